This is an optimization exercise on Yosys and OpenROAD, whose aim is small area, not a production implementation. Where RTL was checked, it was by simulation tests only, not by an equivalence proof against the original. Order is by start time. A run may have started before the one above it ended, and the first run may already hold edits. Some runs may be left out. An edit can pass the tests and still lose a function that they never use. Function not checked in runs 1, 2, 4, 5 and 7: the RTL went through the layout flow alone.

[design/flow/run.sh]
#!/bin/bash
# synth_recipe.tcl (not shown) runs the flow's synth.tcl, then flattens the netlist and writes it again
# the make line also repeats each setting of config.mk as NAME=value (left out here)
make -C /OpenROAD-flow-scripts/flow DESIGN_CONFIG=/design/flow/config.mk WORK_HOME=/design/flow/orfs CLKGATE_MAP_FILE= SYNTH_SCRIPT=/design/flow/synth_recipe.tcl finish
[design/flow/config.mk]
export PLATFORM = sky130hd
export DESIGN_NAME = CORDIC_Rotation_top
export DESIGN_NICKNAME = CORDIC_Rotation_top
export VERILOG_FILES = /design/flow/design.v
export SDC_FILE = /design/flow/constraint.sdc
export NUM_CORES = 4
export LEC_CHECK = 0
export CAP_MARGIN = 20
export CORE_MARGIN = 2
export CORE_UTILIZATION = 40
export PLACE_DENSITY = 0.6
export SLEW_MARGIN = 20
[design/flow/constraint.sdc]
create_clock -name core_clock -period 10.0 [get_ports {clk}]
set_input_delay 2.0000 -clock core_clock [delete_from_list [all_inputs] [get_ports {clk}]]
set_output_delay 2.0000 -clock core_clock [all_outputs]
set_load 0.01 [all_outputs]
[design/flow/design.v]
module quad_chk #(
        parameter DATA_WIDTH = 16,
        parameter ANGLE_WIDTH = 16,
        parameter CORDIC_STAGES = 16
    ) (
    	input clk,
    	input nreset,
    	input signed [DATA_WIDTH-1:0] x_in,
        input signed [DATA_WIDTH-1:0] y_in,
        input signed [ANGLE_WIDTH-1:0] angle_in,
        input [CORDIC_STAGES-1:0] micro_rot_in,
        input enable,
        input angle_microRot_n,
        input [1:0] quad_in,
        output reg signed [DATA_WIDTH-1:0] x_out,
        output reg signed [DATA_WIDTH-1:0] y_out,  
        output reg signed [ANGLE_WIDTH-1:0] angle_out,
        output [CORDIC_STAGES-1:0] micro_rot_out    
    );
	wire [1:0] quad;
	assign quad = angle_microRot_n ? angle_in[ANGLE_WIDTH-1:ANGLE_WIDTH-2] : {quad_in[1],quad_in[1]^quad_in[0]};	
    reg [CORDIC_STAGES-2:0] quad_r;
    always @(posedge clk or negedge nreset) begin
        if (~nreset)
            quad_r <= {CORDIC_STAGES-1{1'b0}};
        else
            quad_r <= {quad_r[CORDIC_STAGES-3:0],enable && quad[0]};
    end
    assign micro_rot_out = {quad_r,quad[0]} ^ micro_rot_in;
	always @* begin
	    case ({enable,quad})
	        3'b100:									 
			    begin
			        x_out = x_in;
					y_out = y_in;
					angle_out = angle_in;
				end
			3'b101: 
			    begin						 
				    x_out = ~x_in + 1'b1;	 
					y_out = ~y_in + 1'b1;
				    angle_out = {1'b1,angle_in[ANGLE_WIDTH-2:0]};
				end
			3'b110:
			    begin						 
				    x_out = ~x_in + 1'b1;	 
					y_out = ~y_in + 1'b1;
				    angle_out = {1'b0,angle_in[ANGLE_WIDTH-2:0]};
				end
			3'b111: 
			    begin						 
				    x_out = x_in;
					y_out = y_in;
					angle_out = angle_in;
				end
			default: 
			    begin
				    x_out = x_in;
					y_out = y_in;
					angle_out = angle_in;
				end
		endcase
	end	
endmodule
module ip_upscale #(
        parameter DATA_WIDTH = 16,
        parameter CORDIC_WIDTH = 22
    ) (
	    input [DATA_WIDTH-1:0] x_in,
        input [DATA_WIDTH-1:0] y_in,
        output [CORDIC_WIDTH-1:0] x_out,
        output [CORDIC_WIDTH-1:0] y_out
    );
    assign x_out = {x_in,{CORDIC_WIDTH-DATA_WIDTH{1'b0}}};
    assign y_out = {y_in,{CORDIC_WIDTH-DATA_WIDTH{1'b0}}};
endmodule
module micro_rot_gen #(
        parameter ANGLE_WIDTH = 16,
        parameter CORDIC_STAGES = 16
    ) (
        input clk,
        input nreset,
        input enable_in,
        input angle_microRot_n,
        input signed [ANGLE_WIDTH-1:0] angle_in,     
        input [CORDIC_STAGES-1:0] micro_rot_in,   
        output [CORDIC_STAGES-1:0] micro_rot_out
    );
    reg [ANGLE_WIDTH-1:0] atan [CORDIC_STAGES-1:0];
    always @(posedge clk) begin
        atan[0] <= 16'h2000;
        atan[1] <= 16'h12E4;
        atan[2] <= 16'h09FB;
        atan[3] <= 16'h0511;
        atan[4] <= 16'h028B;
        atan[5] <= 16'h0145;
        atan[6] <= 16'h00A2;
        atan[7] <= 16'h0051;
        atan[8] <= 16'h0028;
        atan[9] <= 16'h0014;
        atan[10] <= 16'h000A;
        atan[11] <= 16'h0005;
        atan[12] <= 16'h0002;
        atan[13] <= 16'h0001;
        atan[14] <= 16'h0000;
        atan[15] <= 16'h0000;
    end
    reg [CORDIC_STAGES-2:0] angle_microRot_n_r;
    always @(posedge clk or negedge nreset) begin
        if (~nreset)
            angle_microRot_n_r <= {CORDIC_STAGES-1{1'b0}};
        else
            angle_microRot_n_r <= {angle_microRot_n_r[CORDIC_STAGES-3:0],enable_in && angle_microRot_n};
    end
    reg signed [ANGLE_WIDTH-1:0] angle_diff [CORDIC_STAGES-2:0];
    always @(posedge clk or negedge nreset) begin
        if (~nreset)
            angle_diff[0] <= {ANGLE_WIDTH{1'b0}};
        else begin
            if (enable_in && angle_microRot_n) begin
                if (angle_in[ANGLE_WIDTH-1])
                    angle_diff[0] <= angle_in + atan[0]; 
                else
                    angle_diff[0] <= angle_in - atan[0];
            end
            else if (~enable_in && angle_microRot_n_r[0])
                angle_diff[0] <= {ANGLE_WIDTH{1'b0}};
        end 
    end
    genvar i;        
    generate
        for (i=1;i<CORDIC_STAGES-1;i=i+1) begin:genblk_CRM_angle_diff
            always @(posedge clk or negedge nreset) begin
                if (~nreset)
                    angle_diff[i] <= {ANGLE_WIDTH{1'b0}};
                else if (angle_microRot_n_r[i-1]) begin
                    if (angle_diff[i-1][ANGLE_WIDTH-1])
                        angle_diff[i] <= angle_diff[i-1] + atan[i];
                    else
                        angle_diff[i] <= angle_diff[i-1] - atan[i];
                end
            end
        end
    endgenerate 
    wire [CORDIC_STAGES-1:0] micro_rot;
    assign micro_rot[0] = angle_in[ANGLE_WIDTH-1];
    generate  
        for (i=1;i<CORDIC_STAGES;i=i+1) begin:genblk_microRot_angle_direct
            assign micro_rot[i] = angle_diff[i-1][ANGLE_WIDTH-1];
        end
    endgenerate
    assign micro_rot_out[0] = angle_microRot_n ? micro_rot[0] : micro_rot_in[0];
    generate  
        for (i=1;i<CORDIC_STAGES;i=i+1) begin:genblk_microRot_out  
            assign micro_rot_out[i] = angle_microRot_n_r[i-1] ? micro_rot[i] : micro_rot_in[i];
        end
    endgenerate
endmodule
module rot_block_first_stage #(
        parameter CORDIC_WIDTH = 22
    ) (
        input clk,
        input nreset,
        input enable,    
        input signed [CORDIC_WIDTH-1:0] x_in,
        input signed [CORDIC_WIDTH-1:0] y_in,
        input microRot_dir_in,
        output reg signed [CORDIC_WIDTH-1:0] x_out,
        output reg signed [CORDIC_WIDTH-1:0] y_out,    
        output reg enable_next,
        output reg rot_active
    );
    always @(posedge clk or negedge nreset) begin
        if (~nreset) begin
            x_out <= {CORDIC_WIDTH{1'b0}};
            y_out <= {CORDIC_WIDTH{1'b0}};
            enable_next <= 1'b0;
            rot_active <= 1'b0;
        end
        else begin
            if (!enable) begin
                x_out <= {CORDIC_WIDTH{1'b0}};
                y_out <= {CORDIC_WIDTH{1'b0}};
                enable_next <= 1'b0;
                rot_active <= 1'b0;
            end
            else begin
                enable_next <= 1'b1;
                rot_active <= 1'b1;
                if (~microRot_dir_in) begin
                    x_out <= x_in + y_in;       
                    y_out <= y_in - x_in;
                end
                else begin
                    x_out <= x_in - y_in;
                    y_out <= y_in + x_in;
                end
            end
        end
    end 
endmodule
module rot_block #(
        parameter CORDIC_WIDTH = 22,
        parameter MICRO_ROT_STAGE = 1
    ) (
        input clk,
        input nreset,
        input enable,    
        input signed [CORDIC_WIDTH-1:0] x_in,
        input signed [CORDIC_WIDTH-1:0] y_in,
        input microRot_dir_in,
        output reg signed [CORDIC_WIDTH-1:0] x_out,
        output reg signed [CORDIC_WIDTH-1:0] y_out,    
        output reg enable_next
    );
    always @(posedge clk or negedge nreset) begin
        if (~nreset) begin
            x_out <= {CORDIC_WIDTH{1'b0}};
            y_out <= {CORDIC_WIDTH{1'b0}};
            enable_next <= 1'b0;
        end
        else begin
            if (!enable) begin
                x_out <= {CORDIC_WIDTH{1'b0}};
                y_out <= {CORDIC_WIDTH{1'b0}};
                enable_next <= 1'b0;
            end
            else begin
                enable_next <= 1'b1;
                if (~microRot_dir_in) begin     
                    x_out <= x_in + {{MICRO_ROT_STAGE{y_in[CORDIC_WIDTH-1]}},y_in[CORDIC_WIDTH-1:MICRO_ROT_STAGE]};       
                    y_out <= y_in - {{MICRO_ROT_STAGE{x_in[CORDIC_WIDTH-1]}},x_in[CORDIC_WIDTH-1:MICRO_ROT_STAGE]};
                end
                else begin                           
                    x_out <= x_in - {{MICRO_ROT_STAGE{y_in[CORDIC_WIDTH-1]}},y_in[CORDIC_WIDTH-1:MICRO_ROT_STAGE]};
                    y_out <= y_in + {{MICRO_ROT_STAGE{x_in[CORDIC_WIDTH-1]}},x_in[CORDIC_WIDTH-1:MICRO_ROT_STAGE]};
                end
            end
        end
    end 
endmodule
module rot_block_last_stage #(
        parameter CORDIC_WIDTH = 22,
        parameter MICRO_ROT_STAGE = 15
    ) (
        input clk,
        input nreset,
        input enable,    
        input signed [CORDIC_WIDTH-1:0] x_in,
        input signed [CORDIC_WIDTH-1:0] y_in,
        input microRot_dir_in,
        output reg signed [CORDIC_WIDTH-1:0] x_out,
        output reg signed [CORDIC_WIDTH-1:0] y_out,
        output reg op_valid
    );
    always @(posedge clk or negedge nreset) begin
        if (~nreset) begin
            x_out <= {CORDIC_WIDTH{1'b0}};
            y_out <= {CORDIC_WIDTH{1'b0}};
            op_valid <= 1'b0;
        end
        else begin
            if (!enable) begin
                x_out <= {CORDIC_WIDTH{1'b0}};
                y_out <= {CORDIC_WIDTH{1'b0}};
                op_valid <= 1'b0;
            end
            else begin
                op_valid <= 1'b1;
                if (~microRot_dir_in) begin
                    x_out <= x_in + {{MICRO_ROT_STAGE{y_in[CORDIC_WIDTH-1]}},y_in[CORDIC_WIDTH-1:MICRO_ROT_STAGE]};       
                    y_out <= y_in - {{MICRO_ROT_STAGE{x_in[CORDIC_WIDTH-1]}},x_in[CORDIC_WIDTH-1:MICRO_ROT_STAGE]};
                end
                else begin
                    x_out <= x_in - {{MICRO_ROT_STAGE{y_in[CORDIC_WIDTH-1]}},y_in[CORDIC_WIDTH-1:MICRO_ROT_STAGE]};
                    y_out <= y_in + {{MICRO_ROT_STAGE{x_in[CORDIC_WIDTH-1]}},x_in[CORDIC_WIDTH-1:MICRO_ROT_STAGE]};
                end
            end
        end
    end 
endmodule
module output_scale #(
        parameter CORDIC_WIDTH = 22
    ) (
	    input signed [CORDIC_WIDTH-1:0] x_in,
        input signed [CORDIC_WIDTH-1:0] y_in,
        input en,
        output reg signed [CORDIC_WIDTH-1:0] x_out,
        output reg signed [CORDIC_WIDTH-1:0] y_out    
    );
	always @* begin 
	   if (en) begin
	       x_out = {x_in[CORDIC_WIDTH-1],x_in[CORDIC_WIDTH-1:1]} + {{4{x_in[CORDIC_WIDTH-1]}},x_in[CORDIC_WIDTH-1:4]} +
						{{5{x_in[CORDIC_WIDTH-1]}},x_in[CORDIC_WIDTH-1:5]} + {{7{x_in[CORDIC_WIDTH-1]}},x_in[CORDIC_WIDTH-1:7]} +
						{{8{x_in[CORDIC_WIDTH-1]}},x_in[CORDIC_WIDTH-1:8]} + {{10{x_in[CORDIC_WIDTH-1]}},x_in[CORDIC_WIDTH-1:10]} +
						{{11{x_in[CORDIC_WIDTH-1]}},x_in[CORDIC_WIDTH-1:11]} + {{12{x_in[CORDIC_WIDTH-1]}},x_in[CORDIC_WIDTH-1:12]} +
						{{14{x_in[CORDIC_WIDTH-1]}},x_in[CORDIC_WIDTH-1:14]};
	       y_out = {y_in[CORDIC_WIDTH-1],y_in[CORDIC_WIDTH-1:1]} + {{4{y_in[CORDIC_WIDTH-1]}},y_in[CORDIC_WIDTH-1:4]} +
                        {{5{y_in[CORDIC_WIDTH-1]}},y_in[CORDIC_WIDTH-1:5]} + {{7{y_in[CORDIC_WIDTH-1]}},y_in[CORDIC_WIDTH-1:7]} +
                        {{8{y_in[CORDIC_WIDTH-1]}},y_in[CORDIC_WIDTH-1:8]} + {{10{y_in[CORDIC_WIDTH-1]}},y_in[CORDIC_WIDTH-1:10]} +
                        {{11{y_in[CORDIC_WIDTH-1]}},y_in[CORDIC_WIDTH-1:11]} + {{12{y_in[CORDIC_WIDTH-1]}},y_in[CORDIC_WIDTH-1:12]} +
                        {{14{y_in[CORDIC_WIDTH-1]}},y_in[CORDIC_WIDTH-1:14]};
       end
	   else begin
	       x_out = {CORDIC_WIDTH{1'b0}};
	       y_out = {CORDIC_WIDTH{1'b0}};
       end
   end
endmodule
module op_downscale #(
        parameter CORDIC_WIDTH = 22,
        parameter DATA_WIDTH = 16
   ) (
	    input clk,
	    input nreset,
	    input [CORDIC_WIDTH-1:0] x_in,
        input [CORDIC_WIDTH-1:0] y_in,
        input enable,
        output [DATA_WIDTH-1:0] x_out,
        output [DATA_WIDTH-1:0] y_out,
        output op_vld
    );
	reg signed [DATA_WIDTH-1:0] x_downscaled;
    reg signed [DATA_WIDTH-1:0] y_downscaled;
    reg enable_r;
    always @(posedge clk or negedge nreset) begin
        if (~nreset) begin
            x_downscaled <= {DATA_WIDTH{1'b0}};
            y_downscaled <= {DATA_WIDTH{1'b0}};
            enable_r <= 1'b0;
        end
        else begin
            if (enable) begin   
                x_downscaled <= x_in [CORDIC_WIDTH-1:CORDIC_WIDTH-DATA_WIDTH];
                y_downscaled <= y_in [CORDIC_WIDTH-1:CORDIC_WIDTH-DATA_WIDTH];
                enable_r <= 1'b1;
            end
            else
                enable_r <= 1'b0;
        end
    end
    assign x_out = x_downscaled;
    assign y_out = y_downscaled;
    assign op_vld = enable_r;
endmodule
module CORDIC_Rotation_top #(
        parameter DATA_WIDTH = 16,
        parameter CORDIC_WIDTH = 22,
        parameter ANGLE_WIDTH = 16,
        parameter CORDIC_STAGES = 16
    ) (
        input clk,
        input nreset,
        input enable_in,
        input angle_microRot_n,                      
        input signed [DATA_WIDTH-1:0] x_in,
        input signed [DATA_WIDTH-1:0] y_in,
        input signed [ANGLE_WIDTH-1:0] angle_in,     
        input [CORDIC_STAGES-1:0] microRot_dir_in,   
        input microRot_vld,                          
        input [1:0] quad_in,                         
        output signed [DATA_WIDTH-1:0] x_out,
        output signed [DATA_WIDTH-1:0] y_out,
        output output_valid_o,
        output rot_active_o
    );
	wire signed [DATA_WIDTH-1:0] x_quadChk_out;	
    wire signed [DATA_WIDTH-1:0] y_quadChk_out;
	wire [CORDIC_STAGES-1:0] micro_rot_quadChk_out;
	wire signed [ANGLE_WIDTH-1:0] angle;
	wire signed [CORDIC_WIDTH-1:0] x_upscaled;
	wire signed [CORDIC_WIDTH-1:0] y_upscaled;	
	wire upscaled_opvld;
    wire [CORDIC_STAGES-1:0] microRot_dir;
    wire [CORDIC_STAGES-1:0] enable;
    wire [CORDIC_STAGES*CORDIC_WIDTH-1:0] rot_stage_xin;
    wire [CORDIC_STAGES*CORDIC_WIDTH-1:0] rot_stage_yin;            
    wire signed [CORDIC_WIDTH-1:0] rot_lastStage_xout;
    wire signed [CORDIC_WIDTH-1:0] rot_lastStage_yout;
	wire rot_LastStage_opvld;
	wire signed [CORDIC_WIDTH-1:0] x_scaled_out;
	wire signed [CORDIC_WIDTH-1:0] y_scaled_out;	
	wire signed [DATA_WIDTH-1:0] x_downscale;
    wire signed [DATA_WIDTH-1:0] y_downscale;
    reg downscale_vld;
    reg downscale_vld_real;
  always @(posedge clk or negedge nreset) begin
        if (~nreset)
           downscale_vld_real  <= 1'b0;
        else
            downscale_vld_real <= downscale_vld;
    end
	quad_chk #(
	    .DATA_WIDTH (DATA_WIDTH),
	    .ANGLE_WIDTH (ANGLE_WIDTH),
	    .CORDIC_STAGES (CORDIC_STAGES)
	) Quad( 
        .clk(clk),
        .nreset(nreset),
		.x_in (x_in),
		.y_in (y_in),
		.angle_in (angle_in),
		.micro_rot_in (microRot_dir_in),
		.enable (enable_in),
		.angle_microRot_n (angle_microRot_n),
		.quad_in (quad_in),
		.x_out (x_quadChk_out),
		.y_out (y_quadChk_out),
		.angle_out (angle),
		.micro_rot_out (micro_rot_quadChk_out)
	);
	ip_upscale #(
        .DATA_WIDTH (DATA_WIDTH),
        .CORDIC_WIDTH (CORDIC_WIDTH)
    ) ip_up(
        .x_in (x_quadChk_out),
        .y_in (y_quadChk_out),
        .x_out (x_upscaled),
        .y_out (y_upscaled)
    );
    micro_rot_gen #(
        .ANGLE_WIDTH (ANGLE_WIDTH),
        .CORDIC_STAGES (CORDIC_STAGES)
    ) microRot_Gen(
        .clk (clk),
        .nreset (nreset),
        .enable_in (enable_in),
        .angle_microRot_n (angle_microRot_n),
        .micro_rot_in (micro_rot_quadChk_out),
        .angle_in (angle),
        .micro_rot_out (microRot_dir)
    );
    assign rot_stage_xin[CORDIC_WIDTH-1:0] = x_upscaled;
    assign rot_stage_yin[CORDIC_WIDTH-1:0] = y_upscaled;
    assign enable[0] = enable_in;   
	rot_block_first_stage #(
	    .CORDIC_WIDTH (CORDIC_WIDTH)
	) Rot_Stage_0 (
	    .clk (clk),
	    .nreset (nreset),
	    .enable (enable[0]),
	    .x_in (rot_stage_xin[CORDIC_WIDTH-1:0]),
	    .y_in (rot_stage_yin[CORDIC_WIDTH-1:0]),
        .microRot_dir_in (microRot_dir[0]),
        .x_out (rot_stage_xin[CORDIC_WIDTH*2-1:CORDIC_WIDTH]),
        .y_out (rot_stage_yin[CORDIC_WIDTH*2-1:CORDIC_WIDTH]),    
        .enable_next (enable[1]),
        .rot_active (rot_active_o)
	);    	
	genvar i;
	generate
        for (i=1;i<CORDIC_STAGES-1;i=i+1) begin: Rot_Stage
	        rot_block #(
	            .CORDIC_WIDTH (CORDIC_WIDTH),
	            .MICRO_ROT_STAGE (i)
	        ) MicroRot_Stage (
        	    .clk (clk),
                .nreset (nreset),
                .enable (enable[i]),
                .x_in (rot_stage_xin[CORDIC_WIDTH*(i+1)-1:CORDIC_WIDTH*i]),
                .y_in (rot_stage_yin[CORDIC_WIDTH*(i+1)-1:CORDIC_WIDTH*i]),
                .microRot_dir_in (microRot_dir[i]),
                .x_out (rot_stage_xin[CORDIC_WIDTH*(i+2)-1:CORDIC_WIDTH*(i+1)]),
                .y_out (rot_stage_yin[CORDIC_WIDTH*(i+2)-1:CORDIC_WIDTH*(i+1)]),    
                .enable_next (enable[i+1])
            );	            
	    end
	endgenerate
	rot_block_last_stage #(
	    .CORDIC_WIDTH (CORDIC_WIDTH)
	) Rot_Stage_Last (
	    .clk (clk),
	    .nreset (nreset),
	    .enable (enable[CORDIC_STAGES-1]),
	    .x_in (rot_stage_xin[CORDIC_WIDTH*(CORDIC_STAGES)-1:CORDIC_WIDTH*(CORDIC_STAGES-1)]),
	    .y_in (rot_stage_yin[CORDIC_WIDTH*(CORDIC_STAGES)-1:CORDIC_WIDTH*(CORDIC_STAGES-1)]),
        .microRot_dir_in (microRot_dir[CORDIC_STAGES-1]),
        .x_out (rot_lastStage_xout),
        .y_out (rot_lastStage_yout),    
        .op_valid (rot_LastStage_opvld)
	);    		
	output_scale #(
	    .CORDIC_WIDTH (CORDIC_WIDTH)
	) scaling (
		.x_in (rot_lastStage_xout),
		.y_in (rot_lastStage_yout),
		.en (rot_LastStage_opvld),
		.x_out (x_scaled_out),
		.y_out (y_scaled_out)
    );
	op_downscale #(
	    .DATA_WIDTH (DATA_WIDTH),
        .CORDIC_WIDTH (CORDIC_WIDTH)
    ) op_down(
        .clk (clk),
        .nreset (nreset),
        .enable (rot_LastStage_opvld),
		.x_in (x_scaled_out),
		.y_in (y_scaled_out),
		.x_out (x_downscale),
		.y_out (y_downscale),
      .op_vld (downscale_vld)
    );
	assign x_out = x_downscale;
	assign y_out = y_downscale;
    assign output_valid_o = downscale_vld_real;
endmodule
==> results.cfg, run 1 <==
[drt]
first_pass_iters = 6
route.detailed.wl_per_inst_um = 16.9
drt_wl_total_um = 203000
post_drt_via_cell_ratio = 5.38
drt_iter0_markers = 4045
drc_errors = 0
antenna_left = 0
via_count = 64409

[global_route]
grt_pass1_wl_um = 334000
grtUsageTotal_pct = 19.2
antenna_found_initial = 5
grt_pass1_vias = 63831
grt_max_degree = 170
overflow = 0

[place]
dpl_worst_slack_ns = 2.79
place_congestion = 0.894
port_buffers = 103
placed_area_um2 = 85700
dp_cells = 11748
post-dp-hpwl_um = 161000

[layout]
multi_input_area_um2 = 54500
final_nets = 10405
fin_area_um2 = 89700
syn_to_final_growth_pct = 9.80
nFillCells = 19564
instances_no_fill = 11967
final_common_cell = dfrtp_1
regArea_um2 = 24000
drive_gt1_share_pct = 5.62
most-common-layout-cells = dfrtp_1, ha_1, nor2_1

[setup_path]
path_class = in -> reg
worstPathRequired_ns = 10.59
startpoint_type = primary input
critical_path_arrival_ns = 7.04
crit_fanout = 32
end_kind = flip-flop

[clock_tree]
post_cts_resized = 0
clk_pin_slew_ns = 0.06
cts_sinks = 960
holdBufCountCts = 0
htreeDepth = 3
clockBufferDepth = 3
cts_setup_buffers = 0
cts_buffers = 115
cts_tree = built
clockRootBuffer = clkbuf_16
clk_latency_ns = 0.78

[yosys]
synth_cell_types = 91
ys_ff_latch = 960
yosysTopAreaCellShare_pct = 29.4
async_reset_ff_share_pct = 100
seq_area_frac_synth_pct = 29.4
synth_edf_count = 0
synth_largest_area_cell = dfrtp_1
synthCells = 9132
yosys-top-cells-area = dfrtp_1, ha_1, xnor2_1, fa_1, a21oi_1
synth_area_um2 = 81700
postSynthAreaPerCell_um2 = 8.95
synth_nets = 10343
yosys_warnings = 23
ys.flop_type = dfrtp_1

[timing]
finalSetupViolations = 0
hold_violations = 0
fmax_mhz = 155
drv_slew = 0
rsz0062_at_grt = false
setup_ws_ns = 3.55
tns_ns = 0
fin_worst_skew_ns = 0.0501
max-slew-margin-rel_pct = 29.4
period_needed_ns = 6.45
finalCritPeriodShare_pct = 64.5
worst_pin_slew_ns = 1.03

[floorplan]
start_util_pct = 40.3
core_um2 = 203000
die_w_um = 456
fp.dieArea_um2 = 208000
num_rows = 165
dieHeight_um = 456
io_pins = 105

[job]
maxCapViolCount = 0

[worst_hold_path]
min_path_type = reg -> reg

[run_status]
outcome = finished clean
[stage by stage]
step	util, %	hold slack [ns]
detailed placement	42.3	0.337
finish	44.3	0.350
global placement	42.3	0.332
CTS	44.3	0.350
global route	44.3	0.350
floorplan	-	0.331
[Yosys cell counts (all sizes together) (19+ instances only)]
cell / n
dfrtp: 960
ha: 947
nor2: 780
a21oi: 731
inv: 658
xnor2: 594
nand2: 525
o21ai: 486
xor2: 397
nor3: 287
and2: 255
a21o: 235
fa: 193
mux2: 189
nor2b: 189
clkbuf: 176
nand3: 125
nand2b: 114
o31ai: 105
or3: 100
o21a: 95
o21bai: 80
and3: 78
a31oi: 75
a211oi: 67
nor3b: 64
o41ai: 55
mux2i: 52
nor4: 51
a21boi: 44
nand4: 40
o211ai: 40
or2: 35
buf: 27
and3b: 23
a211o: 20
or4: 19
[per-layer routing]
layer	GRT usage [%]	wire length (µm)	vias to the layer above	part of all wire, %
met5	0	13	-	0.0064
met4	5.35	5070	2	2.5
li1	-	-	32101	-
met3	1.90	7390	237	3.6
met1	26.3	95900	31010	47
met2	32.2	94400	1059	47
[final timing paths]
check	startpoint	to	slack, ns	depth (start not counted)
max	enable_in	Rot_Stage_0.x_out[20]	3.55	16
min	op_down.enable_r	downscale_vld_real	0.35	0
max reg2reg	Rot_Stage_Last.x_out[15]	op_down.x_downscaled[15]	4.01	19
min reg2reg	op_down.enable_r	downscale_vld_real	0.35	0
max in group asynchronous	nreset	Rot_Stage[3].MicroRot_Stage.x_out[21]	6.68	3
min in group asynchronous	nreset	Rot_Stage[9].MicroRot_Stage.y_out[14]	1.26	1
[cell type report]
| type | instances | share of cell area, % |
|---|---|---|
| Clock inverter | 57 | 0.703 |
| Timing Repair Buffer | 148 | 1.63 |
| Inverter | 661 | 2.77 |
| Clock buffer | 158 | 3.69 |
| Antenna cell | 3 | 0.00837 |
| Multi-Input combinational cell | 7308 | 60.7 |
| Tap cell | 2672 | 3.73 |
| Sequential cell | 960 | 26.8 |
[flip-flops by register name (all words and copies together), names as in the netlist, 14 cells and up]
signal,flops
op_down.y_downscaled,16
Rot_Stage_0.x_out,16
microRot_Gen.angle_microRot_n_r,15
Rot_Stage.MicroRot_Stage.y_out,297
Rot_Stage_Last.y_out,21
op_down.x_downscaled,16
Quad.quad_r,15
Rot_Stage_Last.x_out,21
Rot_Stage.MicroRot_Stage.x_out,300
microRot_Gen.angle_diff,210
Rot_Stage.MicroRot_Stage.enable_next,14
Rot_Stage_0.y_out,15
[cell families after synthesis]
group	share of synthesized area (%)
AO/OA/AOI/OAI	16.8
XOR/XNOR	10.6
adder cells (fa/ha/maj)	19.2
buffers and inverters	3.98
flip-flops	29.4
multiplexers	3.24
AND/OR/NAND/NOR	16.8
[critical path, cell delays in order]
cell,delay [ns]
clkdlybuf4s50_1,0.66
inv_1,0.48
nor2_1,0.88
mux2i_1,0.60
inv_1,0.20
fa_1,0.48
o21bai_1,0.15
a21oi_1,0.13
o21ai_0,0.25
a21boi_0,0.13
o21a_1,0.24
or3_1,0.32
a21oi_1,0.16
nor3_1,0.09
nor3_1,0.18
nor3_1,0.07
Power of run 1 is not shown: default switching activity piles up to over one toggle a cycle in this logic, so the estimate is an artifact.
==> inputs of run 2 (changes only) <==
==> design/flow/design.v (replaced) <==
module quad_chk (
        input  [15:0] x_in,
        input  [15:0] y_in,
        input         neg,
        output [15:0] x_out,
        output [15:0] y_out
    );
    assign x_out = neg ? (~x_in + 16'd1) : x_in;
    assign y_out = neg ? (~y_in + 16'd1) : y_in;
endmodule
module ip_upscale #(parameter W = 22) (
        input  [W-1:0] a,
        input  [W-1:0] b,
        input          ci,
        output [W-1:0] s
    );
    wire [W:0] c;
    assign c[0] = ci;
    genvar j;
    generate
        for (j = 0; j < W; j = j + 1) begin : bitj
            assign s[j]   = a[j] ^ b[j] ^ c[j];
            assign c[j+1] = (a[j] & b[j]) | (c[j] & (a[j] ^ b[j]));
        end
    endgenerate
endmodule
module micro_rot_gen (
        input         clk,
        input  [13:0] r0,
        input  [15:1] am,
        input  [15:1] qp,
        input  [15:1] dir_in,
        output [15:1] dirs
    );
    localparam [4*14-1:0] WR = {4'd4,4'd4,4'd4,4'd5,4'd6,4'd7,4'd8,4'd9,4'd10,4'd11,4'd12,4'd13,4'd14,4'd14};
    localparam [16*14-1:0] AT = {16'h0001,16'h0002,16'h0005,16'h000A,16'h0014,16'h0028,16'h0051,
                                 16'h00A2,16'h0145,16'h028B,16'h0511,16'h09FB,16'h12E4,16'h2000};
    wire [15:1] asign;
    reg [13:0] rr0;
    always @(posedge clk) rr0 <= r0;
    wire [14*14-1:0] rv;
    assign rv[13:0] = rr0;
    assign asign[1] = rr0[13];
    genvar i;
    generate
        for (i = 1; i < 14; i = i + 1) begin : res
            localparam WI = WR[4*(i-1) +: 4];
            localparam WO = WR[4*i +: 4];
            wire [WO-1:0] rn;
            rot_block_last_stage #(.WI(WI), .WO(WO), .ATAN(AT[16*i +: 16])) st (
                .r_in(rv[14*(i-1) +: WI]), .r_out(rn)
            );
            reg [WO-1:0] rr;
            always @(posedge clk) rr <= rn;
            assign rv[14*i +: 14] = {{(14-WO){1'b0}}, rr};
            assign asign[i+1] = rr[WO-1];
        end
    endgenerate
    reg s14;
    always @(posedge clk) s14 <= asign[14];
    assign asign[15] = s14;
    assign dirs = (am & asign) | (~am & (dir_in ^ qp));
endmodule
module rot_block_first_stage (
        input  [15:0] x_in,
        input  [15:0] y_in,
        input         dir,
        output [15:0] x_out,
        output [15:0] y_out
    );
    ip_upscale #(.W(16)) ax (.a(x_in), .b(y_in ^ {16{dir}}),  .ci(dir),  .s(x_out));
    ip_upscale #(.W(16)) ay (.a(y_in), .b(x_in ^ {16{~dir}}), .ci(~dir), .s(y_out));
endmodule
module rot_block #(
        parameter W  = 22,
        parameter SH = 1,
        parameter LO = 0
    ) (
        input  [W-1:0] x_in,
        input  [W-1:0] y_in,
        input          dir,
        output [W-1:0] x_out,
        output [W-1:0] y_out
    );
    wire [W-1:0] ysh = {{SH{y_in[W-1]}}, y_in[W-1:SH]};
    wire [W-1:0] xsh = {{SH{x_in[W-1]}}, x_in[W-1:SH]};
    wire [W-1:LO] xa, ya;
    ip_upscale #(.W(W-LO)) ax (.a(x_in[W-1:LO]), .b(ysh[W-1:LO] ^ {(W-LO){dir}}),  .ci(dir),  .s(xa));
    ip_upscale #(.W(W-LO)) ay (.a(y_in[W-1:LO]), .b(xsh[W-1:LO] ^ {(W-LO){~dir}}), .ci(~dir), .s(ya));
    generate
        if (LO > 0) begin : pad
            assign x_out = {xa, {LO{1'b0}}};
            assign y_out = {ya, {LO{1'b0}}};
        end else begin : nopad
            assign x_out = xa;
            assign y_out = ya;
        end
    endgenerate
endmodule
module rot_block_last_stage #(
        parameter WI = 14,
        parameter WO = 14,
        parameter [15:0] ATAN = 16'h0
    ) (
        input  [WI-1:0] r_in,
        output [WO-1:0] r_out
    );
    wire [WO-1:0] ri = r_in[WO-1:0];
    wire [WO-1:0] at = ATAN[WO-1:0];
    assign r_out = r_in[WI-1] ? ri + at : ri - at;
endmodule
module output_scale (
        input  [21:0] x_in,
        input  [21:0] y_in,
        output [15:0] x_out,
        output [15:0] y_out
    );
    function [21:0] scl(input [21:0] a);
        scl = {{1{a[21]}},  a[21:1]}  + {{4{a[21]}},  a[21:4]}  + {{5{a[21]}},  a[21:5]}  +
              {{7{a[21]}},  a[21:7]}  + {{8{a[21]}},  a[21:8]}  + {{10{a[21]}}, a[21:10]} +
              {{11{a[21]}}, a[21:11]} + {{12{a[21]}}, a[21:12]} + {{14{a[21]}}, a[21:14]};
    endfunction
    wire [21:0] xs = scl(x_in);
    wire [21:0] ys = scl(y_in);
    assign x_out = xs[21:6];
    assign y_out = ys[21:6];
endmodule
module op_downscale (
        input             clk,
        input             nreset,
        input             en,
        input      [15:0] x_in,
        input      [15:0] y_in,
        output reg [15:0] x_out,
        output reg [15:0] y_out
    );
    always @(posedge clk or negedge nreset) begin
        if (~nreset) begin
            x_out <= 16'd0;
            y_out <= 16'd0;
        end else if (en) begin
            x_out <= x_in;
            y_out <= y_in;
        end
    end
endmodule
module CORDIC_Rotation_top #(
        parameter DATA_WIDTH = 16,
        parameter CORDIC_WIDTH = 22,
        parameter ANGLE_WIDTH = 16,
        parameter CORDIC_STAGES = 16
    ) (
        input clk,
        input nreset,
        input enable_in,
        input angle_microRot_n,
        input signed [DATA_WIDTH-1:0] x_in,
        input signed [DATA_WIDTH-1:0] y_in,
        input signed [ANGLE_WIDTH-1:0] angle_in,
        input [CORDIC_STAGES-1:0] microRot_dir_in,
        input microRot_vld,
        input [1:0] quad_in,
        output signed [DATA_WIDTH-1:0] x_out,
        output signed [DATA_WIDTH-1:0] y_out,
        output output_valid_o,
        output rot_active_o
    );
    localparam W = 22;
    wire [1:0] quad = angle_microRot_n ? angle_in[15:14] : {quad_in[1], quad_in[1] ^ quad_in[0]};
    wire       neg  = quad[1] ^ quad[0];
    wire       dir0 = angle_microRot_n ? angle_in[14] : (microRot_dir_in[0] ^ quad[0]);
    wire [15:0] xq, yq;
    quad_chk qc (.x_in(x_in), .y_in(y_in), .neg(neg), .x_out(xq), .y_out(yq));
    wire [15:0] x1, y1;
    rot_block_first_stage s0 (.x_in(xq), .y_in(yq), .dir(dir0), .x_out(x1), .y_out(y1));
    wire [13:0] r0 = {~angle_in[13], angle_in[12:0]};
    reg [16:1] v;
    reg        v17, v18;
    always @(posedge clk or negedge nreset) begin
        if (~nreset) begin
            v   <= 16'd0;
            v17 <= 1'b0;
            v18 <= 1'b0;
        end else begin
            v   <= {v[15:1], enable_in};
            v17 <= v[16];
            v18 <= v17;
        end
    end
    assign rot_active_o   = v[1];
    assign output_valid_o = v18;
    reg [15:1] am, qp;
    always @(posedge clk) begin
        am <= {am[14:1], angle_microRot_n};
        qp <= {qp[14:1], quad[0]};
    end
    wire [W*17-1:0] xs, ys;
    wire [15:0] dirs;
    assign dirs[0] = dir0;
    micro_rot_gen mrg (
        .clk(clk), .r0(r0), .am(am), .qp(qp), .dir_in(microRot_dir_in[15:1]), .dirs(dirs[15:1])
    );
    reg [15:0] x1r, y1r;
    always @(posedge clk) begin
        x1r <= ~x1;
        y1r <= ~y1;
    end
    assign xs[W*1 +: W] = {~x1r, 6'd0};
    assign ys[W*1 +: W] = {~y1r, 6'd0};
    genvar k;
    generate
        for (k = 1; k < 16; k = k + 1) begin : stg
            localparam LI = (k == 1) ? 6 : (k == 2) ? 5 : (k == 3) ? 3 : 0;    
            localparam LO = (LI > k) ? LI - k : 0;                                
            wire [W-1:0] xi = xs[W*k +: W];
            wire [W-1:0] yi = ys[W*k +: W];
            wire [W-1:0] xn, yn;
            rot_block #(.W(W), .SH(k), .LO(LO)) rb (
                .x_in(xi), .y_in(yi), .dir(dirs[k]), .x_out(xn), .y_out(yn)
            );
            reg [W-1:LO] xr, yr;
            always @(posedge clk) begin
                xr <= ~xn[W-1:LO];
                yr <= ~yn[W-1:LO];
            end
            if (LO > 0) begin : pad
                assign xs[W*(k+1) +: W] = {~xr, {LO{1'b0}}};
                assign ys[W*(k+1) +: W] = {~yr, {LO{1'b0}}};
            end else begin : nopad
                assign xs[W*(k+1) +: W] = ~xr;
                assign ys[W*(k+1) +: W] = ~yr;
            end
        end
    endgenerate
    wire [15:0] xo, yo;
    output_scale sc (.x_in(xs[W*16 +: W]), .y_in(ys[W*16 +: W]), .x_out(xo), .y_out(yo));
    op_downscale od (.clk(clk), .nreset(nreset), .en(v[16]), .x_in(xo), .y_in(yo), .x_out(x_out), .y_out(y_out));
endmodule
==> results.cfg, run 2 <==
[floorplan]
dieHeight_um = 340
num_rows = 123
core_um2 = 112000
start_util_pct = 40.3
die_w_um = 340
fp.dieArea_um2 = 116000
io_pins = 105

[setup_path]
critical_path_arrival_ns = 10.61
worstPathRequired_ns = 10.54
startpoint_type = primary input
crit_fanout = 4
end_kind = flip-flop
path_class = in -> reg
reg2reg_depth = 28
r2r-end = stg[14].xr[21]
r2r-start = qp[14]
slowest_delay_ns = 0.43
crit_top_cell = fa_2
r2r_slack_ns = 1.02
slowest_stage = fa_2

[yosys]
synth_common_cells = dfxtp_1, fa_1, xnor2_1
synthCells = 3312
ys.flop_type = dfxtp_1
postSynthAreaPerCell_um2 = 13.6
async_reset_ff_share_pct = 5.75
synth_area_um2 = 45200
synth_nets = 4319
synth_cell_types = 69
synth_most_common_cell = dfxtp_1
synth.area.mux_share_pct = 1.22
synth-adder-area-share_pct = 38.7
yosys.area_share.simple_pct = 2.10
yosys-top-cells-area = dfxtp_1, fa_1, xnor2_1, ha_1, xor2_1
yosysTopAreaCellShare_pct = 36.3
synth-xor-area-share_pct = 12.0
seq_area_frac_synth_pct = 39.1
synth_largest_area_cell = dfxtp_1
synth-compound-area-share_pct = 3.46
synth_top_family_by_area = adder cells
yosys_warnings = 4
synth_edf_count = 0
ys_ff_latch = 869

[layout]
final_nets = 4573
top_regs = stg.yr x321, stg.xr x318, mrg.res.rr x104
antenna_cells = 0
regArea_um2 = 17600
largest_reg_flops = 321
regMostFlops = stg.yr
drive_gt1_share_pct = 26.0
multi_input_area_um2 = 28000
instances_no_fill = 5142
syn_to_final_growth_pct = 19.5
nFillCells = 9802
final_common_cell = dfxtp_1
most-common-layout-cells = dfxtp_1, fa_2, xnor2_1

[timing]
drv_slew = 0
hold_violations = 0
worst_pin_slew_ns = 0.879
finalSetupViolations = 1
finalCritPeriodShare_pct = 101
setup_ws_ns = -0.0631
fin_worst_skew_ns = 0.0379
rsz0062_at_grt = true
hold_ws_ns = 0.325
period_needed_ns = 10.06
fmax_mhz = 99.4
max-slew-margin-rel_pct = 41.0

[worst_hold_path]
holdCritStartpoint = mrg.res[5].rr[0]
min_path_type = reg -> reg
worstHoldEndpoint = mrg.res[6].rr[0]
hold_path_depth = 0

[clock_tree]
clockRootBuffer = clkbuf_16
clk_pin_slew_ns = 0.06
cts_buffers = 95
cts_tree = built
holdBufCountCts = 0
htreeDepth = 3
clockBufferDepth = 3
cts_sinks = 869
clk_latency_ns = 0.68

[place]
port_buffers = 103
place_congestion = 0.823
dp_cells = 4924
post-dp-hpwl_um = 63200

[drt]
post_drt_via_cell_ratio = 4.36
drc_errors = 0
drt_wl_total_um = 76600
antenna_left = 0
drt_iter0_markers = 577
via_count = 22434
first_pass_iters = 6
route.detailed.wl_per_inst_um = 14.9

[global_route]
antenna_found_initial = 0
overflow = 0
grt_pass1_vias = 25637
grtUsageTotal_pct = 14.0
grt_max_degree = 51
grt_pass1_wl_um = 128000

[job]
maxCapViolCount = 0

[run_status]
outcome = complete, but fails checks
so_faults = negative setup slack
-- run 2: cells by family after synthesis --
| group | count (synthesis) |
|---|---|
| muxes | 51 |
| adders and majority gates | 936 |
| buffers and inverters | 412 |
| AOI/OAI and AO/OA | 237 |
| DFF | 869 |
| xor gates and xnor gates | 621 |
| and+or+nand+nor | 186 |
-- run 2: through the flow --
step	util, %	TNS [ns]	cell area, µm²	setup WS [ns]
6_report	48.1	-0.0631	54000	-0.0631
5_1_grt	48.1	-2.99	54000	-0.304
4_1_cts	47.7	-1.30	53500	-0.363
3_5_place_dp	44.4	-95.56	49800	-1.79
3_3_place_gp	44.4	-90.91	49800	-1.73
2_1_floorplan	-	-15.81	46800	-0.869
-- run 2: worst max-delay path by stage --
stage,from,to,slack [ns]
3_3_place_gp,microRot_dir_in[15],stg[15].xr[21],-1.73
6_report,microRot_dir_in[14],stg[14].xr[21],-0.06
5_1_grt,microRot_dir_in[14],stg[14].xr[21],-0.30
3_5_place_dp,microRot_dir_in[15],stg[15].yr[21],-1.79
2_1_floorplan,microRot_dir_in[15],stg[15].xr[21],-0.87
4_1_cts,microRot_dir_in[10],stg[10].xr[21],-0.36
-- run 2: final cells by class --
| type | instances | share of cell area, % |
|---|---|---|
| timing repair buffer | 207 | 3.75 |
| clock buffer | 140 | 5.09 |
| clock inverter | 33 | 0.718 |
| multi-input combinational | 2031 | 51.8 |
| inverter | 362 | 2.52 |
| tap | 1500 | 3.48 |
| sequential | 869 | 32.7 |
-- run 2: critical path, delay by kind of cell --
| family | cells | cell delay (ns) |
|---|---|---|
| AOI/OAI and AO/OA | 1 | 0.29 |
| and+or+nand+nor | 1 | 0.07 |
| adders and majority gates | 20 | 7.50 |
| xor gates and xnor gates | 3 | 0.36 |
| buffers and inverters | 4 | 0.36 |
-- run 2: what timing repair did --
item	CTS	global route
gates resized for setup	135	101
endpoints found under the setup margin	67	57
buffers inserted	23	27
gates cloned	0	1
pin swaps	142	89
-- run 2: routing by layer --
metal	wire length [µm]	vias up	GRT usage, %	part of all wire [%]
met5	0	-	0	0
met4	2770	0	5.31	3.6
met3	2440	147	2.36	3.2
met2	45100	231	28.4	59
met1	26400	11235	13.8	34
li1	-	10821	-	-
Power of run 2 is left out for the same reason.
==> inputs of run 3 (changes only) <==
--- a/design/flow/design.v
+++ b/design/flow/design.v
@@ -28,7 +28,6 @@
         input         clk,
         input  [13:0] r0,
         input  [15:1] am,
-        input  [15:1] qp,
         input  [15:1] dir_in,
         output [15:1] dirs
     );
@@ -51,7 +50,7 @@
                 .r_in(rv[14*(i-1) +: WI]), .r_out(rn)
             );
             reg [WO-1:0] rr;
-            always @(posedge clk) rr <= rn;
+            always @(posedge clk) rr <= {am[i] ? rn[WO-1] : rv[14*(i-1)+WI-1], rn[WO-2:0]};
             assign rv[14*i +: 14] = {{(14-WO){1'b0}}, rr};
             assign asign[i+1] = rr[WO-1];
         end
@@ -59,7 +58,7 @@
     reg s14;
     always @(posedge clk) s14 <= asign[14];
     assign asign[15] = s14;
-    assign dirs = (am & asign) | (~am & (dir_in ^ qp));
+    assign dirs = asign ^ (~am & dir_in);
 endmodule
 module rot_block_first_stage (
         input  [15:0] x_in,
@@ -173,7 +172,7 @@
     quad_chk qc (.x_in(x_in), .y_in(y_in), .neg(neg), .x_out(xq), .y_out(yq));
     wire [15:0] x1, y1;
     rot_block_first_stage s0 (.x_in(xq), .y_in(yq), .dir(dir0), .x_out(x1), .y_out(y1));
-    wire [13:0] r0 = {~angle_in[13], angle_in[12:0]};
+    wire [13:0] r0 = {angle_microRot_n ? ~angle_in[13] : quad[0], angle_in[12:0]};
     reg [16:1] v;
     reg        v17, v18;
     always @(posedge clk or negedge nreset) begin
@@ -189,16 +188,13 @@
     end
     assign rot_active_o   = v[1];
     assign output_valid_o = v18;
-    reg [15:1] am, qp;
-    always @(posedge clk) begin
-        am <= {am[14:1], angle_microRot_n};
-        qp <= {qp[14:1], quad[0]};
-    end
+    reg [15:1] am;
+    always @(posedge clk) am <= {am[14:1], angle_microRot_n};
     wire [W*17-1:0] xs, ys;
     wire [15:0] dirs;
     assign dirs[0] = dir0;
     micro_rot_gen mrg (
-        .clk(clk), .r0(r0), .am(am), .qp(qp), .dir_in(microRot_dir_in[15:1]), .dirs(dirs[15:1])
+        .clk(clk), .r0(r0), .am(am), .dir_in(microRot_dir_in[15:1]), .dirs(dirs[15:1])
     );
     reg [15:0] x1r, y1r;
     always @(posedge clk) begin
--- a/design/flow/config.mk
+++ b/design/flow/config.mk
@@ -7,6 +7,8 @@
 export LEC_CHECK = 0
 export CAP_MARGIN = 20
 export CORE_MARGIN = 2
-export CORE_UTILIZATION = 40
-export PLACE_DENSITY = 0.6
+export CORE_UTILIZATION = 60
+export CTS_BUF_LIST = sky130_fd_sc_hd__clkbuf_8
+export CTS_CLUSTER_SIZE = 30
+export PLACE_DENSITY = 0.75
 export SLEW_MARGIN = 20
==> results.cfg, run 3 <==
[setup_path]
path_class = in -> reg
r2r-start = am[5]
startpoint_type = primary input
end_kind = flip-flop
crit_fanout = 5
r2r-end = stg[5].xr[21]
r2r_slack_ns = 1.11
worstPathRequired_ns = 10.65
crit_start = microRot_dir_in[11]
critical_path_arrival_ns = 10.56
reg2reg_depth = 27
cp-endpoint = stg[11].yr[21]

[floorplan]
start_util_pct = 60.5
io_pins = 105
core_um2 = 74300
dieHeight_um = 278
die_w_um = 278
fp.dieArea_um2 = 77100
num_rows = 100

[drt]
drc_errors = 0
first_pass_iters = 4
antenna_left = 0
post_drt_via_cell_ratio = 4.98
via_count = 23395
route.detailed.wl_per_inst_um = 16.8
drt_iter0_markers = 749
drt_wl_total_um = 79100

[place]
port_buffers = 103
dp_cells = 4408
place_congestion = 0.849
dpl_worst_slack_ns = -1.03
placed_area_um2 = 49200
post-dp-hpwl_um = 63400

[layout]
final_nets = 4632
most-common-layout-cells = dfxtp_1, fa_2, inv_1
top_regs = stg.yr x321, stg.xr x318, mrg.res.rr x104
regMostFlops = stg.yr
final_common_cell = dfxtp_1
regArea_um2 = 17300
syn_to_final_growth_pct = 17.3
drive_gt1_share_pct = 25.4
multi_input_area_um2 = 28000
nFillCells = 4882
fin_util_pct = 70.9
fin_area_um2 = 52700
largest_reg_flops = 321
instances_no_fill = 4698

[yosys]
synth_largest_area_cell = dfxtp_1
synth_area_um2 = 44900
seq_area_frac_synth_pct = 38.6
synth_nets = 4335
synth_edf_count = 0
synth_cell_types = 63
ys.flop_type = dfxtp_1
postSynthAreaPerCell_um2 = 13.5
async_reset_ff_share_pct = 5.85
synth_most_common_cell = dfxtp_1
yosys_warnings = 4
yosys-top-cells-area = dfxtp_1, fa_1, xnor2_1, xor2_1, ha_1
yosysTopAreaCellShare_pct = 35.8
synth_common_cells = dfxtp_1, fa_1, inv_1
ys_ff_latch = 854
synthCells = 3328

[global_route]
grt_pass1_wl_um = 133000
grt_max_degree = 51
antenna_found_initial = 1
grtUsageTotal_pct = 21.9
overflow = 0
grt_pass1_vias = 27482

[timing]
hold_violations = 0
finalSetupViolations = 0
fmax_mhz = 101
fin_worst_skew_ns = 0.0307
rsz0062_at_grt = true
setup_ws_ns = 0.0926
worst_pin_slew_ns = 1.02
period_needed_ns = 9.91
max-slew-margin-rel_pct = 31.5
drv_slew = 0
finalCritPeriodShare_pct = 99.1

[clock_tree]
clockRootBuffer = clkbuf_8
cts_tree = built
clk_latency_ns = 0.79
clockBufferDepth = 3
clk_pin_slew_ns = 0.06
htreeDepth = 4
cts_sinks = 854
cts_buffers = 143
holdBufCountCts = 0

[job]
maxCapViolCount = 0

[run_status]
outcome = finished clean

[worst_hold_path]
min_path_type = reg -> reg
==> run 3: what timing repair did <==
action	in CTS	in global routing
endpoints found under the setup margin	36	45
pin swaps	151	125
resized for setup	59	58
hold endpoints to repair	0	0
setup buffers	26	16
==> run 3: cell type report <==
class | count | area share [%]
multi-input combinational | 2059 | 53.0
clock inverter | 73 | 0.906
clock buffer | 175 | 4.57
tap | 969 | 2.30
antenna | 1 | 0.00475
sequential | 854 | 32.9
timing repair buffer | 198 | 3.65
inverter | 369 | 2.63
==> run 3: through the flow <==
stage          hold WS (ns)  TNS [ns]
6_report              0.321         0
5_1_grt               0.326    -0.386
4_1_cts               0.324    -0.308
3_5_place_dp          0.312    -67.83
3_3_place_gp          0.315    -59.68
2_1_floorplan         0.310     -9.31
==> run 3: how the worst min path moves through the flow <==
stage                     startpoint           endpoint  cells past startpoint
floorplan           mrg.res[9].rr[0]  mrg.res[10].rr[0]                      0
global placement    mrg.res[8].rr[0]   mrg.res[9].rr[0]                      0
detailed placement  mrg.res[8].rr[0]   mrg.res[9].rr[0]                      0
CTS                 mrg.res[9].rr[0]  mrg.res[10].rr[0]                      0
global route        mrg.res[8].rr[1]   mrg.res[9].rr[1]                      0
finish              mrg.res[9].rr[0]  mrg.res[10].rr[0]                      0
==> run 3: metal layers <==
metal,up-vias,wire (µm),share of wire [%],GRT usage [%]
met5,-,0,0,0
met4,0,2640,3.3,8.69
met3,174,2500,3.2,4.02
met2,322,44400,56,41.5
met1,11953,29600,37,24.1
li1,10946,-,-,-
==> run 3: logic make-up after synthesis <==
group / count (synthesis) / share of synthesized area (%)
and+or+nand+nor: 230 / 2.61
buffers and inverters: 415 / 3.47
adders and majority gates: 936 / 38.9
muxes: 36 / 0.891
AOI/OAI and AO/OA: 247 / 3.56
xor gates and xnor gates: 610 / 12.0
DFF: 854 / 38.6
==> run 3: worst max-delay path: stages <==
cell and delay (ns):
dlygate4sd2_1 0.23, nor2b_4 0.13, xnor2_4 0.40, xor2_1 0.17, fa_2 0.37, fa_2 0.38
fa_2 0.37, fa_2 0.37, fa_2 0.37, fa_2 0.38, fa_2 0.38, fa_2 0.37
fa_2 0.39, fa_2 0.41, fa_2 0.38, fa_2 0.38, fa_2 0.38, fa_2 0.38
fa_2 0.38, fa_2 0.37, fa_2 0.37, fa_2 0.37, inv_2 0.07, fa_2 0.19
inv_2 0.04, fa_2 0.35, xor2_1 0.17
Power of run 3 is left out for the same reason.
==> inputs of run 4 (changes only) <==
--- a/design/flow/design.v
+++ b/design/flow/design.v
@@ -114,15 +114,466 @@
         output [15:0] x_out,
         output [15:0] y_out
     );
-    function [21:0] scl(input [21:0] a);
-        scl = {{1{a[21]}},  a[21:1]}  + {{4{a[21]}},  a[21:4]}  + {{5{a[21]}},  a[21:5]}  +
-              {{7{a[21]}},  a[21:7]}  + {{8{a[21]}},  a[21:8]}  + {{10{a[21]}}, a[21:10]} +
-              {{11{a[21]}}, a[21:11]} + {{12{a[21]}}, a[21:12]} + {{14{a[21]}}, a[21:14]};
-    endfunction
-    wire [21:0] xs = scl(x_in);
-    wire [21:0] ys = scl(y_in);
-    assign x_out = xs[21:6];
-    assign y_out = ys[21:6];
+    wire x_w2 = x_in[1] ^ x_in[4] ^ x_in[5];
+    wire x_w1 = (x_in[1] & x_in[4]) | (x_in[5] & (x_in[1] ^ x_in[4]));
+    wire x_w4 = x_in[7] ^ x_in[8] ^ x_in[10];
+    wire x_w3 = (x_in[7] & x_in[8]) | (x_in[10] & (x_in[7] ^ x_in[8]));
+    wire x_w6 = x_in[11] ^ x_in[12] ^ x_in[14];
+    wire x_w5 = (x_in[11] & x_in[12]) | (x_in[14] & (x_in[11] ^ x_in[12]));
+    wire x_w7 = (x_w2 & x_w4) | (x_w6 & (x_w2 ^ x_w4));
+    wire x_w9 = x_in[2] ^ x_in[5] ^ x_in[6];
+    wire x_w8 = (x_in[2] & x_in[5]) | (x_in[6] & (x_in[2] ^ x_in[5]));
+    wire x_w11 = x_in[8] ^ x_in[9] ^ x_in[11];
+    wire x_w10 = (x_in[8] & x_in[9]) | (x_in[11] & (x_in[8] ^ x_in[9]));
+    wire x_w13 = x_in[12] ^ x_in[13] ^ x_in[15];
+    wire x_w12 = (x_in[12] & x_in[13]) | (x_in[15] & (x_in[12] ^ x_in[13]));
+    wire x_w15 = x_w1 ^ x_w3 ^ x_w5;
+    wire x_w14 = (x_w1 & x_w3) | (x_w5 & (x_w1 ^ x_w3));
+    wire x_w17 = x_w7 ^ x_w9 ^ x_w11;
+    wire x_w16 = (x_w7 & x_w9) | (x_w11 & (x_w7 ^ x_w9));
+    wire x_w18 = (x_w13 & x_w15) | (x_w17 & (x_w13 ^ x_w15));
+    wire x_w20 = x_in[3] ^ x_in[6] ^ x_in[7];
+    wire x_w19 = (x_in[3] & x_in[6]) | (x_in[7] & (x_in[3] ^ x_in[6]));
+    wire x_w22 = x_in[9] ^ x_in[10] ^ x_in[12];
+    wire x_w21 = (x_in[9] & x_in[10]) | (x_in[12] & (x_in[9] ^ x_in[10]));
+    wire x_w24 = x_in[13] ^ x_in[14] ^ x_in[16];
+    wire x_w23 = (x_in[13] & x_in[14]) | (x_in[16] & (x_in[13] ^ x_in[14]));
+    wire x_w26 = x_w8 ^ x_w10 ^ x_w12;
+    wire x_w25 = (x_w8 & x_w10) | (x_w12 & (x_w8 ^ x_w10));
+    wire x_w28 = x_w14 ^ x_w16 ^ x_w18;
+    wire x_w27 = (x_w14 & x_w16) | (x_w18 & (x_w14 ^ x_w16));
+    wire x_w30 = x_w20 ^ x_w22 ^ x_w24;
+    wire x_w29 = (x_w20 & x_w22) | (x_w24 & (x_w20 ^ x_w22));
+    wire x_w31 = (x_w26 & x_w28) | (x_w30 & (x_w26 ^ x_w28));
+    wire x_w33 = x_in[4] ^ x_in[7] ^ x_in[8];
+    wire x_w32 = (x_in[4] & x_in[7]) | (x_in[8] & (x_in[4] ^ x_in[7]));
+    wire x_w35 = x_in[10] ^ x_in[11] ^ x_in[13];
+    wire x_w34 = (x_in[10] & x_in[11]) | (x_in[13] & (x_in[10] ^ x_in[11]));
+    wire x_w37 = x_in[14] ^ x_in[15] ^ x_in[17];
+    wire x_w36 = (x_in[14] & x_in[15]) | (x_in[17] & (x_in[14] ^ x_in[15]));
+    wire x_w39 = x_w19 ^ x_w21 ^ x_w23;
+    wire x_w38 = (x_w19 & x_w21) | (x_w23 & (x_w19 ^ x_w21));
+    wire x_w41 = x_w25 ^ x_w27 ^ x_w29;
+    wire x_w40 = (x_w25 & x_w27) | (x_w29 & (x_w25 ^ x_w27));
+    wire x_w43 = x_w31 ^ x_w33 ^ x_w35;
+    wire x_w42 = (x_w31 & x_w33) | (x_w35 & (x_w31 ^ x_w33));
+    wire x_w45 = x_w37 ^ x_w39 ^ x_w41;
+    wire x_w44 = (x_w37 & x_w39) | (x_w41 & (x_w37 ^ x_w39));
+    wire x_w46 = x_w43 & x_w45;
+    wire x_w48 = x_in[5] ^ x_in[8] ^ x_in[9];
+    wire x_w47 = (x_in[5] & x_in[8]) | (x_in[9] & (x_in[5] ^ x_in[8]));
+    wire x_w50 = x_in[11] ^ x_in[12] ^ x_in[14];
+    wire x_w49 = (x_in[11] & x_in[12]) | (x_in[14] & (x_in[11] ^ x_in[12]));
+    wire x_w52 = x_in[15] ^ x_in[16] ^ x_in[18];
+    wire x_w51 = (x_in[15] & x_in[16]) | (x_in[18] & (x_in[15] ^ x_in[16]));
+    wire x_w54 = x_w32 ^ x_w34 ^ x_w36;
+    wire x_w53 = (x_w32 & x_w34) | (x_w36 & (x_w32 ^ x_w34));
+    wire x_w56 = x_w38 ^ x_w40 ^ x_w42;
+    wire x_w55 = (x_w38 & x_w40) | (x_w42 & (x_w38 ^ x_w40));
+    wire x_w58 = x_w44 ^ x_w46 ^ x_w48;
+    wire x_w57 = (x_w44 & x_w46) | (x_w48 & (x_w44 ^ x_w46));
+    wire x_w60 = x_w50 ^ x_w52 ^ x_w54;
+    wire x_w59 = (x_w50 & x_w52) | (x_w54 & (x_w50 ^ x_w52));
+    wire x_w61 = (x_w56 & x_w58) | (x_w60 & (x_w56 ^ x_w58));
+    wire x_w63 = x_in[6] ^ x_in[9] ^ x_in[10];
+    wire x_w62 = (x_in[6] & x_in[9]) | (x_in[10] & (x_in[6] ^ x_in[9]));
+    wire x_w65 = x_in[12] ^ x_in[13] ^ x_in[15];
+    wire x_w64 = (x_in[12] & x_in[13]) | (x_in[15] & (x_in[12] ^ x_in[13]));
+    wire x_w67 = x_in[16] ^ x_in[17] ^ x_in[19];
+    wire x_w66 = (x_in[16] & x_in[17]) | (x_in[19] & (x_in[16] ^ x_in[17]));
+    wire x_w69 = x_w47 ^ x_w49 ^ x_w51;
+    wire x_w68 = (x_w47 & x_w49) | (x_w51 & (x_w47 ^ x_w49));
+    wire x_w71 = x_w53 ^ x_w55 ^ x_w57;
+    wire x_w70 = (x_w53 & x_w55) | (x_w57 & (x_w53 ^ x_w55));
+    wire x_w73 = x_w59 ^ x_w61 ^ x_w63;
+    wire x_w72 = (x_w59 & x_w61) | (x_w63 & (x_w59 ^ x_w61));
+    wire x_w75 = x_w65 ^ x_w67 ^ x_w69;
+    wire x_w74 = (x_w65 & x_w67) | (x_w69 & (x_w65 ^ x_w67));
+    wire x_w76 = (x_w71 & x_w73) | (x_w75 & (x_w71 ^ x_w73));
+    wire x_w78 = x_in[7] ^ x_in[10] ^ x_in[11];
+    wire x_w77 = (x_in[7] & x_in[10]) | (x_in[11] & (x_in[7] ^ x_in[10]));
+    wire x_w80 = x_in[13] ^ x_in[14] ^ x_in[16];
+    wire x_w79 = (x_in[13] & x_in[14]) | (x_in[16] & (x_in[13] ^ x_in[14]));
+    wire x_w82 = x_in[17] ^ x_in[18] ^ x_in[20];
+    wire x_w81 = (x_in[17] & x_in[18]) | (x_in[20] & (x_in[17] ^ x_in[18]));
+    wire x_w84 = x_w62 ^ x_w64 ^ x_w66;
+    wire x_w83 = (x_w62 & x_w64) | (x_w66 & (x_w62 ^ x_w64));
+    wire x_w86 = x_w68 ^ x_w70 ^ x_w72;
+    wire x_w85 = (x_w68 & x_w70) | (x_w72 & (x_w68 ^ x_w70));
+    wire x_w88 = x_w74 ^ x_w76 ^ x_w78;
+    wire x_w87 = (x_w74 & x_w76) | (x_w78 & (x_w74 ^ x_w76));
+    wire x_w90 = x_w80 ^ x_w82 ^ x_w84;
+    wire x_w89 = (x_w80 & x_w82) | (x_w84 & (x_w80 ^ x_w82));
+    wire x_w92 = x_w86 ^ x_w88 ^ x_w90;
+    wire x_w91 = (x_w86 & x_w88) | (x_w90 & (x_w86 ^ x_w88));
+    wire x_w93 = ~(x_in[8] ^ x_in[11]);
+    wire x_w94 = x_in[8] | x_in[11];
+    wire x_w96 = x_in[12] ^ x_in[14] ^ x_in[15];
+    wire x_w95 = (x_in[12] & x_in[14]) | (x_in[15] & (x_in[12] ^ x_in[14]));
+    wire x_w98 = x_in[17] ^ x_in[18] ^ x_in[19];
+    wire x_w97 = (x_in[17] & x_in[18]) | (x_in[19] & (x_in[17] ^ x_in[18]));
+    wire x_w100 = ~x_in[21] ^ x_w77 ^ x_w79;
+    wire x_w99 = (~x_in[21] & x_w77) | (x_w79 & (~x_in[21] ^ x_w77));
+    wire x_w102 = x_w81 ^ x_w83 ^ x_w85;
+    wire x_w101 = (x_w81 & x_w83) | (x_w85 & (x_w81 ^ x_w83));
+    wire x_w104 = x_w87 ^ x_w89 ^ x_w91;
+    wire x_w103 = (x_w87 & x_w89) | (x_w91 & (x_w87 ^ x_w89));
+    wire x_w106 = x_w93 ^ x_w96 ^ x_w98;
+    wire x_w105 = (x_w93 & x_w96) | (x_w98 & (x_w93 ^ x_w96));
+    wire x_w108 = x_w100 ^ x_w102 ^ x_w104;
+    wire x_w107 = (x_w100 & x_w102) | (x_w104 & (x_w100 ^ x_w102));
+    wire x_w110 = x_w106 ^ x_w108;
+    wire x_w109 = x_w106 & x_w108;
+    wire x_w111 = ~(x_in[9] ^ x_in[12]);
+    wire x_w112 = x_in[9] | x_in[12];
+    wire x_w114 = x_in[13] ^ x_in[15] ^ x_in[16];
+    wire x_w113 = (x_in[13] & x_in[15]) | (x_in[16] & (x_in[13] ^ x_in[15]));
+    wire x_w116 = x_in[18] ^ x_in[19] ^ x_in[20];
+    wire x_w115 = (x_in[18] & x_in[19]) | (x_in[20] & (x_in[18] ^ x_in[19]));
+    wire x_w118 = x_w94 ^ x_w95 ^ x_w97;
+    wire x_w117 = (x_w94 & x_w95) | (x_w97 & (x_w94 ^ x_w95));
+    wire x_w120 = x_w99 ^ x_w101 ^ x_w103;
+    wire x_w119 = (x_w99 & x_w101) | (x_w103 & (x_w99 ^ x_w101));
+    wire x_w122 = x_w105 ^ x_w107 ^ x_w109;
+    wire x_w121 = (x_w105 & x_w107) | (x_w109 & (x_w105 ^ x_w107));
+    wire x_w124 = x_w111 ^ x_w114 ^ x_w116;
+    wire x_w123 = (x_w111 & x_w114) | (x_w116 & (x_w111 ^ x_w114));
+    wire x_w126 = x_w118 ^ x_w120 ^ x_w122;
+    wire x_w125 = (x_w118 & x_w120) | (x_w122 & (x_w118 ^ x_w120));
+    wire x_w128 = x_w124 ^ x_w126;
+    wire x_w127 = x_w124 & x_w126;
+    wire x_w130 = x_in[10] ^ x_in[13] ^ x_in[14];
+    wire x_w129 = (x_in[10] & x_in[13]) | (x_in[14] & (x_in[10] ^ x_in[13]));
+    wire x_w132 = x_in[16] ^ x_in[17] ^ x_in[19];
+    wire x_w131 = (x_in[16] & x_in[17]) | (x_in[19] & (x_in[16] ^ x_in[17]));
+    wire x_w134 = x_in[20] ^ ~x_in[21] ^ x_w112;
+    wire x_w133 = (x_in[20] & ~x_in[21]) | (x_w112 & (x_in[20] ^ ~x_in[21]));
+    wire x_w136 = x_w113 ^ x_w115 ^ x_w117;
+    wire x_w135 = (x_w113 & x_w115) | (x_w117 & (x_w113 ^ x_w115));
+    wire x_w138 = x_w119 ^ x_w121 ^ x_w123;
+    wire x_w137 = (x_w119 & x_w121) | (x_w123 & (x_w119 ^ x_w121));
+    wire x_w140 = x_w125 ^ x_w127 ^ x_w130;
+    wire x_w139 = (x_w125 & x_w127) | (x_w130 & (x_w125 ^ x_w127));
+    wire x_w142 = x_w132 ^ x_w134 ^ x_w136;
+    wire x_w141 = (x_w132 & x_w134) | (x_w136 & (x_w132 ^ x_w134));
+    wire x_w144 = x_w138 ^ x_w140 ^ x_w142;
+    wire x_w143 = (x_w138 & x_w140) | (x_w142 & (x_w138 ^ x_w140));
+    wire x_w146 = x_in[11] ^ x_in[14] ^ x_in[15];
+    wire x_w145 = (x_in[11] & x_in[14]) | (x_in[15] & (x_in[11] ^ x_in[14]));
+    wire x_w148 = x_in[17] ^ x_in[18] ^ x_in[20];
+    wire x_w147 = (x_in[17] & x_in[18]) | (x_in[20] & (x_in[17] ^ x_in[18]));
+    wire x_w150 = ~x_in[21] ^ x_w129 ^ x_w131;
+    wire x_w149 = (~x_in[21] & x_w129) | (x_w131 & (~x_in[21] ^ x_w129));
+    wire x_w152 = x_w133 ^ x_w135 ^ x_w137;
+    wire x_w151 = (x_w133 & x_w135) | (x_w137 & (x_w133 ^ x_w135));
+    wire x_w154 = x_w139 ^ x_w141 ^ x_w143;
+    wire x_w153 = (x_w139 & x_w141) | (x_w143 & (x_w139 ^ x_w141));
+    wire x_w156 = x_w146 ^ x_w148 ^ x_w150;
+    wire x_w155 = (x_w146 & x_w148) | (x_w150 & (x_w146 ^ x_w148));
+    wire x_w158 = x_w152 ^ x_w154 ^ x_w156;
+    wire x_w157 = (x_w152 & x_w154) | (x_w156 & (x_w152 ^ x_w154));
+    wire x_w160 = x_in[12] ^ x_in[15] ^ x_in[16];
+    wire x_w159 = (x_in[12] & x_in[15]) | (x_in[16] & (x_in[12] ^ x_in[15]));
+    wire x_w162 = x_in[18] ^ x_in[19] ^ ~x_in[21];
+    wire x_w161 = (x_in[18] & x_in[19]) | (~x_in[21] & (x_in[18] ^ x_in[19]));
+    wire x_w164 = x_w145 ^ x_w147 ^ x_w149;
+    wire x_w163 = (x_w145 & x_w147) | (x_w149 & (x_w145 ^ x_w147));
+    wire x_w166 = x_w151 ^ x_w153 ^ x_w155;
+    wire x_w165 = (x_w151 & x_w153) | (x_w155 & (x_w151 ^ x_w153));
+    wire x_w168 = x_w157 ^ x_w160 ^ x_w162;
+    wire x_w167 = (x_w157 & x_w160) | (x_w162 & (x_w157 ^ x_w160));
+    wire x_w170 = x_w164 ^ x_w166 ^ x_w168;
+    wire x_w169 = (x_w164 & x_w166) | (x_w168 & (x_w164 ^ x_w166));
+    wire x_w171 = ~(x_in[13] ^ x_in[16]);
+    wire x_w172 = x_in[13] | x_in[16];
+    wire x_w174 = x_in[17] ^ x_in[19] ^ x_in[20];
+    wire x_w173 = (x_in[17] & x_in[19]) | (x_in[20] & (x_in[17] ^ x_in[19]));
+    wire x_w176 = x_w159 ^ x_w161 ^ x_w163;
+    wire x_w175 = (x_w159 & x_w161) | (x_w163 & (x_w159 ^ x_w161));
+    wire x_w178 = x_w165 ^ x_w167 ^ x_w169;
+    wire x_w177 = (x_w165 & x_w167) | (x_w169 & (x_w165 ^ x_w167));
+    wire x_w180 = x_w171 ^ x_w174 ^ x_w176;
+    wire x_w179 = (x_w171 & x_w174) | (x_w176 & (x_w171 ^ x_w174));
+    wire x_w182 = x_w178 ^ x_w180;
+    wire x_w181 = x_w178 & x_w180;
+    wire x_w184 = x_in[14] ^ x_in[17] ^ x_in[18];
+    wire x_w183 = (x_in[14] & x_in[17]) | (x_in[18] & (x_in[14] ^ x_in[17]));
+    wire x_w186 = x_in[20] ^ ~x_in[21] ^ x_w172;
+    wire x_w185 = (x_in[20] & ~x_in[21]) | (x_w172 & (x_in[20] ^ ~x_in[21]));
+    wire x_w188 = x_w173 ^ x_w175 ^ x_w177;
+    wire x_w187 = (x_w173 & x_w175) | (x_w177 & (x_w173 ^ x_w175));
+    wire x_w190 = x_w179 ^ x_w181 ^ x_w184;
+    wire x_w189 = (x_w179 & x_w181) | (x_w184 & (x_w179 ^ x_w181));
+    wire x_w192 = x_w186 ^ x_w188 ^ x_w190;
+    wire x_w191 = (x_w186 & x_w188) | (x_w190 & (x_w186 ^ x_w188));
+    wire x_w194 = x_in[15] ^ x_in[18] ^ x_in[19];
+    wire x_w193 = (x_in[15] & x_in[18]) | (x_in[19] & (x_in[15] ^ x_in[18]));
+    wire x_w196 = ~x_in[21] ^ x_w183 ^ x_w185;
+    wire x_w195 = (~x_in[21] & x_w183) | (x_w185 & (~x_in[21] ^ x_w183));
+    wire x_w198 = x_w187 ^ x_w189 ^ x_w191;
+    wire x_w197 = (x_w187 & x_w189) | (x_w191 & (x_w187 ^ x_w189));
+    wire x_w200 = x_w194 ^ x_w196 ^ x_w198;
+    wire x_w199 = (x_w194 & x_w196) | (x_w198 & (x_w194 ^ x_w196));
+    wire x_w201 = ~(x_in[16] ^ x_in[19]);
+    wire x_w202 = x_in[16] | x_in[19];
+    wire x_w204 = x_in[20] ^ x_w193 ^ x_w195;
+    wire x_w203 = (x_in[20] & x_w193) | (x_w195 & (x_in[20] ^ x_w193));
+    wire x_w206 = x_w197 ^ x_w199 ^ x_w201;
+    wire x_w205 = (x_w197 & x_w199) | (x_w201 & (x_w197 ^ x_w199));
+    wire x_w208 = x_w204 ^ x_w206;
+    wire x_w207 = x_w204 & x_w206;
+    wire x_w210 = x_in[17] ^ x_in[20] ^ ~x_in[21];
+    wire x_w209 = (x_in[17] & x_in[20]) | (~x_in[21] & (x_in[17] ^ x_in[20]));
+    wire x_w212 = x_w202 ^ x_w203 ^ x_w205;
+    wire x_w211 = (x_w202 & x_w203) | (x_w205 & (x_w202 ^ x_w203));
+    wire x_w214 = x_w207 ^ x_w210 ^ x_w212;
+    wire x_w213 = (x_w207 & x_w210) | (x_w212 & (x_w207 ^ x_w210));
+    wire x_w216 = x_in[18] ^ ~x_in[21] ^ x_w209;
+    wire x_w215 = (x_in[18] & ~x_in[21]) | (x_w209 & (x_in[18] ^ ~x_in[21]));
+    wire x_w218 = x_w211 ^ x_w213 ^ x_w216;
+    wire x_w217 = (x_w211 & x_w213) | (x_w216 & (x_w211 ^ x_w213));
+    wire x_w219 = ~(x_in[19] ^ x_w215);
+    wire x_w220 = x_in[19] | x_w215;
+    wire x_w222 = x_w217 ^ x_w219;
+    wire x_w221 = x_w217 & x_w219;
+    wire x_w223 = ~(x_in[20] ^ x_w220);
+    wire x_w224 = x_in[20] | x_w220;
+    wire x_w226 = x_w221 ^ x_w223;
+    wire x_w225 = x_w221 & x_w223;
+    wire x_w228 = ~x_in[21] ^ x_w224 ^ x_w225;
+    wire x_w227 = (~x_in[21] & x_w224) | (x_w225 & (~x_in[21] ^ x_w224));
+    wire x_w229 = ~x_w227;
+    wire y_w231 = y_in[1] ^ y_in[4] ^ y_in[5];
+    wire y_w230 = (y_in[1] & y_in[4]) | (y_in[5] & (y_in[1] ^ y_in[4]));
+    wire y_w233 = y_in[7] ^ y_in[8] ^ y_in[10];
+    wire y_w232 = (y_in[7] & y_in[8]) | (y_in[10] & (y_in[7] ^ y_in[8]));
+    wire y_w235 = y_in[11] ^ y_in[12] ^ y_in[14];
+    wire y_w234 = (y_in[11] & y_in[12]) | (y_in[14] & (y_in[11] ^ y_in[12]));
+    wire y_w236 = (y_w231 & y_w233) | (y_w235 & (y_w231 ^ y_w233));
+    wire y_w238 = y_in[2] ^ y_in[5] ^ y_in[6];
+    wire y_w237 = (y_in[2] & y_in[5]) | (y_in[6] & (y_in[2] ^ y_in[5]));
+    wire y_w240 = y_in[8] ^ y_in[9] ^ y_in[11];
+    wire y_w239 = (y_in[8] & y_in[9]) | (y_in[11] & (y_in[8] ^ y_in[9]));
+    wire y_w242 = y_in[12] ^ y_in[13] ^ y_in[15];
+    wire y_w241 = (y_in[12] & y_in[13]) | (y_in[15] & (y_in[12] ^ y_in[13]));
+    wire y_w244 = y_w230 ^ y_w232 ^ y_w234;
+    wire y_w243 = (y_w230 & y_w232) | (y_w234 & (y_w230 ^ y_w232));
+    wire y_w246 = y_w236 ^ y_w238 ^ y_w240;
+    wire y_w245 = (y_w236 & y_w238) | (y_w240 & (y_w236 ^ y_w238));
+    wire y_w247 = (y_w242 & y_w244) | (y_w246 & (y_w242 ^ y_w244));
+    wire y_w249 = y_in[3] ^ y_in[6] ^ y_in[7];
+    wire y_w248 = (y_in[3] & y_in[6]) | (y_in[7] & (y_in[3] ^ y_in[6]));
+    wire y_w251 = y_in[9] ^ y_in[10] ^ y_in[12];
+    wire y_w250 = (y_in[9] & y_in[10]) | (y_in[12] & (y_in[9] ^ y_in[10]));
+    wire y_w253 = y_in[13] ^ y_in[14] ^ y_in[16];
+    wire y_w252 = (y_in[13] & y_in[14]) | (y_in[16] & (y_in[13] ^ y_in[14]));
+    wire y_w255 = y_w237 ^ y_w239 ^ y_w241;
+    wire y_w254 = (y_w237 & y_w239) | (y_w241 & (y_w237 ^ y_w239));
+    wire y_w257 = y_w243 ^ y_w245 ^ y_w247;
+    wire y_w256 = (y_w243 & y_w245) | (y_w247 & (y_w243 ^ y_w245));
+    wire y_w259 = y_w249 ^ y_w251 ^ y_w253;
+    wire y_w258 = (y_w249 & y_w251) | (y_w253 & (y_w249 ^ y_w251));
+    wire y_w260 = (y_w255 & y_w257) | (y_w259 & (y_w255 ^ y_w257));
+    wire y_w262 = y_in[4] ^ y_in[7] ^ y_in[8];
+    wire y_w261 = (y_in[4] & y_in[7]) | (y_in[8] & (y_in[4] ^ y_in[7]));
+    wire y_w264 = y_in[10] ^ y_in[11] ^ y_in[13];
+    wire y_w263 = (y_in[10] & y_in[11]) | (y_in[13] & (y_in[10] ^ y_in[11]));
+    wire y_w266 = y_in[14] ^ y_in[15] ^ y_in[17];
+    wire y_w265 = (y_in[14] & y_in[15]) | (y_in[17] & (y_in[14] ^ y_in[15]));
+    wire y_w268 = y_w248 ^ y_w250 ^ y_w252;
+    wire y_w267 = (y_w248 & y_w250) | (y_w252 & (y_w248 ^ y_w250));
+    wire y_w270 = y_w254 ^ y_w256 ^ y_w258;
+    wire y_w269 = (y_w254 & y_w256) | (y_w258 & (y_w254 ^ y_w256));
+    wire y_w272 = y_w260 ^ y_w262 ^ y_w264;
+    wire y_w271 = (y_w260 & y_w262) | (y_w264 & (y_w260 ^ y_w262));
+    wire y_w274 = y_w266 ^ y_w268 ^ y_w270;
+    wire y_w273 = (y_w266 & y_w268) | (y_w270 & (y_w266 ^ y_w268));
+    wire y_w275 = y_w272 & y_w274;
+    wire y_w277 = y_in[5] ^ y_in[8] ^ y_in[9];
+    wire y_w276 = (y_in[5] & y_in[8]) | (y_in[9] & (y_in[5] ^ y_in[8]));
+    wire y_w279 = y_in[11] ^ y_in[12] ^ y_in[14];
+    wire y_w278 = (y_in[11] & y_in[12]) | (y_in[14] & (y_in[11] ^ y_in[12]));
+    wire y_w281 = y_in[15] ^ y_in[16] ^ y_in[18];
+    wire y_w280 = (y_in[15] & y_in[16]) | (y_in[18] & (y_in[15] ^ y_in[16]));
+    wire y_w283 = y_w261 ^ y_w263 ^ y_w265;
+    wire y_w282 = (y_w261 & y_w263) | (y_w265 & (y_w261 ^ y_w263));
+    wire y_w285 = y_w267 ^ y_w269 ^ y_w271;
+    wire y_w284 = (y_w267 & y_w269) | (y_w271 & (y_w267 ^ y_w269));
+    wire y_w287 = y_w273 ^ y_w275 ^ y_w277;
+    wire y_w286 = (y_w273 & y_w275) | (y_w277 & (y_w273 ^ y_w275));
+    wire y_w289 = y_w279 ^ y_w281 ^ y_w283;
+    wire y_w288 = (y_w279 & y_w281) | (y_w283 & (y_w279 ^ y_w281));
+    wire y_w290 = (y_w285 & y_w287) | (y_w289 & (y_w285 ^ y_w287));
+    wire y_w292 = y_in[6] ^ y_in[9] ^ y_in[10];
+    wire y_w291 = (y_in[6] & y_in[9]) | (y_in[10] & (y_in[6] ^ y_in[9]));
+    wire y_w294 = y_in[12] ^ y_in[13] ^ y_in[15];
+    wire y_w293 = (y_in[12] & y_in[13]) | (y_in[15] & (y_in[12] ^ y_in[13]));
+    wire y_w296 = y_in[16] ^ y_in[17] ^ y_in[19];
+    wire y_w295 = (y_in[16] & y_in[17]) | (y_in[19] & (y_in[16] ^ y_in[17]));
+    wire y_w298 = y_w276 ^ y_w278 ^ y_w280;
+    wire y_w297 = (y_w276 & y_w278) | (y_w280 & (y_w276 ^ y_w278));
+    wire y_w300 = y_w282 ^ y_w284 ^ y_w286;
+    wire y_w299 = (y_w282 & y_w284) | (y_w286 & (y_w282 ^ y_w284));
+    wire y_w302 = y_w288 ^ y_w290 ^ y_w292;
+    wire y_w301 = (y_w288 & y_w290) | (y_w292 & (y_w288 ^ y_w290));
+    wire y_w304 = y_w294 ^ y_w296 ^ y_w298;
+    wire y_w303 = (y_w294 & y_w296) | (y_w298 & (y_w294 ^ y_w296));
+    wire y_w305 = (y_w300 & y_w302) | (y_w304 & (y_w300 ^ y_w302));
+    wire y_w307 = y_in[7] ^ y_in[10] ^ y_in[11];
+    wire y_w306 = (y_in[7] & y_in[10]) | (y_in[11] & (y_in[7] ^ y_in[10]));
+    wire y_w309 = y_in[13] ^ y_in[14] ^ y_in[16];
+    wire y_w308 = (y_in[13] & y_in[14]) | (y_in[16] & (y_in[13] ^ y_in[14]));
+    wire y_w311 = y_in[17] ^ y_in[18] ^ y_in[20];
+    wire y_w310 = (y_in[17] & y_in[18]) | (y_in[20] & (y_in[17] ^ y_in[18]));
+    wire y_w313 = y_w291 ^ y_w293 ^ y_w295;
+    wire y_w312 = (y_w291 & y_w293) | (y_w295 & (y_w291 ^ y_w293));
+    wire y_w315 = y_w297 ^ y_w299 ^ y_w301;
+    wire y_w314 = (y_w297 & y_w299) | (y_w301 & (y_w297 ^ y_w299));
+    wire y_w317 = y_w303 ^ y_w305 ^ y_w307;
+    wire y_w316 = (y_w303 & y_w305) | (y_w307 & (y_w303 ^ y_w305));
+    wire y_w319 = y_w309 ^ y_w311 ^ y_w313;
+    wire y_w318 = (y_w309 & y_w311) | (y_w313 & (y_w309 ^ y_w311));
+    wire y_w321 = y_w315 ^ y_w317 ^ y_w319;
+    wire y_w320 = (y_w315 & y_w317) | (y_w319 & (y_w315 ^ y_w317));
+    wire y_w322 = ~(y_in[8] ^ y_in[11]);
+    wire y_w323 = y_in[8] | y_in[11];
+    wire y_w325 = y_in[12] ^ y_in[14] ^ y_in[15];
+    wire y_w324 = (y_in[12] & y_in[14]) | (y_in[15] & (y_in[12] ^ y_in[14]));
+    wire y_w327 = y_in[17] ^ y_in[18] ^ y_in[19];
+    wire y_w326 = (y_in[17] & y_in[18]) | (y_in[19] & (y_in[17] ^ y_in[18]));
+    wire y_w329 = ~y_in[21] ^ y_w306 ^ y_w308;
+    wire y_w328 = (~y_in[21] & y_w306) | (y_w308 & (~y_in[21] ^ y_w306));
+    wire y_w331 = y_w310 ^ y_w312 ^ y_w314;
+    wire y_w330 = (y_w310 & y_w312) | (y_w314 & (y_w310 ^ y_w312));
+    wire y_w333 = y_w316 ^ y_w318 ^ y_w320;
+    wire y_w332 = (y_w316 & y_w318) | (y_w320 & (y_w316 ^ y_w318));
+    wire y_w335 = y_w322 ^ y_w325 ^ y_w327;
+    wire y_w334 = (y_w322 & y_w325) | (y_w327 & (y_w322 ^ y_w325));
+    wire y_w337 = y_w329 ^ y_w331 ^ y_w333;
+    wire y_w336 = (y_w329 & y_w331) | (y_w333 & (y_w329 ^ y_w331));
+    wire y_w339 = y_w335 ^ y_w337;
+    wire y_w338 = y_w335 & y_w337;
+    wire y_w340 = ~(y_in[9] ^ y_in[12]);
+    wire y_w341 = y_in[9] | y_in[12];
+    wire y_w343 = y_in[13] ^ y_in[15] ^ y_in[16];
+    wire y_w342 = (y_in[13] & y_in[15]) | (y_in[16] & (y_in[13] ^ y_in[15]));
+    wire y_w345 = y_in[18] ^ y_in[19] ^ y_in[20];
+    wire y_w344 = (y_in[18] & y_in[19]) | (y_in[20] & (y_in[18] ^ y_in[19]));
+    wire y_w347 = y_w323 ^ y_w324 ^ y_w326;
+    wire y_w346 = (y_w323 & y_w324) | (y_w326 & (y_w323 ^ y_w324));
+    wire y_w349 = y_w328 ^ y_w330 ^ y_w332;
+    wire y_w348 = (y_w328 & y_w330) | (y_w332 & (y_w328 ^ y_w330));
+    wire y_w351 = y_w334 ^ y_w336 ^ y_w338;
+    wire y_w350 = (y_w334 & y_w336) | (y_w338 & (y_w334 ^ y_w336));
+    wire y_w353 = y_w340 ^ y_w343 ^ y_w345;
+    wire y_w352 = (y_w340 & y_w343) | (y_w345 & (y_w340 ^ y_w343));
+    wire y_w355 = y_w347 ^ y_w349 ^ y_w351;
+    wire y_w354 = (y_w347 & y_w349) | (y_w351 & (y_w347 ^ y_w349));
+    wire y_w357 = y_w353 ^ y_w355;
+    wire y_w356 = y_w353 & y_w355;
+    wire y_w359 = y_in[10] ^ y_in[13] ^ y_in[14];
+    wire y_w358 = (y_in[10] & y_in[13]) | (y_in[14] & (y_in[10] ^ y_in[13]));
+    wire y_w361 = y_in[16] ^ y_in[17] ^ y_in[19];
+    wire y_w360 = (y_in[16] & y_in[17]) | (y_in[19] & (y_in[16] ^ y_in[17]));
+    wire y_w363 = y_in[20] ^ ~y_in[21] ^ y_w341;
+    wire y_w362 = (y_in[20] & ~y_in[21]) | (y_w341 & (y_in[20] ^ ~y_in[21]));
+    wire y_w365 = y_w342 ^ y_w344 ^ y_w346;
+    wire y_w364 = (y_w342 & y_w344) | (y_w346 & (y_w342 ^ y_w344));
+    wire y_w367 = y_w348 ^ y_w350 ^ y_w352;
+    wire y_w366 = (y_w348 & y_w350) | (y_w352 & (y_w348 ^ y_w350));
+    wire y_w369 = y_w354 ^ y_w356 ^ y_w359;
+    wire y_w368 = (y_w354 & y_w356) | (y_w359 & (y_w354 ^ y_w356));
+    wire y_w371 = y_w361 ^ y_w363 ^ y_w365;
+    wire y_w370 = (y_w361 & y_w363) | (y_w365 & (y_w361 ^ y_w363));
+    wire y_w373 = y_w367 ^ y_w369 ^ y_w371;
+    wire y_w372 = (y_w367 & y_w369) | (y_w371 & (y_w367 ^ y_w369));
+    wire y_w375 = y_in[11] ^ y_in[14] ^ y_in[15];
+    wire y_w374 = (y_in[11] & y_in[14]) | (y_in[15] & (y_in[11] ^ y_in[14]));
+    wire y_w377 = y_in[17] ^ y_in[18] ^ y_in[20];
+    wire y_w376 = (y_in[17] & y_in[18]) | (y_in[20] & (y_in[17] ^ y_in[18]));
+    wire y_w379 = ~y_in[21] ^ y_w358 ^ y_w360;
+    wire y_w378 = (~y_in[21] & y_w358) | (y_w360 & (~y_in[21] ^ y_w358));
+    wire y_w381 = y_w362 ^ y_w364 ^ y_w366;
+    wire y_w380 = (y_w362 & y_w364) | (y_w366 & (y_w362 ^ y_w364));
+    wire y_w383 = y_w368 ^ y_w370 ^ y_w372;
+    wire y_w382 = (y_w368 & y_w370) | (y_w372 & (y_w368 ^ y_w370));
+    wire y_w385 = y_w375 ^ y_w377 ^ y_w379;
+    wire y_w384 = (y_w375 & y_w377) | (y_w379 & (y_w375 ^ y_w377));
+    wire y_w387 = y_w381 ^ y_w383 ^ y_w385;
+    wire y_w386 = (y_w381 & y_w383) | (y_w385 & (y_w381 ^ y_w383));
+    wire y_w389 = y_in[12] ^ y_in[15] ^ y_in[16];
+    wire y_w388 = (y_in[12] & y_in[15]) | (y_in[16] & (y_in[12] ^ y_in[15]));
+    wire y_w391 = y_in[18] ^ y_in[19] ^ ~y_in[21];
+    wire y_w390 = (y_in[18] & y_in[19]) | (~y_in[21] & (y_in[18] ^ y_in[19]));
+    wire y_w393 = y_w374 ^ y_w376 ^ y_w378;
+    wire y_w392 = (y_w374 & y_w376) | (y_w378 & (y_w374 ^ y_w376));
+    wire y_w395 = y_w380 ^ y_w382 ^ y_w384;
+    wire y_w394 = (y_w380 & y_w382) | (y_w384 & (y_w380 ^ y_w382));
+    wire y_w397 = y_w386 ^ y_w389 ^ y_w391;
+    wire y_w396 = (y_w386 & y_w389) | (y_w391 & (y_w386 ^ y_w389));
+    wire y_w399 = y_w393 ^ y_w395 ^ y_w397;
+    wire y_w398 = (y_w393 & y_w395) | (y_w397 & (y_w393 ^ y_w395));
+    wire y_w400 = ~(y_in[13] ^ y_in[16]);
+    wire y_w401 = y_in[13] | y_in[16];
+    wire y_w403 = y_in[17] ^ y_in[19] ^ y_in[20];
+    wire y_w402 = (y_in[17] & y_in[19]) | (y_in[20] & (y_in[17] ^ y_in[19]));
+    wire y_w405 = y_w388 ^ y_w390 ^ y_w392;
+    wire y_w404 = (y_w388 & y_w390) | (y_w392 & (y_w388 ^ y_w390));
+    wire y_w407 = y_w394 ^ y_w396 ^ y_w398;
+    wire y_w406 = (y_w394 & y_w396) | (y_w398 & (y_w394 ^ y_w396));
+    wire y_w409 = y_w400 ^ y_w403 ^ y_w405;
+    wire y_w408 = (y_w400 & y_w403) | (y_w405 & (y_w400 ^ y_w403));
+    wire y_w411 = y_w407 ^ y_w409;
+    wire y_w410 = y_w407 & y_w409;
+    wire y_w413 = y_in[14] ^ y_in[17] ^ y_in[18];
+    wire y_w412 = (y_in[14] & y_in[17]) | (y_in[18] & (y_in[14] ^ y_in[17]));
+    wire y_w415 = y_in[20] ^ ~y_in[21] ^ y_w401;
+    wire y_w414 = (y_in[20] & ~y_in[21]) | (y_w401 & (y_in[20] ^ ~y_in[21]));
+    wire y_w417 = y_w402 ^ y_w404 ^ y_w406;
+    wire y_w416 = (y_w402 & y_w404) | (y_w406 & (y_w402 ^ y_w404));
+    wire y_w419 = y_w408 ^ y_w410 ^ y_w413;
+    wire y_w418 = (y_w408 & y_w410) | (y_w413 & (y_w408 ^ y_w410));
+    wire y_w421 = y_w415 ^ y_w417 ^ y_w419;
+    wire y_w420 = (y_w415 & y_w417) | (y_w419 & (y_w415 ^ y_w417));
+    wire y_w423 = y_in[15] ^ y_in[18] ^ y_in[19];
+    wire y_w422 = (y_in[15] & y_in[18]) | (y_in[19] & (y_in[15] ^ y_in[18]));
+    wire y_w425 = ~y_in[21] ^ y_w412 ^ y_w414;
+    wire y_w424 = (~y_in[21] & y_w412) | (y_w414 & (~y_in[21] ^ y_w412));
+    wire y_w427 = y_w416 ^ y_w418 ^ y_w420;
+    wire y_w426 = (y_w416 & y_w418) | (y_w420 & (y_w416 ^ y_w418));
+    wire y_w429 = y_w423 ^ y_w425 ^ y_w427;
+    wire y_w428 = (y_w423 & y_w425) | (y_w427 & (y_w423 ^ y_w425));
+    wire y_w430 = ~(y_in[16] ^ y_in[19]);
+    wire y_w431 = y_in[16] | y_in[19];
+    wire y_w433 = y_in[20] ^ y_w422 ^ y_w424;
+    wire y_w432 = (y_in[20] & y_w422) | (y_w424 & (y_in[20] ^ y_w422));
+    wire y_w435 = y_w426 ^ y_w428 ^ y_w430;
+    wire y_w434 = (y_w426 & y_w428) | (y_w430 & (y_w426 ^ y_w428));
+    wire y_w437 = y_w433 ^ y_w435;
+    wire y_w436 = y_w433 & y_w435;
+    wire y_w439 = y_in[17] ^ y_in[20] ^ ~y_in[21];
+    wire y_w438 = (y_in[17] & y_in[20]) | (~y_in[21] & (y_in[17] ^ y_in[20]));
+    wire y_w441 = y_w431 ^ y_w432 ^ y_w434;
+    wire y_w440 = (y_w431 & y_w432) | (y_w434 & (y_w431 ^ y_w432));
+    wire y_w443 = y_w436 ^ y_w439 ^ y_w441;
+    wire y_w442 = (y_w436 & y_w439) | (y_w441 & (y_w436 ^ y_w439));
+    wire y_w445 = y_in[18] ^ ~y_in[21] ^ y_w438;
+    wire y_w444 = (y_in[18] & ~y_in[21]) | (y_w438 & (y_in[18] ^ ~y_in[21]));
+    wire y_w447 = y_w440 ^ y_w442 ^ y_w445;
+    wire y_w446 = (y_w440 & y_w442) | (y_w445 & (y_w440 ^ y_w442));
+    wire y_w448 = ~(y_in[19] ^ y_w444);
+    wire y_w449 = y_in[19] | y_w444;
+    wire y_w451 = y_w446 ^ y_w448;
+    wire y_w450 = y_w446 & y_w448;
+    wire y_w452 = ~(y_in[20] ^ y_w449);
+    wire y_w453 = y_in[20] | y_w449;
+    wire y_w455 = y_w450 ^ y_w452;
+    wire y_w454 = y_w450 & y_w452;
+    wire y_w457 = ~y_in[21] ^ y_w453 ^ y_w454;
+    wire y_w456 = (~y_in[21] & y_w453) | (y_w454 & (~y_in[21] ^ y_w453));
+    wire y_w458 = ~y_w456;
+    assign x_out = {x_w229, x_w228, x_w226, x_w222, x_w218, x_w214, x_w208, x_w200, x_w192, x_w182, x_w170, x_w158, x_w144, x_w128, x_w110, x_w92};
+    assign y_out = {y_w458, y_w457, y_w455, y_w451, y_w447, y_w443, y_w437, y_w429, y_w421, y_w411, y_w399, y_w387, y_w373, y_w357, y_w339, y_w321};
 endmodule
 module op_downscale (
         input             clk,
--- a/design/flow/config.mk
+++ b/design/flow/config.mk
@@ -9,6 +9,7 @@
 export CORE_MARGIN = 2
 export CORE_UTILIZATION = 60
 export CTS_BUF_LIST = sky130_fd_sc_hd__clkbuf_8
-export CTS_CLUSTER_SIZE = 30
+export CTS_CLUSTER_DIAMETER = 80
+export CTS_CLUSTER_SIZE = 20
 export PLACE_DENSITY = 0.75
 export SLEW_MARGIN = 20
==> results.cfg, run 4 <==
[run_status]
outcome = complete, but fails checks
so_faults = negative setup slack

[place]
place_congestion = 0.884
post-dp-hpwl_um = 67600
port_buffers = 103

[drt]
via_count = 21816
first_pass_iters = 24
antenna_left = 0
drt_wl_total_um = 78400
drt_iter0_markers = 716
drc_errors = 0
route.detailed.wl_per_inst_um = 17.6
post_drt_via_cell_ratio = 4.89

[clock_tree]
htreeDepth = 2
cts_tree = built
cts_sinks = 854
clk_pin_slew_ns = 0.11
clockBufferDepth = 3
cts_buffers = 52
holdBufCountCts = 0
clockRootBuffer = clkbuf_8
clk_latency_ns = 0.70

[yosys]
yosysTopAreaCellShare_pct = 36.3
synth_nets = 4223
ys.flop_type = dfxtp_1
synth_cell_types = 51
synthCells = 3228
yosys-top-cells-area = fa_1, dfxtp_1, xnor2_1, xor2_1, inv_1
ys_ff_latch = 854
synth_common_cells = fa_1, dfxtp_1, inv_1
yosys_warnings = 3
synth_edf_count = 0
synth_area_um2 = 44400
seq_area_frac_synth_pct = 39.1
synth_most_common_cell = fa_1
async_reset_ff_share_pct = 5.85
postSynthAreaPerCell_um2 = 13.8
synth_largest_area_cell = fa_1

[worst_hold_path]
min_path_type = reg -> reg
holdCritStartpoint = mrg.res[9].rr[0]

[setup_path]
reg2reg_depth = 59
path_class = reg -> reg
r2r-end = od.x_out[14]
crit_start = stg[15].xr[1]
startpoint_type = flip-flop
slowest_stage = fa_1
crit_top_cell = fa_1
crit_fanout = 1
r2r-start = stg[15].xr[1]
end_kind = flip-flop
r2r_slack_ns = -5.86
slowest_delay_ns = 0.54
critical_path_arrival_ns = 16.49
worstPathRequired_ns = 10.63
cp-endpoint = od.x_out[14]

[global_route]
overflow = 0
grt_max_degree = 37
grtUsageTotal_pct = 21.5
antenna_found_initial = 3
grt_pass1_vias = 25409
grt_pass1_wl_um = 129000

[floorplan]
num_rows = 99
dieHeight_um = 276
fp.dieArea_um2 = 76200
io_pins = 105
start_util_pct = 60.8
core_um2 = 73100
die_w_um = 276

[timing]
drv_slew = 0
hold_violations = 0
fmax_mhz = 63.1
hold_ws_ns = 0.324
finalCritPeriodShare_pct = 159
fin_worst_skew_ns = 0.0286
setup_ws_ns = -5.86
max-slew-margin-rel_pct = 26.3
period_needed_ns = 15.86
rsz0062_at_grt = true
worst_pin_slew_ns = 1.09
finalSetupViolations = 24

[job]
maxCapViolCount = 0

[layout]
drive_gt1_share_pct = 22.6
syn_to_final_growth_pct = 13.0
top_regs = stg.yr x321, stg.xr x318, mrg.res.rr x104
regMostFlops = stg.yr
final_nets = 4478
largest_reg_flops = 321
final_common_cell = dfxtp_1
most-common-layout-cells = dfxtp_1, fa_2, inv_1
run 4: cell count changes after synthesis, moves of 7 or more:
cell      previous run  this run
inv_1              367       419
ha_1               168       118
fa_1               768       806
a21oi_1             95        65
xor2_1             268       240
o21bai_1            21         3
mux2i_1              7        18
o21ai_0             33        22
nand3_1             16         6
nor2_1              71        62
mux2_2              28        36
o31ai_1             11         4
run 4: worst min-delay path by stage:
stage | endpoint | slack [ns] | cells after the start
final | mrg.res[10].rr[0] | 0.32 | 0
after global placement | mrg.res[1].rr[1] | 0.31 | 0
after CTS | mrg.res[10].rr[0] | 0.32 | 0
after global routing | mrg.res[10].rr[0] | 0.33 | 0
after detailed placement | mrg.res[9].rr[0] | 0.31 | 0
after floorplan | mrg.res[10].rr[0] | 0.31 | 0
run 4: cell type report:
type	instances	area, µm²
fillers	5104	22900
well taps	959	1200
inverters	420	1590
diodes	2	5.00
clock inverters	13	193
clock buffers	54	743
flip-flops and latches	854	17400
repair buffers	246	2160
multi-input cells	1909	26900
run 4: what timing repair did:
action                                  4_1_cts  5_1_grt
setup buffers                                 6       12
pin swaps                                    80       63
gates resized for setup                      37       61
endpoints found under the setup margin       43       64
run 4: logic make-up (layout without fill, tap and decap cells):
family	after synthesis	count (layout)	share of synthesized area, %
flip-flops	854	854	39.1
buffers and inverters	465	733	3.95
adder cells (fa/ha/maj)	924	924	39.7
AO/OA/AOI/OAI	169	169	2.42
multiplexers	54	54	1.32
other	0	2	0
AND/OR/NAND/NOR	174	174	1.88
XOR/XNOR	588	588	11.7
run 4: worst max-delay path: cells and delay by family, from the launching register on:
kind | cells | cell delay (ns)
compound gates | 5 | 0.71
buf+inv | 15 | 0.77
simple gates | 1 | 0.07
mux | 1 | 0.15
flops | 1 | 0.34
fa+ha+maj | 37 | 13.76
run 4: per-layer routing:
layer / global-route usage (%) / routed length [µm]
met3: 3.00 / 2660
met4: 4.97 / 1900
met5: 0 / 13
met2: 41.5 / 43500
met1: 25.1 / 30300
run 4: through the flow:
stage	worst slack (ns)	cell area [µm²]	instances	util, %	setup TNS, ns
global route	-6.36	50200	4457	68.7	-105.84
detailed placement	-6.03	48800	4370	66.8	-148.02
CTS	-5.95	49900	4443	68.3	-96.43
finish	-5.86	50200	4457	68.7	-94.08
floorplan	-5.47	45900	3228	-	-89.39
global placement	-5.74	48800	4370	66.8	-133.92
Power of run 4 is left out for the same reason.
==> inputs of run 5 (changes only) <==
--- a/design/flow/config.mk
+++ b/design/flow/config.mk
@@ -8,8 +8,8 @@
 export CAP_MARGIN = 20
 export CORE_MARGIN = 2
 export CORE_UTILIZATION = 60
-export CTS_BUF_LIST = sky130_fd_sc_hd__clkbuf_8
-export CTS_CLUSTER_DIAMETER = 80
-export CTS_CLUSTER_SIZE = 20
+export CTS_BUF_LIST = sky130_fd_sc_hd__clkbuf_16
+export CTS_CLUSTER_DIAMETER = 100
+export CTS_CLUSTER_SIZE = 35
 export PLACE_DENSITY = 0.75
 export SLEW_MARGIN = 20
==> results.cfg, run 5 <==
[run_status]
outcome = complete, but fails checks
so_faults = negative setup slack

[global_route]
grt_pass1_wl_um = 131000
grt_max_degree = 37
grtUsageTotal_pct = 21.8
grt_pass1_vias = 25692
overflow = 0
antenna_found_initial = 2

[timing]
period_needed_ns = 15.89
fin_worst_skew_ns = 0.0339
max-slew-margin-rel_pct = 27.3
hold_ws_ns = 0.341
setup_ws_ns = -5.89
worst_pin_slew_ns = 1.07
rsz0062_at_grt = true
finalCritPeriodShare_pct = 159
finalSetupViolations = 24
fmax_mhz = 63.0
hold_violations = 0
drv_slew = 0

[clock_tree]
clk_latency_ns = 0.60
clockRootBuffer = clkbuf_16
holdBufCountCts = 0
cts_sinks = 854
cts_buffers = 35
clockBufferDepth = 3
clk_pin_slew_ns = 0.12
cts_tree = built
htreeDepth = 2

[place]
dp_cells = 4370
post-dp-hpwl_um = 67600
port_buffers = 103
placed_area_um2 = 48800
place_congestion = 0.884

[drt]
post_drt_via_cell_ratio = 4.92
antenna_left = 0
drt_wl_total_um = 79900
drc_errors = 0
route.detailed.wl_per_inst_um = 17.9
via_count = 21928
drt_iter0_markers = 813
first_pass_iters = 24

[yosys]
async_reset_ff_share_pct = 5.85
synth_most_common_cell = fa_1
synth-adder-area-share_pct = 39.7
synth_area_um2 = 44400
seq_area_frac_synth_pct = 39.1
postSynthAreaPerCell_um2 = 13.8
synth_top_family_by_area = adder cells
synth-xor-area-share_pct = 11.7
synth-compound-area-share_pct = 2.42
yosys.area_share.simple_pct = 1.88
ys_ff_latch = 854
synth_nets = 4223
yosys-top-cells-area = fa_1, dfxtp_1, xnor2_1, xor2_1, inv_1
yosysTopAreaCellShare_pct = 36.3
ys.flop_type = dfxtp_1
synth_cell_types = 51
synth_largest_area_cell = fa_1
synth_common_cells = fa_1, dfxtp_1, inv_1
yosys_warnings = 3
synth.area.mux_share_pct = 1.32
synth_edf_count = 0
synthCells = 3228

[setup_path]
r2r_slack_ns = -5.89
r2r-start = stg[15].xr[1]
end_kind = flip-flop
startpoint_type = flip-flop
reg2reg_depth = 59
crit_top_cell = fa_1
path_buf_inv = 15
critical_path_arrival_ns = 16.38
slowest_delay_ns = 0.54
r2r-end = od.x_out[14]
crit_fanout = 1
path_class = reg -> reg
worstPathRequired_ns = 10.50
crit_family = adder cells
slowest_stage = fa_1

[floorplan]
core_um2 = 73100
fp.dieArea_um2 = 76200
io_pins = 105
dieHeight_um = 276
start_util_pct = 60.8
die_w_um = 276
num_rows = 99

[layout]
drive_gt1_share_pct = 24.0
top_regs = stg.yr x321, stg.xr x318, mrg.res.rr x104
instances_no_fill = 4456
fin_area_um2 = 50800
most-common-layout-cells = dfxtp_1, fa_2, inv_1
largest_reg_flops = 321
final_common_cell = dfxtp_1
regMostFlops = stg.yr
final_nets = 4472
syn_to_final_growth_pct = 14.3

[worst_hold_path]
min_path_type = reg -> reg
worstHoldEndpoint = mrg.res[9].rr[0]
holdCritStartpoint = mrg.res[8].rr[0]
hold_path_depth = 0

[job]
maxCapViolCount = 0
==> run 5: worst max-delay path by stage <==
stage	endpoint	cells past startpoint	startpoint	slack, ns
floorplan	od.y_out[14]	59	stg[15].yr[7]	-5.47
global route	od.x_out[14]	59	stg[15].xr[10]	-6.40
global placement	od.y_out[14]	59	stg[15].yr[1]	-5.74
finish	od.x_out[14]	59	stg[15].xr[1]	-5.89
CTS	od.x_out[14]	59	stg[15].xr[1]	-5.98
detailed placement	od.y_out[14]	59	stg[15].yr[7]	-6.03
==> run 5: per-layer routing <==
| layer | global-route usage (%) | share of wire [%] | vias to the layer above |
|---|---|---|---|
| li1 | - | - | 10238 |
| met1 | 25.5 | 39 | 11315 |
| met2 | 42.1 | 56 | 264 |
| met3 | 2.50 | 2.8 | 109 |
| met4 | 5.77 | 2.8 | 2 |
| met5 | 0 | 0.016 | - |
==> run 5: area by class of cell <==
class | instances | area [µm²]
multi-input cells | 1910 | 27100
flip-flops and latches | 854 | 17400
clock inverters | 19 | 230
repair buffers | 256 | 2320
fillers | 4963 | 22300
well taps | 959 | 1200
inverters | 420 | 1590
diodes | 1 | 2.50
clock buffers | 37 | 926
==> run 5: kinds of logic after synthesis <==
family / after synthesis
adder cells (fa/ha/maj): 924
flip-flops: 854
XOR/XNOR: 588
buffers and inverters: 465
AND/OR/NAND/NOR: 174
AO/OA/AOI/OAI: 169
multiplexers: 54
==> run 5: worst reg2reg max path: cells and delay by family (launching register included) <==
family / cells / cell delay [ns]
simple gates: 1 / 0.06
flops: 1 / 0.34
fa+ha+maj: 37 / 13.76
mux: 1 / 0.15
buf+inv: 15 / 0.77
compound gates: 5 / 0.70
==> run 5: metrics by stage <==
stage / util, % / setup slack, ns / TNS [ns]
floorplan: - / -5.47 / -89.39
global placement: 66.8 / -5.74 / -133.92
detailed placement: 66.8 / -6.03 / -148.02
CTS: 68.8 / -5.98 / -97.32
global route: 69.5 / -6.40 / -106.03
finish: 69.5 / -5.89 / -94.21
==> run 5: timing repair <==
action,CTS,global route
cloned,0,1
setup endpoints to repair,61,76
resized for setup,71,91
pin swaps,79,96
setup buffers,13,18
hold endpoints to repair,0,0
Power of run 5 is left out for the same reason.
==> inputs of run 6 (changes only) <==
==> design/flow/design.v (replaced) <==
module quad_chk (
        input  [15:0] x_in,
        input  [15:0] y_in,
        input         neg,
        output [15:0] x_out,
        output [15:0] y_out
    );
    assign x_out = neg ? (~x_in + 16'd1) : x_in;
    assign y_out = neg ? (~y_in + 16'd1) : y_in;
endmodule
module ip_upscale #(parameter W = 22) (
        input  [W-1:0] a,
        input  [W-1:0] b,
        input          ci,
        output [W-1:0] s
    );
    wire [W:0] c;
    assign c[0] = ci;
    genvar j;
    generate
        for (j = 0; j < W; j = j + 1) begin : bitj
            assign s[j]   = a[j] ^ b[j] ^ c[j];
            assign c[j+1] = (a[j] & b[j]) | (c[j] & (a[j] ^ b[j]));
        end
    endgenerate
endmodule
module micro_rot_gen (
        input         clk,
        input  [13:0] r0,
        input  [15:1] am,
        input  [15:1] dir_in,
        output [15:1] dirs
    );
    localparam [4*14-1:0] WR = {4'd4,4'd4,4'd4,4'd5,4'd6,4'd7,4'd8,4'd9,4'd10,4'd11,4'd12,4'd13,4'd14,4'd14};
    localparam [16*14-1:0] AT = {16'h0001,16'h0002,16'h0005,16'h000A,16'h0014,16'h0028,16'h0051,
                                 16'h00A2,16'h0145,16'h028B,16'h0511,16'h09FB,16'h12E4,16'h2000};
    wire [15:1] asign;
    reg [13:0] rr0;
    always @(posedge clk) rr0 <= r0;
    wire [14*14-1:0] rv;
    assign rv[13:0] = rr0;
    assign asign[1] = rr0[13];
    genvar i;
    generate
        for (i = 1; i < 14; i = i + 1) begin : res
            localparam WI = WR[4*(i-1) +: 4];
            localparam WO = WR[4*i +: 4];
            wire [WO-1:0] rn;
            rot_block_last_stage #(.WI(WI), .WO(WO), .ATAN(AT[16*i +: 16])) st (
                .r_in(rv[14*(i-1) +: WI]), .r_out(rn)
            );
            reg [WO-1:0] rr;
            always @(posedge clk) rr <= {am[i] ? rn[WO-1] : rv[14*(i-1)+WI-1], rn[WO-2:0]};
            assign rv[14*i +: 14] = {{(14-WO){1'b0}}, rr};
            assign asign[i+1] = rr[WO-1];
        end
    endgenerate
    reg s14;
    always @(posedge clk) s14 <= asign[14];
    assign asign[15] = s14;
    assign dirs = asign ^ (~am & dir_in);
endmodule
module rot_block_first_stage (
        input  [15:0] x_in,
        input  [15:0] y_in,
        input         dir,
        output [15:0] x_out,
        output [15:0] y_out
    );
    ip_upscale #(.W(16)) ax (.a(x_in), .b(y_in ^ {16{dir}}),  .ci(dir),  .s(x_out));
    ip_upscale #(.W(16)) ay (.a(y_in), .b(x_in ^ {16{~dir}}), .ci(~dir), .s(y_out));
endmodule
module rot_block #(
        parameter W  = 22,
        parameter SH = 1,
        parameter LO = 0
    ) (
        input  [W-1:0] x_in,
        input  [W-1:0] y_in,
        input          dir,
        output [W-1:0] x_out,
        output [W-1:0] y_out
    );
    wire [W-1:0] ysh = {{SH{y_in[W-1]}}, y_in[W-1:SH]};
    wire [W-1:0] xsh = {{SH{x_in[W-1]}}, x_in[W-1:SH]};
    wire [W-1:LO] xa, ya;
    ip_upscale #(.W(W-LO)) ax (.a(x_in[W-1:LO]), .b(ysh[W-1:LO] ^ {(W-LO){dir}}),  .ci(dir),  .s(xa));
    ip_upscale #(.W(W-LO)) ay (.a(y_in[W-1:LO]), .b(xsh[W-1:LO] ^ {(W-LO){~dir}}), .ci(~dir), .s(ya));
    generate
        if (LO > 0) begin : pad
            assign x_out = {xa, {LO{1'b0}}};
            assign y_out = {ya, {LO{1'b0}}};
        end else begin : nopad
            assign x_out = xa;
            assign y_out = ya;
        end
    endgenerate
endmodule
module rot_block_last_stage #(
        parameter WI = 14,
        parameter WO = 14,
        parameter [15:0] ATAN = 16'h0
    ) (
        input  [WI-1:0] r_in,
        output [WO-1:0] r_out
    );
    wire [WO-1:0] ri = r_in[WO-1:0];
    wire [WO-1:0] at = ATAN[WO-1:0];
    assign r_out = r_in[WI-1] ? ri + at : ri - at;
endmodule
module output_scale (
        input  [21:0] x_in,
        input  [21:0] y_in,
        output [15:0] x_out,
        output [15:0] y_out
    );
    localparam SPLIT = 16;
    wire xw_1 = x_in[8] ^ x_in[11];
    wire xw_2 = x_in[8] & x_in[11];
    wire xw_3 = x_in[9] ^ x_in[12];
    wire xw_4 = x_in[9] & x_in[12];
    wire xw_5 = x_in[1] ^ x_in[4] ^ x_in[5];
    wire xw_6 = (x_in[1] & x_in[4]) | (x_in[5] & (x_in[1] ^ x_in[4]));
    wire xw_7 = x_in[7] ^ x_in[8];
    wire xw_8 = x_in[7] & x_in[8];
    wire xw_9 = x_in[2] ^ x_in[5] ^ x_in[6];
    wire xw_10 = (x_in[2] & x_in[5]) | (x_in[6] & (x_in[2] ^ x_in[5]));
    wire xw_11 = x_in[8] ^ x_in[9] ^ x_in[11];
    wire xw_12 = (x_in[8] & x_in[9]) | (x_in[11] & (x_in[8] ^ x_in[9]));
    wire xw_13 = x_in[12] ^ x_in[13];
    wire xw_14 = x_in[12] & x_in[13];
    wire xw_15 = x_in[3] ^ x_in[6] ^ x_in[7];
    wire xw_16 = (x_in[3] & x_in[6]) | (x_in[7] & (x_in[3] ^ x_in[6]));
    wire xw_17 = x_in[9] ^ x_in[10] ^ x_in[12];
    wire xw_18 = (x_in[9] & x_in[10]) | (x_in[12] & (x_in[9] ^ x_in[10]));
    wire xw_19 = x_in[13] ^ x_in[14] ^ x_in[16];
    wire xw_20 = (x_in[13] & x_in[14]) | (x_in[16] & (x_in[13] ^ x_in[14]));
    wire xw_21 = x_in[4] ^ x_in[7] ^ x_in[8];
    wire xw_22 = (x_in[4] & x_in[7]) | (x_in[8] & (x_in[4] ^ x_in[7]));
    wire xw_23 = x_in[10] ^ x_in[11] ^ x_in[13];
    wire xw_24 = (x_in[10] & x_in[11]) | (x_in[13] & (x_in[10] ^ x_in[11]));
    wire xw_25 = x_in[14] ^ x_in[15] ^ x_in[17];
    wire xw_26 = (x_in[14] & x_in[15]) | (x_in[17] & (x_in[14] ^ x_in[15]));
    wire xw_27 = x_in[5] ^ x_in[8] ^ x_in[9];
    wire xw_28 = (x_in[5] & x_in[8]) | (x_in[9] & (x_in[5] ^ x_in[8]));
    wire xw_29 = x_in[11] ^ x_in[12] ^ x_in[14];
    wire xw_30 = (x_in[11] & x_in[12]) | (x_in[14] & (x_in[11] ^ x_in[12]));
    wire xw_31 = x_in[15] ^ x_in[16] ^ x_in[18];
    wire xw_32 = (x_in[15] & x_in[16]) | (x_in[18] & (x_in[15] ^ x_in[16]));
    wire xw_33 = x_in[6] ^ x_in[9] ^ x_in[10];
    wire xw_34 = (x_in[6] & x_in[9]) | (x_in[10] & (x_in[6] ^ x_in[9]));
    wire xw_35 = x_in[12] ^ x_in[13] ^ x_in[15];
    wire xw_36 = (x_in[12] & x_in[13]) | (x_in[15] & (x_in[12] ^ x_in[13]));
    wire xw_37 = x_in[16] ^ x_in[17] ^ x_in[19];
    wire xw_38 = (x_in[16] & x_in[17]) | (x_in[19] & (x_in[16] ^ x_in[17]));
    wire xw_39 = x_in[7] ^ x_in[10] ^ x_in[11];
    wire xw_40 = (x_in[7] & x_in[10]) | (x_in[11] & (x_in[7] ^ x_in[10]));
    wire xw_41 = x_in[13] ^ x_in[14] ^ x_in[16];
    wire xw_42 = (x_in[13] & x_in[14]) | (x_in[16] & (x_in[13] ^ x_in[14]));
    wire xw_43 = x_in[17] ^ x_in[18] ^ x_in[20];
    wire xw_44 = (x_in[17] & x_in[18]) | (x_in[20] & (x_in[17] ^ x_in[18]));
    wire xw_45 = x_in[12] ^ x_in[14] ^ x_in[15];
    wire xw_46 = (x_in[12] & x_in[14]) | (x_in[15] & (x_in[12] ^ x_in[14]));
    wire xw_47 = x_in[17] ^ x_in[18] ^ x_in[19];
    wire xw_48 = (x_in[17] & x_in[18]) | (x_in[19] & (x_in[17] ^ x_in[18]));
    wire xw_49 = ~x_in[21] ^ 1'b1 ^ xw_1;
    wire xw_50 = (~x_in[21] & 1'b1) | (xw_1 & (~x_in[21] ^ 1'b1));
    wire xw_51 = x_in[13] ^ x_in[15] ^ x_in[16];
    wire xw_52 = (x_in[13] & x_in[15]) | (x_in[16] & (x_in[13] ^ x_in[15]));
    wire xw_53 = x_in[18] ^ x_in[19] ^ x_in[20];
    wire xw_54 = (x_in[18] & x_in[19]) | (x_in[20] & (x_in[18] ^ x_in[19]));
    wire xw_55 = 1'b1 ^ xw_3 ^ xw_2;
    wire xw_56 = (1'b1 & xw_3) | (xw_2 & (1'b1 ^ xw_3));
    wire xw_57 = x_in[10] ^ x_in[13] ^ x_in[14];
    wire xw_58 = (x_in[10] & x_in[13]) | (x_in[14] & (x_in[10] ^ x_in[13]));
    wire xw_59 = x_in[16] ^ x_in[17] ^ x_in[19];
    wire xw_60 = (x_in[16] & x_in[17]) | (x_in[19] & (x_in[16] ^ x_in[17]));
    wire xw_61 = x_in[20] ^ ~x_in[21] ^ xw_4;
    wire xw_62 = (x_in[20] & ~x_in[21]) | (xw_4 & (x_in[20] ^ ~x_in[21]));
    wire xw_63 = x_in[11] ^ x_in[14] ^ x_in[15];
    wire xw_64 = (x_in[11] & x_in[14]) | (x_in[15] & (x_in[11] ^ x_in[14]));
    wire xw_65 = x_in[17] ^ x_in[18] ^ x_in[20];
    wire xw_66 = (x_in[17] & x_in[18]) | (x_in[20] & (x_in[17] ^ x_in[18]));
    wire xw_67 = x_in[12] ^ x_in[15] ^ x_in[16];
    wire xw_68 = (x_in[12] & x_in[15]) | (x_in[16] & (x_in[12] ^ x_in[15]));
    wire xw_69 = x_in[13] ^ x_in[16];
    wire xw_70 = x_in[13] & x_in[16];
    wire xw_71 = x_in[10] ^ x_in[11] ^ x_in[12];
    wire xw_72 = (x_in[10] & x_in[11]) | (x_in[12] & (x_in[10] ^ x_in[11]));
    wire xw_73 = x_in[15] ^ xw_9 ^ xw_11;
    wire xw_74 = (x_in[15] & xw_9) | (xw_11 & (x_in[15] ^ xw_9));
    wire xw_75 = xw_13 ^ xw_6;
    wire xw_76 = xw_13 & xw_6;
    wire xw_77 = xw_15 ^ xw_17 ^ xw_19;
    wire xw_78 = (xw_15 & xw_17) | (xw_19 & (xw_15 ^ xw_17));
    wire xw_79 = xw_10 ^ xw_12 ^ xw_14;
    wire xw_80 = (xw_10 & xw_12) | (xw_14 & (xw_10 ^ xw_12));
    wire xw_81 = xw_21 ^ xw_23 ^ xw_25;
    wire xw_82 = (xw_21 & xw_23) | (xw_25 & (xw_21 ^ xw_23));
    wire xw_83 = xw_16 ^ xw_18 ^ xw_20;
    wire xw_84 = (xw_16 & xw_18) | (xw_20 & (xw_16 ^ xw_18));
    wire xw_85 = xw_27 ^ xw_29 ^ xw_31;
    wire xw_86 = (xw_27 & xw_29) | (xw_31 & (xw_27 ^ xw_29));
    wire xw_87 = xw_22 ^ xw_24 ^ xw_26;
    wire xw_88 = (xw_22 & xw_24) | (xw_26 & (xw_22 ^ xw_24));
    wire xw_89 = xw_33 ^ xw_35 ^ xw_37;
    wire xw_90 = (xw_33 & xw_35) | (xw_37 & (xw_33 ^ xw_35));
    wire xw_91 = xw_28 ^ xw_30 ^ xw_32;
    wire xw_92 = (xw_28 & xw_30) | (xw_32 & (xw_28 ^ xw_30));
    wire xw_93 = xw_39 ^ xw_41 ^ xw_43;
    wire xw_94 = (xw_39 & xw_41) | (xw_43 & (xw_39 ^ xw_41));
    wire xw_95 = xw_34 ^ xw_36 ^ xw_38;
    wire xw_96 = (xw_34 & xw_36) | (xw_38 & (xw_34 ^ xw_36));
    wire xw_97 = xw_45 ^ xw_47 ^ xw_49;
    wire xw_98 = (xw_45 & xw_47) | (xw_49 & (xw_45 ^ xw_47));
    wire xw_99 = xw_40 ^ xw_42 ^ xw_44;
    wire xw_100 = (xw_40 & xw_42) | (xw_44 & (xw_40 ^ xw_42));
    wire xw_101 = xw_51 ^ xw_53 ^ xw_55;
    wire xw_102 = (xw_51 & xw_53) | (xw_55 & (xw_51 ^ xw_53));
    wire xw_103 = xw_46 ^ xw_48 ^ xw_50;
    wire xw_104 = (xw_46 & xw_48) | (xw_50 & (xw_46 ^ xw_48));
    wire xw_105 = xw_57 ^ xw_59 ^ xw_61;
    wire xw_106 = (xw_57 & xw_59) | (xw_61 & (xw_57 ^ xw_59));
    wire xw_107 = xw_52 ^ xw_54 ^ xw_56;
    wire xw_108 = (xw_52 & xw_54) | (xw_56 & (xw_52 ^ xw_54));
    wire xw_109 = ~x_in[21] ^ xw_63 ^ xw_65;
    wire xw_110 = (~x_in[21] & xw_63) | (xw_65 & (~x_in[21] ^ xw_63));
    wire xw_111 = xw_58 ^ xw_60 ^ xw_62;
    wire xw_112 = (xw_58 & xw_60) | (xw_62 & (xw_58 ^ xw_60));
    wire xw_113 = x_in[18] ^ x_in[19] ^ ~x_in[21];
    wire xw_114 = (x_in[18] & x_in[19]) | (~x_in[21] & (x_in[18] ^ x_in[19]));
    wire xw_115 = xw_67 ^ xw_64 ^ xw_66;
    wire xw_116 = (xw_67 & xw_64) | (xw_66 & (xw_67 ^ xw_64));
    wire xw_117 = x_in[17] ^ x_in[19] ^ x_in[20];
    wire xw_118 = (x_in[17] & x_in[19]) | (x_in[20] & (x_in[17] ^ x_in[19]));
    wire xw_119 = 1'b1 ^ xw_69 ^ xw_68;
    wire xw_120 = (1'b1 & xw_69) | (xw_68 & (1'b1 ^ xw_69));
    wire xw_121 = x_in[14] ^ x_in[17] ^ x_in[18];
    wire xw_122 = (x_in[14] & x_in[17]) | (x_in[18] & (x_in[14] ^ x_in[17]));
    wire xw_123 = x_in[20] ^ ~x_in[21] ^ xw_70;
    wire xw_124 = (x_in[20] & ~x_in[21]) | (xw_70 & (x_in[20] ^ ~x_in[21]));
    wire xw_125 = x_in[15] ^ x_in[18] ^ x_in[19];
    wire xw_126 = (x_in[15] & x_in[18]) | (x_in[19] & (x_in[15] ^ x_in[18]));
    wire xw_127 = x_in[16] ^ x_in[19];
    wire xw_128 = x_in[16] & x_in[19];
    wire xw_129 = x_in[14] ^ xw_5;
    wire xw_130 = x_in[14] & xw_5;
    wire xw_131 = xw_8 ^ xw_73 ^ xw_75;
    wire xw_132 = (xw_8 & xw_73) | (xw_75 & (xw_8 ^ xw_73));
    wire xw_133 = xw_77 ^ xw_79 ^ xw_74;
    wire xw_134 = (xw_77 & xw_79) | (xw_74 & (xw_77 ^ xw_79));
    wire xw_135 = xw_81 ^ xw_83 ^ xw_78;
    wire xw_136 = (xw_81 & xw_83) | (xw_78 & (xw_81 ^ xw_83));
    wire xw_137 = xw_85 ^ xw_87 ^ xw_82;
    wire xw_138 = (xw_85 & xw_87) | (xw_82 & (xw_85 ^ xw_87));
    wire xw_139 = xw_89 ^ xw_91 ^ xw_86;
    wire xw_140 = (xw_89 & xw_91) | (xw_86 & (xw_89 ^ xw_91));
    wire xw_141 = xw_93 ^ xw_95 ^ xw_90;
    wire xw_142 = (xw_93 & xw_95) | (xw_90 & (xw_93 ^ xw_95));
    wire xw_143 = xw_97 ^ xw_99 ^ xw_94;
    wire xw_144 = (xw_97 & xw_99) | (xw_94 & (xw_97 ^ xw_99));
    wire xw_145 = xw_101 ^ xw_103 ^ xw_98;
    wire xw_146 = (xw_101 & xw_103) | (xw_98 & (xw_101 ^ xw_103));
    wire xw_147 = xw_105 ^ xw_107 ^ xw_102;
    wire xw_148 = (xw_105 & xw_107) | (xw_102 & (xw_105 ^ xw_107));
    wire xw_149 = xw_109 ^ xw_111 ^ xw_106;
    wire xw_150 = (xw_109 & xw_111) | (xw_106 & (xw_109 ^ xw_111));
    wire xw_151 = xw_113 ^ xw_115 ^ xw_110;
    wire xw_152 = (xw_113 & xw_115) | (xw_110 & (xw_113 ^ xw_115));
    wire xw_153 = xw_117 ^ xw_119 ^ xw_114;
    wire xw_154 = (xw_117 & xw_119) | (xw_114 & (xw_117 ^ xw_119));
    wire xw_155 = xw_121 ^ xw_123 ^ xw_118;
    wire xw_156 = (xw_121 & xw_123) | (xw_118 & (xw_121 ^ xw_123));
    wire xw_157 = ~x_in[21] ^ xw_125 ^ xw_122;
    wire xw_158 = (~x_in[21] & xw_125) | (xw_122 & (~x_in[21] ^ xw_125));
    wire xw_159 = x_in[20] ^ 1'b1 ^ xw_127;
    wire xw_160 = (x_in[20] & 1'b1) | (xw_127 & (x_in[20] ^ 1'b1));
    wire xw_161 = x_in[17] ^ x_in[20] ^ ~x_in[21];
    wire xw_162 = (x_in[17] & x_in[20]) | (~x_in[21] & (x_in[17] ^ x_in[20]));
    wire xw_163 = xw_7 ^ xw_71;
    wire xw_164 = xw_7 & xw_71;
    wire xw_165 = xw_72 ^ xw_131 ^ xw_130;
    wire xw_166 = (xw_72 & xw_131) | (xw_130 & (xw_72 ^ xw_131));
    wire xw_167 = xw_76 ^ xw_133 ^ xw_132;
    wire xw_168 = (xw_76 & xw_133) | (xw_132 & (xw_76 ^ xw_133));
    wire xw_169 = xw_80 ^ xw_135 ^ xw_134;
    wire xw_170 = (xw_80 & xw_135) | (xw_134 & (xw_80 ^ xw_135));
    wire xw_171 = xw_84 ^ xw_137 ^ xw_136;
    wire xw_172 = (xw_84 & xw_137) | (xw_136 & (xw_84 ^ xw_137));
    wire xw_173 = xw_88 ^ xw_139 ^ xw_138;
    wire xw_174 = (xw_88 & xw_139) | (xw_138 & (xw_88 ^ xw_139));
    wire xw_175 = xw_92 ^ xw_141 ^ xw_140;
    wire xw_176 = (xw_92 & xw_141) | (xw_140 & (xw_92 ^ xw_141));
    wire xw_177 = xw_96 ^ xw_143 ^ xw_142;
    wire xw_178 = (xw_96 & xw_143) | (xw_142 & (xw_96 ^ xw_143));
    wire xw_179 = xw_100 ^ xw_145 ^ xw_144;
    wire xw_180 = (xw_100 & xw_145) | (xw_144 & (xw_100 ^ xw_145));
    wire xw_181 = xw_104 ^ xw_147 ^ xw_146;
    wire xw_182 = (xw_104 & xw_147) | (xw_146 & (xw_104 ^ xw_147));
    wire xw_183 = xw_108 ^ xw_149 ^ xw_148;
    wire xw_184 = (xw_108 & xw_149) | (xw_148 & (xw_108 ^ xw_149));
    wire xw_185 = xw_112 ^ xw_151 ^ xw_150;
    wire xw_186 = (xw_112 & xw_151) | (xw_150 & (xw_112 ^ xw_151));
    wire xw_187 = xw_116 ^ xw_153 ^ xw_152;
    wire xw_188 = (xw_116 & xw_153) | (xw_152 & (xw_116 ^ xw_153));
    wire xw_189 = xw_120 ^ xw_155 ^ xw_154;
    wire xw_190 = (xw_120 & xw_155) | (xw_154 & (xw_120 ^ xw_155));
    wire xw_191 = xw_124 ^ xw_157 ^ xw_156;
    wire xw_192 = (xw_124 & xw_157) | (xw_156 & (xw_124 ^ xw_157));
    wire xw_193 = xw_126 ^ xw_159 ^ xw_158;
    wire xw_194 = (xw_126 & xw_159) | (xw_158 & (xw_126 ^ xw_159));
    wire xw_195 = xw_128 ^ xw_161 ^ xw_160;
    wire xw_196 = (xw_128 & xw_161) | (xw_160 & (xw_128 ^ xw_161));
    wire xw_197 = x_in[18] ^ ~x_in[21] ^ xw_162;
    wire xw_198 = (x_in[18] & ~x_in[21]) | (xw_162 & (x_in[18] ^ ~x_in[21]));
    wire xw_199 = x_in[19] ^ 1'b1;
    wire xw_200 = x_in[19] & 1'b1;
    wire xw_201 = x_in[20] ^ 1'b1;
    wire xw_202 = x_in[20] & 1'b1;
    wire yw_1 = y_in[8] ^ y_in[11];
    wire yw_2 = y_in[8] & y_in[11];
    wire yw_3 = y_in[9] ^ y_in[12];
    wire yw_4 = y_in[9] & y_in[12];
    wire yw_5 = y_in[1] ^ y_in[4] ^ y_in[5];
    wire yw_6 = (y_in[1] & y_in[4]) | (y_in[5] & (y_in[1] ^ y_in[4]));
    wire yw_7 = y_in[7] ^ y_in[8];
    wire yw_8 = y_in[7] & y_in[8];
    wire yw_9 = y_in[2] ^ y_in[5] ^ y_in[6];
    wire yw_10 = (y_in[2] & y_in[5]) | (y_in[6] & (y_in[2] ^ y_in[5]));
    wire yw_11 = y_in[8] ^ y_in[9] ^ y_in[11];
    wire yw_12 = (y_in[8] & y_in[9]) | (y_in[11] & (y_in[8] ^ y_in[9]));
    wire yw_13 = y_in[12] ^ y_in[13];
    wire yw_14 = y_in[12] & y_in[13];
    wire yw_15 = y_in[3] ^ y_in[6] ^ y_in[7];
    wire yw_16 = (y_in[3] & y_in[6]) | (y_in[7] & (y_in[3] ^ y_in[6]));
    wire yw_17 = y_in[9] ^ y_in[10] ^ y_in[12];
    wire yw_18 = (y_in[9] & y_in[10]) | (y_in[12] & (y_in[9] ^ y_in[10]));
    wire yw_19 = y_in[13] ^ y_in[14] ^ y_in[16];
    wire yw_20 = (y_in[13] & y_in[14]) | (y_in[16] & (y_in[13] ^ y_in[14]));
    wire yw_21 = y_in[4] ^ y_in[7] ^ y_in[8];
    wire yw_22 = (y_in[4] & y_in[7]) | (y_in[8] & (y_in[4] ^ y_in[7]));
    wire yw_23 = y_in[10] ^ y_in[11] ^ y_in[13];
    wire yw_24 = (y_in[10] & y_in[11]) | (y_in[13] & (y_in[10] ^ y_in[11]));
    wire yw_25 = y_in[14] ^ y_in[15] ^ y_in[17];
    wire yw_26 = (y_in[14] & y_in[15]) | (y_in[17] & (y_in[14] ^ y_in[15]));
    wire yw_27 = y_in[5] ^ y_in[8] ^ y_in[9];
    wire yw_28 = (y_in[5] & y_in[8]) | (y_in[9] & (y_in[5] ^ y_in[8]));
    wire yw_29 = y_in[11] ^ y_in[12] ^ y_in[14];
    wire yw_30 = (y_in[11] & y_in[12]) | (y_in[14] & (y_in[11] ^ y_in[12]));
    wire yw_31 = y_in[15] ^ y_in[16] ^ y_in[18];
    wire yw_32 = (y_in[15] & y_in[16]) | (y_in[18] & (y_in[15] ^ y_in[16]));
    wire yw_33 = y_in[6] ^ y_in[9] ^ y_in[10];
    wire yw_34 = (y_in[6] & y_in[9]) | (y_in[10] & (y_in[6] ^ y_in[9]));
    wire yw_35 = y_in[12] ^ y_in[13] ^ y_in[15];
    wire yw_36 = (y_in[12] & y_in[13]) | (y_in[15] & (y_in[12] ^ y_in[13]));
    wire yw_37 = y_in[16] ^ y_in[17] ^ y_in[19];
    wire yw_38 = (y_in[16] & y_in[17]) | (y_in[19] & (y_in[16] ^ y_in[17]));
    wire yw_39 = y_in[7] ^ y_in[10] ^ y_in[11];
    wire yw_40 = (y_in[7] & y_in[10]) | (y_in[11] & (y_in[7] ^ y_in[10]));
    wire yw_41 = y_in[13] ^ y_in[14] ^ y_in[16];
    wire yw_42 = (y_in[13] & y_in[14]) | (y_in[16] & (y_in[13] ^ y_in[14]));
    wire yw_43 = y_in[17] ^ y_in[18] ^ y_in[20];
    wire yw_44 = (y_in[17] & y_in[18]) | (y_in[20] & (y_in[17] ^ y_in[18]));
    wire yw_45 = y_in[12] ^ y_in[14] ^ y_in[15];
    wire yw_46 = (y_in[12] & y_in[14]) | (y_in[15] & (y_in[12] ^ y_in[14]));
    wire yw_47 = y_in[17] ^ y_in[18] ^ y_in[19];
    wire yw_48 = (y_in[17] & y_in[18]) | (y_in[19] & (y_in[17] ^ y_in[18]));
    wire yw_49 = ~y_in[21] ^ 1'b1 ^ yw_1;
    wire yw_50 = (~y_in[21] & 1'b1) | (yw_1 & (~y_in[21] ^ 1'b1));
    wire yw_51 = y_in[13] ^ y_in[15] ^ y_in[16];
    wire yw_52 = (y_in[13] & y_in[15]) | (y_in[16] & (y_in[13] ^ y_in[15]));
    wire yw_53 = y_in[18] ^ y_in[19] ^ y_in[20];
    wire yw_54 = (y_in[18] & y_in[19]) | (y_in[20] & (y_in[18] ^ y_in[19]));
    wire yw_55 = 1'b1 ^ yw_3 ^ yw_2;
    wire yw_56 = (1'b1 & yw_3) | (yw_2 & (1'b1 ^ yw_3));
    wire yw_57 = y_in[10] ^ y_in[13] ^ y_in[14];
    wire yw_58 = (y_in[10] & y_in[13]) | (y_in[14] & (y_in[10] ^ y_in[13]));
    wire yw_59 = y_in[16] ^ y_in[17] ^ y_in[19];
    wire yw_60 = (y_in[16] & y_in[17]) | (y_in[19] & (y_in[16] ^ y_in[17]));
    wire yw_61 = y_in[20] ^ ~y_in[21] ^ yw_4;
    wire yw_62 = (y_in[20] & ~y_in[21]) | (yw_4 & (y_in[20] ^ ~y_in[21]));
    wire yw_63 = y_in[11] ^ y_in[14] ^ y_in[15];
    wire yw_64 = (y_in[11] & y_in[14]) | (y_in[15] & (y_in[11] ^ y_in[14]));
    wire yw_65 = y_in[17] ^ y_in[18] ^ y_in[20];
    wire yw_66 = (y_in[17] & y_in[18]) | (y_in[20] & (y_in[17] ^ y_in[18]));
    wire yw_67 = y_in[12] ^ y_in[15] ^ y_in[16];
    wire yw_68 = (y_in[12] & y_in[15]) | (y_in[16] & (y_in[12] ^ y_in[15]));
    wire yw_69 = y_in[13] ^ y_in[16];
    wire yw_70 = y_in[13] & y_in[16];
    wire yw_71 = y_in[10] ^ y_in[11] ^ y_in[12];
    wire yw_72 = (y_in[10] & y_in[11]) | (y_in[12] & (y_in[10] ^ y_in[11]));
    wire yw_73 = y_in[15] ^ yw_9 ^ yw_11;
    wire yw_74 = (y_in[15] & yw_9) | (yw_11 & (y_in[15] ^ yw_9));
    wire yw_75 = yw_13 ^ yw_6;
    wire yw_76 = yw_13 & yw_6;
    wire yw_77 = yw_15 ^ yw_17 ^ yw_19;
    wire yw_78 = (yw_15 & yw_17) | (yw_19 & (yw_15 ^ yw_17));
    wire yw_79 = yw_10 ^ yw_12 ^ yw_14;
    wire yw_80 = (yw_10 & yw_12) | (yw_14 & (yw_10 ^ yw_12));
    wire yw_81 = yw_21 ^ yw_23 ^ yw_25;
    wire yw_82 = (yw_21 & yw_23) | (yw_25 & (yw_21 ^ yw_23));
    wire yw_83 = yw_16 ^ yw_18 ^ yw_20;
    wire yw_84 = (yw_16 & yw_18) | (yw_20 & (yw_16 ^ yw_18));
    wire yw_85 = yw_27 ^ yw_29 ^ yw_31;
    wire yw_86 = (yw_27 & yw_29) | (yw_31 & (yw_27 ^ yw_29));
    wire yw_87 = yw_22 ^ yw_24 ^ yw_26;
    wire yw_88 = (yw_22 & yw_24) | (yw_26 & (yw_22 ^ yw_24));
    wire yw_89 = yw_33 ^ yw_35 ^ yw_37;
    wire yw_90 = (yw_33 & yw_35) | (yw_37 & (yw_33 ^ yw_35));
    wire yw_91 = yw_28 ^ yw_30 ^ yw_32;
    wire yw_92 = (yw_28 & yw_30) | (yw_32 & (yw_28 ^ yw_30));
    wire yw_93 = yw_39 ^ yw_41 ^ yw_43;
    wire yw_94 = (yw_39 & yw_41) | (yw_43 & (yw_39 ^ yw_41));
    wire yw_95 = yw_34 ^ yw_36 ^ yw_38;
    wire yw_96 = (yw_34 & yw_36) | (yw_38 & (yw_34 ^ yw_36));
    wire yw_97 = yw_45 ^ yw_47 ^ yw_49;
    wire yw_98 = (yw_45 & yw_47) | (yw_49 & (yw_45 ^ yw_47));
    wire yw_99 = yw_40 ^ yw_42 ^ yw_44;
    wire yw_100 = (yw_40 & yw_42) | (yw_44 & (yw_40 ^ yw_42));
    wire yw_101 = yw_51 ^ yw_53 ^ yw_55;
    wire yw_102 = (yw_51 & yw_53) | (yw_55 & (yw_51 ^ yw_53));
    wire yw_103 = yw_46 ^ yw_48 ^ yw_50;
    wire yw_104 = (yw_46 & yw_48) | (yw_50 & (yw_46 ^ yw_48));
    wire yw_105 = yw_57 ^ yw_59 ^ yw_61;
    wire yw_106 = (yw_57 & yw_59) | (yw_61 & (yw_57 ^ yw_59));
    wire yw_107 = yw_52 ^ yw_54 ^ yw_56;
    wire yw_108 = (yw_52 & yw_54) | (yw_56 & (yw_52 ^ yw_54));
    wire yw_109 = ~y_in[21] ^ yw_63 ^ yw_65;
    wire yw_110 = (~y_in[21] & yw_63) | (yw_65 & (~y_in[21] ^ yw_63));
    wire yw_111 = yw_58 ^ yw_60 ^ yw_62;
    wire yw_112 = (yw_58 & yw_60) | (yw_62 & (yw_58 ^ yw_60));
    wire yw_113 = y_in[18] ^ y_in[19] ^ ~y_in[21];
    wire yw_114 = (y_in[18] & y_in[19]) | (~y_in[21] & (y_in[18] ^ y_in[19]));
    wire yw_115 = yw_67 ^ yw_64 ^ yw_66;
    wire yw_116 = (yw_67 & yw_64) | (yw_66 & (yw_67 ^ yw_64));
    wire yw_117 = y_in[17] ^ y_in[19] ^ y_in[20];
    wire yw_118 = (y_in[17] & y_in[19]) | (y_in[20] & (y_in[17] ^ y_in[19]));
    wire yw_119 = 1'b1 ^ yw_69 ^ yw_68;
    wire yw_120 = (1'b1 & yw_69) | (yw_68 & (1'b1 ^ yw_69));
    wire yw_121 = y_in[14] ^ y_in[17] ^ y_in[18];
    wire yw_122 = (y_in[14] & y_in[17]) | (y_in[18] & (y_in[14] ^ y_in[17]));
    wire yw_123 = y_in[20] ^ ~y_in[21] ^ yw_70;
    wire yw_124 = (y_in[20] & ~y_in[21]) | (yw_70 & (y_in[20] ^ ~y_in[21]));
    wire yw_125 = y_in[15] ^ y_in[18] ^ y_in[19];
    wire yw_126 = (y_in[15] & y_in[18]) | (y_in[19] & (y_in[15] ^ y_in[18]));
    wire yw_127 = y_in[16] ^ y_in[19];
    wire yw_128 = y_in[16] & y_in[19];
    wire yw_129 = y_in[14] ^ yw_5;
    wire yw_130 = y_in[14] & yw_5;
    wire yw_131 = yw_8 ^ yw_73 ^ yw_75;
    wire yw_132 = (yw_8 & yw_73) | (yw_75 & (yw_8 ^ yw_73));
    wire yw_133 = yw_77 ^ yw_79 ^ yw_74;
    wire yw_134 = (yw_77 & yw_79) | (yw_74 & (yw_77 ^ yw_79));
    wire yw_135 = yw_81 ^ yw_83 ^ yw_78;
    wire yw_136 = (yw_81 & yw_83) | (yw_78 & (yw_81 ^ yw_83));
    wire yw_137 = yw_85 ^ yw_87 ^ yw_82;
    wire yw_138 = (yw_85 & yw_87) | (yw_82 & (yw_85 ^ yw_87));
    wire yw_139 = yw_89 ^ yw_91 ^ yw_86;
    wire yw_140 = (yw_89 & yw_91) | (yw_86 & (yw_89 ^ yw_91));
    wire yw_141 = yw_93 ^ yw_95 ^ yw_90;
    wire yw_142 = (yw_93 & yw_95) | (yw_90 & (yw_93 ^ yw_95));
    wire yw_143 = yw_97 ^ yw_99 ^ yw_94;
    wire yw_144 = (yw_97 & yw_99) | (yw_94 & (yw_97 ^ yw_99));
    wire yw_145 = yw_101 ^ yw_103 ^ yw_98;
    wire yw_146 = (yw_101 & yw_103) | (yw_98 & (yw_101 ^ yw_103));
    wire yw_147 = yw_105 ^ yw_107 ^ yw_102;
    wire yw_148 = (yw_105 & yw_107) | (yw_102 & (yw_105 ^ yw_107));
    wire yw_149 = yw_109 ^ yw_111 ^ yw_106;
    wire yw_150 = (yw_109 & yw_111) | (yw_106 & (yw_109 ^ yw_111));
    wire yw_151 = yw_113 ^ yw_115 ^ yw_110;
    wire yw_152 = (yw_113 & yw_115) | (yw_110 & (yw_113 ^ yw_115));
    wire yw_153 = yw_117 ^ yw_119 ^ yw_114;
    wire yw_154 = (yw_117 & yw_119) | (yw_114 & (yw_117 ^ yw_119));
    wire yw_155 = yw_121 ^ yw_123 ^ yw_118;
    wire yw_156 = (yw_121 & yw_123) | (yw_118 & (yw_121 ^ yw_123));
    wire yw_157 = ~y_in[21] ^ yw_125 ^ yw_122;
    wire yw_158 = (~y_in[21] & yw_125) | (yw_122 & (~y_in[21] ^ yw_125));
    wire yw_159 = y_in[20] ^ 1'b1 ^ yw_127;
    wire yw_160 = (y_in[20] & 1'b1) | (yw_127 & (y_in[20] ^ 1'b1));
    wire yw_161 = y_in[17] ^ y_in[20] ^ ~y_in[21];
    wire yw_162 = (y_in[17] & y_in[20]) | (~y_in[21] & (y_in[17] ^ y_in[20]));
    wire yw_163 = yw_7 ^ yw_71;
    wire yw_164 = yw_7 & yw_71;
    wire yw_165 = yw_72 ^ yw_131 ^ yw_130;
    wire yw_166 = (yw_72 & yw_131) | (yw_130 & (yw_72 ^ yw_131));
    wire yw_167 = yw_76 ^ yw_133 ^ yw_132;
    wire yw_168 = (yw_76 & yw_133) | (yw_132 & (yw_76 ^ yw_133));
    wire yw_169 = yw_80 ^ yw_135 ^ yw_134;
    wire yw_170 = (yw_80 & yw_135) | (yw_134 & (yw_80 ^ yw_135));
    wire yw_171 = yw_84 ^ yw_137 ^ yw_136;
    wire yw_172 = (yw_84 & yw_137) | (yw_136 & (yw_84 ^ yw_137));
    wire yw_173 = yw_88 ^ yw_139 ^ yw_138;
    wire yw_174 = (yw_88 & yw_139) | (yw_138 & (yw_88 ^ yw_139));
    wire yw_175 = yw_92 ^ yw_141 ^ yw_140;
    wire yw_176 = (yw_92 & yw_141) | (yw_140 & (yw_92 ^ yw_141));
    wire yw_177 = yw_96 ^ yw_143 ^ yw_142;
    wire yw_178 = (yw_96 & yw_143) | (yw_142 & (yw_96 ^ yw_143));
    wire yw_179 = yw_100 ^ yw_145 ^ yw_144;
    wire yw_180 = (yw_100 & yw_145) | (yw_144 & (yw_100 ^ yw_145));
    wire yw_181 = yw_104 ^ yw_147 ^ yw_146;
    wire yw_182 = (yw_104 & yw_147) | (yw_146 & (yw_104 ^ yw_147));
    wire yw_183 = yw_108 ^ yw_149 ^ yw_148;
    wire yw_184 = (yw_108 & yw_149) | (yw_148 & (yw_108 ^ yw_149));
    wire yw_185 = yw_112 ^ yw_151 ^ yw_150;
    wire yw_186 = (yw_112 & yw_151) | (yw_150 & (yw_112 ^ yw_151));
    wire yw_187 = yw_116 ^ yw_153 ^ yw_152;
    wire yw_188 = (yw_116 & yw_153) | (yw_152 & (yw_116 ^ yw_153));
    wire yw_189 = yw_120 ^ yw_155 ^ yw_154;
    wire yw_190 = (yw_120 & yw_155) | (yw_154 & (yw_120 ^ yw_155));
    wire yw_191 = yw_124 ^ yw_157 ^ yw_156;
    wire yw_192 = (yw_124 & yw_157) | (yw_156 & (yw_124 ^ yw_157));
    wire yw_193 = yw_126 ^ yw_159 ^ yw_158;
    wire yw_194 = (yw_126 & yw_159) | (yw_158 & (yw_126 ^ yw_159));
    wire yw_195 = yw_128 ^ yw_161 ^ yw_160;
    wire yw_196 = (yw_128 & yw_161) | (yw_160 & (yw_128 ^ yw_161));
    wire yw_197 = y_in[18] ^ ~y_in[21] ^ yw_162;
    wire yw_198 = (y_in[18] & ~y_in[21]) | (yw_162 & (y_in[18] ^ ~y_in[21]));
    wire yw_199 = y_in[19] ^ 1'b1;
    wire yw_200 = y_in[19] & 1'b1;
    wire yw_201 = y_in[20] ^ 1'b1;
    wire yw_202 = y_in[20] & 1'b1;
    wire [21:0] x_r0 = {1'b1, ~x_in[21], xw_201, xw_199, xw_197, xw_195, xw_193, xw_191, xw_189, xw_187, xw_185, xw_183, xw_181, xw_179, xw_177, xw_175, xw_173, xw_171, xw_169, xw_167, xw_165, xw_129};
    wire [21:0] x_r1 = {1'b0, xw_202, xw_200, xw_198, xw_196, xw_194, xw_192, xw_190, xw_188, xw_186, xw_184, xw_182, xw_180, xw_178, xw_176, xw_174, xw_172, xw_170, xw_168, xw_166, xw_164, xw_163};
    wire [22:0] x_c; assign x_c[0] = 1'b0; wire [21:0] x_sum;
    genvar x_j; generate for (x_j = 0; x_j < SPLIT; x_j = x_j + 1) begin : x_cpa
        assign x_sum[x_j] = x_r0[x_j] ^ x_r1[x_j] ^ x_c[x_j];
        assign x_c[x_j+1] = (x_r0[x_j] & x_r1[x_j]) | (x_c[x_j] & (x_r0[x_j] ^ x_r1[x_j]));
    end endgenerate
    assign x_sum[21:SPLIT] = x_r0[21:SPLIT] + x_r1[21:SPLIT] + x_c[SPLIT];
    wire [21:0] y_r0 = {1'b1, ~y_in[21], yw_201, yw_199, yw_197, yw_195, yw_193, yw_191, yw_189, yw_187, yw_185, yw_183, yw_181, yw_179, yw_177, yw_175, yw_173, yw_171, yw_169, yw_167, yw_165, yw_129};
    wire [21:0] y_r1 = {1'b0, yw_202, yw_200, yw_198, yw_196, yw_194, yw_192, yw_190, yw_188, yw_186, yw_184, yw_182, yw_180, yw_178, yw_176, yw_174, yw_172, yw_170, yw_168, yw_166, yw_164, yw_163};
    wire [22:0] y_c; assign y_c[0] = 1'b0; wire [21:0] y_sum;
    genvar y_j; generate for (y_j = 0; y_j < SPLIT; y_j = y_j + 1) begin : y_cpa
        assign y_sum[y_j] = y_r0[y_j] ^ y_r1[y_j] ^ y_c[y_j];
        assign y_c[y_j+1] = (y_r0[y_j] & y_r1[y_j]) | (y_c[y_j] & (y_r0[y_j] ^ y_r1[y_j]));
    end endgenerate
    assign y_sum[21:SPLIT] = y_r0[21:SPLIT] + y_r1[21:SPLIT] + y_c[SPLIT];
    assign x_out = x_sum[21:6];
    assign y_out = y_sum[21:6];
endmodule
module op_downscale (
        input             clk,
        input             nreset,
        input             en,
        input      [15:0] x_in,
        input      [15:0] y_in,
        output reg [15:0] x_out,
        output reg [15:0] y_out
    );
    always @(posedge clk or negedge nreset) begin
        if (~nreset) begin
            x_out <= 16'd0;
            y_out <= 16'd0;
        end else if (en) begin
            x_out <= x_in;
            y_out <= y_in;
        end
    end
endmodule
module CORDIC_Rotation_top #(
        parameter DATA_WIDTH = 16,
        parameter CORDIC_WIDTH = 22,
        parameter ANGLE_WIDTH = 16,
        parameter CORDIC_STAGES = 16
    ) (
        input clk,
        input nreset,
        input enable_in,
        input angle_microRot_n,
        input signed [DATA_WIDTH-1:0] x_in,
        input signed [DATA_WIDTH-1:0] y_in,
        input signed [ANGLE_WIDTH-1:0] angle_in,
        input [CORDIC_STAGES-1:0] microRot_dir_in,
        input microRot_vld,
        input [1:0] quad_in,
        output signed [DATA_WIDTH-1:0] x_out,
        output signed [DATA_WIDTH-1:0] y_out,
        output output_valid_o,
        output rot_active_o
    );
    localparam W = 22;
    wire [1:0] quad = angle_microRot_n ? angle_in[15:14] : {quad_in[1], quad_in[1] ^ quad_in[0]};
    wire       neg  = quad[1] ^ quad[0];
    wire       dir0 = angle_microRot_n ? angle_in[14] : (microRot_dir_in[0] ^ quad[0]);
    wire [15:0] xq, yq;
    quad_chk qc (.x_in(x_in), .y_in(y_in), .neg(neg), .x_out(xq), .y_out(yq));
    wire [15:0] x1, y1;
    rot_block_first_stage s0 (.x_in(xq), .y_in(yq), .dir(dir0), .x_out(x1), .y_out(y1));
    wire [13:0] r0 = {angle_microRot_n ? ~angle_in[13] : quad[0], angle_in[12:0]};
    reg [16:1] v;
    reg        v17, v18;
    always @(posedge clk or negedge nreset) begin
        if (~nreset) begin
            v   <= 16'd0;
            v17 <= 1'b0;
            v18 <= 1'b0;
        end else begin
            v   <= {v[15:1], enable_in};
            v17 <= v[16];
            v18 <= v17;
        end
    end
    assign rot_active_o   = v[1];
    assign output_valid_o = v18;
    reg [15:1] am;
    always @(posedge clk) am <= {am[14:1], angle_microRot_n};
    wire [W*17-1:0] xs, ys;
    wire [15:0] dirs;
    assign dirs[0] = dir0;
    micro_rot_gen mrg (
        .clk(clk), .r0(r0), .am(am), .dir_in(microRot_dir_in[15:1]), .dirs(dirs[15:1])
    );
    reg [15:0] x1r, y1r;
    always @(posedge clk) begin
        x1r <= ~x1;
        y1r <= ~y1;
    end
    assign xs[W*1 +: W] = {~x1r, 6'd0};
    assign ys[W*1 +: W] = {~y1r, 6'd0};
    genvar k;
    generate
        for (k = 1; k < 16; k = k + 1) begin : stg
            localparam LI = (k == 1) ? 6 : (k == 2) ? 5 : (k == 3) ? 3 : 0;    
            localparam LO = (LI > k) ? LI - k : 0;                                
            wire [W-1:0] xi = xs[W*k +: W];
            wire [W-1:0] yi = ys[W*k +: W];
            wire [W-1:0] xn, yn;
            rot_block #(.W(W), .SH(k), .LO(LO)) rb (
                .x_in(xi), .y_in(yi), .dir(dirs[k]), .x_out(xn), .y_out(yn)
            );
            reg [W-1:LO] xr, yr;
            always @(posedge clk) begin
                xr <= ~xn[W-1:LO];
                yr <= ~yn[W-1:LO];
            end
            if (LO > 0) begin : pad
                assign xs[W*(k+1) +: W] = {~xr, {LO{1'b0}}};
                assign ys[W*(k+1) +: W] = {~yr, {LO{1'b0}}};
            end else begin : nopad
                assign xs[W*(k+1) +: W] = ~xr;
                assign ys[W*(k+1) +: W] = ~yr;
            end
        end
    endgenerate
    wire [15:0] xo, yo;
    output_scale sc (.x_in(xs[W*16 +: W]), .y_in(ys[W*16 +: W]), .x_out(xo), .y_out(yo));
    op_downscale od (.clk(clk), .nreset(nreset), .en(v[16]), .x_in(xo), .y_in(yo), .x_out(x_out), .y_out(y_out));
endmodule
--- a/design/flow/config.mk
+++ b/design/flow/config.mk
@@ -8,8 +8,8 @@
 export CAP_MARGIN = 20
 export CORE_MARGIN = 2
 export CORE_UTILIZATION = 60
-export CTS_BUF_LIST = sky130_fd_sc_hd__clkbuf_16
-export CTS_CLUSTER_DIAMETER = 100
-export CTS_CLUSTER_SIZE = 35
+export CTS_BUF_LIST = sky130_fd_sc_hd__clkbuf_8
+export CTS_CLUSTER_DIAMETER = 70
+export CTS_CLUSTER_SIZE = 16
 export PLACE_DENSITY = 0.75
 export SLEW_MARGIN = 20
==> results.cfg, run 6 <==
[run_status]
outcome = finished clean

[clock_tree]
clockBufferDepth = 3
cts_tree = built
clk_pin_slew_ns = 0.10
cts_buffers = 67
cts_sinks = 854
holdBufCountCts = 0
clk_latency_ns = 0.69
clockRootBuffer = clkbuf_8
htreeDepth = 3

[place]
port_buffers = 103
dpl_worst_slack_ns = -1.26
place_congestion = 0.883
post-dp-hpwl_um = 65000

[setup_path]
slowest_delay_ns = 0.41
startpoint_type = primary input
crit_fanout = 3
critical_path_arrival_ns = 10.43
path_buf_inv = 3
path_class = in -> reg
worstPathRequired_ns = 10.55
crit_top_cell = fa_2
crit_family = adder cells
end_kind = flip-flop
slowest_stage = clkdlybuf4s50_1

[layout]
syn_to_final_growth_pct = 12.6
most-common-layout-cells = dfxtp_1, fa_2, inv_1
top_regs = stg.yr x321, stg.xr x318, mrg.res.rr x104
final_common_cell = dfxtp_1
nFillCells = 5045
regMostFlops = stg.yr
final_nets = 4460
largest_reg_flops = 321
drive_gt1_share_pct = 20.5

[yosys]
synth_most_common_cell = fa_1
postSynthAreaPerCell_um2 = 13.9
synth-xor-area-share_pct = 11.9
synth_edf_count = 0
synth_area_um2 = 44600
synth_nets = 4225
ys_ff_latch = 854
yosysTopAreaCellShare_pct = 36.3
yosys.area_share.simple_pct = 1.44
synth-adder-area-share_pct = 39.8
synth-compound-area-share_pct = 2.92
synth_top_family_by_area = adder cells
synth.area.mux_share_pct = 1.19
synth_cell_types = 53
yosys-top-cells-area = fa_1, dfxtp_1, xnor2_1, xor2_1, ha_1
yosys_warnings = 3
ys.flop_type = dfxtp_1
async_reset_ff_share_pct = 5.85
synth_largest_area_cell = fa_1
seq_area_frac_synth_pct = 38.9
synthCells = 3218
synth_common_cells = fa_1, dfxtp_1, inv_1

[drt]
drt_wl_total_um = 77600
antenna_left = 0
via_count = 21852
first_pass_iters = 4
drc_errors = 0
route.detailed.wl_per_inst_um = 17.5
drt_iter0_markers = 583
post_drt_via_cell_ratio = 4.93

[floorplan]
start_util_pct = 60.8
io_pins = 105
num_rows = 99
die_w_um = 277
dieHeight_um = 277
fp.dieArea_um2 = 76600
core_um2 = 73300

[timing]
rsz0062_at_grt = true
finalSetupViolations = 0
finalCritPeriodShare_pct = 98.8
hold_violations = 0
drv_slew = 0
fmax_mhz = 101
setup_ws_ns = 0.118
max-slew-margin-rel_pct = 38.4
period_needed_ns = 9.88
worst_pin_slew_ns = 0.921
fin_worst_skew_ns = 0.0330

[global_route]
grtUsageTotal_pct = 21.4
grt_pass1_wl_um = 129000
grt_pass1_vias = 25753
grt_max_degree = 51
overflow = 0
antenna_found_initial = 2

[worst_hold_path]
min_path_type = reg -> reg

[job]
maxCapViolCount = 0
## run 6: cell types whose count changed in the layout (fill, tap and decap cells not counted), sizes merged, moves of 7 or more
cell | previous run | this run
buf | 155 | 106
clkbuf | 38 | 71
xor2 | 240 | 266
xnor2 | 349 | 328
nor2 | 62 | 44
nor3 | 23 | 8
a21oi | 66 | 80
ha | 118 | 128
mux2i | 18 | 8
clkinv | 10 | 1
inv | 427 | 418
o21ai | 22 | 30
o21bai | 3 | 10
## run 6: layout make-up
cell class	instances	area (µm²)	share of cell area (%)
clock inverter	19	148	0.294
timing repair buffer	210	2010	4.01
antenna	1	2.50	0.00498
sequential	854	17400	34.5
inverter	406	1530	3.04
clock buffer	70	963	1.92
tap	959	1200	2.39
multi-input combinational	1914	27000	53.8
## run 6: worst register-to-register path, delay by kind of cell, from the launching register on
family / cells / cell delay, ns
adder cells (fa/ha/maj): 17 / 7.39
AO/OA/AOI/OAI: 6 / 1.01
flip-flops: 1 / 0.38
buffers and inverters: 5 / 0.35
multiplexers: 1 / 0.27
XOR/XNOR: 1 / 0.08
## run 6: cells by family after synthesis
group,count (synthesis)
flops,854
simple gates,131
buf+inv,450
fa+ha+maj,936
compound gates,203
mux,48
xor+xnor,596
## run 6: final timing paths
path | from | to | slack [ns] | depth (start not counted)
worst max register to register | stg[15].yr[11] | od.y_out[14] | 0.41 | 30
worst min-delay path | mrg.res[9].rr[0] | mrg.res[10].rr[0] | 0.33 | 0
worst min register to register | mrg.res[9].rr[0] | mrg.res[10].rr[0] | 0.33 | 0
worst max-delay path | microRot_dir_in[14] | stg[14].yr[21] | 0.12 | 27
max in group asynchronous | nreset | v[2] | 8.07 | 2
min in group asynchronous | nreset | od.y_out[13] | 1.42 | 2
## run 6: through the flow
step | instance area (µm²) | utilization (%) | hold slack (ns) | std cells | TNS (ns)
after floorplan | 45700 | - | 0.310 | 3218 | -2.34
after detailed placement | 48200 | 65.8 | 0.312 | 4306 | -54.84
after global placement | 48200 | 65.8 | 0.314 | 4306 | -46.76
after global routing | 50200 | 68.5 | 0.330 | 4433 | -0.189
after CTS | 49700 | 67.8 | 0.333 | 4406 | -0.0729
final | 50200 | 68.5 | 0.330 | 4433 | 0
## run 6: repair_timing
item                       in CTS  in global routing
gates cloned                    2                  0
resized for setup              54                117
pin swaps                      16                 61
setup endpoints to repair      26                 48
setup buffers                   9                 27
## run 6: metal layers
layer,wire length [µm],part of all wire (%),track usage (%),vias up
li1,-,-,-,10216
met1,28100,36,23.2,11232
met2,44900,58,43.1,272
met3,2110,2.7,2.56,130
met4,2450,3.2,6.26,2
met5,13,0.017,0,-
Power of run 6 is left out for the same reason.
==> inputs of run 7 (changes only) <==
==> design/flow/design.v (replaced) <==
module quad_chk (
        input  [15:0] x_in,
        input  [15:0] y_in,
        input         neg,
        output [15:0] x_out,
        output [15:0] y_out
    );
    assign x_out = neg ? (~x_in + 16'd1) : x_in;
    assign y_out = neg ? (~y_in + 16'd1) : y_in;
endmodule
module fa_cell (
        input  a,
        input  b,
        input  c,
        output s,
        output co
    );
    assign s  = a ^ b ^ c;
    assign co = (a & b) | (c & (a ^ b));
endmodule
module micro_rot_gen (
        input  [15:1] asign,
        input  [15:1] am,
        input  [15:1] dir_in,
        output [15:1] dirs
    );
    assign dirs = asign ^ (~am & dir_in);
endmodule
module rot_block_first_stage (
        input  [15:0] x_in,
        input  [15:0] y_in,
        input         dir,
        output [15:0] x_out,
        output [15:0] y_out
    );
    wire [15:0] bx = y_in ^ {16{dir}};
    wire [15:0] by = x_in ^ {16{~dir}};
    wire [16:0] cx, cy;
    assign x_out[0] = x_in[0] ^ y_in[0];
    assign y_out[0] = y_in[0] ^ x_in[0];
    assign cx[1] = dir ? (x_in[0] | ~y_in[0]) : (x_in[0] & y_in[0]);
    assign cy[1] = dir ? (y_in[0] & x_in[0]) : (y_in[0] | ~x_in[0]);
    genvar j;
    generate
        for (j = 1; j < 16; j = j + 1) begin : bitj
            fa_cell fx (.a(x_in[j]), .b(bx[j]), .c(cx[j]), .s(x_out[j]), .co(cx[j+1]));
            fa_cell fy (.a(y_in[j]), .b(by[j]), .c(cy[j]), .s(y_out[j]), .co(cy[j+1]));
        end
    endgenerate
endmodule
module rot_block #(
        parameter W  = 22,
        parameter SH = 1,
        parameter LI = 0,
        parameter LO = 0
    ) (
        input  [W-1:LI] x_in,
        input  [W-1:LI] y_in,
        input           dir,
        output [W-1:LO] x_out,
        output [W-1:LO] y_out
    );
    localparam M = W - 1 - SH;
    localparam R = SH + 1;
    localparam L = (R >= 3) ? (R + 1) / 2 : 0;
    wire [W-1:0] xf, yf;
    generate
        if (LI > 0) begin : zx
            assign xf = {x_in, {LI{1'b0}}};
            assign yf = {y_in, {LI{1'b0}}};
        end else begin : nz
            assign xf = x_in;
            assign yf = y_in;
        end
    endgenerate
    wire [2*W-1:0] av = {yf, xf};
    wire [2*W-1:0] tv = {{{SH{xf[W-1]}}, xf[W-1:SH]}, {{SH{yf[W-1]}}, yf[W-1:SH]}};
    wire [1:0]     dv = {~dir, dir};
    wire [2*W-1:0]  sv;
    assign x_out = sv[W-1+0*W -: W-LO] ;
    assign y_out = sv[W-1+1*W -: W-LO] ;
    genvar n, j;
    generate
        for (n = 0; n < 2; n = n + 1) begin : lane
            wire [W-1:0] a = av[n*W +: W];
            wire [W-1:0] t = tv[n*W +: W];
            wire         d = dv[n];
            wire [W-1:0] b = t ^ {W{d}};
            wire [W:0]   c;
            wire [W-1:0] s;
            assign s[LO]   = a[LO] ^ t[LO];
            assign c[LO+1] = d ? (a[LO] | ~t[LO]) : (a[LO] & t[LO]);
            for (j = LO + 1; j < W; j = j + 1) begin : bitj
                wire cj;
                if (L > 0 && j == M + L) begin : skip
                    wire e = b[M];
                    assign cj = (c[M] & ((&a[M+L-1:M]) | e)) | (e & (|a[M+L-1:M]));
                end else begin : rip
                    assign cj = c[j];
                end
                if (j < LI) begin : half
                    ha_cell h (.a(b[j]), .b(cj), .s(s[j]), .co(c[j+1]));
                end else begin : full
                    fa_cell f (.a(a[j]), .b(b[j]), .c(cj), .s(s[j]), .co(c[j+1]));
                end
            end
            assign sv[n*W+LO +: W-LO] = s[W-1:LO];
            if (LO > 0) begin : low
                assign s[LO-1:0] = {LO{1'b0}};
                assign sv[n*W +: LO] = {LO{1'b0}};
            end
        end
    endgenerate
endmodule
module rot_block_last_stage #(
        parameter WI = 14,
        parameter WO = 14,
        parameter [15:0] ATAN = 16'h0
    ) (
        input  [WI-1:0] r_in,
        output [WO-1:0] r_out
    );
    wire [WO-1:0] ri = r_in[WO-1:0];
    wire [WO-1:0] at = ATAN[WO-1:0];
    assign r_out = r_in[WI-1] ? ri + at : ri - at;
endmodule
module output_scale (
        input  [21:1] x_in,
        input  [21:1] y_in,
        output [15:0] x_out,
        output [15:0] y_out
    );
    wire xw_n21 = ~x_in[21];
    wire xw1 = ~x_in[8];
    wire xw2 = x_in[8];
    wire xw3 = ~x_in[9];
    wire xw4 = x_in[9];
    wire xw5, xw6;
    fa_cell u_xw5 (.a(x_in[1]), .b(x_in[4]), .c(x_in[5]), .s(xw5), .co(xw6));
    wire xw7, xw8;
    ha_cell u_xw7 (.a(x_in[7]), .b(x_in[8]), .s(xw7), .co(xw8));
    wire xw9, xw10;
    fa_cell u_xw9 (.a(x_in[2]), .b(x_in[5]), .c(x_in[6]), .s(xw9), .co(xw10));
    wire xw11, xw12;
    fa_cell u_xw11 (.a(x_in[8]), .b(x_in[9]), .c(x_in[11]), .s(xw11), .co(xw12));
    wire xw13, xw14;
    ha_cell u_xw13 (.a(x_in[12]), .b(x_in[13]), .s(xw13), .co(xw14));
    wire xw15, xw16;
    fa_cell u_xw15 (.a(x_in[3]), .b(x_in[6]), .c(x_in[7]), .s(xw15), .co(xw16));
    wire xw17, xw18;
    fa_cell u_xw17 (.a(x_in[9]), .b(x_in[10]), .c(x_in[12]), .s(xw17), .co(xw18));
    wire xw19, xw20;
    fa_cell u_xw19 (.a(x_in[13]), .b(x_in[14]), .c(x_in[16]), .s(xw19), .co(xw20));
    wire xw21, xw22;
    fa_cell u_xw21 (.a(x_in[4]), .b(x_in[7]), .c(x_in[8]), .s(xw21), .co(xw22));
    wire xw23, xw24;
    fa_cell u_xw23 (.a(x_in[10]), .b(x_in[11]), .c(x_in[13]), .s(xw23), .co(xw24));
    wire xw25, xw26;
    fa_cell u_xw25 (.a(x_in[14]), .b(x_in[15]), .c(x_in[17]), .s(xw25), .co(xw26));
    wire xw27, xw28;
    fa_cell u_xw27 (.a(x_in[5]), .b(x_in[8]), .c(x_in[9]), .s(xw27), .co(xw28));
    wire xw29, xw30;
    fa_cell u_xw29 (.a(x_in[11]), .b(x_in[12]), .c(x_in[14]), .s(xw29), .co(xw30));
    wire xw31, xw32;
    fa_cell u_xw31 (.a(x_in[15]), .b(x_in[16]), .c(x_in[18]), .s(xw31), .co(xw32));
    wire xw33, xw34;
    fa_cell u_xw33 (.a(x_in[6]), .b(x_in[9]), .c(x_in[10]), .s(xw33), .co(xw34));
    wire xw35, xw36;
    fa_cell u_xw35 (.a(x_in[12]), .b(x_in[13]), .c(x_in[15]), .s(xw35), .co(xw36));
    wire xw37, xw38;
    fa_cell u_xw37 (.a(x_in[16]), .b(x_in[17]), .c(x_in[19]), .s(xw37), .co(xw38));
    wire xw39, xw40;
    fa_cell u_xw39 (.a(x_in[7]), .b(x_in[10]), .c(x_in[11]), .s(xw39), .co(xw40));
    wire xw41, xw42;
    fa_cell u_xw41 (.a(x_in[13]), .b(x_in[14]), .c(x_in[16]), .s(xw41), .co(xw42));
    wire xw43, xw44;
    fa_cell u_xw43 (.a(x_in[17]), .b(x_in[18]), .c(x_in[20]), .s(xw43), .co(xw44));
    wire xw45, xw46;
    fa_cell u_xw45 (.a(x_in[11]), .b(x_in[12]), .c(x_in[14]), .s(xw45), .co(xw46));
    wire xw47, xw48;
    fa_cell u_xw47 (.a(x_in[15]), .b(x_in[17]), .c(x_in[18]), .s(xw47), .co(xw48));
    wire xw49, xw50;
    fa_cell u_xw49 (.a(x_in[19]), .b(xw_n21), .c(xw1), .s(xw49), .co(xw50));
    wire xw51, xw52;
    fa_cell u_xw51 (.a(x_in[12]), .b(x_in[13]), .c(x_in[15]), .s(xw51), .co(xw52));
    wire xw53, xw54;
    fa_cell u_xw53 (.a(x_in[16]), .b(x_in[18]), .c(x_in[19]), .s(xw53), .co(xw54));
    wire xw55, xw56;
    fa_cell u_xw55 (.a(x_in[20]), .b(xw3), .c(xw2), .s(xw55), .co(xw56));
    wire xw57, xw58;
    fa_cell u_xw57 (.a(x_in[10]), .b(x_in[13]), .c(x_in[14]), .s(xw57), .co(xw58));
    wire xw59, xw60;
    fa_cell u_xw59 (.a(x_in[16]), .b(x_in[17]), .c(x_in[19]), .s(xw59), .co(xw60));
    wire xw61, xw62;
    fa_cell u_xw61 (.a(x_in[20]), .b(xw_n21), .c(xw4), .s(xw61), .co(xw62));
    wire xw63, xw64;
    fa_cell u_xw63 (.a(x_in[11]), .b(x_in[14]), .c(x_in[15]), .s(xw63), .co(xw64));
    wire xw65, xw66;
    fa_cell u_xw65 (.a(x_in[17]), .b(x_in[18]), .c(x_in[20]), .s(xw65), .co(xw66));
    wire xw67, xw68;
    fa_cell u_xw67 (.a(x_in[12]), .b(x_in[15]), .c(x_in[16]), .s(xw67), .co(xw68));
    wire xw69 = ~x_in[13];
    wire xw70 = x_in[13];
    wire xw71, xw72;
    fa_cell u_xw71 (.a(x_in[10]), .b(x_in[11]), .c(x_in[12]), .s(xw71), .co(xw72));
    wire xw73, xw74;
    fa_cell u_xw73 (.a(x_in[15]), .b(xw9), .c(xw11), .s(xw73), .co(xw74));
    wire xw75, xw76;
    ha_cell u_xw75 (.a(xw13), .b(xw6), .s(xw75), .co(xw76));
    wire xw77, xw78;
    fa_cell u_xw77 (.a(xw15), .b(xw17), .c(xw19), .s(xw77), .co(xw78));
    wire xw79, xw80;
    fa_cell u_xw79 (.a(xw10), .b(xw12), .c(xw14), .s(xw79), .co(xw80));
    wire xw81, xw82;
    fa_cell u_xw81 (.a(xw21), .b(xw23), .c(xw25), .s(xw81), .co(xw82));
    wire xw83, xw84;
    fa_cell u_xw83 (.a(xw16), .b(xw18), .c(xw20), .s(xw83), .co(xw84));
    wire xw85, xw86;
    fa_cell u_xw85 (.a(xw27), .b(xw29), .c(xw31), .s(xw85), .co(xw86));
    wire xw87, xw88;
    fa_cell u_xw87 (.a(xw22), .b(xw24), .c(xw26), .s(xw87), .co(xw88));
    wire xw89, xw90;
    fa_cell u_xw89 (.a(xw33), .b(xw35), .c(xw37), .s(xw89), .co(xw90));
    wire xw91, xw92;
    fa_cell u_xw91 (.a(xw28), .b(xw30), .c(xw32), .s(xw91), .co(xw92));
    wire xw93, xw94;
    fa_cell u_xw93 (.a(xw39), .b(xw41), .c(xw43), .s(xw93), .co(xw94));
    wire xw95, xw96;
    fa_cell u_xw95 (.a(xw34), .b(xw36), .c(xw38), .s(xw95), .co(xw96));
    wire xw97, xw98;
    fa_cell u_xw97 (.a(xw45), .b(xw47), .c(xw49), .s(xw97), .co(xw98));
    wire xw99, xw100;
    fa_cell u_xw99 (.a(xw40), .b(xw42), .c(xw44), .s(xw99), .co(xw100));
    wire xw101, xw102;
    fa_cell u_xw101 (.a(xw51), .b(xw53), .c(xw55), .s(xw101), .co(xw102));
    wire xw103, xw104;
    fa_cell u_xw103 (.a(xw46), .b(xw48), .c(xw50), .s(xw103), .co(xw104));
    wire xw105, xw106;
    fa_cell u_xw105 (.a(xw57), .b(xw59), .c(xw61), .s(xw105), .co(xw106));
    wire xw107, xw108;
    fa_cell u_xw107 (.a(xw52), .b(xw54), .c(xw56), .s(xw107), .co(xw108));
    wire xw109, xw110;
    fa_cell u_xw109 (.a(xw_n21), .b(xw63), .c(xw65), .s(xw109), .co(xw110));
    wire xw111, xw112;
    fa_cell u_xw111 (.a(xw58), .b(xw60), .c(xw62), .s(xw111), .co(xw112));
    wire xw113, xw114;
    fa_cell u_xw113 (.a(x_in[18]), .b(x_in[19]), .c(xw_n21), .s(xw113), .co(xw114));
    wire xw115, xw116;
    fa_cell u_xw115 (.a(xw67), .b(xw64), .c(xw66), .s(xw115), .co(xw116));
    wire xw117, xw118;
    fa_cell u_xw117 (.a(x_in[16]), .b(x_in[17]), .c(x_in[19]), .s(xw117), .co(xw118));
    wire xw119, xw120;
    fa_cell u_xw119 (.a(x_in[20]), .b(xw69), .c(xw68), .s(xw119), .co(xw120));
    wire xw121, xw122;
    fa_cell u_xw121 (.a(x_in[14]), .b(x_in[17]), .c(x_in[18]), .s(xw121), .co(xw122));
    wire xw123, xw124;
    fa_cell u_xw123 (.a(x_in[20]), .b(xw_n21), .c(xw70), .s(xw123), .co(xw124));
    wire xw125, xw126;
    fa_cell u_xw125 (.a(x_in[15]), .b(x_in[18]), .c(x_in[19]), .s(xw125), .co(xw126));
    wire xw127 = ~x_in[16];
    wire xw128 = x_in[16];
    wire xw129, xw130;
    ha_cell u_xw129 (.a(x_in[14]), .b(xw5), .s(xw129), .co(xw130));
    wire xw131, xw132;
    fa_cell u_xw131 (.a(xw8), .b(xw73), .c(xw75), .s(xw131), .co(xw132));
    wire xw133, xw134;
    fa_cell u_xw133 (.a(xw77), .b(xw79), .c(xw74), .s(xw133), .co(xw134));
    wire xw135, xw136;
    fa_cell u_xw135 (.a(xw81), .b(xw83), .c(xw78), .s(xw135), .co(xw136));
    wire xw137, xw138;
    fa_cell u_xw137 (.a(xw85), .b(xw87), .c(xw82), .s(xw137), .co(xw138));
    wire xw139, xw140;
    fa_cell u_xw139 (.a(xw89), .b(xw91), .c(xw86), .s(xw139), .co(xw140));
    wire xw141, xw142;
    fa_cell u_xw141 (.a(xw93), .b(xw95), .c(xw90), .s(xw141), .co(xw142));
    wire xw143, xw144;
    fa_cell u_xw143 (.a(xw97), .b(xw99), .c(xw94), .s(xw143), .co(xw144));
    wire xw145, xw146;
    fa_cell u_xw145 (.a(xw101), .b(xw103), .c(xw98), .s(xw145), .co(xw146));
    wire xw147, xw148;
    fa_cell u_xw147 (.a(xw105), .b(xw107), .c(xw102), .s(xw147), .co(xw148));
    wire xw149, xw150;
    fa_cell u_xw149 (.a(xw109), .b(xw111), .c(xw106), .s(xw149), .co(xw150));
    wire xw151, xw152;
    fa_cell u_xw151 (.a(xw113), .b(xw115), .c(xw110), .s(xw151), .co(xw152));
    wire xw153, xw154;
    fa_cell u_xw153 (.a(xw117), .b(xw119), .c(xw114), .s(xw153), .co(xw154));
    wire xw155, xw156;
    fa_cell u_xw155 (.a(xw121), .b(xw123), .c(xw118), .s(xw155), .co(xw156));
    wire xw157, xw158;
    fa_cell u_xw157 (.a(xw_n21), .b(xw125), .c(xw122), .s(xw157), .co(xw158));
    wire xw159, xw160;
    fa_cell u_xw159 (.a(x_in[19]), .b(x_in[20]), .c(xw127), .s(xw159), .co(xw160));
    wire xw161, xw162;
    fa_cell u_xw161 (.a(x_in[17]), .b(x_in[20]), .c(xw_n21), .s(xw161), .co(xw162));
    wire xw163, xw164;
    ha_cell u_xw163 (.a(xw7), .b(xw71), .s(xw163), .co(xw164));
    wire xw165, xw166;
    fa_cell u_xw165 (.a(xw72), .b(xw131), .c(xw130), .s(xw165), .co(xw166));
    wire xw167, xw168;
    fa_cell u_xw167 (.a(xw76), .b(xw133), .c(xw132), .s(xw167), .co(xw168));
    wire xw169, xw170;
    fa_cell u_xw169 (.a(xw80), .b(xw135), .c(xw134), .s(xw169), .co(xw170));
    wire xw171, xw172;
    fa_cell u_xw171 (.a(xw84), .b(xw137), .c(xw136), .s(xw171), .co(xw172));
    wire xw173, xw174;
    fa_cell u_xw173 (.a(xw88), .b(xw139), .c(xw138), .s(xw173), .co(xw174));
    wire xw175, xw176;
    fa_cell u_xw175 (.a(xw92), .b(xw141), .c(xw140), .s(xw175), .co(xw176));
    wire xw177, xw178;
    fa_cell u_xw177 (.a(xw96), .b(xw143), .c(xw142), .s(xw177), .co(xw178));
    wire xw179, xw180;
    fa_cell u_xw179 (.a(xw100), .b(xw145), .c(xw144), .s(xw179), .co(xw180));
    wire xw181, xw182;
    fa_cell u_xw181 (.a(xw104), .b(xw147), .c(xw146), .s(xw181), .co(xw182));
    wire xw183, xw184;
    fa_cell u_xw183 (.a(xw108), .b(xw149), .c(xw148), .s(xw183), .co(xw184));
    wire xw185, xw186;
    fa_cell u_xw185 (.a(xw112), .b(xw151), .c(xw150), .s(xw185), .co(xw186));
    wire xw187, xw188;
    fa_cell u_xw187 (.a(xw116), .b(xw153), .c(xw152), .s(xw187), .co(xw188));
    wire xw189, xw190;
    fa_cell u_xw189 (.a(xw120), .b(xw155), .c(xw154), .s(xw189), .co(xw190));
    wire xw191, xw192;
    fa_cell u_xw191 (.a(xw124), .b(xw157), .c(xw156), .s(xw191), .co(xw192));
    wire xw193, xw194;
    fa_cell u_xw193 (.a(xw126), .b(xw159), .c(xw158), .s(xw193), .co(xw194));
    wire xw195, xw196;
    fa_cell u_xw195 (.a(xw128), .b(xw161), .c(xw160), .s(xw195), .co(xw196));
    wire xw197, xw198;
    fa_cell u_xw197 (.a(x_in[18]), .b(xw_n21), .c(xw162), .s(xw197), .co(xw198));
    wire xw199 = ~x_in[19];
    wire xw200 = x_in[19];
    wire xw201 = ~x_in[20];
    wire xw202 = x_in[20];
    wire xw203 = xw129 & xw163;
    wire xw204 = (xw165 & xw164) | (xw203 & (xw165 ^ xw164));
    wire xw205 = (xw167 & xw166) | (xw204 & (xw167 ^ xw166));
    wire xw206 = (xw169 & xw168) | (xw205 & (xw169 ^ xw168));
    wire xw207 = (xw171 & xw170) | (xw206 & (xw171 ^ xw170));
    wire xw208 = (xw173 & xw172) | (xw207 & (xw173 ^ xw172));
    wire xw209, xw210;
    fa_cell u_xw209 (.a(xw175), .b(xw174), .c(xw208), .s(xw209), .co(xw210));
    wire xw211, xw212;
    fa_cell u_xw211 (.a(xw177), .b(xw176), .c(xw210), .s(xw211), .co(xw212));
    wire xw213, xw214;
    fa_cell u_xw213 (.a(xw179), .b(xw178), .c(xw212), .s(xw213), .co(xw214));
    wire xw215, xw216;
    fa_cell u_xw215 (.a(xw181), .b(xw180), .c(xw214), .s(xw215), .co(xw216));
    wire xw217, xw218;
    fa_cell u_xw217 (.a(xw183), .b(xw182), .c(xw216), .s(xw217), .co(xw218));
    wire xw219, xw220;
    fa_cell u_xw219 (.a(xw185), .b(xw184), .c(xw218), .s(xw219), .co(xw220));
    wire xw221, xw222;
    fa_cell u_xw221 (.a(xw187), .b(xw186), .c(xw220), .s(xw221), .co(xw222));
    wire xw223, xw224;
    fa_cell u_xw223 (.a(xw189), .b(xw188), .c(xw222), .s(xw223), .co(xw224));
    wire xw225, xw226;
    fa_cell u_xw225 (.a(xw191), .b(xw190), .c(xw224), .s(xw225), .co(xw226));
    wire xw227, xw228;
    fa_cell u_xw227 (.a(xw193), .b(xw192), .c(xw226), .s(xw227), .co(xw228));
    wire [5:0] xwhi = {1'b1, xw_n21, xw201, xw199, xw197, xw195} + {1'b0, xw202, xw200, xw198, xw196, xw194} + xw228;
    wire yw_n21 = ~y_in[21];
    wire yw1 = ~y_in[8];
    wire yw2 = y_in[8];
    wire yw3 = ~y_in[9];
    wire yw4 = y_in[9];
    wire yw5, yw6;
    fa_cell u_yw5 (.a(y_in[1]), .b(y_in[4]), .c(y_in[5]), .s(yw5), .co(yw6));
    wire yw7, yw8;
    ha_cell u_yw7 (.a(y_in[7]), .b(y_in[8]), .s(yw7), .co(yw8));
    wire yw9, yw10;
    fa_cell u_yw9 (.a(y_in[2]), .b(y_in[5]), .c(y_in[6]), .s(yw9), .co(yw10));
    wire yw11, yw12;
    fa_cell u_yw11 (.a(y_in[8]), .b(y_in[9]), .c(y_in[11]), .s(yw11), .co(yw12));
    wire yw13, yw14;
    ha_cell u_yw13 (.a(y_in[12]), .b(y_in[13]), .s(yw13), .co(yw14));
    wire yw15, yw16;
    fa_cell u_yw15 (.a(y_in[3]), .b(y_in[6]), .c(y_in[7]), .s(yw15), .co(yw16));
    wire yw17, yw18;
    fa_cell u_yw17 (.a(y_in[9]), .b(y_in[10]), .c(y_in[12]), .s(yw17), .co(yw18));
    wire yw19, yw20;
    fa_cell u_yw19 (.a(y_in[13]), .b(y_in[14]), .c(y_in[16]), .s(yw19), .co(yw20));
    wire yw21, yw22;
    fa_cell u_yw21 (.a(y_in[4]), .b(y_in[7]), .c(y_in[8]), .s(yw21), .co(yw22));
    wire yw23, yw24;
    fa_cell u_yw23 (.a(y_in[10]), .b(y_in[11]), .c(y_in[13]), .s(yw23), .co(yw24));
    wire yw25, yw26;
    fa_cell u_yw25 (.a(y_in[14]), .b(y_in[15]), .c(y_in[17]), .s(yw25), .co(yw26));
    wire yw27, yw28;
    fa_cell u_yw27 (.a(y_in[5]), .b(y_in[8]), .c(y_in[9]), .s(yw27), .co(yw28));
    wire yw29, yw30;
    fa_cell u_yw29 (.a(y_in[11]), .b(y_in[12]), .c(y_in[14]), .s(yw29), .co(yw30));
    wire yw31, yw32;
    fa_cell u_yw31 (.a(y_in[15]), .b(y_in[16]), .c(y_in[18]), .s(yw31), .co(yw32));
    wire yw33, yw34;
    fa_cell u_yw33 (.a(y_in[6]), .b(y_in[9]), .c(y_in[10]), .s(yw33), .co(yw34));
    wire yw35, yw36;
    fa_cell u_yw35 (.a(y_in[12]), .b(y_in[13]), .c(y_in[15]), .s(yw35), .co(yw36));
    wire yw37, yw38;
    fa_cell u_yw37 (.a(y_in[16]), .b(y_in[17]), .c(y_in[19]), .s(yw37), .co(yw38));
    wire yw39, yw40;
    fa_cell u_yw39 (.a(y_in[7]), .b(y_in[10]), .c(y_in[11]), .s(yw39), .co(yw40));
    wire yw41, yw42;
    fa_cell u_yw41 (.a(y_in[13]), .b(y_in[14]), .c(y_in[16]), .s(yw41), .co(yw42));
    wire yw43, yw44;
    fa_cell u_yw43 (.a(y_in[17]), .b(y_in[18]), .c(y_in[20]), .s(yw43), .co(yw44));
    wire yw45, yw46;
    fa_cell u_yw45 (.a(y_in[11]), .b(y_in[12]), .c(y_in[14]), .s(yw45), .co(yw46));
    wire yw47, yw48;
    fa_cell u_yw47 (.a(y_in[15]), .b(y_in[17]), .c(y_in[18]), .s(yw47), .co(yw48));
    wire yw49, yw50;
    fa_cell u_yw49 (.a(y_in[19]), .b(yw_n21), .c(yw1), .s(yw49), .co(yw50));
    wire yw51, yw52;
    fa_cell u_yw51 (.a(y_in[12]), .b(y_in[13]), .c(y_in[15]), .s(yw51), .co(yw52));
    wire yw53, yw54;
    fa_cell u_yw53 (.a(y_in[16]), .b(y_in[18]), .c(y_in[19]), .s(yw53), .co(yw54));
    wire yw55, yw56;
    fa_cell u_yw55 (.a(y_in[20]), .b(yw3), .c(yw2), .s(yw55), .co(yw56));
    wire yw57, yw58;
    fa_cell u_yw57 (.a(y_in[10]), .b(y_in[13]), .c(y_in[14]), .s(yw57), .co(yw58));
    wire yw59, yw60;
    fa_cell u_yw59 (.a(y_in[16]), .b(y_in[17]), .c(y_in[19]), .s(yw59), .co(yw60));
    wire yw61, yw62;
    fa_cell u_yw61 (.a(y_in[20]), .b(yw_n21), .c(yw4), .s(yw61), .co(yw62));
    wire yw63, yw64;
    fa_cell u_yw63 (.a(y_in[11]), .b(y_in[14]), .c(y_in[15]), .s(yw63), .co(yw64));
    wire yw65, yw66;
    fa_cell u_yw65 (.a(y_in[17]), .b(y_in[18]), .c(y_in[20]), .s(yw65), .co(yw66));
    wire yw67, yw68;
    fa_cell u_yw67 (.a(y_in[12]), .b(y_in[15]), .c(y_in[16]), .s(yw67), .co(yw68));
    wire yw69 = ~y_in[13];
    wire yw70 = y_in[13];
    wire yw71, yw72;
    fa_cell u_yw71 (.a(y_in[10]), .b(y_in[11]), .c(y_in[12]), .s(yw71), .co(yw72));
    wire yw73, yw74;
    fa_cell u_yw73 (.a(y_in[15]), .b(yw9), .c(yw11), .s(yw73), .co(yw74));
    wire yw75, yw76;
    ha_cell u_yw75 (.a(yw13), .b(yw6), .s(yw75), .co(yw76));
    wire yw77, yw78;
    fa_cell u_yw77 (.a(yw15), .b(yw17), .c(yw19), .s(yw77), .co(yw78));
    wire yw79, yw80;
    fa_cell u_yw79 (.a(yw10), .b(yw12), .c(yw14), .s(yw79), .co(yw80));
    wire yw81, yw82;
    fa_cell u_yw81 (.a(yw21), .b(yw23), .c(yw25), .s(yw81), .co(yw82));
    wire yw83, yw84;
    fa_cell u_yw83 (.a(yw16), .b(yw18), .c(yw20), .s(yw83), .co(yw84));
    wire yw85, yw86;
    fa_cell u_yw85 (.a(yw27), .b(yw29), .c(yw31), .s(yw85), .co(yw86));
    wire yw87, yw88;
    fa_cell u_yw87 (.a(yw22), .b(yw24), .c(yw26), .s(yw87), .co(yw88));
    wire yw89, yw90;
    fa_cell u_yw89 (.a(yw33), .b(yw35), .c(yw37), .s(yw89), .co(yw90));
    wire yw91, yw92;
    fa_cell u_yw91 (.a(yw28), .b(yw30), .c(yw32), .s(yw91), .co(yw92));
    wire yw93, yw94;
    fa_cell u_yw93 (.a(yw39), .b(yw41), .c(yw43), .s(yw93), .co(yw94));
    wire yw95, yw96;
    fa_cell u_yw95 (.a(yw34), .b(yw36), .c(yw38), .s(yw95), .co(yw96));
    wire yw97, yw98;
    fa_cell u_yw97 (.a(yw45), .b(yw47), .c(yw49), .s(yw97), .co(yw98));
    wire yw99, yw100;
    fa_cell u_yw99 (.a(yw40), .b(yw42), .c(yw44), .s(yw99), .co(yw100));
    wire yw101, yw102;
    fa_cell u_yw101 (.a(yw51), .b(yw53), .c(yw55), .s(yw101), .co(yw102));
    wire yw103, yw104;
    fa_cell u_yw103 (.a(yw46), .b(yw48), .c(yw50), .s(yw103), .co(yw104));
    wire yw105, yw106;
    fa_cell u_yw105 (.a(yw57), .b(yw59), .c(yw61), .s(yw105), .co(yw106));
    wire yw107, yw108;
    fa_cell u_yw107 (.a(yw52), .b(yw54), .c(yw56), .s(yw107), .co(yw108));
    wire yw109, yw110;
    fa_cell u_yw109 (.a(yw_n21), .b(yw63), .c(yw65), .s(yw109), .co(yw110));
    wire yw111, yw112;
    fa_cell u_yw111 (.a(yw58), .b(yw60), .c(yw62), .s(yw111), .co(yw112));
    wire yw113, yw114;
    fa_cell u_yw113 (.a(y_in[18]), .b(y_in[19]), .c(yw_n21), .s(yw113), .co(yw114));
    wire yw115, yw116;
    fa_cell u_yw115 (.a(yw67), .b(yw64), .c(yw66), .s(yw115), .co(yw116));
    wire yw117, yw118;
    fa_cell u_yw117 (.a(y_in[16]), .b(y_in[17]), .c(y_in[19]), .s(yw117), .co(yw118));
    wire yw119, yw120;
    fa_cell u_yw119 (.a(y_in[20]), .b(yw69), .c(yw68), .s(yw119), .co(yw120));
    wire yw121, yw122;
    fa_cell u_yw121 (.a(y_in[14]), .b(y_in[17]), .c(y_in[18]), .s(yw121), .co(yw122));
    wire yw123, yw124;
    fa_cell u_yw123 (.a(y_in[20]), .b(yw_n21), .c(yw70), .s(yw123), .co(yw124));
    wire yw125, yw126;
    fa_cell u_yw125 (.a(y_in[15]), .b(y_in[18]), .c(y_in[19]), .s(yw125), .co(yw126));
    wire yw127 = ~y_in[16];
    wire yw128 = y_in[16];
    wire yw129, yw130;
    ha_cell u_yw129 (.a(y_in[14]), .b(yw5), .s(yw129), .co(yw130));
    wire yw131, yw132;
    fa_cell u_yw131 (.a(yw8), .b(yw73), .c(yw75), .s(yw131), .co(yw132));
    wire yw133, yw134;
    fa_cell u_yw133 (.a(yw77), .b(yw79), .c(yw74), .s(yw133), .co(yw134));
    wire yw135, yw136;
    fa_cell u_yw135 (.a(yw81), .b(yw83), .c(yw78), .s(yw135), .co(yw136));
    wire yw137, yw138;
    fa_cell u_yw137 (.a(yw85), .b(yw87), .c(yw82), .s(yw137), .co(yw138));
    wire yw139, yw140;
    fa_cell u_yw139 (.a(yw89), .b(yw91), .c(yw86), .s(yw139), .co(yw140));
    wire yw141, yw142;
    fa_cell u_yw141 (.a(yw93), .b(yw95), .c(yw90), .s(yw141), .co(yw142));
    wire yw143, yw144;
    fa_cell u_yw143 (.a(yw97), .b(yw99), .c(yw94), .s(yw143), .co(yw144));
    wire yw145, yw146;
    fa_cell u_yw145 (.a(yw101), .b(yw103), .c(yw98), .s(yw145), .co(yw146));
    wire yw147, yw148;
    fa_cell u_yw147 (.a(yw105), .b(yw107), .c(yw102), .s(yw147), .co(yw148));
    wire yw149, yw150;
    fa_cell u_yw149 (.a(yw109), .b(yw111), .c(yw106), .s(yw149), .co(yw150));
    wire yw151, yw152;
    fa_cell u_yw151 (.a(yw113), .b(yw115), .c(yw110), .s(yw151), .co(yw152));
    wire yw153, yw154;
    fa_cell u_yw153 (.a(yw117), .b(yw119), .c(yw114), .s(yw153), .co(yw154));
    wire yw155, yw156;
    fa_cell u_yw155 (.a(yw121), .b(yw123), .c(yw118), .s(yw155), .co(yw156));
    wire yw157, yw158;
    fa_cell u_yw157 (.a(yw_n21), .b(yw125), .c(yw122), .s(yw157), .co(yw158));
    wire yw159, yw160;
    fa_cell u_yw159 (.a(y_in[19]), .b(y_in[20]), .c(yw127), .s(yw159), .co(yw160));
    wire yw161, yw162;
    fa_cell u_yw161 (.a(y_in[17]), .b(y_in[20]), .c(yw_n21), .s(yw161), .co(yw162));
    wire yw163, yw164;
    ha_cell u_yw163 (.a(yw7), .b(yw71), .s(yw163), .co(yw164));
    wire yw165, yw166;
    fa_cell u_yw165 (.a(yw72), .b(yw131), .c(yw130), .s(yw165), .co(yw166));
    wire yw167, yw168;
    fa_cell u_yw167 (.a(yw76), .b(yw133), .c(yw132), .s(yw167), .co(yw168));
    wire yw169, yw170;
    fa_cell u_yw169 (.a(yw80), .b(yw135), .c(yw134), .s(yw169), .co(yw170));
    wire yw171, yw172;
    fa_cell u_yw171 (.a(yw84), .b(yw137), .c(yw136), .s(yw171), .co(yw172));
    wire yw173, yw174;
    fa_cell u_yw173 (.a(yw88), .b(yw139), .c(yw138), .s(yw173), .co(yw174));
    wire yw175, yw176;
    fa_cell u_yw175 (.a(yw92), .b(yw141), .c(yw140), .s(yw175), .co(yw176));
    wire yw177, yw178;
    fa_cell u_yw177 (.a(yw96), .b(yw143), .c(yw142), .s(yw177), .co(yw178));
    wire yw179, yw180;
    fa_cell u_yw179 (.a(yw100), .b(yw145), .c(yw144), .s(yw179), .co(yw180));
    wire yw181, yw182;
    fa_cell u_yw181 (.a(yw104), .b(yw147), .c(yw146), .s(yw181), .co(yw182));
    wire yw183, yw184;
    fa_cell u_yw183 (.a(yw108), .b(yw149), .c(yw148), .s(yw183), .co(yw184));
    wire yw185, yw186;
    fa_cell u_yw185 (.a(yw112), .b(yw151), .c(yw150), .s(yw185), .co(yw186));
    wire yw187, yw188;
    fa_cell u_yw187 (.a(yw116), .b(yw153), .c(yw152), .s(yw187), .co(yw188));
    wire yw189, yw190;
    fa_cell u_yw189 (.a(yw120), .b(yw155), .c(yw154), .s(yw189), .co(yw190));
    wire yw191, yw192;
    fa_cell u_yw191 (.a(yw124), .b(yw157), .c(yw156), .s(yw191), .co(yw192));
    wire yw193, yw194;
    fa_cell u_yw193 (.a(yw126), .b(yw159), .c(yw158), .s(yw193), .co(yw194));
    wire yw195, yw196;
    fa_cell u_yw195 (.a(yw128), .b(yw161), .c(yw160), .s(yw195), .co(yw196));
    wire yw197, yw198;
    fa_cell u_yw197 (.a(y_in[18]), .b(yw_n21), .c(yw162), .s(yw197), .co(yw198));
    wire yw199 = ~y_in[19];
    wire yw200 = y_in[19];
    wire yw201 = ~y_in[20];
    wire yw202 = y_in[20];
    wire yw203 = yw129 & yw163;
    wire yw204 = (yw165 & yw164) | (yw203 & (yw165 ^ yw164));
    wire yw205 = (yw167 & yw166) | (yw204 & (yw167 ^ yw166));
    wire yw206 = (yw169 & yw168) | (yw205 & (yw169 ^ yw168));
    wire yw207 = (yw171 & yw170) | (yw206 & (yw171 ^ yw170));
    wire yw208 = (yw173 & yw172) | (yw207 & (yw173 ^ yw172));
    wire yw209, yw210;
    fa_cell u_yw209 (.a(yw175), .b(yw174), .c(yw208), .s(yw209), .co(yw210));
    wire yw211, yw212;
    fa_cell u_yw211 (.a(yw177), .b(yw176), .c(yw210), .s(yw211), .co(yw212));
    wire yw213, yw214;
    fa_cell u_yw213 (.a(yw179), .b(yw178), .c(yw212), .s(yw213), .co(yw214));
    wire yw215, yw216;
    fa_cell u_yw215 (.a(yw181), .b(yw180), .c(yw214), .s(yw215), .co(yw216));
    wire yw217, yw218;
    fa_cell u_yw217 (.a(yw183), .b(yw182), .c(yw216), .s(yw217), .co(yw218));
    wire yw219, yw220;
    fa_cell u_yw219 (.a(yw185), .b(yw184), .c(yw218), .s(yw219), .co(yw220));
    wire yw221, yw222;
    fa_cell u_yw221 (.a(yw187), .b(yw186), .c(yw220), .s(yw221), .co(yw222));
    wire yw223, yw224;
    fa_cell u_yw223 (.a(yw189), .b(yw188), .c(yw222), .s(yw223), .co(yw224));
    wire yw225, yw226;
    fa_cell u_yw225 (.a(yw191), .b(yw190), .c(yw224), .s(yw225), .co(yw226));
    wire yw227, yw228;
    fa_cell u_yw227 (.a(yw193), .b(yw192), .c(yw226), .s(yw227), .co(yw228));
    wire [5:0] ywhi = {1'b1, yw_n21, yw201, yw199, yw197, yw195} + {1'b0, yw202, yw200, yw198, yw196, yw194} + yw228;
    assign x_out = {xwhi[5], xwhi[4], xwhi[3], xwhi[2], xwhi[1], xwhi[0], xw227, xw225, xw223, xw221, xw219, xw217, xw215, xw213, xw211, xw209};
    assign y_out = {ywhi[5], ywhi[4], ywhi[3], ywhi[2], ywhi[1], ywhi[0], yw227, yw225, yw223, yw221, yw219, yw217, yw215, yw213, yw211, yw209};
endmodule
module ha_cell (
        input  a,
        input  b,
        output s,
        output co
    );
    assign s  = a ^ b;
    assign co = a & b;
endmodule
module CORDIC_Rotation_top #(
        parameter DATA_WIDTH = 16,
        parameter CORDIC_WIDTH = 22,
        parameter ANGLE_WIDTH = 16,
        parameter CORDIC_STAGES = 16
    ) (
        input clk,
        input nreset,
        input enable_in,
        input angle_microRot_n,
        input signed [DATA_WIDTH-1:0] x_in,
        input signed [DATA_WIDTH-1:0] y_in,
        input signed [ANGLE_WIDTH-1:0] angle_in,
        input [CORDIC_STAGES-1:0] microRot_dir_in,
        input microRot_vld,
        input [1:0] quad_in,
        output signed [DATA_WIDTH-1:0] x_out,
        output signed [DATA_WIDTH-1:0] y_out,
        output output_valid_o,
        output rot_active_o
    );
    localparam W = 22;
    wire [1:0] quad = angle_microRot_n ? angle_in[15:14] : {quad_in[1], quad_in[1] ^ quad_in[0]};
    wire       neg  = quad[1] ^ quad[0];
    wire       dir0 = angle_microRot_n ? angle_in[14] : (microRot_dir_in[0] ^ quad[0]);
    wire [15:0] xq, yq;
    quad_chk qc (.x_in(x_in), .y_in(y_in), .neg(neg), .x_out(xq), .y_out(yq));
    wire [15:0] x1, y1;
    rot_block_first_stage s0 (.x_in(xq), .y_in(yq), .dir(dir0), .x_out(x1), .y_out(y1));
    wire [13:0] r0 = {angle_microRot_n ? ~angle_in[13] : quad[0], angle_in[12:0]};
    reg [16:1] v;
    reg        v17, v18;
    always @(posedge clk or negedge nreset) begin
        if (~nreset) begin
            v   <= 16'd0;
            v17 <= 1'b0;
            v18 <= 1'b0;
        end else begin
            v   <= {v[15:1], enable_in};
            v17 <= v[16];
            v18 <= v17;
        end
    end
    assign rot_active_o   = v[1];
    assign output_valid_o = v18;
    reg [15:1] am;
    always @(posedge clk) am <= {am[14:1], angle_microRot_n};
    localparam [4*14-1:0] WR = {4'd4,4'd4,4'd4,4'd5,4'd6,4'd7,4'd8,4'd9,4'd10,4'd11,4'd12,4'd13,4'd14,4'd14};
    localparam [16*14-1:0] AT = {16'h0001,16'h0002,16'h0005,16'h000A,16'h0014,16'h0028,16'h0051,
                                 16'h00A2,16'h0145,16'h028B,16'h0511,16'h09FB,16'h12E4,16'h2000};
    wire [15:1] asign;
    reg  [13:0] rr0;
    always @(posedge clk) rr0 <= r0;
    wire [14*14-1:0] rv;
    assign rv[13:0] = rr0;
    assign asign[1] = rr0[13];
    genvar i;
    generate
        for (i = 1; i < 14; i = i + 1) begin : res
            localparam WI = WR[4*(i-1) +: 4];
            localparam WO = WR[4*i +: 4];
            wire [WO-1:0] rn;
            rot_block_last_stage #(.WI(WI), .WO(WO), .ATAN(AT[16*i +: 16])) st (
                .r_in(rv[14*(i-1) +: WI]), .r_out(rn)
            );
            reg [WO-1:0] rr;
            always @(posedge clk) rr <= {am[i] ? rn[WO-1] : rv[14*(i-1)+WI-1], rn[WO-2:0]};
            assign rv[14*i +: 14] = {{(14-WO){1'b0}}, rr};
            assign asign[i+1] = rr[WO-1];
        end
    endgenerate
    reg s14;
    always @(posedge clk) s14 <= asign[14];
    assign asign[15] = s14;
    wire [15:0] dirs;
    assign dirs[0] = dir0;
    micro_rot_gen mrg (.asign(asign), .am(am), .dir_in(microRot_dir_in[15:1]), .dirs(dirs[15:1]));
    wire [W*17-1:0] xs, ys;
    reg [15:0] x1r, y1r;
    always @(posedge clk) begin
        x1r <= x1;
        y1r <= y1;
    end
    assign xs[W*1 +: W] = {x1r, 6'd0};
    assign ys[W*1 +: W] = {y1r, 6'd0};
    genvar k;
    generate
        for (k = 1; k < 16; k = k + 1) begin : stg
            localparam LI = (k == 1) ? 6 : (k == 2) ? 5 : (k == 3) ? 3 : 0;
            localparam LO = (LI > k) ? LI - k : 0;
            wire [W-1:LO] xn, yn;
            rot_block #(.W(W), .SH(k), .LI(LI), .LO(LO)) rb (
                .x_in(xs[W*k+LI +: W-LI]), .y_in(ys[W*k+LI +: W-LI]), .dir(dirs[k]),
                .x_out(xn), .y_out(yn)
            );
            reg [W-1:LO] xr, yr;
            always @(posedge clk) begin
                xr <= xn;
                yr <= yn;
            end
            if (LO > 0) begin : pad
                assign xs[W*(k+1) +: W] = {xr, {LO{1'b0}}};
                assign ys[W*(k+1) +: W] = {yr, {LO{1'b0}}};
            end else begin : nopad
                assign xs[W*(k+1) +: W] = xr;
                assign ys[W*(k+1) +: W] = yr;
            end
        end
    endgenerate
    wire [15:0] xo, yo;
    output_scale sc (.x_in(xs[W*16+1 +: W-1]), .y_in(ys[W*16+1 +: W-1]), .x_out(xo), .y_out(yo));
    reg [15:0] xor_q, yor_q;
    always @(posedge clk or negedge nreset) begin
        if (~nreset) begin
            xor_q <= 16'd0;
            yor_q <= 16'd0;
        end else if (v[16]) begin
            xor_q <= xo;
            yor_q <= yo;
        end
    end
    assign x_out = xor_q;
    assign y_out = yor_q;
endmodule
--- a/design/flow/config.mk
+++ b/design/flow/config.mk
@@ -13,3 +13,4 @@
 export CTS_CLUSTER_SIZE = 16
 export PLACE_DENSITY = 0.75
 export SLEW_MARGIN = 20
+export SYNTH_HIERARCHICAL = 1
==> results.cfg, run 7 <==
[global_route]
grt_pass1_wl_um = 130000
overflow = 0
grt_max_degree = 51
antenna_found_initial = 0
grtUsageTotal_pct = 20.7
grt_pass1_vias = 25773

[clock_tree]
htreeDepth = 3
clk_latency_ns = 0.68
holdBufCountCts = 0
cts_sinks = 858
cts_tree = built
post_cts_resized = 0
cts_buffers = 67
clockBufferDepth = 3
cts_setup_buffers = 0
clockRootBuffer = clkbuf_8
clk_pin_slew_ns = 0.10

[setup_path]
end_kind = flip-flop
r2r_slack_ns = 1.02
crit_fanout = 6
reg2reg_depth = 26
path_class = in -> reg
startpoint_type = primary input
critical_path_arrival_ns = 10.27
worstPathRequired_ns = 10.55

[layout]
top_regs = stg.xr x321, stg.yr x321, res.rr x104
final_common_cell = fa_1
antenna_cells = 0
regArea_um2 = 17400
nFillCells = 5436
instances_no_fill = 4290
multi_input_area_um2 = 27800
drive_gt1_share_pct = 9.39
syn_to_final_growth_pct = 6.60
most-common-layout-cells = fa_1, dfxtp_1, xnor2_1
final_nets = 4271

[timing]
period_needed_ns = 9.72
hold_violations = 0
worst_pin_slew_ns = 1.02
finalCritPeriodShare_pct = 97.2
drv_slew = 0
fin_worst_skew_ns = 0.0324
max-slew-margin-rel_pct = 32.1
finalSetupViolations = 0
setup_ws_ns = 0.275
rsz0062_at_grt = false
fmax_mhz = 103

[drt]
drc_errors = 0
first_pass_iters = 4
post_drt_via_cell_ratio = 5.13
drt_iter0_markers = 896
antenna_left = 0
route.detailed.wl_per_inst_um = 17.7
via_count = 21994
drt_wl_total_um = 75900

[yosys]
synth_nets = 4145
synthCells = 3114
yosys_warnings = 7
synth_area_um2 = 46300
postSynthAreaPerCell_um2 = 14.9

[floorplan]
start_util_pct = 60.7
fp.dieArea_um2 = 79400
dieHeight_um = 282
num_rows = 101
core_um2 = 76200
io_pins = 105
die_w_um = 282

[place]
dpl_worst_slack_ns = -0.755
port_buffers = 103
dp_cells = 4201
post-dp-hpwl_um = 63600
place_congestion = 0.872

[run_status]
outcome = finished clean

[job]
maxCapViolCount = 0

[worst_hold_path]
hold_path_depth = 0
min_path_type = reg -> reg
-- run 7: cell count changes in the layout (fill, tap and decap cells not counted), moves of 23 or more --
cell,before,now
fa_1,398,848
nand2_1,28,52
mux2_4,5,30
o21ai_1,0,26
xnor2_1,309,281
a21oi_1,75,52
inv_1,403,87
fa_2,410,6
nand4_1,3,29
buf_4,85,49
-- run 7: worst paths after layout --
check / start / end
setup reg to reg: stg[15].yr[15] / yor_q[14]
max in group asynchronous: nreset / v[16]
hold / removal: rr0[0] / res[1].rr[0]
setup / recovery: microRot_dir_in[7] / stg[7].yr[21]
hold reg to reg: rr0[0] / res[1].rr[0]
min in group asynchronous: nreset / yor_q[11]
-- run 7: area by class of cell --
class | instances | area share, %
multi-input combinational | 2075 | 56.2
sequential | 858 | 35.3
timing repair buffer | 154 | 2.90
tap | 1030 | 2.61
clock buffer | 69 | 1.92
inverter | 84 | 0.639
clock inverter | 20 | 0.355
-- run 7: layer usage --
metal	vias up	part of all wire (%)	routed length (µm)	global-route usage, %
met5	-	0	0	0
met4	0	2.0	1530	5.36
met3	98	2.2	1670	2.41
met2	235	57	43500	39.8
met1	11535	39	29200	24.5
li1	10126	-	-	-
-- run 7: critical path: stages --
cell	delay [ns]
clkdlybuf4s50_1	0.54
nand2b_4	0.09
xnor2_4	0.32
o21ai_0	0.19
fa_1	0.42
fa_1	0.40
fa_1	0.39
fa_1	0.40
fa_1	0.40
fa_1	0.40
fa_1	0.40
fa_1	0.39
fa_1	0.39
fa_1	0.39
fa_1	0.39
fa_1	0.39
fa_1	0.42
nand4_1	0.13
nand2_1	0.07
o2bb2ai_1	0.15
fa_1	0.39
fa_1	0.38
fa_1	0.39
fa_1	0.43
-- run 7: stage by stage --
stage | cell area (µm²) | hold WS (ns) | utilization [%] | TNS, ns
2_1_floorplan | 46300 | 0.331 | - | -0.000952
5_1_grt | 49300 | 0.337 | 64.8 | 0
3_5_place_dp | 48200 | 0.315 | 63.2 | -14.11
4_1_cts | 49300 | 0.332 | 64.7 | 0
6_report | 49300 | 0.329 | 64.8 | 0
3_3_place_gp | 48200 | 0.313 | 63.2 | -8.35
Power of run 7 is left out for the same reason.
==> inputs of run 8 (changes only) <==
==> design/flow/design.v (replaced) <==
module quad_chk (
        input  [15:0] x_in,
        input  [15:0] y_in,
        input         neg,
        output [15:0] x_out,
        output [15:0] y_out
    );
    assign x_out = neg ? (~x_in + 16'd1) : x_in;
    assign y_out = neg ? (~y_in + 16'd1) : y_in;
endmodule
module ip_upscale #(parameter W = 22) (
        input  [W-1:0] a,
        input  [W-1:0] b,
        input          ci,
        output [W-1:0] s
    );
    wire [W:0] c;
    assign c[0] = ci;
    genvar j;
    generate
        for (j = 0; j < W; j = j + 1) begin : bitj
            assign s[j]   = a[j] ^ b[j] ^ c[j];
            assign c[j+1] = (a[j] & b[j]) | (c[j] & (a[j] ^ b[j]));
        end
    endgenerate
endmodule
module addsub_sh #(
        parameter W = 22,
        parameter M = 21,
        parameter L = 0
    ) (
        input  [W-1:0] a,
        input  [W-1:0] t,
        input          d,
        output [W-1:0] s
    );
    wire [W-1:0] b = t ^ {W{d}};
    wire [W:0] c;
    assign s[0] = a[0] ^ t[0];
    assign c[1] = d ? (a[0] | ~t[0]) : (a[0] & t[0]);
    genvar j;
    generate
        for (j = 1; j < W; j = j + 1) begin : bitj
            wire cj;
            if (L > 0 && j == M + L) begin : skip
                wire e = b[M];
                assign cj = (c[M] & ((&a[M+L-1:M]) | e)) | (e & (|a[M+L-1:M]));
            end else begin : rip
                assign cj = c[j];
            end
            assign s[j]   = a[j] ^ b[j] ^ cj;
            assign c[j+1] = (a[j] & b[j]) | (cj & (a[j] ^ b[j]));
        end
    endgenerate
endmodule
module micro_rot_gen (
        input         clk,
        input  [13:0] r0,
        input  [15:1] am,
        input  [15:1] dir_in,
        output [15:1] dirs
    );
    localparam [4*14-1:0] WR = {4'd4,4'd4,4'd4,4'd5,4'd6,4'd7,4'd8,4'd9,4'd10,4'd11,4'd12,4'd13,4'd14,4'd14};
    localparam [16*14-1:0] AT = {16'h0001,16'h0002,16'h0005,16'h000A,16'h0014,16'h0028,16'h0051,
                                 16'h00A2,16'h0145,16'h028B,16'h0511,16'h09FB,16'h12E4,16'h2000};
    wire [15:1] asign;
    reg [13:0] rr0;
    always @(posedge clk) rr0 <= r0;
    wire [14*14-1:0] rv;
    assign rv[13:0] = rr0;
    assign asign[1] = rr0[13];
    genvar i;
    generate
        for (i = 1; i < 14; i = i + 1) begin : res
            localparam WI = WR[4*(i-1) +: 4];
            localparam WO = WR[4*i +: 4];
            wire [WO-1:0] rn;
            rot_block_last_stage #(.WI(WI), .WO(WO), .ATAN(AT[16*i +: 16])) st (
                .r_in(rv[14*(i-1) +: WI]), .r_out(rn)
            );
            reg [WO-1:0] rr;
            always @(posedge clk) rr <= {am[i] ? rn[WO-1] : rv[14*(i-1)+WI-1], rn[WO-2:0]};
            assign rv[14*i +: 14] = {{(14-WO){1'b0}}, rr};
            assign asign[i+1] = rr[WO-1];
        end
    endgenerate
    reg s14;
    always @(posedge clk) s14 <= asign[14];
    assign asign[15] = s14;
    assign dirs = asign ^ (~am & dir_in);
endmodule
module rot_block_first_stage (
        input  [15:0] x_in,
        input  [15:0] y_in,
        input         dir,
        output [15:0] x_out,
        output [15:0] y_out
    );
    ip_upscale #(.W(16)) ax (.a(x_in), .b(y_in ^ {16{dir}}),  .ci(dir),  .s(x_out));
    ip_upscale #(.W(16)) ay (.a(y_in), .b(x_in ^ {16{~dir}}), .ci(~dir), .s(y_out));
endmodule
module rot_block #(
        parameter W  = 22,
        parameter SH = 1,
        parameter LO = 0
    ) (
        input  [W-1:0] x_in,
        input  [W-1:0] y_in,
        input          dir,
        output [W-1:0] x_out,
        output [W-1:0] y_out
    );
    wire [W-1:0] ysh = {{SH{y_in[W-1]}}, y_in[W-1:SH]};
    wire [W-1:0] xsh = {{SH{x_in[W-1]}}, x_in[W-1:SH]};
    localparam M = W - 1 - SH - LO;              
    localparam R = SH + 1;                       
    localparam L = (R >= 3) ? (R + 1) / 2 : 0;   
    wire [W-1:LO] xa, ya;
    addsub_sh #(.W(W-LO), .M(M), .L(L)) ax (.a(x_in[W-1:LO]), .t(ysh[W-1:LO]), .d(dir),  .s(xa));
    addsub_sh #(.W(W-LO), .M(M), .L(L)) ay (.a(y_in[W-1:LO]), .t(xsh[W-1:LO]), .d(~dir), .s(ya));
    generate
        if (LO > 0) begin : pad
            assign x_out = {xa, {LO{1'b0}}};
            assign y_out = {ya, {LO{1'b0}}};
        end else begin : nopad
            assign x_out = xa;
            assign y_out = ya;
        end
    endgenerate
endmodule
module rot_block_last_stage #(
        parameter WI = 14,
        parameter WO = 14,
        parameter [15:0] ATAN = 16'h0
    ) (
        input  [WI-1:0] r_in,
        output [WO-1:0] r_out
    );
    wire [WO-1:0] ri = r_in[WO-1:0];
    wire [WO-1:0] at = ATAN[WO-1:0];
    assign r_out = r_in[WI-1] ? ri + at : ri - at;
endmodule
module output_scale (
        input  [21:0] x_in,
        input  [21:0] y_in,
        output [15:0] x_out,
        output [15:0] y_out
    );
    localparam SPLIT = 16;
    wire xw_1 = x_in[8] ^ x_in[11];
    wire xw_2 = x_in[8] & x_in[11];
    wire xw_3 = x_in[9] ^ x_in[12];
    wire xw_4 = x_in[9] & x_in[12];
    wire xw_5 = x_in[1] ^ x_in[4] ^ x_in[5];
    wire xw_6 = (x_in[1] & x_in[4]) | (x_in[5] & (x_in[1] ^ x_in[4]));
    wire xw_7 = x_in[7] ^ x_in[8];
    wire xw_8 = x_in[7] & x_in[8];
    wire xw_9 = x_in[2] ^ x_in[5] ^ x_in[6];
    wire xw_10 = (x_in[2] & x_in[5]) | (x_in[6] & (x_in[2] ^ x_in[5]));
    wire xw_11 = x_in[8] ^ x_in[9] ^ x_in[11];
    wire xw_12 = (x_in[8] & x_in[9]) | (x_in[11] & (x_in[8] ^ x_in[9]));
    wire xw_13 = x_in[12] ^ x_in[13];
    wire xw_14 = x_in[12] & x_in[13];
    wire xw_15 = x_in[3] ^ x_in[6] ^ x_in[7];
    wire xw_16 = (x_in[3] & x_in[6]) | (x_in[7] & (x_in[3] ^ x_in[6]));
    wire xw_17 = x_in[9] ^ x_in[10] ^ x_in[12];
    wire xw_18 = (x_in[9] & x_in[10]) | (x_in[12] & (x_in[9] ^ x_in[10]));
    wire xw_19 = x_in[13] ^ x_in[14] ^ x_in[16];
    wire xw_20 = (x_in[13] & x_in[14]) | (x_in[16] & (x_in[13] ^ x_in[14]));
    wire xw_21 = x_in[4] ^ x_in[7] ^ x_in[8];
    wire xw_22 = (x_in[4] & x_in[7]) | (x_in[8] & (x_in[4] ^ x_in[7]));
    wire xw_23 = x_in[10] ^ x_in[11] ^ x_in[13];
    wire xw_24 = (x_in[10] & x_in[11]) | (x_in[13] & (x_in[10] ^ x_in[11]));
    wire xw_25 = x_in[14] ^ x_in[15] ^ x_in[17];
    wire xw_26 = (x_in[14] & x_in[15]) | (x_in[17] & (x_in[14] ^ x_in[15]));
    wire xw_27 = x_in[5] ^ x_in[8] ^ x_in[9];
    wire xw_28 = (x_in[5] & x_in[8]) | (x_in[9] & (x_in[5] ^ x_in[8]));
    wire xw_29 = x_in[11] ^ x_in[12] ^ x_in[14];
    wire xw_30 = (x_in[11] & x_in[12]) | (x_in[14] & (x_in[11] ^ x_in[12]));
    wire xw_31 = x_in[15] ^ x_in[16] ^ x_in[18];
    wire xw_32 = (x_in[15] & x_in[16]) | (x_in[18] & (x_in[15] ^ x_in[16]));
    wire xw_33 = x_in[6] ^ x_in[9] ^ x_in[10];
    wire xw_34 = (x_in[6] & x_in[9]) | (x_in[10] & (x_in[6] ^ x_in[9]));
    wire xw_35 = x_in[12] ^ x_in[13] ^ x_in[15];
    wire xw_36 = (x_in[12] & x_in[13]) | (x_in[15] & (x_in[12] ^ x_in[13]));
    wire xw_37 = x_in[16] ^ x_in[17] ^ x_in[19];
    wire xw_38 = (x_in[16] & x_in[17]) | (x_in[19] & (x_in[16] ^ x_in[17]));
    wire xw_39 = x_in[7] ^ x_in[10] ^ x_in[11];
    wire xw_40 = (x_in[7] & x_in[10]) | (x_in[11] & (x_in[7] ^ x_in[10]));
    wire xw_41 = x_in[13] ^ x_in[14] ^ x_in[16];
    wire xw_42 = (x_in[13] & x_in[14]) | (x_in[16] & (x_in[13] ^ x_in[14]));
    wire xw_43 = x_in[17] ^ x_in[18] ^ x_in[20];
    wire xw_44 = (x_in[17] & x_in[18]) | (x_in[20] & (x_in[17] ^ x_in[18]));
    wire xw_45 = x_in[12] ^ x_in[14] ^ x_in[15];
    wire xw_46 = (x_in[12] & x_in[14]) | (x_in[15] & (x_in[12] ^ x_in[14]));
    wire xw_47 = x_in[17] ^ x_in[18] ^ x_in[19];
    wire xw_48 = (x_in[17] & x_in[18]) | (x_in[19] & (x_in[17] ^ x_in[18]));
    wire xw_49 = ~x_in[21] ^ 1'b1 ^ xw_1;
    wire xw_50 = (~x_in[21] & 1'b1) | (xw_1 & (~x_in[21] ^ 1'b1));
    wire xw_51 = x_in[13] ^ x_in[15] ^ x_in[16];
    wire xw_52 = (x_in[13] & x_in[15]) | (x_in[16] & (x_in[13] ^ x_in[15]));
    wire xw_53 = x_in[18] ^ x_in[19] ^ x_in[20];
    wire xw_54 = (x_in[18] & x_in[19]) | (x_in[20] & (x_in[18] ^ x_in[19]));
    wire xw_55 = 1'b1 ^ xw_3 ^ xw_2;
    wire xw_56 = (1'b1 & xw_3) | (xw_2 & (1'b1 ^ xw_3));
    wire xw_57 = x_in[10] ^ x_in[13] ^ x_in[14];
    wire xw_58 = (x_in[10] & x_in[13]) | (x_in[14] & (x_in[10] ^ x_in[13]));
    wire xw_59 = x_in[16] ^ x_in[17] ^ x_in[19];
    wire xw_60 = (x_in[16] & x_in[17]) | (x_in[19] & (x_in[16] ^ x_in[17]));
    wire xw_61 = x_in[20] ^ ~x_in[21] ^ xw_4;
    wire xw_62 = (x_in[20] & ~x_in[21]) | (xw_4 & (x_in[20] ^ ~x_in[21]));
    wire xw_63 = x_in[11] ^ x_in[14] ^ x_in[15];
    wire xw_64 = (x_in[11] & x_in[14]) | (x_in[15] & (x_in[11] ^ x_in[14]));
    wire xw_65 = x_in[17] ^ x_in[18] ^ x_in[20];
    wire xw_66 = (x_in[17] & x_in[18]) | (x_in[20] & (x_in[17] ^ x_in[18]));
    wire xw_67 = x_in[12] ^ x_in[15] ^ x_in[16];
    wire xw_68 = (x_in[12] & x_in[15]) | (x_in[16] & (x_in[12] ^ x_in[15]));
    wire xw_69 = x_in[13] ^ x_in[16];
    wire xw_70 = x_in[13] & x_in[16];
    wire xw_71 = x_in[10] ^ x_in[11] ^ x_in[12];
    wire xw_72 = (x_in[10] & x_in[11]) | (x_in[12] & (x_in[10] ^ x_in[11]));
    wire xw_73 = x_in[15] ^ xw_9 ^ xw_11;
    wire xw_74 = (x_in[15] & xw_9) | (xw_11 & (x_in[15] ^ xw_9));
    wire xw_75 = xw_13 ^ xw_6;
    wire xw_76 = xw_13 & xw_6;
    wire xw_77 = xw_15 ^ xw_17 ^ xw_19;
    wire xw_78 = (xw_15 & xw_17) | (xw_19 & (xw_15 ^ xw_17));
    wire xw_79 = xw_10 ^ xw_12 ^ xw_14;
    wire xw_80 = (xw_10 & xw_12) | (xw_14 & (xw_10 ^ xw_12));
    wire xw_81 = xw_21 ^ xw_23 ^ xw_25;
    wire xw_82 = (xw_21 & xw_23) | (xw_25 & (xw_21 ^ xw_23));
    wire xw_83 = xw_16 ^ xw_18 ^ xw_20;
    wire xw_84 = (xw_16 & xw_18) | (xw_20 & (xw_16 ^ xw_18));
    wire xw_85 = xw_27 ^ xw_29 ^ xw_31;
    wire xw_86 = (xw_27 & xw_29) | (xw_31 & (xw_27 ^ xw_29));
    wire xw_87 = xw_22 ^ xw_24 ^ xw_26;
    wire xw_88 = (xw_22 & xw_24) | (xw_26 & (xw_22 ^ xw_24));
    wire xw_89 = xw_33 ^ xw_35 ^ xw_37;
    wire xw_90 = (xw_33 & xw_35) | (xw_37 & (xw_33 ^ xw_35));
    wire xw_91 = xw_28 ^ xw_30 ^ xw_32;
    wire xw_92 = (xw_28 & xw_30) | (xw_32 & (xw_28 ^ xw_30));
    wire xw_93 = xw_39 ^ xw_41 ^ xw_43;
    wire xw_94 = (xw_39 & xw_41) | (xw_43 & (xw_39 ^ xw_41));
    wire xw_95 = xw_34 ^ xw_36 ^ xw_38;
    wire xw_96 = (xw_34 & xw_36) | (xw_38 & (xw_34 ^ xw_36));
    wire xw_97 = xw_45 ^ xw_47 ^ xw_49;
    wire xw_98 = (xw_45 & xw_47) | (xw_49 & (xw_45 ^ xw_47));
    wire xw_99 = xw_40 ^ xw_42 ^ xw_44;
    wire xw_100 = (xw_40 & xw_42) | (xw_44 & (xw_40 ^ xw_42));
    wire xw_101 = xw_51 ^ xw_53 ^ xw_55;
    wire xw_102 = (xw_51 & xw_53) | (xw_55 & (xw_51 ^ xw_53));
    wire xw_103 = xw_46 ^ xw_48 ^ xw_50;
    wire xw_104 = (xw_46 & xw_48) | (xw_50 & (xw_46 ^ xw_48));
    wire xw_105 = xw_57 ^ xw_59 ^ xw_61;
    wire xw_106 = (xw_57 & xw_59) | (xw_61 & (xw_57 ^ xw_59));
    wire xw_107 = xw_52 ^ xw_54 ^ xw_56;
    wire xw_108 = (xw_52 & xw_54) | (xw_56 & (xw_52 ^ xw_54));
    wire xw_109 = ~x_in[21] ^ xw_63 ^ xw_65;
    wire xw_110 = (~x_in[21] & xw_63) | (xw_65 & (~x_in[21] ^ xw_63));
    wire xw_111 = xw_58 ^ xw_60 ^ xw_62;
    wire xw_112 = (xw_58 & xw_60) | (xw_62 & (xw_58 ^ xw_60));
    wire xw_113 = x_in[18] ^ x_in[19] ^ ~x_in[21];
    wire xw_114 = (x_in[18] & x_in[19]) | (~x_in[21] & (x_in[18] ^ x_in[19]));
    wire xw_115 = xw_67 ^ xw_64 ^ xw_66;
    wire xw_116 = (xw_67 & xw_64) | (xw_66 & (xw_67 ^ xw_64));
    wire xw_117 = x_in[17] ^ x_in[19] ^ x_in[20];
    wire xw_118 = (x_in[17] & x_in[19]) | (x_in[20] & (x_in[17] ^ x_in[19]));
    wire xw_119 = 1'b1 ^ xw_69 ^ xw_68;
    wire xw_120 = (1'b1 & xw_69) | (xw_68 & (1'b1 ^ xw_69));
    wire xw_121 = x_in[14] ^ x_in[17] ^ x_in[18];
    wire xw_122 = (x_in[14] & x_in[17]) | (x_in[18] & (x_in[14] ^ x_in[17]));
    wire xw_123 = x_in[20] ^ ~x_in[21] ^ xw_70;
    wire xw_124 = (x_in[20] & ~x_in[21]) | (xw_70 & (x_in[20] ^ ~x_in[21]));
    wire xw_125 = x_in[15] ^ x_in[18] ^ x_in[19];
    wire xw_126 = (x_in[15] & x_in[18]) | (x_in[19] & (x_in[15] ^ x_in[18]));
    wire xw_127 = x_in[16] ^ x_in[19];
    wire xw_128 = x_in[16] & x_in[19];
    wire xw_129 = x_in[14] ^ xw_5;
    wire xw_130 = x_in[14] & xw_5;
    wire xw_131 = xw_8 ^ xw_73 ^ xw_75;
    wire xw_132 = (xw_8 & xw_73) | (xw_75 & (xw_8 ^ xw_73));
    wire xw_133 = xw_77 ^ xw_79 ^ xw_74;
    wire xw_134 = (xw_77 & xw_79) | (xw_74 & (xw_77 ^ xw_79));
    wire xw_135 = xw_81 ^ xw_83 ^ xw_78;
    wire xw_136 = (xw_81 & xw_83) | (xw_78 & (xw_81 ^ xw_83));
    wire xw_137 = xw_85 ^ xw_87 ^ xw_82;
    wire xw_138 = (xw_85 & xw_87) | (xw_82 & (xw_85 ^ xw_87));
    wire xw_139 = xw_89 ^ xw_91 ^ xw_86;
    wire xw_140 = (xw_89 & xw_91) | (xw_86 & (xw_89 ^ xw_91));
    wire xw_141 = xw_93 ^ xw_95 ^ xw_90;
    wire xw_142 = (xw_93 & xw_95) | (xw_90 & (xw_93 ^ xw_95));
    wire xw_143 = xw_97 ^ xw_99 ^ xw_94;
    wire xw_144 = (xw_97 & xw_99) | (xw_94 & (xw_97 ^ xw_99));
    wire xw_145 = xw_101 ^ xw_103 ^ xw_98;
    wire xw_146 = (xw_101 & xw_103) | (xw_98 & (xw_101 ^ xw_103));
    wire xw_147 = xw_105 ^ xw_107 ^ xw_102;
    wire xw_148 = (xw_105 & xw_107) | (xw_102 & (xw_105 ^ xw_107));
    wire xw_149 = xw_109 ^ xw_111 ^ xw_106;
    wire xw_150 = (xw_109 & xw_111) | (xw_106 & (xw_109 ^ xw_111));
    wire xw_151 = xw_113 ^ xw_115 ^ xw_110;
    wire xw_152 = (xw_113 & xw_115) | (xw_110 & (xw_113 ^ xw_115));
    wire xw_153 = xw_117 ^ xw_119 ^ xw_114;
    wire xw_154 = (xw_117 & xw_119) | (xw_114 & (xw_117 ^ xw_119));
    wire xw_155 = xw_121 ^ xw_123 ^ xw_118;
    wire xw_156 = (xw_121 & xw_123) | (xw_118 & (xw_121 ^ xw_123));
    wire xw_157 = ~x_in[21] ^ xw_125 ^ xw_122;
    wire xw_158 = (~x_in[21] & xw_125) | (xw_122 & (~x_in[21] ^ xw_125));
    wire xw_159 = x_in[20] ^ 1'b1 ^ xw_127;
    wire xw_160 = (x_in[20] & 1'b1) | (xw_127 & (x_in[20] ^ 1'b1));
    wire xw_161 = x_in[17] ^ x_in[20] ^ ~x_in[21];
    wire xw_162 = (x_in[17] & x_in[20]) | (~x_in[21] & (x_in[17] ^ x_in[20]));
    wire xw_163 = xw_7 ^ xw_71;
    wire xw_164 = xw_7 & xw_71;
    wire xw_165 = xw_72 ^ xw_131 ^ xw_130;
    wire xw_166 = (xw_72 & xw_131) | (xw_130 & (xw_72 ^ xw_131));
    wire xw_167 = xw_76 ^ xw_133 ^ xw_132;
    wire xw_168 = (xw_76 & xw_133) | (xw_132 & (xw_76 ^ xw_133));
    wire xw_169 = xw_80 ^ xw_135 ^ xw_134;
    wire xw_170 = (xw_80 & xw_135) | (xw_134 & (xw_80 ^ xw_135));
    wire xw_171 = xw_84 ^ xw_137 ^ xw_136;
    wire xw_172 = (xw_84 & xw_137) | (xw_136 & (xw_84 ^ xw_137));
    wire xw_173 = xw_88 ^ xw_139 ^ xw_138;
    wire xw_174 = (xw_88 & xw_139) | (xw_138 & (xw_88 ^ xw_139));
    wire xw_175 = xw_92 ^ xw_141 ^ xw_140;
    wire xw_176 = (xw_92 & xw_141) | (xw_140 & (xw_92 ^ xw_141));
    wire xw_177 = xw_96 ^ xw_143 ^ xw_142;
    wire xw_178 = (xw_96 & xw_143) | (xw_142 & (xw_96 ^ xw_143));
    wire xw_179 = xw_100 ^ xw_145 ^ xw_144;
    wire xw_180 = (xw_100 & xw_145) | (xw_144 & (xw_100 ^ xw_145));
    wire xw_181 = xw_104 ^ xw_147 ^ xw_146;
    wire xw_182 = (xw_104 & xw_147) | (xw_146 & (xw_104 ^ xw_147));
    wire xw_183 = xw_108 ^ xw_149 ^ xw_148;
    wire xw_184 = (xw_108 & xw_149) | (xw_148 & (xw_108 ^ xw_149));
    wire xw_185 = xw_112 ^ xw_151 ^ xw_150;
    wire xw_186 = (xw_112 & xw_151) | (xw_150 & (xw_112 ^ xw_151));
    wire xw_187 = xw_116 ^ xw_153 ^ xw_152;
    wire xw_188 = (xw_116 & xw_153) | (xw_152 & (xw_116 ^ xw_153));
    wire xw_189 = xw_120 ^ xw_155 ^ xw_154;
    wire xw_190 = (xw_120 & xw_155) | (xw_154 & (xw_120 ^ xw_155));
    wire xw_191 = xw_124 ^ xw_157 ^ xw_156;
    wire xw_192 = (xw_124 & xw_157) | (xw_156 & (xw_124 ^ xw_157));
    wire xw_193 = xw_126 ^ xw_159 ^ xw_158;
    wire xw_194 = (xw_126 & xw_159) | (xw_158 & (xw_126 ^ xw_159));
    wire xw_195 = xw_128 ^ xw_161 ^ xw_160;
    wire xw_196 = (xw_128 & xw_161) | (xw_160 & (xw_128 ^ xw_161));
    wire xw_197 = x_in[18] ^ ~x_in[21] ^ xw_162;
    wire xw_198 = (x_in[18] & ~x_in[21]) | (xw_162 & (x_in[18] ^ ~x_in[21]));
    wire xw_199 = x_in[19] ^ 1'b1;
    wire xw_200 = x_in[19] & 1'b1;
    wire xw_201 = x_in[20] ^ 1'b1;
    wire xw_202 = x_in[20] & 1'b1;
    wire yw_1 = y_in[8] ^ y_in[11];
    wire yw_2 = y_in[8] & y_in[11];
    wire yw_3 = y_in[9] ^ y_in[12];
    wire yw_4 = y_in[9] & y_in[12];
    wire yw_5 = y_in[1] ^ y_in[4] ^ y_in[5];
    wire yw_6 = (y_in[1] & y_in[4]) | (y_in[5] & (y_in[1] ^ y_in[4]));
    wire yw_7 = y_in[7] ^ y_in[8];
    wire yw_8 = y_in[7] & y_in[8];
    wire yw_9 = y_in[2] ^ y_in[5] ^ y_in[6];
    wire yw_10 = (y_in[2] & y_in[5]) | (y_in[6] & (y_in[2] ^ y_in[5]));
    wire yw_11 = y_in[8] ^ y_in[9] ^ y_in[11];
    wire yw_12 = (y_in[8] & y_in[9]) | (y_in[11] & (y_in[8] ^ y_in[9]));
    wire yw_13 = y_in[12] ^ y_in[13];
    wire yw_14 = y_in[12] & y_in[13];
    wire yw_15 = y_in[3] ^ y_in[6] ^ y_in[7];
    wire yw_16 = (y_in[3] & y_in[6]) | (y_in[7] & (y_in[3] ^ y_in[6]));
    wire yw_17 = y_in[9] ^ y_in[10] ^ y_in[12];
    wire yw_18 = (y_in[9] & y_in[10]) | (y_in[12] & (y_in[9] ^ y_in[10]));
    wire yw_19 = y_in[13] ^ y_in[14] ^ y_in[16];
    wire yw_20 = (y_in[13] & y_in[14]) | (y_in[16] & (y_in[13] ^ y_in[14]));
    wire yw_21 = y_in[4] ^ y_in[7] ^ y_in[8];
    wire yw_22 = (y_in[4] & y_in[7]) | (y_in[8] & (y_in[4] ^ y_in[7]));
    wire yw_23 = y_in[10] ^ y_in[11] ^ y_in[13];
    wire yw_24 = (y_in[10] & y_in[11]) | (y_in[13] & (y_in[10] ^ y_in[11]));
    wire yw_25 = y_in[14] ^ y_in[15] ^ y_in[17];
    wire yw_26 = (y_in[14] & y_in[15]) | (y_in[17] & (y_in[14] ^ y_in[15]));
    wire yw_27 = y_in[5] ^ y_in[8] ^ y_in[9];
    wire yw_28 = (y_in[5] & y_in[8]) | (y_in[9] & (y_in[5] ^ y_in[8]));
    wire yw_29 = y_in[11] ^ y_in[12] ^ y_in[14];
    wire yw_30 = (y_in[11] & y_in[12]) | (y_in[14] & (y_in[11] ^ y_in[12]));
    wire yw_31 = y_in[15] ^ y_in[16] ^ y_in[18];
    wire yw_32 = (y_in[15] & y_in[16]) | (y_in[18] & (y_in[15] ^ y_in[16]));
    wire yw_33 = y_in[6] ^ y_in[9] ^ y_in[10];
    wire yw_34 = (y_in[6] & y_in[9]) | (y_in[10] & (y_in[6] ^ y_in[9]));
    wire yw_35 = y_in[12] ^ y_in[13] ^ y_in[15];
    wire yw_36 = (y_in[12] & y_in[13]) | (y_in[15] & (y_in[12] ^ y_in[13]));
    wire yw_37 = y_in[16] ^ y_in[17] ^ y_in[19];
    wire yw_38 = (y_in[16] & y_in[17]) | (y_in[19] & (y_in[16] ^ y_in[17]));
    wire yw_39 = y_in[7] ^ y_in[10] ^ y_in[11];
    wire yw_40 = (y_in[7] & y_in[10]) | (y_in[11] & (y_in[7] ^ y_in[10]));
    wire yw_41 = y_in[13] ^ y_in[14] ^ y_in[16];
    wire yw_42 = (y_in[13] & y_in[14]) | (y_in[16] & (y_in[13] ^ y_in[14]));
    wire yw_43 = y_in[17] ^ y_in[18] ^ y_in[20];
    wire yw_44 = (y_in[17] & y_in[18]) | (y_in[20] & (y_in[17] ^ y_in[18]));
    wire yw_45 = y_in[12] ^ y_in[14] ^ y_in[15];
    wire yw_46 = (y_in[12] & y_in[14]) | (y_in[15] & (y_in[12] ^ y_in[14]));
    wire yw_47 = y_in[17] ^ y_in[18] ^ y_in[19];
    wire yw_48 = (y_in[17] & y_in[18]) | (y_in[19] & (y_in[17] ^ y_in[18]));
    wire yw_49 = ~y_in[21] ^ 1'b1 ^ yw_1;
    wire yw_50 = (~y_in[21] & 1'b1) | (yw_1 & (~y_in[21] ^ 1'b1));
    wire yw_51 = y_in[13] ^ y_in[15] ^ y_in[16];
    wire yw_52 = (y_in[13] & y_in[15]) | (y_in[16] & (y_in[13] ^ y_in[15]));
    wire yw_53 = y_in[18] ^ y_in[19] ^ y_in[20];
    wire yw_54 = (y_in[18] & y_in[19]) | (y_in[20] & (y_in[18] ^ y_in[19]));
    wire yw_55 = 1'b1 ^ yw_3 ^ yw_2;
    wire yw_56 = (1'b1 & yw_3) | (yw_2 & (1'b1 ^ yw_3));
    wire yw_57 = y_in[10] ^ y_in[13] ^ y_in[14];
    wire yw_58 = (y_in[10] & y_in[13]) | (y_in[14] & (y_in[10] ^ y_in[13]));
    wire yw_59 = y_in[16] ^ y_in[17] ^ y_in[19];
    wire yw_60 = (y_in[16] & y_in[17]) | (y_in[19] & (y_in[16] ^ y_in[17]));
    wire yw_61 = y_in[20] ^ ~y_in[21] ^ yw_4;
    wire yw_62 = (y_in[20] & ~y_in[21]) | (yw_4 & (y_in[20] ^ ~y_in[21]));
    wire yw_63 = y_in[11] ^ y_in[14] ^ y_in[15];
    wire yw_64 = (y_in[11] & y_in[14]) | (y_in[15] & (y_in[11] ^ y_in[14]));
    wire yw_65 = y_in[17] ^ y_in[18] ^ y_in[20];
    wire yw_66 = (y_in[17] & y_in[18]) | (y_in[20] & (y_in[17] ^ y_in[18]));
    wire yw_67 = y_in[12] ^ y_in[15] ^ y_in[16];
    wire yw_68 = (y_in[12] & y_in[15]) | (y_in[16] & (y_in[12] ^ y_in[15]));
    wire yw_69 = y_in[13] ^ y_in[16];
    wire yw_70 = y_in[13] & y_in[16];
    wire yw_71 = y_in[10] ^ y_in[11] ^ y_in[12];
    wire yw_72 = (y_in[10] & y_in[11]) | (y_in[12] & (y_in[10] ^ y_in[11]));
    wire yw_73 = y_in[15] ^ yw_9 ^ yw_11;
    wire yw_74 = (y_in[15] & yw_9) | (yw_11 & (y_in[15] ^ yw_9));
    wire yw_75 = yw_13 ^ yw_6;
    wire yw_76 = yw_13 & yw_6;
    wire yw_77 = yw_15 ^ yw_17 ^ yw_19;
    wire yw_78 = (yw_15 & yw_17) | (yw_19 & (yw_15 ^ yw_17));
    wire yw_79 = yw_10 ^ yw_12 ^ yw_14;
    wire yw_80 = (yw_10 & yw_12) | (yw_14 & (yw_10 ^ yw_12));
    wire yw_81 = yw_21 ^ yw_23 ^ yw_25;
    wire yw_82 = (yw_21 & yw_23) | (yw_25 & (yw_21 ^ yw_23));
    wire yw_83 = yw_16 ^ yw_18 ^ yw_20;
    wire yw_84 = (yw_16 & yw_18) | (yw_20 & (yw_16 ^ yw_18));
    wire yw_85 = yw_27 ^ yw_29 ^ yw_31;
    wire yw_86 = (yw_27 & yw_29) | (yw_31 & (yw_27 ^ yw_29));
    wire yw_87 = yw_22 ^ yw_24 ^ yw_26;
    wire yw_88 = (yw_22 & yw_24) | (yw_26 & (yw_22 ^ yw_24));
    wire yw_89 = yw_33 ^ yw_35 ^ yw_37;
    wire yw_90 = (yw_33 & yw_35) | (yw_37 & (yw_33 ^ yw_35));
    wire yw_91 = yw_28 ^ yw_30 ^ yw_32;
    wire yw_92 = (yw_28 & yw_30) | (yw_32 & (yw_28 ^ yw_30));
    wire yw_93 = yw_39 ^ yw_41 ^ yw_43;
    wire yw_94 = (yw_39 & yw_41) | (yw_43 & (yw_39 ^ yw_41));
    wire yw_95 = yw_34 ^ yw_36 ^ yw_38;
    wire yw_96 = (yw_34 & yw_36) | (yw_38 & (yw_34 ^ yw_36));
    wire yw_97 = yw_45 ^ yw_47 ^ yw_49;
    wire yw_98 = (yw_45 & yw_47) | (yw_49 & (yw_45 ^ yw_47));
    wire yw_99 = yw_40 ^ yw_42 ^ yw_44;
    wire yw_100 = (yw_40 & yw_42) | (yw_44 & (yw_40 ^ yw_42));
    wire yw_101 = yw_51 ^ yw_53 ^ yw_55;
    wire yw_102 = (yw_51 & yw_53) | (yw_55 & (yw_51 ^ yw_53));
    wire yw_103 = yw_46 ^ yw_48 ^ yw_50;
    wire yw_104 = (yw_46 & yw_48) | (yw_50 & (yw_46 ^ yw_48));
    wire yw_105 = yw_57 ^ yw_59 ^ yw_61;
    wire yw_106 = (yw_57 & yw_59) | (yw_61 & (yw_57 ^ yw_59));
    wire yw_107 = yw_52 ^ yw_54 ^ yw_56;
    wire yw_108 = (yw_52 & yw_54) | (yw_56 & (yw_52 ^ yw_54));
    wire yw_109 = ~y_in[21] ^ yw_63 ^ yw_65;
    wire yw_110 = (~y_in[21] & yw_63) | (yw_65 & (~y_in[21] ^ yw_63));
    wire yw_111 = yw_58 ^ yw_60 ^ yw_62;
    wire yw_112 = (yw_58 & yw_60) | (yw_62 & (yw_58 ^ yw_60));
    wire yw_113 = y_in[18] ^ y_in[19] ^ ~y_in[21];
    wire yw_114 = (y_in[18] & y_in[19]) | (~y_in[21] & (y_in[18] ^ y_in[19]));
    wire yw_115 = yw_67 ^ yw_64 ^ yw_66;
    wire yw_116 = (yw_67 & yw_64) | (yw_66 & (yw_67 ^ yw_64));
    wire yw_117 = y_in[17] ^ y_in[19] ^ y_in[20];
    wire yw_118 = (y_in[17] & y_in[19]) | (y_in[20] & (y_in[17] ^ y_in[19]));
    wire yw_119 = 1'b1 ^ yw_69 ^ yw_68;
    wire yw_120 = (1'b1 & yw_69) | (yw_68 & (1'b1 ^ yw_69));
    wire yw_121 = y_in[14] ^ y_in[17] ^ y_in[18];
    wire yw_122 = (y_in[14] & y_in[17]) | (y_in[18] & (y_in[14] ^ y_in[17]));
    wire yw_123 = y_in[20] ^ ~y_in[21] ^ yw_70;
    wire yw_124 = (y_in[20] & ~y_in[21]) | (yw_70 & (y_in[20] ^ ~y_in[21]));
    wire yw_125 = y_in[15] ^ y_in[18] ^ y_in[19];
    wire yw_126 = (y_in[15] & y_in[18]) | (y_in[19] & (y_in[15] ^ y_in[18]));
    wire yw_127 = y_in[16] ^ y_in[19];
    wire yw_128 = y_in[16] & y_in[19];
    wire yw_129 = y_in[14] ^ yw_5;
    wire yw_130 = y_in[14] & yw_5;
    wire yw_131 = yw_8 ^ yw_73 ^ yw_75;
    wire yw_132 = (yw_8 & yw_73) | (yw_75 & (yw_8 ^ yw_73));
    wire yw_133 = yw_77 ^ yw_79 ^ yw_74;
    wire yw_134 = (yw_77 & yw_79) | (yw_74 & (yw_77 ^ yw_79));
    wire yw_135 = yw_81 ^ yw_83 ^ yw_78;
    wire yw_136 = (yw_81 & yw_83) | (yw_78 & (yw_81 ^ yw_83));
    wire yw_137 = yw_85 ^ yw_87 ^ yw_82;
    wire yw_138 = (yw_85 & yw_87) | (yw_82 & (yw_85 ^ yw_87));
    wire yw_139 = yw_89 ^ yw_91 ^ yw_86;
    wire yw_140 = (yw_89 & yw_91) | (yw_86 & (yw_89 ^ yw_91));
    wire yw_141 = yw_93 ^ yw_95 ^ yw_90;
    wire yw_142 = (yw_93 & yw_95) | (yw_90 & (yw_93 ^ yw_95));
    wire yw_143 = yw_97 ^ yw_99 ^ yw_94;
    wire yw_144 = (yw_97 & yw_99) | (yw_94 & (yw_97 ^ yw_99));
    wire yw_145 = yw_101 ^ yw_103 ^ yw_98;
    wire yw_146 = (yw_101 & yw_103) | (yw_98 & (yw_101 ^ yw_103));
    wire yw_147 = yw_105 ^ yw_107 ^ yw_102;
    wire yw_148 = (yw_105 & yw_107) | (yw_102 & (yw_105 ^ yw_107));
    wire yw_149 = yw_109 ^ yw_111 ^ yw_106;
    wire yw_150 = (yw_109 & yw_111) | (yw_106 & (yw_109 ^ yw_111));
    wire yw_151 = yw_113 ^ yw_115 ^ yw_110;
    wire yw_152 = (yw_113 & yw_115) | (yw_110 & (yw_113 ^ yw_115));
    wire yw_153 = yw_117 ^ yw_119 ^ yw_114;
    wire yw_154 = (yw_117 & yw_119) | (yw_114 & (yw_117 ^ yw_119));
    wire yw_155 = yw_121 ^ yw_123 ^ yw_118;
    wire yw_156 = (yw_121 & yw_123) | (yw_118 & (yw_121 ^ yw_123));
    wire yw_157 = ~y_in[21] ^ yw_125 ^ yw_122;
    wire yw_158 = (~y_in[21] & yw_125) | (yw_122 & (~y_in[21] ^ yw_125));
    wire yw_159 = y_in[20] ^ 1'b1 ^ yw_127;
    wire yw_160 = (y_in[20] & 1'b1) | (yw_127 & (y_in[20] ^ 1'b1));
    wire yw_161 = y_in[17] ^ y_in[20] ^ ~y_in[21];
    wire yw_162 = (y_in[17] & y_in[20]) | (~y_in[21] & (y_in[17] ^ y_in[20]));
    wire yw_163 = yw_7 ^ yw_71;
    wire yw_164 = yw_7 & yw_71;
    wire yw_165 = yw_72 ^ yw_131 ^ yw_130;
    wire yw_166 = (yw_72 & yw_131) | (yw_130 & (yw_72 ^ yw_131));
    wire yw_167 = yw_76 ^ yw_133 ^ yw_132;
    wire yw_168 = (yw_76 & yw_133) | (yw_132 & (yw_76 ^ yw_133));
    wire yw_169 = yw_80 ^ yw_135 ^ yw_134;
    wire yw_170 = (yw_80 & yw_135) | (yw_134 & (yw_80 ^ yw_135));
    wire yw_171 = yw_84 ^ yw_137 ^ yw_136;
    wire yw_172 = (yw_84 & yw_137) | (yw_136 & (yw_84 ^ yw_137));
    wire yw_173 = yw_88 ^ yw_139 ^ yw_138;
    wire yw_174 = (yw_88 & yw_139) | (yw_138 & (yw_88 ^ yw_139));
    wire yw_175 = yw_92 ^ yw_141 ^ yw_140;
    wire yw_176 = (yw_92 & yw_141) | (yw_140 & (yw_92 ^ yw_141));
    wire yw_177 = yw_96 ^ yw_143 ^ yw_142;
    wire yw_178 = (yw_96 & yw_143) | (yw_142 & (yw_96 ^ yw_143));
    wire yw_179 = yw_100 ^ yw_145 ^ yw_144;
    wire yw_180 = (yw_100 & yw_145) | (yw_144 & (yw_100 ^ yw_145));
    wire yw_181 = yw_104 ^ yw_147 ^ yw_146;
    wire yw_182 = (yw_104 & yw_147) | (yw_146 & (yw_104 ^ yw_147));
    wire yw_183 = yw_108 ^ yw_149 ^ yw_148;
    wire yw_184 = (yw_108 & yw_149) | (yw_148 & (yw_108 ^ yw_149));
    wire yw_185 = yw_112 ^ yw_151 ^ yw_150;
    wire yw_186 = (yw_112 & yw_151) | (yw_150 & (yw_112 ^ yw_151));
    wire yw_187 = yw_116 ^ yw_153 ^ yw_152;
    wire yw_188 = (yw_116 & yw_153) | (yw_152 & (yw_116 ^ yw_153));
    wire yw_189 = yw_120 ^ yw_155 ^ yw_154;
    wire yw_190 = (yw_120 & yw_155) | (yw_154 & (yw_120 ^ yw_155));
    wire yw_191 = yw_124 ^ yw_157 ^ yw_156;
    wire yw_192 = (yw_124 & yw_157) | (yw_156 & (yw_124 ^ yw_157));
    wire yw_193 = yw_126 ^ yw_159 ^ yw_158;
    wire yw_194 = (yw_126 & yw_159) | (yw_158 & (yw_126 ^ yw_159));
    wire yw_195 = yw_128 ^ yw_161 ^ yw_160;
    wire yw_196 = (yw_128 & yw_161) | (yw_160 & (yw_128 ^ yw_161));
    wire yw_197 = y_in[18] ^ ~y_in[21] ^ yw_162;
    wire yw_198 = (y_in[18] & ~y_in[21]) | (yw_162 & (y_in[18] ^ ~y_in[21]));
    wire yw_199 = y_in[19] ^ 1'b1;
    wire yw_200 = y_in[19] & 1'b1;
    wire yw_201 = y_in[20] ^ 1'b1;
    wire yw_202 = y_in[20] & 1'b1;
    wire [21:0] x_r0 = {1'b1, ~x_in[21], xw_201, xw_199, xw_197, xw_195, xw_193, xw_191, xw_189, xw_187, xw_185, xw_183, xw_181, xw_179, xw_177, xw_175, xw_173, xw_171, xw_169, xw_167, xw_165, xw_129};
    wire [21:0] x_r1 = {1'b0, xw_202, xw_200, xw_198, xw_196, xw_194, xw_192, xw_190, xw_188, xw_186, xw_184, xw_182, xw_180, xw_178, xw_176, xw_174, xw_172, xw_170, xw_168, xw_166, xw_164, xw_163};
    wire [22:0] x_c; assign x_c[0] = 1'b0; wire [21:0] x_sum;
    genvar x_j; generate for (x_j = 0; x_j < SPLIT; x_j = x_j + 1) begin : x_cpa
        assign x_sum[x_j] = x_r0[x_j] ^ x_r1[x_j] ^ x_c[x_j];
        assign x_c[x_j+1] = (x_r0[x_j] & x_r1[x_j]) | (x_c[x_j] & (x_r0[x_j] ^ x_r1[x_j]));
    end endgenerate
    assign x_sum[21:SPLIT] = x_r0[21:SPLIT] + x_r1[21:SPLIT] + x_c[SPLIT];
    wire [21:0] y_r0 = {1'b1, ~y_in[21], yw_201, yw_199, yw_197, yw_195, yw_193, yw_191, yw_189, yw_187, yw_185, yw_183, yw_181, yw_179, yw_177, yw_175, yw_173, yw_171, yw_169, yw_167, yw_165, yw_129};
    wire [21:0] y_r1 = {1'b0, yw_202, yw_200, yw_198, yw_196, yw_194, yw_192, yw_190, yw_188, yw_186, yw_184, yw_182, yw_180, yw_178, yw_176, yw_174, yw_172, yw_170, yw_168, yw_166, yw_164, yw_163};
    wire [22:0] y_c; assign y_c[0] = 1'b0; wire [21:0] y_sum;
    genvar y_j; generate for (y_j = 0; y_j < SPLIT; y_j = y_j + 1) begin : y_cpa
        assign y_sum[y_j] = y_r0[y_j] ^ y_r1[y_j] ^ y_c[y_j];
        assign y_c[y_j+1] = (y_r0[y_j] & y_r1[y_j]) | (y_c[y_j] & (y_r0[y_j] ^ y_r1[y_j]));
    end endgenerate
    assign y_sum[21:SPLIT] = y_r0[21:SPLIT] + y_r1[21:SPLIT] + y_c[SPLIT];
    assign x_out = x_sum[21:6];
    assign y_out = y_sum[21:6];
endmodule
module op_downscale (
        input             clk,
        input             nreset,
        input             en,
        input      [15:0] x_in,
        input      [15:0] y_in,
        output reg [15:0] x_out,
        output reg [15:0] y_out
    );
    always @(posedge clk or negedge nreset) begin
        if (~nreset) begin
            x_out <= 16'd0;
            y_out <= 16'd0;
        end else if (en) begin
            x_out <= x_in;
            y_out <= y_in;
        end
    end
endmodule
module CORDIC_Rotation_top #(
        parameter DATA_WIDTH = 16,
        parameter CORDIC_WIDTH = 22,
        parameter ANGLE_WIDTH = 16,
        parameter CORDIC_STAGES = 16
    ) (
        input clk,
        input nreset,
        input enable_in,
        input angle_microRot_n,
        input signed [DATA_WIDTH-1:0] x_in,
        input signed [DATA_WIDTH-1:0] y_in,
        input signed [ANGLE_WIDTH-1:0] angle_in,
        input [CORDIC_STAGES-1:0] microRot_dir_in,
        input microRot_vld,
        input [1:0] quad_in,
        output signed [DATA_WIDTH-1:0] x_out,
        output signed [DATA_WIDTH-1:0] y_out,
        output output_valid_o,
        output rot_active_o
    );
    localparam W = 22;
    wire [1:0] quad = angle_microRot_n ? angle_in[15:14] : {quad_in[1], quad_in[1] ^ quad_in[0]};
    wire       neg  = quad[1] ^ quad[0];
    wire       dir0 = angle_microRot_n ? angle_in[14] : (microRot_dir_in[0] ^ quad[0]);
    wire [15:0] xq, yq;
    quad_chk qc (.x_in(x_in), .y_in(y_in), .neg(neg), .x_out(xq), .y_out(yq));
    wire [15:0] x1, y1;
    rot_block_first_stage s0 (.x_in(xq), .y_in(yq), .dir(dir0), .x_out(x1), .y_out(y1));
    wire [13:0] r0 = {angle_microRot_n ? ~angle_in[13] : quad[0], angle_in[12:0]};
    reg [16:1] v;
    reg        v17, v18;
    always @(posedge clk or negedge nreset) begin
        if (~nreset) begin
            v   <= 16'd0;
            v17 <= 1'b0;
            v18 <= 1'b0;
        end else begin
            v   <= {v[15:1], enable_in};
            v17 <= v[16];
            v18 <= v17;
        end
    end
    assign rot_active_o   = v[1];
    assign output_valid_o = v18;
    reg [15:1] am;
    always @(posedge clk) am <= {am[14:1], angle_microRot_n};
    wire [W*17-1:0] xs, ys;
    wire [15:0] dirs;
    assign dirs[0] = dir0;
    micro_rot_gen mrg (
        .clk(clk), .r0(r0), .am(am), .dir_in(microRot_dir_in[15:1]), .dirs(dirs[15:1])
    );
    reg [15:0] x1r, y1r;
    always @(posedge clk) begin
        x1r <= ~x1;
        y1r <= ~y1;
    end
    assign xs[W*1 +: W] = {~x1r, 6'd0};
    assign ys[W*1 +: W] = {~y1r, 6'd0};
    genvar k;
    generate
        for (k = 1; k < 16; k = k + 1) begin : stg
            localparam LI = (k == 1) ? 6 : (k == 2) ? 5 : (k == 3) ? 3 : 0;    
            localparam LO = (LI > k) ? LI - k : 0;                                
            wire [W-1:0] xi = xs[W*k +: W];
            wire [W-1:0] yi = ys[W*k +: W];
            wire [W-1:0] xn, yn;
            rot_block #(.W(W), .SH(k), .LO(LO)) rb (
                .x_in(xi), .y_in(yi), .dir(dirs[k]), .x_out(xn), .y_out(yn)
            );
            reg [W-1:LO] xr, yr;
            always @(posedge clk) begin
                xr <= ~xn[W-1:LO];
                yr <= ~yn[W-1:LO];
            end
            if (LO > 0) begin : pad
                assign xs[W*(k+1) +: W] = {~xr, {LO{1'b0}}};
                assign ys[W*(k+1) +: W] = {~yr, {LO{1'b0}}};
            end else begin : nopad
                assign xs[W*(k+1) +: W] = ~xr;
                assign ys[W*(k+1) +: W] = ~yr;
            end
        end
    endgenerate
    wire [15:0] xo, yo;
    output_scale sc (.x_in(xs[W*16 +: W]), .y_in(ys[W*16 +: W]), .x_out(xo), .y_out(yo));
    op_downscale od (.clk(clk), .nreset(nreset), .en(v[16]), .x_in(xo), .y_in(yo), .x_out(x_out), .y_out(y_out));
endmodule
--- a/design/flow/config.mk
+++ b/design/flow/config.mk
@@ -13,4 +13,3 @@
 export CTS_CLUSTER_SIZE = 16
 export PLACE_DENSITY = 0.75
 export SLEW_MARGIN = 20
-export SYNTH_HIERARCHICAL = 1
==> results.cfg, run 8 <==
[setup_path]
end_kind = flip-flop
critical_path_arrival_ns = 10.24
crit_family = adder cells
crit_top_cell = fa_1
slowest_delay_ns = 0.50
slowest_stage = clkdlybuf4s50_1
path_buf_inv = 3
crit_fanout = 5
startpoint_type = primary input
path_class = in -> reg
worstPathRequired_ns = 10.57

[run_status]
outcome = finished clean

[layout]
top_regs = stg.yr x321, stg.xr x318, mrg.res.rr x104
fin_area_um2 = 49400
regMostFlops = stg.yr
multi_input_area_um2 = 26600
regArea_um2 = 17300
final_nets = 4643
final_common_cell = dfxtp_1
fin_util_pct = 65.4
nFillCells = 5631
largest_reg_flops = 321
drive_gt1_share_pct = 5.53
most-common-layout-cells = dfxtp_1, fa_1, inv_1
syn_to_final_growth_pct = 8.32

[yosys]
seq_area_frac_synth_pct = 38.0
synth_edf_count = 0
yosys-top-cells-area = dfxtp_1, fa_1, xnor2_1, xor2_1, inv_1
postSynthAreaPerCell_um2 = 13.1
synthCells = 3486
synth_cell_types = 66
yosys_warnings = 3
synth_area_um2 = 45600
synth_most_common_cell = dfxtp_1
ys.flop_type = dfxtp_1
synth_largest_area_cell = dfxtp_1
synth_nets = 4459
synth_common_cells = dfxtp_1, fa_1, inv_1
ys_ff_latch = 854
async_reset_ff_share_pct = 5.85
yosysTopAreaCellShare_pct = 35.3

[place]
placed_area_um2 = 48300
place_congestion = 0.871
post-dp-hpwl_um = 64200
dpl_worst_slack_ns = -0.439
port_buffers = 103

[worst_hold_path]
min_path_type = reg -> reg

[clock_tree]
clockBufferDepth = 3
clk_pin_slew_ns = 0.10
cts_buffers = 67
clk_latency_ns = 0.68
cts_sinks = 854
htreeDepth = 3
holdBufCountCts = 0
clockRootBuffer = clkbuf_8
cts_tree = built
cts_setup_buffers = 0

[timing]
fin_worst_skew_ns = 0.0466
tns_ns = 0
drv_slew = 0
setup_ws_ns = 0.332
fmax_mhz = 103
period_needed_ns = 9.67
finalCritPeriodShare_pct = 96.7
hold_violations = 0
worst_pin_slew_ns = 0.936
max-slew-margin-rel_pct = 37.4
finalSetupViolations = 0
rsz0062_at_grt = false

[drt]
route.detailed.wl_per_inst_um = 16.3
drt_wl_total_um = 75900
via_count = 23385
drc_errors = 0
first_pass_iters = 5
drt_iter0_markers = 709
antenna_left = 0
post_drt_via_cell_ratio = 5.01

[global_route]
antenna_found_initial = 2
grt_pass1_wl_um = 127000
grt_pass1_vias = 25689
grt_max_degree = 51
grtUsageTotal_pct = 20.7
overflow = 0

[floorplan]
core_um2 = 75600
start_util_pct = 60.4
fp.dieArea_um2 = 78300
io_pins = 105
die_w_um = 280
num_rows = 101
dieHeight_um = 280

[job]
maxCapViolCount = 0
==> run 8: what timing repair did <==
item                                    in CTS  in global routing
endpoints found under the setup margin       0                  1
resized for setup                            0                  1
hold endpoints to repair                     0                  0
==> run 8: cells by family (layout without fill, tap and decap cells) <==
logic type | after synthesis | count (layout) | share of synthesized area [%]
mux | 47 | 47 | 1.14
xor+xnor | 641 | 641 | 12.4
other cells | 0 | 2 | 0
simple gates | 290 | 290 | 3.30
flops | 854 | 854 | 38.0
compound gates | 254 | 254 | 3.53
buf+inv | 498 | 698 | 4.11
fa+ha+maj | 902 | 902 | 37.6
==> run 8: path summary, 6_finish.rpt <==
path,slack [ns],to,depth (start not counted),startpoint
hold / removal,0.32,mrg.res[12].rr[0],0,mrg.res[11].rr[0]
hold reg to reg,0.32,mrg.res[12].rr[0],0,mrg.res[11].rr[0]
min in group asynchronous,1.42,od.x_out[15],2,nreset
setup reg to reg,0.73,od.y_out[14],32,stg[15].yr[8]
max in group asynchronous,8.11,v[6],2,nreset
setup / recovery,0.33,stg[5].xr[21],25,microRot_dir_in[5]
==> run 8: per-stage QoR <==
stage,cells,hold slack [ns]
2_1_floorplan,3486,0.310
3_3_place_gp,4579,0.310
3_5_place_dp,4579,0.312
4_1_cts,4664,0.330
5_1_grt,4666,0.330
6_report,4666,0.323
==> run 8: cell type report <==
| type | instances | area share, % |
|---|---|---|
| Antenna cell | 2 | 0.0101 |
| Sequential cell | 854 | 35.1 |
| Clock buffer | 70 | 1.95 |
| Timing Repair Buffer | 161 | 3.01 |
| Clock inverter | 15 | 0.337 |
| Tap cell | 978 | 2.47 |
| Inverter | 452 | 3.43 |
| Multi-Input combinational cell | 2134 | 53.7 |
==> run 8: metal layers <==
layer  track usage [%]  part of all wire, %  up-vias
li1                  -                    -    11150
met1              22.2                   37    11784
met2              40.8                   57      307
met3              2.60                  2.3      144
met4              7.73                  3.8        0
met5                 0                    0        -
Power of run 8 is left out for the same reason.
==> inputs of run 9 (changes only) <==
--- a/design/flow/design.v
+++ b/design/flow/design.v
@@ -44,7 +44,7 @@
             wire cj;
             if (L > 0 && j == M + L) begin : skip
                 wire e = b[M];
-                assign cj = (c[M] & ((&a[M+L-1:M]) | e)) | (e & (|a[M+L-1:M]));
+                assign cj = ~(e ? (~c[M] & ~(|a[M+L-1:M])) : (~c[M] | ~(&a[M+L-1:M])));
             end else begin : rip
                 assign cj = c[j];
             end
==> results.cfg, run 9 <==
[job]
maxCapViolCount = 0

[clock_tree]
cts_setup_buffers = 0
htreeDepth = 3
clk_latency_ns = 0.69
cts_buffers = 66
holdBufCountCts = 0
clk_pin_slew_ns = 0.09
cts_tree = built
cts_sinks = 854
clockBufferDepth = 3
post_cts_resized = 0
clockRootBuffer = clkbuf_8

[yosys]
synth-xor-area-share_pct = 12.7
postSynthAreaPerCell_um2 = 13.2
synth-adder-area-share_pct = 37.8
ys.flop_type = dfxtp_1
synth_nets = 4414
synth_most_common_cell = dfxtp_1
synth_edf_count = 0
yosys.area_share.simple_pct = 2.93
synthCells = 3441
yosys-top-cells-area = dfxtp_1, fa_1, xnor2_1, xor2_1, inv_1
synth_top_family_by_area = adder cells
ys_ff_latch = 854
async_reset_ff_share_pct = 5.85
synth_cell_types = 56
seq_area_frac_synth_pct = 38.2
yosys_warnings = 3
synth_common_cells = dfxtp_1, fa_1, inv_1
synth-compound-area-share_pct = 3.14
yosysTopAreaCellShare_pct = 35.5
synth_largest_area_cell = dfxtp_1
synth.area.mux_share_pct = 1.10
synth_area_um2 = 45400

[setup_path]
critical_path_arrival_ns = 10.28
crit_top_cell = fa_1
r2r-end = od.x_out[14]
r2r-start = stg[15].xr[9]
path_class = in -> reg
end_kind = flip-flop
slowest_delay_ns = 0.50
reg2reg_depth = 32
slowest_stage = clkdlybuf4s50_1
startpoint_type = primary input
crit_fanout = 6
r2r_slack_ns = 0.83
worstPathRequired_ns = 10.56

[timing]
hold_violations = 0
finalCritPeriodShare_pct = 97.1
worst_pin_slew_ns = 0.844
rsz0062_at_grt = false
drv_slew = 0
fin_worst_skew_ns = 0.0287
finalSetupViolations = 0
period_needed_ns = 9.71
max-slew-margin-rel_pct = 43.4
fmax_mhz = 103

[layout]
largest_reg_flops = 321
syn_to_final_growth_pct = 8.27
multi_input_area_um2 = 26300
drive_gt1_share_pct = 5.66
most-common-layout-cells = dfxtp_1, fa_1, inv_1
nFillCells = 5491
regArea_um2 = 17300
final_nets = 4593
final_common_cell = dfxtp_1
fin_area_um2 = 49100
top_regs = stg.yr x321, stg.xr x318, mrg.res.rr x104
regMostFlops = stg.yr

[global_route]
grt_pass1_wl_um = 126000
overflow = 0
use_met2_pct = 41.6
grt_pass1_vias = 25831
use_met3_pct = 2.67
met1_usage_pct = 21.9
grt_max_degree = 51
grtUsageTotal_pct = 20.7
antenna_found_initial = 2
busiest_layer = met2

[floorplan]
fp.dieArea_um2 = 77900
dieHeight_um = 279
num_rows = 100
core_um2 = 74700
start_util_pct = 60.8
die_w_um = 279
io_pins = 105

[drt]
post_drt_via_cell_ratio = 4.97
drt_wl_total_um = 73900
antenna_left = 0
drc_errors = 0
route.detailed.wl_per_inst_um = 16.0
first_pass_iters = 5
drt_iter0_markers = 759
via_count = 22893

[place]
place_congestion = 0.834
post-dp-hpwl_um = 61700
placed_area_um2 = 48000
port_buffers = 103

[worst_hold_path]
hold_path_depth = 0
holdCritStartpoint = mrg.res[8].rr[0]
worstHoldEndpoint = mrg.res[9].rr[0]
min_path_type = reg -> reg

[run_status]
outcome = finished clean
[run 9: kinds of logic (layout without fill, tap and decap cells)]
logic type,count (synthesis),count (layout)
fa+ha+maj,902,902
buf+inv,495,691
other cells,0,2
compound gates,235,235
xor+xnor,653,653
flops,854,854
mux,45,45
simple gates,257,257
[run 9: through the flow]
step	hold WS (ns)	std cells	setup WS [ns]	utilization, %	setup TNS [ns]
4_1_cts	0.333	4606	0.154	65.8	0
3_3_place_gp	0.311	4521	-0.582	64.2	-8.19
5_1_grt	0.340	4608	0.0120	65.8	0
6_report	0.329	4608	0.286	65.8	0
2_1_floorplan	0.310	3441	-0.0164	-	-0.0164
3_5_place_dp	0.312	4521	-0.587	64.2	-10.71
[run 9: per-layer routing]
| metal | up-vias | routed length [µm] |
|---|---|---|
| met5 | - | 0 |
| met4 | 0 | 2490 |
| met3 | 145 | 1910 |
| met2 | 268 | 43300 |
| met1 | 11584 | 26300 |
| li1 | 10896 | - |
[run 9: worst max-delay path, delay by kind of cell]
| kind | cells | cell delay (ns) |
|---|---|---|
| multiplexers | 1 | 0.27 |
| buffers and inverters | 3 | 0.74 |
| AND/OR/NAND/NOR | 1 | 0.32 |
| XOR/XNOR | 2 | 0.26 |
| adder cells (fa/ha/maj) | 17 | 6.47 |
| AO/OA/AOI/OAI | 1 | 0.21 |
[run 9: worst max-delay path by stage]
stage,start,to,slack [ns],depth (start not counted)
after floorplan,microRot_dir_in[4],stg[4].yr[19],-0.02,25
after CTS,microRot_dir_in[4],stg[4].xr[18],0.15,25
after global routing,microRot_dir_in[5],stg[5].yr[21],0.01,25
final,microRot_dir_in[5],stg[5].xr[21],0.29,25
after global placement,microRot_dir_in[4],stg[4].xr[18],-0.58,25
after detailed placement,microRot_dir_in[4],stg[4].xr[18],-0.59,25
[run 9: area by class of cell]
| cell class | instances | area share [%] |
|---|---|---|
| diodes | 2 | 0.0102 |
| clock buffers | 73 | 2.04 |
| clock inverters | 12 | 0.280 |
| inverters | 449 | 3.43 |
| multi-input cells | 2092 | 53.6 |
| flip-flops and latches | 854 | 35.3 |
| well taps | 969 | 2.47 |
| repair buffers | 157 | 2.91 |
Power of run 9 is left out for the same reason.
==> inputs of run 10 (changes only) <==
--- a/design/flow/design.v
+++ b/design/flow/design.v
@@ -44,7 +44,7 @@
             wire cj;
             if (L > 0 && j == M + L) begin : skip
                 wire e = b[M];
-                assign cj = ~(e ? (~c[M] & ~(|a[M+L-1:M])) : (~c[M] | ~(&a[M+L-1:M])));
+                assign cj = (c[M] & ((&a[M+L-1:M]) | e)) | (e & (|a[M+L-1:M]));
             end else begin : rip
                 assign cj = c[j];
             end
==> design/flow/flow/run.sh (new file) <==
#!/bin/bash
set -o pipefail
bash standard.sh BUFFER_PORTS_ARGS="-buffer_cell sky130_fd_sc_hd__buf_1" finish > standard_flow.log 2>&1
==> design/flow/standard.sh (new file) <==
#!/bin/bash
# synth_recipe.tcl (not shown) runs the flow's synth.tcl, then flattens the netlist and writes it again
# the make line also repeats each setting of config.mk as NAME=value (left out here)
make -C /OpenROAD-flow-scripts/flow DESIGN_CONFIG=/design/flow/config.mk WORK_HOME=/design/flow/orfs CLKGATE_MAP_FILE= SYNTH_SCRIPT=/design/flow/synth_recipe.tcl "${@:-finish}"
removed: design/flow/run.sh
==> results.cfg, run 10 <==
[run_status]
outcome = finished clean

[layout]
multi_input_area_um2 = 26500
most-common-layout-cells = dfxtp_1, fa_1, inv_1
syn_to_final_growth_pct = 6.61
fin_util_pct = 64.4
fin_area_um2 = 48700
drive_gt1_share_pct = 5.20
regMostFlops = stg.yr
final_common_cell = dfxtp_1
top_regs = stg.yr x321, stg.xr x318, mrg.res.rr x104
final_nets = 4627
largest_reg_flops = 321
regArea_um2 = 17300
nFillCells = 5610

[yosys]
synth_cell_types = 66
synth-adder-area-share_pct = 37.6
yosys_warnings = 3
yosys-top-cells-area = dfxtp_1, fa_1, xnor2_1, xor2_1, inv_1
synth_most_common_cell = dfxtp_1
synth-compound-area-share_pct = 3.53
synth_largest_area_cell = dfxtp_1
ys.flop_type = dfxtp_1
yosysTopAreaCellShare_pct = 35.3
synth_edf_count = 0
synth_nets = 4459
synth_common_cells = dfxtp_1, fa_1, inv_1
synth.area.mux_share_pct = 1.14
synthCells = 3486
postSynthAreaPerCell_um2 = 13.1
yosys.area_share.simple_pct = 3.30
synth_top_family_by_area = adder cells
async_reset_ff_share_pct = 5.85
synth_area_um2 = 45600
synth-xor-area-share_pct = 12.4
ys_ff_latch = 854
seq_area_frac_synth_pct = 38.0

[global_route]
grt_max_degree = 51
overflow = 0
met1_usage_pct = 21.3
busiest_layer = met2
use_met3_pct = 2.44
antenna_found_initial = 1
grt_pass1_wl_um = 125000
grtUsageTotal_pct = 20.2
use_met2_pct = 40.5
grt_pass1_vias = 25603

[clock_tree]
clk_pin_slew_ns = 0.10
cts_tree = built
holdBufCountCts = 0
clk_latency_ns = 0.68
clockBufferDepth = 3
clockRootBuffer = clkbuf_8
cts_buffers = 66
cts_sinks = 854
cts_setup_buffers = 0
post_cts_resized = 0
htreeDepth = 3

[drt]
drt_wl_total_um = 75000
post_drt_via_cell_ratio = 5.00
drc_errors = 0
via_count = 23268
first_pass_iters = 5
route.detailed.wl_per_inst_um = 16.1
antenna_left = 0
drt_iter0_markers = 837

[setup_path]
r2r-end = od.y_out[14]
reg2reg_depth = 32
slowest_stage = xnor2_2
critical_path_arrival_ns = 9.89
slowest_delay_ns = 0.56
worstPathRequired_ns = 10.57
r2r_slack_ns = 0.74
r2r-start = stg[15].yr[8]
startpoint_type = primary input
path_class = in -> reg
end_kind = flip-flop
crit_fanout = 7
crit_top_cell = fa_1

[job]
maxCapViolCount = 0

[floorplan]
start_util_pct = 60.4
num_rows = 101
io_pins = 105
core_um2 = 75600
dieHeight_um = 280
fp.dieArea_um2 = 78300
die_w_um = 280

[timing]
worst_pin_slew_ns = 1.00
hold_ws_ns = 0.331
finalSetupViolations = 0
drv_slew = 0
tns_ns = 0
rsz0062_at_grt = false
fmax_mhz = 107
hold_violations = 0
period_needed_ns = 9.32
fin_worst_skew_ns = 0.0485
max-slew-margin-rel_pct = 32.8
finalCritPeriodShare_pct = 93.2

[place]
placed_area_um2 = 47500
port_buffers = 103
post-dp-hpwl_um = 63500
place_congestion = 0.848

[worst_hold_path]
min_path_type = reg -> reg
worstHoldEndpoint = mrg.res[12].rr[0]
holdCritStartpoint = mrg.res[11].rr[0]
hold_path_depth = 0
run 10: final cells by class:
| cell class | count | area share (%) |
|---|---|---|
| Antenna cell | 1 | 0.00514 |
| Inverter | 452 | 3.49 |
| Timing Repair Buffer | 146 | 1.49 |
| Clock inverter | 18 | 0.311 |
| Multi-Input combinational cell | 2134 | 54.5 |
| Tap cell | 978 | 2.51 |
| Sequential cell | 854 | 35.6 |
| Clock buffer | 71 | 2.01 |
run 10: critical path: cells and delay by family:
kind                     cells  cell delay (ns)
adder cells (fa/ha/maj)     18             6.23
XOR/XNOR                     3             0.94
buffers and inverters        4             0.28
AO/OA/AOI/OAI                2             0.27
AND/OR/NAND/NOR              1             0.15
run 10: per-layer routing:
layer | wire (µm) | part of all wire (%)
met5 | 0 | 0
met4 | 2710 | 3.6
met3 | 1840 | 2.4
met2 | 43200 | 58
met1 | 27200 | 36
run 10: through the flow:
step                      std cells  setup WS [ns]
final                          4654          0.684
after global routing           4654          0.333
after CTS                      4653          0.622
after detailed placement       4564        -0.0999
after global placement         4564         0.0442
after floorplan                3486        -0.0274
run 10: cell families (layout without fill, tap and decap cells):
family,Yosys count,after routing
AO/OA/AOI/OAI,254,254
XOR/XNOR,641,641
adder cells (fa/ha/maj),902,902
buffers and inverters,498,687
flip-flops,854,854
multiplexers,47,47
other,0,1
AND/OR/NAND/NOR,290,290
run 10: worst max path at each step:
stage | from | endpoint | slack [ns] | depth (start not counted)
6_report | microRot_dir_in[3] | stg[3].yr[21] | 0.68 | 28
5_1_grt | stg[15].yr[8] | od.y_out[14] | 0.33 | 32
4_1_cts | stg[15].yr[8] | od.y_out[14] | 0.62 | 32
3_5_place_dp | microRot_dir_in[3] | stg[3].yr[21] | -0.1 | 28
3_3_place_gp | microRot_dir_in[4] | stg[4].yr[21] | 0.04 | 26
2_1_floorplan | microRot_dir_in[7] | stg[7].yr[21] | -0.03 | 27
Power of run 10 is left out for the same reason.
==> inputs of run 11 (changes only) <==
==> design/flow/design.v (replaced) <==
module quad_chk (
        input  [15:0] x_in,
        input  [15:0] y_in,
        input         neg,
        output [15:0] x_out,
        output [15:0] y_out
    );
    assign x_out = neg ? (~x_in + 16'd1) : x_in;
    assign y_out = neg ? (~y_in + 16'd1) : y_in;
endmodule
module fa_cell (
        input  a,
        input  b,
        input  c,
        output s,
        output co
    );
    assign s  = a ^ b ^ c;
    assign co = (a & b) | (c & (a ^ b));
endmodule
module micro_rot_gen (
        input  [15:1] asign,
        input  [15:1] am,
        input  [15:1] dir_in,
        output [15:1] dirs
    );
    assign dirs = asign ^ (~am & dir_in);
endmodule
module rot_block_first_stage (
        input  [15:0] x_in,
        input  [15:0] y_in,
        input         dir,
        output [15:0] x_out,
        output [15:0] y_out
    );
    wire [15:0] bx = y_in ^ {16{dir}};
    wire [15:0] by = x_in ^ {16{~dir}};
    wire [16:0] cx, cy;
    assign x_out[0] = x_in[0] ^ y_in[0];
    assign y_out[0] = y_in[0] ^ x_in[0];
    assign cx[1] = dir ? (x_in[0] | ~y_in[0]) : (x_in[0] & y_in[0]);
    assign cy[1] = dir ? (y_in[0] & x_in[0]) : (y_in[0] | ~x_in[0]);
    genvar j;
    generate
        for (j = 1; j < 16; j = j + 1) begin : bitj
            fa_cell fx (.a(x_in[j]), .b(bx[j]), .c(cx[j]), .s(x_out[j]), .co(cx[j+1]));
            fa_cell fy (.a(y_in[j]), .b(by[j]), .c(cy[j]), .s(y_out[j]), .co(cy[j+1]));
        end
    endgenerate
endmodule
module rot_block #(
        parameter W  = 22,
        parameter SH = 1,
        parameter LI = 0,
        parameter LO = 0
    ) (
        input  [W-1:LI] x_in,
        input  [W-1:LI] y_in,
        input           dir,
        output [W-1:LO] x_out,
        output [W-1:LO] y_out
    );
    localparam M = W - 1 - SH;
    localparam R = SH + 1;
    localparam L = (R >= 3) ? (R + 1) / 2 : 0;
    wire [W-1:0] xf, yf;
    generate
        if (LI > 0) begin : zx
            assign xf = {x_in, {LI{1'b0}}};
            assign yf = {y_in, {LI{1'b0}}};
        end else begin : nz
            assign xf = x_in;
            assign yf = y_in;
        end
    endgenerate
    wire [2*W-1:0] av = {yf, xf};
    wire [2*W-1:0] tv = {{{SH{xf[W-1]}}, xf[W-1:SH]}, {{SH{yf[W-1]}}, yf[W-1:SH]}};
    wire [1:0]     dv = {~dir, dir};
    wire [2*W-1:0]  sv;
    assign x_out = sv[W-1+0*W -: W-LO] ;
    assign y_out = sv[W-1+1*W -: W-LO] ;
    genvar n, j;
    generate
        for (n = 0; n < 2; n = n + 1) begin : lane
            wire [W-1:0] a = av[n*W +: W];
            wire [W-1:0] t = tv[n*W +: W];
            wire         d = dv[n];
            wire [W-1:0] b = t ^ {W{d}};
            wire [W:0]   c;
            wire [W-1:0] s;
            assign s[LO]   = a[LO] ^ t[LO];
            assign c[LO+1] = d ? (a[LO] | ~t[LO]) : (a[LO] & t[LO]);
            for (j = LO + 1; j < W; j = j + 1) begin : bitj
                wire cj;
                if (L > 0 && j == M + L) begin : skip
                    wire e = b[M];
                    assign cj = (c[M] & ((&a[M+L-1:M]) | e)) | (e & (|a[M+L-1:M]));
                end else begin : rip
                    assign cj = c[j];
                end
                if (j == W - 1 || (L > 0 && j == M + L - 1)) begin : sumonly
                    assign s[j] = a[j] ^ b[j] ^ cj;
                    assign c[j+1] = 1'b0;
                end else if (j < LI) begin : half
                    ha_cell h (.a(b[j]), .b(cj), .s(s[j]), .co(c[j+1]));
                end else begin : full
                    fa_cell f (.a(a[j]), .b(b[j]), .c(cj), .s(s[j]), .co(c[j+1]));
                end
            end
            assign sv[n*W+LO +: W-LO] = s[W-1:LO];
            if (LO > 0) begin : low
                assign s[LO-1:0] = {LO{1'b0}};
                assign sv[n*W +: LO] = {LO{1'b0}};
            end
        end
    endgenerate
endmodule
module rot_block_last_stage #(
        parameter WI = 14,
        parameter WO = 14,
        parameter [15:0] ATAN = 16'h0
    ) (
        input  [WI-1:0] r_in,
        output [WO-1:0] r_out
    );
    wire [WO-1:0] ri = r_in[WO-1:0];
    wire [WO-1:0] at = ATAN[WO-1:0];
    assign r_out = r_in[WI-1] ? ri + at : ri - at;
endmodule
module output_scale (
        input  [21:1] x_in,
        input  [21:1] y_in,
        output [15:0] x_out,
        output [15:0] y_out
    );
    wire xw_n21 = ~x_in[21];
    wire xw1 = ~x_in[8];
    wire xw2 = x_in[8];
    wire xw3 = ~x_in[9];
    wire xw4 = x_in[9];
    wire xw5, xw6;
    fa_cell u_xw5 (.a(x_in[1]), .b(x_in[4]), .c(x_in[5]), .s(xw5), .co(xw6));
    wire xw7, xw8;
    ha_cell u_xw7 (.a(x_in[7]), .b(x_in[8]), .s(xw7), .co(xw8));
    wire xw9, xw10;
    fa_cell u_xw9 (.a(x_in[2]), .b(x_in[5]), .c(x_in[6]), .s(xw9), .co(xw10));
    wire xw11, xw12;
    fa_cell u_xw11 (.a(x_in[8]), .b(x_in[9]), .c(x_in[11]), .s(xw11), .co(xw12));
    wire xw13, xw14;
    ha_cell u_xw13 (.a(x_in[12]), .b(x_in[13]), .s(xw13), .co(xw14));
    wire xw15, xw16;
    fa_cell u_xw15 (.a(x_in[3]), .b(x_in[6]), .c(x_in[7]), .s(xw15), .co(xw16));
    wire xw17, xw18;
    fa_cell u_xw17 (.a(x_in[9]), .b(x_in[10]), .c(x_in[12]), .s(xw17), .co(xw18));
    wire xw19, xw20;
    fa_cell u_xw19 (.a(x_in[13]), .b(x_in[14]), .c(x_in[16]), .s(xw19), .co(xw20));
    wire xw21, xw22;
    fa_cell u_xw21 (.a(x_in[4]), .b(x_in[7]), .c(x_in[8]), .s(xw21), .co(xw22));
    wire xw23, xw24;
    fa_cell u_xw23 (.a(x_in[10]), .b(x_in[11]), .c(x_in[13]), .s(xw23), .co(xw24));
    wire xw25, xw26;
    fa_cell u_xw25 (.a(x_in[14]), .b(x_in[15]), .c(x_in[17]), .s(xw25), .co(xw26));
    wire xw27, xw28;
    fa_cell u_xw27 (.a(x_in[5]), .b(x_in[8]), .c(x_in[9]), .s(xw27), .co(xw28));
    wire xw29, xw30;
    fa_cell u_xw29 (.a(x_in[11]), .b(x_in[12]), .c(x_in[14]), .s(xw29), .co(xw30));
    wire xw31, xw32;
    fa_cell u_xw31 (.a(x_in[15]), .b(x_in[16]), .c(x_in[18]), .s(xw31), .co(xw32));
    wire xw33, xw34;
    fa_cell u_xw33 (.a(x_in[6]), .b(x_in[9]), .c(x_in[10]), .s(xw33), .co(xw34));
    wire xw35, xw36;
    fa_cell u_xw35 (.a(x_in[12]), .b(x_in[13]), .c(x_in[15]), .s(xw35), .co(xw36));
    wire xw37, xw38;
    fa_cell u_xw37 (.a(x_in[16]), .b(x_in[17]), .c(x_in[19]), .s(xw37), .co(xw38));
    wire xw39, xw40;
    fa_cell u_xw39 (.a(x_in[7]), .b(x_in[10]), .c(x_in[11]), .s(xw39), .co(xw40));
    wire xw41, xw42;
    fa_cell u_xw41 (.a(x_in[13]), .b(x_in[14]), .c(x_in[16]), .s(xw41), .co(xw42));
    wire xw43, xw44;
    fa_cell u_xw43 (.a(x_in[17]), .b(x_in[18]), .c(x_in[20]), .s(xw43), .co(xw44));
    wire xw45, xw46;
    fa_cell u_xw45 (.a(x_in[11]), .b(x_in[12]), .c(x_in[14]), .s(xw45), .co(xw46));
    wire xw47, xw48;
    fa_cell u_xw47 (.a(x_in[15]), .b(x_in[17]), .c(x_in[18]), .s(xw47), .co(xw48));
    wire xw49, xw50;
    fa_cell u_xw49 (.a(x_in[19]), .b(xw_n21), .c(xw1), .s(xw49), .co(xw50));
    wire xw51, xw52;
    fa_cell u_xw51 (.a(x_in[12]), .b(x_in[13]), .c(x_in[15]), .s(xw51), .co(xw52));
    wire xw53, xw54;
    fa_cell u_xw53 (.a(x_in[16]), .b(x_in[18]), .c(x_in[19]), .s(xw53), .co(xw54));
    wire xw55, xw56;
    fa_cell u_xw55 (.a(x_in[20]), .b(xw3), .c(xw2), .s(xw55), .co(xw56));
    wire xw57, xw58;
    fa_cell u_xw57 (.a(x_in[10]), .b(x_in[13]), .c(x_in[14]), .s(xw57), .co(xw58));
    wire xw59, xw60;
    fa_cell u_xw59 (.a(x_in[16]), .b(x_in[17]), .c(x_in[19]), .s(xw59), .co(xw60));
    wire xw61, xw62;
    fa_cell u_xw61 (.a(x_in[20]), .b(xw_n21), .c(xw4), .s(xw61), .co(xw62));
    wire xw63, xw64;
    fa_cell u_xw63 (.a(x_in[11]), .b(x_in[14]), .c(x_in[15]), .s(xw63), .co(xw64));
    wire xw65, xw66;
    fa_cell u_xw65 (.a(x_in[17]), .b(x_in[18]), .c(x_in[20]), .s(xw65), .co(xw66));
    wire xw67, xw68;
    fa_cell u_xw67 (.a(x_in[12]), .b(x_in[15]), .c(x_in[16]), .s(xw67), .co(xw68));
    wire xw69 = ~x_in[13];
    wire xw70 = x_in[13];
    wire xw71, xw72;
    fa_cell u_xw71 (.a(x_in[10]), .b(x_in[11]), .c(x_in[12]), .s(xw71), .co(xw72));
    wire xw73, xw74;
    fa_cell u_xw73 (.a(x_in[15]), .b(xw9), .c(xw11), .s(xw73), .co(xw74));
    wire xw75, xw76;
    ha_cell u_xw75 (.a(xw13), .b(xw6), .s(xw75), .co(xw76));
    wire xw77, xw78;
    fa_cell u_xw77 (.a(xw15), .b(xw17), .c(xw19), .s(xw77), .co(xw78));
    wire xw79, xw80;
    fa_cell u_xw79 (.a(xw10), .b(xw12), .c(xw14), .s(xw79), .co(xw80));
    wire xw81, xw82;
    fa_cell u_xw81 (.a(xw21), .b(xw23), .c(xw25), .s(xw81), .co(xw82));
    wire xw83, xw84;
    fa_cell u_xw83 (.a(xw16), .b(xw18), .c(xw20), .s(xw83), .co(xw84));
    wire xw85, xw86;
    fa_cell u_xw85 (.a(xw27), .b(xw29), .c(xw31), .s(xw85), .co(xw86));
    wire xw87, xw88;
    fa_cell u_xw87 (.a(xw22), .b(xw24), .c(xw26), .s(xw87), .co(xw88));
    wire xw89, xw90;
    fa_cell u_xw89 (.a(xw33), .b(xw35), .c(xw37), .s(xw89), .co(xw90));
    wire xw91, xw92;
    fa_cell u_xw91 (.a(xw28), .b(xw30), .c(xw32), .s(xw91), .co(xw92));
    wire xw93, xw94;
    fa_cell u_xw93 (.a(xw39), .b(xw41), .c(xw43), .s(xw93), .co(xw94));
    wire xw95, xw96;
    fa_cell u_xw95 (.a(xw34), .b(xw36), .c(xw38), .s(xw95), .co(xw96));
    wire xw97, xw98;
    fa_cell u_xw97 (.a(xw45), .b(xw47), .c(xw49), .s(xw97), .co(xw98));
    wire xw99, xw100;
    fa_cell u_xw99 (.a(xw40), .b(xw42), .c(xw44), .s(xw99), .co(xw100));
    wire xw101, xw102;
    fa_cell u_xw101 (.a(xw51), .b(xw53), .c(xw55), .s(xw101), .co(xw102));
    wire xw103, xw104;
    fa_cell u_xw103 (.a(xw46), .b(xw48), .c(xw50), .s(xw103), .co(xw104));
    wire xw105, xw106;
    fa_cell u_xw105 (.a(xw57), .b(xw59), .c(xw61), .s(xw105), .co(xw106));
    wire xw107, xw108;
    fa_cell u_xw107 (.a(xw52), .b(xw54), .c(xw56), .s(xw107), .co(xw108));
    wire xw109, xw110;
    fa_cell u_xw109 (.a(xw_n21), .b(xw63), .c(xw65), .s(xw109), .co(xw110));
    wire xw111, xw112;
    fa_cell u_xw111 (.a(xw58), .b(xw60), .c(xw62), .s(xw111), .co(xw112));
    wire xw113, xw114;
    fa_cell u_xw113 (.a(x_in[18]), .b(x_in[19]), .c(xw_n21), .s(xw113), .co(xw114));
    wire xw115, xw116;
    fa_cell u_xw115 (.a(xw67), .b(xw64), .c(xw66), .s(xw115), .co(xw116));
    wire xw117, xw118;
    fa_cell u_xw117 (.a(x_in[16]), .b(x_in[17]), .c(x_in[19]), .s(xw117), .co(xw118));
    wire xw119, xw120;
    fa_cell u_xw119 (.a(x_in[20]), .b(xw69), .c(xw68), .s(xw119), .co(xw120));
    wire xw121, xw122;
    fa_cell u_xw121 (.a(x_in[14]), .b(x_in[17]), .c(x_in[18]), .s(xw121), .co(xw122));
    wire xw123, xw124;
    fa_cell u_xw123 (.a(x_in[20]), .b(xw_n21), .c(xw70), .s(xw123), .co(xw124));
    wire xw125, xw126;
    fa_cell u_xw125 (.a(x_in[15]), .b(x_in[18]), .c(x_in[19]), .s(xw125), .co(xw126));
    wire xw127 = ~x_in[16];
    wire xw128 = x_in[16];
    wire xw129, xw130;
    ha_cell u_xw129 (.a(x_in[14]), .b(xw5), .s(xw129), .co(xw130));
    wire xw131, xw132;
    fa_cell u_xw131 (.a(xw8), .b(xw73), .c(xw75), .s(xw131), .co(xw132));
    wire xw133, xw134;
    fa_cell u_xw133 (.a(xw77), .b(xw79), .c(xw74), .s(xw133), .co(xw134));
    wire xw135, xw136;
    fa_cell u_xw135 (.a(xw81), .b(xw83), .c(xw78), .s(xw135), .co(xw136));
    wire xw137, xw138;
    fa_cell u_xw137 (.a(xw85), .b(xw87), .c(xw82), .s(xw137), .co(xw138));
    wire xw139, xw140;
    fa_cell u_xw139 (.a(xw89), .b(xw91), .c(xw86), .s(xw139), .co(xw140));
    wire xw141, xw142;
    fa_cell u_xw141 (.a(xw93), .b(xw95), .c(xw90), .s(xw141), .co(xw142));
    wire xw143, xw144;
    fa_cell u_xw143 (.a(xw97), .b(xw99), .c(xw94), .s(xw143), .co(xw144));
    wire xw145, xw146;
    fa_cell u_xw145 (.a(xw101), .b(xw103), .c(xw98), .s(xw145), .co(xw146));
    wire xw147, xw148;
    fa_cell u_xw147 (.a(xw105), .b(xw107), .c(xw102), .s(xw147), .co(xw148));
    wire xw149, xw150;
    fa_cell u_xw149 (.a(xw109), .b(xw111), .c(xw106), .s(xw149), .co(xw150));
    wire xw151, xw152;
    fa_cell u_xw151 (.a(xw113), .b(xw115), .c(xw110), .s(xw151), .co(xw152));
    wire xw153, xw154;
    fa_cell u_xw153 (.a(xw117), .b(xw119), .c(xw114), .s(xw153), .co(xw154));
    wire xw155, xw156;
    fa_cell u_xw155 (.a(xw121), .b(xw123), .c(xw118), .s(xw155), .co(xw156));
    wire xw157, xw158;
    fa_cell u_xw157 (.a(xw_n21), .b(xw125), .c(xw122), .s(xw157), .co(xw158));
    wire xw159, xw160;
    fa_cell u_xw159 (.a(x_in[19]), .b(x_in[20]), .c(xw127), .s(xw159), .co(xw160));
    wire xw161, xw162;
    fa_cell u_xw161 (.a(x_in[17]), .b(x_in[20]), .c(xw_n21), .s(xw161), .co(xw162));
    wire xw163, xw164;
    ha_cell u_xw163 (.a(xw7), .b(xw71), .s(xw163), .co(xw164));
    wire xw165, xw166;
    fa_cell u_xw165 (.a(xw72), .b(xw131), .c(xw130), .s(xw165), .co(xw166));
    wire xw167, xw168;
    fa_cell u_xw167 (.a(xw76), .b(xw133), .c(xw132), .s(xw167), .co(xw168));
    wire xw169, xw170;
    fa_cell u_xw169 (.a(xw80), .b(xw135), .c(xw134), .s(xw169), .co(xw170));
    wire xw171, xw172;
    fa_cell u_xw171 (.a(xw84), .b(xw137), .c(xw136), .s(xw171), .co(xw172));
    wire xw173, xw174;
    fa_cell u_xw173 (.a(xw88), .b(xw139), .c(xw138), .s(xw173), .co(xw174));
    wire xw175, xw176;
    fa_cell u_xw175 (.a(xw92), .b(xw141), .c(xw140), .s(xw175), .co(xw176));
    wire xw177, xw178;
    fa_cell u_xw177 (.a(xw96), .b(xw143), .c(xw142), .s(xw177), .co(xw178));
    wire xw179, xw180;
    fa_cell u_xw179 (.a(xw100), .b(xw145), .c(xw144), .s(xw179), .co(xw180));
    wire xw181, xw182;
    fa_cell u_xw181 (.a(xw104), .b(xw147), .c(xw146), .s(xw181), .co(xw182));
    wire xw183, xw184;
    fa_cell u_xw183 (.a(xw108), .b(xw149), .c(xw148), .s(xw183), .co(xw184));
    wire xw185, xw186;
    fa_cell u_xw185 (.a(xw112), .b(xw151), .c(xw150), .s(xw185), .co(xw186));
    wire xw187, xw188;
    fa_cell u_xw187 (.a(xw116), .b(xw153), .c(xw152), .s(xw187), .co(xw188));
    wire xw189, xw190;
    fa_cell u_xw189 (.a(xw120), .b(xw155), .c(xw154), .s(xw189), .co(xw190));
    wire xw191, xw192;
    fa_cell u_xw191 (.a(xw124), .b(xw157), .c(xw156), .s(xw191), .co(xw192));
    wire xw193, xw194;
    fa_cell u_xw193 (.a(xw126), .b(xw159), .c(xw158), .s(xw193), .co(xw194));
    wire xw195, xw196;
    fa_cell u_xw195 (.a(xw128), .b(xw161), .c(xw160), .s(xw195), .co(xw196));
    wire xw197, xw198;
    fa_cell u_xw197 (.a(x_in[18]), .b(xw_n21), .c(xw162), .s(xw197), .co(xw198));
    wire xw199 = ~x_in[19];
    wire xw200 = x_in[19];
    wire xw201 = ~x_in[20];
    wire xw202 = x_in[20];
    wire xw203 = xw129 & xw163;
    wire xw204 = (xw165 & xw164) | (xw203 & (xw165 ^ xw164));
    wire xw205 = (xw167 & xw166) | (xw204 & (xw167 ^ xw166));
    wire xw206 = (xw169 & xw168) | (xw205 & (xw169 ^ xw168));
    wire xw207 = (xw171 & xw170) | (xw206 & (xw171 ^ xw170));
    wire xw208 = (xw173 & xw172) | (xw207 & (xw173 ^ xw172));
    wire xw209, xw210;
    fa_cell u_xw209 (.a(xw175), .b(xw174), .c(xw208), .s(xw209), .co(xw210));
    wire xw211, xw212;
    fa_cell u_xw211 (.a(xw177), .b(xw176), .c(xw210), .s(xw211), .co(xw212));
    wire xw213, xw214;
    fa_cell u_xw213 (.a(xw179), .b(xw178), .c(xw212), .s(xw213), .co(xw214));
    wire xw215, xw216;
    fa_cell u_xw215 (.a(xw181), .b(xw180), .c(xw214), .s(xw215), .co(xw216));
    wire xw217, xw218;
    fa_cell u_xw217 (.a(xw183), .b(xw182), .c(xw216), .s(xw217), .co(xw218));
    wire xw219, xw220;
    fa_cell u_xw219 (.a(xw185), .b(xw184), .c(xw218), .s(xw219), .co(xw220));
    wire xw221, xw222;
    fa_cell u_xw221 (.a(xw187), .b(xw186), .c(xw220), .s(xw221), .co(xw222));
    wire xw223, xw224;
    fa_cell u_xw223 (.a(xw189), .b(xw188), .c(xw222), .s(xw223), .co(xw224));
    wire xw225, xw226;
    fa_cell u_xw225 (.a(xw191), .b(xw190), .c(xw224), .s(xw225), .co(xw226));
    wire xw227, xw228;
    fa_cell u_xw227 (.a(xw193), .b(xw192), .c(xw226), .s(xw227), .co(xw228));
    wire [5:0] xwhi = {1'b1, xw_n21, xw201, xw199, xw197, xw195} + {1'b0, xw202, xw200, xw198, xw196, xw194} + xw228;
    wire yw_n21 = ~y_in[21];
    wire yw1 = ~y_in[8];
    wire yw2 = y_in[8];
    wire yw3 = ~y_in[9];
    wire yw4 = y_in[9];
    wire yw5, yw6;
    fa_cell u_yw5 (.a(y_in[1]), .b(y_in[4]), .c(y_in[5]), .s(yw5), .co(yw6));
    wire yw7, yw8;
    ha_cell u_yw7 (.a(y_in[7]), .b(y_in[8]), .s(yw7), .co(yw8));
    wire yw9, yw10;
    fa_cell u_yw9 (.a(y_in[2]), .b(y_in[5]), .c(y_in[6]), .s(yw9), .co(yw10));
    wire yw11, yw12;
    fa_cell u_yw11 (.a(y_in[8]), .b(y_in[9]), .c(y_in[11]), .s(yw11), .co(yw12));
    wire yw13, yw14;
    ha_cell u_yw13 (.a(y_in[12]), .b(y_in[13]), .s(yw13), .co(yw14));
    wire yw15, yw16;
    fa_cell u_yw15 (.a(y_in[3]), .b(y_in[6]), .c(y_in[7]), .s(yw15), .co(yw16));
    wire yw17, yw18;
    fa_cell u_yw17 (.a(y_in[9]), .b(y_in[10]), .c(y_in[12]), .s(yw17), .co(yw18));
    wire yw19, yw20;
    fa_cell u_yw19 (.a(y_in[13]), .b(y_in[14]), .c(y_in[16]), .s(yw19), .co(yw20));
    wire yw21, yw22;
    fa_cell u_yw21 (.a(y_in[4]), .b(y_in[7]), .c(y_in[8]), .s(yw21), .co(yw22));
    wire yw23, yw24;
    fa_cell u_yw23 (.a(y_in[10]), .b(y_in[11]), .c(y_in[13]), .s(yw23), .co(yw24));
    wire yw25, yw26;
    fa_cell u_yw25 (.a(y_in[14]), .b(y_in[15]), .c(y_in[17]), .s(yw25), .co(yw26));
    wire yw27, yw28;
    fa_cell u_yw27 (.a(y_in[5]), .b(y_in[8]), .c(y_in[9]), .s(yw27), .co(yw28));
    wire yw29, yw30;
    fa_cell u_yw29 (.a(y_in[11]), .b(y_in[12]), .c(y_in[14]), .s(yw29), .co(yw30));
    wire yw31, yw32;
    fa_cell u_yw31 (.a(y_in[15]), .b(y_in[16]), .c(y_in[18]), .s(yw31), .co(yw32));
    wire yw33, yw34;
    fa_cell u_yw33 (.a(y_in[6]), .b(y_in[9]), .c(y_in[10]), .s(yw33), .co(yw34));
    wire yw35, yw36;
    fa_cell u_yw35 (.a(y_in[12]), .b(y_in[13]), .c(y_in[15]), .s(yw35), .co(yw36));
    wire yw37, yw38;
    fa_cell u_yw37 (.a(y_in[16]), .b(y_in[17]), .c(y_in[19]), .s(yw37), .co(yw38));
    wire yw39, yw40;
    fa_cell u_yw39 (.a(y_in[7]), .b(y_in[10]), .c(y_in[11]), .s(yw39), .co(yw40));
    wire yw41, yw42;
    fa_cell u_yw41 (.a(y_in[13]), .b(y_in[14]), .c(y_in[16]), .s(yw41), .co(yw42));
    wire yw43, yw44;
    fa_cell u_yw43 (.a(y_in[17]), .b(y_in[18]), .c(y_in[20]), .s(yw43), .co(yw44));
    wire yw45, yw46;
    fa_cell u_yw45 (.a(y_in[11]), .b(y_in[12]), .c(y_in[14]), .s(yw45), .co(yw46));
    wire yw47, yw48;
    fa_cell u_yw47 (.a(y_in[15]), .b(y_in[17]), .c(y_in[18]), .s(yw47), .co(yw48));
    wire yw49, yw50;
    fa_cell u_yw49 (.a(y_in[19]), .b(yw_n21), .c(yw1), .s(yw49), .co(yw50));
    wire yw51, yw52;
    fa_cell u_yw51 (.a(y_in[12]), .b(y_in[13]), .c(y_in[15]), .s(yw51), .co(yw52));
    wire yw53, yw54;
    fa_cell u_yw53 (.a(y_in[16]), .b(y_in[18]), .c(y_in[19]), .s(yw53), .co(yw54));
    wire yw55, yw56;
    fa_cell u_yw55 (.a(y_in[20]), .b(yw3), .c(yw2), .s(yw55), .co(yw56));
    wire yw57, yw58;
    fa_cell u_yw57 (.a(y_in[10]), .b(y_in[13]), .c(y_in[14]), .s(yw57), .co(yw58));
    wire yw59, yw60;
    fa_cell u_yw59 (.a(y_in[16]), .b(y_in[17]), .c(y_in[19]), .s(yw59), .co(yw60));
    wire yw61, yw62;
    fa_cell u_yw61 (.a(y_in[20]), .b(yw_n21), .c(yw4), .s(yw61), .co(yw62));
    wire yw63, yw64;
    fa_cell u_yw63 (.a(y_in[11]), .b(y_in[14]), .c(y_in[15]), .s(yw63), .co(yw64));
    wire yw65, yw66;
    fa_cell u_yw65 (.a(y_in[17]), .b(y_in[18]), .c(y_in[20]), .s(yw65), .co(yw66));
    wire yw67, yw68;
    fa_cell u_yw67 (.a(y_in[12]), .b(y_in[15]), .c(y_in[16]), .s(yw67), .co(yw68));
    wire yw69 = ~y_in[13];
    wire yw70 = y_in[13];
    wire yw71, yw72;
    fa_cell u_yw71 (.a(y_in[10]), .b(y_in[11]), .c(y_in[12]), .s(yw71), .co(yw72));
    wire yw73, yw74;
    fa_cell u_yw73 (.a(y_in[15]), .b(yw9), .c(yw11), .s(yw73), .co(yw74));
    wire yw75, yw76;
    ha_cell u_yw75 (.a(yw13), .b(yw6), .s(yw75), .co(yw76));
    wire yw77, yw78;
    fa_cell u_yw77 (.a(yw15), .b(yw17), .c(yw19), .s(yw77), .co(yw78));
    wire yw79, yw80;
    fa_cell u_yw79 (.a(yw10), .b(yw12), .c(yw14), .s(yw79), .co(yw80));
    wire yw81, yw82;
    fa_cell u_yw81 (.a(yw21), .b(yw23), .c(yw25), .s(yw81), .co(yw82));
    wire yw83, yw84;
    fa_cell u_yw83 (.a(yw16), .b(yw18), .c(yw20), .s(yw83), .co(yw84));
    wire yw85, yw86;
    fa_cell u_yw85 (.a(yw27), .b(yw29), .c(yw31), .s(yw85), .co(yw86));
    wire yw87, yw88;
    fa_cell u_yw87 (.a(yw22), .b(yw24), .c(yw26), .s(yw87), .co(yw88));
    wire yw89, yw90;
    fa_cell u_yw89 (.a(yw33), .b(yw35), .c(yw37), .s(yw89), .co(yw90));
    wire yw91, yw92;
    fa_cell u_yw91 (.a(yw28), .b(yw30), .c(yw32), .s(yw91), .co(yw92));
    wire yw93, yw94;
    fa_cell u_yw93 (.a(yw39), .b(yw41), .c(yw43), .s(yw93), .co(yw94));
    wire yw95, yw96;
    fa_cell u_yw95 (.a(yw34), .b(yw36), .c(yw38), .s(yw95), .co(yw96));
    wire yw97, yw98;
    fa_cell u_yw97 (.a(yw45), .b(yw47), .c(yw49), .s(yw97), .co(yw98));
    wire yw99, yw100;
    fa_cell u_yw99 (.a(yw40), .b(yw42), .c(yw44), .s(yw99), .co(yw100));
    wire yw101, yw102;
    fa_cell u_yw101 (.a(yw51), .b(yw53), .c(yw55), .s(yw101), .co(yw102));
    wire yw103, yw104;
    fa_cell u_yw103 (.a(yw46), .b(yw48), .c(yw50), .s(yw103), .co(yw104));
    wire yw105, yw106;
    fa_cell u_yw105 (.a(yw57), .b(yw59), .c(yw61), .s(yw105), .co(yw106));
    wire yw107, yw108;
    fa_cell u_yw107 (.a(yw52), .b(yw54), .c(yw56), .s(yw107), .co(yw108));
    wire yw109, yw110;
    fa_cell u_yw109 (.a(yw_n21), .b(yw63), .c(yw65), .s(yw109), .co(yw110));
    wire yw111, yw112;
    fa_cell u_yw111 (.a(yw58), .b(yw60), .c(yw62), .s(yw111), .co(yw112));
    wire yw113, yw114;
    fa_cell u_yw113 (.a(y_in[18]), .b(y_in[19]), .c(yw_n21), .s(yw113), .co(yw114));
    wire yw115, yw116;
    fa_cell u_yw115 (.a(yw67), .b(yw64), .c(yw66), .s(yw115), .co(yw116));
    wire yw117, yw118;
    fa_cell u_yw117 (.a(y_in[16]), .b(y_in[17]), .c(y_in[19]), .s(yw117), .co(yw118));
    wire yw119, yw120;
    fa_cell u_yw119 (.a(y_in[20]), .b(yw69), .c(yw68), .s(yw119), .co(yw120));
    wire yw121, yw122;
    fa_cell u_yw121 (.a(y_in[14]), .b(y_in[17]), .c(y_in[18]), .s(yw121), .co(yw122));
    wire yw123, yw124;
    fa_cell u_yw123 (.a(y_in[20]), .b(yw_n21), .c(yw70), .s(yw123), .co(yw124));
    wire yw125, yw126;
    fa_cell u_yw125 (.a(y_in[15]), .b(y_in[18]), .c(y_in[19]), .s(yw125), .co(yw126));
    wire yw127 = ~y_in[16];
    wire yw128 = y_in[16];
    wire yw129, yw130;
    ha_cell u_yw129 (.a(y_in[14]), .b(yw5), .s(yw129), .co(yw130));
    wire yw131, yw132;
    fa_cell u_yw131 (.a(yw8), .b(yw73), .c(yw75), .s(yw131), .co(yw132));
    wire yw133, yw134;
    fa_cell u_yw133 (.a(yw77), .b(yw79), .c(yw74), .s(yw133), .co(yw134));
    wire yw135, yw136;
    fa_cell u_yw135 (.a(yw81), .b(yw83), .c(yw78), .s(yw135), .co(yw136));
    wire yw137, yw138;
    fa_cell u_yw137 (.a(yw85), .b(yw87), .c(yw82), .s(yw137), .co(yw138));
    wire yw139, yw140;
    fa_cell u_yw139 (.a(yw89), .b(yw91), .c(yw86), .s(yw139), .co(yw140));
    wire yw141, yw142;
    fa_cell u_yw141 (.a(yw93), .b(yw95), .c(yw90), .s(yw141), .co(yw142));
    wire yw143, yw144;
    fa_cell u_yw143 (.a(yw97), .b(yw99), .c(yw94), .s(yw143), .co(yw144));
    wire yw145, yw146;
    fa_cell u_yw145 (.a(yw101), .b(yw103), .c(yw98), .s(yw145), .co(yw146));
    wire yw147, yw148;
    fa_cell u_yw147 (.a(yw105), .b(yw107), .c(yw102), .s(yw147), .co(yw148));
    wire yw149, yw150;
    fa_cell u_yw149 (.a(yw109), .b(yw111), .c(yw106), .s(yw149), .co(yw150));
    wire yw151, yw152;
    fa_cell u_yw151 (.a(yw113), .b(yw115), .c(yw110), .s(yw151), .co(yw152));
    wire yw153, yw154;
    fa_cell u_yw153 (.a(yw117), .b(yw119), .c(yw114), .s(yw153), .co(yw154));
    wire yw155, yw156;
    fa_cell u_yw155 (.a(yw121), .b(yw123), .c(yw118), .s(yw155), .co(yw156));
    wire yw157, yw158;
    fa_cell u_yw157 (.a(yw_n21), .b(yw125), .c(yw122), .s(yw157), .co(yw158));
    wire yw159, yw160;
    fa_cell u_yw159 (.a(y_in[19]), .b(y_in[20]), .c(yw127), .s(yw159), .co(yw160));
    wire yw161, yw162;
    fa_cell u_yw161 (.a(y_in[17]), .b(y_in[20]), .c(yw_n21), .s(yw161), .co(yw162));
    wire yw163, yw164;
    ha_cell u_yw163 (.a(yw7), .b(yw71), .s(yw163), .co(yw164));
    wire yw165, yw166;
    fa_cell u_yw165 (.a(yw72), .b(yw131), .c(yw130), .s(yw165), .co(yw166));
    wire yw167, yw168;
    fa_cell u_yw167 (.a(yw76), .b(yw133), .c(yw132), .s(yw167), .co(yw168));
    wire yw169, yw170;
    fa_cell u_yw169 (.a(yw80), .b(yw135), .c(yw134), .s(yw169), .co(yw170));
    wire yw171, yw172;
    fa_cell u_yw171 (.a(yw84), .b(yw137), .c(yw136), .s(yw171), .co(yw172));
    wire yw173, yw174;
    fa_cell u_yw173 (.a(yw88), .b(yw139), .c(yw138), .s(yw173), .co(yw174));
    wire yw175, yw176;
    fa_cell u_yw175 (.a(yw92), .b(yw141), .c(yw140), .s(yw175), .co(yw176));
    wire yw177, yw178;
    fa_cell u_yw177 (.a(yw96), .b(yw143), .c(yw142), .s(yw177), .co(yw178));
    wire yw179, yw180;
    fa_cell u_yw179 (.a(yw100), .b(yw145), .c(yw144), .s(yw179), .co(yw180));
    wire yw181, yw182;
    fa_cell u_yw181 (.a(yw104), .b(yw147), .c(yw146), .s(yw181), .co(yw182));
    wire yw183, yw184;
    fa_cell u_yw183 (.a(yw108), .b(yw149), .c(yw148), .s(yw183), .co(yw184));
    wire yw185, yw186;
    fa_cell u_yw185 (.a(yw112), .b(yw151), .c(yw150), .s(yw185), .co(yw186));
    wire yw187, yw188;
    fa_cell u_yw187 (.a(yw116), .b(yw153), .c(yw152), .s(yw187), .co(yw188));
    wire yw189, yw190;
    fa_cell u_yw189 (.a(yw120), .b(yw155), .c(yw154), .s(yw189), .co(yw190));
    wire yw191, yw192;
    fa_cell u_yw191 (.a(yw124), .b(yw157), .c(yw156), .s(yw191), .co(yw192));
    wire yw193, yw194;
    fa_cell u_yw193 (.a(yw126), .b(yw159), .c(yw158), .s(yw193), .co(yw194));
    wire yw195, yw196;
    fa_cell u_yw195 (.a(yw128), .b(yw161), .c(yw160), .s(yw195), .co(yw196));
    wire yw197, yw198;
    fa_cell u_yw197 (.a(y_in[18]), .b(yw_n21), .c(yw162), .s(yw197), .co(yw198));
    wire yw199 = ~y_in[19];
    wire yw200 = y_in[19];
    wire yw201 = ~y_in[20];
    wire yw202 = y_in[20];
    wire yw203 = yw129 & yw163;
    wire yw204 = (yw165 & yw164) | (yw203 & (yw165 ^ yw164));
    wire yw205 = (yw167 & yw166) | (yw204 & (yw167 ^ yw166));
    wire yw206 = (yw169 & yw168) | (yw205 & (yw169 ^ yw168));
    wire yw207 = (yw171 & yw170) | (yw206 & (yw171 ^ yw170));
    wire yw208 = (yw173 & yw172) | (yw207 & (yw173 ^ yw172));
    wire yw209, yw210;
    fa_cell u_yw209 (.a(yw175), .b(yw174), .c(yw208), .s(yw209), .co(yw210));
    wire yw211, yw212;
    fa_cell u_yw211 (.a(yw177), .b(yw176), .c(yw210), .s(yw211), .co(yw212));
    wire yw213, yw214;
    fa_cell u_yw213 (.a(yw179), .b(yw178), .c(yw212), .s(yw213), .co(yw214));
    wire yw215, yw216;
    fa_cell u_yw215 (.a(yw181), .b(yw180), .c(yw214), .s(yw215), .co(yw216));
    wire yw217, yw218;
    fa_cell u_yw217 (.a(yw183), .b(yw182), .c(yw216), .s(yw217), .co(yw218));
    wire yw219, yw220;
    fa_cell u_yw219 (.a(yw185), .b(yw184), .c(yw218), .s(yw219), .co(yw220));
    wire yw221, yw222;
    fa_cell u_yw221 (.a(yw187), .b(yw186), .c(yw220), .s(yw221), .co(yw222));
    wire yw223, yw224;
    fa_cell u_yw223 (.a(yw189), .b(yw188), .c(yw222), .s(yw223), .co(yw224));
    wire yw225, yw226;
    fa_cell u_yw225 (.a(yw191), .b(yw190), .c(yw224), .s(yw225), .co(yw226));
    wire yw227, yw228;
    fa_cell u_yw227 (.a(yw193), .b(yw192), .c(yw226), .s(yw227), .co(yw228));
    wire [5:0] ywhi = {1'b1, yw_n21, yw201, yw199, yw197, yw195} + {1'b0, yw202, yw200, yw198, yw196, yw194} + yw228;
    assign x_out = {xwhi[5], xwhi[4], xwhi[3], xwhi[2], xwhi[1], xwhi[0], xw227, xw225, xw223, xw221, xw219, xw217, xw215, xw213, xw211, xw209};
    assign y_out = {ywhi[5], ywhi[4], ywhi[3], ywhi[2], ywhi[1], ywhi[0], yw227, yw225, yw223, yw221, yw219, yw217, yw215, yw213, yw211, yw209};
endmodule
module ha_cell (
        input  a,
        input  b,
        output s,
        output co
    );
    assign s  = a ^ b;
    assign co = a & b;
endmodule
module CORDIC_Rotation_top #(
        parameter DATA_WIDTH = 16,
        parameter CORDIC_WIDTH = 22,
        parameter ANGLE_WIDTH = 16,
        parameter CORDIC_STAGES = 16
    ) (
        input clk,
        input nreset,
        input enable_in,
        input angle_microRot_n,
        input signed [DATA_WIDTH-1:0] x_in,
        input signed [DATA_WIDTH-1:0] y_in,
        input signed [ANGLE_WIDTH-1:0] angle_in,
        input [CORDIC_STAGES-1:0] microRot_dir_in,
        input microRot_vld,
        input [1:0] quad_in,
        output signed [DATA_WIDTH-1:0] x_out,
        output signed [DATA_WIDTH-1:0] y_out,
        output output_valid_o,
        output rot_active_o
    );
    localparam W = 22;
    wire [1:0] quad = angle_microRot_n ? angle_in[15:14] : {quad_in[1], quad_in[1] ^ quad_in[0]};
    wire       neg  = quad[1] ^ quad[0];
    wire       dir0 = angle_microRot_n ? angle_in[14] : (microRot_dir_in[0] ^ quad[0]);
    wire [15:0] xq, yq;
    quad_chk qc (.x_in(x_in), .y_in(y_in), .neg(neg), .x_out(xq), .y_out(yq));
    wire [15:0] x1, y1;
    rot_block_first_stage s0 (.x_in(xq), .y_in(yq), .dir(dir0), .x_out(x1), .y_out(y1));
    wire [13:0] r0 = {angle_microRot_n ? ~angle_in[13] : quad[0], angle_in[12:0]};
    reg [16:1] v;
    reg        v17, v18;
    always @(posedge clk or negedge nreset) begin
        if (~nreset) begin
            v   <= 16'd0;
            v17 <= 1'b0;
            v18 <= 1'b0;
        end else begin
            v   <= {v[15:1], enable_in};
            v17 <= v[16];
            v18 <= v17;
        end
    end
    assign rot_active_o   = v[1];
    assign output_valid_o = v18;
    reg [15:1] am;
    always @(posedge clk) am <= {am[14:1], angle_microRot_n};
    localparam [4*14-1:0] WR = {4'd4,4'd4,4'd4,4'd5,4'd6,4'd7,4'd8,4'd9,4'd10,4'd11,4'd12,4'd13,4'd14,4'd14};
    localparam [16*14-1:0] AT = {16'h0001,16'h0002,16'h0005,16'h000A,16'h0014,16'h0028,16'h0051,
                                 16'h00A2,16'h0145,16'h028B,16'h0511,16'h09FB,16'h12E4,16'h2000};
    wire [15:1] asign;
    reg  [13:0] rr0;
    always @(posedge clk) rr0 <= r0;
    wire [14*14-1:0] rv;
    assign rv[13:0] = rr0;
    assign asign[1] = rr0[13];
    genvar i;
    generate
        for (i = 1; i < 14; i = i + 1) begin : res
            localparam WI = WR[4*(i-1) +: 4];
            localparam WO = WR[4*i +: 4];
            wire [WO-1:0] rn;
            rot_block_last_stage #(.WI(WI), .WO(WO), .ATAN(AT[16*i +: 16])) st (
                .r_in(rv[14*(i-1) +: WI]), .r_out(rn)
            );
            reg [WO-1:0] rr;
            always @(posedge clk) rr <= {am[i] ? rn[WO-1] : rv[14*(i-1)+WI-1], rn[WO-2:0]};
            assign rv[14*i +: 14] = {{(14-WO){1'b0}}, rr};
            assign asign[i+1] = rr[WO-1];
        end
    endgenerate
    reg s14;
    always @(posedge clk) s14 <= asign[14];
    assign asign[15] = s14;
    wire [15:0] dirs;
    assign dirs[0] = dir0;
    micro_rot_gen mrg (.asign(asign), .am(am), .dir_in(microRot_dir_in[15:1]), .dirs(dirs[15:1]));
    wire [W*17-1:0] xs, ys;
    reg [15:0] x1r, y1r;
    always @(posedge clk) begin
        x1r <= x1;
        y1r <= {y1[15:1], x1[0]};
    end
    assign xs[W*1 +: W] = {x1r, 6'd0};
    assign ys[W*1 +: W] = {y1r, 6'd0};
    genvar k;
    generate
        for (k = 1; k < 16; k = k + 1) begin : stg
            localparam LI = (k == 1) ? 6 : (k == 2) ? 5 : (k == 3) ? 3 : 0;
            localparam LO = (LI > k) ? LI - k : 0;
            wire [W-1:LO] xn, yn;
            rot_block #(.W(W), .SH(k), .LI(LI), .LO(LO)) rb (
                .x_in(xs[W*k+LI +: W-LI]), .y_in(ys[W*k+LI +: W-LI]), .dir(dirs[k]),
                .x_out(xn), .y_out(yn)
            );
            reg [W-1:LO] xr, yr;
            always @(posedge clk) begin
                xr <= xn;
                yr <= (LO < LI) ? {yn[W-1:LO+1], xn[LO]} : yn;
            end
            if (LO > 0) begin : pad
                assign xs[W*(k+1) +: W] = {xr, {LO{1'b0}}};
                assign ys[W*(k+1) +: W] = {yr, {LO{1'b0}}};
            end else begin : nopad
                assign xs[W*(k+1) +: W] = xr;
                assign ys[W*(k+1) +: W] = yr;
            end
        end
    endgenerate
    wire [15:0] xo, yo;
    output_scale sc (.x_in(xs[W*16+1 +: W-1]), .y_in(ys[W*16+1 +: W-1]), .x_out(xo), .y_out(yo));
    reg [15:0] xor_q, yor_q;
    always @(posedge clk or negedge nreset) begin
        if (~nreset) begin
            xor_q <= 16'd0;
            yor_q <= 16'd0;
        end else if (v[16]) begin
            xor_q <= xo;
            yor_q <= yo;
        end
    end
    assign x_out = xor_q;
    assign y_out = yor_q;
endmodule
==> design/flow/run.sh (new file) <==
#!/bin/bash
# synth_recipe.tcl (not shown) runs the flow's synth.tcl, then flattens the netlist and writes it again
# the make line also repeats each setting of config.mk as NAME=value (left out here)
make -C /OpenROAD-flow-scripts/flow DESIGN_CONFIG=/design/flow/config.mk WORK_HOME=/design/flow/orfs CLKGATE_MAP_FILE= SYNTH_SCRIPT=/design/flow/synth_recipe.tcl finish
--- a/design/flow/config.mk
+++ b/design/flow/config.mk
@@ -13,3 +13,4 @@
 export CTS_CLUSTER_SIZE = 16
 export PLACE_DENSITY = 0.75
 export SLEW_MARGIN = 20
+export SYNTH_HIERARCHICAL = 1
removed: design/flow/flow/run.sh
removed: design/flow/standard.sh
==> results.cfg, run 11 <==
[clock_tree]
holdBufCountCts = 0
clockRootBuffer = clkbuf_8
cts_buffers = 66
clk_pin_slew_ns = 0.10
cts_setup_buffers = 0
cts_tree = built
clockBufferDepth = 3
clk_latency_ns = 0.68
post_cts_resized = 0
cts_sinks = 854
htreeDepth = 3

[global_route]
overflow = 0
grt_max_degree = 51
grtUsageTotal_pct = 20.5
grt_pass1_vias = 25651
grt_pass1_wl_um = 128000
antenna_found_initial = 1

[drt]
drc_errors = 0
antenna_left = 0
route.detailed.wl_per_inst_um = 17.6
post_drt_via_cell_ratio = 5.21
via_count = 22152
first_pass_iters = 4
drt_wl_total_um = 75000
drt_iter0_markers = 764

[layout]
fin_util_pct = 64.6
syn_to_final_growth_pct = 6.68
regMostFlops = stg.yr
instances_no_fill = 4253
fin_area_um2 = 49000
largest_reg_flops = 321
final_common_cell = dfxtp_1
drive_gt1_share_pct = 9.01
most-common-layout-cells = dfxtp_1, fa_1, xnor2_1
final_nets = 4230
top_regs = stg.yr x321, stg.xr x318, res.rr x104

[timing]
rsz0062_at_grt = false
worst_pin_slew_ns = 1.01
fin_worst_skew_ns = 0.0270
period_needed_ns = 9.85
finalSetupViolations = 0
tns_ns = 0
hold_violations = 0
fmax_mhz = 102
max-slew-margin-rel_pct = 32.3
finalCritPeriodShare_pct = 98.5
drv_slew = 0

[floorplan]
fp.dieArea_um2 = 78700
die_w_um = 281
io_pins = 105
dieHeight_um = 281
num_rows = 101
core_um2 = 75800
start_util_pct = 60.5

[worst_hold_path]
min_path_type = reg -> reg
hold_path_depth = 0

[setup_path]
r2r-start = stg[15].xr[15]
r2r_slack_ns = 0.86
crit_family = adder cells
worstPathRequired_ns = 10.57
path_class = in -> reg
crit_cells = 24
r2r-end = xor_q[14]
path_buf_inv = 1
crit_top_cell = fa_1
end_kind = flip-flop
critical_path_arrival_ns = 10.42
crit_start = microRot_dir_in[5]
slowest_stage = clkdlybuf4s50_1
crit_fanout = 5
cp_cell_sequence = clkdlybuf4s50_1, nand2b_4, xnor2_4, o21ai_0, fa_1, fa_1, fa_1, fa_1, fa_1, fa_1, fa_1, fa_1, fa_1, fa_1, fa_1, fa_1, fa_1, fa_1, fa_1, o21ai_0, nand3_1, fa_1, fa_1, xor2_1
slowest_delay_ns = 0.56
reg2reg_depth = 26
cp-endpoint = stg[5].yr[21]
startpoint_type = primary input

[run_status]
outcome = finished clean

[place]
placed_area_um2 = 47800
port_buffers = 103
place_congestion = 0.855
post-dp-hpwl_um = 62300
dp_cells = 4167

[yosys]
synthCells = 3141
postSynthAreaPerCell_um2 = 14.6
synth_area_um2 = 45900
yosys_warnings = 7
synth_nets = 4114

[job]
maxCapViolCount = 0
==> run 11: worst min path at each step <==
stage               slack [ns]           end          from
detailed placement        0.31  res[1].rr[0]        rr0[0]
CTS                       0.34  res[8].rr[1]  res[7].rr[1]
global placement          0.31  res[1].rr[0]        rr0[0]
global route              0.35  res[8].rr[1]  res[7].rr[1]
floorplan                 0.33           v18           v17
finish                    0.34  res[8].rr[1]  res[7].rr[1]
==> run 11: layout make-up <==
| type | count | area (µm²) |
|---|---|---|
| Antenna cell | 1 | 2.50 |
| Clock buffer | 69 | 950 |
| Clock inverter | 16 | 125 |
| Fill cell | 5397 | 26900 |
| Inverter | 78 | 293 |
| Multi-Input combinational cell | 2116 | 27700 |
| Sequential cell | 854 | 17300 |
| Tap cell | 978 | 1220 |
| Timing Repair Buffer | 141 | 1310 |
==> run 11: worst register-to-register path: stages (launching register included) <==
cell and delay (ns):
dfxtp_1 0.82, fa_1 0.58, fa_1 0.51, fa_1 0.58
fa_1 0.44, ha_1 0.33, a21o_1 0.18, a31oi_1 0.15
o21ai_0 0.17, fa_1 0.41, fa_1 0.38, fa_1 0.38
fa_1 0.38, fa_1 0.39, fa_1 0.40, fa_1 0.39
fa_1 0.39, fa_1 0.40, fa_1 0.36, inv_1 0.08
fa_1 0.17, inv_1 0.06, fa_1 0.41, a21o_1 0.19
a21oi_2 0.14, xnor2_1 0.07, mux2_4 0.25
==> run 11: metal layers <==
metal / up-vias / GRT usage [%] / part of all wire, %
met3: 98 / 2.97 / 2.4
met5: - / 0 / 0
met2: 211 / 39.0 / 57
li1: 10269 / - / -
met4: 0 / 4.63 / 1.9
met1: 11574 / 24.5 / 39
==> run 11: through the flow <==
stage | hold slack [ns] | setup slack [ns]
after floorplan | 0.331 | 0.0597
after global placement | 0.315 | -0.521
after detailed placement | 0.314 | -0.705
after CTS | 0.340 | 0.0608
after global routing | 0.348 | 0.0361
final | 0.337 | 0.154
Power of run 11 is left out for the same reason.
==> inputs of run 12 (changes only) <==
==> design/flow/design.v: back to that of run 9 <==
==> design/flow/flow/run.sh (new file) <==
#!/bin/bash
set -o pipefail
bash standard.sh BUFFER_PORTS_ARGS="-buffer_cell sky130_fd_sc_hd__buf_1" finish > standard_flow.log 2>&1
==> design/flow/standard.sh (new file) <==
#!/bin/bash
# synth_recipe.tcl (not shown) runs the flow's synth.tcl, then flattens the netlist and writes it again
# the make line also repeats each setting of config.mk as NAME=value (left out here)
make -C /OpenROAD-flow-scripts/flow DESIGN_CONFIG=/design/flow/config.mk WORK_HOME=/design/flow/orfs CLKGATE_MAP_FILE= SYNTH_SCRIPT=/design/flow/synth_recipe.tcl "${@:-finish}"
--- a/design/flow/config.mk
+++ b/design/flow/config.mk
@@ -7,10 +7,9 @@
 export LEC_CHECK = 0
 export CAP_MARGIN = 20
 export CORE_MARGIN = 2
-export CORE_UTILIZATION = 60
+export CORE_UTILIZATION = 75
 export CTS_BUF_LIST = sky130_fd_sc_hd__clkbuf_8
 export CTS_CLUSTER_DIAMETER = 70
 export CTS_CLUSTER_SIZE = 16
-export PLACE_DENSITY = 0.75
+export PLACE_DENSITY = 0.85
 export SLEW_MARGIN = 20
-export SYNTH_HIERARCHICAL = 1
removed: design/flow/run.sh
==> results.cfg, run 12 <==
[clock_tree]
holdBufCountCts = 0
clockBufferDepth = 3
clk_pin_slew_ns = 0.09
post_cts_resized = 0
cts_setup_buffers = 0
clk_latency_ns = 0.68
cts_sinks = 854
clockRootBuffer = clkbuf_8
htreeDepth = 3
cts_buffers = 66
cts_tree = built

[global_route]
grtUsageTotal_pct = 27.3
overflow = 0
grt_pass1_wl_um = 135000
grt_max_degree = 51
grt_pass1_vias = 27668
antenna_found_initial = 0

[setup_path]
r2r_slack_ns = 0.64
path_class = in -> reg
r2r-start = stg[15].xr[11]
end_kind = flip-flop
reg2reg_depth = 32
critical_path_arrival_ns = 10.09
r2r-end = od.x_out[14]
crit_fanout = 5
worstPathRequired_ns = 10.61
startpoint_type = primary input

[layout]
largest_reg_flops = 321
most-common-layout-cells = dfxtp_1, fa_1, inv_1
regMostFlops = stg.yr
top_regs = stg.yr x321, stg.xr x318, mrg.res.rr x104
drive_gt1_share_pct = 4.98
syn_to_final_growth_pct = 5.89
nFillCells = 3392
instances_no_fill = 4396
final_nets = 4571
final_common_cell = dfxtp_1
antenna_cells = 0

[drt]
via_count = 23679
first_pass_iters = 5
drt_wl_total_um = 79000
post_drt_via_cell_ratio = 5.39
antenna_left = 0
drc_errors = 0
route.detailed.wl_per_inst_um = 18.0
drt_iter0_markers = 1010

[yosys]
yosysTopAreaCellShare_pct = 35.5
postSynthAreaPerCell_um2 = 13.2
synthCells = 3441
yosys_warnings = 3
synth_most_common_cell = dfxtp_1
seq_area_frac_synth_pct = 38.2
synth_largest_area_cell = dfxtp_1
synth_common_cells = dfxtp_1, fa_1, inv_1
ys_ff_latch = 854
synth_area_um2 = 45400
synth_edf_count = 0
synth_cell_types = 56
yosys-top-cells-area = dfxtp_1, fa_1, xnor2_1, xor2_1, inv_1
synth_nets = 4414
async_reset_ff_share_pct = 5.85
ys.flop_type = dfxtp_1

[timing]
finalSetupViolations = 0
hold_violations = 0
fmax_mhz = 106
drv_slew = 0
period_needed_ns = 9.47
finalCritPeriodShare_pct = 94.7
rsz0062_at_grt = false
worst_pin_slew_ns = 1.01
setup_ws_ns = 0.529
max-slew-margin-rel_pct = 32.5
tns_ns = 0
fin_worst_skew_ns = 0.0416

[floorplan]
num_rows = 90
start_util_pct = 75.5
io_pins = 105
core_um2 = 60100
fp.dieArea_um2 = 62500
die_w_um = 250
dieHeight_um = 250

[place]
dp_cells = 4312
port_buffers = 103
place_congestion = 0.888
dpl_worst_slack_ns = -0.200
post-dp-hpwl_um = 65500

[run_status]
outcome = finished clean

[worst_hold_path]
min_path_type = reg -> reg
holdCritStartpoint = mrg.res[5].rr[0]
worstHoldEndpoint = mrg.res[6].rr[0]
hold_path_depth = 0

[job]
maxCapViolCount = 0
-- run 12: layer usage --
metal / up-vias / wire length [µm] / track usage, %
met5: - / 0 / 0
met2: 372 / 44700 / 51.4
met4: 0 / 2330 / 8.26
li1: 10846 / - / -
met3: 167 / 2290 / 3.73
met1: 12294 / 29700 / 32.4
-- run 12: stage by stage --
step	instance area [µm²]	utilization, %	hold slack (ns)
floorplan	45400	-	0.310
global placement	46900	78.1	0.312
detailed placement	46900	78.1	0.312
CTS	48100	79.9	0.325
global route	48100	79.9	0.331
finish	48100	79.9	0.324
-- run 12: cells by family (layout without fill, tap and decap cells) --
logic type | Yosys count | count (layout) | synth area share (%)
compound gates | 235 | 235 | 3.14
xor+xnor | 653 | 653 | 12.7
fa+ha+maj | 902 | 902 | 37.8
buf+inv | 495 | 668 | 4.10
flops | 854 | 854 | 38.2
mux | 45 | 45 | 1.10
simple gates | 257 | 257 | 2.93
-- run 12: area by class of cell --
type | instances | area [µm²] | share of cell area (%)
Tap cell | 782 | 978 | 2.04
Clock inverter | 11 | 114 | 0.237
Timing Repair Buffer | 135 | 628 | 1.31
Multi-Input combinational cell | 2092 | 26300 | 54.7
Inverter | 449 | 1690 | 3.51
Sequential cell | 854 | 17300 | 36.1
Clock buffer | 73 | 1000 | 2.09
-- run 12: how the worst max path moves through the flow --
stage,slack [ns],end,start
final,0.53,stg[4].xr[18],microRot_dir_in[4]
after global routing,0.18,od.x_out[14],stg[15].xr[11]
after CTS,0.53,stg[4].xr[18],microRot_dir_in[4]
after detailed placement,-0.20,stg[4].xr[18],microRot_dir_in[4]
after global placement,-0.03,stg[4].yr[19],microRot_dir_in[4]
after floorplan,-0.02,stg[4].yr[19],microRot_dir_in[4]
-- run 12: critical path: stages --
cell	delay, ns
buf_1	0.08
nor2b_1	0.30
xnor2_4	0.17
mux2_2	0.32
fa_1	0.38
fa_1	0.41
fa_1	0.40
fa_1	0.38
fa_1	0.39
fa_1	0.39
fa_1	0.39
fa_1	0.39
fa_1	0.39
fa_1	0.39
fa_1	0.40
fa_1	0.39
fa_1	0.40
fa_1	0.39
fa_1	0.39
fa_1	0.42
fa_1	0.37
inv_1	0.07
fa_1	0.41
inv_1	0.06
Power of run 12 is left out for the same reason.
==> inputs of run 13 (changes only) <==
==> design/flow/flow/run.sh (replaced) <==
#!/bin/bash
set -o pipefail
CTS="-sink_clustering_enable -repair_clock_nets -sink_clustering_size 16 -sink_clustering_max_diameter 70 -buf_list sky130_fd_sc_hd__clkbuf_8 -dont_use_dummy_load"
bash standard.sh \
    BUFFER_PORTS_ARGS="-buffer_cell sky130_fd_sc_hd__buf_1" \
    CTS_ARGS="$CTS" \
    RECOVER_POWER=100 \
    finish > standard_flow.log 2>&1
==> results.cfg, run 13 <==
[yosys]
synth_area_um2 = 45400
yosys_warnings = 3
synth_largest_area_cell = dfxtp_1
synth_nets = 4414
synth_most_common_cell = dfxtp_1
synth_cell_types = 56
synth_common_cells = dfxtp_1, fa_1, inv_1
synthCells = 3441
yosys-top-cells-area = dfxtp_1, fa_1, xnor2_1, xor2_1, inv_1
async_reset_ff_share_pct = 5.85
postSynthAreaPerCell_um2 = 13.2
yosysTopAreaCellShare_pct = 35.5
ys.flop_type = dfxtp_1
synth_edf_count = 0
ys_ff_latch = 854
seq_area_frac_synth_pct = 38.2

[worst_hold_path]
min_path_type = reg -> reg
hold_path_depth = 0

[setup_path]
end_kind = flip-flop
path_class = in -> reg
critical_path_arrival_ns = 10.11
r2r-end = od.x_out[14]
r2r-start = stg[15].xr[11]
crit_fanout = 11
startpoint_type = primary input
worstPathRequired_ns = 10.54
reg2reg_depth = 32
cp-endpoint = stg[2].yr[21]
crit_start = microRot_dir_in[2]
r2r_slack_ns = 0.61

[timing]
rsz0062_at_grt = false
max-slew-margin-rel_pct = -74.0
fin_worst_skew_ns = 0.0747
drv_slew = 63
setup_ws_ns = 0.430
hold_violations = 0
finalCritPeriodShare_pct = 95.7
period_needed_ns = 9.57
finalSetupViolations = 0
worst_pin_slew_ns = 2.61
fmax_mhz = 104
tns_ns = 0

[drt]
drt_wl_total_um = 78700
route.detailed.wl_per_inst_um = 18.0
via_count = 23662
drc_errors = 0
antenna_left = 0
drt_iter0_markers = 1049
post_drt_via_cell_ratio = 5.40
first_pass_iters = 5

[layout]
most-common-layout-cells = dfxtp_1, fa_1, inv_1
drive_gt1_share_pct = 4.09
largest_reg_flops = 321
top_regs = stg.yr x321, stg.xr x318, mrg.res.rr x104
regMostFlops = stg.yr
nFillCells = 3449
final_nets = 4571
final_common_cell = dfxtp_1
syn_to_final_growth_pct = 5.18

[global_route]
grt_pass1_wl_um = 134000
antenna_found_initial = 1
grt_pass1_vias = 27588
grtUsageTotal_pct = 27.1
overflow = 0
use_met2_pct = 51.2
use_met3_pct = 3.73
grt_max_degree = 51
met1_usage_pct = 32.3
busiest_layer = met2

[clock_tree]
holdBufCountCts = 0
cts_sinks = 854
clockRootBuffer = clkbuf_8
cts_buffers = 66
cts_setup_buffers = 0
clk_pin_slew_ns = 0.09
htreeDepth = 3
post_cts_resized = 0
clockBufferDepth = 3
clk_latency_ns = 0.68
cts_tree = built

[floorplan]
die_w_um = 250
io_pins = 105
core_um2 = 60100
start_util_pct = 75.5
fp.dieArea_um2 = 62500
dieHeight_um = 250
num_rows = 90

[place]
post-dp-hpwl_um = 65500
dpl_worst_slack_ns = -0.200
port_buffers = 103
place_congestion = 0.888

[job]
maxCapViolCount = 2

[run_status]
outcome = complete, but fails checks
so_faults = max-capacitance violations, max-slew violations
## run 13: cell counts after synthesis
Identical to the previous run, type by type.
## run 13: worst max-delay path, cell delays in order
cell     delay [ns]
buf_1          0.06
nor2b_1        0.13
xnor2_1        1.15
and2_0         0.26
ha_1           0.15
inv_1          0.04
fa_1           0.37
fa_1           0.40
fa_1           0.39
fa_1           0.39
fa_1           0.39
fa_1           0.38
fa_1           0.38
fa_1           0.38
fa_1           0.40
fa_1           0.43
fa_1           0.43
fa_1           0.42
fa_1           0.43
fa_1           0.45
or3_1          0.36
o21a_1         0.18
xnor2_1        0.12
## run 13: per-layer routing
| layer | wire [µm] | vias up |
|---|---|---|
| li1 | - | 10836 |
| met1 | 29600 | 12271 |
| met2 | 44400 | 387 |
| met3 | 2490 | 168 |
| met4 | 2240 | 0 |
| met5 | 0 | - |
## run 13: worst min path at each step
stage,from,to,slack (ns)
6_report,mrg.res[5].rr[0],mrg.res[6].rr[0],0.31
5_1_grt,mrg.res[5].rr[0],mrg.res[6].rr[0],0.31
4_1_cts,mrg.res[5].rr[0],mrg.res[6].rr[0],0.31
3_5_place_dp,mrg.res[7].rr[1],mrg.res[8].rr[1],0.31
3_3_place_gp,mrg.res[5].rr[0],mrg.res[6].rr[0],0.31
2_1_floorplan,mrg.res[9].rr[0],mrg.res[10].rr[0],0.31
## run 13: logic make-up (layout without fill, tap and decap cells)
family                     count (synthesis)  in the layout  synth area share, %
other                                      0              1                    0
adders and majority gates                902            902                 37.8
buffers and inverters                    495            650                 4.10
xor gates and xnor gates                 653            653                 12.7
muxes                                     45             45                 1.10
and+or+nand+nor                          257            257                 2.93
AOI/OAI and AO/OA                        235            235                 3.14
DFF                                      854            854                 38.2
## run 13: cell type report
class | instances | area (µm²) | share of cell area, %
inverters | 449 | 1690 | 3.53
clock buffers | 66 | 908 | 1.90
repair buffers | 135 | 598 | 1.25
diodes | 1 | 2.50 | 0.00524
well taps | 782 | 978 | 2.05
multi-input cells | 2092 | 26200 | 54.9
flip-flops and latches | 854 | 17300 | 36.3
## run 13: through the flow
| stage | cells | utilization, % | hold slack (ns) | area [µm²] |
|---|---|---|---|---|
| final | 4379 | 79.4 | 0.307 | 47700 |
| after global routing | 4379 | 79.4 | 0.313 | 47700 |
| after CTS | 4378 | 79.6 | 0.308 | 47800 |
| after detailed placement | 4312 | 78.1 | 0.312 | 46900 |
| after global placement | 4312 | 78.1 | 0.312 | 46900 |
| after floorplan | 3441 | - | 0.310 | 45400 |
Power of run 13 is left out for the same reason.
==> inputs of run 14 (changes only) <==
==> design/flow/design.v: back to that of run 11 <==
==> design/flow/flow/run.sh (replaced) <==
#!/bin/bash
set -o pipefail
bash standard.sh BUFFER_PORTS_ARGS="-buffer_cell sky130_fd_sc_hd__buf_1" finish > standard_flow.log 2>&1
--- a/design/flow/config.mk
+++ b/design/flow/config.mk
@@ -13,3 +13,4 @@
 export CTS_CLUSTER_SIZE = 16
 export PLACE_DENSITY = 0.85
 export SLEW_MARGIN = 20
+export SYNTH_HIERARCHICAL = 1
==> results.cfg, run 14 <==
[run_status]
outcome = finished clean

[floorplan]
core_um2 = 60500
start_util_pct = 75.9
dieHeight_um = 251
io_pins = 105
fp.dieArea_um2 = 63200
die_w_um = 251
num_rows = 90

[timing]
worst_pin_slew_ns = 1.09
fin_worst_skew_ns = 0.0369
max-slew-margin-rel_pct = 27.1
period_needed_ns = 9.59
finalSetupViolations = 0
hold_violations = 0
rsz0062_at_grt = false
finalCritPeriodShare_pct = 95.9
fmax_mhz = 104
hold_ws_ns = 0.325
drv_slew = 0

[global_route]
grt_max_degree = 51
antenna_found_initial = 0
grt_pass1_vias = 26286
grt_pass1_wl_um = 133000
grtUsageTotal_pct = 26.7
overflow = 0

[drt]
via_count = 22624
post_drt_via_cell_ratio = 5.59
drt_iter0_markers = 1048
drt_wl_total_um = 78800
route.detailed.wl_per_inst_um = 19.5
first_pass_iters = 5
antenna_left = 0
drc_errors = 0

[setup_path]
reg2reg_depth = 26
critical_path_arrival_ns = 10.19
crit_top_cell = fa_1
r2r_slack_ns = 0.80
end_kind = flip-flop
startpoint_type = primary input
crit_start = microRot_dir_in[4]
worstPathRequired_ns = 10.59
r2r-start = stg[15].xr[11]
slowest_delay_ns = 0.42
slowest_stage = fa_1
path_class = in -> reg
cp_cell_sequence = buf_1, nand2b_4, xnor2_4, xor2_1, fa_1, fa_1, fa_1, fa_1, fa_1, fa_1, fa_1, fa_1, fa_1, fa_1, fa_1, fa_1, fa_1, fa_1, fa_1, fa_1, fa_1, fa_1, xor2_1, xnor2_1
crit_fanout = 5
r2r-end = xor_q[14]

[place]
placed_area_um2 = 46900
dp_cells = 3970
post-dp-hpwl_um = 64000
port_buffers = 103
place_congestion = 0.896

[clock_tree]
clockBufferDepth = 3
cts_buffers = 60
clockRootBuffer = clkbuf_8
htreeDepth = 2
cts_tree = built
clk_pin_slew_ns = 0.10
clk_latency_ns = 0.74
cts_setup_buffers = 0
holdBufCountCts = 0
post_cts_resized = 0
cts_sinks = 854

[yosys]
synthCells = 3141
synth_area_um2 = 45900
yosys_warnings = 7
synth_nets = 4114
postSynthAreaPerCell_um2 = 14.6

[layout]
instances_no_fill = 4044
most-common-layout-cells = dfxtp_1, fa_1, xnor2_1
regMostFlops = stg.yr
fin_util_pct = 79.2
top_regs = stg.yr x321, stg.xr x318, res.rr x104
antenna_cells = 0
fin_area_um2 = 47900
final_nets = 4223
drive_gt1_share_pct = 8.43
final_common_cell = dfxtp_1
syn_to_final_growth_pct = 4.33
largest_reg_flops = 321

[worst_hold_path]
holdCritStartpoint = v[10]
worstHoldEndpoint = v[11]
min_path_type = reg -> reg
hold_path_depth = 0

[job]
maxCapViolCount = 0
[run 14: layout make-up]
type / instances / area (µm²)
multi-input cells: 2116 / 27700
flip-flops and latches: 854 / 17300
fillers: 3410 / 12600
well taps: 782 / 978
clock buffers: 61 / 840
repair buffers: 140 / 666
inverters: 78 / 293
clock inverters: 13 / 95.1
[run 14: worst max-delay path by stage]
stage / to / slack (ns) / cells after the start
after floorplan: stg[4].yr[19] / 0.06 / 25
after global placement: stg[4].yr[19] / -0.18 / 24
after detailed placement: stg[4].xr[19] / -0.36 / 24
after CTS: stg[4].yr[19] / 0.41 / 24
after global routing: stg[4].yr[19] / 0.14 / 24
final: stg[4].xr[19] / 0.41 / 24
[run 14: metal layers]
metal	track usage, %	vias up	share of wire (%)
li1	-	10260	-
met1	32.7	11848	38
met2	50.1	385	56
met3	3.59	131	3.3
met4	6.84	0	2.5
met5	0	-	0
[run 14: stage by stage]
step,setup TNS (ns),setup WS (ns)
2_1_floorplan,0,0.0597
3_3_place_gp,-0.338,-0.184
3_5_place_dp,-1.74,-0.363
4_1_cts,0,0.408
5_1_grt,0,0.142
6_report,0,0.406
[run 14: worst max-delay path, delay by kind of cell]
kind                       cells  cell delay [ns]
adders and majority gates     18             7.16
xor gates and xnor gates       4             0.76
buffers and inverters          1             0.16
and+or+nand+nor                1             0.09
Power of run 14 is left out for the same reason.
==> inputs of run 15 (changes only) <==
==> design/flow/design.v: back to that of run 9 <==
==> design/flow/flow/run.sh (replaced) <==
#!/bin/bash
set -o pipefail
CTS="-sink_clustering_enable -repair_clock_nets -sink_clustering_size 16 -sink_clustering_max_diameter 70 -buf_list sky130_fd_sc_hd__clkbuf_8 -dont_use_dummy_load"
bash standard.sh \
    BUFFER_PORTS_ARGS="-buffer_cell sky130_fd_sc_hd__buf_1" \
    CTS_ARGS="$CTS" \
    RECOVER_POWER=100 \
    POST_GLOBAL_ROUTE_TCL="$PWD/flow/post_grt.tcl" \
    finish > standard_flow.log 2>&1
==> design/flow/flow/post_grt.tcl (new file) <==
# After the power recovery at the end of global routing: repair max slew / max capacitance /
# fanout again (the recovery may have downsized drivers of high-fanout nets such as the
# reset), then re-route the changed nets and rewrite the route guides.
global_route -start_incremental
repair_design_helper
detailed_placement
global_route -end_incremental
estimate_parasitics -global_routing
write_guides $::env(RESULTS_DIR)/route.guide
--- a/design/flow/config.mk
+++ b/design/flow/config.mk
@@ -13,4 +13,3 @@
 export CTS_CLUSTER_SIZE = 16
 export PLACE_DENSITY = 0.85
 export SLEW_MARGIN = 20
-export SYNTH_HIERARCHICAL = 1
==> results.cfg, run 15 <==
[worst_hold_path]
min_path_type = reg -> reg

[clock_tree]
htreeDepth = 3
cts_buffers = 66
clockRootBuffer = clkbuf_8
clk_latency_ns = 0.68
holdBufCountCts = 0
cts_tree = built
cts_setup_buffers = 0
clockBufferDepth = 3
post_cts_resized = 0
cts_sinks = 854
clk_pin_slew_ns = 0.09

[yosys]
yosysTopAreaCellShare_pct = 35.5
synth_cell_types = 56
synth_largest_area_cell = dfxtp_1
ys_ff_latch = 854
synthCells = 3441
async_reset_ff_share_pct = 5.85
ys.flop_type = dfxtp_1
synth_area_um2 = 45400
synth_most_common_cell = dfxtp_1
seq_area_frac_synth_pct = 38.2
yosys-top-cells-area = dfxtp_1, fa_1, xnor2_1, xor2_1, inv_1
synth_edf_count = 0
synth_common_cells = dfxtp_1, fa_1, inv_1
postSynthAreaPerCell_um2 = 13.2
yosys_warnings = 3
synth_nets = 4414

[setup_path]
path_buf_inv = 4
crit_family = adder cells
critical_path_arrival_ns = 10.06
crit_fanout = 9
startpoint_type = primary input
worstPathRequired_ns = 10.53
slowest_stage = clkbuf_1
end_kind = flip-flop
path_class = in -> reg
crit_top_cell = fa_1
slowest_delay_ns = 0.53

[floorplan]
die_w_um = 250
io_pins = 105
start_util_pct = 75.5
num_rows = 90
dieHeight_um = 250
core_um2 = 60100
fp.dieArea_um2 = 62500

[timing]
period_needed_ns = 9.52
fin_worst_skew_ns = 0.0755
fmax_mhz = 105
hold_violations = 0
finalCritPeriodShare_pct = 95.2
hold_ws_ns = 0.307
worst_pin_slew_ns = 1.02
drv_slew = 0
finalSetupViolations = 0
max-slew-margin-rel_pct = 32.0

[layout]
multi_input_area_um2 = 26200
most-common-layout-cells = dfxtp_1, fa_1, inv_1
nFillCells = 3445
syn_to_final_growth_pct = 5.25
final_nets = 4572
regArea_um2 = 17300
top_regs = stg.yr x321, stg.xr x318, mrg.res.rr x104
fin_util_pct = 79.4
regMostFlops = stg.yr
fin_area_um2 = 47800
largest_reg_flops = 321
final_common_cell = dfxtp_1
drive_gt1_share_pct = 4.23

[place]
place_congestion = 0.888
placed_area_um2 = 46900
post-dp-hpwl_um = 65500
port_buffers = 103

[global_route]
grt_pass1_wl_um = 134000
antenna_found_initial = 1
overflow = 0
grt_max_degree = 51
grtUsageTotal_pct = 27.1
grt_pass1_vias = 27588

[run_status]
outcome = finished clean

[drt]
antenna_left = 0
drt_wl_total_um = 78700
first_pass_iters = 5
drt_iter0_markers = 992
route.detailed.wl_per_inst_um = 18.0
via_count = 23658
drc_errors = 0
post_drt_via_cell_ratio = 5.40

[job]
maxCapViolCount = 0
[run 15: cell type report]
class	instances	share of cell area, %
Antenna cell	1	0.00524
Clock buffer	66	1.90
Inverter	449	3.53
Tap cell	782	2.05
Timing Repair Buffer	136	1.28
Multi-Input combinational cell	2092	54.9
Sequential cell	854	36.3
[run 15: cell families after synthesis]
logic type      after synthesis  synth area share, %
compound gates              235                 3.14
xor+xnor                    653                 12.7
fa+ha+maj                   902                 37.8
buf+inv                     495                 4.10
flops                       854                 38.2
mux                          45                 1.10
simple gates                257                 2.93
[run 15: worst paths after layout]
kind | endpoint | startpoint | slack (ns) | depth (start not counted)
max in group asynchronous | od.y_out[0] | nreset | 8.07 | 2
hold / removal | mrg.res[6].rr[0] | mrg.res[5].rr[0] | 0.31 | 0
min in group asynchronous | od.y_out[3] | nreset | 1.46 | 2
hold reg to reg | mrg.res[6].rr[0] | mrg.res[5].rr[0] | 0.31 | 0
setup reg to reg | od.x_out[14] | stg[15].xr[11] | 0.62 | 32
setup / recovery | stg[7].yr[21] | microRot_dir_in[7] | 0.48 | 26
[run 15: per-layer routing]
metal / wire [µm] / track usage (%) / vias to the layer above
met2: 44500 / 51.2 / 367
met4: 2220 / 7.97 / 0
li1: - / - / 10838
met3: 2320 / 3.73 / 157
met5: 0 / 0 / -
met1: 29700 / 32.3 / 12296
[run 15: per-stage QoR]
stage                     setup WS (ns)  std cells  setup TNS, ns
after floorplan                 -0.0164       3441        -0.0164
after global placement          -0.0336       4312        -0.0428
after detailed placement         -0.200       4312          -1.33
after CTS                         0.528       4378              0
final                             0.476       4380              0
[run 15: worst reg2reg max path, delay by kind of cell, from the launching register on]
family                   cells  cell delay [ns]
AND/OR/NAND/NOR              2             0.18
XOR/XNOR                     1             0.09
AO/OA/AOI/OAI                6             1.07
buffers and inverters        5             0.60
adder cells (fa/ha/maj)     17             6.75
multiplexers                 1             0.27
flip-flops                   1             0.31
Power of run 15 is left out for the same reason.
==> inputs of run 16 (changes only) <==
==> design/flow/design.v: back to that of run 11 <==
--- a/design/flow/config.mk
+++ b/design/flow/config.mk
@@ -13,3 +13,4 @@
 export CTS_CLUSTER_SIZE = 16
 export PLACE_DENSITY = 0.85
 export SLEW_MARGIN = 20
+export SYNTH_HIERARCHICAL = 1
==> results.cfg, run 16 <==
[run_status]
outcome = finished clean

[layout]
nFillCells = 3523
fin_area_um2 = 47400
multi_input_area_um2 = 27300
top_regs = stg.yr x321, stg.xr x318, res.rr x104
instances_no_fill = 4033
syn_to_final_growth_pct = 3.24
regArea_um2 = 17300
final_common_cell = dfxtp_1
most-common-layout-cells = dfxtp_1, fa_1, xnor2_1
final_nets = 4225
largest_reg_flops = 321
regMostFlops = stg.yr
drive_gt1_share_pct = 6.34

[clock_tree]
cts_tree = built
holdBufCountCts = 0
clk_latency_ns = 0.69
cts_buffers = 60
cts_setup_buffers = 0
clk_pin_slew_ns = 0.10
post_cts_resized = 0
clockRootBuffer = clkbuf_8
clockBufferDepth = 3
htreeDepth = 2
cts_sinks = 854

[worst_hold_path]
min_path_type = reg -> reg
hold_path_depth = 0

[timing]
tns_ns = 0
period_needed_ns = 9.71
max-slew-margin-rel_pct = 27.8
setup_ws_ns = 0.292
hold_violations = 0
drv_slew = 0
finalSetupViolations = 0
finalCritPeriodShare_pct = 97.1
fin_worst_skew_ns = 0.0368
worst_pin_slew_ns = 1.08
fmax_mhz = 103

[setup_path]
path_class = in -> reg
slowest_delay_ns = 0.54
r2r_slack_ns = 0.83
crit_fanout = 7
critical_path_arrival_ns = 10.27
crit_cells = 24
slowest_stage = xnor2_1
crit_top_cell = fa_1
end_kind = flip-flop
path_buf_inv = 2
worstPathRequired_ns = 10.56
crit_family = adder cells
reg2reg_depth = 26
startpoint_type = primary input
cp_cell_sequence = buf_1, nand2b_4, xnor2_1, clkbuf_1, o21ai_0, fa_1, fa_1, fa_1, fa_1, fa_1, fa_1, fa_1, fa_1, fa_1, fa_1, fa_1, fa_1, fa_1, nor4_1, o2bb2ai_1, fa_1, fa_1, fa_1, xor2_1

[floorplan]
core_um2 = 60500
start_util_pct = 75.9
fp.dieArea_um2 = 63200
io_pins = 105
dieHeight_um = 251
die_w_um = 251
num_rows = 90

[drt]
route.detailed.wl_per_inst_um = 19.4
post_drt_via_cell_ratio = 5.60
antenna_left = 0
drc_errors = 0
first_pass_iters = 5
drt_iter0_markers = 945
drt_wl_total_um = 78100
via_count = 22584

[global_route]
antenna_found_initial = 0
grt_max_degree = 51
grt_pass1_vias = 26253
grt_pass1_wl_um = 132000
overflow = 0
grtUsageTotal_pct = 26.6

[yosys]
synthCells = 3141
synth_area_um2 = 45900
synth_nets = 4114
postSynthAreaPerCell_um2 = 14.6
yosys_warnings = 7

[place]
placed_area_um2 = 46900
place_congestion = 0.896
dp_cells = 3970
dpl_worst_slack_ns = -0.363
port_buffers = 103
post-dp-hpwl_um = 64000

[job]
maxCapViolCount = 0
==> run 16: final timing paths <==
check / end / startpoint
hold reg to reg: res[6].rr[0] / res[5].rr[0]
hold / removal: res[6].rr[0] / res[5].rr[0]
max in group asynchronous: v[16] / nreset
setup / recovery: stg[7].yr[21] / microRot_dir_in[7]
setup reg to reg: xor_q[14] / stg[15].xr[15]
min in group asynchronous: yor_q[6] / nreset
==> run 16: cell type report <==
cell class / count / share of cell area [%]
Antenna cell: 1 / 0.00528
Clock buffer: 60 / 1.74
Multi-Input combinational cell: 2116 / 57.5
Tap cell: 782 / 2.07
Sequential cell: 854 / 36.6
Inverter: 78 / 0.618
Timing Repair Buffer: 142 / 1.42
==> run 16: through the flow <==
stage / hold slack (ns) / utilization [%]
after global placement: 0.313 / 77.6
after CTS: 0.338 / 79.0
final: 0.334 / 78.4
after floorplan: 0.331 / -
after detailed placement: 0.314 / 77.6
==> run 16: worst reg2reg max path, stage by stage (launching register included) <==
cell and delay, ns:
dfxtp_1 0.82, fa_1 0.58, fa_1 0.50, fa_1 0.58, fa_1 0.43, ha_1 0.33
a21o_1 0.16, a31oi_1 0.15, o21ai_0 0.15, fa_1 0.40, fa_1 0.41, fa_1 0.43
fa_1 0.40, fa_1 0.40, fa_1 0.39, fa_1 0.39, fa_1 0.38, fa_1 0.39
fa_1 0.37, inv_1 0.07, fa_1 0.18, inv_1 0.06, fa_1 0.39, a21o_1 0.18
a21oi_1 0.19, xnor2_1 0.09, mux2_4 0.25
==> run 16: per-layer routing <==
layer / GRT usage [%] / part of all wire, % / vias to the layer above
met5: 0 / 0 / -
met4: 7.11 / 2.8 / 0
met3: 2.84 / 2.8 / 135
met2: 50.1 / 56 / 340
met1: 32.6 / 39 / 11860
li1: - / - / 10249
Power of run 16 is left out for the same reason.
==> inputs of run 17 (changes only) <==
--- a/design/flow/config.mk
+++ b/design/flow/config.mk
@@ -7,10 +7,10 @@
 export LEC_CHECK = 0
 export CAP_MARGIN = 20
 export CORE_MARGIN = 2
-export CORE_UTILIZATION = 75
+export CORE_UTILIZATION = 85
 export CTS_BUF_LIST = sky130_fd_sc_hd__clkbuf_8
 export CTS_CLUSTER_DIAMETER = 70
 export CTS_CLUSTER_SIZE = 16
-export PLACE_DENSITY = 0.85
+export PLACE_DENSITY = 0.92
 export SLEW_MARGIN = 20
 export SYNTH_HIERARCHICAL = 1
==> results.cfg, run 17 <==
[layout]
final_nets = 4226
fin_util_pct = 88.3
instances_no_fill = 3948
syn_to_final_growth_pct = 3.16
final_common_cell = dfxtp_1
most-common-layout-cells = dfxtp_1, fa_1, xnor2_1
regMostFlops = stg.yr
drive_gt1_share_pct = 6.27
nFillCells = 2200
largest_reg_flops = 321
top_regs = stg.yr x321, stg.xr x318, res.rr x104

[clock_tree]
htreeDepth = 3
cts_setup_buffers = 0
cts_tree = built
clk_pin_slew_ns = 0.10
cts_buffers = 66
cts_sinks = 854
clockRootBuffer = clkbuf_8
clk_latency_ns = 0.69
post_cts_resized = 0
clockBufferDepth = 3
holdBufCountCts = 0

[floorplan]
start_util_pct = 85.6
core_um2 = 53600
fp.dieArea_um2 = 55900
num_rows = 85
dieHeight_um = 236
die_w_um = 236
io_pins = 105

[drt]
drc_errors = 0
post_drt_via_cell_ratio = 6.30
first_pass_iters = 9
antenna_left = 0
via_count = 24874
drt_wl_total_um = 104000
route.detailed.wl_per_inst_um = 26.2
drt_iter0_markers = 1776

[timing]
hold_violations = 0
period_needed_ns = 9.91
drv_slew = 0
finalSetupViolations = 0
worst_pin_slew_ns = 1.24
fmax_mhz = 101
max-slew-margin-rel_pct = 16.8
finalCritPeriodShare_pct = 99.1
fin_worst_skew_ns = 0.0566

[setup_path]
r2r_slack_ns = 0.45
end_kind = flip-flop
critical_path_arrival_ns = 10.49
path_class = in -> reg
crit_fanout = 6
worstPathRequired_ns = 10.58
startpoint_type = primary input

[global_route]
use_met2_pct = 69.3
grtUsageTotal_pct = 37.9
grt_max_degree = 51
overflow = 0
antenna_found_initial = 1
use_met3_pct = 5.90
grt_pass1_vias = 28861
met1_usage_pct = 43.0
busiest_layer = met2
grt_pass1_wl_um = 159000

[yosys]
synth_area_um2 = 45900
yosys_warnings = 7
postSynthAreaPerCell_um2 = 14.6
synthCells = 3141
synth_nets = 4114

[worst_hold_path]
min_path_type = reg -> reg

[job]
maxCapViolCount = 0

[place]
place_congestion = 0.892
post-dp-hpwl_um = 71100
dp_cells = 3878
port_buffers = 103

[run_status]
outcome = finished clean
==> run 17: cell types whose count changed in the layout (fill, tap and decap cells not counted), sizes merged <==
| cell | change |
|---|---|
| clkbuf | +5 |
| buf | -4 |
==> run 17: cell type report <==
class                   count  area (µm²)  area share (%)
inverters                  78         293           0.618
clock buffers              66         908            1.92
flip-flops and latches    854       17300            36.6
repair buffers            137         649            1.37
well taps                 696         871            1.84
diodes                      1        2.50         0.00529
multi-input cells        2116       27300            57.6
==> run 17: per-stage QoR <==
| stage | setup TNS (ns) | setup WS [ns] | instance area (µm²) | hold slack, ns |
|---|---|---|---|---|
| 3_5_place_dp | -3.91 | -0.423 | 46800 | 0.312 |
| 3_3_place_gp | -0.732 | -0.175 | 46800 | 0.312 |
| 6_report | 0 | 0.0877 | 47300 | 0.271 |
| 2_1_floorplan | 0 | 0.0597 | 45900 | 0.331 |
| 4_1_cts | 0 | 0.120 | 47700 | 0.273 |
==> run 17: worst max-delay path: stages <==
cell and delay (ns):
buf_1 0.17, nand2b_4 0.06, xnor2_1 0.86, o21ai_0 0.47, fa_1 0.54, fa_1 0.44, fa_1 0.44, fa_1 0.41
fa_1 0.40, fa_1 0.42, fa_1 0.40, fa_1 0.42, fa_1 0.43, fa_1 0.41, fa_1 0.48, a31oi_1 0.23
a211oi_1 0.08, fa_1 0.41, fa_1 0.41, fa_1 0.39, fa_1 0.42, xor2_1 0.18
==> run 17: worst paths after layout <==
check                      depth (start not counted)             to                from
max                                               22  stg[9].yr[21]  microRot_dir_in[9]
min in group asynchronous                          2       xor_q[2]              nreset
max reg2reg                                       26      xor_q[14]      stg[15].xr[15]
max in group asynchronous                          2          v[16]              nreset
min reg2reg                                        0   res[1].rr[0]              rr0[0]
min                                                0   res[1].rr[0]              rr0[0]
==> run 17: per-layer routing <==
layer	part of all wire [%]	routed length, µm	vias up
met3	5.1	5300	551
met1	33	34500	12848
met2	54	56400	1225
met4	7.2	7450	0
li1	-	-	10250
met5	0	0	-
Power of run 17 is left out for the same reason.
==> inputs of run 18 (changes only) <==
--- a/design/flow/config.mk
+++ b/design/flow/config.mk
@@ -7,10 +7,12 @@
 export LEC_CHECK = 0
 export CAP_MARGIN = 20
 export CORE_MARGIN = 2
-export CORE_UTILIZATION = 85
+export CORE_UTILIZATION = 75
 export CTS_BUF_LIST = sky130_fd_sc_hd__clkbuf_8
 export CTS_CLUSTER_DIAMETER = 70
 export CTS_CLUSTER_SIZE = 16
-export PLACE_DENSITY = 0.92
+export GPL_ROUTABILITY_DRIVEN = 0
+export GPL_TIMING_DRIVEN = 0
+export PLACE_DENSITY = 0.85
 export SLEW_MARGIN = 20
 export SYNTH_HIERARCHICAL = 1
==> results.cfg, run 18 <==
[timing]
drv_slew = 0
finalCritPeriodShare_pct = 97.6
hold_violations = 0
fin_worst_skew_ns = 0.0461
fmax_mhz = 102
period_needed_ns = 9.76
finalSetupViolations = 0
max-slew-margin-rel_pct = 33.6
worst_pin_slew_ns = 0.995

[global_route]
grt_max_degree = 38
grt_pass1_vias = 26503
grt_pass1_wl_um = 135000
antenna_found_initial = 1
grtUsageTotal_pct = 27.0
overflow = 0

[layout]
fin_area_um2 = 47900
nFillCells = 3391
regArea_um2 = 17300
top_regs = stg.yr x321, stg.xr x318, res.rr x104
regMostFlops = stg.yr
instances_no_fill = 4095
multi_input_area_um2 = 27300
syn_to_final_growth_pct = 4.35
most-common-layout-cells = dfxtp_1, fa_1, xnor2_1
final_common_cell = dfxtp_1
drive_gt1_share_pct = 7.88
final_nets = 4287
largest_reg_flops = 321

[drt]
drt_wl_total_um = 78800
via_count = 22858
post_drt_via_cell_ratio = 5.58
drt_iter0_markers = 1063
first_pass_iters = 5
antenna_left = 0
drc_errors = 0
route.detailed.wl_per_inst_um = 19.2

[clock_tree]
cts_sinks = 854
cts_setup_buffers = 0
clk_latency_ns = 0.72
cts_tree = built
holdBufCountCts = 0
cts_buffers = 61
clockRootBuffer = clkbuf_8
htreeDepth = 2
clockBufferDepth = 3
clk_pin_slew_ns = 0.10
post_cts_resized = 0

[floorplan]
dieHeight_um = 251
num_rows = 90
die_w_um = 251
start_util_pct = 75.9
core_um2 = 60500
fp.dieArea_um2 = 63200
io_pins = 105

[job]
maxCapViolCount = 0

[place]
placed_area_um2 = 47400
post-dp-hpwl_um = 64700
dp_cells = 4032
port_buffers = 103

[setup_path]
startpoint_type = primary input
worstPathRequired_ns = 10.60
slowest_stage = fa_1
crit_fanout = 10
crit_top_cell = fa_1
slowest_delay_ns = 0.43
path_class = in -> reg
crit_family = adder cells
end_kind = flip-flop
path_buf_inv = 3
critical_path_arrival_ns = 10.36

[yosys]
postSynthAreaPerCell_um2 = 14.6
synth_nets = 4114
synth_area_um2 = 45900
yosys_warnings = 7
synthCells = 3141

[run_status]
outcome = finished clean

[worst_hold_path]
min_path_type = reg -> reg
[run 18: final timing paths]
path	end	slack (ns)	depth (start not counted)	from
worst max-delay path	stg[3].yr[21]	0.24	27	microRot_dir_in[3]
worst min-delay path	v[16]	0.31	0	v[15]
worst max register to register	yor_q[14]	0.72	26	stg[15].yr[16]
worst min register to register	v[16]	0.31	0	v[15]
max in group asynchronous	v[14]	7.71	3	nreset
min in group asynchronous	yor_q[10]	1.31	1	nreset
[run 18: per-stage QoR]
step           hold WS (ns)  setup WS, ns  util, %  setup TNS, ns
6_report              0.315         0.244     79.2              0
4_1_cts               0.317         0.282     79.7              0
3_3_place_gp          0.332        -0.377     78.2          -2.71
2_1_floorplan         0.331        0.0597        -              0
3_5_place_dp          0.336        -0.518     78.3          -7.88
[run 18: final cells by class]
class                   count  area share, %
plain buffers              93           1.47
multi-input cells        2116           56.9
clock buffers              61           1.75
inverters                  78          0.611
flip-flops and latches    854           36.2
well taps                 782           2.04
repair buffers            110          0.969
diodes                      1        0.00523
[run 18: routing by layer]
metal  part of all wire [%]  global-route usage, %  vias up
met1                     39                   33.2    12007
met4                    2.7                   7.13        0
met2                     56                   50.9      339
met5                      0                      0        -
met3                    2.5                   2.92      143
li1                       -                      -    10369
[run 18: worst register-to-register path: stages (launching register included)]
cell	delay, ns
dfxtp_1	0.84
fa_1	0.56
fa_1	0.49
fa_1	0.64
fa_1	0.47
ha_1	0.34
a21o_1	0.18
a31oi_1	0.15
o21ai_0	0.15
fa_1	0.43
fa_1	0.39
fa_1	0.39
fa_1	0.40
fa_1	0.40
fa_1	0.38
fa_1	0.39
fa_1	0.40
fa_1	0.38
fa_1	0.37
inv_1	0.08
fa_1	0.18
inv_1	0.06
fa_1	0.41
a21o_1	0.18
a21oi_1	0.17
xnor2_1	0.09
mux2_4	0.26
Power of run 18 is left out for the same reason.
==> inputs of run 19 (changes only) <==
==> design/flow/flow/run.sh (replaced) <==
#!/bin/bash
set -o pipefail
CTS="-sink_clustering_enable -repair_clock_nets -sink_clustering_size 20 -sink_clustering_max_diameter 70 -buf_list sky130_fd_sc_hd__clkbuf_8 -dont_use_dummy_load"
bash standard.sh \
    BUFFER_PORTS_ARGS="-buffer_cell sky130_fd_sc_hd__buf_1" \
    CTS_ARGS="$CTS" \
    RECOVER_POWER=100 \
    POST_GLOBAL_ROUTE_TCL="$PWD/flow/post_grt.tcl" \
    finish > standard_flow.log 2>&1
--- a/design/flow/config.mk
+++ b/design/flow/config.mk
@@ -11,8 +11,6 @@
 export CTS_BUF_LIST = sky130_fd_sc_hd__clkbuf_8
 export CTS_CLUSTER_DIAMETER = 70
 export CTS_CLUSTER_SIZE = 16
-export GPL_ROUTABILITY_DRIVEN = 0
-export GPL_TIMING_DRIVEN = 0
 export PLACE_DENSITY = 0.85
 export SLEW_MARGIN = 20
 export SYNTH_HIERARCHICAL = 1
==> results.cfg, run 19 <==
[drt]
drt_iter0_markers = 984
post_drt_via_cell_ratio = 5.59
route.detailed.wl_per_inst_um = 19.3
antenna_left = 0
drc_errors = 0
via_count = 22470
first_pass_iters = 5
drt_wl_total_um = 77500

[clock_tree]
post_cts_resized = 0
clockBufferDepth = 3
htreeDepth = 2
cts_buffers = 51
holdBufCountCts = 0
clk_latency_ns = 0.69
clockRootBuffer = clkbuf_8
cts_tree = built
cts_setup_buffers = 0
clk_pin_slew_ns = 0.12
cts_sinks = 854

[setup_path]
cp_cell_sequence = buf_1, nand2b_4, xnor2_1, clkbuf_1, o21ai_0, fa_1, fa_1, fa_1, fa_1, fa_1, fa_1, fa_1, fa_1, fa_1, fa_1, fa_1, fa_1, fa_1, nor4_1, o2bb2ai_1, fa_1, fa_1, fa_1, xor2_1
crit_start = microRot_dir_in[7]
r2r_slack_ns = 0.82
path_class = in -> reg
crit_cells = 24
r2r-end = yor_q[14]
crit_top_cell = fa_1
crit_family = adder cells
end_kind = flip-flop
worstPathRequired_ns = 10.56
critical_path_arrival_ns = 10.30
r2r-start = stg[15].yr[15]
path_buf_inv = 2
slowest_stage = xnor2_1
slowest_delay_ns = 0.55
reg2reg_depth = 26
cp-endpoint = stg[7].yr[21]
startpoint_type = primary input
crit_fanout = 7

[yosys]
synth_area_um2 = 45900
postSynthAreaPerCell_um2 = 14.6
yosys_warnings = 7
synthCells = 3141
synth_nets = 4114

[floorplan]
num_rows = 90
core_um2 = 60500
io_pins = 105
fp.dieArea_um2 = 63200
start_util_pct = 75.9
dieHeight_um = 251
die_w_um = 251

[global_route]
use_met2_pct = 49.8
grt_pass1_vias = 26149
grt_pass1_wl_um = 131000
met1_usage_pct = 32.1
overflow = 0
antenna_found_initial = 0
grt_max_degree = 51
grtUsageTotal_pct = 26.4
use_met3_pct = 2.85
busiest_layer = met2

[timing]
drv_slew = 0
fmax_mhz = 103
finalCritPeriodShare_pct = 97.4
fin_worst_skew_ns = 0.0561
hold_ws_ns = 0.310
finalSetupViolations = 0
setup_ws_ns = 0.261
period_needed_ns = 9.74
tns_ns = 0
worst_pin_slew_ns = 1.10
hold_violations = 0
max-slew-margin-rel_pct = 26.5

[layout]
nFillCells = 3534
syn_to_final_growth_pct = 2.94
regMostFlops = stg.yr
top_regs = stg.yr x321, stg.xr x318, res.rr x104
final_nets = 4215
largest_reg_flops = 321
drive_gt1_share_pct = 6.05
fin_area_um2 = 47200
final_common_cell = dfxtp_1
most-common-layout-cells = dfxtp_1, fa_1, xnor2_1

[place]
post-dp-hpwl_um = 64000
place_congestion = 0.896
placed_area_um2 = 46900
port_buffers = 103
dpl_worst_slack_ns = -0.363

[job]
maxCapViolCount = 0

[worst_hold_path]
min_path_type = reg -> reg

[run_status]
outcome = finished clean
run 19: cell type report:
class	count	area, µm²	area share [%]
well taps	782	978	2.07
diodes	1	2.50	0.00530
repair buffers	141	661	1.40
clock buffers	51	702	1.49
flip-flops and latches	854	17300	36.7
inverters	78	293	0.620
multi-input cells	2116	27300	57.7
run 19: worst min-delay path by stage:
stage                 start           end  slack, ns  depth (start not counted)
2_1_floorplan           v17           v18       0.33                          0
3_3_place_gp   res[5].rr[0]  res[6].rr[0]       0.31                          0
3_5_place_dp   res[5].rr[0]  res[6].rr[0]       0.31                          0
4_1_cts               v[10]         v[11]       0.33                          0
6_report              v[10]         v[11]       0.31                          0
run 19: layer usage:
| layer | up-vias | wire, µm |
|---|---|---|
| li1 | 10235 | - |
| met1 | 11827 | 30100 |
| met2 | 283 | 43400 |
| met3 | 125 | 1860 |
| met4 | 0 | 2170 |
| met5 | - | 0 |
run 19: per-stage QoR:
| step | utilization (%) | cells |
|---|---|---|
| 3_5_place_dp | 77.6 | 3970 |
| 2_1_floorplan | - | 3141 |
| 3_3_place_gp | 77.6 | 3970 |
| 6_report | 78.1 | 4023 |
| 4_1_cts | 78.8 | 4021 |
Power of run 19 is left out for the same reason.
==> inputs of run 20 (changes only) <==
--- a/design/flow/design.v
+++ b/design/flow/design.v
@@ -123,9 +123,32 @@
         input  [WI-1:0] r_in,
         output [WO-1:0] r_out
     );
+    function integer lsb1(input [15:0] v);
+        integer n;
+        begin
+            lsb1 = 16;
+            for (n = 15; n >= 0; n = n - 1)
+                if (v[n]) lsb1 = n;
+        end
+    endfunction
+    localparam Z = lsb1(ATAN);
+    wire          s  = r_in[WI-1];
     wire [WO-1:0] ri = r_in[WO-1:0];
-    wire [WO-1:0] at = ATAN[WO-1:0];
-    assign r_out = r_in[WI-1] ? ri + at : ri - at;
+    wire [WO-1:0] b  = ATAN[WO-1:0] ^ {WO{~s}};
+    wire [WO:0]   c;
+    assign c[Z] = ~s;
+    genvar j;
+    generate
+        for (j = 0; j < WO; j = j + 1) begin : bitj
+            if (j < Z) begin : pass
+                assign r_out[j] = ri[j];
+            end else if (j == WO - 1) begin : top
+                assign r_out[j] = ri[j] ^ b[j] ^ c[j];
+            end else begin : full
+                fa_cell f (.a(ri[j]), .b(b[j]), .c(c[j]), .s(r_out[j]), .co(c[j+1]));
+            end
+        end
+    endgenerate
 endmodule
 module output_scale (
         input  [21:1] x_in,
==> design/flow/flow/run.sh (replaced) <==
#!/bin/bash
set -o pipefail
CTS="-sink_clustering_enable -repair_clock_nets -sink_clustering_size 16 -sink_clustering_max_diameter 70 -buf_list sky130_fd_sc_hd__clkbuf_8 -dont_use_dummy_load"
bash standard.sh \
    BUFFER_PORTS_ARGS="-buffer_cell sky130_fd_sc_hd__buf_1" \
    CTS_ARGS="$CTS" \
    RECOVER_POWER=100 \
    POST_GLOBAL_ROUTE_TCL="$PWD/flow/post_grt.tcl" \
    finish > standard_flow.log 2>&1
==> results.cfg, run 20 <==
[timing]
max-slew-margin-rel_pct = 34.2
finalSetupViolations = 0
finalCritPeriodShare_pct = 95.8
drv_slew = 0
period_needed_ns = 9.58
hold_violations = 0
fin_worst_skew_ns = 0.0652
fmax_mhz = 104
worst_pin_slew_ns = 0.987

[floorplan]
fp.dieArea_um2 = 61200
num_rows = 89
core_um2 = 58800
dieHeight_um = 247
start_util_pct = 75.6
die_w_um = 247
io_pins = 105

[layout]
syn_to_final_growth_pct = 3.73
largest_reg_flops = 321
final_common_cell = fa_1
drive_gt1_share_pct = 6.62
regMostFlops = stg.yr
most-common-layout-cells = fa_1, dfxtp_1, xnor2_1
fin_util_pct = 78.4
nFillCells = 3383
final_nets = 3922
top_regs = stg.yr x321, stg.xr x318, res.rr x104

[setup_path]
slowest_stage = fa_1
crit_top_cell = fa_1
slowest_delay_ns = 0.44
r2r-start = stg[15].yr[15]
r2r-end = yor_q[14]
critical_path_arrival_ns = 10.20
end_kind = flip-flop
r2r_slack_ns = 0.80
crit_start = microRot_dir_in[4]
path_class = in -> reg
startpoint_type = primary input
crit_fanout = 5
cp_cell_sequence = buf_1, nand2b_2, xnor2_4, mux2_2, fa_1, fa_1, fa_1, fa_1, fa_1, fa_1, fa_1, fa_1, fa_1, fa_1, fa_1, fa_1, fa_1, fa_1, fa_1, fa_1, fa_1, fa_1, xor2_1, xnor2_1
reg2reg_depth = 26
worstPathRequired_ns = 10.62

[global_route]
grt_pass1_vias = 24047
grtUsageTotal_pct = 26.4
overflow = 0
antenna_found_initial = 1
grt_max_degree = 51
grt_pass1_wl_um = 124000

[place]
port_buffers = 103
place_congestion = 0.850
post-dp-hpwl_um = 60200

[drt]
via_count = 20288
antenna_left = 0
post_drt_via_cell_ratio = 5.46
route.detailed.wl_per_inst_um = 19.7
drt_wl_total_um = 73300
drc_errors = 0
first_pass_iters = 5
drt_iter0_markers = 791

[yosys]
yosys_warnings = 7
synth_nets = 3809
postSynthAreaPerCell_um2 = 15.7
synthCells = 2834
synth_area_um2 = 44400

[worst_hold_path]
worstHoldEndpoint = res[6].rr[0]
min_path_type = reg -> reg
hold_path_depth = 0
holdCritStartpoint = res[5].rr[0]

[clock_tree]
clk_latency_ns = 0.72
holdBufCountCts = 0
cts_tree = built
clockBufferDepth = 3
clk_pin_slew_ns = 0.10
cts_sinks = 854
cts_setup_buffers = 0
cts_buffers = 61
post_cts_resized = 0
htreeDepth = 2
clockRootBuffer = clkbuf_8

[run_status]
outcome = finished clean

[job]
maxCapViolCount = 0
==> run 20: metal layers <==
metal	vias to the layer above	share of wire, %	GRT usage (%)
met5	-	0	0
met4	0	2.3	7.19
met3	98	2.9	3.18
met2	289	56	48.7
met1	10847	39	33.1
li1	9054	-	-
==> run 20: critical path, delay by kind of cell <==
| kind | cells | cell delay (ns) |
|---|---|---|
| adder cells (fa/ha/maj) | 18 | 7.06 |
| multiplexers | 1 | 0.32 |
| AND/OR/NAND/NOR | 1 | 0.11 |
| XOR/XNOR | 3 | 0.60 |
| buffers and inverters | 1 | 0.12 |
==> run 20: area by class of cell <==
type	instances	area (µm²)	share of cell area, %
timing repair buffer	143	683	1.48
clock buffer	61	840	1.82
sequential	854	17300	37.6
inverter	55	206	0.448
multi-input combinational	1832	26100	56.5
tap	773	967	2.10
antenna	1	2.50	0.00543
==> run 20: per-stage QoR <==
stage / instances / TNS [ns] / cell area, µm² / setup slack (ns) / hold WS, ns
final: 3719 / 0 / 46100 / 0.418 / 0.328
after global placement: 3653 / -0.203 / 45500 / -0.107 / 0.311
after floorplan: 2834 / 0 / 44500 / 0.0519 / 0.331
after detailed placement: 3653 / -1.26 / 45500 / -0.321 / 0.312
after CTS: 3714 / 0 / 46300 / 0.445 / 0.326
==> run 20: worst max path at each step <==
stage               endpoint  cells past startpoint
2_1_floorplan  stg[4].yr[19]                     25
3_3_place_gp   stg[4].xr[19]                     24
3_5_place_dp   stg[4].xr[19]                     24
4_1_cts        stg[4].xr[19]                     24
6_report       stg[4].xr[19]                     24
Power of run 20 is left out for the same reason.
==> inputs of run 21 (changes only) <==
==> design/flow/flow/run.sh (replaced) <==
#!/bin/bash
set -o pipefail
CTS="-sink_clustering_enable -repair_clock_nets -sink_clustering_size 18 -sink_clustering_max_diameter 70 -buf_list sky130_fd_sc_hd__clkbuf_8 -dont_use_dummy_load"
bash standard.sh \
    BUFFER_PORTS_ARGS="-buffer_cell sky130_fd_sc_hd__buf_1" \
    CTS_ARGS="$CTS" \
    RECOVER_POWER=100 \
    POST_GLOBAL_ROUTE_TCL="$PWD/flow/post_grt.tcl" \
    finish > standard_flow.log 2>&1
==> results.cfg, run 21 <==
[run_status]
outcome = finished clean

[floorplan]
num_rows = 89
io_pins = 105
fp.dieArea_um2 = 61200
core_um2 = 58800
die_w_um = 247
start_util_pct = 75.6
dieHeight_um = 247

[drt]
route.detailed.wl_per_inst_um = 19.7
drc_errors = 0
first_pass_iters = 4
drt_iter0_markers = 785
antenna_left = 0
post_drt_via_cell_ratio = 5.43
via_count = 20179
drt_wl_total_um = 73000

[global_route]
grt_pass1_vias = 24025
grt_max_degree = 51
grt_pass1_wl_um = 123000
grtUsageTotal_pct = 26.3
overflow = 0
antenna_found_initial = 1

[clock_tree]
cts_sinks = 854
post_cts_resized = 0
clockRootBuffer = clkbuf_8
cts_buffers = 56
clockBufferDepth = 3
htreeDepth = 2
cts_tree = built
clk_pin_slew_ns = 0.10
holdBufCountCts = 0
clk_latency_ns = 0.71
cts_setup_buffers = 0

[timing]
worst_pin_slew_ns = 1.01
hold_violations = 0
drv_slew = 0
fin_worst_skew_ns = 0.0866
fmax_mhz = 104
finalCritPeriodShare_pct = 96.2
setup_ws_ns = 0.380
finalSetupViolations = 0
max-slew-margin-rel_pct = 32.7
period_needed_ns = 9.62

[layout]
regMostFlops = stg.yr
final_common_cell = fa_1
syn_to_final_growth_pct = 3.56
most-common-layout-cells = fa_1, dfxtp_1, xnor2_1
largest_reg_flops = 321
drive_gt1_share_pct = 6.50
top_regs = stg.yr x321, stg.xr x318, res.rr x104
final_nets = 3916
fin_area_um2 = 46000

[setup_path]
critical_path_arrival_ns = 10.21
cp_cell_sequence = buf_1, nand2b_2, xnor2_4, mux2_2, fa_1, fa_1, fa_1, fa_1, fa_1, fa_1, fa_1, fa_1, fa_1, fa_1, fa_1, fa_1, fa_1, fa_1, fa_1, fa_1, fa_1, fa_1, xor2_1, xnor2_1
startpoint_type = primary input
crit_cells = 24
crit_family = adder cells
slowest_stage = fa_1
end_kind = flip-flop
slowest_delay_ns = 0.44
path_buf_inv = 1
crit_top_cell = fa_1
reg2reg_depth = 26
path_class = in -> reg
crit_fanout = 5
worstPathRequired_ns = 10.59

[worst_hold_path]
min_path_type = reg -> reg
hold_path_depth = 0

[place]
port_buffers = 103
post-dp-hpwl_um = 60200
placed_area_um2 = 45500
place_congestion = 0.850
dpl_worst_slack_ns = -0.321

[yosys]
yosys_warnings = 7
synthCells = 2834
synth_area_um2 = 44400
synth_nets = 3809
postSynthAreaPerCell_um2 = 15.7

[job]
maxCapViolCount = 0
## run 21: final timing paths
kind                            endpoint  slack, ns                from
max                        stg[4].xr[19]       0.38  microRot_dir_in[4]
min                         res[9].rr[0]       0.33        res[8].rr[0]
max reg2reg                    yor_q[14]       0.82      stg[15].yr[15]
min reg2reg                 res[9].rr[0]       0.33        res[8].rr[0]
max in group asynchronous          v[16]       8.17              nreset
min in group asynchronous       xor_q[0]       1.36              nreset
## run 21: layout make-up
type                            count  area (µm²)
Tap cell                          773         967
Timing Repair Buffer              142         672
Fill cell                        3400       12800
Antenna cell                        1        2.50
Clock buffer                       56         771
Inverter                           55         206
Sequential cell                   854       17300
Multi-Input combinational cell   1832       26100
## run 21: per-stage QoR
stage / utilization (%) / TNS [ns] / instances / hold WS [ns]
2_1_floorplan: - / 0 / 2834 / 0.331
3_3_place_gp: 77.4 / -0.203 / 3653 / 0.311
3_5_place_dp: 77.4 / -1.26 / 3653 / 0.312
4_1_cts: 78.7 / 0 / 3709 / 0.331
6_report: 78.3 / 0 / 3713 / 0.330
## run 21: worst register-to-register path, cell delays in order, from the launching register on
cell and delay [ns]:
dfxtp_1 0.80, fa_1 0.57, fa_1 0.50, fa_1 0.64, fa_1 0.46, ha_1 0.32, a21o_1 0.17, a31oi_1 0.12
o21ai_0 0.13, fa_1 0.43, fa_1 0.43, fa_1 0.39, fa_1 0.38, fa_1 0.39, fa_1 0.38, fa_1 0.38
fa_1 0.38, fa_1 0.39, fa_1 0.36, inv_1 0.07, fa_1 0.19, inv_1 0.06, fa_1 0.41, a21o_1 0.18
a21oi_1 0.18, xnor2_1 0.09, mux2_4 0.25
## run 21: layer usage
layer	track usage (%)	up-vias	part of all wire [%]
met4	7.52	0	2.7
li1	-	9024	-
met1	33.1	10794	39
met2	48.3	235	56
met3	3.15	126	2.7
met5	0	-	0
Power of run 21 is left out for the same reason.
==> inputs of run 22 (changes only) <==
==> design/flow/flow/run.sh (replaced) <==
#!/bin/bash
set -o pipefail
CTS="-sink_clustering_enable -repair_clock_nets -sink_clustering_size 16 -sink_clustering_max_diameter 70 -buf_list sky130_fd_sc_hd__clkbuf_8 -dont_use_dummy_load"
bash standard.sh \
    BUFFER_PORTS_ARGS="-buffer_cell sky130_fd_sc_hd__buf_1" \
    CTS_ARGS="$CTS" \
    RECOVER_POWER=100 \
    POST_GLOBAL_ROUTE_TCL="$PWD/flow/post_grt.tcl" \
    finish > standard_flow.log 2>&1
--- a/design/flow/config.mk
+++ b/design/flow/config.mk
@@ -7,10 +7,10 @@
 export LEC_CHECK = 0
 export CAP_MARGIN = 20
 export CORE_MARGIN = 2
-export CORE_UTILIZATION = 75
+export CORE_UTILIZATION = 80
 export CTS_BUF_LIST = sky130_fd_sc_hd__clkbuf_8
 export CTS_CLUSTER_DIAMETER = 70
 export CTS_CLUSTER_SIZE = 16
-export PLACE_DENSITY = 0.85
+export PLACE_DENSITY = 0.88
 export SLEW_MARGIN = 20
 export SYNTH_HIERARCHICAL = 1
==> results.cfg, run 22 <==
[timing]
period_needed_ns = 9.69
worst_pin_slew_ns = 1.14
max-slew-margin-rel_pct = 23.6
tns_ns = 0
finalSetupViolations = 0
finalCritPeriodShare_pct = 96.9
fin_worst_skew_ns = 0.0441
drv_slew = 0
hold_violations = 0
hold_ws_ns = 0.334
fmax_mhz = 103

[clock_tree]
htreeDepth = 2
cts_tree = built
clockBufferDepth = 3
cts_setup_buffers = 0
post_cts_resized = 0
holdBufCountCts = 0
cts_sinks = 854
clk_latency_ns = 0.71
clk_pin_slew_ns = 0.10
cts_buffers = 61
clockRootBuffer = clkbuf_8

[yosys]
synthCells = 2834
synth_nets = 3809
yosys_warnings = 7
synth_area_um2 = 44400
postSynthAreaPerCell_um2 = 15.7

[place]
post-dp-hpwl_um = 63800
port_buffers = 103
place_congestion = 0.838
placed_area_um2 = 45500

[floorplan]
start_util_pct = 80.8
num_rows = 86
core_um2 = 55000
io_pins = 105
fp.dieArea_um2 = 57500
die_w_um = 240
dieHeight_um = 240

[layout]
multi_input_area_um2 = 26100
drive_gt1_share_pct = 6.42
regMostFlops = stg.yr
fin_area_um2 = 46100
regArea_um2 = 17300
antenna_cells = 0
most-common-layout-cells = fa_1, dfxtp_1, xnor2_1
largest_reg_flops = 321
syn_to_final_growth_pct = 3.64
final_common_cell = fa_1
final_nets = 3920
fin_util_pct = 83.8
top_regs = stg.yr x321, stg.xr x318, res.rr x104
nFillCells = 2755

[setup_path]
r2r_slack_ns = 0.88
startpoint_type = primary input
path_class = in -> reg
r2r-end = yor_q[14]
crit_start = microRot_dir_in[4]
cp-endpoint = stg[4].xr[19]
end_kind = flip-flop
r2r-start = stg[15].yr[16]
reg2reg_depth = 26
crit_fanout = 14
critical_path_arrival_ns = 10.29
worstPathRequired_ns = 10.61

[drt]
first_pass_iters = 5
route.detailed.wl_per_inst_um = 21.5
antenna_left = 0
drt_iter0_markers = 982
post_drt_via_cell_ratio = 5.58
via_count = 20606
drc_errors = 0
drt_wl_total_um = 79500

[global_route]
grtUsageTotal_pct = 30.1
overflow = 0
antenna_found_initial = 0
grt_pass1_wl_um = 130000
grt_max_degree = 51
grt_pass1_vias = 25076

[run_status]
outcome = finished clean

[worst_hold_path]
min_path_type = reg -> reg

[job]
maxCapViolCount = 0
[run 22: layout make-up]
class	instances	share of cell area, %
clock buffer	61	1.82
inverter	55	0.448
timing repair buffer	141	1.44
tap	748	2.03
multi-input combinational	1832	56.6
sequential	854	37.7
[run 22: how the worst min path moves through the flow]
stage                            start           end  cells past startpoint  slack (ns)
after floorplan                    v17           v18                      0        0.33
after global placement    res[7].rr[0]  res[8].rr[0]                      0        0.31
after detailed placement  res[5].rr[0]  res[6].rr[0]                      0        0.31
after CTS                 res[5].rr[0]  res[6].rr[0]                      0        0.34
final                     res[8].rr[0]  res[9].rr[0]                      0        0.33
[run 22: per-layer routing]
| metal | vias up | global-route usage [%] | part of all wire (%) | wire, µm |
|---|---|---|---|---|
| li1 | 9035 | - | - | - |
| met1 | 11085 | 36.4 | 37 | 29100 |
| met2 | 334 | 56.8 | 58 | 45700 |
| met3 | 152 | 3.39 | 2.7 | 2180 |
| met4 | 0 | 8.92 | 3.1 | 2470 |
| met5 | - | 0 | 0 | 0 |
[run 22: through the flow]
stage               worst slack (ns)  cells
finish                         0.312   3691
CTS                            0.386   3690
detailed placement            -0.326   3629
global placement              -0.161   3629
floorplan                     0.0519   2834
[run 22: critical path: stages]
cell and delay, ns:
buf_1 0.10, nand2b_2 0.10, xnor2_4 0.15, buf_12 0.19, mux2_2 0.28, fa_1 0.38
fa_1 0.38, fa_1 0.39, fa_1 0.38, fa_1 0.39, fa_1 0.39, fa_1 0.40
fa_1 0.39, fa_1 0.42, fa_1 0.41, fa_1 0.41, fa_1 0.42, fa_1 0.40
fa_1 0.39, fa_1 0.39, fa_1 0.41, fa_1 0.41, fa_1 0.39, xor2_1 0.17
xnor2_1 0.13
Power of run 22 is left out for the same reason.
==> inputs of run 23 (changes only) <==
==> design/flow/flow/run.sh (replaced) <==
#!/bin/bash
set -o pipefail
CTS="-sink_clustering_enable -repair_clock_nets -sink_clustering_size 10 -sink_clustering_max_diameter 50 -buf_list sky130_fd_sc_hd__clkbuf_4 -dont_use_dummy_load"
bash standard.sh \
    BUFFER_PORTS_ARGS="-buffer_cell sky130_fd_sc_hd__buf_1" \
    CTS_ARGS="$CTS" \
    RECOVER_POWER=100 \
    POST_GLOBAL_ROUTE_TCL="$PWD/flow/post_grt.tcl" \
    finish > standard_flow.log 2>&1
--- a/design/flow/config.mk
+++ b/design/flow/config.mk
@@ -7,10 +7,10 @@
 export LEC_CHECK = 0
 export CAP_MARGIN = 20
 export CORE_MARGIN = 2
-export CORE_UTILIZATION = 80
+export CORE_UTILIZATION = 75
 export CTS_BUF_LIST = sky130_fd_sc_hd__clkbuf_8
 export CTS_CLUSTER_DIAMETER = 70
 export CTS_CLUSTER_SIZE = 16
-export PLACE_DENSITY = 0.88
+export PLACE_DENSITY = 0.85
 export SLEW_MARGIN = 20
 export SYNTH_HIERARCHICAL = 1
==> results.cfg, run 23 <==
[timing]
worst_pin_slew_ns = 0.994
fmax_mhz = 104
setup_ws_ns = 0.353
period_needed_ns = 9.65
fin_worst_skew_ns = 0.0911
finalSetupViolations = 0
drv_slew = 0
finalCritPeriodShare_pct = 96.5
max-slew-margin-rel_pct = 33.8
hold_violations = 0

[setup_path]
end_kind = flip-flop
slowest_stage = xnor2_1
crit_start = microRot_dir_in[5]
cp_cell_sequence = buf_1, nand2b_4, xnor2_1, xor2_1, fa_1, fa_1, fa_1, fa_1, fa_1, fa_1, fa_1, fa_1, fa_1, fa_1, fa_1, fa_1, fa_1, fa_1, fa_1, o21ai_0, nand3_1, fa_1, fa_1, xnor2_1
path_class = in -> reg
r2r_slack_ns = 0.82
r2r-start = stg[15].xr[17]
r2r-end = xor_q[14]
crit_cells = 24
crit_top_cell = fa_1
crit_fanout = 5
critical_path_arrival_ns = 10.43
worstPathRequired_ns = 10.78
slowest_delay_ns = 0.72
path_buf_inv = 1
reg2reg_depth = 26
crit_family = adder cells
startpoint_type = primary input

[global_route]
grt_max_degree = 51
overflow = 0
grt_pass1_vias = 24247
grtUsageTotal_pct = 26.4
grt_pass1_wl_um = 123000
antenna_found_initial = 2

[job]
maxCapViolCount = 0

[clock_tree]
holdBufCountCts = 0
clockBufferDepth = 3
post_cts_resized = 0
clk_pin_slew_ns = 0.11
clk_latency_ns = 0.88
cts_sinks = 854
cts_tree = built
cts_buffers = 99
htreeDepth = 3
cts_setup_buffers = 0
clockRootBuffer = clkbuf_4

[run_status]
outcome = finished clean

[worst_hold_path]
holdCritStartpoint = res[8].rr[0]
worstHoldEndpoint = res[9].rr[0]
hold_path_depth = 0
min_path_type = reg -> reg

[floorplan]
start_util_pct = 75.6
dieHeight_um = 247
fp.dieArea_um2 = 61200
num_rows = 89
io_pins = 105
die_w_um = 247
core_um2 = 58800

[layout]
top_regs = stg.yr x321, stg.xr x318, res.rr x104
final_nets = 3958
final_common_cell = fa_1
largest_reg_flops = 321
syn_to_final_growth_pct = 3.47
nFillCells = 3425
regMostFlops = stg.yr
instances_no_fill = 3759
drive_gt1_share_pct = 7.78
multi_input_area_um2 = 26000
most-common-layout-cells = fa_1, dfxtp_1, xnor2_1
regArea_um2 = 17300

[drt]
route.detailed.wl_per_inst_um = 19.5
first_pass_iters = 5
drt_wl_total_um = 73100
post_drt_via_cell_ratio = 5.44
drt_iter0_markers = 748
drc_errors = 0
via_count = 20451
antenna_left = 0

[place]
place_congestion = 0.850
post-dp-hpwl_um = 60200
dpl_worst_slack_ns = -0.321
port_buffers = 103
dp_cells = 3653

[yosys]
yosys_warnings = 7
synth_area_um2 = 44400
synthCells = 2834
synth_nets = 3809
postSynthAreaPerCell_um2 = 15.7
run 23: worst reg2reg max path, delay by kind of cell, from the launching register on:
| family | cells | cell delay [ns] |
|---|---|---|
| flip-flops | 1 | 0.84 |
| adder cells (fa/ha/maj) | 17 | 6.89 |
| multiplexers | 1 | 0.25 |
| buffers and inverters | 2 | 0.14 |
| AO/OA/AOI/OAI | 5 | 0.85 |
| XOR/XNOR | 1 | 0.09 |
run 23: area by class of cell:
cell class	instances	area share, %
Timing Repair Buffer	141	1.44
Clock buffer	99	1.62
Inverter	55	0.449
Antenna cell	5	0.0272
Tap cell	773	2.10
Sequential cell	854	37.7
Multi-Input combinational cell	1832	56.6
run 23: worst max path at each step:
stage | endpoint
floorplan | stg[4].yr[19]
global placement | stg[4].xr[19]
detailed placement | stg[4].xr[19]
CTS | stg[4].xr[19]
finish | stg[5].xr[21]
run 23: metrics by stage:
step	instance area [µm²]	TNS, ns	utilization (%)	hold slack (ns)
final	46000	0	78.2	0.332
after CTS	46200	0	78.6	0.335
after detailed placement	45500	-1.26	77.4	0.312
after global placement	45500	-0.203	77.4	0.311
after floorplan	44500	0	-	0.331
run 23: metal layers:
layer / GRT usage [%] / vias up / share of wire [%] / routed length [µm]
met5: 0 / - / 0 / 0
met2: 48.3 / 298 / 56 / 40900
met4: 7.22 / 0 / 2.4 / 1740
li1: - / 9161 / - / -
met3: 3.81 / 129 / 3.1 / 2260
met1: 33.0 / 10863 / 39 / 28200
Power of run 23 is left out for the same reason.

-- port drivers added, routing unchanged --
Ports are ideal in the flow. The routed layouts listed here were re-timed in OpenROAD. Step 1 sets driving cells, clkbuf_16 on the clock port and buf_2 on the other inputs (assumed; they add their load-dependent delay and slew). Step 2 moves the port delays by t, midway between the first and last clock arrival at a register: inputs arrive t later, outputs are due t later. That takes back most of the time a late clock gives input paths. Three values: no drivers, after step 1, after step 2; two values: the first two.
run | t (ns) | setup WS [ns] | worst register clock-pin slew, ns
run 1 | 0.840 | 3.552 / 3.620 / 2.780 | 0.07 / 0.07
run 2 | 0.725 | -0.063 / -0.027 / -0.752 | 0.06 / 0.06
run 3 | 0.839 | 0.093 / 0.136 / -0.702 | 0.07 / 0.07
run 4 | 0.750 | -5.860 / -5.860 / -5.860 | 0.12 / 0.12
run 5 | 0.659 | -5.885 / -5.885 / -5.885 | 0.12 / 0.12
run 6 | 0.736 | 0.118 / 0.149 / -0.587 | 0.10 / 0.10
run 7 | 0.722 | 0.275 / 0.310 / -0.411 | 0.11 / 0.11
run 8 | 0.726 | 0.332 / 0.377 / -0.349 | 0.11 / 0.11
run 9 | 0.730 | 0.286 / 0.325 / -0.406 | 0.10 / 0.10
run 10 | 0.724 | 0.684 / 0.730 / 0.006 | 0.10 / 0.10
run 11 | 0.734 | 0.154 / 0.192 / -0.542 | 0.10 / 0.10
run 12 | 0.721 | 0.529 / 0.541 / -0.180 | 0.10 / 0.10
run 13 | 0.697 | 0.430 / 0.462 / -0.234 | 0.10 / 0.10
run 14 | 0.775 | 0.406 / 0.430 / -0.345 | 0.11 / 0.11
run 15 | 0.698 | 0.476 / 0.511 / -0.187 | 0.10 / 0.10
run 16 | 0.734 | 0.292 / 0.324 / -0.410 | 0.10 / 0.10
run 17 | 0.732 | 0.088 / 0.117 / -0.615 | 0.12 / 0.12
run 18 | 0.752 | 0.244 / 0.278 / -0.475 | 0.10 / 0.10
run 19 | 0.723 | 0.261 / 0.292 / -0.430 | 0.12 / 0.12
run 20 | 0.750 | 0.418 / 0.451 / -0.299 | 0.10 / 0.10
run 21 | 0.726 | 0.380 / 0.405 / -0.321 | 0.12 / 0.12
run 22 | 0.751 | 0.312 / 0.340 / -0.411 | 0.10 / 0.10
run 23 | 0.896 | 0.353 / 0.386 / -0.510 | 0.12 / 0.12
The setup slack of run 23, which loses most, moves by +0.033 ns with the drivers and by -0.863 ns with both steps.
